From an optimization exercise on the open Yosys and OpenROAD flow, aimed at small area, a short achievable clock period and few clock cycles; shortcuts taken in it are not production practice. RTL that was checked went through simulation tests only; none was proved equivalent to the original. Runs are listed by start time; runs that overlapped did not see each other's results, and the first one shown may already differ from the original design. Not every run is shown, and edits may drop behaviour that the tests do not exercise. The RTL of runs 7 to 12, 29, 32, 36 to 38 and 41 was laid out without a check of its function. Power figures rest on the tool's default switching activity, not on a simulated workload.

==> flow/design.v <==
module CLA4(A,B,Cin,Cout,P,G,S);
input [3:0]A,B;
input Cin;
output Cout, P,G;
output [3:0]S;
wire p0,p1,p2,p3;
wire g0,g1,g2,g3;
wire c1,c2,c3;
pfa bit0 (.A(A[0]),.B(B[0]),.Cin(Cin),.S(S[0]),.P(p0),.G(g0));
pfa bit1 (.A(A[1]),.B(B[1]),.Cin(c1),.S(S[1]),.P(p1),.G(g1));
pfa bit2 (.A(A[2]),.B(B[2]),.Cin(c2),.S(S[2]),.P(p2),.G(g2));
pfa bit3 (.A(A[3]),.B(B[3]),.Cin(c3),.S(S[3]),.P(p3),.G(g3));
assign P = p0&p1&p2&p3;
assign G = g3|(g2&p3)|(g1&p2&p3)|(g0&p1&p2&p3);
assign c1 = g0|(Cin&p0);
assign c2 = g1|(g0&p1)|(Cin&p0&p1);
assign c3 = g2|(g1&p2)|(g0&p1&p2)|(Cin&p0&p1&p2);
assign Cout = G |(Cin&P);
endmodule
module CLA16(A,B,Cin,Cout,S);
input [15:0]A,B;
input Cin;
output Cout;
output[15:0]S;
wire c30,c74,c118,c1512;
wire p30,p74,p118,p1512;
wire g30,g74,g118,g1512;
wire g70,p70,g158,p158;
wire p150,g150;
CLA4 A3_0 (.A(A[3:0]),.B(B[3:0]),.Cin(Cin),.Cout(),.P(p30),.G(g30),.S(S[3:0]));
CLA4 A7_4 (.A(A[7:4]),.B(B[7:4]),.Cin(c30),.Cout(),.P(p74),.G(g74),.S(S[7:4]));
CLA4 A11_8 (.A(A[11:8]),.B(B[11:8]),.Cin(c74),.Cout(),.P(p118),.G(g118),.S(S[11:8]));
CLA4 A15_12 (.A(A[15:12]),.B(B[15:12]),.Cin(c118),.Cout(),.P(p1512),.G(g1512),.S(S[15:12]));
assign g70 = g74|(p74&g30);
assign p70 = p30&p74;
assign g158 = g1512|(p1512&g118);
assign p158 = p118&p1512;
assign g150 = g158|(p158&g70);
assign p150 = p70&p158;
assign c30 = g30|(Cin&p30);
assign c74 = g70|(Cin&p70);
assign c118 = g118|(g74&p118)|(g30&p74&p118)|(Cin&p70&p118);
assign Cout = g1512|(g118&p1512)|(g74&p158)|(g30&p74&p158)|(Cin&p150);
endmodule
module pfa(A,B,Cin,S,P,G);
input A,B,Cin;
output S,P,G;
assign P = A^B;
assign S = P^Cin;
assign G = A&B;
endmodule
module dff (q, d, clk, rst);
    output         q;
    input          d;
    input          clk;
    input          rst;
    reg            state;
    assign q = state;
    always @(posedge clk) begin
      state <= rst? 0 : d;
    end
endmodule
module reg1(d,q,clk,rst,en);
input d, clk, rst,en;
output q;
wire d_in;
assign d_in = en? d:q;
dff d0 (.q(q),.d(d_in),.clk(clk),.rst(rst));
endmodule
module reg3(read,write,wr_en,rst,clk);
input [2:0]write;
input wr_en,rst,clk;
output [2:0] read;
wire [2:0]d_in;
assign d_in = (wr_en)? write:read;
dff d0 (.q(read[0]),.d(d_in[0]),.clk(clk),.rst(rst));
dff d1 (.q(read[1]),.d(d_in[1]),.clk(clk),.rst(rst));
dff d2 (.q(read[2]),.d(d_in[2]),.clk(clk),.rst(rst));
endmodule
module reg16(read,write,wr_en,rst,clk);
input [15:0]write;
input wr_en,rst,clk;
output [15:0] read;
wire [15:0]d_in;
assign d_in = (wr_en)? write:read;
dff d0 (.q(read[0]),.d(d_in[0]),.clk(clk),.rst(rst));
dff d1 (.q(read[1]),.d(d_in[1]),.clk(clk),.rst(rst));
dff d2 (.q(read[2]),.d(d_in[2]),.clk(clk),.rst(rst));
dff d3 (.q(read[3]),.d(d_in[3]),.clk(clk),.rst(rst));
dff d4 (.q(read[4]),.d(d_in[4]),.clk(clk),.rst(rst));
dff d5 (.q(read[5]),.d(d_in[5]),.clk(clk),.rst(rst));
dff d6 (.q(read[6]),.d(d_in[6]),.clk(clk),.rst(rst));
dff d7 (.q(read[7]),.d(d_in[7]),.clk(clk),.rst(rst));
dff d8 (.q(read[8]),.d(d_in[8]),.clk(clk),.rst(rst));
dff d9 (.q(read[9]),.d(d_in[9]),.clk(clk),.rst(rst));
dff d10 (.q(read[10]),.d(d_in[10]),.clk(clk),.rst(rst));
dff d11 (.q(read[11]),.d(d_in[11]),.clk(clk),.rst(rst));
dff d12 (.q(read[12]),.d(d_in[12]),.clk(clk),.rst(rst));
dff d13 (.q(read[13]),.d(d_in[13]),.clk(clk),.rst(rst));
dff d14 (.q(read[14]),.d(d_in[14]),.clk(clk),.rst(rst));
dff d15 (.q(read[15]),.d(d_in[15]),.clk(clk),.rst(rst));
endmodule
module reg16_init(read,write,wr_en,rst,clk);
input [15:0]write;
input wr_en,rst,clk;
output [15:0] read;
wire [15:0]d_in;
assign d_in = (rst)? 16'h0800:
              (wr_en)? write:
              read;
dff d0 (.q(read[0]),.d(d_in[0]),.clk(clk),.rst(1'b0));
dff d1 (.q(read[1]),.d(d_in[1]),.clk(clk),.rst(1'b0));
dff d2 (.q(read[2]),.d(d_in[2]),.clk(clk),.rst(1'b0));
dff d3 (.q(read[3]),.d(d_in[3]),.clk(clk),.rst(1'b0));
dff d4 (.q(read[4]),.d(d_in[4]),.clk(clk),.rst(1'b0));
dff d5 (.q(read[5]),.d(d_in[5]),.clk(clk),.rst(1'b0));
dff d6 (.q(read[6]),.d(d_in[6]),.clk(clk),.rst(1'b0));
dff d7 (.q(read[7]),.d(d_in[7]),.clk(clk),.rst(1'b0));
dff d8 (.q(read[8]),.d(d_in[8]),.clk(clk),.rst(1'b0));
dff d9 (.q(read[9]),.d(d_in[9]),.clk(clk),.rst(1'b0));
dff d10 (.q(read[10]),.d(d_in[10]),.clk(clk),.rst(1'b0));
dff d11 (.q(read[11]),.d(d_in[11]),.clk(clk),.rst(1'b0));
dff d12 (.q(read[12]),.d(d_in[12]),.clk(clk),.rst(1'b0));
dff d13 (.q(read[13]),.d(d_in[13]),.clk(clk),.rst(1'b0));
dff d14 (.q(read[14]),.d(d_in[14]),.clk(clk),.rst(1'b0));
dff d15 (.q(read[15]),.d(d_in[15]),.clk(clk),.rst(1'b0));
endmodule
module rf (
           read1data, read2data, err,
           clk, rst, read1regsel, read2regsel, writeregsel, writedata, write
           );
   input clk, rst;
   input [2:0] read1regsel;
   input [2:0] read2regsel;
   input [2:0] writeregsel;
   input [15:0] writedata;
   input        write;
   output [15:0] read1data;
   output [15:0] read2data;
   output        err;
   reg [7:0] writedecode;
   wire [15:0] readoutR0;
   wire [15:0] readoutR1;
   wire [15:0] readoutR2;
   wire [15:0] readoutR3;
   wire [15:0] readoutR4;
   wire [15:0] readoutR5;
   wire [15:0] readoutR6;
   wire [15:0] readoutR7;
   always @*
   begin
     case (writeregsel)
	   4'h0: writedecode = write?8'h01:8'h00;
	   4'h1: writedecode = write?8'h02:8'h00;
	   4'h2: writedecode = write?8'h04:8'h00;
	   4'h3: writedecode = write?8'h08:8'h00;
	   4'h4: writedecode = write?8'h10:8'h00;
	   4'h5: writedecode = write?8'h20:8'h00;
	   4'h6: writedecode = write?8'h40:8'h00;
	   4'h7: writedecode = write?8'h80:8'h00;
	   default: writedecode = 8'h00;
	 endcase
   end
   reg16 r0(.read(readoutR0),.write(writedata),.wr_en(writedecode[0]),.rst(rst),.clk(clk));
   reg16 r1(.read(readoutR1),.write(writedata),.wr_en(writedecode[1]),.rst(rst),.clk(clk));
   reg16 r2(.read(readoutR2),.write(writedata),.wr_en(writedecode[2]),.rst(rst),.clk(clk));
   reg16 r3(.read(readoutR3),.write(writedata),.wr_en(writedecode[3]),.rst(rst),.clk(clk));
   reg16 r4(.read(readoutR4),.write(writedata),.wr_en(writedecode[4]),.rst(rst),.clk(clk));
   reg16 r5(.read(readoutR5),.write(writedata),.wr_en(writedecode[5]),.rst(rst),.clk(clk));
   reg16 r6(.read(readoutR6),.write(writedata),.wr_en(writedecode[6]),.rst(rst),.clk(clk));
   reg16 r7(.read(readoutR7),.write(writedata),.wr_en(writedecode[7]),.rst(rst),.clk(clk));
   assign read1data = (read1regsel==0)? readoutR0:
                      (read1regsel==1)? readoutR1:
					  (read1regsel==2)? readoutR2:
					  (read1regsel==3)? readoutR3:
					  (read1regsel==4)? readoutR4:
					  (read1regsel==5)? readoutR5:
					  (read1regsel==6)? readoutR6:
					  (read1regsel==7)? readoutR7:16'h0000;
	assign read2data = (read2regsel==0)? readoutR0:
                      (read2regsel==1)? readoutR1:
					  (read2regsel==2)? readoutR2:
					  (read2regsel==3)? readoutR3:
					  (read2regsel==4)? readoutR4:
					  (read2regsel==5)? readoutR5:
					  (read2regsel==6)? readoutR6:
					  (read2regsel==7)? readoutR7:16'h0000;
endmodule
module rf_bypass (
           read1data, read2data, err,
           clk, rst, read1regsel, read2regsel, writeregsel, writedata, write
           );
   input clk, rst;
   input [2:0] read1regsel;
   input [2:0] read2regsel;
   input [2:0] writeregsel;
   input [15:0] writedata;
   input        write;
   output [15:0] read1data;
   output [15:0] read2data;
   output        err;
wire [15:0] read1tmp, read2tmp;
rf RFile (      
           .read1data(read1tmp), .read2data(read2tmp), .err(err),
           .clk(clk), .rst(rst), .read1regsel(read1regsel), .read2regsel(read2regsel),
            .writeregsel(writeregsel), .writedata(writedata), .write(write)
           );
           assign read1data = (read1regsel==writeregsel&&write)? writedata:
                               read1tmp;
           assign read2data = (read2regsel==writeregsel&&write)? writedata:
                               read2tmp;
endmodule
module shifter (In, Cnt, Op, Out);
   input [15:0] In;
   input [3:0]  Cnt;
   input [1:0]  Op;
   output [15:0] Out;
   reg [15:0] c;
   reg [15:0] d;
   reg [15:0] e;
   reg [15:0] inreg;
   reg [15:0] outreg;
   reg [1:0]  opreg;
   reg [3:0]  cntreg;
   always @ *
   begin
     inreg = In;
     opreg = Op;
     cntreg = Cnt;
    case (Op)
  	  2'b00	:	
		begin
	             	e = cntreg[0] ? {inreg[14:0],inreg[15]}	:	inreg;
             		d = cntreg[1] ? {e[13:0], e[15:14]}	: 	e;
             		c = cntreg[2] ? {d[11:0],d[15:12]} 	: 	d;
             		outreg = cntreg[3] ? {c[7:0], c[15:8]} : 	c;          
		end
	  2'b01	:
		begin
	             	e = cntreg[0] ? {inreg[14:0],1'b0}	:	inreg;
             		d = cntreg[1] ? {e[13:0], {2{1'b0}}}	: 	e;
             		c = cntreg[2] ? {d[11:0],{4{1'b0}}} 	: 	d;
             		outreg = cntreg[3] ? {c[7:0], {8{1'b0}}}: 	c;          
		end
  	  2'b10	:	
		begin
	             	e = cntreg[0] ? {inreg[0],inreg[15:1]}	:	inreg;
             		d = cntreg[1] ? {e[1:0], e[15:2]}	: 	e;
             		c = cntreg[2] ? {d[3:0],d[15:4]} 	: 	d;
             		outreg = cntreg[3] ? {c[7:0], c[15:8]} : 	c;          
		end
	  2'b11	:
		begin
	             	e = cntreg[0] ? {1'b0,inreg[15:1]}	:	inreg;
             		d = cntreg[1] ? {{2{1'b0}}, e[15:2]}	: 	e;
             		c = cntreg[2] ? {{4{1'b0}},d[15:4]} 	: 	d;
             		outreg = cntreg[3] ? {{8{1'b0}}, c[15:8]}: 	c;          
		end
	  default:	outreg = inreg;
      endcase
    end
    assign Out = outreg;
endmodule
module alu (A, B, Cin, Op, invA, invB, sign, Out, Ofl, Z,N,P, c_out);
        input [15:0] A;
        input [15:0] B;
        input Cin;
        input [2:0] Op;
        input invA;
        input invB;
        input sign;
        output reg [15:0] Out;
        output reg Ofl;
        output Z,N,P;
        output c_out;
  wire [15:0]notA,twosA ;
  wire [15:0]notB,twosB ;
  wire [15:0]shiftOut;
  wire [15:0]opA,opB;
  wire cout;
  wire [15:0] sumOut;
  wire or0,or1,or2,or3;
  assign notA = {~A[15],~A[14],~A[13],~A[12],~A[11],~A[10],~A[9],~A[8],~A[7],~A[6],~A[5],~A[4],~A[3],~A[2],~A[1],~A[0]};
  assign opA = (invA)?notA:A;
  assign notB = {~B[15],~B[14],~B[13],~B[12],~B[11],~B[10],~B[9],~B[8],~B[7],~B[6],~B[5],~B[4],~B[3],~B[2],~B[1],~B[0]};
  assign opB = (invB)?notB:B;
  shifter shift(.In(opA), .Cnt(opB[3:0]), .Op(Op[1:0]), .Out(shiftOut));
  CLA16 adder(.A(opA),.B(opB),.Cin(Cin),.Cout(cout),.S(sumOut));
  always @*
  begin
    Ofl = ((opA[15]&opB[15]&(~sumOut[15])))||((~opA[15])&(~opB[15])&(~opB[15])&sumOut[15]);
    case (Op[2])
      1'b0: Out = shiftOut;
      1'b1:begin
        case (Op[1:0])
          2'b00:
          begin
            Out = sumOut;
          end
          2'b01: Out = {opA[15]|opB[15],opA[14]|opB[14],opA[13]|opB[13],opA[12]|opB[12],opA[11]|opB[11],opA[10]|opB[10],opA[9]|opB[9],opA[8]|opB[8],opA[7]|opB[7],opA[6]|opB[6],opA[5]|opB[5],opA[4]|opB[4],opA[3]|opB[3],opA[2]|opB[2],opA[1]|opB[1],opA[0]|opB[0]};
          2'b10: Out = {opA[15]^opB[15],opA[14]^opB[14],opA[13]^opB[13],opA[12]^opB[12],opA[11]^opB[11],opA[10]^opB[10],opA[9]^opB[9],opA[8]^opB[8],opA[7]^opB[7],opA[6]^opB[6],opA[5]^opB[5],opA[4]^opB[4],opA[3]^opB[3],opA[2]^opB[2],opA[1]^opB[1],opA[0]^opB[0]};
          2'b11: Out = {opA[15]&opB[15],opA[14]&opB[14],opA[13]&opB[13],opA[12]&opB[12],opA[11]&opB[11],opA[10]&opB[10],opA[9]&opB[9],opA[8]&opB[8],opA[7]&opB[7],opA[6]&opB[6],opA[5]&opB[5],opA[4]&opB[4],opA[3]&opB[3],opA[2]&opB[2],opA[1]&opB[1],opA[0]&opB[0]};
        endcase
      end
      default:Out = shiftOut;
    endcase
  end
  assign or0 = Out[0]|Out[1]|Out[2]|Out[3];
  assign or1 = Out[4]|Out[5]|Out[6]|Out[7];
  assign or2 = Out[8]|Out[9]|Out[10]|Out[11];
  assign or3 = Out[12]|Out[13]|Out[14]|Out[15];
  assign Z = ~(or0|or1|or2|or3);
  assign N = Out[15];
  wire ovf_add;
  assign ovf_add = (opA[15] == opB[15]) & (sumOut[15] != opA[15]);
  assign P = ~(sumOut[15] ^ ovf_add) & ~Z;       
  assign c_out = cout; 
endmodule
module alu_control(
  alu_op,
  inv_a,
  inv_b,
  cin,
  shamt,
  flip_1,
  flip_2,
  shift,
  SLBI,
  opcode,
  func,
  immd
);
  output reg[2:0] alu_op;
  output reg inv_a;
  output reg inv_b;
  output reg cin;
  output reg [3:0] shamt;
  output reg flip_1;
  output reg flip_2; 
  output reg shift; 
  output reg SLBI;
  input [4:0] opcode;
  input [1:0] func;
  input [3:0] immd;
  always @ *
  begin
    inv_a = 1'b0;	
    alu_op = 3'b000;
    inv_b = 1'b0;
    cin = 1'b0; 
    shamt = 4'b0000;
    flip_1 = 1'b0;
    flip_2 = 1'b0;
    shift = 1'b0;
    SLBI = 1'b0;
    case(opcode)
			5'b01000 :  
			begin
				alu_op = 3'b100;
				inv_b = 0;
        cin = 0;
    		shamt = 4'b0000;
	    	flip_1 = 1'b0;
      	flip_2 = 1'b0;
		    shift = 1'b0;
		end      
	    5'b01001 :  
		  begin
				alu_op = 3'b100;
				inv_a = 1'b1;
        cin = 1'b1;
        shamt = 4'b0000;
	    	flip_1 = 1'b0;
      	flip_2 = 1'b0;
		    shift = 1'b0;
		end      
      5'b01010 :  
			begin
				alu_op = 3'b110; 
				inv_b = 1'b0;
				cin = 1'b0;		
        shamt = 4'b0000;
	    	flip_1 = 1'b0;
      	flip_2 = 1'b0;
		    shift = 1'b0;
		end
			5'b01011 :  
			begin
				alu_op = 3'b111;
				inv_b = 1'b1;
				cin = 1'b0;
        shamt = 4'b0000;
	    	flip_1 = 1'b0;
      	flip_2 = 1'b0;
		    shift = 1'b0;
		end
      5'b10100 :  
			begin
				alu_op = 3'b000;
				inv_b = 1'b0;
				cin = 1'b0;
				shamt = immd;
  	    flip_1 = 1'b0;
      	flip_2 = 1'b0;
 		    shift = 1'b1;
	   	end
      5'b10101 :  
			begin
				alu_op = 3'b001; 
				inv_b = 1'b0;
        cin = 1'b0;
				shamt = immd;
	    	flip_1 = 1'b0;
				flip_2 = 1'b0;
 		    shift = 1'b1;
			end
      5'b10110 :  
			begin
				alu_op = 3'b010; 
				inv_b = 1'b0;
        cin = 1'b0;
				shamt = immd;
	    	flip_1 = 1'b1;
      	flip_2 = 1'b1;
 		    shift = 1'b1;
			end
      5'b10111 :  
			begin
				alu_op = 3'b011; 
				inv_b = 1'b0;
        cin = 1'b0;
				shamt = immd;
	    	flip_1 = 1'b0;
      	flip_2 = 1'b0;
 		    shift = 1'b1;
			end
      5'b10000 :  
			begin
				alu_op = 3'b100; 
				inv_b = 1'b0;
        cin = 1'b0;
				shamt = 4'b0000;
	    	flip_1 = 1'b0;
      	flip_2 = 1'b0;
 		    shift = 1'b0;
			end
      5'b10001 :  
			begin
				alu_op = 3'b100; 
				inv_b = 1'b0;
        cin = 1'b0;
				shamt = 4'b0000;
	    	flip_1 = 1'b0;
      	flip_2 = 1'b0;
 		    shift = 1'b0;
			end
      5'b10011 :  
			begin
				alu_op = 3'b100; 
				inv_b = 1'b0;
        cin = 1'b0;
				shamt = 4'b0000;
	    	flip_1 = 1'b0;
      	flip_2 = 1'b0;
 		    shift = 1'b0;
			end
      5'b11001 :  
			begin
				alu_op = 3'b100; 
				inv_b = 1'b0;
        cin = 1'b0;
				shamt = 4'b0000;
	    	flip_1 = 1'b0;
      	flip_2 = 1'b0;
 		    shift = 1'b0;
			end
			5'b11011 :  
			begin
				case(func)
					2'b00 :  
						begin
							alu_op = 3'b100;
							inv_b = 1'b0;
							cin = 1'b0;
							shamt = 4'b0000;
							flip_1 = 1'b0;
							flip_2 = 1'b0;
 		    			shift = 1'b0;
						end
					2'b01 :  
						begin
							alu_op = 3'b100;
							inv_a = 1'b1;
							cin = 1'b1;
							shamt = 4'b0000;
							flip_1 = 1'b0;
							flip_2 = 1'b0;
 		    			shift = 1'b0;
						end
					2'b10 :  
						begin
							alu_op = 3'b110;
							inv_b = 1'b0;
							cin = 1'b0;
							shamt = 4'b0000;
							flip_1 = 1'b0;
							flip_2 = 1'b0;
 		    			shift = 1'b0;
						end
					2'b11 :  
						begin
							alu_op = 3'b111;
							inv_b = 1'b1;
							cin = 1'b0;
							shamt = 4'b0000;
							flip_1 = 1'b0;
							flip_2 = 1'b0;
 		    			shift = 1'b0;
						end
					endcase
			end
			5'b11010 :  
			begin
				case(func)
					2'b00 :  
						begin
							alu_op = 3'b000;
							inv_b = 1'b0;
							cin = 1'b0;
							shamt = immd;
							flip_1 = 1'b0;
							flip_2 = 1'b0;
 		    			shift = 1'b1;
						end
					2'b01 :  
						begin
							alu_op = 3'b001;
							inv_b = 1'b0;
							cin = 1'b0;
							shamt = immd;
							flip_1 = 1'b0;
							flip_2 = 1'b0;
 		    			shift = 1'b1;
						end
					2'b10 :  
						begin
							alu_op = 3'b010;
							inv_b = 1'b0;
							cin = 1'b0;
							shamt = immd;
							flip_1 = 1'b1;
							flip_2 = 1'b1;
 		    			shift = 1'b1;
						end
					2'b11 :  
						begin
							alu_op = 3'b011;
							inv_b = 1'b0;
							cin = 1'b0;
							shamt = immd;
							flip_1 = 1'b0;
							flip_2 = 1'b0;
 		    			shift = 1'b1;
						end
					endcase
			end
			5'b11100 :  
			begin
				alu_op = 3'b100;
				inv_a = 1;
        cin = 1;
    		shamt = 4'b0000;
	    	flip_1 = 1'b0;
      	flip_2 = 1'b0;
 		    shift = 1'b0;
			end      
	    5'b11101 :  
		  begin
				alu_op = 3'b100;
				inv_a = 1'b1;  
        cin = 1'b1;
        shamt = 4'b0000;
	    	flip_1 = 1'b0;
      	flip_2 = 1'b0;
 		    shift = 1'b0;
			end      
      5'b11110 :  
			begin
				alu_op = 3'b100; 
				inv_a = 1'b1;
				cin = 1'b1;		
        shamt = 4'b0000;
	    	flip_1 = 1'b0;
      	flip_2 = 1'b0;
 		    shift = 1'b0;
			end
			5'b11111 :  
			begin
				alu_op = 3'b100;
				inv_b = 1'b0;
				cin = 1'b0;
        shamt = 4'b0000;
	    	flip_1 = 1'b0;
      	flip_2 = 1'b0;
 		    shift = 1'b0;
			end
			5'b10010 :  
			begin
				alu_op = 3'b001;
				inv_b = 1'b0;
				cin = 1'b0;
        shamt = 4'b1000;
	    	flip_1 = 1'b0;
      	flip_2 = 1'b0;
 		    shift = 1'b1;
 		    SLBI = 1'b1;
			end
			default : 
			begin
		inv_a = 1'b0;
    		alu_op = 3'b000;
    		inv_b = 1'b0;
    		cin = 1'b0; 
    		shamt = 4'b0000;
    		flip_1 = 1'b0;
    		flip_2 = 1'b0;
 		    shift = 1'b0;
			end
    endcase
  end
endmodule
module decoder(inst,rt,rs,rd,imm,displacement);
  input[15:0] inst;
  output reg [2:0] rt,rs,rd;
  output reg [15:0] imm;
  output reg [15:0] displacement;
  always @* begin
      rt= 3'h0;
      rs= 3'h0;
      rd= 3'h0;
      imm = 16'h0000;
    displacement = 16'h0000;
    case (inst[15:13])
    3'b010: 
    begin
      rs = inst[10:8];
      rd = inst[7:5];
      rt = 3'h0;
      case (inst[12])
      1'b0:
        imm = {{11{inst[4]}},inst[4:0]};
      1'b1:
        imm = {{11{1'b0}},inst[4:0]};
      endcase
    end
    3'b101:
    begin
      rs = inst[10:8];
      rd = inst[7:5];
      rt = 3'h0;
      imm = {{11{inst[4]}},inst[4:0]};
    end
    3'b100:
    begin
      case (inst[12:11])
      2'b10:  
      begin
        rs = inst[10:8];
        imm = {{8{1'b0}},inst[7:0]};
        rd = 3'h0;
        rt = 3'h0;
      end
      default:
      begin
        rs = inst[10:8];
        rd = inst [7:5];
        rt = 3'h0;
       imm = {{11{inst[4]}},inst[4:0]};
      end
      endcase
    end
    3'b110:
    begin
      case (inst[12:11])
      2'b00:
      begin
        rs = inst[10:8];
        imm = {{8{inst[7]}},inst[7:0]};
        rd = 3'h0;
        rt = 3'h0;
      end
      2'b01:
      begin
        rs = inst[10:8];
        rd = inst[4:2];
        imm = 16'h0000;
        rt = 3'h0;
      end
      default:
      begin
        rd = inst[4:2];
        rs = inst[10:8];
        rt = inst[7:5];
        imm = 16'h0000;
      end
      endcase
    end
    3'b111:
    begin
      rd = inst[4:2];
      rs = inst[10:8];
      rt = inst[7:5];
      imm = 16'h0000;
    end
    3'b011:
    begin
      rs = inst[10:8];
      imm = {{8{inst[7]}},inst[7:0]};
      rd = 3'h0;
      rt = 3'h0;
    end
    3'b001:
    begin
      case (inst[12:11])
      2'b00:begin
        displacement = {{5{inst[11]}},inst[10:0]};
        imm = 16'h0000;
        rs = 3'h0;
        rd = 3'h0;
        rt = 3'h0;
      end
      2'b01:begin
        imm = {{8{inst[7]}},inst[7:0]};
        rs = inst[10:8];
        rd = 3'h0;
        rt = 3'h0;
        imm = 16'h0000;
      end
      2'b10:begin
        displacement = {{5{inst[11]}},inst[10:0]};
        imm = 16'h0000;
        rs = 3'h0;
        rd = 3'b111;
        rt = 3'h0;
      end
      2'b11:begin
        imm = {{8{inst[7]}},inst[7:0]};
        rs = inst[10:8];
        rd = 3'b111;
        rt = 3'h0;
        imm = 16'h0000;
      end
      endcase
    end
    endcase
  end
endmodule
module IF_control(
	Jump,
	Branch,
        jmp_r,
	opcode
);
	output reg Jump; 
        output reg jmp_r;
	output reg Branch;
	input [4:0] opcode;
	always @ *
	begin
		Jump = 1'b0;		 
		Branch = 1'b0;		 
                jmp_r = 1'b0;
		case(opcode)
			5'b00000 :  
			begin	
				Jump = 1'b0;
				Branch = 1'b0;
			end
			5'b00001 :  
			begin	
				Jump = 1'b0;
				Branch = 1'b0;
			end
			5'b01000 :  
			begin	
				Jump = 1'b0;
				Branch = 1'b0;
			end
			5'b01001 :  
			begin	
				Jump = 1'b0;
				Branch = 1'b0;
			end
			5'b01010 :  
			begin	
				Jump = 1'b0;
				Branch = 1'b0;
			end
			5'b01011 :  
			begin	
				Jump = 1'b0;
				Branch = 1'b0;
			end
			5'b10100 :  
			begin	
				Jump = 1'b0;
				Branch = 1'b0;
			end
			5'b10101 :  
			begin	
				Jump = 1'b0;
				Branch = 1'b0;
			end
			5'b10110 :  
			begin	
				Jump = 1'b0;
				Branch = 1'b0;
			end
			5'b10111 :  
			begin	
				Jump = 1'b0;
				Branch = 1'b0;
			end
			5'b10000 :  
			begin	
				Jump = 1'b0;
				Branch = 1'b0;
			end
			5'b10001 :  
			begin	
				Jump = 1'b0;
				Branch = 1'b0;
			end
			5'b10011 :  
			begin	
				Jump = 1'b0;
				Branch = 1'b0;
			end
			5'b11001 :  
			begin	
				Jump = 1'b0;
				Branch = 1'b0;
			end
			5'b11011 :  
			begin	
				Jump = 1'b0;
				Branch = 1'b0;
			end
			5'b11010 :  
			begin	
				Jump = 1'b0;
				Branch = 1'b0;
			end
			5'b11100 :  
			begin	
				Jump = 1'b0;
				Branch = 1'b0;
			end
			5'b11101 :  
			begin	
				Jump = 1'b0;
				Branch = 1'b0;
			end
			5'b11110 :  
			begin	
				Jump = 1'b0;
				Branch = 1'b0;
			end
			5'b11111 :  
			begin	
				Jump = 1'b0;
				Branch = 1'b0;
			end
			5'b01100 :  
			begin	
				Jump = 1'b0;
				Branch = 1'b1;
			end
			5'b01101 :  
			begin	
				Jump = 1'b0;
				Branch = 1'b1;
			end
			5'b01110 :  
			begin	
				Jump = 1'b0;
				Branch = 1'b1;
			end
			5'b01111 :  
			begin	
				Jump = 1'b0;
				Branch = 1'b1;
			end
			5'b11000 :  
			begin	
				Jump = 1'b0;
				Branch = 1'b0;
			end
			5'b10010 :  
			begin	
				Jump = 1'b0;
				Branch = 1'b0;
			end
			5'b00100 :  
			begin	
				Jump = 1'b1;
				Branch = 1'b0;
			end
			5'b00101 :  
			begin	
				Jump = 1'b1;
				Branch = 1'b0;
                                jmp_r = 1'b1;
			end
			5'b00110 :  
			begin	
				Jump = 1'b1;
				Branch = 1'b0;
			end
			5'b00111 :  
			begin	
				Jump = 1'b1;
				Branch = 1'b0;
                                jmp_r = 1'b1;
			end
			5'b00010 :  
			begin	
				Jump = 1'b0;
				Branch = 1'b0;
			end
			5'b00011 :  
			begin	
				Jump = 1'b0;
				Branch = 1'b0;
			end
			default:  
			begin	
				Jump = 1'b0;
				Branch = 1'b0;
                                jmp_r = 1'b0;
			end
		endcase
	end
endmodule
module ID_control(
	Rt_Rd,
	Halt,
        jmp_r,
	opcode
);
	output reg Rt_Rd;
        output reg Halt;
        output reg jmp_r;
	input [4:0] opcode;
	always @ *
	begin
	        Rt_Rd = 1'b0;		 
	        Halt = 1'b0;		 
                jmp_r = 1'b0;
		case(opcode)
			5'b00000 :  
			begin	
				Halt = 1'b1;
			end
			5'b10000 :  
			begin	
				Rt_Rd = 1'b1;
			end
			5'b10011 :  
			begin	
				Rt_Rd = 1'b1;
			end
			5'b00101 :  
			begin	
				jmp_r = 1'b1;
			end
			5'b00111 :  
			begin	
				jmp_r = 1'b1;
			end
			default:  
			begin	
				Halt = 1'b0;
				jmp_r = 1'b0;
			end
		endcase
	end
endmodule
module EX_control(
	ALUOp,
	ALUSrc,
        wr_r7,
        compareS_EX,
	opcode
);
	output reg[4:0] ALUOp;
	output reg ALUSrc;
        output reg wr_r7;
	output reg compareS_EX;
	input [4:0] opcode;
	always @ *
	begin
		ALUOp = 5'b00000;	 
		ALUSrc = 1'b0;		 
		wr_r7 = 1'b0;
		compareS_EX = 1'b1;
		case(opcode)
			5'b00000 :  
			begin
				ALUOp = 5'b00000;
				ALUSrc = 1'b0;
			end
			5'b00001 :  
			begin	
				ALUOp = 5'b00000;
				ALUSrc = 1'b0;
			end
			5'b01000 :  
			begin	
				ALUOp = 5'b01000;
				ALUSrc = 1'b0;
			end
			5'b01001 :  
			begin	
				ALUOp = 5'b01001;
				ALUSrc = 1'b0;
			end
			5'b01010 :  
			begin	
				ALUOp = 5'b01010;
				ALUSrc = 1'b0;
			end
			5'b01011 :  
			begin	
				ALUOp = 5'b01011;
				ALUSrc = 1'b0;
			end
			5'b10100 :  
			begin	
				ALUOp = 5'b10100;
				ALUSrc = 1'b0;
			end
			5'b10101 :  
			begin	
				ALUOp = 5'b10101;
				ALUSrc = 1'b0;
			end
			5'b10110 :  
			begin	
				ALUOp = 5'b10110;
				ALUSrc = 1'b0;
			end
			5'b10111 :  
			begin	
				ALUOp = 5'b10111;
				ALUSrc = 1'b0;
			end
			5'b10000 :  
			begin	
				ALUOp = 5'b10000;
				ALUSrc = 1'b0;
			end
			5'b10001 :  
			begin	
				ALUOp = 5'b10001;
				ALUSrc = 1'b0;
			end
			5'b10011 :  
			begin	
				ALUOp = 5'b10011;
				ALUSrc = 1'b0;
			end
			5'b11001 :  
			begin	
				ALUOp = 5'b11001;
				ALUSrc = 1'b0;	
			end
			5'b11011 :  
			begin	
				ALUOp = 5'b11011;
				ALUSrc = 1'b1;
			end
			5'b11010 :  
			begin	
				ALUOp = 5'b11010;
				ALUSrc = 1'b1;
			end
			5'b11100 :  
			begin	
				ALUOp = 5'b11100;
				ALUSrc = 1'b1;
			end
			5'b11101 :  
			begin	
				ALUOp = 5'b11101;
				ALUSrc = 1'b1;
			end
			5'b11110 :  
			begin	
				ALUOp = 5'b11110;
				ALUSrc = 1'b1;
			end
			5'b11111 :  
			begin	
				ALUOp = 5'b11111;
				ALUSrc = 1'b1;
				compareS_EX = 1'b1;
			end
			5'b01100 :  
			begin	
				ALUOp = 5'b01100;
				ALUSrc = 1'b0;
			end
			5'b01101 :  
			begin	
				ALUOp = 5'b01101;
				ALUSrc = 1'b0;
			end
			5'b01110 :  
			begin	
				ALUOp = 5'b01110;
				ALUSrc = 1'b0;
			end
			5'b01111 :  
			begin	
				ALUOp = 5'b01111;
				ALUSrc = 1'b0;
			end
			5'b11000 :  
			begin	
				ALUOp = 5'b11000;
				ALUSrc = 1'b0;
			end
			5'b10010 :  
			begin	
				ALUOp = 5'b10010;
				ALUSrc = 1'b0;
			end
			5'b00100 :  
			begin	
				ALUOp = 5'b00100;
				ALUSrc = 1'b0;
			end
			5'b00101 :  
			begin	
				ALUOp = 5'b00101;
				ALUSrc = 1'b0;
			end
			5'b00110 :  
			begin	
				ALUOp = 5'b00110;
				ALUSrc = 1'b0;
				wr_r7 = 1'b1;
			end
			5'b00111 :  
			begin	
				ALUOp = 5'b00111;
				ALUSrc = 1'b0;
				wr_r7 = 1'b1;
			end
			5'b00010 :  
			begin	
				ALUOp = 5'b00000;
				ALUSrc = 1'b0;
			end
			5'b00011 :  
			begin	
				ALUOp = 5'b00000;
				ALUSrc = 1'b0;
			end
			default:  
			begin	
				ALUOp = 5'b00000;
				ALUSrc = 1'b0;
				wr_r7 = 1'b0;
				compareS_EX = 1'b1;
			end
		endcase
	end
endmodule
module MEM_control(
	MemRead,
	MemWrite,
	opcode
);
	output reg MemRead;
	output reg MemWrite;
        input [4:0] opcode;
	always @ *
	begin
		MemRead = 1'b0;		 
		MemWrite = 1'b0;	 
		case(opcode)
			5'b00000 :  
			begin	
				MemRead = 1'b0;
				MemWrite = 1'b0;
			end
			5'b00001 :  
			begin	
				MemRead = 1'b0;
				MemWrite = 1'b0;
			end
			5'b01000 :  
			begin	
				MemRead = 1'b0;
				MemWrite = 1'b0;
			end
			5'b01001 :  
			begin	
				MemRead = 1'b0;
				MemWrite = 1'b0;
			end
			5'b01010 :  
			begin	
				MemRead = 1'b0;
				MemWrite = 1'b0;
			end
			5'b01011 :  
			begin	
				MemRead = 1'b0;
				MemWrite = 1'b0;
			end
			5'b10100 :  
			begin	
				MemRead = 1'b0;
				MemWrite = 1'b0;
			end
			5'b10101 :  
			begin	
				MemRead = 1'b0;
				MemWrite = 1'b0;
			end
			5'b10110 :  
			begin	
				MemRead = 1'b0;
				MemWrite = 1'b0;
			end
			5'b10111 :  
			begin	
				MemRead = 1'b0;
				MemWrite = 1'b0;
			end
			5'b10000 :  
			begin	
				MemRead = 1'b0;
				MemWrite = 1'b1;
			end
			5'b10001 :  
			begin	
				MemRead = 1'b1;
				MemWrite = 1'b0;
			end
			5'b10011 :  
			begin	
				MemRead = 1'b0;
				MemWrite = 1'b1;
			end
			5'b11001 :  
			begin	
				MemRead = 1'b0;
				MemWrite = 1'b0;
			end
			5'b11011 :  
			begin	
;
				MemRead = 1'b0;
				MemWrite = 1'b0;
			end
			5'b11010 :  
			begin	
				MemRead = 1'b0;
				MemWrite = 1'b0;
			end
			5'b11100 :  
			begin	
				MemRead = 1'b0;
				MemWrite = 1'b0;
			end
			5'b11101 :  
			begin	
				MemRead = 1'b0;
				MemWrite = 1'b0;
			end
			5'b11110 :  
			begin	
				MemRead = 1'b0;
				MemWrite = 1'b0;
			end
			5'b11111 :  
			begin	
				MemRead = 1'b0;
				MemWrite = 1'b0;
			end
			5'b01100 :  
			begin	
				MemRead = 1'b0;
				MemWrite = 1'b0;
			end
			5'b01101 :  
			begin	
				MemRead = 1'b0;
				MemWrite = 1'b0;
			end
			5'b01110 :  
			begin	
				MemRead = 1'b0;
				MemWrite = 1'b0;
			end
			5'b01111 :  
			begin	
				MemRead = 1'b0;
				MemWrite = 1'b0;
			end
			5'b11000 :  
			begin	
				MemRead = 1'b0;
				MemWrite = 1'b0;
			end
			5'b10010 :  
			begin	
				MemRead = 1'b0;
				MemWrite = 1'b0;
			end
			5'b00100 :  
			begin	
				MemRead = 1'b0;
				MemWrite = 1'b0;
			end
			5'b00101 :  
			begin	
				MemRead = 1'b0;
				MemWrite = 1'b0;
			end
			5'b00110 :  
			begin	
				MemRead = 1'b0;
				MemWrite = 1'b0;
			end
			5'b00111 :  
			begin	
				MemRead = 1'b0;
				MemWrite = 1'b0;
			end
			5'b00010 :  
			begin	
				MemRead = 1'b0;
				MemWrite = 1'b0;
			end
			5'b00011 :  
			begin	
				MemRead = 1'b0;
				MemWrite = 1'b0;
			end
			default:  
			begin	
				MemRead = 1'b0;
				MemWrite = 1'b0;
			end
		endcase
	end
endmodule
module WB_control(
	MemtoReg,
	RegWrite,
	ld_imm,
	compareS,
	btr,
	writeR7,
        RegDst,
	opcode
);
        output reg MemtoReg;
	output reg RegWrite;
	output reg ld_imm;
	output reg compareS;
	output reg btr;
        output reg writeR7;
        output reg RegDst;
	input [4:0] opcode;
	always @ *
	begin
		MemtoReg = 1'b0;	 
		RegWrite = 1'b0;	 
	        ld_imm = 1'b0;		 
		compareS = 1'b0;	 
		btr = 1'b0;		 
		writeR7 = 1'b0;		 
                RegDst = 1'b0;           
		case(opcode)
			5'b00000 :  
			begin	
				MemtoReg = 1'b0;
				RegWrite = 1'b0;
				RegDst = 1'b0;
			end
			5'b00001 :  
			begin	
				MemtoReg = 1'b0;
				RegWrite = 1'b0;
				RegDst = 1'b0;
			end
			5'b01000 :  
			begin	
				MemtoReg = 1'b0;
				RegWrite = 1'b1;
				RegDst = 1'b1;
			end
			5'b01001 :  
			begin	
				MemtoReg = 1'b0;
				RegWrite = 1'b1;
				RegDst = 1'b1;
			end
			5'b01010 :  
			begin	
				MemtoReg = 1'b0;
				RegWrite = 1'b1;
				RegDst = 1'b1;
			end
			5'b01011 :  
			begin	
				MemtoReg = 1'b0;
				RegWrite = 1'b1;
				RegDst = 1'b1;
			end
			5'b10100 :  
			begin	
				MemtoReg = 1'b0;
				RegWrite = 1'b1;
				RegDst = 1'b1;
			end
			5'b10101 :  
			begin	
				MemtoReg = 1'b0;
				RegWrite = 1'b1;
				RegDst = 1'b1;
			end
			5'b10110 :  
			begin	
				MemtoReg = 1'b0;
				RegWrite = 1'b1;
				RegDst = 1'b1;
			end
			5'b10111 :  
			begin	
				MemtoReg = 1'b0;
				RegWrite = 1'b1;
				RegDst = 1'b1;
			end
			5'b10000 :  
			begin	
				MemtoReg = 1'b0;
				RegWrite = 1'b0;
				RegDst = 1'b0;
			end
			5'b10001 :  
			begin	
				MemtoReg = 1'b1;
				RegWrite = 1'b1;
				RegDst = 1'b1;
			end
			5'b10011 :  
			begin	
				MemtoReg = 1'b0;
				RegWrite = 1'b1;
				RegDst = 1'b0;
			end
			5'b11001 :  
			begin	
				MemtoReg = 1'b0;
				RegWrite = 1'b1;
				btr = 1'b1;
				RegDst = 1'b1;	
			end
			5'b11011 :  
			begin	
				MemtoReg = 1'b0;
				RegWrite = 1'b1;
				RegDst = 1'b1;
			end
			5'b11010 :  
			begin	
				MemtoReg = 1'b0;
				RegWrite = 1'b1;
				RegDst = 1'b1;
			end
			5'b11100 :  
			begin	
				MemtoReg = 1'b0;
				RegWrite = 1'b1;
				compareS = 1'b1;
				RegDst = 1'b1;
			end
			5'b11101 :  
			begin	
				MemtoReg = 1'b0;
				RegWrite = 1'b1;
				compareS = 1'b1;
				RegDst = 1'b1;
			end
			5'b11110 :  
			begin	
				MemtoReg = 1'b0;
				RegWrite = 1'b1;
				compareS = 1'b1;
				RegDst = 1'b1;
			end
			5'b11111 :  
			begin	
				MemtoReg = 1'b0;
				RegWrite = 1'b1;
				compareS = 1'b1;
				RegDst = 1'b1;
			end
			5'b01100 :  
			begin	
				MemtoReg = 1'b0;
				RegWrite = 1'b0;
				RegDst = 1'b0;
			end
			5'b01101 :  
			begin	
				MemtoReg = 1'b0;
				RegWrite = 1'b0;
				RegDst = 1'b0;
			end
			5'b01110 :  
			begin	
				MemtoReg = 1'b0;
				RegWrite = 1'b0;
				RegDst = 1'b0;
			end
			5'b01111 :  
			begin	
				MemtoReg = 1'b0;
				RegWrite = 1'b0;
				RegDst = 1'b0;
			end
			5'b11000 :  
			begin	
				MemtoReg = 1'b0;
				RegWrite = 1'b1;
				ld_imm = 1'b1;
				RegDst = 1'b0;
			end
			5'b10010 :  
			begin	
				MemtoReg = 1'b0;
				RegWrite = 1'b1;
				RegDst = 1'b0;
			end
			5'b00100 :  
			begin	
				MemtoReg = 1'b0;
				RegWrite = 1'b0;
				RegDst = 1'b0;
			end
			5'b00101 :  
			begin	
				MemtoReg = 1'b0;
				RegWrite = 1'b0;
				RegDst = 1'b0;
			end
			5'b00110 :  
			begin	
				MemtoReg = 1'b0;
				RegWrite = 1'b1;
				writeR7 = 1'b1;
				RegDst = 1'b1;
			end
			5'b00111 :  
			begin	
				MemtoReg = 1'b0;
				RegWrite = 1'b1;
				writeR7 = 1'b1;
				RegDst = 1'b1;
			end
			5'b00010 :  
			begin	
				MemtoReg = 1'b0;
				RegWrite = 1'b0;
				RegDst = 1'b0;
			end
			5'b00011 :  
			begin	
				MemtoReg = 1'b0;
				RegWrite = 1'b0;
				RegDst = 1'b0;
			end
			default:  
			begin	
				MemtoReg = 1'b0;
				RegWrite = 1'b0;
				RegDst = 1'b0;
			end
		endcase
	end
endmodule
module reg_control(
    rs_v,
    rt_v,
    rd_v,
    r1_reg,
    r2_reg,
    r_wr,
	inst
);
    output reg rs_v;
    output reg rt_v;
    output reg rd_v;
    output reg [2:0] r1_reg;
    output reg [2:0] r2_reg;
    output reg [2:0] r_wr;
	input [15:0] inst;
	always @ *
	begin
        rs_v = 1'b0;
        rt_v = 1'b0;
        rd_v = 1'b0;
        r1_reg = 3'b000;
        r2_reg = 3'b000;
        r_wr = 3'b000;
		case(inst[15:11])
			5'b00000 :  
			begin	
                rs_v = 1'b0;
                rt_v = 1'b0;
                rd_v = 1'b0;
                r1_reg = 3'b000;
                r2_reg = 3'b000;
                r_wr = 3'b000;
			end
			5'b00001 :  
			begin
                rs_v = 1'b0;
                rt_v = 1'b0;
                rd_v = 1'b0;
                r1_reg = 3'b000;
                r2_reg = 3'b000;
                r_wr = 3'b000;
			end
			5'b01000 :  
			begin
                rs_v = 1'b1;
                rt_v = 1'b0;
                rd_v = 1'b1;
                r1_reg = inst[10:8];
                r2_reg = 3'b000;
                r_wr = inst[7:5];
			end
			5'b01001 :  
			begin
                rs_v = 1'b1;
                rt_v = 1'b0;
                rd_v = 1'b1;
                r1_reg = inst[10:8];
                r2_reg = 3'b000;
                r_wr = inst[7:5];
			end
			5'b01010 :  
			begin
                rs_v = 1'b1;
                rt_v = 1'b0;
                rd_v = 1'b1;
                r1_reg = inst[10:8];
                r2_reg = 3'b000;
                r_wr = inst[7:5];
			end
			5'b01011 :  
			begin
                rs_v = 1'b1;
                rt_v = 1'b0;
                rd_v = 1'b1;
                r1_reg = inst[10:8];
                r2_reg = 3'b000;
                r_wr = inst[7:5];
			end
			5'b10100 :  
			begin
                rs_v = 1'b1;
                rt_v = 1'b0;
                rd_v = 1'b1;
                r1_reg = inst[10:8];
                r2_reg = 3'b000;
                r_wr = inst[7:5];
			end
			5'b10101 :  
			begin
                rs_v = 1'b1;
                rt_v = 1'b0;
                rd_v = 1'b1;
                r1_reg = inst[10:8];
                r2_reg = 3'b000;
                r_wr = inst[7:5];
			end
			5'b10110 :  
			begin
                rs_v = 1'b1;
                rt_v = 1'b0;
                rd_v = 1'b1;
                r1_reg = inst[10:8];
                r2_reg = 3'b000;
                r_wr = inst[7:5];
			end
			5'b10111 :  
			begin
                rs_v = 1'b1;
                rt_v = 1'b0;
                rd_v = 1'b1;
                r1_reg = inst[10:8];
                r2_reg = 3'b000;
                r_wr = inst[7:5];
			end
			5'b10000 :  
			begin
                rs_v = 1'b1;
                rt_v = 1'b1;
                rd_v = 1'b0;
                r1_reg = inst[10:8];
                r2_reg = inst[7:5];
                r_wr = 3'b000;
			end
			5'b10001 :  
			begin
                rs_v = 1'b1;
                rt_v = 1'b0;
                rd_v = 1'b1;
                r1_reg = inst[10:8];
                r2_reg = 3'b000;
                r_wr = inst[7:5];
			end
			5'b10011 :  
			begin	
                rs_v = 1'b1;
                rt_v = 1'b1;
                rd_v = 1'b1;
                r1_reg = inst[10:8];
                r2_reg = inst[7:5];
                r_wr = inst[10:8];
			end
			5'b11001 :  
			begin	
                rs_v = 1'b1;
                rt_v = 1'b0;
                rd_v = 1'b1;
                r1_reg = inst[10:8];
                r2_reg = 3'b000;
                r_wr = inst[4:2];
			end
			5'b11011 :  
			begin	
                rs_v = 1'b1;
                rt_v = 1'b1;
                rd_v = 1'b1;
                r1_reg = inst[10:8];
                r2_reg = inst[7:5];
                r_wr = inst[4:2];
			end
			5'b11010 :  
			begin	
                rs_v = 1'b1;
                rt_v = 1'b1;
                rd_v = 1'b1;
                r1_reg = inst[10:8];
                r2_reg = inst[7:5];
                r_wr = inst[4:2];
			end
			5'b11100 :  
			begin	
                rs_v = 1'b1;
                rt_v = 1'b1;
                rd_v = 1'b1;
                r1_reg = inst[10:8];
                r2_reg = inst[7:5];
                r_wr = inst[4:2];
			end
			5'b11101 :  
			begin	
                rs_v = 1'b1;
                rt_v = 1'b1;
                rd_v = 1'b1;
                r1_reg = inst[10:8];
                r2_reg = inst[7:5];
                r_wr = inst[4:2];
			end
			5'b11110 :  
			begin	
                rs_v = 1'b1;
                rt_v = 1'b1;
                rd_v = 1'b1;
                r1_reg = inst[10:8];
                r2_reg = inst[7:5];
                r_wr = inst[4:2];
			end
			5'b11111 :  
			begin	
                rs_v = 1'b1;
                rt_v = 1'b1;
                rd_v = 1'b1;
                r1_reg = inst[10:8];
                r2_reg = inst[7:5];
                r_wr = inst[4:2];
			end
			5'b01100 :  
			begin	
                rs_v = 1'b1;
                rt_v = 1'b0;
                rd_v = 1'b0;
                r1_reg = inst[10:8];
                r2_reg = 3'b000;
                r_wr = 3'b000;
			end
			5'b01101 :  
			begin	
                rs_v = 1'b1;
                rt_v = 1'b0;
                rd_v = 1'b0;
                r1_reg = inst[10:8];
                r2_reg = 3'b000;
                r_wr = 3'b000;
			end
			5'b01110 :  
			begin	
                rs_v = 1'b1;
                rt_v = 1'b0;
                rd_v = 1'b0;
                r1_reg = inst[10:8];
                r2_reg = 3'b000;
                r_wr = 3'b000;
			end
			5'b01111 :  
			begin	
                rs_v = 1'b1;
                rt_v = 1'b0;
                rd_v = 1'b0;
                r1_reg = inst[10:8];
                r2_reg = 3'b000;
                r_wr = 3'b000;
			end
			5'b11000 :  
			begin	
                rs_v = 1'b0;
                rt_v = 1'b0;
                rd_v = 1'b1;
                r1_reg = 3'b000;
                r2_reg = 3'b000;
                r_wr = inst[10:8];
			end
			5'b10010 :  
			begin	
                rs_v = 1'b1;
                rt_v = 1'b0;
                rd_v = 1'b1;
                r1_reg = inst[10:8];
                r2_reg = 3'b000;
                r_wr = inst[10:8];
			end
			5'b00100 :  
			begin	
                rs_v = 1'b0;
                rt_v = 1'b0;
                rd_v = 1'b0;
                r1_reg = 3'b000;
                r2_reg = 3'b000;
                r_wr = 3'b000;
			end
			5'b00101 :  
			begin	
                rs_v = 1'b1;
                rt_v = 1'b0;
                rd_v = 1'b0;
                r1_reg = inst[10:8];
                r2_reg = 3'b000;
                r_wr = 3'b000;
			end
			5'b00110 :  
			begin	
                rs_v = 1'b0;
                rt_v = 1'b0;
                rd_v = 1'b1;
                r1_reg = 3'b000;
                r2_reg = 3'b000;
                r_wr = 3'b111;
			end
			5'b00111 :  
			begin	
                rs_v = 1'b1;
                rt_v = 1'b0;
                rd_v = 1'b1;
                r1_reg = inst[10:8];
                r2_reg = 3'b000;
                r_wr = 3'b111;
			end
			5'b00010 :  
			begin	
			end
			5'b00011 :  
			begin	
			end
			default:  
			begin	
                rs_v = 1'b0;
                rt_v = 1'b0;
                rd_v = 1'b0;
                r1_reg = 3'b000;
                r2_reg = 3'b000;
                r_wr = 3'b000;
			end
		endcase
	end
endmodule
module mf_data(rd,rs,regdst,memtoreg,slbi,compareS,btr_cntl,aluOut,mem_out,alu_out,imm,writereg,ofl,zero,N,P,cout,inst,ld_imm,regwritedata);
input [2:0] rd,rs;
input ofl,zero,N,P,ld_imm, cout;
input regdst,memtoreg,slbi,compareS,btr_cntl;
input [15:0] mem_out,alu_out,imm,inst,aluOut;
output [2:0]writereg;
output [15:0]regwritedata;
wire [15:0] regwrback, sResults, slbi_aluOut, btr_out;
assign writereg = (regdst)? rd:rs;
assign regwrback = (memtoreg)?mem_out:
                     (slbi)?slbi_aluOut:
                     (compareS)? sResults:
                     btr_cntl? btr_out:
                      aluOut;
assign sResults =  (zero&(inst[15:11]==5'b11100))? 16'h0001:
                   (P&(inst[15:11]==5'b11101))? 16'h0001:
                   ((P|zero)&(inst[15:11]==5'b11110))? 16'h0001:
                   (cout&(inst[15:11]==5'b11111))? 16'h0001:
                   16'h0000;
assign slbi_aluOut = {(aluOut[15]|imm[15]), (aluOut[14]|imm[14]),
                        (aluOut[13]|imm[13]), (aluOut[12]|imm[12]),
                        (aluOut[11]|imm[11]), (aluOut[10]|imm[10]),
                        (aluOut[9]|imm[9]), (aluOut[8]|imm[8]),
                        (aluOut[7]|imm[7]), (aluOut[6]|imm[6]),
                        (aluOut[5]|imm[5]), (aluOut[4]|imm[4]),
                        (aluOut[3]|imm[3]), (aluOut[2]|imm[2]),
                        (aluOut[1]|imm[1]), (aluOut[0]|imm[0])};
assign btr_out = {aluOut[0],aluOut[1],aluOut[2],aluOut[3],
                     aluOut[4],aluOut[5],aluOut[6],aluOut[7],
                    aluOut[8],aluOut[9],aluOut[10],aluOut[11],
                    aluOut[12],aluOut[13],aluOut[14],aluOut[15]};
assign regwritedata = (ld_imm)? imm:regwrback;
endmodule
module writeback(nxt_pc, wr_r7,rd,rs,regdst,memtoreg,slbi,compareS,btr_cntl,aluOut,mem_out,alu_out,imm,writereg,ofl,zero,N,P, cout,inst,ld_imm,regwritedata);
input[15:0] nxt_pc;
input wr_r7;
input [2:0] rd,rs;
input ofl,zero,N,P,ld_imm, cout;
input regdst,memtoreg,slbi,compareS,btr_cntl;
input [15:0] mem_out,alu_out,imm,inst,aluOut;
output [2:0]writereg;
output [15:0]regwritedata;
wire [15:0] regwrback, sResults, slbi_aluOut, btr_out;
assign writereg = (regdst)? rd:rs;
assign regwrback = (memtoreg)?mem_out:
                     (slbi)?slbi_aluOut:
                     (compareS)? sResults:
                     (btr_cntl) ? btr_out:
                     (wr_r7) ? nxt_pc:
                      aluOut;
assign sResults =  (zero&(inst[15:11]==5'b11100))? 16'h0001:
                   (P&(inst[15:11]==5'b11101))? 16'h0001:
                   ((P|zero)&(inst[15:11]==5'b11110))? 16'h0001:
                   (cout&(inst[15:11]==5'b11111))? 16'h0001:
                   16'h0000;
assign slbi_aluOut = {(aluOut[15]|imm[15]), (aluOut[14]|imm[14]),
  			(aluOut[13]|imm[13]), (aluOut[12]|imm[12]),
  			(aluOut[11]|imm[11]), (aluOut[10]|imm[10]),
  			(aluOut[9]|imm[9]), (aluOut[8]|imm[8]),
  			(aluOut[7]|imm[7]), (aluOut[6]|imm[6]),
  			(aluOut[5]|imm[5]), (aluOut[4]|imm[4]),
  			(aluOut[3]|imm[3]), (aluOut[2]|imm[2]),
  			(aluOut[1]|imm[1]), (aluOut[0]|imm[0])};
assign btr_out = {aluOut[0],aluOut[1],aluOut[2],aluOut[3],
                     aluOut[4],aluOut[5],aluOut[6],aluOut[7],
                    aluOut[8],aluOut[9],aluOut[10],aluOut[11],
                    aluOut[12],aluOut[13],aluOut[14],aluOut[15]};
assign regwritedata = (ld_imm)? imm:regwrback;
endmodule
module pc(ex_pc_inc_two, branch_if, pc_inc_two, jmp_r, en,clk,rst,jump,inst,addr,branch,rs,pc_nx,EX_inst,br_ctl);
input jmp_r;
input [15:0] ex_pc_inc_two;  
input branch_if;
input en, clk, rst, jump,branch;
input[15:0] inst,EX_inst;
input [15:0] rs;
output [15:0] addr;
output [15:0] pc_nx;
output br_ctl;
output [15:0] pc_inc_two;
wire Z,N,P;
wire [15:0] pc_wb, nxt_pc;
wire br_ctl;
wire [15:0] br_imm, br_out,br_pre;
wire [15:0] jmp_d, jmp_i, jmp_out;
wire [15:0] br_inc;
wire [15:0] prev_pc;
wire [15:0] inc;
wire [15:0] branch_addr;
reg16 branch_addr_reg(.read(branch_addr),.write(addr),.wr_en(branch_if),.rst(rst),.clk(clk));
reg16 pc_dff(.read(addr),.write(pc_wb),.wr_en(en),.rst(rst),.clk(clk));
CLA16 pc_incr(.A(addr),.B(16'h0002),.Cin(1'b0),.Cout(),.S(nxt_pc));
CLA16 br_inc_two(.A(branch_addr),.B(16'h0002),.Cin(1'b0),.Cout(),.S(br_inc));
CLA16 br_add(.A(ex_pc_inc_two),.B(br_imm),.Cin(1'b0),.Cout(),.S(br_pre));
  assign or0 = rs[0]|rs[1]|rs[2]|rs[3];
  assign or1 = rs[4]|rs[5]|rs[6]|rs[7];
  assign or2 = rs[8]|rs[9]|rs[10]|rs[11];
  assign or3 = rs[12]|rs[13]|rs[14]|rs[15];
  assign Z = ~(or0|or1|or2|or3);
  assign N = rs[15];
  assign P = ~(Z^N); 
assign br_ctl = ((EX_inst[15:11]==5'b01100)&Z) ?1'b1:
                ((EX_inst[15:11]==5'b01101)&(~Z))? 1'b1:
                ((EX_inst[15:11]==5'b01110)&N)? 1'b1:
                ((EX_inst[15:11]==5'b01111)&(Z|P))? 1'b1:
                1'b0;
assign br_imm = {{8{EX_inst[7]}}, EX_inst[7:0]};		 
CLA16 jmp_add_d(.A(nxt_pc),.B({{5{EX_inst[10]}},EX_inst[10:0]}),.Cin(1'b0),.Cout(),.S(jmp_d));
CLA16 jmp_add_i(.A(rs),.B({{8{EX_inst[7]}},EX_inst[7:0]}),.Cin(1'b0),.Cout(),.S(jmp_i));
assign jmp_out = (EX_inst[11])? jmp_i:jmp_d;
assign br_out = (br_ctl)? br_pre:nxt_pc;
assign pc_wb = (jump)? jmp_out : br_out;
assign pc_nx = pc_wb;
assign pc_inc_two = nxt_pc;
endmodule
module Harzard(ID_rs, ID_rt, EX_rd,MEM_rd,ID_rs_v, ID_rt_v, EX_rd_v,MEM_rd_v,EX_inst,fow_EXID_rs,fow_EXID_rt, fow_MEMID_rs,fow_MEMID_rt,stall,clk,rst);
input[2:0] ID_rs, ID_rt, EX_rd,MEM_rd;
input ID_rs_v, ID_rt_v, EX_rd_v,MEM_rd_v;
input [15:0] EX_inst;
input rst,clk;
output fow_EXID_rs,fow_EXID_rt, fow_MEMID_rs,fow_MEMID_rt; 
output  stall;
reg [1:0]stall_cnt;
wire [1:0]stall_cnt_q;
wire stall_LD;
assign fow_EXID_rs = (EX_rd_v&ID_rs_v&(EX_rd==ID_rs));
assign fow_EXID_rt = (EX_rd_v&ID_rt_v&(EX_rd==ID_rt));
assign fow_MEMID_rs = (MEM_rd_v&ID_rs_v&~(EX_rd_v&(EX_rd==MEM_rd))&(MEM_rd==ID_rs));
assign fow_MEMID_rt = (MEM_rd_v&ID_rt_v&~(EX_rd_v&(EX_rd==MEM_rd))&(MEM_rd==ID_rt));
dff st_cnt0(.q(stall_cnt_q[0]),.d(stall_cnt[0]),.clk(clk),.rst(rst));
dff st_cnt1(.q(stall_cnt_q[1]),.d(stall_cnt[1]),.clk(clk),.rst(rst));
assign stall = stall_LD;
assign stall_LD = ((EX_inst[15:11]==5'b10001)&EX_rd_v)&((ID_rs==EX_rd)|(ID_rt==EX_rd)); 
endmodule
module proc ( 
   imem_addr, dmem_addr, dmem_wdata, dmem_en, dmem_wr, halt,
   clk, rst, imem_rdata, dmem_rdata
   );
   input clk;
   input rst;
   output [15:0] imem_addr;
   input  [15:0] imem_rdata;
   output [15:0] dmem_addr;
   output [15:0] dmem_wdata;
   output        dmem_en;
   output        dmem_wr;
   input  [15:0] dmem_rdata;
   output        halt;
   wire err;
   wire pc_en;
   wire jump_IF;
   wire jump_ID, jump_EX, wr_jump_ID, wr_jump_IF;
   wire [15:0] instIF, instIF_normal, addr;
   wire [2:0] rs,rt,rd;
   wire [15:0] instID,immID,displacementID, read_instID;
   wire [15:0] read1dataID,read2dataID;
   wire [15:0] read1dataEX, read2dataEX, immEX,displacementEX, pc_nx;
   wire rt_rd;
   wire [2:0] writereg, writereg_m, read2sel;
   wire regdst;
   wire haltID, haltEX, haltMEM, haltWB;
   wire [15:0] immMEM, immWB;
   wire [15:0] opB;
   wire [4:0] aluop;
   wire [2:0] alu_op;
   wire slbi_EX, slbi_WB, slbi_MEM, invA,invB,cin,flip1,flip2; 
   wire [3:0]shamt;
   wire [15:0]aluOut,aluOutMEM,read2dataMEM,instEX_normal,instEX, instMEM, instWB;
   wire ofl,zero,N,P,c_out, c_outMEM, c_outWB,oflMEM,zeroMEM,NMEM,PMEM;
   wire [15:0]slbi_aluOut;
   wire memtoreg, regwrite,ld_imm,compareS,btr,writeR7;
   wire [15:0] aluOutWB;
   wire oflWB,zeroWB,PWB,NWB;
   wire [2:0] rdEX,rsEX ,rdMEM,rsMEM,rdWB,rsWB;
   wire[15:0] regwritedata, mem_out,mem_outWB;
   wire stall;
   wire br_ctl;
   wire [15:0] instStall;
   wire [15:0] wr_instIF, wr_instID, wr_read1dataID, wr_read2dataID;
   wire [2:0] wr_rs, wr_r_wr, wr_rd;
   wire wr_haltID;
   wire wr_branch_if;
   wire regdst_ex, memtoreg_ex, compareS_ex, btr_ex, ld_imm_ex, writeR7_ex;
   wire [15:0] regwritedata_m;
   wire regdst_m, memtoreg_m, compareS_m, btr_m, ld_imm_m, writeR7_m;
   wire [15:0] nx_pcID, nx_pcEX, nx_pcMEM, nx_pcWB; 
   wire [15:0] pc_inc_two, pc_inc_two_ID, pc_inc_two_EX, pc_inc_two_MEM, pc_inc_two_WB;
   wire jmp_r_IF;
   wire writeR7_EX;
   wire jmp_r_ID;
   wire jmp_r_EX;
   wire compareS_EX;
   wire branch_if;
   wire branch_id, branch_ex;
   wire id_rs_v,id_rt_v,id_rd_v;
   wire ex_rd_v,mem_rd_v;
   wire[15:0] forwarded_read1dataEX,forwarded_read2dataEX,read1dataWB,read2dataWB,read1dataMEM;
   wire fow_EXID_rs_ID,fow_EXID_rt_ID, fow_MEMID_rs_ID,fow_MEMID_rt_ID;
   wire fow_EXID_rs_EX,fow_EXID_rt_EX, fow_MEMID_rs_EX,fow_MEMID_rt_EX;
   wire[2:0] r1_reg,r2_reg,r_wr,ex_r_wr,mem_r_wr,wb_r_wr;
   wire  stall_q;
   wire[15:0] aluOEX;
   wire[15:0] forwarded_read2dataMEM;
   dff stal (.q(stall_q),.d(stall),.clk(clk),.rst(rst));
   assign instStall = 16'h0800;
   assign pc_en=( (stall&~rst) | ((jump_IF | jump_ID) & (~br_ctl)) )? 1'b0:1'b1;
   assign instIF = (jump_ID | jump_EX) ? instStall:instIF_normal;  
   IF_control ifcont (.Jump(jump_IF),.Branch(branch_if), .jmp_r(jmp_r_IF), .opcode(instIF[15:11]));
   pc prog_c (.ex_pc_inc_two(pc_inc_two_EX), .branch_if(branch_if),.pc_inc_two(pc_inc_two),.jmp_r(jmp_r),.en(pc_en),.clk(clk),.rst(rst),.jump(jump_EX),.inst(instIF),.addr(addr),.branch(branch_ex),.rs(forwarded_read1dataEX),.pc_nx(pc_nx),.EX_inst(instEX),.br_ctl(br_ctl));
   assign imem_addr = addr;
   assign instIF_normal = imem_rdata;
   assign wr_instIF = br_ctl? 16'h0800 :
                      haltMEM? 16'h0800 :
                      instIF;
  assign wr_jump_IF = br_ctl? 3'h0 :
                      haltMEM? 3'h0:
                      jump_IF;
  assign wr_branch_if = br_ctl? 3'h0 :
                        haltMEM? 3'h0:
                        branch_if;
   reg16_init IFID (.read(instID),.write(wr_instIF),.wr_en(~stall),.rst(rst),.clk(clk));
   reg16 nx_pcid(.read(nx_pcID),.write(pc_nx),.wr_en(~stall),.rst(rst),.clk(clk));
   reg16 pc_inc_twoid(.read(pc_inc_two_ID),.write(pc_inc_two),.wr_en(~stall),.rst(rst),.clk(clk));
   reg1 branchid(.q(branch_id),.d(wr_branch_if),.clk(clk),.rst(rst),.en(~stall));
   reg1 jumpid(.q(jump_ID),.d(wr_jump_IF),.clk(clk),.rst(rst),.en(~stall));
   ID_control idcont (.Rt_Rd(rt_rd),.Halt(haltID), .jmp_r(jmp_r_ID), .opcode(read_instID[15:11]));
   decoder inst_decode(.inst(read_instID),.rt(rt),.rs(rs),.rd(rd),.imm(immID),.displacement(displacementID));
   rf_bypass regfile (.read1data(read1dataID), .read2data(read2dataID), .err(err), .clk(clk), .rst(rst), .read1regsel(r1_reg), .read2regsel(r2_reg), .writeregsel(wb_r_wr), .writedata(regwritedata), .write(regwrite)); 
   reg_control regctl(
    .rs_v(id_rs_v),.rt_v(id_rt_v),.rd_v(id_rd_v),.r1_reg(r1_reg),.r2_reg(r2_reg),.
    r_wr(r_wr),.inst(read_instID));
   wire [2:0] hz_r1_reg, hz_r2_reg, hz_r_wr;
   wire hz_rs_v, hz_rt_v, hz_rd_v;
   reg_control hzctl(
    .rs_v(hz_rs_v),.rt_v(hz_rt_v),.rd_v(hz_rd_v),.r1_reg(hz_r1_reg),.r2_reg(hz_r2_reg),
    .r_wr(hz_r_wr),.inst(instID));
   assign read_instID = stall?16'h0800:
                           instID;
   assign wr_instID = (br_ctl|stall)? 16'h0800 :
                      haltMEM? 16'h0800 :
                      instID;
  assign wr_read1dataID = br_ctl? 16'h0000 :
                          haltMEM? 16'h0000 :
                          read1dataID;
  assign wr_read2dataID = br_ctl? 16'h0000 :
                          haltMEM? 16'h0000 :
                          read2dataID;
  assign wr_rs = br_ctl? 3'h0 :
                 haltMEM? 3'h0:
                 rs;
  assign wr_r_wr = (br_ctl|stall)? 3'h0 :
                 haltMEM? 3'h0:
                 r_wr;
  assign wr_rd = br_ctl? 3'h0 :
                 haltMEM? 3'h0:
                 rd;
  assign wr_jump_ID = (br_ctl|stall)? 3'h0 :
                 haltMEM? 3'h0:
                 jump_ID;
  assign wr_haltID = (br_ctl|stall)? 1'b0 :
                   haltMEM? 1'b0:
                   haltID;
   assign read2sel = (rt_rd)?rd:rt;
   reg3 rdex(.read(rdEX),.write(wr_rd),.wr_en(1'b1),.rst(rst),.clk(clk));
   reg3 rsex(.read(rsEX),.write(wr_rs),.wr_en(1'b1),.rst(rst),.clk(clk));
   reg3 rwrex(.read(ex_r_wr),.write(wr_r_wr),.wr_en(1'b1),.rst(rst),.clk(clk));
   reg16 instex (.read(instEX_normal),.write(wr_instID),.wr_en(1'b1),.rst(rst),.clk(clk));
   reg16 read1dataex(.read(read1dataEX),.write(wr_read1dataID),.wr_en(1'b1),.rst(rst),.clk(clk));
   reg16 read2dataex(.read(read2dataEX),.write(wr_read2dataID),.wr_en(1'b1),.rst(rst),.clk(clk));
   reg16 immex (.read(immEX),.write(immID),.wr_en(1'b1),.rst(rst),.clk(clk));
   reg16 disex (.read(displacementEX),.write(displacementID),.wr_en(1'b1),.rst(rst),.clk(clk));
   reg1 rdexv(.q(ex_rd_v),.d(id_rd_v & ~(br_ctl|haltMEM)),.clk(clk),.rst(rst),.en(1'b1));
   reg1 haltex(.q(haltEX),.d(wr_haltID),.clk(clk),.rst(rst),.en(1'b1));
   reg16 pc_inc_twoex(.read(pc_inc_two_EX),.write(pc_inc_two_ID),.wr_en(1'b1),.rst(rst),.clk(clk));
   reg1 ex_rs(.q(fow_EXID_rs_EX),.d(fow_EXID_rs_ID),.clk(clk),.rst(rst),.en(1'b1));
   reg1 mem_rs(.q(fow_MEMID_rs_EX),.d(fow_MEMID_rs_ID),.clk(clk),.rst(rst),.en(1'b1));
   reg1 ex_rt(.q(fow_EXID_rt_EX),.d(fow_EXID_rt_ID),.clk(clk),.rst(rst),.en(1'b1));
   reg1 mem_rt(.q(fow_MEMID_rt_EX),.d(fow_MEMID_rt_ID),.clk(clk),.rst(rst),.en(1'b1));
   reg1 jmp_rex(.q(jmp_r_EX),.d(jmp_r_ID),.clk(clk),.rst(rst),.en(1'b1));
   reg16 nx_pcex(.read(nx_pcEX),.write(nx_pcID),.wr_en(1'b1),.rst(rst),.clk(clk));
   reg16 aluO_ex(.read(aluOEX),.write(aluOut),.wr_en(1'b1),.rst(rst),.clk(clk));
   reg1 branchex(.q(branch_ex),.d(branch_id&~stall),.clk(clk),.rst(rst),.en(1'b1));
   reg1 jumpex(.q(jump_EX),.d(wr_jump_ID),.clk(clk),.rst(rst),.en(1'b1));
   assign instEX = instEX_normal;
   assign forwarded_read1dataEX = (fow_EXID_rs_EX)? regwritedata_m:
                                (fow_MEMID_rs_EX)?  regwritedata:
                                read1dataEX;
   assign forwarded_read2dataEX = (fow_EXID_rt_EX)? regwritedata_m:  
                                (fow_MEMID_rt_EX)?  regwritedata:   
                                read2dataEX;
   EX_control excont (.ALUOp(aluop),.ALUSrc(alusrc), .wr_r7(writeR7_EX), .compareS_EX(compareS_EX), .opcode(instEX[15:11]));
   alu ALU(.A(forwarded_read1dataEX), .B(opB), .Cin(cin), .Op(alu_op), .invA(invA), .invB(invB), .sign(1'b1), .Out(aluOut), .Ofl(ofl), .Z(zero),.N(N),.P(P),.c_out(c_out));
   alu_control a_c(
  .alu_op(alu_op), .inv_a(invA), .inv_b(invB), .cin(cin), .shamt(shamt),.flip_1(flip1),
  .flip_2(flip2), .shift(shift),.SLBI(slbi_EX), .opcode(instEX[15:11]), .func(instEX[1:0]),.immd(instEX[3:0]));
      assign opB = (alusrc)? forwarded_read2dataEX:
                (shift) ? {{12{1'b0}},shamt}:
                immEX; 
   reg3 rdmem(.read(rdMEM),.write(rdEX),.wr_en(1'b1),.rst(rst),.clk(clk));
   reg3 rsmem(.read(rsMEM),.write(rsEX),.wr_en(1'b1),.rst(rst),.clk(clk));
   reg3 rwrmem(.read(mem_r_wr),.write(ex_r_wr),.wr_en(1'b1),.rst(rst),.clk(clk));
   reg16 instM(.read(instMEM),.write(instEX),.wr_en(1'b1),.rst(rst),.clk(clk));
   reg16 aluOutM(.read(aluOutMEM),.write(aluOut),.wr_en(1'b1),.rst(rst),.clk(clk));
   reg16 read1dataM(.read(read1dataMEM),.write(forwarded_read1dataEX),.wr_en(1'b1),.rst(rst),.clk(clk));
   reg16 read2dataM(.read(read2dataMEM),.write(opB),.wr_en(1'b1),.rst(rst),.clk(clk));
   reg16 immM (.read(immMEM),.write(immEX),.wr_en(1'b1),.rst(rst),.clk(clk));
   reg16 reg_forwarded_read2dataMEM(.read(forwarded_read2dataMEM),.write(forwarded_read2dataEX),.wr_en(1'b1),.rst(rst),.clk(clk));
   reg16 pc_inc_twomem(.read(pc_inc_two_MEM),.write(pc_inc_two_EX),.wr_en(1'b1),.rst(rst),.clk(clk));
   reg1 oflM(.q(oflMEM),.d(ofl),.clk(clk),.rst(rst),.en(1'b1));
   reg1 c_outM(.q(c_outMEM),.d(c_out),.clk(clk),.rst(rst),.en(1'b1));
   reg1 zeroM(.q(zeroMEM),.d(zero),.clk(clk),.rst(rst),.en(1'b1));
   reg1 NM(.q(NMEM),.d(N),.clk(clk),.rst(rst),.en(1'b1));
   reg1 PM(.q(PMEM),.d(P),.clk(clk),.rst(rst),.en(1'b1));
   reg1 rdmemv(.q(mem_rd_v),.d(ex_rd_v),.clk(clk),.rst(rst),.en(1'b1));
   reg1 haltmem(.q(haltMEM),.d(haltEX),.clk(clk),.rst(rst),.en(1'b1));
   reg1 slbimem(.q(slbi_MEM),.d(slbi_EX),.clk(clk),.rst(rst),.en(1'b1));
   reg16 nx_pcmem(.read(nx_pcMEM),.write(nx_pcEX),.wr_en(1'b1),.rst(rst),.clk(clk));
   MEM_control memcont (.MemRead(memread),.MemWrite(memwrite),.opcode(instMEM[15:11]));
   WB_control mem_wbcntl(.MemtoReg(memtoreg_m),.RegWrite(regwrite_m),.ld_imm(ld_imm_m),.compareS(compareS_m),.btr(btr_m),.writeR7(writeR7_m),.opcode(instMEM[15:11]),.RegDst(regdst_m));
   assign dmem_addr = aluOutMEM;
   assign dmem_wdata = forwarded_read2dataMEM;
   assign dmem_en = memread|memwrite;
   assign dmem_wr = memwrite;
   assign mem_out = (dmem_en & ~dmem_wr) ? dmem_rdata : 16'h0000;
   mf_data mdata(.rd(rdMEM),.rs(rsMEM),.regdst(regdst_m),.memtoreg(memtoreg_m),.slbi(slbi_MEM),.compareS(compareS_m),.btr_cntl(btr_m),.aluOut(aluOutMEM),.mem_out(mem_out),.alu_out(aluOutMEM),.imm(immMEM),.writereg(writereg_m),.ofl(oflMEM),.zero(zeroMEM),.N(NMEM),.P(PMEM),.cout(c_outMEM),.inst(instMEM),.ld_imm(ld_imm_m),.regwritedata(regwritedata_m));
   reg3 rdwb(.read(rdWB),.write(rdMEM),.wr_en(1'b1),.rst(rst),.clk(clk));
   reg3 rswb(.read(rsWB),.write(rsMEM),.wr_en(1'b1),.rst(rst),.clk(clk));
   reg3 rwrwb(.read(wb_r_wr),.write(mem_r_wr),.wr_en(1'b1),.rst(rst),.clk(clk));
   reg16 instwb(.read(instWB),.write(instMEM),.wr_en(1'b1),.rst(rst),.clk(clk));
   reg16 aluOutwb(.read(aluOutWB),.write(aluOutMEM),.wr_en(1'b1),.rst(rst),.clk(clk));
   reg16 memoutwb(.read(mem_outWB),.write(mem_out),.wr_en(1'b1),.rst(rst),.clk(clk));
   reg16 immwb (.read(immWB),.write(immMEM),.wr_en(1'b1),.rst(rst),.clk(clk));
   reg16 read1datawb(.read(read1dataWB),.write(read1dataMEM),.wr_en(1'b1),.rst(rst),.clk(clk));
   reg16 read2datawb(.read(read2dataWB),.write(read2dataMEM),.wr_en(1'b1),.rst(rst),.clk(clk));
   reg16 pc_inc_twowb(.read(pc_inc_two_WB),.write(pc_inc_two_MEM),.wr_en(1'b1),.rst(rst),.clk(clk));
   reg1 oflwb(.q(oflWB),.d(oflMEM),.clk(clk),.rst(rst),.en(1'b1));
   reg1 zerowb(.q(zeroWB),.d(zeroMEM),.clk(clk),.rst(rst),.en(1'b1));
   reg1 Nwb(.q(NWB),.d(NMEM),.clk(clk),.rst(rst),.en(1'b1));
   reg1 Pwb(.q(PWB),.d(PMEM),.clk(clk),.rst(rst),.en(1'b1));
   reg1 c_out_WB(.q(c_outWB),.d(c_outMEM),.clk(clk),.rst(rst),.en(1'b1));
   reg1 haltwb(.q(haltWB),.d(haltMEM),.clk(clk),.rst(rst),.en(1'b1));
   reg1 slbiwb(.q(slbi_WB),.d(slbi_MEM),.clk(clk),.rst(rst),.en(1'b1));
   reg16 nx_pcwb(.read(nx_pcWB),.write(nx_pcMEM),.wr_en(1'b1),.rst(rst),.clk(clk));
   WB_control wbcntl(.MemtoReg(memtoreg),.RegWrite(regwrite),.ld_imm(ld_imm),.compareS(compareS),.btr(btr),.writeR7(writeR7),.opcode(instWB[15:11]),.RegDst(regdst));
    writeback wback (.nxt_pc(pc_inc_two_WB), .wr_r7(writeR7),.rd(rdWB),.rs(rsWB),.regdst(regdst),.memtoreg(memtoreg),.slbi(slbi_WB),.compareS(compareS),.btr_cntl(btr),.aluOut(aluOutWB),.mem_out(mem_outWB),.alu_out(aluOutWB),.imm(immWB),.writereg(writereg),.ofl(oflWB),.zero(zeroWB),.N(NWB),.P(PWB),.cout(c_outWB),.inst(instWB),.ld_imm(ld_imm),.regwritedata(regwritedata));
   Harzard HDU (.ID_rs(hz_r1_reg), .ID_rt(hz_r2_reg), .EX_rd(ex_r_wr),.MEM_rd(mem_r_wr),.ID_rs_v(id_rs_v), .ID_rt_v(id_rt_v), .EX_rd_v(ex_rd_v),.MEM_rd_v(mem_rd_v),.EX_inst(instEX),.fow_EXID_rs(fow_EXID_rs_ID),.fow_EXID_rt(fow_EXID_rt_ID),. fow_MEMID_rs(fow_MEMID_rs_ID),.fow_MEMID_rt(fow_MEMID_rt_ID),.stall(stall),.rst(rst),.clk(clk));
   assign halt = haltWB;
endmodule  
==> flow/run.sh <==
#!/bin/bash
# synth_recipe.tcl (not shown) runs the flow's synth.tcl, then flattens the netlist and writes it again
# the make line also repeats each setting of config.mk as NAME=value (left out here)
make -C /OpenROAD-flow-scripts/flow DESIGN_CONFIG=/design/flow/config.mk WORK_HOME=/design/flow/orfs CLKGATE_MAP_FILE= SYNTH_SCRIPT=/design/flow/synth_recipe.tcl finish
==> flow/config.mk <==
export PLATFORM = sky130hd
export DESIGN_NAME = proc
export DESIGN_NICKNAME = proc
export VERILOG_FILES = /design/flow/design.v
export SDC_FILE = /design/flow/constraint.sdc
export NUM_CORES = 4
export LEC_CHECK = 0
export CAP_MARGIN = 20
export CORE_MARGIN = 2
export CORE_UTILIZATION = 40
export SLEW_MARGIN = 20
==> flow/constraint.sdc <==
create_clock -name core_clock -period 9.0 [get_ports {clk}]
set_input_delay 1.8000 -clock core_clock [delete_from_list [all_inputs] [get_ports {clk}]]
set_output_delay 1.8000 -clock core_clock [all_outputs]
set_load 0.01 [all_outputs]
==> results of run 1 <==
-- per-stage QoR --
step / power [mW] / worst slack (ns) / util [%]
after global placement: 2.74 / 1.45 / 41.7
after floorplan: 2.47 / 2.19 / -
after detailed placement: 2.73 / 1.38 / 41.7
after CTS: 4.71 / 1.97 / 44.1
final: 4.71 / 1.87 / 44.1
after global routing: 4.85 / 1.47 / 44.1
-- cells in the mapped netlist (11+ instances only) --
master	number	share of area, %
buf_4	66	1.9
xnor2_1	56	1.8
mux2i_1	89	3.4
nor4_1	17	0.40
xor2_1	19	0.63
fa_1	15	1.1
nand3_1	56	1.1
ha_1	100	4.7
a22oi_1	47	1.3
buf_2	48	0.90
nor3_1	65	1.2
and3_1	39	0.92
buf_6	21	0.89
nand3b_1	24	0.68
a22o_1	33	1.1
o21ai_1	23	0.43
a211oi_1	108	3.1
o31ai_1	17	0.48
buf_1	14	0.20
inv_2	18	0.25
nand2_1	273	3.9
nand4_1	11	0.26
inv_1	86	1.2
clkbuf_1	153	2.2
o221ai_1	14	0.46
nor2b_1	128	3.0
dfxtp_1	412	31
or3_1	18	0.42
and2_1	11	0.26
nand2b_1	38	0.90
o211ai_1	42	1.2
o2111ai_1	12	0.40
o21ai_0	110	2.1
o21a_1	42	1.2
a31oi_1	38	0.90
a221oi_1	54	1.8
nor2_1	337	4.8
a21o_1	14	0.40
a32oi_1	11	0.36
nor3b_1	15	0.42
a221o_1	27	1.0
a21oi_1	243	4.6
o22ai_1	22	0.52
mux2_2	14	0.59
-- power breakdown --
part / total (mW) / internal (mW) / switching (mW)
logic: 0.765 / 0.276 / 0.488
clock network: 1.99 / 1.16 / 0.836
registers: 1.95 / 1.87 / 0.0806
total: 4.71 / 3.30 / 1.40
-- placed cells by master, fill, tap and decap left out, types with 16 or more instances in the layout --
master / count
a221oi_1: 54
o21a_1: 42
nor2_1: 334
a221o_1: 27
inv_1: 86
nand2b_1: 38
nand2_1: 273
o21ai_1: 22
clkdlybuf4s50_1: 83
o22ai_1: 21
buf_4: 60
inv_2: 18
mux2i_1: 89
a22o_1: 33
and3_1: 39
o21ai_0: 110
nand3b_1: 24
nand3_1: 55
a211oi_1: 108
a21oi_1: 243
xor2_1: 19
a31oi_1: 38
a22oi_1: 47
nor2b_1: 128
ha_1: 100
o31ai_1: 17
o211ai_1: 42
or3_1: 18
nor3_1: 59
clkbuf_16: 47
nor4_1: 16
dfxtp_1: 410
xnor2_1: 56
-- final cells by class --
class / count / area (µm²) / share of cell area (%)
sequential: 412 / 8250 / 28.4
timing repair buffer: 144 / 1300 / 4.47
inverter: 107 / 404 / 1.39
tap: 864 / 1080 / 3.73
clock buffer: 62 / 1280 / 4.42
clock inverter: 22 / 282 / 0.970
multi-input combinational: 2405 / 16400 / 56.6
-- worst paths after layout --
check,startpoint,end,cells past startpoint
worst max-delay path,dmem_rdata[1],PM.d0.state$_SDFF_PP0_,27
worst min-delay path,pc_inc_twomem.d0.state$_SDFF_PP0_,pc_inc_twowb.d0.state$_SDFF_PP0_,1
worst max register to register,wback.wr_r7$_SDFF_PP0_,PM.d0.state$_SDFF_PP0_,27
worst min register to register,pc_inc_twomem.d0.state$_SDFF_PP0_,pc_inc_twowb.d0.state$_SDFF_PP0_,1
-- per-layer routing --
| layer | up-vias | GRT usage, % | part of all wire [%] |
|---|---|---|---|
| met1 | 11800 | 39.8 | 43 |
| met4 | 0 | 12.2 | 4.6 |
| li1 | 11400 | - | - |
| met2 | 1314 | 43.7 | 43 |
| met5 | - | 0 | 0 |
| met3 | 256 | 5.16 | 9.1 |
-- cells by family (layout without fill, tap and decap cells) --
| family | after synthesis | in the layout | share of synthesized area (%) |
|---|---|---|---|
| compound gates | 980 | 980 | 26.4 |
| xor+xnor | 87 | 87 | 3.29 |
| fa+ha+maj | 115 | 115 | 5.84 |
| buf+inv | 410 | 335 | 7.60 |
| flops | 412 | 412 | 31.1 |
| mux | 119 | 119 | 4.95 |
| simple gates | 1104 | 1104 | 20.9 |
==> reports/results.tsv, run 1 <==
metric	value	unit
criticalPathCategory	input pin to flip-flop	
placed_area	27400	µm²
tritoncts	built	
arrival	7.59	ns
post_drt_wl_per_cell	25.0	µm
fin_skew	0.0310	ns
clock.fmax	140	MHz
instances_no_fill	4016	
overflow	0	
cp_num_buf_inv	1	
avgSynthCellArea	8.23	µm²
place.gp.congestion	0.978	
synthCells	3227	
rrSetupSlack	1.95	ns
io_buffers	84	
cts_buffer_depth	3	
die_area	68500	µm²
numCtsBuffers	47	
diodes	0	
min_period	7.13	ns
core-area	65700	µm²
tns	0	ns
ys_seq_elements	412	
synth_edf_count	0	
hp-class	flip-flop to flip-flop	
grt_pass1_wl	150000	µm
yosys_warnings	22	
drc	0	
power_density	162	nW/µm²
grt_max_degree	95	
report.final.slew_viol_count	0	
worst_slew_pin_slew	1.29	ns
drive_above_1_share	9.45	%
slew_headroom	11.5	%
maxCapViolCount	0	
drt_iter0_markers	3045	
ir_drop	0.000127	V
worst_path_max_delay_cell	clkdlybuf4s50_1	
drt_first_pass_iters	6	
cp-end-kind	flip-flop	
n_fill_cell	6571	
hpwl	70500	µm
grt_antenna_before_repair	0	
grt_pass1_vias	23400	
dieHeight	262	µm
rsz0062_at_grt	no	
post-route-period-util	79.3	%
stdcell_area	29000	µm²
status	finished clean	
clock_latency	0.61	ns
dp_cells	3932	
crit_path_max_incr_delay	0.56	ns
path_delay_family	compound AO/OA/AOI/OAI gates	
cts.clk_slew.worst_paths	0.06	ns
cp_max_fo	8	
cts_sinks	412	
cp.required	9.45	ns
rows	94	
start_util	40.4	%
holdWs	0.435	ns
track_usage	28.7	%
mappedNetlistArea	26600	µm²
ys_async_sr_fraction	0	%
vias	24800	
cts_setup_buffers	0	
htree_levels	2	
drtAntennaViolNets	0	
hold_violations	0	
synth_seq_area_share	31.1	%
crit_top_cell	o21a_1	
cts_hold_buf	0	
cp-start-kind	input pin	
ys.flop_type	dfxtp_1	
ys_types	126	
syn_nets	3376	
area_delta_synth_final	9.26	%
viasPerCell	6.17	
ctsResizeCount	0	
leakage	10.7	nW
drt-total-wl	100000	µm
ios	85	
cts_root_buffer	clkbuf_16	
die_x	262	µm
finalSetupViolCount	0	
nets	3266	
Testbench counts, summed over its fixed seeds: cycles 133,036.
==> run 2, diff against run 1 <==
==> flow/design.v (replaced) <==
module proc (
   imem_addr, dmem_addr, dmem_wdata, dmem_en, dmem_wr, halt,
   clk, rst, imem_rdata, dmem_rdata
   );
   input clk;
   input rst;
   output [15:0] imem_addr;
   input  [15:0] imem_rdata;
   output [15:0] dmem_addr;
   output [15:0] dmem_wdata;
   output        dmem_en;
   output        dmem_wr;
   input  [15:0] dmem_rdata;
   output        halt;
   reg  [15:0] ir;
   reg  [15:1] f;               
   reg  [15:0] r0, r1, r2, r3, r4, r5, r6, r7;
   wire [4:0]  op = ir[15:11];
   wire [2:0]  rs = ir[10:8];
   wire [2:0]  rt = ir[7:5];
   wire [2:0]  rd = ir[4:2];
   reg  [15:0] a, b;
   always @* begin
      case (rs)
        3'd0: a = r0; 3'd1: a = r1; 3'd2: a = r2; 3'd3: a = r3;
        3'd4: a = r4; 3'd5: a = r5; 3'd6: a = r6; default: a = r7;
      endcase
      case (rt)
        3'd0: b = r0; 3'd1: b = r1; 3'd2: b = r2; 3'd3: b = r3;
        3'd4: b = r4; 3'd5: b = r5; 3'd6: b = r6; default: b = r7;
      endcase
   end
   wire [15:0] s5  = {{11{ir[4]}}, ir[4:0]};
   wire [15:0] z5  = {11'd0, ir[4:0]};
   wire [15:0] s8  = {{8{ir[7]}}, ir[7:0]};
   wire        jr   = (op[4:2] == 3'b001) & op[0];        
   wire [15:0] agu  = a + (jr ? s8 : s5);
   wire        az   = ~|a;
   wire        bcond = (op[1:0] == 2'b00) ?  az :
                       (op[1:0] == 2'b01) ? ~az :
                       (op[1:0] == 2'b10) ?  a[15] : ~a[15];
   wire        isbr = (op[4:2] == 3'b011);
   wire        isj  = (op[4:2] == 3'b001) & ~op[0];       
   wire        taken = (isbr & bcond) | isj;
   wire [15:1] boff = isj ? {{5{ir[10]}}, ir[10:1]} : {{8{ir[7]}}, ir[7:1]};
   wire [15:1] btgt = f + boff;
   wire [15:1] nxt  = jr ? agu[15:1] : taken ? btgt : f;
   assign imem_addr = {nxt, 1'b0};
   always @(posedge clk) begin
      if (rst) begin
         f  <= 15'd0;
         ir <= {5'b00001, imem_rdata[10:0]};            
      end else begin
         f  <= nxt + 15'd1;
         ir <= imem_rdata;
      end
   end
   assign halt = (op == 5'b00000);
   wire        isst = (op == 5'b10000) | (op == 5'b10011);
   wire        isld = (op == 5'b10001);
   assign dmem_addr  = agu;
   assign dmem_wdata = b;
   assign dmem_en    = isst | isld;
   assign dmem_wr    = isst;
   wire        rfmt = (op[4:3] == 2'b11);
   wire        sub  = rfmt ? ((op[2:0] == 3'b011) ? ir[0] : (op[2:0] == 3'b101 || op[2:0] == 3'b110))
                           : 1'b1;                        
   wire [15:0] ax   = sub ? ~a : a;
   wire [15:0] by   = rfmt ? b : s5;
   wire [16:0] sum  = {1'b0, ax} + {1'b0, by} + {16'd0, sub};
   wire        eq   = (a == b);
   wire        sle  = (a[15] & ~b[15]) | (~(a[15] ^ b[15]) & sum[16]);
   wire        slt  = sle & ~eq;
   wire [15:0] lb   = rfmt ? b : z5;
   wire [15:0] lres = ((rfmt ? ir[0] : op[0]) ? (a & ~lb) : (a ^ lb));
   wire [1:0]  sht  = rfmt ? ir[1:0] : op[1:0];
   wire [3:0]  cnt  = rfmt ? b[3:0] : ir[3:0];
   wire [3:0]  k    = sht[1] ? (4'd0 - cnt) : cnt;
   wire [15:0] t1   = k[0] ? {a[14:0], a[15]}    : a;
   wire [15:0] t2   = k[1] ? {t1[13:0], t1[15:14]} : t1;
   wire [15:0] t3   = k[2] ? {t2[11:0], t2[15:12]} : t2;
   wire [15:0] rot  = k[3] ? {t3[7:0], t3[15:8]}   : t3;
   reg  [15:0] mask;
   integer i;
   always @* begin
      for (i = 0; i < 16; i = i + 1)
        mask[i] = ~sht[0] | (sht[1] ? (15 - i >= cnt) : (i >= cnt));
   end
   wire [15:0] shres = rot & mask;
   reg  [15:0] btr;
   always @* begin
      for (i = 0; i < 16; i = i + 1)
        btr[i] = a[15 - i];
   end
   reg  [15:0] wd;
   reg  [2:0]  wa;
   reg         we;
   always @* begin
      wd = agu; wa = rd; we = 1'b0;
      case (op)
        5'b01000: begin we = 1; wa = rt; wd = agu; end                
        5'b01001: begin we = 1; wa = rt; wd = sum[15:0]; end          
        5'b01010, 5'b01011: begin we = 1; wa = rt; wd = lres; end     
        5'b10100, 5'b10101, 5'b10110, 5'b10111:
                  begin we = 1; wa = rt; wd = shres; end              
        5'b10001: begin we = 1; wa = rt; wd = dmem_rdata; end         
        5'b10011: begin we = 1; wa = rs; wd = agu; end                
        5'b11001: begin we = 1; wa = rd; wd = btr; end                
        5'b11011: begin we = 1; wa = rd; wd = ir[1] ? lres : sum[15:0]; end
        5'b11010: begin we = 1; wa = rd; wd = shres; end
        5'b11100: begin we = 1; wa = rd; wd = {15'd0, eq}; end
        5'b11101: begin we = 1; wa = rd; wd = {15'd0, slt}; end
        5'b11110: begin we = 1; wa = rd; wd = {15'd0, sle}; end
        5'b11111: begin we = 1; wa = rd; wd = {15'd0, sum[16]}; end
        5'b11000: begin we = 1; wa = rs; wd = s8; end                 
        5'b10010: begin we = 1; wa = rs; wd = {a[7:0], ir[7:0]}; end  
        5'b00110, 5'b00111: begin we = 1; wa = 3'd7; wd = {f, 1'b0}; end  
        default: ;
      endcase
   end
   always @(posedge clk) begin
      if (we) begin
         case (wa)
           3'd0: r0 <= wd; 3'd1: r1 <= wd; 3'd2: r2 <= wd; 3'd3: r3 <= wd;
           3'd4: r4 <= wd; 3'd5: r5 <= wd; 3'd6: r6 <= wd; default: r7 <= wd;
         endcase
      end
   end
endmodule
==> run 2 against run 1 <==
Against the previous run:
- die area decreased by 51%
- clock power shrank 64%
- setup slack got worse by 0.66 ns
- highest routed layer unchanged
- non-clock buffer count fell by 19
- register-to-register slack improved by 0.35 ns
- critical path depth decreased by 11
==> reports/results.tsv, run 2 <==
metric	value	unit	change
cp-start-kind	flip-flop		was input pin
reg2reg_to	r0[12]$_DFFE_PP_		was PM.d0.state$_SDFF_PP0_
fin_skew	0.0144	ns	was 0.0310 ns
grt_pass1_wl	67800	µm	was 150,000 µm
synth_edf_count	128		was 0
synth.largest_area_cell	edfxtp_1		was dfxtp_1
synth_area_leaders	edfxtp_1, ha_1, mux2i_1		was dfxtp_1, nor2_1, ha_1
numCtsBuffers	17		was 47
fin_total_pwr	2.64	mW	was 4.71 mW
maxCapViolCount	0		unchanged
r2r-start	ir[7]$_DFF_P_		was wback.wr_r7$_SDFF_PP0_
leakage	5.55	nW	was 10.7 nW
hpwl	33900	µm	was 70,500 µm
pre_cts_ws	1.84	ns	was 1.38 ns
drc	0		unchanged
slew_headroom	25.9	%	was 11.5%
cts.clk_slew.worst_paths	0.07	ns	was 0.06 ns
tns	0	ns	unchanged
rsz0062_at_grt	no		unchanged
n_fill_cell	2945		was 6,571
synthTopCellsByCount	nor2_1, nand2_1, edfxtp_1		was dfxtp_1, nor2_1, nand2_1
min_period	7.79	ns	was 7.13 ns
grt_antenna_before_repair	0		unchanged
clock_latency	0.45	ns	was 0.61 ns
drtAntennaViolNets	0		unchanged
finalSetupViolCount	0		unchanged
ys_types	93		was 126
final_cell_mix	nor2_1, nand2_1, edfxtp_1, a21oi_1, clkdlybuf4s50_1		was dfxtp_1, nor2_1, nand2_1, a21oi_1, nor2b_1
cts_sinks	159		was 412
start_util	40.7	%	was 40.4%
drt_first_pass_iters	6		unchanged
hold_end	f[1]$_SDFF_PP0_		was pc_inc_twowb.d0.state$_SDFF_PP0_
synthCells	1394		was 3,227
cts_setup_buffers	0		unchanged
criticalPathCategory	flip-flop to output pin		was input pin to flip-flop
ctsResizeCount	0		unchanged
overflow	0		unchanged
fin_ws	1.21	ns	was 1.87 ns
synth_top_area_share	29.8	%	was 31.1%
instances_no_fill	1866		was 4,016
status	finished clean		unchanged
dieHeight	183	µm	was 262 µm
area_delta_synth_final	14.1	%	was 9.26%
hold_start	f[1]$_SDFF_PP0_		was pc_inc_twomem.d0.state$_SDFF_PP0_
yosys_warnings	1		was 22
die_x	183	µm	was 262 µm
syn_nets	1496		was 3,376
ys.flop_type	edfxtp_1		was dfxtp_1
rows	65		was 94
dp_cells	1832		was 3,932
ys_seq_elements	159		was 412
grt_pass1_vias	11100		was 23,400
avgSynthCellArea	9.24	µm²	was 8.23 µm²
grt_max_degree	44		was 95
drt_iter0_markers	1561		was 3,045
post-route-period-util	86.5	%	was 79.3%
tritoncts	built		unchanged
ios	85		unchanged
report.final.slew_viol_count	0		unchanged
synth_seq_area_share	34.7	%	was 31.1%
mappedNetlistArea	12900	µm²	was 26,600 µm²
drive_above_1_share	11.1	%	was 9.45%
final_common_cell	nor2_1		was dfxtp_1
ir_drop	0.000135	V	was 0.000127 V
holdPathStages	5		was 1
vias	11700		was 24,800
ys_async_sr_fraction	0	%	unchanged
hp-class	flip-flop to flip-flop		unchanged
rrSetupSlack	2.30	ns	was 1.95 ns
cts_buffer_depth	2		was 3
drt-total-wl	45600	µm	was 100,000 µm
clock.fmax	128	MHz	was 140 MHz
htree_levels	4		was 2
worst_slew_pin_slew	1.08	ns	was 1.29 ns
yosysMostFrequentCell	nor2_1		was dfxtp_1
arrival	5.99	ns	was 7.59 ns
cp-end-kind	output pin		was flip-flop
io_buffers	83		was 84
cp_max_fo	35		was 8
viasPerCell	6.25		was 6.17
cts_hold_buf	0		unchanged
power_density	180	nW/µm²	was 162 nW/µm²
die_area	33700	µm²	was 68,500 µm²
core-area	31600	µm²	was 65,700 µm²
track_usage	26.8	%	was 28.7%
hold_violations	0		unchanged
nets	1553		was 3,266
post_drt_wl_per_cell	24.4	µm	was 25.0 µm
rr_worst_depth	17		was 27
place.gp.congestion	0.982		was 0.978
cp.required	7.20	ns	was 9.45 ns
cts_root_buffer	clkbuf_16		unchanged
run 2: cell count changes after synthesis, sizes merged, moves of 106 or more:
cell / previous run / this run
nor2: 342 / 143
nand2: 274 / 130
buf: 150 / 32
dfxtp: 412 / 31
nor2b: 130 / 24
a21oi: 247 / 101
edfxtp: 0 / 128
run 2: worst max-delay path by stage:
stage | start | to | slack, ns | cells past startpoint
finish | ir[8]$_DFF_P_ | imem_addr[13] | 1.21 | 16
global route | ir[8]$_DFF_P_ | imem_addr[14] | 0.89 | 17
CTS | ir[8]$_DFF_P_ | imem_addr[13] | 1.33 | 16
detailed placement | ir[8]$_DFF_P_ | imem_addr[13] | 1.84 | 16
global placement | ir[8]$_DFF_P_ | imem_addr[13] | 1.99 | 16
floorplan | ir[9]$_DFF_P_ | imem_addr[13] | 3.29 | 18
run 2: cells by family after synthesis:
group / count (synthesis) / synth area share [%]
xor+xnor: 80 / 5.44
other cells: 1 / 0.0291
mux: 110 / 10.2
compound gates: 403 / 22.2
simple gates: 434 / 16.0
fa+ha+maj: 68 / 6.78
flops: 159 / 34.7
buf+inv: 139 / 4.78
run 2: per-stage QoR:
step | instance area [µm²] | util (%) | hold slack, ns
floorplan | 12900 | - | 0.739
global placement | 14100 | 44.6 | 0.774
detailed placement | 14100 | 44.6 | 0.784
CTS | 14700 | 46.4 | 0.800
global route | 14700 | 46.5 | 0.858
finish | 14700 | 46.5 | 0.793
run 2: layout make-up:
type                            count  area (µm²)  area share, %
Multi-Input combinational cell   1096        7810           53.1
Clock buffer                       18         429           2.92
Inverter                           52         195           1.33
Sequential cell                   159        4470           30.4
Timing Repair Buffer              125        1140           7.78
Clock inverter                     13         150           1.02
Antenna cell                        1        2.50         0.0170
Tap cell                          402         503           3.42
run 2: power breakdown:
group          internal [mW]  switching, mW  leakage, nW
clock                  0.391          0.322        0.278
combinational          0.384          0.611         3.85
sequential             0.887         0.0438         1.42
run 2: worst max-delay path: stages, from the launching register on:
cell and delay, ns:
dfxtp_2 0.86, and2_4 0.36, a221o_1 0.17, a21oi_1 0.05, nor2_1 0.68, ha_1 0.38, a21o_1 0.16, a21oi_1 0.21
o21ai_0 0.15, a2111o_1 0.47, nand2_1 0.13, o21ai_0 0.15, a31oi_1 0.33, xnor2_1 0.21, a221oi_1 0.55, inv_1 0.15
clkdlybuf4s50_1 0.51
run 2: metal layers:
metal	share of wire, %	vias up	global-route usage, %
li1	-	5365	-
met1	42	5613	35.6
met2	46	567	42.5
met3	8.1	115	4.56
met4	4.5	0	12.6
met5	0	-	0
Testbench counts for the RTL of run 2, summed over its fixed seeds: cycles 87,473.
==> run 3, diff against run 2 <==
--- a/flow/config.mk
+++ b/flow/config.mk
@@ -9,3 +9,4 @@
 export CORE_MARGIN = 2
 export CORE_UTILIZATION = 40
+export SETUP_SLACK_MARGIN = 4.0
 export SLEW_MARGIN = 20
==> run 3 against run 2 <==
Against the previous run:
- still clean on timing, DRC and antenna
- flip-flop and latch count unchanged
- first-iteration DRC count increased by 15%
- synthesized cell count is the same
- utilization is 6.9 points higher
- synthesized area is the same
- clock-buffer cell count rose by 1
- sequential power barely moved
- clock power increased by 0.6%
- sequential share of layout area shrank 3.8 points
- highest routed layer unchanged
==> reports/results.tsv, run 3 <==
metric	value	unit	change
drc	0		unchanged
cp_max_fo	5		was 35
fin_total_pwr	2.97	mW	was 2.64 mW
dp_cells	1840		was 1,832
place.gp.congestion	0.979		was 0.982
start_util	40.7	%	unchanged
overflow	0		unchanged
post-route-period-util	65.7	%	was 86.5%
numCtsBuffers	17		unchanged
min_period	5.91	ns	was 7.79 ns
drt-total-wl	52300	µm	was 45,600 µm
drive_above_1_share	28.1	%	was 11.1%
syn_nets	1496		unchanged
leakage	6.56	nW	was 5.55 nW
instances_no_fill	2002		was 1,866
tns	0	ns	unchanged
yosysMostFrequentCell	nor2_1		unchanged
cts_root_buffer	clkbuf_16		unchanged
cp-end-kind	output pin		unchanged
report.final.slew_viol_count	0		unchanged
synth_area_leaders	edfxtp_1, ha_1, mux2i_1		unchanged
drt_iter0_markers	1795		was 1,561
n_fill_cell	2720		was 2,945
io_buffers	83		unchanged
dieHeight	183	µm	unchanged
status	finished clean		unchanged
grt_antenna_before_repair	1		was 0
ys.flop_type	edfxtp_1		unchanged
clock.fmax	169	MHz	was 128 MHz
synth_seq_area_share	34.7	%	unchanged
criticalPathCategory	flip-flop to output pin		unchanged
worst_slew_pin_slew	0.994	ns	was 1.08 ns
area_delta_synth_final	31.0	%	was 14.1%
slew_headroom	33.5	%	was 25.9%
synthTopCellsByCount	nor2_1, nand2_1, edfxtp_1		unchanged
hp-class	flip-flop to flip-flop		unchanged
htree_levels	4		unchanged
vias	12900		was 11,700
cts_sinks	159		unchanged
hpwl	35900	µm	was 33,900 µm
cts_buffer_depth	2		unchanged
core-area	31600	µm²	unchanged
rsz0062_at_grt	yes		was no
final_common_cell	buf_4		was nor2_1
ys_types	93		unchanged
post_drt_wl_per_cell	26.1	µm	was 24.4 µm
ys_seq_elements	159		unchanged
yosys_warnings	1		unchanged
track_usage	31.0	%	was 26.8%
nets	1688		was 1,553
synth.largest_area_cell	edfxtp_1		unchanged
finalSetupViolCount	0		unchanged
cts.clk_slew.worst_paths	0.08	ns	was 0.07 ns
drt_first_pass_iters	8		was 6
cp-start-kind	flip-flop		unchanged
cp.required	7.20	ns	about the same
ios	85		unchanged
maxCapViolCount	0		unchanged
arrival	4.11	ns	was 5.99 ns
mappedNetlistArea	12900	µm²	unchanged
fin_ws	3.09	ns	was 1.21 ns
ir_drop	0.000153	V	was 0.000135 V
pre_cts_ws	2.17	ns	was 1.84 ns
hold_violations	0		unchanged
rows	65		unchanged
fin_skew	0.0188	ns	was 0.0144 ns
viasPerCell	6.44		was 6.25
final_cell_mix	buf_4, nor2_1, edfxtp_1, nand2_1, a21oi_1		was nor2_1, nand2_1, edfxtp_1, a21oi_1, clkdlybuf4s50_1
power_density	176	nW/µm²	was 180 nW/µm²
synth_top_area_share	29.8	%	unchanged
die_x	183	µm	unchanged
grt_max_degree	36		was 44
tritoncts	built		unchanged
drtAntennaViolNets	0		unchanged
synthCells	1394		unchanged
ys_async_sr_fraction	0	%	unchanged
clock_latency	0.46	ns	was 0.45 ns
avgSynthCellArea	9.24	µm²	unchanged
synth_edf_count	128		unchanged
die_area	33700	µm²	unchanged
grt_pass1_vias	12200		was 11,100
grt_pass1_wl	77900	µm	was 67,800 µm
==> run 3: area by class of cell <==
cell class	count	area, µm²	share of cell area (%)
diodes	1	2.50	0.0148
clock buffers	19	453	2.68
clock inverters	13	124	0.734
inverters	52	198	1.17
multi-input cells	1096	8710	51.6
flip-flops and latches	159	4490	26.6
well taps	402	503	2.98
repair buffers	260	2390	14.2
==> run 3: logic make-up after synthesis <==
family                   after synthesis  synth area share, %
AND/OR/NAND/NOR                      434                 16.0
adder cells (fa/ha/maj)               68                 6.78
multiplexers                         110                 10.2
other                                  1               0.0291
flip-flops                           159                 34.7
buffers and inverters                139                 4.78
XOR/XNOR                              80                 5.44
AO/OA/AOI/OAI                        403                 22.2
==> run 3: path summary, 6_finish.rpt <==
path                          from                to  slack [ns]  cells after the start
hold reg to reg   f[13]$_SDFF_PP0_  f[13]$_SDFF_PP0_        0.80                      4
hold / removal    f[13]$_SDFF_PP0_  f[13]$_SDFF_PP0_        0.80                      4
setup reg to reg    ir[10]$_DFF_P_  f[15]$_SDFF_PP0_        4.10                     24
setup / recovery    ir[10]$_DFF_P_     imem_addr[14]        3.09                     18
==> run 3: worst max-delay path, cell delays in order (launching register included) <==
cell      delay, ns
dfxtp_4        0.43
buf_12         0.14
buf_4          0.11
mux2_2         0.32
a221oi_1       0.28
a21oi_1        0.13
o22ai_4        0.20
inv_1          0.18
ha_1           0.48
a21oi_1        0.25
nand2_1        0.09
a31oi_2        0.23
buf_4          0.16
buf_6          0.09
o21ai_4        0.06
xor2_2         0.16
o21ai_2        0.17
inv_2          0.04
buf_2          0.13
==> run 3: repair_timing <==
item	4_1_cts	5_1_grt
resized for setup	228	74
setup endpoints to repair	168	110
cloned	2	2
setup buffers	106	19
pin swaps	56	35
hold buffers	0	0
==> run 3: power by group <==
group	total [mW]	internal, mW	switching, mW
clock network	0.716	0.378	0.338
logic	1.33	0.573	0.752
registers	0.929	0.885	0.0437
total	2.97	1.84	1.13
==> run 3: through the flow <==
step	hold WS, ns	area (µm²)	utilization, %
2_1_floorplan	0.728	13000	-
5_1_grt	0.844	16900	53.3
3_3_place_gp	0.775	14300	45.2
3_5_place_dp	0.777	14300	45.2
4_1_cts	0.789	16400	51.9
6_report	0.797	16900	53.3
==> run 3: metal layers <==
| metal | vias to the layer above | global-route usage, % | share of wire, % |
|---|---|---|---|
| li1 | 5637 | - | - |
| met1 | 6199 | 42.9 | 40 |
| met2 | 892 | 46.3 | 43 |
| met3 | 166 | 6.91 | 12 |
| met4 | 0 | 13.6 | 5.0 |
| met5 | - | 0 | 0 |
==> run 4, diff against run 3 <==
--- a/flow/config.mk
+++ b/flow/config.mk
@@ -6,4 +6,5 @@
 export NUM_CORES = 4
 export LEC_CHECK = 0
+export ABC_CLOCK_PERIOD_IN_PS = 4000
 export CAP_MARGIN = 20
 export CORE_MARGIN = 2
==> run 4 against run 3 <==
Against the previous run:
- clock-buffer cell count unchanged
- critical path type unchanged
- die area unchanged
- sequential share of layout area unchanged
- clock skew stayed put
- synthesized area did not move
- power unchanged
- combinational power about the same
- non-clock buffer count did not move
==> reports/results.tsv, run 4 <==
metric	value	unit	change
status	finished clean		unchanged
maxCapViolCount	0		unchanged
die_x	183	µm	unchanged
final_cell_mix	buf_4, nor2_1, edfxtp_1, nand2_1, a21oi_1		unchanged
cp-start-kind	flip-flop		unchanged
cts_buffer_depth	2		unchanged
io_buffers	83		unchanged
report.final.slew_viol_count	0		unchanged
synth_xor_xnor_area_share	5.44	%	unchanged
hold_start	f[13]$_SDFF_PP0_		unchanged
ir_drop	0.000153	V	unchanged
rrSetupSlack	4.10	ns	about the same
min_period	5.91	ns	unchanged
mappedNetlistArea	12900	µm²	unchanged
yosys_warnings	1		unchanged
drt_first_pass_iters	8		unchanged
place.gp.congestion	0.979		unchanged
numCtsBuffers	17		unchanged
drtAntennaViolNets	0		unchanged
yosysMostFrequentCell	nor2_1		unchanged
avgSynthCellArea	9.24	µm²	unchanged
synth_compound_area_share	22.2	%	unchanged
overflow	0		unchanged
clock.fmax	169	MHz	unchanged
holdPathStages	4		unchanged
synth_seq_area_share	34.7	%	unchanged
hold_violations	0		unchanged
synth_adder_area_share	6.78	%	unchanged
cts_hold_buf	0		unchanged
criticalPathCategory	flip-flop to output pin		unchanged
cts.clk_slew.worst_paths	0.08	ns	about the same
area_delta_synth_final	31.0	%	unchanged
synthMuxAreaShare	10.2	%	unchanged
cp.required	7.20	ns	about the same
viasPerCell	6.44		unchanged
core-area	31600	µm²	unchanged
dieHeight	183	µm	unchanged
rows	65		unchanged
post_drt_wl_per_cell	26.1	µm	unchanged
nets	1688		unchanged
synthTopCellsByCount	nor2_1, nand2_1, edfxtp_1		unchanged
worst_slew_pin_slew	0.994	ns	unchanged
synth.largest_area_cell	edfxtp_1		unchanged
track_usage	31.0	%	unchanged
hold_end	f[13]$_SDFF_PP0_		unchanged
finalSetupViolCount	0		unchanged
ys_async_sr_fraction	0	%	unchanged
cts_root_buffer	clkbuf_16		unchanged
leakage	6.56	nW	unchanged
slew_headroom	33.5	%	unchanged
grt_max_degree	36		unchanged
final_common_cell	buf_4		unchanged
reg2reg_to	f[15]$_SDFF_PP0_		unchanged
rr_worst_depth	24		unchanged
ys_seq_elements	159		unchanged
synth_area_leaders	edfxtp_1, ha_1, mux2i_1		unchanged
synth_top_family_by_area	compound AO/OA/AOI/OAI gates		unchanged
arrival	4.11	ns	about the same
tns	0	ns	unchanged
r2r-start	ir[10]$_DFF_P_		unchanged
synth-simple-area-share	16.0	%	unchanged
grt_antenna_before_repair	1		unchanged
rsz0062_at_grt	yes		unchanged
post-route-period-util	65.7	%	unchanged
crit_start	ir[10]$_DFF_P_		unchanged
fin_total_pwr	2.97	mW	unchanged
hp-class	flip-flop to flip-flop		unchanged
start_util	40.7	%	unchanged
power_density	176	nW/µm²	unchanged
syn_nets	1496		unchanged
fin_skew	0.0188	ns	unchanged
synth_edf_count	128		unchanged
vias	12900		unchanged
ys.flop_type	edfxtp_1		unchanged
tritoncts	built		unchanged
htree_levels	4		unchanged
hpwl	35900	µm	unchanged
cts_sinks	159		unchanged
drt_iter0_markers	1795		unchanged
grt_pass1_vias	12200		unchanged
cp_max_fo	5		unchanged
ys_types	93		unchanged
synth_top_area_share	29.8	%	unchanged
die_area	33700	µm²	unchanged
drt-total-wl	52300	µm	unchanged
drive_above_1_share	28.1	%	unchanged
cp-end-kind	output pin		unchanged
synthCells	1394		unchanged
grt_pass1_wl	77900	µm	unchanged
ios	85		unchanged
drc	0		unchanged
clock_latency	0.46	ns	about the same
run 4: worst max-delay path: stages, from the launching register on:
cell and delay [ns]:
dfxtp_4 0.43, buf_12 0.14, buf_4 0.11, mux2_2 0.32
a221oi_1 0.28, a21oi_1 0.13, o22ai_4 0.20, inv_1 0.18
ha_1 0.48, a21oi_1 0.25, nand2_1 0.09, a31oi_2 0.23
buf_4 0.16, buf_6 0.09, o21ai_4 0.06, xor2_2 0.16
o21ai_2 0.17, inv_2 0.04, buf_2 0.13
run 4: how the worst max path moves through the flow:
stage	to	slack, ns	cells past startpoint
2_1_floorplan	imem_addr[13]	3.83	17
3_3_place_gp	imem_addr[14]	2.27	18
3_5_place_dp	imem_addr[8]	2.17	19
4_1_cts	imem_addr[15]	3.10	18
5_1_grt	imem_addr[14]	2.92	21
6_report	imem_addr[14]	3.09	18
run 4: cell type report:
class	count	area, µm²
Sequential cell	159	4490
Antenna cell	1	2.50
Clock inverter	13	124
Timing Repair Buffer	260	2390
Tap cell	402	503
Fill cell	2720	14800
Clock buffer	19	453
Multi-Input combinational cell	1096	8710
Inverter	52	198
run 4: repair_timing:
action | CTS | global route
buffers inserted | 106 | 19
gates cloned | 2 | 2
resized for setup | 228 | 74
pin swaps | 56 | 35
setup endpoints to repair | 168 | 110
run 4: cell families after synthesis:
group           Yosys count
other cells               1
mux                     110
buf+inv                 139
simple gates            434
xor+xnor                 80
flops                   159
fa+ha+maj                68
compound gates          403
run 4: through the flow:
stage | hold slack, ns | area [µm²] | worst slack [ns] | instances | util [%]
2_1_floorplan | 0.728 | 13000 | 3.83 | 1394 | -
3_3_place_gp | 0.775 | 14300 | 2.27 | 1840 | 45.2
3_5_place_dp | 0.777 | 14300 | 2.17 | 1840 | 45.2
4_1_cts | 0.789 | 16400 | 3.10 | 1980 | 51.9
5_1_grt | 0.844 | 16900 | 2.92 | 2001 | 53.3
6_report | 0.797 | 16900 | 3.09 | 2002 | 53.3
run 4: power by group:
group	internal [mW]	switching [mW]
Combinational	0.573	0.752
Clock	0.378	0.338
Sequential	0.885	0.0437
Total	1.84	1.13
run 4: metal layers:
metal	part of all wire [%]	vias to the layer above	track usage, %
li1	-	5637	-
met2	43	892	46.3
met3	12	166	6.91
met4	5.0	0	13.6
met5	0	-	0
met1	40	6199	42.9
==> run 5, diff against run 4 <==
--- a/flow/config.mk
+++ b/flow/config.mk
@@ -6,8 +6,7 @@
 export NUM_CORES = 4
 export LEC_CHECK = 0
-export ABC_CLOCK_PERIOD_IN_PS = 4000
 export CAP_MARGIN = 20
 export CORE_MARGIN = 2
-export CORE_UTILIZATION = 40
-export SETUP_SLACK_MARGIN = 4.0
+export CORE_UTILIZATION = 60
+export SETUP_SLACK_MARGIN = 4.5
 export SLEW_MARGIN = 20
==> run 5 against run 4 <==
Against the previous run:
- sequential share of layout area is 0.96 points lower
- highest routed layer unchanged
- first-iteration DRC count is 26% higher
- synthesized area stayed put
- clock-buffer cell count is 2 lower
- largest cell class unchanged
- utilization is 30 points higher
==> reports/results.tsv, run 5 <==
metric	value	unit	change
avgSynthCellArea	9.24	µm²	unchanged
utilization	83.3	%	was 53.3%
viasPerCell	7.33		was 6.44
criticalPathCategory	flip-flop to output pin		unchanged
post-route-period-util	66.3	%	was 65.7%
syn_nets	1496		unchanged
arrival	4.17	ns	was 4.11 ns
p_int	1.89	mW	was 1.84 mW
start_util	61.3	%	was 40.7%
hp-class	flip-flop to flip-flop		unchanged
ios	85		unchanged
grt_pass1_vias	12500		was 12,200
stdcell_area	17500	µm²	was 16,900 µm²
post_drt_wl_per_cell	28.6	µm	was 26.1 µm
rr_worst_depth	24		unchanged
cp_num_buf_inv	4		was 7
fin_skew	0.0217	ns	was 0.0188 ns
clkPwrFrac	23.4	%	was 24.1%
drt_iter0_markers	2258		was 1,795
yosysMostFrequentCell	nor2_1		unchanged
cp_max_fo	6		was 5
cts_root_buffer	clkbuf_16		unchanged
final_cell_mix	buf_4, nor2_1, edfxtp_1, nand2_1, a21oi_1		unchanged
leakage	6.90	nW	was 6.56 nW
cts_buffer_depth	2		unchanged
n_fill_cell	1159		was 2,720
grt_pass1_wl	75400	µm	was 77,900 µm
r2r-start	ir[8]$_DFF_P_		was ir[10]$_DFF_P_
use_met2	66.7	%	was 46.3%
synth_top_area_share	29.8	%	unchanged
synth.largest_area_cell	edfxtp_1		unchanged
rows	53		was 65
die_area	22700	µm²	was 33,700 µm²
ir_drop	0.000144	V	was 0.000153 V
area_delta_synth_final	36.0	%	was 31.0%
maxCapViolCount	0		unchanged
numCtsBuffers	17		unchanged
slew_headroom	24.4	%	was 33.5%
crit_start	ir[8]$_DFF_P_		was ir[10]$_DFF_P_
drc	0		unchanged
cts.clk_slew.worst_paths	0.07	ns	was 0.08 ns
synth_edf_count	128		unchanged
diodes	0		was 1
final_common_cell	buf_4		unchanged
seq_area	4500	µm²	was 4490 µm²
holdWs	0.881	ns	was 0.797 ns
cp-start-kind	flip-flop		unchanged
tns	0	ns	unchanged
ys.flop_type	edfxtp_1		unchanged
grt.busiest_layer	met2		unchanged
crit_path_max_incr_delay	0.45	ns	was 0.48 ns
hold_violations	0		unchanged
mappedNetlistArea	12900	µm²	unchanged
overflow	0		unchanged
synth_area_leaders	edfxtp_1, ha_1, mux2i_1		unchanged
synthCells	1394		unchanged
nets	1729		was 1,688
yosys_warnings	1		unchanged
track_usage	45.0	%	was 31.0%
drt_first_pass_iters	17		was 8
hold_end	f[15]$_SDFF_PP0_		was f[13]$_SDFF_PP0_
grt_antenna_before_repair	0		was 1
synthTopCellsByCount	nor2_1, nand2_1, edfxtp_1		unchanged
rrSetupSlack	3.98	ns	was 4.10 ns
p_switching	1.22	mW	was 1.13 mW
ys_seq_elements	159		unchanged
tritoncts	built		unchanged
finalSetupViolCount	0		unchanged
dieHeight	151	µm	was 183 µm
ys_types	93		unchanged
status	finished clean		unchanged
core-area	21000	µm²	was 31,600 µm²
worst_path_max_delay_cell	dfxtp_4		was ha_1
worst_slew_pin_slew	1.12	ns	was 0.994 ns
reg2reg_to	f[13]$_SDFF_PP0_		was f[15]$_SDFF_PP0_
htree_levels	4		unchanged
drive_above_1_share	32.4	%	was 28.1%
report.final.slew_viol_count	0		unchanged
die_x	151	µm	was 183 µm
grt_max_degree	36		unchanged
hpwl	32900	µm	was 35,900 µm
crit_chain	buf_12 -> mux2i_1 -> o21ai_2 -> a21oi_2 -> nor2_4 -> ha_4 -> a21o_1 -> a21oi_2 -> o21ai_2 -> a2111o_1 -> nand2_4 -> o21ai_4 -> a31oi_4 -> buf_6 -> xnor2_4 -> a221oi_4 -> inv_2 -> buf_6		was buf_12 -> buf_4 -> mux2_2 -> a221oi_1 -> a21oi_1 -> o22ai_4 -> inv_1 -> ha_1 -> a21oi_1 -> nand2_1 -> a31oi_2 -> buf_4 -> buf_6 -> o21ai_4 -> xor2_2 -> o21ai_2 -> inv_2 -> buf_2
place.gp.congestion	1.03		was 0.979
met1_usage	59.5	%	was 42.9%
multi_input_area	9030	µm²	was 8710 µm²
io_buffers	83		unchanged
swShare	39.2	%	was 38.2%
clock_latency	0.44	ns	was 0.46 ns
min_period	5.97	ns	was 5.91 ns
drtAntennaViolNets	0		unchanged
holdPathStages	5		was 4
drt-total-wl	54800	µm	was 52,300 µm
rsz0062_at_grt	yes		unchanged
fin_total_pwr	3.12	mW	was 2.97 mW
met3_usage	12.1	%	was 6.91%
clock.fmax	168	MHz	was 169 MHz
power_frac_comb	46.9	%	was 44.6%
cts_sinks	159		unchanged
vias	14000		was 12,900
cp.required	7.20	ns	about the same
cp-end-kind	output pin		unchanged
placed_area	14100	µm²	was 14,300 µm²
hold_start	f[15]$_SDFF_PP0_		was f[13]$_SDFF_PP0_
path_delay_family	compound AO/OA/AOI/OAI gates		unchanged
ys_async_sr_fraction	0	%	unchanged
synth_seq_area_share	34.7	%	unchanged
power_density	178	nW/µm²	was 176 nW/µm²
power.sequential.fraction	29.7	%	was 31.3%
run 5: routing by layer:
layer	wire length, µm	part of all wire (%)	vias up
li1	-	-	5735
met1	18800	34	6544
met2	22900	42	1361
met3	8390	15	388
met4	4660	8.5	0
met5	0	0	-
run 5: how the worst max path moves through the flow:
stage / to / slack (ns) / cells past startpoint
after floorplan: imem_addr[13] / 3.83 / 17
after global placement: imem_addr[14] / 2.34 / 19
after detailed placement: imem_addr[14] / 2.22 / 19
after CTS: imem_addr[13] / 3.17 / 17
after global routing: imem_addr[13] / 2.95 / 18
final: imem_addr[13] / 3.03 / 18
run 5: logic make-up (layout without fill, tap and decap cells):
| family | after synthesis | after routing | synth area share, % |
|---|---|---|---|
| AOI/OAI and AO/OA | 403 | 403 | 22.2 |
| xor gates and xnor gates | 80 | 80 | 5.44 |
| adders and majority gates | 68 | 68 | 6.78 |
| buffers and inverters | 139 | 385 | 4.78 |
| DFF | 159 | 159 | 34.7 |
| muxes | 110 | 110 | 10.2 |
| other | 1 | 1 | 0.0291 |
| and+or+nand+nor | 434 | 434 | 16.0 |
run 5: timing repair:
action | in CTS | in global routing
resized for setup | 282 | 130
pin swaps | 67 | 57
hold buffers | 0 | 0
cloned | 2 | 2
endpoints found under the setup margin | 189 | 167
buffers inserted | 135 | 42
run 5: cell type report:
class | instances | area share (%)
clock buffer | 17 | 2.43
multi-input combinational | 1096 | 51.6
timing repair buffer | 301 | 16.2
inverter | 52 | 1.18
clock inverter | 15 | 0.950
sequential | 159 | 25.7
tap | 275 | 1.96
run 5: power groups by stage:
stage	combinational (mW)	sequential (mW)	clock, mW
finish	1.46	0.926	0.728
global route	1.50	0.927	0.760
CTS	1.23	0.921	0.724
detailed placement	0.982	0.951	0
global placement	0.971	0.950	0
floorplan	0.655	0.917	0
run 5: stage by stage:
step / setup slack (ns) / std cells
after floorplan: 3.83 / 1394
after global placement: 2.34 / 1702
after detailed placement: 2.22 / 1702
after CTS: 3.17 / 1871
after global routing: 2.95 / 1915
final: 3.03 / 1915
run 5: worst reg2reg max path, stage by stage (launching register included):
cell	delay (ns)
dfxtp_4	0.45
buf_12	0.16
mux2i_1	0.33
o21ai_2	0.15
a21oi_2	0.24
nor2_4	0.07
ha_4	0.22
a21o_1	0.20
a21oi_2	0.21
o21ai_2	0.09
a2111o_1	0.46
nand2_4	0.11
o21ai_4	0.07
buf_4	0.15
buf_6	0.12
xnor2_4	0.13
buf_6	0.14
o221ai_4	0.20
buf_6	0.13
nand4_1	0.12
or4_4	0.56
buf_6	0.13
buf_6	0.11
or2_2	0.27
a21oi_2	0.12
==> run 6, diff against run 5 <==
--- a/flow/config.mk
+++ b/flow/config.mk
@@ -8,5 +8,5 @@
 export CAP_MARGIN = 20
 export CORE_MARGIN = 2
-export CORE_UTILIZATION = 60
-export SETUP_SLACK_MARGIN = 4.5
+export CORE_UTILIZATION = 40
+export SETUP_SLACK_MARGIN = 5.0
 export SLEW_MARGIN = 20
==> run 6 against run 5 <==
Against the previous run:
- sequential power fell by 0.5%
- first-iteration DRC count is 15% lower
- clock skew down 0.0053 ns
- maximum frequency grew 0.93%
- critical endpoint is now imem_addr[15]
==> reports/results.tsv, run 6 <==
metric	value	unit	change
utilization	61.7	%	was 83.3%
final_common_cell	buf_4		unchanged
criticalPathCategory	flip-flop to output pin		unchanged
drc	0		unchanged
grt_pass1_wl	77000	µm	was 75,400 µm
core-area	31600	µm²	was 21,000 µm²
yosysMostFrequentCell	nor2_1		unchanged
cp_max_fo	6		unchanged
yosys_warnings	1		unchanged
clock_latency	0.45	ns	was 0.44 ns
drive_above_1_share	43.0	%	was 32.4%
synth_edf_count	128		unchanged
viasPerCell	6.33		was 7.33
power_density	170	nW/µm²	was 178 nW/µm²
syn_nets	1496		unchanged
mappedNetlistArea	12900	µm²	unchanged
nets	1821		was 1,729
cts_sinks	159		unchanged
maxCapViolCount	0		unchanged
slew_headroom	45.5	%	was 24.4%
tritoncts	built		unchanged
cts.clk_slew.worst_paths	0.08	ns	was 0.07 ns
die_x	183	µm	was 151 µm
drtAntennaViolNets	0		unchanged
rsz0062_at_grt	yes		unchanged
area_delta_synth_final	51.5	%	was 36.0%
post-route-period-util	65.7	%	was 66.3%
avgSynthCellArea	9.24	µm²	unchanged
ys_async_sr_fraction	0	%	unchanged
synth_seq_area_share	34.7	%	unchanged
drt_first_pass_iters	6		was 17
synthCells	1394		unchanged
post_drt_wl_per_cell	25.5	µm	was 28.6 µm
cp.required	7.20	ns	about the same
synth.largest_area_cell	edfxtp_1		unchanged
cts_buffer_depth	2		unchanged
grt_pass1_vias	12500		about the same
finalSetupViolCount	0		unchanged
vias	13500		was 14,000
synth_top_area_share	29.8	%	unchanged
track_usage	30.7	%	was 45.0%
cp-start-kind	flip-flop		unchanged
worst_slew_pin_slew	0.815	ns	was 1.12 ns
cp-end-kind	output pin		unchanged
rows	65		was 53
dieHeight	183	µm	was 151 µm
status	finished clean		unchanged
n_fill_cell	2466		was 1,159
start_util	40.7	%	was 61.3%
ir_drop	0.000151	V	was 0.000144 V
rr_worst_depth	21		was 24
min_period	5.91	ns	was 5.97 ns
hp-class	flip-flop to flip-flop		unchanged
grt_max_degree	36		unchanged
numCtsBuffers	17		unchanged
grt_antenna_before_repair	0		unchanged
final_cell_mix	buf_4, edfxtp_1, nor2_1, nand2_1, buf_6		was buf_4, nor2_1, edfxtp_1, nand2_1, a21oi_1
drt-total-wl	54500	µm	was 54,800 µm
die_area	33700	µm²	was 22,700 µm²
clock.fmax	169	MHz	was 168 MHz
drt_iter0_markers	1929		was 2,258
tns	0	ns	unchanged
htree_levels	4		unchanged
overflow	0		unchanged
ys_seq_elements	159		unchanged
place.gp.congestion	0.930		was 1.03
ys.flop_type	edfxtp_1		unchanged
ios	85		unchanged
synth_area_leaders	edfxtp_1, ha_1, mux2i_1		unchanged
arrival	4.11	ns	was 4.17 ns
cts_root_buffer	clkbuf_16		unchanged
holdPathStages	3		was 5
fin_skew	0.0164	ns	was 0.0217 ns
io_buffers	83		unchanged
report.final.slew_viol_count	0		unchanged
hpwl	34100	µm	was 32,900 µm
leakage	7.69	nW	was 6.90 nW
hold_violations	0		unchanged
ys_types	93		unchanged
synthTopCellsByCount	nor2_1, nand2_1, edfxtp_1		unchanged
-- run 6: kinds of logic (layout without fill, tap and decap cells) --
kind of cell             after synthesis  after routing  share of synthesized area [%]
AND/OR/NAND/NOR                      434            434                           16.0
other                                  1              2                         0.0291
buffers and inverters                139            477                           4.78
flip-flops                           159            159                           34.7
AO/OA/AOI/OAI                        403            403                           22.2
XOR/XNOR                              80             80                           5.44
multiplexers                         110            110                           10.2
adder cells (fa/ha/maj)               68             68                           6.78
-- run 6: final timing paths --
kind	from	end	slack [ns]
worst max-delay path	ir[9]$_DFF_P_	imem_addr[15]	3.09
worst min-delay path	f[7]$_SDFF_PP0_	f[7]$_SDFF_PP0_	0.81
worst max register to register	ir[9]$_DFF_P_	f[15]$_SDFF_PP0_	4.16
worst min register to register	f[7]$_SDFF_PP0_	f[7]$_SDFF_PP0_	0.81
-- run 6: final cells by class --
type / count / area (µm²) / area share, %
diodes: 1 / 2.50 / 0.0128
clock buffers: 18 / 439 / 2.25
clock inverters: 14 / 166 / 0.853
inverters: 52 / 213 / 1.09
multi-input cells: 1096 / 9870 / 50.6
flip-flops and latches: 159 / 4500 / 23.0
well taps: 402 / 503 / 2.58
repair buffers: 393 / 3830 / 19.6
-- run 6: timing repair --
item / in CTS / in global routing
hold buffers: 0 / 0
setup endpoints to repair: 193 / 183
buffers inserted: 196 / 72
resized for setup: 422 / 245
cloned: 4 / 0
endpoints found under the hold margin: 0 / 0
pin swaps: 101 / 95
-- run 6: report_power, final --
group          total [mW]  switching, mW  leakage (nW)  internal [mW]
Sequential          0.921         0.0374          1.42          0.884
Combinational        1.68          0.885          5.97          0.792
Clock               0.726          0.346         0.291          0.380
Total                3.33           1.27          7.69           2.06
-- run 6: layer usage --
layer	GRT usage, %	vias up	routed length, µm
li1	-	5910	-
met1	42.1	6524	21900
met2	47.8	885	24200
met3	5.78	186	5640
met4	12.5	0	2750
met5	0	-	0
-- run 6: critical path: stages, from the launching register on --
cell and delay, ns:
dfxtp_4 0.41, mux2_4 0.30, a221o_1 0.36, a21oi_2 0.19
nor2_4 0.07, ha_4 0.21, a21o_1 0.17, a21oi_2 0.18
o21ai_2 0.10, a2111o_1 0.42, nand2_4 0.13, o21ai_4 0.07
a31oi_4 0.20, mux2i_2 0.30, buf_4 0.16, buf_6 0.09
o21ai_2 0.05, o21ai_2 0.09, buf_2 0.15
-- run 6: through the flow --
stage | std cells | total power [mW] | setup WS [ns] | area, µm² | hold WS [ns]
floorplan | 1394 | 1.59 | 3.83 | 13300 | 0.727
global route | 2134 | 3.44 | 2.99 | 19500 | 0.878
detailed placement | 1829 | 1.96 | 2.18 | 14400 | 0.753
CTS | 2061 | 3.04 | 3.03 | 18000 | 0.808
global placement | 1829 | 1.96 | 2.29 | 14400 | 0.743
finish | 2135 | 3.33 | 3.09 | 19500 | 0.810
==> run 7, diff against run 6 <==
--- a/flow/design.v
+++ b/flow/design.v
@@ -20,9 +20,10 @@
    wire [2:0]  rt = ir[7:5];
    wire [2:0]  rd = ir[4:2];
-   reg  [15:0] a, b;
+   reg  [15:0] a, an, b;
+   wire [2:0]  nrs = imem_rdata[10:8];
    always @* begin
-      case (rs)
-        3'd0: a = r0; 3'd1: a = r1; 3'd2: a = r2; 3'd3: a = r3;
-        3'd4: a = r4; 3'd5: a = r5; 3'd6: a = r6; default: a = r7;
+      case (nrs)
+        3'd0: an = r0; 3'd1: an = r1; 3'd2: an = r2; 3'd3: an = r3;
+        3'd4: an = r4; 3'd5: an = r5; 3'd6: an = r6; default: an = r7;
       endcase
       case (rt)
@@ -119,4 +120,6 @@
       endcase
    end
+   always @(posedge clk)
+      a <= (we && wa == nrs) ? wd : an;
    always @(posedge clk) begin
       if (we) begin
--- a/flow/config.mk
+++ b/flow/config.mk
@@ -9,4 +9,4 @@
 export CORE_MARGIN = 2
 export CORE_UTILIZATION = 40
-export SETUP_SLACK_MARGIN = 5.0
+export SETUP_SLACK_MARGIN = 4.5
 export SLEW_MARGIN = 20
==> run 7 against run 6 <==
Against the previous run:
- still clean
- synthesized cell count is 17% higher
- setup slack better by 0.31 ns
- flip-flop and latch count grew 16
- critical path depth shrank 1
- design area decreased by 2.0%
- clock power grew 0.8%
- non-clock buffer count shrank 106
- die area is 12% higher
- synthesized area increased by 12%
- utilization decreased by 7.9 points
- register-to-register slack got worse by 0.46 ns
- power is 6.4% higher
- critical path type unchanged
==> reports/results.tsv, run 7 <==
metric	value	unit	change
status	finished clean		unchanged
nets	1924		was 1,821
post-route-period-util	62.2	%	was 65.7%
p_switching	1.43	mW	was 1.27 mW
drive_above_1_share	28.8	%	was 43.0%
grt_max_degree	58		was 36
slew_headroom	22.8	%	was 45.5%
clkPwrFrac	20.7	%	was 21.8%
yosys_warnings	1		unchanged
core-area	35600	µm²	was 31,600 µm²
criticalPathCategory	flip-flop to output pin		unchanged
min_period	5.60	ns	was 5.91 ns
synth_seq_area_share	33.2	%	was 34.7%
diodes	0		was 1
rr_worst_depth	37		was 21
cp-end-kind	output pin		unchanged
synthTopCellsByCount	nand2_1, nor2_1, edfxtp_1		was nor2_1, nand2_1, edfxtp_1
final_common_cell	nand2_1		was buf_4
drt_first_pass_iters	7		was 6
drc	0		unchanged
grt_pass1_vias	14000		was 12,500
fin_skew	0.0289	ns	was 0.0164 ns
ys_async_sr_fraction	0	%	unchanged
dieHeight	194	µm	was 183 µm
power_frac_comb	49.5	%	was 50.4%
worst_slew_pin_slew	1.15	ns	was 0.815 ns
multi_input_area	10200	µm²	was 9870 µm²
maxCapViolCount	0		unchanged
rrSetupSlack	3.70	ns	was 4.16 ns
ios	85		unchanged
finalSetupViolCount	0		unchanged
hpwl	41700	µm	was 34,100 µm
die_area	37600	µm²	was 33,700 µm²
die_x	194	µm	was 183 µm
io_buffers	83		unchanged
power_density	185	nW/µm²	was 170 nW/µm²
numCtsBuffers	17		unchanged
cp-start-kind	flip-flop		unchanged
htree_levels	4		unchanged
synth_edf_count	128		unchanged
reg2reg_to	f[14]$_SDFF_PP0_		was f[15]$_SDFF_PP0_
clock_latency	0.48	ns	was 0.45 ns
ys_seq_elements	175		was 159
hold_violations	0		unchanged
report.final.slew_viol_count	0		unchanged
overflow	0		unchanged
seq_area	4820	µm²	was 4500 µm²
track_usage	31.3	%	was 30.7%
cts_sinks	175		was 159
synth_top_area_share	26.6	%	was 29.8%
fin_ws	3.40	ns	was 3.09 ns
r2r-start	ir[15]$_SDFF_PP0_		was ir[9]$_DFF_P_
cts.clk_slew.worst_paths	0.09	ns	was 0.08 ns
ir_drop	0.000192	V	was 0.000151 V
cp.required	7.20	ns	about the same
area_delta_synth_final	32.6	%	was 51.5%
drtAntennaViolNets	0		unchanged
synth_area_leaders	edfxtp_1, dfxtp_1, ha_1		was edfxtp_1, ha_1, mux2i_1
ys_types	115		was 93
post_drt_wl_per_cell	27.2	µm	was 25.5 µm
endpoint	dmem_addr[15]		was imem_addr[15]
crit_start	ir[15]$_SDFF_PP0_		was ir[9]$_DFF_P_
final_cell_mix	nand2_1, buf_4, nor2_1, edfxtp_1		was buf_4, edfxtp_1, nor2_1, nand2_1, buf_6
cp_max_fo	3		was 6
arrival	3.80	ns	was 4.11 ns
start_util	40.6	%	was 40.7%
grt_pass1_wl	89500	µm	was 77,000 µm
cts_root_buffer	clkbuf_16		unchanged
tritoncts	built		unchanged
place.gp.congestion	0.978		was 0.930
pre_cts_ws	2.67	ns	was 2.18 ns
clock.fmax	179	MHz	was 169 MHz
avgSynthCellArea	8.87	µm²	was 9.24 µm²
tns	0	ns	unchanged
rows	69		was 65
drt_iter0_markers	1948		was 1,929
drt-total-wl	62400	µm	was 54,500 µm
rsz0062_at_grt	yes		unchanged
power.sequential.fraction	29.8	%	was 27.7%
yosysMostFrequentCell	nand2_1		was nor2_1
grt_antenna_before_repair	2		was 0
cts_buffer_depth	2		unchanged
synthCells	1627		was 1,394
leakage	7.26	nW	was 7.69 nW
swShare	40.3	%	was 38.2%
viasPerCell	6.64		was 6.33
hp-class	flip-flop to flip-flop		unchanged
ys.flop_type	edfxtp_1		unchanged
n_fill_cell	3194		was 2,466
syn_nets	1729		was 1,496
p_int	2.11	mW	was 2.06 mW
synth.largest_area_cell	edfxtp_1		unchanged
vias	15300		was 13,500
mappedNetlistArea	14400	µm²	was 12,900 µm²
-- run 7: changes by cell type in the layout (fill, tap and decap cells not counted), moves of 13 or more --
cell | previous run | this run
a22oi_1 | 19 | 45
o21ai_0 | 36 | 75
a221oi_1 | 11 | 24
a21o_1 | 13 | 34
nor3_1 | 13 | 26
buf_4 | 192 | 148
nand3_1 | 16 | 51
dfxtp_1 | 21 | 36
nand2_1 | 116 | 150
o22ai_1 | 4 | 28
buf_6 | 97 | 46
a31oi_1 | 9 | 22
o211ai_1 | 19 | 47
-- run 7: cell type report --
cell class / count / share of cell area [%]
Inverter: 45 / 1.01
Tap cell: 461 / 3.02
Clock buffer: 17 / 2.22
Sequential cell: 175 / 25.2
Clock inverter: 15 / 0.759
Timing Repair Buffer: 287 / 14.5
Multi-Input combinational cell: 1296 / 53.3
-- run 7: power by group through the flow --
stage	clock network [mW]	logic, mW	registers [mW]
global placement	0	1.25	1.07
floorplan	0	0.822	1.03
global route	0.773	1.84	1.06
finish	0.732	1.75	1.05
detailed placement	0	1.26	1.07
CTS	0.740	1.51	1.05
-- run 7: cell families (layout without fill, tap and decap cells) --
family          after synthesis  count (layout)  synth area share, %
compound gates              581             582                 29.0
xor+xnor                     71              71                 4.49
fa+ha+maj                    68              68                 6.05
buf+inv                     158             364                 5.06
flops                       175             175                 33.2
mux                          73              73                 5.76
other cells                   1               1               0.0260
simple gates                500             501                 16.4
-- run 7: timing repair --
item | CTS | global route
pin swaps | 62 | 71
gates resized for setup | 263 | 147
hold buffers | 0 | 0
buffers inserted | 113 | 47
cloned | 6 | 3
endpoints found under the setup margin | 193 | 181
-- run 7: routing by layer --
layer  track usage (%)  routed length [µm]  up-vias
li1                  -                   -     6649
met1              42.3               25100     7377
met2              48.5               27600     1007
met3              5.77                6410      216
met4              15.0                3280        2
met5                 0                  17        -
-- run 7: worst min-delay path by stage --
stage / startpoint / end / slack [ns] / cells past startpoint
3_3_place_gp: r7[6]$_DFFE_PP_ / a[6]$_DFF_P_ / 0.60 / 2
3_5_place_dp: r7[6]$_DFFE_PP_ / a[6]$_DFF_P_ / 0.60 / 2
4_1_cts: r7[6]$_DFFE_PP_ / a[6]$_DFF_P_ / 0.62 / 2
5_1_grt: r7[6]$_DFFE_PP_ / a[6]$_DFF_P_ / 0.66 / 2
2_1_floorplan: r7[6]$_DFFE_PP_ / a[6]$_DFF_P_ / 0.55 / 2
6_report: r7[6]$_DFFE_PP_ / a[6]$_DFF_P_ / 0.63 / 2
-- run 7: through the flow --
step | instances | area [µm²] | hold WS, ns | total power, mW | utilization, %
2_1_floorplan | 1627 | 14600 | 0.551 | 1.85 | -
3_5_place_dp | 2095 | 15700 | 0.602 | 2.33 | 44.1
3_3_place_gp | 2094 | 15700 | 0.602 | 2.32 | 44.1
5_1_grt | 2296 | 19100 | 0.660 | 3.67 | 53.8
4_1_cts | 2246 | 18000 | 0.621 | 3.30 | 50.7
6_report | 2296 | 19100 | 0.627 | 3.54 | 53.8
-- run 7: critical path, stage by stage, from the launching register on --
cell and delay (ns):
dfxtp_4 0.35, buf_12 0.12, nor3b_4 0.25, nand2_4 0.12, nand2_4 0.08, a21boi_4 0.23, inv_4 0.09, buf_12 0.14
ha_4 0.22, and3_4 0.18, o311a_1 0.12, a221o_1 0.42, a21oi_2 0.20, a21oi_2 0.08, xor2_1 0.26, buf_4 0.19
xnor2_4 0.13, buf_2 0.16
==> run 8, diff against run 7 <==
--- a/flow/design.v
+++ b/flow/design.v
@@ -37,11 +37,6 @@
    wire        jr   = (op[4:2] == 3'b001) & op[0];        
    wire [15:0] agu  = a + (jr ? s8 : s5);
-   wire        az   = ~|a;
-   wire        bcond = (op[1:0] == 2'b00) ?  az :
-                       (op[1:0] == 2'b01) ? ~az :
-                       (op[1:0] == 2'b10) ?  a[15] : ~a[15];
-   wire        isbr = (op[4:2] == 3'b011);
+   reg         taken;
    wire        isj  = (op[4:2] == 3'b001) & ~op[0];       
-   wire        taken = (isbr & bcond) | isj;
    wire [15:1] boff = isj ? {{5{ir[10]}}, ir[10:1]} : {{8{ir[7]}}, ir[7:1]};
    wire [15:1] btgt = f + boff;
@@ -120,6 +115,15 @@
       endcase
    end
-   always @(posedge clk)
-      a <= (we && wa == nrs) ? wd : an;
+   wire [15:0] av   = (we && wa == nrs) ? wd : an;
+   wire [4:0]  nop_ = imem_rdata[15:11];
+   wire        naz  = ~|av;
+   wire        nbc  = (nop_[1:0] == 2'b00) ?  naz :
+                      (nop_[1:0] == 2'b01) ? ~naz :
+                      (nop_[1:0] == 2'b10) ?  av[15] : ~av[15];
+   wire        ntk  = ((nop_[4:2] == 3'b011) & nbc) | ((nop_[4:2] == 3'b001) & ~nop_[0]);
+   always @(posedge clk) begin
+      a     <= av;
+      taken <= ~rst & ntk;
+   end
    always @(posedge clk) begin
       if (we) begin
==> run 8 against run 7 <==
Against the previous run:
- maximum frequency increased by 4.2%
- critical path depth decreased by 3
- clock-buffer cell count unchanged
- global-route usage increased by 1.6 points
- utilization increased by 1.3 points
- synthesized cell count increased by 0.80%
- highest routed layer unchanged
==> reports/results.tsv, run 8 <==
metric	value	unit	change
post_drt_wl_per_cell	28.7	µm	was 27.2 µm
htree_levels	4		unchanged
vias	15700		was 15,300
diodes	0		unchanged
placed_area	16000	µm²	was 15,700 µm²
core-area	35700	µm²	was 35,600 µm²
clock_latency	0.45	ns	was 0.48 ns
grt_pass1_wl	93800	µm	was 89,500 µm
ir_drop	0.000173	V	was 0.000192 V
place.gp.congestion	1.00		was 0.978
grt_pass1_vias	14400		was 14,000
multi_input_area	10700	µm²	was 10,200 µm²
drt_iter0_markers	2152		was 1,948
cts.clk_slew.worst_paths	0.08	ns	was 0.09 ns
arrival	3.57	ns	was 3.80 ns
n_fill_cell	3129		was 3,194
mappedNetlistArea	14600	µm²	was 14,400 µm²
cp_max_fo	3		unchanged
ys_seq_elements	176		was 175
cp-end-kind	output pin		unchanged
instances_no_fill	2319		was 2,296
seq_area	4840	µm²	was 4820 µm²
drt_first_pass_iters	6		was 7
synth.largest_area_cell	edfxtp_1		unchanged
criticalPathCategory	flip-flop to output pin		unchanged
maxCapViolCount	0		unchanged
drive_above_1_share	30.2	%	was 28.8%
cts_sinks	176		was 175
viasPerCell	6.78		was 6.64
area_delta_synth_final	35.0	%	was 32.6%
rsz0062_at_grt	yes		unchanged
io_buffers	83		unchanged
synth_edf_count	128		unchanged
drc	0		unchanged
yosys_warnings	1		unchanged
dp_cells	2111		was 2,095
utilization	55.0	%	was 53.8%
hold_violations	0		unchanged
rr_worst_depth	24		was 37
pre_cts_ws	2.62	ns	was 2.67 ns
nets	1947		was 1,924
holdPathStages	2		unchanged
clock.fmax	186	MHz	was 179 MHz
fin_ws	3.63	ns	was 3.40 ns
status	finished clean		unchanged
die_area	38000	µm²	was 37,600 µm²
grt_antenna_before_repair	1		was 2
syn_nets	1742		was 1,729
final_cell_mix	nand2_1, buf_4, edfxtp_1, nor2_1, o21ai_0		was nand2_1, buf_4, nor2_1, edfxtp_1
synth_seq_area_share	33.0	%	was 33.2%
dieHeight	195	µm	was 194 µm
report.final.slew_viol_count	0		unchanged
die_x	195	µm	was 194 µm
min_period	5.37	ns	was 5.60 ns
synthTopCellsByCount	nand2_1, nor2_1, edfxtp_1		unchanged
cts_hold_buf	0		unchanged
leakage	7.45	nW	was 7.26 nW
fin_skew	0.0157	ns	was 0.0289 ns
slew_headroom	12.8	%	was 22.8%
synthCells	1640		was 1,627
yosysMostFrequentCell	nand2_1		unchanged
ys.flop_type	edfxtp_1		unchanged
hp-class	flip-flop to flip-flop		unchanged
ys_types	96		was 115
track_usage	33.0	%	was 31.3%
worst_slew_pin_slew	1.27	ns	was 1.15 ns
synth_top_area_share	26.4	%	was 26.6%
cp.required	7.20	ns	about the same
stdcell_area	19700	µm²	was 19,100 µm²
cts_buffer_depth	2		unchanged
post-route-period-util	59.7	%	was 62.2%
drt-total-wl	66500	µm	was 62,400 µm
cp-start-kind	flip-flop		unchanged
tns	0	ns	unchanged
ys_async_sr_fraction	0	%	unchanged
drtAntennaViolNets	0		unchanged
holdWs	0.667	ns	was 0.627 ns
power_density	188	nW/µm²	was 185 nW/µm²
hpwl	43100	µm	was 41,700 µm
synth_area_leaders	edfxtp_1, dfxtp_1, ha_1		unchanged
fin_total_pwr	3.69	mW	was 3.54 mW
ios	85		unchanged
start_util	40.8	%	was 40.6%
cts_root_buffer	clkbuf_16		unchanged
rows	69		unchanged
finalSetupViolCount	0		unchanged
avgSynthCellArea	8.89	µm²	was 8.87 µm²
grt_max_degree	52		was 58
overflow	0		unchanged
tritoncts	built		unchanged
numCtsBuffers	17		unchanged
-- run 8: cell types whose count changed after synthesis, moves of 15 or more --
cell	change
o221ai_1	+19
a21oi_1	-16
mux2i_1	+16
o22ai_1	-16
nand2b_1	+15
nor2_1	-17
a2111oi_0	+20
o211ai_1	-29
-- run 8: cell type report --
cell class	instances	area share [%]
clock inverters	15	0.986
clock buffers	17	2.16
repair buffers	298	14.1
flip-flops and latches	176	24.6
inverters	44	0.897
multi-input cells	1308	54.3
well taps	461	2.93
-- run 8: path summary, 6_finish.rpt --
kind	from	endpoint	slack [ns]
setup / recovery	ir[0]$_DFF_P_	imem_addr[10]	3.63
hold / removal	r7[8]$_DFFE_PP_	a[8]$_DFF_P_	0.67
setup reg to reg	ir[5]$_DFF_P_	taken$_DFF_P_	4.04
hold reg to reg	r7[8]$_DFFE_PP_	a[8]$_DFF_P_	0.67
-- run 8: routing by layer --
metal,routed length (µm),track usage [%],up-vias
met2,28800,50.4,1098
li1,-,-,6770
met3,7450,7.95,261
met5,13,0,-
met4,4240,16.9,2
met1,26000,43.5,7592
-- run 8: worst max-delay path, stage by stage (launching register included) --
cell,delay [ns]
dfxtp_1,0.32
buf_6,0.13
ha_4,0.16
fa_2,0.36
a21o_1,0.22
a211o_4,0.36
a2111oi_4,0.44
o311ai_4,0.16
buf_4,0.17
xor2_2,0.16
buf_4,0.17
nand2_4,0.06
o21ai_1,0.09
o21a_2,0.21
buf_6,0.12
-- run 8: timing repair --
item                       in CTS  in global routing
setup endpoints to repair     195                171
gates cloned                    7                  3
buffers inserted              106                 59
pin swaps                      69                 59
resized for setup             278                154
-- run 8: power breakdown --
group	internal, mW	total (mW)	switching (mW)
combinational	0.797	1.85	1.05
sequential	0.978	1.06	0.0774
clock	0.383	0.786	0.402
-- run 8: cell families (layout without fill, tap and decap cells) --
family                   count (synthesis)  in the layout  synth area share [%]
AO/OA/AOI/OAI                          548            550                  27.6
other                                    1              1                0.0257
multiplexers                            93             93                  7.23
flip-flops                             176            176                  33.0
buffers and inverters                  159            374                  4.66
XOR/XNOR                                73             73                  4.39
adder cells (fa/ha/maj)                 68             68                  5.99
AND/OR/NAND/NOR                        522            523                  17.2
==> run 9, diff against run 8 <==
--- a/flow/design.v
+++ b/flow/design.v
@@ -35,6 +35,7 @@
    wire [15:0] z5  = {11'd0, ir[4:0]};
    wire [15:0] s8  = {{8{ir[7]}}, ir[7:0]};
+   reg  [7:5]  ix;
    wire        jr   = (op[4:2] == 3'b001) & op[0];        
-   wire [15:0] agu  = a + (jr ? s8 : s5);
+   wire [15:0] agu  = a + {{8{ix[7]}}, ix, ir[4:0]};
    reg         taken;
    wire        isj  = (op[4:2] == 3'b001) & ~op[0];       
@@ -125,4 +126,5 @@
       a     <= av;
       taken <= ~rst & ntk;
+      ix    <= ((nop_[4:2] == 3'b001) & nop_[0]) ? imem_rdata[7:5] : {3{imem_rdata[4]}};
    end
    always @(posedge clk) begin
--- a/flow/config.mk
+++ b/flow/config.mk
@@ -9,4 +9,4 @@
 export CORE_MARGIN = 2
 export CORE_UTILIZATION = 40
-export SETUP_SLACK_MARGIN = 4.5
+export SETUP_SLACK_MARGIN = 3.5
 export SLEW_MARGIN = 20
==> run 9 against run 8 <==
Against the previous run:
- still clean on timing, DRC and antenna
- utilization fell by 7.7 points
- synthesized cell count fell by 1.4%
- clock power fell by 2.7%
- setup slack improved by 0.010 ns
- critical path depth fell by 3
- largest power group unchanged
==> reports/results.tsv, run 9 <==
metric	value	unit	change
ios	85		unchanged
leakage	6.28	nW	was 7.45 nW
grt_max_degree	54		was 52
diodes	0		unchanged
drtAntennaViolNets	0		unchanged
drt-total-wl	57100	µm	was 66,500 µm
fin_skew	0.0162	ns	was 0.0157 ns
final_cell_mix	nand2_1, edfxtp_1, nor2_1, o21ai_0, a21oi_1		was nand2_1, buf_4, edfxtp_1, nor2_1, o21ai_0
start_util	40.4	%	was 40.8%
hold_violations	0		unchanged
drt_first_pass_iters	6		unchanged
worst_slew_pin_slew	1.11	ns	was 1.27 ns
drive_above_1_share	14.3	%	was 30.2%
track_usage	30.3	%	was 33.0%
crit_top_cell	o21ai_0		
rows	69		unchanged
hp-class	flip-flop to flip-flop		unchanged
cp-start-kind	flip-flop		unchanged
fin_ws	3.64	ns	was 3.63 ns
die_x	193	µm	was 195 µm
clock.fmax	186	MHz	about the same
worst_path_max_delay_cell	clkdlybuf4s50_1		was a2111oi_4
synthTopCellsByCount	nand2_1, edfxtp_1, nor2_1		was nand2_1, nor2_1, edfxtp_1
synth.largest_area_cell	edfxtp_1		unchanged
rsz0062_at_grt	yes		unchanged
cts.clk_slew.worst_paths	0.07	ns	was 0.08 ns
cts_hold_buf	0		unchanged
holdWs	0.613	ns	was 0.667 ns
ys_async_sr_fraction	0	%	unchanged
cp_num_buf_inv	2		was 4
path_delay_family	compound AO/OA/AOI/OAI gates		unchanged
grt_antenna_before_repair	1		unchanged
synth_top_area_share	26.9	%	was 26.4%
vias	13900		was 15,700
place.gp.congestion	0.972		was 1.00
drt_iter0_markers	1571		was 2,152
status	finished clean		unchanged
die_area	37300	µm²	was 38,000 µm²
nets	1771		was 1,947
overflow	0		unchanged
ys_types	97		was 96
grt_pass1_vias	13000		was 14,400
mappedNetlistArea	14300	µm²	was 14,600 µm²
placed_area	15500	µm²	was 16,000 µm²
numCtsBuffers	17		unchanged
core-area	35400	µm²	was 35,700 µm²
pre_cts_ws	1.86	ns	was 2.62 ns
cp-end-kind	output pin		unchanged
cts_root_buffer	clkbuf_16		unchanged
finalSetupViolCount	0		unchanged
crit_path_max_incr_delay	0.57	ns	was 0.44 ns
crit_chain	ha_1 -> fa_2 -> a211oi_2 -> o21ai_0 -> a31oi_1 -> buf_4 -> o21ai_0 -> xor2_2 -> a21oi_1 -> nand2_1 -> clkdlybuf4s50_1		was buf_6 -> ha_4 -> fa_2 -> a21o_1 -> a211o_4 -> a2111oi_4 -> o311ai_4 -> buf_4 -> xor2_2 -> buf_4 -> nand2_4 -> o21ai_1 -> o21a_2 -> buf_6
synthCells	1617		was 1,640
cp_max_fo	6		was 3
synth_seq_area_share	34.0	%	was 33.0%
syn_nets	1719		was 1,742
synth_edf_count	128		unchanged
instances_no_fill	2143		was 2,319
io_buffers	83		unchanged
post-route-period-util	59.6	%	was 59.7%
drc	0		unchanged
tns	0	ns	unchanged
ir_drop	0.000162	V	was 0.000173 V
avgSynthCellArea	8.84	µm²	was 8.89 µm²
maxCapViolCount	0		unchanged
arrival	3.56	ns	was 3.57 ns
ys.flop_type	edfxtp_1		unchanged
cts_sinks	179		was 176
tritoncts	built		unchanged
htree_levels	4		unchanged
hpwl	41700	µm	was 43,100 µm
dieHeight	193	µm	was 195 µm
dp_cells	2083		was 2,111
final_common_cell	nand2_1		
clock_latency	0.46	ns	was 0.45 ns
power_density	188	nW/µm²	about the same
yosys_warnings	1		unchanged
grt_pass1_wl	82900	µm	was 93,800 µm
yosysMostFrequentCell	nand2_1		unchanged
min_period	5.36	ns	was 5.37 ns
criticalPathCategory	flip-flop to output pin		unchanged
report.final.slew_viol_count	0		unchanged
cp.required	7.20	ns	about the same
viasPerCell	6.50		was 6.78
area_delta_synth_final	17.3	%	was 35.0%
ys_seq_elements	179		was 176
stdcell_area	16800	µm²	was 19,700 µm²
slew_headroom	24.7	%	was 12.8%
cts_buffer_depth	2		unchanged
post_drt_wl_per_cell	26.7	µm	was 28.7 µm
synth_area_leaders	edfxtp_1, dfxtp_1, ha_1		unchanged
[run 9: cell types whose count changed in the layout (fill, tap and decap cells not counted), moves of 11 or more]
cell	change
o21ai_0	+25
and3_1	+24
a41o_1	-12
buf_6	-48
a21o_1	-11
a22oi_1	+14
a21oi_1	+41
clkdlybuf4s50_1	+23
nor2_4	-13
nand4_1	+15
a2111oi_0	-15
o221ai_1	-16
nor2_1	+12
buf_4	-104
[run 9: layer usage]
metal / GRT usage [%] / up-vias / wire length, µm
met5: 0 / - / 13
met4: 13.9 / 2 / 3130
met3: 4.83 / 176 / 4690
met2: 49.1 / 761 / 26000
li1: - / 6214 / -
met1: 39.9 / 6786 / 23300
[run 9: logic make-up (layout without fill, tap and decap cells)]
logic type                 count (synthesis)  in the layout  share of synthesized area [%]
AOI/OAI and AO/OA                        506            506                           23.9
other                                      1              1                         0.0262
adders and majority gates                 68             68                           6.11
DFF                                      179            179                           34.0
buffers and inverters                    167            231                           4.97
muxes                                    101            101                           8.46
and+or+nand+nor                          527            528                           18.3
xor gates and xnor gates                  68             68                           4.17
[run 9: final cells by class]
class,instances,area [µm²]
timing repair buffer,150,1400
multi-input combinational,1272,9100
inverter,49,184
clock inverter,14,170
clock buffer,18,429
sequential,179,4900
tap,461,577
fill,3375,18600
[run 9: report_power, final]
group	switching [mW]	internal, mW
sequential	0.0630	0.998
clock	0.348	0.418
combinational	0.823	0.495
[run 9: what timing repair did]
action,CTS,global route
setup endpoints to repair,154,19
pin swaps,11,12
setup buffers,11,15
gates cloned,0,2
resized for setup,79,37
[run 9: through the flow]
stage | power [mW] | util [%]
4_1_cts | 3.09 | 46.5
3_5_place_dp | 2.29 | 43.7
6_report | 3.15 | 47.4
2_1_floorplan | 1.80 | -
3_3_place_gp | 2.28 | 43.7
5_1_grt | 3.27 | 47.4
[run 9: path summary, 6_finish.rpt]
kind	start	end	depth (start not counted)	slack, ns
max	ir[0]$_DFF_P_	imem_addr[10]	11	3.64
min	r7[4]$_DFFE_PP_	a[4]$_DFF_P_	2	0.61
max reg2reg	ir[15]$_SDFF_PP0_	taken$_DFF_P_	20	3.65
min reg2reg	r7[4]$_DFFE_PP_	a[4]$_DFF_P_	2	0.61
[run 9: worst min-delay path: cells and delay by family (launching register included)]
family             cells  cell delay, ns
and+or+nand+nor        1            0.09
AOI/OAI and AO/OA      1            0.16
DFF                    1            0.34
==> run 10, diff against run 9 <==
--- a/flow/config.mk
+++ b/flow/config.mk
@@ -9,4 +9,4 @@
 export CORE_MARGIN = 2
 export CORE_UTILIZATION = 40
-export SETUP_SLACK_MARGIN = 3.5
+export SETUP_SLACK_MARGIN = 4.0
 export SLEW_MARGIN = 20
==> run 10 against run 9 <==
Against the previous run:
- synthesized area unchanged
- via count grew 1.6%
- routed wire length is 1.6% higher
- non-clock buffer count rose by 36
- clock skew barely moved
- sequential power about the same
- critical path depth grew 5
- setup slack better by 0.093 ns
- power rose by 3.7%
- first-iteration DRC count rose by 9.5%
- largest cell class unchanged
- register-to-register slack gained 0.08 ns
- maximum frequency rose by 1.8%
- highest routed layer is now met4
==> reports/results.tsv, run 10 <==
metric	value	unit	change
status	finished clean		unchanged
cts.clk_slew.worst_paths	0.08	ns	was 0.07 ns
fin_total_pwr	3.26	mW	was 3.15 mW
cts_sinks	179		unchanged
drt_first_pass_iters	8		was 6
drive_above_1_share	18.6	%	was 14.3%
drc	0		unchanged
dieHeight	193	µm	unchanged
cp-start-kind	flip-flop		unchanged
place.gp.congestion	0.994		was 0.972
drt_iter0_markers	1720		was 1,571
cts_hold_buf	0		unchanged
synthMuxAreaShare	8.46	%	unchanged
grt_pass1_vias	13400		was 13,000
start_util	40.4	%	unchanged
area_delta_synth_final	21.3	%	was 17.3%
avgSynthCellArea	8.84	µm²	unchanged
grt_pass1_wl	84500	µm	was 82,900 µm
mappedNetlistArea	14300	µm²	unchanged
cp_max_fo	2		was 6
ys_types	97		unchanged
die_x	193	µm	unchanged
overflow	0		unchanged
worst_slew_pin_slew	1.06	ns	was 1.11 ns
final_common_cell	nand2_1		unchanged
synth.largest_area_cell	edfxtp_1		unchanged
crit_chain	buf_6 -> ha_4 -> fa_2 -> a21o_1 -> a21oi_2 -> o21bai_1 -> a21oi_2 -> o21bai_2 -> a211oi_2 -> o21a_1 -> o31ai_2 -> xnor2_1 -> a21oi_1 -> nor3b_4 -> nor2_1 -> buf_2		was ha_1 -> fa_2 -> a211oi_2 -> o21ai_0 -> a31oi_1 -> buf_4 -> o21ai_0 -> xor2_2 -> a21oi_1 -> nand2_1 -> clkdlybuf4s50_1
synth_edf_count	128		unchanged
synth_adder_area_share	6.11	%	unchanged
cts_root_buffer	clkbuf_16		unchanged
htree_levels	4		unchanged
arrival	3.47	ns	was 3.56 ns
synth_xor_xnor_area_share	4.17	%	unchanged
cts_buffer_depth	2		unchanged
rows	69		unchanged
p_switching	1.28	mW	was 1.23 mW
core-area	35400	µm²	unchanged
die_area	37300	µm²	unchanged
diodes	0		unchanged
ios	85		unchanged
viasPerCell	6.50		about the same
maxCapViolCount	0		unchanged
fin_skew	0.0159	ns	was 0.0162 ns
yosys_warnings	1		unchanged
yosysMostFrequentCell	nand2_1		unchanged
hold_violations	0		unchanged
hpwl	41700	µm	about the same
ys_async_sr_fraction	0	%	unchanged
tns	0	ns	unchanged
finalSetupViolCount	0		unchanged
synth_seq_area_share	34.0	%	unchanged
power.sequential.fraction	32.7	%	was 33.7%
drtAntennaViolNets	0		unchanged
cp-end-kind	output pin		unchanged
post_drt_wl_per_cell	26.6	µm	was 26.7 µm
slew_headroom	29.4	%	was 24.7%
clock.fmax	190	MHz	was 186 MHz
clock_latency	0.46	ns	about the same
vias	14200		was 13,900
power_density	188	nW/µm²	about the same
power_frac_comb	43.2	%	was 41.9%
crit_path_max_incr_delay	0.36	ns	was 0.57 ns
track_usage	30.8	%	was 30.3%
nets	1807		was 1,771
n_fill_cell	3320		was 3,375
synthTopCellsByCount	nand2_1, edfxtp_1, nor2_1		unchanged
hp-class	flip-flop to flip-flop		unchanged
grt_antenna_before_repair	0		was 1
post-route-period-util	58.6	%	was 59.6%
criticalPathCategory	flip-flop to output pin		unchanged
grt_max_degree	53		was 54
rsz0062_at_grt	yes		unchanged
synth_top_family_by_area	compound AO/OA/AOI/OAI gates		unchanged
cp.required	7.20	ns	about the same
placed_area	15500	µm²	about the same
drt-total-wl	58000	µm	was 57,100 µm
syn_nets	1719		unchanged
report.final.slew_viol_count	0		unchanged
synth-simple-area-share	18.3	%	unchanged
crit_top_cell	a21oi_2		was o21ai_0
synthCells	1617		unchanged
p_int	1.99	mW	was 1.91 mW
numCtsBuffers	17		unchanged
synth_top_area_share	26.9	%	unchanged
ys_seq_elements	179		unchanged
min_period	5.27	ns	was 5.36 ns
tritoncts	built		unchanged
ys.flop_type	edfxtp_1		unchanged
holdWs	0.620	ns	was 0.613 ns
leakage	6.59	nW	was 6.28 nW
final_cell_mix	nand2_1, edfxtp_1, nor2_1, o21ai_0, a21oi_1		unchanged
clkPwrFrac	24.0	%	was 24.3%
synth_compound_area_share	23.9	%	unchanged
synth_area_leaders	edfxtp_1, dfxtp_1, ha_1		unchanged
worst_path_max_delay_cell	fa_2		was clkdlybuf4s50_1
io_buffers	83		unchanged
ir_drop	0.000215	V	was 0.000162 V
swShare	39.1	%	was 39.2%
stdcell_area	17300	µm²	was 16,800 µm²
==> run 10: through the flow <==
step	worst slack, ns	utilization [%]	cells
floorplan	4.02	-	1617
global placement	2.07	43.8	2085
detailed placement	1.92	43.8	2085
CTS	3.72	47.9	2157
global route	3.60	49.0	2179
finish	3.73	49.0	2179
==> run 10: layer usage <==
metal / vias up / part of all wire (%) / global-route usage (%)
li1: 6290 / - / -
met1: 6874 / 39 / 38.8
met2: 818 / 46 / 50.5
met3: 185 / 9.1 / 5.94
met4: 0 / 5.4 / 15.6
met5: - / 0 / 0
==> run 10: final cells by class <==
class	instances	area (µm²)	share of cell area, %
Sequential cell	179	4910	28.3
Tap cell	461	577	3.33
Inverter	49	188	1.08
Multi-Input combinational cell	1272	9340	53.9
Clock buffer	24	547	3.15
Clock inverter	8	75.1	0.433
Timing Repair Buffer	186	1700	9.80
==> run 10: power by group through the flow <==
stage	combinational [mW]	clock, mW	sequential (mW)
after floorplan	0.758	0	1.04
after global placement	1.19	0	1.09
after detailed placement	1.20	0	1.09
after CTS	1.31	0.793	1.06
after global routing	1.49	0.823	1.07
final	1.41	0.784	1.07
==> run 10: cells by family after synthesis <==
family | Yosys count
other cells | 1
xor+xnor | 68
simple gates | 527
buf+inv | 167
mux | 101
compound gates | 506
flops | 179
fa+ha+maj | 68
==> run 10: worst max-delay path, delay by kind of cell (launching register included) <==
kind | cells | cell delay, ns
xor gates and xnor gates | 1 | 0.21
buffers and inverters | 2 | 0.26
DFF | 1 | 0.32
and+or+nand+nor | 2 | 0.29
AOI/OAI and AO/OA | 9 | 1.41
adders and majority gates | 2 | 0.52
==> run 10: final timing paths <==
kind | startpoint | endpoint | slack [ns] | cells past startpoint
worst max-delay path | ir[1]$_DFF_P_ | imem_addr[15] | 3.73 | 16
worst min-delay path | r7[4]$_DFFE_PP_ | a[4]$_DFF_P_ | 0.62 | 2
worst max register to register | ir[5]$_DFF_P_ | taken$_DFF_P_ | 3.73 | 19
worst min register to register | r7[4]$_DFFE_PP_ | a[4]$_DFF_P_ | 0.62 | 2
==> run 10: what timing repair did <==
action / CTS / global route
setup endpoints to repair: 176 / 46
buffers inserted: 38 / 22
pin swaps: 42 / 38
resized for setup: 161 / 54
gates cloned: 2 / 0
==> run 11, diff against run 10 <==
--- a/flow/design.v
+++ b/flow/design.v
@@ -20,5 +20,6 @@
    wire [2:0]  rt = ir[7:5];
    wire [2:0]  rd = ir[4:2];
-   reg  [15:0] a, an, b;
+   reg  [15:0] a, an, b, bn;
+   wire [2:0]  nrt = imem_rdata[7:5];
    wire [2:0]  nrs = imem_rdata[10:8];
    always @* begin
@@ -27,7 +28,7 @@
         3'd4: an = r4; 3'd5: an = r5; 3'd6: an = r6; default: an = r7;
       endcase
-      case (rt)
-        3'd0: b = r0; 3'd1: b = r1; 3'd2: b = r2; 3'd3: b = r3;
-        3'd4: b = r4; 3'd5: b = r5; 3'd6: b = r6; default: b = r7;
+      case (nrt)
+        3'd0: bn = r0; 3'd1: bn = r1; 3'd2: bn = r2; 3'd3: bn = r3;
+        3'd4: bn = r4; 3'd5: bn = r5; 3'd6: bn = r6; default: bn = r7;
       endcase
    end
@@ -125,4 +126,5 @@
    always @(posedge clk) begin
       a     <= av;
+      b     <= (we && wa == nrt) ? wd : bn;
       taken <= ~rst & ntk;
       ix    <= ((nop_[4:2] == 3'b001) & nop_[0]) ? imem_rdata[7:5] : {3{imem_rdata[4]}};
--- a/flow/config.mk
+++ b/flow/config.mk
@@ -9,4 +9,4 @@
 export CORE_MARGIN = 2
 export CORE_UTILIZATION = 40
-export SETUP_SLACK_MARGIN = 4.0
+export SETUP_SLACK_MARGIN = 3.5
 export SLEW_MARGIN = 20
==> run 11 against run 10 <==
Against the previous run:
- critical path depth is 6 lower
- clock-buffer cell count is 6 lower
- clock skew is 0.017 ns higher
- register-to-register slack worse by 0.08 ns
- non-clock buffer count is 44 lower
- largest cell class unchanged
- largest power group unchanged
==> reports/results.tsv, run 11 <==
metric	value	unit	change
cts_buffer_depth	2		unchanged
final_cell_mix	nand2_1, edfxtp_1, nor2_1, o21ai_0, a21oi_1		unchanged
pre_cts_ws	2.89	ns	was 1.92 ns
hp-class	flip-flop to flip-flop		unchanged
cp-end-kind	flip-flop		was output pin
cp_max_fo	39		was 2
n_fill_cell	3482		was 3,320
synth_top_area_share	25.9	%	was 26.9%
core-area	36600	µm²	was 35,400 µm²
multi_input_area	9320	µm²	was 9340 µm²
post_drt_wl_per_cell	26.1	µm	was 26.6 µm
hold_start	r7[12]$_DFFE_PP_		was r7[4]$_DFFE_PP_
crit_chain	clkdlybuf4s50_1 -> buf_4 -> nand3_1 -> o221ai_1 -> nand4_1 -> nor4_1 -> o221ai_1 -> a2111oi_2 -> mux2_1 -> o311ai_1		was buf_6 -> ha_4 -> fa_2 -> a21o_1 -> a21oi_2 -> o21bai_1 -> a21oi_2 -> o21bai_2 -> a211oi_2 -> o21a_1 -> o31ai_2 -> xnor2_1 -> a21oi_1 -> nor3b_4 -> nor2_1 -> buf_2
synthCells	1614		was 1,617
place.gp.congestion	1.02		was 0.994
post-route-period-util	60.0	%	was 58.6%
overflow	0		unchanged
tritoncts	built		unchanged
ys_async_sr_fraction	0	%	unchanged
grt_pass1_vias	13200		was 13,400
stdcell_area	17200	µm²	was 17,300 µm²
cp.required	9.36	ns	was 7.20 ns
ios	85		unchanged
final_common_cell	nand2_1		unchanged
ys_types	104		was 97
leakage	6.27	nW	was 6.59 nW
yosysMostFrequentCell	nand2_1		unchanged
diodes	0		unchanged
crit_path_max_incr_delay	0.79	ns	was 0.36 ns
die_x	197	µm	was 193 µm
syn_nets	1716		was 1,719
track_usage	28.8	%	was 30.8%
yosys_warnings	1		unchanged
finalSetupViolCount	0		unchanged
synthTopCellsByCount	nand2_1, edfxtp_1, nor2_1		unchanged
fin_ws	3.60	ns	was 3.73 ns
drt_iter0_markers	1365		was 1,720
holdWs	0.594	ns	was 0.620 ns
synth_area_leaders	edfxtp_1, dfxtp_1, ha_1		unchanged
criticalPathCategory	input pin to flip-flop		was flip-flop to output pin
hpwl	40600	µm	was 41,700 µm
crit_top_cell	o221ai_1		was a21oi_2
area_delta_synth_final	15.6	%	was 21.3%
wl_met3	5060	µm	was 5280 µm
rsz0062_at_grt	yes		unchanged
dieHeight	197	µm	was 193 µm
htree_levels	4		unchanged
highest_layer	met4		unchanged
io_buffers	83		unchanged
r2r-start	ir[14]$_SDFF_PP0_		was ir[5]$_DFF_P_
grt_antenna_before_repair	0		unchanged
drive_above_1_share	14.0	%	was 18.6%
rows	70		was 69
mappedNetlistArea	14800	µm²	was 14,300 µm²
slew_headroom	28.3	%	was 29.4%
worst_slew_pin_slew	1.07	ns	was 1.06 ns
die_area	38700	µm²	was 37,300 µm²
synth_edf_count	128		unchanged
power_density	190	nW/µm²	was 188 nW/µm²
drtAntennaViolNets	0		unchanged
min_period	5.40	ns	was 5.27 ns
viasPerCell	6.48		was 6.50
synth.largest_area_cell	edfxtp_1		unchanged
ys_seq_elements	195		was 179
clock_latency	0.48	ns	was 0.46 ns
nets	1771		was 1,807
hold_violations	0		unchanged
numCtsBuffers	17		unchanged
cts.clk_slew.worst_paths	0.08	ns	about the same
cts_root_buffer	clkbuf_16		unchanged
fin_skew	0.0330	ns	was 0.0159 ns
dr_wl_met2	25900	µm	was 26,800 µm
avgSynthCellArea	9.20	µm²	was 8.84 µm²
ys.flop_type	edfxtp_1		unchanged
tns	0	ns	unchanged
drt-total-wl	56100	µm	was 58,000 µm
clock.fmax	185	MHz	was 190 MHz
crit_start	imem_rdata[10]		was ir[1]$_DFF_P_
grt_max_degree	55		was 53
vias	13900		was 14,200
cts_sinks	195		was 179
drt_first_pass_iters	5		was 8
worst_path_max_delay_cell	nand3_1		was fa_2
drc	0		unchanged
start_util	40.6	%	was 40.4%
synth_seq_area_share	34.9	%	was 34.0%
ir_drop	0.000165	V	was 0.000215 V
seq_area	5200	µm²	was 4910 µm²
cts_hold_buf	0		unchanged
status	finished clean		unchanged
grt_pass1_wl	83200	µm	was 84,500 µm
wl_met1	22800	µm	about the same
arrival	5.76	ns	was 3.47 ns
dp_cells	2100		was 2,085
report.final.slew_viol_count	0		unchanged
placed_area	16100	µm²	was 15,500 µm²
cp-start-kind	input pin		was flip-flop
maxCapViolCount	0		unchanged
instances_no_fill	2150		was 2,179
-- run 11: cell types whose count changed in the layout (fill, tap and decap cells not counted), sizes merged, moves of 12 or more --
cell | before | now
buf | 110 | 62
mux2i | 66 | 34
a211oi | 15 | 42
and3 | 40 | 19
mux4 | 13 | 32
dfxtp | 51 | 67
nand4 | 25 | 12
xor2 | 25 | 37
-- run 11: per-layer routing --
metal	up-vias	GRT usage, %
met5	-	0
met4	0	12.3
met3	130	6.26
met2	705	46.2
met1	6806	37.5
li1	6300	-
-- run 11: area by class of cell --
type	count	area share (%)
Clock buffer	18	2.56
Clock inverter	14	0.926
Inverter	44	0.962
Multi-Input combinational cell	1269	54.3
Sequential cell	195	30.3
Tap cell	468	3.41
Timing Repair Buffer	142	7.54
-- run 11: kinds of logic (layout without fill, tap and decap cells) --
kind of cell	after synthesis	after routing	share of synthesized area [%]
buffers and inverters	150	218	4.51
and+or+nand+nor	494	494	16.4
xor gates and xnor gates	72	72	4.25
adders and majority gates	68	68	5.88
DFF	195	195	34.9
other	1	1	0.0253
muxes	89	89	8.91
AOI/OAI and AO/OA	545	545	25.1
-- run 11: metrics by stage --
| stage | utilization (%) | power, mW |
|---|---|---|
| floorplan | - | 1.88 |
| global placement | 43.9 | 2.38 |
| detailed placement | 43.9 | 2.39 |
| CTS | 46.3 | 3.21 |
| global route | 46.9 | 3.40 |
| finish | 46.9 | 3.26 |
-- run 11: timing repair --
| action | in CTS | in global routing |
|---|---|---|
| resized for setup | 48 | 26 |
| setup endpoints to repair | 14 | 10 |
| buffers inserted | 7 | 10 |
| cloned | 0 | 1 |
| pin swaps | 8 | 14 |
| endpoints found under the hold margin | 0 | 0 |
-- run 11: final timing paths --
path,endpoint,slack [ns],cells past startpoint
worst max-delay path,taken$_DFF_P_,3.60,10
worst min-delay path,b[12]$_DFF_P_,0.59,2
worst min register to register,b[12]$_DFF_P_,0.59,2
worst max register to register,taken$_DFF_P_,3.65,16
-- run 11: critical path: cells and delay by family --
family	cells	cell delay, ns
compound gates	4	1.43
buf+inv	2	0.88
simple gates	3	1.25
mux	1	0.37
-- run 11: power breakdown --
group	internal, mW	switching (mW)	total [mW]
logic	0.511	0.785	1.30
registers	1.08	0.109	1.18
clock network	0.403	0.375	0.778
total	1.99	1.27	3.26
==> run 12, diff against run 11 <==
--- a/flow/config.mk
+++ b/flow/config.mk
@@ -9,4 +9,4 @@
 export CORE_MARGIN = 2
 export CORE_UTILIZATION = 40
-export SETUP_SLACK_MARGIN = 3.5
+export SETUP_SLACK_MARGIN = 3.0
 export SLEW_MARGIN = 20
==> run 12 against run 11 <==
Against the previous run:
- still clean on timing, DRC and antenna
- die area did not move
- setup slack got worse by 0.40 ns
- clock-buffer cell count did not move
- routed wire length fell by 0.97%
- cell count fell by 0.79%
- design area fell by 2.1%
- non-clock buffer count fell by 17
- critical path type is now flip-flop to output pin
==> reports/results.tsv, run 12 <==
metric	value	unit	change
drt-total-wl	55600	µm	was 56,100 µm
n_fill_cell	3524		was 3,482
cp-start-kind	flip-flop		was input pin
leakage	6.09	nW	was 6.27 nW
fin_skew	0.0384	ns	was 0.0330 ns
power.sequential.fraction	36.9	%	was 36.4%
cp_max_fo	8		was 39
vias	13800		was 13,900
synth_edf_count	128		unchanged
hold_start	r7[12]$_DFFE_PP_		unchanged
mappedNetlistArea	14800	µm²	unchanged
min_period	5.80	ns	was 5.40 ns
worst_slew_pin_slew	1.09	ns	was 1.07 ns
synthTopCellsByCount	nand2_1, edfxtp_1, nor2_1		unchanged
synth_top_area_share	25.9	%	unchanged
cp_num_buf_inv	1		was 2
dieHeight	197	µm	unchanged
criticalPathCategory	flip-flop to output pin		was input pin to flip-flop
cts_sinks	195		unchanged
grt_pass1_wl	82600	µm	was 83,200 µm
hpwl	40600	µm	unchanged
rows	70		unchanged
crit_path_max_incr_delay	0.63	ns	was 0.79 ns
slew_headroom	26.9	%	was 28.3%
ys_types	104		unchanged
area_delta_synth_final	13.2	%	was 15.6%
crit_chain	ha_1 -> a21o_1 -> and4_1 -> o31ai_2 -> a311oi_1 -> nor2_1 -> xnor2_2 -> nor2_1 -> a21oi_1 -> clkdlybuf4s50_1		was clkdlybuf4s50_1 -> buf_4 -> nand3_1 -> o221ai_1 -> nand4_1 -> nor4_1 -> o221ai_1 -> a2111oi_2 -> mux2_1 -> o311ai_1
rr_worst_depth	16		unchanged
drt_first_pass_iters	5		unchanged
cp-end-kind	output pin		was flip-flop
place.gp.congestion	1.02		unchanged
rsz0062_at_grt	yes		unchanged
power_frac_comb	38.7	%	was 39.8%
reg2reg_to	taken$_DFF_P_		unchanged
track_usage	28.6	%	was 28.8%
die_x	197	µm	unchanged
tns	0	ns	unchanged
start_util	40.6	%	unchanged
ir_drop	0.000165	V	about the same
instances_no_fill	2133		was 2,150
yosys_warnings	1		unchanged
ys_async_sr_fraction	0	%	unchanged
path_delay_family	compound AO/OA/AOI/OAI gates		unchanged
status	finished clean		unchanged
rrSetupSlack	3.40	ns	was 3.65 ns
cts_hold_buf	0		unchanged
maxCapViolCount	0		unchanged
crit_start	ir[0]$_DFF_P_		was imem_rdata[10]
swShare	38.9	%	about the same
p_int	1.96	mW	was 1.99 mW
cp.required	7.20	ns	was 9.36 ns
tritoncts	built		unchanged
cts_setup_buffers	0		was 7
fin_total_pwr	3.20	mW	was 3.26 mW
synth_seq_area_share	34.9	%	unchanged
io_buffers	83		unchanged
clock.fmax	172	MHz	was 185 MHz
r2r-start	ir[14]$_SDFF_PP0_		unchanged
diodes	0		unchanged
core-area	36600	µm²	unchanged
drc	0		unchanged
synth.largest_area_cell	edfxtp_1		unchanged
crit_top_cell	nor2_1		was o221ai_1
clock_latency	0.48	ns	about the same
power_density	191	nW/µm²	was 190 nW/µm²
drive_above_1_share	11.7	%	was 14.0%
syn_nets	1716		unchanged
cts_buffer_depth	2		unchanged
post-route-period-util	64.4	%	was 60.0%
grt_pass1_vias	13100		was 13,200
ys_seq_elements	195		unchanged
worst_path_max_delay_cell	clkdlybuf4s50_1		was nand3_1
hold_violations	0		unchanged
ys.flop_type	edfxtp_1		unchanged
final_cell_mix	nand2_1, edfxtp_1, nor2_1, o21ai_0, a21oi_1		unchanged
ios	85		unchanged
post_drt_wl_per_cell	26.0	µm	was 26.1 µm
cts_root_buffer	clkbuf_16		unchanged
holdPathStages	2		unchanged
p_switching	1.25	mW	was 1.27 mW
clkPwrFrac	24.3	%	was 23.9%
synthCells	1614		unchanged
dp_cells	2100		unchanged
drt_iter0_markers	1351		was 1,365
hp-class	flip-flop to flip-flop		unchanged
drtAntennaViolNets	0		unchanged
finalSetupViolCount	0		unchanged
die_area	38700	µm²	unchanged
yosysMostFrequentCell	nand2_1		unchanged
grt_max_degree	55		unchanged
hold_end	b[12]$_DFF_P_		unchanged
avgSynthCellArea	9.20	µm²	unchanged
htree_levels	4		unchanged
final_common_cell	nand2_1		unchanged
grt_antenna_before_repair	0		unchanged
arrival	4.00	ns	was 5.76 ns
report.final.slew_viol_count	0		unchanged
numCtsBuffers	17		unchanged
nets	1754		was 1,771
cts.clk_slew.worst_paths	0.08	ns	about the same
overflow	0		unchanged
synth_area_leaders	edfxtp_1, dfxtp_1, ha_1		unchanged
utilization	45.9	%	was 46.9%
viasPerCell	6.48		about the same
run 12: cell count changes in the layout (fill, tap and decap cells not counted), sizes merged:
cell / change
clkdlybuf4s50: +5
buf: -16
clkbuf: -1
dlygate4sd2: -1
clkdlybuf4s15: -1
dlymetal6s2s: -3
run 12: routing by layer:
metal	vias to the layer above	track usage (%)	routed length, µm
met3	113	5.41	4650
li1	6270	-	-
met5	-	0	0
met4	0	12.1	2290
met2	705	46.0	25500
met1	6742	37.8	23100
run 12: cell families after synthesis:
family | Yosys count | share of synthesized area [%]
compound gates | 545 | 25.1
xor+xnor | 72 | 4.25
fa+ha+maj | 68 | 5.88
buf+inv | 150 | 4.51
flops | 195 | 34.9
mux | 89 | 8.91
other cells | 1 | 0.0253
simple gates | 494 | 16.4
run 12: repair_timing:
action / 4_1_cts / 5_1_grt
setup endpoints to repair: 5 / 7
gates cloned: 0 / 0
gates resized for setup: 9 / 20
pin swaps: 2 / 2
run 12: area by class of cell:
| cell class | instances | area (µm²) | area share, % |
|---|---|---|---|
| clock buffers | 18 | 439 | 2.61 |
| clock inverters | 14 | 159 | 0.946 |
| inverters | 44 | 165 | 0.983 |
| multi-input cells | 1269 | 9130 | 54.4 |
| flip-flops and latches | 195 | 5190 | 30.9 |
| well taps | 468 | 586 | 3.48 |
| repair buffers | 125 | 1130 | 6.71 |
run 12: worst max-delay path by stage:
stage,to,slack (ns),cells after the start
final,imem_addr[11],3.20,10
after global routing,imem_addr[13],2.99,14
after CTS,imem_addr[15],3.00,15
after detailed placement,imem_addr[15],2.89,13
after global placement,imem_addr[15],2.98,13
after floorplan,imem_addr[15],3.92,15
run 12: tightest hold or removal path: stages, from the launching register on:
cell and delay [ns]:
edfxtp_1 0.35, o22ai_1 0.09, o21ai_0 0.13
run 12: through the flow:
stage / area, µm² / setup slack (ns) / hold slack [ns]
after floorplan: 14800 / 3.92 / 0.534
after global placement: 16100 / 2.98 / 0.586
after detailed placement: 16100 / 2.89 / 0.586
after CTS: 16700 / 3.00 / 0.595
after global routing: 16800 / 2.99 / 0.648
final: 16800 / 3.20 / 0.595
run 12: power by group through the flow:
stage,Clock [mW],Combinational (mW),Sequential [mW]
after floorplan,0,0.735,1.15
after global placement,0,1.18,1.20
after detailed placement,0,1.19,1.20
after CTS,0.794,1.20,1.18
after global routing,0.827,1.33,1.18
final,0.780,1.24,1.18
==> run 13, diff against run 12 <==
==> flow/design.v (replaced) <==
module proc (
   imem_addr, dmem_addr, dmem_wdata, dmem_en, dmem_wr, halt,
   clk, rst, imem_rdata, dmem_rdata
   );
   input clk;
   input rst;
   output [15:0] imem_addr;
   input  [15:0] imem_rdata;
   output [15:0] dmem_addr;
   output [15:0] dmem_wdata;
   output        dmem_en;
   output        dmem_wr;
   input  [15:0] dmem_rdata;
   output        halt;
   function [16:0] add16;
      input [15:0] x, y;
      input        cin;
      reg   [15:0] g, p, gg, pp;
      integer      l, m, n;
      begin
         g  = x & y;
         p  = x ^ y;
         gg = g;
         pp = p;
         gg[0] = g[0] | (p[0] & cin);
         for (l = 1; l < 16; l = l * 2)
            for (m = 0; m < 16; m = m + 1)
               if (m & l) begin
                  n = (m & ~(2 * l - 1)) + l - 1;
                  gg[m] = gg[m] | (pp[m] & gg[n]);
                  pp[m] = pp[m] & pp[n];
               end
         add16 = {gg[15], p ^ {gg[14:0], cin}};
      end
   endfunction
   wire [15:0] ni  = imem_rdata;
   wire [4:0]  nop = ni[15:11];
   wire [2:0]  nrs = ni[10:8];
   wire [2:0]  nrt = ni[7:5];
   wire n_rfmt  = (nop[4:3] == 2'b11) & (nop[2:1] != 2'b00);    
   wire n_addi  = (nop == 5'b01000);
   wire n_subi  = (nop == 5'b01001);
   wire n_logi  = (nop[4:1] == 4'b0101);                       
   wire n_shi   = (nop[4:2] == 3'b101);                        
   wire n_st    = (nop == 5'b10000);
   wire n_ld    = (nop == 5'b10001);
   wire n_slbi  = (nop == 5'b10010);
   wire n_stu   = (nop == 5'b10011);
   wire n_btr   = (nop == 5'b11001);
   wire n_lbi   = (nop == 5'b11000);
   wire n_arith = (nop == 5'b11011);                           
   wire n_shr   = (nop == 5'b11010);                           
   wire n_cmp   = (nop[4:2] == 3'b111);                        
   wire n_br    = (nop[4:2] == 3'b011);
   wire n_j     = (nop[4:2] == 3'b001) & ~nop[0];              
   wire n_jr    = (nop[4:2] == 3'b001) &  nop[0];              
   wire n_link  = (nop[4:1] == 4'b0011);                       
   wire       n_we = n_addi | n_subi | n_logi | n_shi | n_ld | n_slbi | n_stu |
                     n_btr | n_lbi | n_arith | n_shr | n_cmp | n_link;
   wire [2:0] n_wa = n_link ? 3'd7 :
                     (n_lbi | n_slbi | n_stu) ? nrs :
                     (n_btr | n_arith | n_shr | n_cmp) ? ni[4:2] : nrt;
   reg  [15:0] r0, r1, r2, r3, r4, r5, r6, r7;
   reg  [15:0] an, bn;
   always @* begin
      case (nrs)
        3'd0: an = r0; 3'd1: an = r1; 3'd2: an = r2; 3'd3: an = r3;
        3'd4: an = r4; 3'd5: an = r5; 3'd6: an = r6; default: an = r7;
      endcase
      case (nrt)
        3'd0: bn = r0; 3'd1: bn = r1; 3'd2: bn = r2; 3'd3: bn = r3;
        3'd4: bn = r4; 3'd5: bn = r5; 3'd6: bn = r6; default: bn = r7;
      endcase
   end
   reg  [15:1] f;            
   reg  [15:0] agu;          
   reg  [15:1] bt;           
   reg  [15:0] a, b;         
   reg         we;
   reg  [2:0]  wa;
   reg         x_jr, taken;
   reg         x_en, x_wr, x_halt;
   reg         x_sub, x_andn;
   reg  [1:0]  x_sht, x_cmpt;
   reg         s_agu, s_add, s_log, s_sh, s_btr, s_cmp, s_imm, s_slbi, s_ld, s_link;
   assign dmem_addr  = agu;
   assign dmem_wdata = b;
   assign dmem_en    = x_en;
   assign dmem_wr    = x_wr;
   assign halt       = x_halt;
   wire [15:1] nxt   = x_jr ? agu[15:1] : taken ? bt : f;
   assign imem_addr  = {nxt, 1'b0};
   wire [15:0] ax   = x_sub ? ~a : a;
   wire [16:0] sum  = add16(ax, b, x_sub);
   wire        eq   = (a == b);
   wire        sle  = (a[15] & ~b[15]) | (~(a[15] ^ b[15]) & sum[16]);
   wire        cmpb = (x_cmpt == 2'd0) ? eq :
                      (x_cmpt == 2'd1) ? (sle & ~eq) :
                      (x_cmpt == 2'd2) ? sle : sum[16];
   wire [15:0] lres = x_andn ? (a & ~b) : (a ^ b);
   wire [3:0]  k    = b[3:0];
   wire [15:0] t1   = k[0] ? {a[14:0], a[15]}      : a;
   wire [15:0] t2   = k[1] ? {t1[13:0], t1[15:14]} : t1;
   wire [15:0] t3   = k[2] ? {t2[11:0], t2[15:12]} : t2;
   wire [15:0] rot  = k[3] ? {t3[7:0], t3[15:8]}   : t3;
   reg  [15:0] mask, btr;
   integer i;
   always @* begin
      for (i = 0; i < 16; i = i + 1) begin
         mask[i] = ~x_sht[0] | (x_sht[1] ? (i < k || k == 4'd0) : (i >= k));
         btr[i]  = a[15 - i];
      end
   end
   wire [15:0] shres = rot & mask;
   wire [15:0] wd = ({16{s_agu}}  & agu) |
                    ({16{s_add}}  & sum[15:0]) |
                    ({16{s_log}}  & lres) |
                    ({16{s_sh}}   & shres) |
                    ({16{s_btr}}  & btr) |
                    ({16{s_cmp}}  & {15'd0, cmpb}) |
                    ({16{s_imm}}  & {s_slbi ? a[7:0] : b[15:8], b[7:0]}) |
                    ({16{s_ld}}   & dmem_rdata) |
                    ({16{s_link}} & {f, 1'b0});
   always @(posedge clk) begin
      if (we) begin
         case (wa)
           3'd0: r0 <= wd; 3'd1: r1 <= wd; 3'd2: r2 <= wd; 3'd3: r3 <= wd;
           3'd4: r4 <= wd; 3'd5: r5 <= wd; 3'd6: r6 <= wd; default: r7 <= wd;
         endcase
      end
   end
   wire [15:0] n_s5 = {{11{ni[4]}}, ni[4:0]};
   wire [15:0] n_z5 = {11'd0, ni[4:0]};
   wire [15:0] n_s8 = {{8{ni[7]}}, ni[7:0]};
   wire [15:0] fa   = (we && wa == nrs) ? wd : an;
   wire [15:0] fb   = (we && wa == nrt) ? wd : bn;
   wire [3:0]  n_cnt = n_shi ? ni[3:0] : fb[3:0];
   wire        n_rgt = n_shi ? nop[1] : ni[1];
   wire [3:0]  n_k   = n_rgt ? 4'd0 - n_cnt : n_cnt;
   wire        n_az  = ~|fa;
   wire        n_tk  = n_j | (n_br & ((nop[1:0] == 2'b00) ?  n_az :
                                      (nop[1:0] == 2'b01) ? ~n_az :
                                      (nop[1:0] == 2'b10) ?  fa[15] : ~fa[15]));
   always @(posedge clk) begin
      a <= fa;
      b <= n_subi           ? n_s5 :
           (n_shi | n_shr)  ? {12'd0, n_k} :
           n_logi           ? n_z5 :
           (n_lbi | n_slbi) ? n_s8 : fb;
      agu <= add16(fa, n_jr ? n_s8 : n_s5, 1'b0);
      bt  <= nxt + (n_j ? {{5{ni[10]}}, ni[10:1]} : {{8{ni[7]}}, ni[7:1]}) + 15'd1;
      f        <= rst ? 15'd0 : nxt + 15'd1;
      we     <= ~rst & n_we;
      wa     <= n_wa;
      x_jr   <= ~rst & n_jr;
      taken  <= ~rst & n_tk;
      x_en   <= ~rst & (n_st | n_ld | n_stu);
      x_wr   <= ~rst & (n_st | n_stu);
      x_halt <= ~rst & (nop == 5'b00000);
      x_sub  <= n_subi | (n_arith & (ni[1:0] == 2'b01)) | (n_cmp & (nop[1:0] == 2'b01 || nop[1:0] == 2'b10));
      x_andn <= n_rfmt ? ni[0] : nop[0];
      x_sht  <= n_rfmt ? ni[1:0] : nop[1:0];
      x_cmpt <= nop[1:0];
      s_agu  <= n_addi | n_stu;
      s_add  <= n_subi | (n_arith & ~ni[1]);
      s_log  <= n_logi | (n_arith & ni[1]);
      s_sh   <= n_shi | n_shr;
      s_btr  <= n_btr;
      s_cmp  <= n_cmp;
      s_imm  <= n_lbi | n_slbi;
      s_slbi <= n_slbi;
      s_ld   <= n_ld;
      s_link <= n_link;
   end
endmodule
--- a/flow/config.mk
+++ b/flow/config.mk
@@ -9,4 +9,4 @@
 export CORE_MARGIN = 2
 export CORE_UTILIZATION = 40
-export SETUP_SLACK_MARGIN = 3.0
+export SETUP_SLACK_MARGIN = 4.5
 export SLEW_MARGIN = 20
==> run 13 against run 12 <==
Against the previous run:
- clock-buffer cell count up 10
- critical path depth rose by 11
- synthesized area down 1.9%
- register-to-register slack improved by 0.96 ns
- still clean
- largest cell class unchanged
==> reports/results.tsv, run 13 <==
metric	value	unit	change
clock_latency	0.57	ns	was 0.48 ns
synthCells	1477		was 1,614
synth_top_area_share	26.4	%	was 25.9%
final_cell_mix	nand2_1, edfxtp_1, o21ai_0, nor2_1, dfxtp_1		was nand2_1, edfxtp_1, nor2_1, o21ai_0, a21oi_1
criticalPathCategory	input pin to flip-flop		was flip-flop to output pin
cp.required	9.47	ns	was 7.20 ns
nets	1675		was 1,754
post_drt_wl_per_cell	25.3	µm	was 26.0 µm
holdWs	0.781	ns	was 0.595 ns
cp_max_fo	12		was 8
hold_violations	0		unchanged
ir_drop	0.000149	V	was 0.000165 V
area_delta_synth_final	22.2	%	was 13.2%
yosys_warnings	1		unchanged
cts_buffer_depth	3		was 2
final_common_cell	nand2_1		unchanged
cp_num_buf_inv	5		was 1
status	finished clean		unchanged
fin_total_pwr	3.59	mW	was 3.20 mW
cts_sinks	230		was 195
ios	85		unchanged
dp_cells	1949		was 2,100
min_period	4.67	ns	was 5.80 ns
report.final.slew_viol_count	0		unchanged
worst_path_max_delay_cell	fa_2		was clkdlybuf4s50_1
ys_types	82		was 104
crit_path_max_incr_delay	0.35	ns	was 0.63 ns
hp-class	flip-flop to flip-flop		unchanged
synth_area_leaders	edfxtp_1, dfxtp_1, ha_1		unchanged
vias	12700		was 13,800
viasPerCell	6.19		was 6.48
grt_pass1_vias	12300		was 13,100
rrSetupSlack	4.36	ns	was 3.40 ns
die_area	38000	µm²	was 38,700 µm²
drt_iter0_markers	1322		was 1,351
path_delay_family	compound AO/OA/AOI/OAI gates		unchanged
avgSynthCellArea	9.86	µm²	was 9.20 µm²
syn_nets	1584		was 1,716
tritoncts	built		unchanged
finalSetupViolCount	0		unchanged
power_density	202	nW/µm²	was 191 nW/µm²
cp-end-kind	flip-flop		was output pin
core-area	35700	µm²	was 36,600 µm²
grt_pass1_wl	76700	µm	was 82,600 µm
start_util	40.7	%	was 40.6%
ys_seq_elements	230		was 195
drc	0		unchanged
cp-start-kind	input pin		was flip-flop
diodes	0		unchanged
crit_top_cell	o21ai_1		was nor2_1
synth_seq_area_share	40.4	%	was 34.9%
track_usage	26.5	%	was 28.6%
grt_max_degree	53		was 55
tns	0	ns	unchanged
clock.fmax	214	MHz	was 172 MHz
crit_chain	buf_2 -> buf_12 -> clkinvlp_4 -> nor3_1 -> o31a_1 -> o21ai_1 -> nor2_2 -> a31oi_4 -> ha_2 -> inv_2 -> fa_2 -> nor2b_2 -> o21a_1 -> o21ai_2 -> a21oi_2 -> o2111ai_2 -> a311oi_2 -> o21ai_1 -> nand2b_1 -> buf_4 -> xor2_1		was ha_1 -> a21o_1 -> and4_1 -> o31ai_2 -> a311oi_1 -> nor2_1 -> xnor2_2 -> nor2_1 -> a21oi_1 -> clkdlybuf4s50_1
ys.flop_type	edfxtp_1		unchanged
cts.clk_slew.worst_paths	0.06	ns	was 0.08 ns
drtAntennaViolNets	0		unchanged
yosysMostFrequentCell	nand2_1		unchanged
maxCapViolCount	0		unchanged
overflow	0		unchanged
die_x	195	µm	was 197 µm
drt-total-wl	51900	µm	was 55,600 µm
synth_edf_count	128		unchanged
slew_headroom	28.1	%	was 26.9%
mappedNetlistArea	14600	µm²	was 14,800 µm²
post-route-period-util	51.8	%	was 64.4%
cts_hold_buf	0		unchanged
rows	69		was 70
place.gp.congestion	0.990		was 1.02
synth.largest_area_cell	edfxtp_1		unchanged
dieHeight	195	µm	was 197 µm
grt_antenna_before_repair	0		unchanged
drt_first_pass_iters	5		unchanged
worst_slew_pin_slew	1.07	ns	was 1.09 ns
rsz0062_at_grt	yes		unchanged
fin_skew	0.0377	ns	was 0.0384 ns
arrival	5.14	ns	was 4.00 ns
ys_async_sr_fraction	0	%	unchanged
synthTopCellsByCount	nand2_1, edfxtp_1, o21ai_0		was nand2_1, edfxtp_1, nor2_1
drive_above_1_share	18.7	%	was 11.7%
leakage	6.70	nW	was 6.09 nW
htree_levels	1		was 4
numCtsBuffers	26		was 17
cts_root_buffer	clkbuf_16		unchanged
utilization	49.8	%	was 45.9%
io_buffers	83		unchanged
hpwl	35400	µm	was 40,600 µm
instances_no_fill	2048		was 2,133
==> run 13: timing repair <==
action                     4_1_cts  5_1_grt
buffers inserted                34       11
setup endpoints to repair       35       26
hold endpoints to repair         0        0
pin swaps                       32       30
gates resized for setup        117       57
cloned                           4        3
==> run 13: worst register-to-register path: stages, from the launching register on <==
cell and delay, ns:
dfxtp_2 0.38, buf_12 0.18, ha_2 0.38, o211ai_1 0.27, o211a_4 0.36, nor4_4 0.33
o21ai_2 0.15, o2bb2ai_4 0.18, a31oi_4 0.23, ha_2 0.20, inv_2 0.04, fa_2 0.35
nor2b_2 0.13, o21a_1 0.17, o21ai_2 0.08, a21oi_2 0.21, o2111ai_2 0.18, a311oi_2 0.30
o21ai_1 0.11, nand2b_1 0.10, buf_4 0.11, xor2_1 0.15
==> run 13: per-stage QoR <==
step                      area, µm²  worst slack, ns
after floorplan               14700             3.93
final                         17800             4.33
after CTS                     17400             4.32
after detailed placement      15800             2.30
after global placement        15800             2.45
after global routing          17800             4.20
==> run 13: cell families after synthesis <==
group	Yosys count	synth area share, %
simple gates	415	13.8
compound gates	410	18.6
flops	230	40.4
buf+inv	169	4.76
mux	115	11.8
fa+ha+maj	73	6.74
xor+xnor	64	3.85
other cells	1	0.0257
==> run 13: path summary, 6_finish.rpt <==
path                   start                to  cells after the start
max            imem_rdata[9]   agu[14]$_DFF_P_                     21
min          agu[15]$_DFF_P_  f[15]$_SDFF_PP0_                      3
max reg2reg     b[3]$_DFF_P_   agu[14]$_DFF_P_                     21
min reg2reg  agu[15]$_DFF_P_  f[15]$_SDFF_PP0_                      3
==> run 13: metal layers <==
metal	track usage (%)	share of wire [%]
met5	0	0
met4	10.4	4.0
met3	5.54	8.9
met2	43.2	46
met1	34.5	41
==> run 13: report_power, final <==
| group | internal [mW] | switching [mW] |
|---|---|---|
| clock network | 0.595 | 0.453 |
| registers | 1.24 | 0.128 |
| logic | 0.524 | 0.643 |
==> run 13: area by class of cell <==
class | count | area, µm²
Inverter | 69 | 287
Clock buffer | 28 | 658
Clock inverter | 19 | 191
Sequential cell | 230 | 5920
Fill cell | 3237 | 18000
Multi-Input combinational cell | 1078 | 8500
Tap cell | 461 | 577
Timing Repair Buffer | 163 | 1660
Testbench counts for the RTL of run 13, summed over its fixed seeds: cycles 87,473.
==> run 14, diff against run 13 <==
--- a/flow/config.mk
+++ b/flow/config.mk
@@ -9,4 +9,4 @@
 export CORE_MARGIN = 2
 export CORE_UTILIZATION = 40
-export SETUP_SLACK_MARGIN = 4.5
+export SETUP_SLACK_MARGIN = 4.0
 export SLEW_MARGIN = 20
==> run 14 against run 13 <==
Against the previous run:
- flip-flop and latch count unchanged
- clock power about the same
- synthesized area unchanged
- cell count down 1.6%
- utilization down 2.2 points
- sequential share of layout area up 1.4 points
- clock skew down 0.018 ns
- synthesized cell count unchanged
- combinational power down 9%
==> reports/results.tsv, run 14 <==
metric	value	unit	change
status	finished clean		unchanged
clock_latency	0.55	ns	was 0.57 ns
core-area	35700	µm²	unchanged
arrival	5.31	ns	was 5.14 ns
area_delta_synth_final	16.9	%	was 22.2%
drt-total-wl	49700	µm	was 51,900 µm
io_buffers	83		unchanged
synth_top_area_share	26.4	%	unchanged
tns	0	ns	unchanged
clock.fmax	204	MHz	was 214 MHz
track_usage	25.7	%	was 26.5%
synthTopCellsByCount	nand2_1, edfxtp_1, o21ai_0		unchanged
cts_root_buffer	clkbuf_16		unchanged
start_util	40.7	%	unchanged
report.final.slew_viol_count	0		unchanged
cp-end-kind	flip-flop		unchanged
htree_levels	1		unchanged
dr_wl_met2	23100	µm	was 24,100 µm
drive_above_1_share	13.6	%	was 18.7%
grt_pass1_vias	11900		was 12,300
ir_drop	0.000173	V	was 0.000149 V
hold_violations	0		unchanged
fin_skew	0.0202	ns	was 0.0377 ns
synth_area_leaders	edfxtp_1, dfxtp_1, ha_1		unchanged
ios	85		unchanged
finalSetupViolCount	0		unchanged
grt_antenna_before_repair	1		was 0
overflow	0		unchanged
vias	12500		was 12,700
nets	1642		was 1,675
post-route-period-util	54.4	%	was 51.8%
final_cell_mix	nand2_1, edfxtp_1, o21ai_0, nor2_1, dfxtp_1		unchanged
numCtsBuffers	26		unchanged
mappedNetlistArea	14600	µm²	unchanged
power_density	205	nW/µm²	was 202 nW/µm²
ys_async_sr_fraction	0	%	unchanged
cts_sinks	230		unchanged
drt_first_pass_iters	6		was 5
post_drt_wl_per_cell	24.6	µm	was 25.3 µm
synth.largest_area_cell	edfxtp_1		unchanged
cp.required	9.42	ns	was 9.47 ns
ys_seq_elements	230		unchanged
synth_edf_count	128		unchanged
syn_nets	1584		unchanged
highest_layer	met4		unchanged
min_period	4.89	ns	was 4.67 ns
criticalPathCategory	input pin to flip-flop		unchanged
rsz0062_at_grt	yes		unchanged
wl_met3	3890	µm	was 4610 µm
die_area	38000	µm²	unchanged
yosys_warnings	1		unchanged
synthCells	1477		unchanged
diodes	0		unchanged
worst_slew_pin_slew	1.06	ns	was 1.07 ns
ys_types	82		unchanged
cp-start-kind	input pin		unchanged
ys.flop_type	edfxtp_1		unchanged
viasPerCell	6.21		was 6.19
yosysMostFrequentCell	nand2_1		unchanged
grt_max_degree	50		was 53
placed_area	15700	µm²	was 15,800 µm²
hpwl	35700	µm	was 35,400 µm
grt_pass1_wl	74700	µm	was 76,700 µm
rows	69		unchanged
slew_headroom	29.2	%	was 28.1%
cts.clk_slew.worst_paths	0.06	ns	about the same
place.gp.congestion	0.971		was 0.990
tritoncts	built		unchanged
cts_buffer_depth	3		unchanged
die_x	195	µm	unchanged
stdcell_area	17000	µm²	was 17,800 µm²
leakage	6.40	nW	was 6.70 nW
cp_max_fo	3		was 12
drc	0		unchanged
synth_seq_area_share	40.4	%	unchanged
maxCapViolCount	0		unchanged
avgSynthCellArea	9.86	µm²	unchanged
final_common_cell	nand2_1		unchanged
drt_iter0_markers	1396		was 1,322
wl_met1	20900	µm	was 21,000 µm
cts_hold_buf	0		unchanged
hp-class	flip-flop to flip-flop		unchanged
dieHeight	195	µm	unchanged
drtAntennaViolNets	0		unchanged
-- run 14: cell counts after synthesis --
No cell type changed its count.
-- run 14: final cells by class --
cell class | count | area, µm²
clock buffers | 31 | 711
clock inverters | 17 | 148
fillers | 3375 | 18700
inverters | 69 | 272
multi-input cells | 1078 | 8160
flip-flops and latches | 230 | 5900
well taps | 461 | 577
repair buffers | 130 | 1250
-- run 14: worst max-delay path: stages --
cell and delay [ns]:
clkdlybuf4s50_1 0.44, a22o_1 0.21, a221oi_1 0.71, and4_1 0.31, a32oi_1 0.17, a211o_1 0.31
or4b_4 0.51, nor4b_2 0.25, nand4bb_1 0.23, o41ai_1 0.30, nor3_1 0.08
-- run 14: logic make-up (layout without fill, tap and decap cells) --
group	after synthesis	in the layout	share of synthesized area (%)
flip-flops	230	230	40.4
AO/OA/AOI/OAI	410	410	18.6
other	1	1	0.0257
AND/OR/NAND/NOR	415	415	13.8
XOR/XNOR	64	64	3.85
multiplexers	115	115	11.8
buffers and inverters	169	247	4.76
adder cells (fa/ha/maj)	73	73	6.74
-- run 14: report_power, final --
| group | switching [mW] | internal, mW | total, mW | leakage, nW |
|---|---|---|---|---|
| sequential | 0.123 | 1.24 | 1.37 | 2.03 |
| clock | 0.442 | 0.620 | 1.06 | 0.412 |
| combinational | 0.605 | 0.461 | 1.07 | 3.96 |
| total | 1.17 | 2.32 | 3.49 | 6.40 |
-- run 14: timing repair --
action / CTS / global route
gates cloned: 1 / 0
setup buffers: 4 / 15
resized for setup: 25 / 48
pin swaps: 4 / 8
setup endpoints to repair: 14 / 9
-- run 14: worst paths after layout --
kind | start | end | slack (ns) | cells after the start
hold reg to reg | agu[15]$_DFF_P_ | f[15]$_SDFF_PP0_ | 0.76 | 3
setup / recovery | dmem_rdata[9] | taken$_DFF_P_ | 4.11 | 11
setup reg to reg | b[0]$_DFF_P_ | agu[15]$_DFF_P_ | 4.17 | 20
hold / removal | agu[15]$_DFF_P_ | f[15]$_SDFF_PP0_ | 0.76 | 3
-- run 14: per-layer routing --
layer	GRT usage (%)	vias up
met5	0	-
met4	9.22	0
met3	3.73	110
met2	42.3	602
met1	34.5	6119
li1	-	5690
-- run 14: through the flow --
stage | utilization, % | total power, mW | instances | setup slack [ns] | hold slack, ns
2_1_floorplan | - | 1.99 | 1477 | 3.95 | 0.542
3_3_place_gp | 44.1 | 2.37 | 1948 | 2.66 | 0.757
3_5_place_dp | 44.1 | 2.38 | 1948 | 2.56 | 0.762
4_1_cts | 46.8 | 3.46 | 2001 | 3.94 | 0.769
5_1_grt | 47.6 | 3.64 | 2016 | 3.97 | 0.807
6_report | 47.6 | 3.49 | 2016 | 4.11 | 0.763
==> run 15, diff against run 14 <==
--- a/flow/design.v
+++ b/flow/design.v
@@ -13,12 +13,10 @@
    input  [15:0] dmem_rdata;
    output        halt;
-   function [16:0] add16;
-      input [15:0] x, y;
+   function [16:0] pfx16;
+      input [15:0] p, g;
       input        cin;
-      reg   [15:0] g, p, gg, pp;
+      reg   [15:0] gg, pp;
       integer      l, m, n;
       begin
-         g  = x & y;
-         p  = x ^ y;
          gg = g;
          pp = p;
@@ -31,5 +29,5 @@
                   pp[m] = pp[m] & pp[n];
                end
-         add16 = {gg[15], p ^ {gg[14:0], cin}};
+         pfx16 = {gg[15], p ^ {gg[14:0], cin}};
       end
    endfunction
@@ -75,9 +73,8 @@
    reg  [15:1] f;            
    reg  [15:0] agu;          
-   reg  [15:1] bt;           
+   reg         redir;        
    reg  [15:0] a, b;         
    reg         we;
    reg  [2:0]  wa;
-   reg         x_jr, taken;
    reg         x_en, x_wr, x_halt;
    reg         x_sub, x_andn;
@@ -89,8 +86,8 @@
    assign dmem_wr    = x_wr;
    assign halt       = x_halt;
-   wire [15:1] nxt   = x_jr ? agu[15:1] : taken ? bt : f;
+   wire [15:1] nxt   = redir ? agu[15:1] : f;
    assign imem_addr  = {nxt, 1'b0};
    wire [15:0] ax   = x_sub ? ~a : a;
-   wire [16:0] sum  = add16(ax, b, x_sub);
+   wire [16:0] sum  = pfx16(ax ^ b, ax & b, x_sub);
    wire        eq   = (a == b);
    wire        sle  = (a[15] & ~b[15]) | (~(a[15] ^ b[15]) & sum[16]);
@@ -135,4 +132,9 @@
    wire [15:0] fa   = (we && wa == nrs) ? wd : an;
    wire [15:0] fb   = (we && wa == nrt) ? wd : bn;
+   wire        n_pcrel = n_j | n_br;
+   wire [15:0] n_x  = n_pcrel ? {nxt, 1'b1} : fa;
+   wire [15:0] n_y  = n_j  ? {{5{ni[10]}}, ni[10:1], 1'b1} :
+                      n_br ? {{8{ni[7]}}, ni[7:1], 1'b1} :
+                      n_jr ? n_s8 : n_s5;
    wire [3:0]  n_cnt = n_shi ? ni[3:0] : fb[3:0];
    wire        n_rgt = n_shi ? nop[1] : ni[1];
@@ -148,11 +150,9 @@
            n_logi           ? n_z5 :
            (n_lbi | n_slbi) ? n_s8 : fb;
-      agu <= add16(fa, n_jr ? n_s8 : n_s5, 1'b0);
-      bt  <= nxt + (n_j ? {{5{ni[10]}}, ni[10:1]} : {{8{ni[7]}}, ni[7:1]}) + 15'd1;
+      agu <= pfx16(n_x ^ n_y, n_x & n_y, 1'b0);
       f        <= rst ? 15'd0 : nxt + 15'd1;
       we     <= ~rst & n_we;
       wa     <= n_wa;
-      x_jr   <= ~rst & n_jr;
-      taken  <= ~rst & n_tk;
+      redir  <= ~rst & (n_jr | n_tk);
       x_en   <= ~rst & (n_st | n_ld | n_stu);
       x_wr   <= ~rst & (n_st | n_stu);
--- a/flow/config.mk
+++ b/flow/config.mk
@@ -9,4 +9,7 @@
 export CORE_MARGIN = 2
 export CORE_UTILIZATION = 40
-export SETUP_SLACK_MARGIN = 4.0
+export CTS_BUF_LIST = sky130_fd_sc_hd__clkbuf_16
+export CTS_CLUSTER_DIAMETER = 150
+export CTS_CLUSTER_SIZE = 30
+export SETUP_SLACK_MARGIN = 4.5
 export SLEW_MARGIN = 20
==> run 15 against run 14 <==
Against the previous run:
- design area fell by 4.5%
- routed wire length rose by 1.1%
- utilization rose by 0.63 points
- global-route usage rose by 1.6 points
- power fell by 12%
- flip-flop and latch count fell by 16
- still clean
- critical path depth rose by 5
- first-iteration DRC count rose by 24%
- non-clock buffer count rose by 31
- synthesized cell count fell by 5.3%
- maximum frequency fell by 0.55%
==> reports/results.tsv, run 15 <==
metric	value	unit	change
status	finished clean		unchanged
final_common_cell	edfxtp_1		was nand2_1
cts.clk_slew.worst_paths	0.12	ns	was 0.06 ns
drive_above_1_share	17.0	%	was 13.6%
overflow	0		unchanged
final_cell_mix	edfxtp_1, nor2_1, nand2_1, o21ai_0, clkdlybuf4s50_1		was nand2_1, edfxtp_1, o21ai_0, nor2_1, dfxtp_1
viasPerCell	6.32		was 6.21
ir_drop	0.000121	V	was 0.000173 V
yosys_warnings	1		unchanged
core-area	33700	µm²	was 35,700 µm²
ys.flop_type	edfxtp_1		unchanged
ys_types	86		was 82
arrival	5.35	ns	was 5.31 ns
clock_latency	0.49	ns	was 0.55 ns
criticalPathCategory	input pin to flip-flop		unchanged
slew_headroom	31.4	%	was 29.2%
numCtsBuffers	11		was 26
synthTopCellsByCount	edfxtp_1, nor2_1, nand2_1		was nand2_1, edfxtp_1, o21ai_0
synth_seq_area_share	40.5	%	was 40.4%
cts_hold_buf	0		unchanged
post-route-period-util	54.7	%	was 54.4%
drc	0		unchanged
dieHeight	189	µm	was 195 µm
leakage	6.23	nW	was 6.40 nW
io_buffers	83		unchanged
drt_first_pass_iters	6		unchanged
stdcell_area	16300	µm²	was 17,000 µm²
min_period	4.92	ns	was 4.89 ns
area_delta_synth_final	18.4	%	was 16.9%
die_x	189	µm	was 195 µm
place.gp.congestion	0.929		was 0.971
tritoncts	built		unchanged
hpwl	35400	µm	was 35,700 µm
maxCapViolCount	0		unchanged
tns	0	ns	unchanged
diodes	0		unchanged
drtAntennaViolNets	0		unchanged
report.final.slew_viol_count	0		unchanged
vias	12200		was 12,500
grt_max_degree	50		unchanged
power_density	190	nW/µm²	was 205 nW/µm²
ys_async_sr_fraction	0	%	unchanged
synth_top_area_share	28.0	%	was 26.4%
synth_area_leaders	edfxtp_1, dfxtp_1, ha_1		unchanged
cp_max_fo	10		was 3
drt_iter0_markers	1730		was 1,396
hp-class	flip-flop to flip-flop		unchanged
drt-total-wl	50200	µm	was 49,700 µm
track_usage	27.3	%	was 25.7%
synth_edf_count	128		unchanged
worst_slew_pin_slew	1.03	ns	was 1.06 ns
n_fill_cell	3091		was 3,375
grt_pass1_vias	11700		was 11,900
syn_nets	1490		was 1,584
fin_ws	4.08	ns	was 4.11 ns
ios	85		unchanged
rsz0062_at_grt	yes		unchanged
clock.fmax	203	MHz	was 204 MHz
nets	1570		was 1,642
post_drt_wl_per_cell	26.0	µm	was 24.6 µm
rows	67		was 69
htree_levels	1		unchanged
cp-start-kind	input pin		unchanged
grt_pass1_wl	74000	µm	was 74,700 µm
die_area	35800	µm²	was 38,000 µm²
cts_sinks	214		was 230
mappedNetlistArea	13700	µm²	was 14,600 µm²
cts_buffer_depth	3		unchanged
cts_root_buffer	clkbuf_16		unchanged
pre_cts_ws	2.47	ns	was 2.56 ns
ys_seq_elements	214		was 230
cp-end-kind	flip-flop		unchanged
hold_violations	0		unchanged
cp.required	9.43	ns	was 9.42 ns
placed_area	15000	µm²	was 15,700 µm²
synthCells	1398		was 1,477
grt_antenna_before_repair	0		was 1
finalSetupViolCount	0		unchanged
synth.largest_area_cell	edfxtp_1		unchanged
fin_skew	0.0423	ns	was 0.0202 ns
avgSynthCellArea	9.82	µm²	was 9.86 µm²
yosysMostFrequentCell	edfxtp_1		was nand2_1
start_util	40.8	%	was 40.7%
run 15: logic make-up (layout without fill, tap and decap cells):
logic type	Yosys count	after routing	share of synthesized area, %
and+or+nand+nor	395	395	13.6
AOI/OAI and AO/OA	394	394	19.5
DFF	214	214	40.5
buffers and inverters	160	243	4.73
muxes	124	124	12.6
adders and majority gates	58	58	5.72
xor gates and xnor gates	52	52	3.32
other	1	1	0.0273
run 15: per-layer routing:
metal	up-vias	wire [µm]	track usage, %
met4	0	1630	8.20
met1	6028	21300	38.6
met2	648	22600	42.6
li1	5411	-	-
met5	-	0	0
met3	95	4690	4.67
run 15: path summary, 6_finish.rpt:
| kind | from | to | slack [ns] | depth (start not counted) |
|---|---|---|---|---|
| worst max register to register | b[0]$_DFF_P_ | agu[15]$_DFF_P_ | 4.11 | 22 |
| worst min-delay path | f[1]$_SDFF_PP0_ | f[1]$_SDFF_PP0_ | 0.67 | 2 |
| worst max-delay path | dmem_rdata[13] | agu[15]$_DFF_P_ | 4.08 | 16 |
| worst min register to register | f[1]$_SDFF_PP0_ | f[1]$_SDFF_PP0_ | 0.67 | 2 |
run 15: metrics by stage:
| step | std cells | hold WS, ns | power [mW] | util [%] |
|---|---|---|---|---|
| 6_report | 1929 | 0.675 | 3.09 | 48.3 |
| 5_1_grt | 1929 | 0.724 | 3.21 | 48.3 |
| 4_1_cts | 1915 | 0.674 | 3.03 | 47.6 |
| 3_5_place_dp | 1866 | 0.659 | 2.36 | 44.6 |
| 3_3_place_gp | 1866 | 0.646 | 2.34 | 44.6 |
| 2_1_floorplan | 1398 | 0.574 | 1.92 | - |
run 15: area by class of cell:
cell class                      count  area, µm²  share of cell area (%)
Multi-Input combinational cell   1024       7890                    48.5
Sequential cell                   214       5600                    34.4
Timing Repair Buffer              161       1630                    10.0
Tap cell                          448        561                    3.45
Clock buffer                       11        275                    1.69
Inverter                           66        259                    1.59
Clock inverter                      5       45.0                   0.277
run 15: report_power, final:
part           internal [mW]  total [mW]  switching (mW)
registers               1.16        1.30           0.137
logic                  0.555        1.22           0.669
clock network          0.232       0.563           0.331
run 15: worst max-delay path, cell delays in order:
cell and delay (ns):
clkdlybuf4s50_1 0.40, a22oi_1 0.22, nand3_1 0.10, a221o_1 0.35, a311oi_1 0.39, o311ai_1 0.24, buf_4 0.23, o21a_1 0.30
nor2_1 0.14, a21oi_1 0.06, ha_1 0.35, and2_1 0.18, o21ai_1 0.21, o31ai_4 0.12, nor2_1 0.14, xnor2_1 0.12
run 15: timing repair:
item	4_1_cts	5_1_grt
cloned	4	1
pin swaps	35	19
gates resized for setup	100	24
hold endpoints to repair	0	0
setup buffers	29	13
setup endpoints to repair	24	22
Testbench counts for the RTL of run 15, summed over its fixed seeds: cycles 87,473.
==> run 16, diff against run 15 <==
--- a/flow/config.mk
+++ b/flow/config.mk
@@ -9,7 +9,4 @@
 export CORE_MARGIN = 2
 export CORE_UTILIZATION = 40
-export CTS_BUF_LIST = sky130_fd_sc_hd__clkbuf_16
-export CTS_CLUSTER_DIAMETER = 150
-export CTS_CLUSTER_SIZE = 30
 export SETUP_SLACK_MARGIN = 4.5
 export SLEW_MARGIN = 20
==> run 16 against run 15 <==
Against the previous run:
- largest power group unchanged
- highest routed layer unchanged
- still clean on timing, DRC and antenna
- critical path depth is the same
- via count grew 2.0%
- largest cell class unchanged
- cell count grew 2.1%
- critical endpoint unchanged
==> reports/results.tsv, run 16 <==
metric	value	unit	change
rr_worst_depth	23		was 22
fin_total_pwr	3.58	mW	was 3.09 mW
tns	0	ns	unchanged
rrSetupSlack	4.24	ns	was 4.11 ns
ys_types	86		unchanged
slew_headroom	40.3	%	was 31.4%
ys_async_sr_fraction	0	%	unchanged
cp_max_fo	10		unchanged
rsz0062_at_grt	yes		unchanged
nets	1595		was 1,570
n_fill_cell	3013		was 3,091
cts_root_buffer	clkbuf_16		unchanged
drtAntennaViolNets	0		unchanged
hpwl	35400	µm	unchanged
p_switching	1.23	mW	was 1.14 mW
drt_iter0_markers	1712		was 1,730
finalSetupViolCount	0		unchanged
clock.fmax	208	MHz	was 203 MHz
cts_sinks	214		unchanged
worst_slew_pin_slew	0.894	ns	was 1.03 ns
htree_levels	1		unchanged
drive_above_1_share	19.5	%	was 17.0%
synth_top_area_share	28.0	%	unchanged
viasPerCell	6.31		was 6.32
grt_pass1_vias	11800		was 11,700
start_util	40.8	%	unchanged
maxCapViolCount	0		unchanged
holdPathStages	2		unchanged
mappedNetlistArea	13700	µm²	unchanged
numCtsBuffers	24		was 11
die_x	189	µm	unchanged
dieHeight	189	µm	unchanged
min_period	4.82	ns	was 4.92 ns
yosysMostFrequentCell	edfxtp_1		unchanged
crit_chain	clkdlybuf4s50_1 -> a22oi_1 -> nand3_1 -> a221o_1 -> a311oi_2 -> o311ai_1 -> buf_4 -> o21a_1 -> nor2_1 -> a21oi_1 -> ha_1 -> and2_1 -> o21ai_1 -> o31ai_4 -> nor2_1 -> xnor2_1		was clkdlybuf4s50_1 -> a22oi_1 -> nand3_1 -> a221o_1 -> a311oi_1 -> o311ai_1 -> buf_4 -> o21a_1 -> nor2_1 -> a21oi_1 -> ha_1 -> and2_1 -> o21ai_1 -> o31ai_4 -> nor2_1 -> xnor2_1
synthTopCellsByCount	edfxtp_1, nor2_1, nand2_1		unchanged
grt_antenna_before_repair	0		unchanged
synth.largest_area_cell	edfxtp_1		unchanged
hp-class	flip-flop to flip-flop		unchanged
status	finished clean		unchanged
hold_end	f[1]$_SDFF_PP0_		unchanged
r2r-start	x_sub$_DFF_P_		was b[0]$_DFF_P_
grt_pass1_wl	74800	µm	was 74,000 µm
drt_first_pass_iters	6		unchanged
p_int	2.36	mW	was 1.95 mW
synthCells	1398		unchanged
tritoncts	built		unchanged
synth_edf_count	128		unchanged
power_frac_comb	35.4	%	was 39.6%
cp.required	9.39	ns	was 9.43 ns
track_usage	27.5	%	was 27.3%
die_area	35800	µm²	unchanged
ys.flop_type	edfxtp_1		unchanged
overflow	0		unchanged
power_density	211	nW/µm²	was 190 nW/µm²
criticalPathCategory	input pin to flip-flop		unchanged
synth_seq_area_share	40.5	%	unchanged
post-route-period-util	53.5	%	was 54.7%
clock_latency	0.54	ns	was 0.49 ns
crit_path_max_incr_delay	0.41	ns	was 0.40 ns
post_drt_wl_per_cell	25.9	µm	was 26.0 µm
drc	0		unchanged
vias	12400		was 12,200
cts_hold_buf	0		unchanged
swShare	34.3	%	was 36.8%
report.final.slew_viol_count	0		unchanged
crit_top_cell	nor2_1		unchanged
clkPwrFrac	28.2	%	was 18.2%
arrival	5.21	ns	was 5.35 ns
synth_area_leaders	edfxtp_1, dfxtp_1, ha_1		unchanged
power.sequential.fraction	36.4	%	was 42.1%
drt-total-wl	51000	µm	was 50,200 µm
grt_max_degree	50		unchanged
path_delay_family	compound AO/OA/AOI/OAI gates		unchanged
cp-end-kind	flip-flop		unchanged
yosys_warnings	1		unchanged
cts_buffer_depth	3		unchanged
fin_skew	0.0395	ns	was 0.0423 ns
place.gp.congestion	0.929		unchanged
final_cell_mix	edfxtp_1, nor2_1, nand2_1, o21ai_0, clkdlybuf4s50_1		unchanged
cp_num_buf_inv	2		unchanged
cp-start-kind	input pin		unchanged
reg2reg_to	agu[15]$_DFF_P_		unchanged
final_common_cell	edfxtp_1		unchanged
hold_violations	0		unchanged
holdWs	0.671	ns	was 0.675 ns
avgSynthCellArea	9.82	µm²	unchanged
core-area	33700	µm²	unchanged
hold_start	f[1]$_SDFF_PP0_		unchanged
ys_seq_elements	214		unchanged
ir_drop	0.000120	V	was 0.000121 V
io_buffers	83		unchanged
worst_path_max_delay_cell	clkdlybuf4s50_1		unchanged
syn_nets	1490		unchanged
leakage	6.57	nW	was 6.23 nW
ios	85		unchanged
cts.clk_slew.worst_paths	0.06	ns	was 0.12 ns
diodes	0		unchanged
rows	67		unchanged
utilization	50.3	%	was 48.3%
area_delta_synth_final	23.5	%	was 18.4%
run 16: tightest hold or removal path: cells and delay by family, from the launching register on:
family	cells	cell delay (ns)
flops	1	0.33
mux	1	0.24
simple gates	1	0.05
run 16: logic make-up after synthesis:
kind of cell               after synthesis  synth area share [%]
other                                    1                0.0273
xor gates and xnor gates                52                  3.32
and+or+nand+nor                        395                  13.6
muxes                                  124                  12.6
adders and majority gates               58                  5.72
DFF                                    214                  40.5
AOI/OAI and AO/OA                      394                  19.5
buffers and inverters                  160                  4.73
run 16: worst max-delay path by stage:
stage / slack (ns) / cells past startpoint / end / start
6_report: 4.18 / 16 / agu[15]$_DFF_P_ / dmem_rdata[13]
5_1_grt: 4.06 / 16 / agu[15]$_DFF_P_ / dmem_rdata[13]
4_1_cts: 4.18 / 23 / agu[15]$_DFF_P_ / x_sub$_DFF_P_
3_5_place_dp: 2.47 / 16 / agu[13]$_DFF_P_ / imem_rdata[10]
3_3_place_gp: 2.67 / 16 / agu[13]$_DFF_P_ / imem_rdata[10]
2_1_floorplan: 3.93 / 19 / agu[13]$_DFF_P_ / imem_rdata[9]
run 16: stage by stage:
step	setup WS, ns	instances	area [µm²]
CTS	4.18	1947	16600
detailed placement	2.47	1866	15000
global placement	2.67	1866	15000
finish	4.18	1969	17000
global route	4.06	1969	17000
floorplan	3.93	1398	13900
run 16: layer usage:
metal	track usage, %	up-vias	wire, µm
met5	0	-	0
li1	-	5478	-
met1	39.1	6181	21200
met3	4.80	93	5360
met2	43.0	668	22900
met4	7.81	0	1490
run 16: cell type report:
| type | instances | area [µm²] | area share [%] |
|---|---|---|---|
| multi-input combinational | 1024 | 7960 | 46.9 |
| sequential | 214 | 5590 | 33.0 |
| clock inverter | 14 | 183 | 1.08 |
| tap | 448 | 561 | 3.30 |
| timing repair buffer | 173 | 1790 | 10.6 |
| clock buffer | 30 | 623 | 3.67 |
| inverter | 66 | 255 | 1.50 |
run 16: repair_timing:
action | in CTS | in global routing
endpoints found under the hold margin | 0 | 0
pin swaps | 36 | 40
endpoints found under the setup margin | 24 | 22
gates cloned | 4 | 2
buffers inserted | 33 | 20
resized for setup | 101 | 48
run 16: power groups by stage:
| stage | clock, mW | sequential (mW) | combinational (mW) |
|---|---|---|---|
| 6_report | 1.01 | 1.30 | 1.27 |
| 3_5_place_dp | 0 | 1.31 | 1.05 |
| 3_3_place_gp | 0 | 1.31 | 1.03 |
| 2_1_floorplan | 0 | 1.26 | 0.660 |
| 4_1_cts | 1.02 | 1.29 | 1.17 |
| 5_1_grt | 1.06 | 1.31 | 1.35 |
==> run 17, diff against run 16 <==
--- a/flow/config.mk
+++ b/flow/config.mk
@@ -6,4 +6,5 @@
 export NUM_CORES = 4
 export LEC_CHECK = 0
+export ABC_AREA = 1
 export CAP_MARGIN = 20
 export CORE_MARGIN = 2
==> run 17 against run 16 <==
Against the previous run:
- clock power about the same
- non-clock buffer count decreased by 23
- critical path depth increased by 4
- combinational power decreased by 13%
- maximum frequency increased by 7.7%
- synthesized area decreased by 0.35%
- worst hold slack got worse by 0.017 ns
- synthesized cell count increased by 29%
- global-route usage increased by 1.5 points
- register-to-register slack improved by 0.32 ns
- power decreased by 4.8%
- sequential power about the same
- critical path type unchanged
- largest cell class unchanged
==> reports/results.tsv, run 17 <==
metric	value	unit	change
mappedNetlistArea	13700	µm²	about the same
worst_slew_pin_slew	1.10	ns	was 0.894 ns
drc	0		unchanged
drt_iter0_markers	1498		was 1,712
dieHeight	189	µm	about the same
yosysMostFrequentCell	nand2_1		was edfxtp_1
htree_levels	1		unchanged
arrival	4.94	ns	was 5.21 ns
post-route-period-util	49.7	%	was 53.5%
min_period	4.47	ns	was 4.82 ns
holdPathStages	4		was 2
r2r-start	b[0]$_DFF_P_		was x_sub$_DFF_P_
finalSetupViolCount	0		unchanged
die_area	35700	µm²	was 35,800 µm²
place.gp.congestion	0.961		was 0.929
core-area	33600	µm²	was 33,700 µm²
die_x	189	µm	about the same
synth_top_area_share	28.1	%	was 28.0%
grt_pass1_wl	78400	µm	was 74,800 µm
rr_worst_depth	29		was 23
grt_max_degree	36		was 50
cp.required	9.47	ns	was 9.39 ns
cp-start-kind	input pin		unchanged
rows	67		unchanged
power_density	207	nW/µm²	was 211 nW/µm²
rsz0062_at_grt	yes		unchanged
ir_drop	0.000163	V	was 0.000120 V
grt_pass1_vias	12400		was 11,800
clock.fmax	224	MHz	was 208 MHz
drive_above_1_share	12.3	%	was 19.5%
tns	0	ns	unchanged
utilization	49.0	%	was 50.3%
cp-end-kind	flip-flop		unchanged
overflow	0		unchanged
post_drt_wl_per_cell	22.4	µm	was 25.9 µm
numCtsBuffers	24		unchanged
nets	2000		was 1,595
ys_types	62		was 86
drt-total-wl	53100	µm	was 51,000 µm
report.final.slew_viol_count	0		unchanged
synth_area_leaders	edfxtp_1, dfxtp_1, nand2_1		was edfxtp_1, dfxtp_1, ha_1
ys_async_sr_fraction	0	%	unchanged
viasPerCell	5.67		was 6.31
status	finished clean		unchanged
synthCells	1797		was 1,398
reg2reg_to	agu[14]$_DFF_P_		was agu[15]$_DFF_P_
cp_max_fo	4		was 10
criticalPathCategory	input pin to flip-flop		unchanged
clock_latency	0.56	ns	was 0.54 ns
cts.clk_slew.worst_paths	0.07	ns	was 0.06 ns
syn_nets	1889		was 1,490
multi_input_area	7070	µm²	was 7960 µm²
area_delta_synth_final	20.4	%	was 23.5%
synth_edf_count	128		unchanged
maxCapViolCount	0		unchanged
synth.largest_area_cell	edfxtp_1		unchanged
final_cell_mix	nand2_1, inv_1, nand3_1, edfxtp_1, o21ai_0		was edfxtp_1, nor2_1, nand2_1, o21ai_0, clkdlybuf4s50_1
rrSetupSlack	4.56	ns	was 4.24 ns
hold_violations	0		unchanged
drtAntennaViolNets	0		unchanged
hpwl	39500	µm	was 35,400 µm
slew_headroom	26.2	%	was 40.3%
grt_antenna_before_repair	1		was 0
hp-class	flip-flop to flip-flop		unchanged
hold_end	a[2]$_DFF_P_		was f[1]$_SDFF_PP0_
diodes	0		unchanged
cts_sinks	214		unchanged
ys.flop_type	edfxtp_1		unchanged
vias	13400		was 12,400
cts_root_buffer	clkbuf_16		unchanged
final_common_cell	nand2_1		was edfxtp_1
yosys_warnings	1		unchanged
drt_first_pass_iters	7		was 6
tritoncts	built		unchanged
hold_start	r7[2]$_DFFE_PP_		was f[1]$_SDFF_PP0_
n_fill_cell	3350		was 3,013
fin_skew	0.0367	ns	was 0.0395 ns
start_util	40.7	%	was 40.8%
ios	85		unchanged
leakage	7.19	nW	was 6.57 nW
cts_buffer_depth	3		unchanged
ys_seq_elements	214		unchanged
synthTopCellsByCount	nand2_1, inv_1, nand3_1		was edfxtp_1, nor2_1, nand2_1
io_buffers	83		unchanged
synth_seq_area_share	40.7	%	was 40.5%
avgSynthCellArea	7.62	µm²	was 9.82 µm²
seq_area	5590	µm²	about the same
track_usage	29.0	%	was 27.5%
-- run 17: where the power goes --
group          internal (mW)  total [mW]  switching [mW]
registers               1.16        1.27           0.114
logic                  0.412        1.10           0.686
clock network          0.615        1.04           0.425
total                   2.19        3.41            1.23
-- run 17: logic make-up (layout without fill, tap and decap cells) --
logic type | count (synthesis) | after routing | synth area share, %
adder cells (fa/ha/maj) | 58 | 58 | 5.74
flip-flops | 214 | 214 | 40.7
buffers and inverters | 324 | 452 | 10.0
XOR/XNOR | 29 | 29 | 1.86
multiplexers | 1 | 1 | 0.0731
AO/OA/AOI/OAI | 390 | 390 | 16.5
other | 1 | 1 | 0.0274
AND/OR/NAND/NOR | 780 | 780 | 25.1
-- run 17: how the worst max path moves through the flow --
stage                        start               to  slack, ns  cells after the start
detailed placement  imem_rdata[10]  agu[14]$_DFF_P_       2.94                     23
global route          b[0]$_DFF_P_  agu[14]$_DFF_P_       4.33                     29
global placement    imem_rdata[10]  agu[14]$_DFF_P_       3.02                     25
floorplan           imem_rdata[10]  agu[14]$_DFF_P_       4.34                     26
CTS                 imem_rdata[14]  agu[14]$_DFF_P_       4.43                     23
finish               dmem_rdata[3]  agu[14]$_DFF_P_       4.53                     20
-- run 17: worst max-delay path, stage by stage --
cell	delay (ns)
clkdlybuf4s50_1	0.40
nand2_1	0.08
nand4_1	0.11
nor3_2	0.32
nand3_1	0.14
nand2_1	0.18
o21ai_1	0.09
ha_1	0.33
nand2_1	0.11
nor2_2	0.04
a211oi_2	0.23
o21ai_2	0.12
nand2_1	0.09
nand2_2	0.07
a21oi_4	0.23
o21bai_4	0.11
a21oi_2	0.15
inv_1	0.06
a21oi_2	0.14
xor2_1	0.13
-- run 17: routing by layer --
metal	global-route usage [%]	share of wire, %	vias to the layer above
li1	-	-	6322
met1	39.0	43	6386
met2	49.1	47	623
met3	3.37	6.9	114
met4	8.53	3.4	2
met5	0	0.017	-
-- run 17: what timing repair did --
item / in CTS / in global routing
setup endpoints to repair: 20 / 11
cloned: 0 / 1
gates resized for setup: 66 / 73
setup buffers: 17 / 31
pin swaps: 8 / 34
hold buffers: 0 / 0
-- run 17: per-stage QoR --
stage	total power [mW]	area, µm²	worst slack [ns]	std cells	hold WS [ns]
3_5_place_dp	2.29	14900	2.94	2281	0.592
3_3_place_gp	2.28	14900	3.02	2281	0.571
6_report	3.41	16500	4.53	2373	0.655
2_1_floorplan	1.88	13700	4.34	1797	0.525
5_1_grt	3.57	16500	4.33	2373	0.701
4_1_cts	3.35	16000	4.43	2341	0.628
-- run 17: area by class of cell --
cell class | instances | share of cell area (%)
timing repair buffer | 150 | 8.32
sequential | 214 | 33.9
tap | 448 | 3.40
clock buffer | 30 | 4.03
inverter | 259 | 6.33
multi-input combinational | 1259 | 42.9
clock inverter | 13 | 1.11
==> run 18, diff against run 17 <==
--- a/flow/config.mk
+++ b/flow/config.mk
@@ -10,4 +10,4 @@
 export CORE_MARGIN = 2
 export CORE_UTILIZATION = 40
-export SETUP_SLACK_MARGIN = 4.5
+export SETUP_SLACK_MARGIN = 5.0
 export SLEW_MARGIN = 20
==> run 18 against run 17 <==
Against the previous run:
- via count grew 1.5%
- flip-flop and latch count stayed put
- synthesized area is the same
- power down 1.4%
- largest cell class unchanged
- largest power group unchanged
- highest routed layer is now met4
==> reports/results.tsv, run 18 <==
metric	value	unit	change
place.gp.congestion	0.974		was 0.961
clock.fmax	233	MHz	was 224 MHz
vias	13600		was 13,400
ios	85		unchanged
yosysMostFrequentCell	nand2_1		unchanged
crit_start	b[0]$_DFF_P_		was dmem_rdata[3]
numCtsBuffers	24		unchanged
cp_max_fo	3		was 4
grt_pass1_vias	12700		was 12,400
fin_skew	0.0316	ns	was 0.0367 ns
synth_seq_area_share	40.7	%	unchanged
synth_top_area_share	28.1	%	unchanged
report.final.slew_viol_count	0		unchanged
synth_edf_count	128		unchanged
drive_above_1_share	14.6	%	was 12.3%
cp.depth	30		was 20
power_density	202	nW/µm²	was 207 nW/µm²
diodes	0		unchanged
placed_area	14900	µm²	about the same
htree_levels	1		unchanged
endpoint	agu[11]$_DFF_P_		was agu[14]$_DFF_P_
min_period	4.29	ns	was 4.47 ns
drtAntennaViolNets	0		unchanged
rrSetupSlack	4.71	ns	was 4.56 ns
final_common_cell	nand2_1		unchanged
post_drt_wl_per_cell	22.1	µm	was 22.4 µm
nets	2019		was 2,000
post-route-period-util	47.7	%	was 49.7%
ys.flop_type	edfxtp_1		unchanged
clock_latency	0.56	ns	about the same
r2r-start	b[0]$_DFF_P_		unchanged
dieHeight	189	µm	unchanged
cp_num_buf_inv	7		was 2
synth_area_leaders	edfxtp_1, dfxtp_1, nand2_1		unchanged
cts_sinks	214		unchanged
cts.clk_slew.worst_paths	0.06	ns	was 0.07 ns
io_buffers	83		unchanged
crit_path_max_incr_delay	0.40	ns	about the same
start_util	40.7	%	unchanged
hold_violations	0		unchanged
hpwl	39000	µm	was 39,500 µm
viasPerCell	5.71		was 5.67
status	finished clean		unchanged
drt-total-wl	52800	µm	was 53,100 µm
rsz0062_at_grt	yes		unchanged
slew_headroom	45.3	%	was 26.2%
arrival	4.75	ns	was 4.94 ns
synthTopCellsByCount	nand2_1, inv_1, nand3_1		unchanged
cts_root_buffer	clkbuf_16		unchanged
area_delta_synth_final	21.7	%	was 20.4%
grt_max_degree	36		unchanged
overflow	0		unchanged
crit_top_cell	nand2_1		unchanged
grt_pass1_wl	79000	µm	was 78,400 µm
syn_nets	1889		unchanged
cts_buffer_depth	3		unchanged
synthCells	1797		unchanged
ys_seq_elements	214		unchanged
hp-class	flip-flop to flip-flop		unchanged
track_usage	29.1	%	was 29.0%
rows	67		unchanged
drt_iter0_markers	1722		was 1,498
drt_first_pass_iters	6		was 7
worst_slew_pin_slew	0.820	ns	was 1.10 ns
stdcell_area	16700	µm²	was 16,500 µm²
maxCapViolCount	0		unchanged
worst_path_max_delay_cell	fa_2		was clkdlybuf4s50_1
ys_async_sr_fraction	0	%	unchanged
ir_drop	0.000156	V	was 0.000163 V
grt_antenna_before_repair	0		was 1
ys_types	62		unchanged
final_cell_mix	nand2_1, inv_1, nand3_1, edfxtp_1, nor2_1		was nand2_1, inv_1, nand3_1, edfxtp_1, o21ai_0
finalSetupViolCount	0		unchanged
yosys_warnings	1		unchanged
criticalPathCategory	flip-flop to flip-flop		was input pin to flip-flop
rr_worst_depth	30		was 29
die_x	189	µm	unchanged
seq_area	5590	µm²	about the same
mappedNetlistArea	13700	µm²	unchanged
drc	0		unchanged
cp-end-kind	flip-flop		unchanged
tns	0	ns	unchanged
multi_input_area	7180	µm²	was 7070 µm²
cp-start-kind	flip-flop		was input pin
die_area	35700	µm²	unchanged
tritoncts	built		unchanged
path_delay_family	adder cells		was simple AND/OR/NAND/NOR gates
avgSynthCellArea	7.62	µm²	unchanged
synth.largest_area_cell	edfxtp_1		unchanged
reg2reg_to	agu[11]$_DFF_P_		was agu[14]$_DFF_P_
n_fill_cell	3295		was 3,350
core-area	33600	µm²	unchanged
cp.required	9.46	ns	was 9.47 ns
hold_start	f[14]$_SDFF_PP0_		was r7[2]$_DFFE_PP_
leakage	7.25	nW	was 7.19 nW
-- run 18: cell counts after synthesis --
Identical to the previous run, type by type.
-- run 18: logic make-up after synthesis --
| logic type | Yosys count | synth area share, % |
|---|---|---|
| compound gates | 390 | 16.5 |
| xor+xnor | 29 | 1.86 |
| fa+ha+maj | 58 | 5.74 |
| buf+inv | 324 | 10.0 |
| flops | 214 | 40.7 |
| mux | 1 | 0.0731 |
| other cells | 1 | 0.0274 |
| simple gates | 780 | 25.1 |
-- run 18: area by class of cell --
type	count	share of cell area, %
multi-input combinational	1259	43.1
inverter	259	6.23
timing repair buffer	169	9.34
clock inverter	11	0.571
sequential	214	33.5
clock buffer	31	3.88
tap	448	3.36
-- run 18: repair_timing --
item | in CTS | in global routing
endpoints found under the setup margin | 47 | 32
pin swaps | 58 | 36
cloned | 1 | 0
resized for setup | 153 | 44
hold buffers | 0 | 0
setup buffers | 51 | 17
-- run 18: worst min-delay path by stage --
| stage | end | cells past startpoint |
|---|---|---|
| detailed placement | f[10]$_SDFF_PP0_ | 2 |
| global route | f[4]$_SDFF_PP0_ | 2 |
| finish | f[14]$_SDFF_PP0_ | 2 |
| CTS | a[2]$_DFF_P_ | 4 |
| global placement | f[10]$_SDFF_PP0_ | 2 |
| floorplan | a[9]$_DFF_P_ | 2 |
-- run 18: stage by stage --
| stage | std cells | util (%) | worst slack, ns | total power [mW] | hold WS (ns) |
|---|---|---|---|---|---|
| final | 2391 | 49.6 | 4.71 | 3.37 | 0.638 |
| after global routing | 2391 | 49.6 | 4.47 | 3.53 | 0.697 |
| after CTS | 2374 | 48.9 | 4.70 | 3.31 | 0.662 |
| after detailed placement | 2280 | 44.2 | 2.93 | 2.29 | 0.590 |
| after global placement | 2280 | 44.2 | 3.07 | 2.28 | 0.570 |
| after floorplan | 1797 | - | 4.38 | 1.89 | 0.525 |
-- run 18: where the power goes --
group / internal (mW) / switching, mW / leakage (nW)
logic: 0.458 / 0.714 / 5.00
clock network: 0.512 / 0.411 / 0.356
registers: 1.16 / 0.110 / 1.90
total: 2.13 / 1.24 / 7.25
-- run 18: layer usage --
metal  up-vias  track usage, %  part of all wire, %
met4         0            10.1                  3.8
met2       692            48.3                   47
met1      6460            38.8                   42
met5         -               0                    0
li1       6361               -                    -
met3       131            3.97                  7.5
-- run 18: worst min-delay path, delay by kind of cell (launching register included) --
family	cells	cell delay, ns
DFF	1	0.33
AOI/OAI and AO/OA	2	0.27
==> run 19, diff against run 18 <==
--- a/flow/design.v
+++ b/flow/design.v
@@ -72,6 +72,8 @@
    end
    reg  [15:1] f;            
-   reg  [15:0] agu;          
-   reg         redir;        
+   reg  [7:0]  agl;          
+   reg         x_inc, x_dec;     
+   reg  [15:1] bt;           
+   reg         nx_f, nx_bt, nx_agu;  
    reg  [15:0] a, b;         
    reg         we;
@@ -81,4 +83,6 @@
    reg  [1:0]  x_sht, x_cmpt;
    reg         s_agu, s_add, s_log, s_sh, s_btr, s_cmp, s_imm, s_slbi, s_ld, s_link;
+   wire [15:8] agh   = x_inc ? a[15:8] + 8'd1 : x_dec ? a[15:8] - 8'd1 : a[15:8];
+   wire [15:0] agu   = {agh, agl};
    assign dmem_addr  = agu;
    assign dmem_wdata = b;
@@ -86,5 +90,5 @@
    assign dmem_wr    = x_wr;
    assign halt       = x_halt;
-   wire [15:1] nxt   = redir ? agu[15:1] : f;
+   wire [15:1] nxt   = ({15{nx_f}} & f) | ({15{nx_bt}} & bt) | ({15{nx_agu}} & agu[15:1]);
    assign imem_addr  = {nxt, 1'b0};
    wire [15:0] ax   = x_sub ? ~a : a;
@@ -132,9 +136,7 @@
    wire [15:0] fa   = (we && wa == nrs) ? wd : an;
    wire [15:0] fb   = (we && wa == nrt) ? wd : bn;
-   wire        n_pcrel = n_j | n_br;
-   wire [15:0] n_x  = n_pcrel ? {nxt, 1'b1} : fa;
-   wire [15:0] n_y  = n_j  ? {{5{ni[10]}}, ni[10:1], 1'b1} :
-                      n_br ? {{8{ni[7]}}, ni[7:1], 1'b1} :
-                      n_jr ? n_s8 : n_s5;
+   wire [7:0]  n_imm = n_jr ? ni[7:0] : {{3{ni[4]}}, ni[4:0]};
+   wire [8:0]  n_agl = {1'b0, fa[7:0]} + {1'b0, n_imm};
+   wire [15:1] n_off = n_j ? {{5{ni[10]}}, ni[10:1]} : {{8{ni[7]}}, ni[7:1]};
    wire [3:0]  n_cnt = n_shi ? ni[3:0] : fb[3:0];
    wire        n_rgt = n_shi ? nop[1] : ni[1];
@@ -150,9 +152,14 @@
            n_logi           ? n_z5 :
            (n_lbi | n_slbi) ? n_s8 : fb;
-      agu <= pfx16(n_x ^ n_y, n_x & n_y, 1'b0);
+      agl   <= n_agl[7:0];
+      x_inc <= n_agl[8] & ~n_imm[7];
+      x_dec <= ~n_agl[8] & n_imm[7];
+      bt    <= nxt + n_off + 15'd1;
       f        <= rst ? 15'd0 : nxt + 15'd1;
       we     <= ~rst & n_we;
       wa     <= n_wa;
-      redir  <= ~rst & (n_jr | n_tk);
+      nx_f   <= rst | ~(n_jr | n_tk);
+      nx_bt  <= ~rst & n_tk;
+      nx_agu <= ~rst & n_jr;
       x_en   <= ~rst & (n_st | n_ld | n_stu);
       x_wr   <= ~rst & (n_st | n_stu);
==> run 19 against run 18 <==
Against the previous run:
- cell count grew 5.5%
- via count is 4.6% higher
- first-iteration DRC count is 15% lower
- critical endpoint is now imem_addr[10]
- clock skew fell by 0.0021 ns
- worst hold slack gained 0.0065 ns
- largest cell class unchanged
- critical path type is now flip-flop to output pin
- still clean on timing, DRC and antenna
- non-clock buffer count fell by 9
- die area is 5.3% higher
==> reports/results.tsv, run 19 <==
metric	value	unit	change
status	finished clean		unchanged
hold_violations	0		unchanged
reg2reg_to	x_inc$_DFF_P_		was agu[11]$_DFF_P_
wl_met3	3930	µm	was 3970 µm
drt_iter0_markers	1458		was 1,722
drt-total-wl	55600	µm	was 52,800 µm
io_buffers	83		unchanged
grt_antenna_before_repair	0		unchanged
n_fill_cell	3549		was 3,295
clock.fmax	252	MHz	was 233 MHz
fin_ws	5.04	ns	was 4.71 ns
synth.largest_area_cell	edfxtp_1		unchanged
rr_worst_depth	23		was 30
pre_cts_ws	3.38	ns	was 2.93 ns
post_drt_wl_per_cell	22.0	µm	was 22.1 µm
cp_max_fo	5		was 3
vias	14300		was 13,600
cp-start-kind	flip-flop		unchanged
ys_async_sr_fraction	0	%	unchanged
path_delay_family	buffers and inverters		was adder cells
numCtsBuffers	25		was 24
nets	2142		was 2,019
criticalPathCategory	flip-flop to output pin		was flip-flop to flip-flop
ys.flop_type	edfxtp_1		unchanged
hpwl	41000	µm	was 39,000 µm
crit_path_max_incr_delay	0.41	ns	was 0.40 ns
final_common_cell	nand2_1		unchanged
avgSynthCellArea	7.51	µm²	was 7.62 µm²
tns	0	ns	unchanged
drtAntennaViolNets	0		unchanged
area_delta_synth_final	21.5	%	was 21.7%
r2r-start	b[0]$_DFF_P_		unchanged
drt_first_pass_iters	7		was 6
slew_headroom	39.1	%	was 45.3%
cts_sinks	225		was 214
syn_nets	2022		was 1,889
tritoncts	built		unchanged
cts_root_buffer	clkbuf_16		unchanged
cp_num_buf_inv	5		was 7
seq_area	5840	µm²	was 5590 µm²
clock_latency	0.55	ns	was 0.56 ns
instances_no_fill	2522		was 2,391
synth_area_leaders	edfxtp_1, dfxtp_1, nand2_1		unchanged
multi_input_area	7740	µm²	was 7180 µm²
min_period	3.96	ns	was 4.29 ns
post-route-period-util	44.0	%	was 47.7%
hold_start	r7[13]$_DFFE_PP_		was f[14]$_SDFF_PP0_
synthCells	1922		was 1,797
crit_chain	inv_4 -> ha_4 -> nand2_2 -> o21ai_2 -> xor2_1 -> buf_4 -> nand2_1 -> inv_1 -> a221oi_2 -> inv_1 -> buf_2		
worst_path_max_delay_cell	dfxtp_4		was fa_2
ir_drop	0.000143	V	was 0.000156 V
synth_seq_area_share	40.1	%	was 40.7%
grt_pass1_wl	82200	µm	was 79,000 µm
arrival	2.16	ns	was 4.75 ns
hp-class	flip-flop to flip-flop		unchanged
leakage	7.75	nW	was 7.25 nW
grt_max_degree	43		was 36
synth_edf_count	128		unchanged
final_cell_mix	nand2_1, inv_1, nand3_1, edfxtp_1, nor2_1		unchanged
mappedNetlistArea	14400	µm²	was 13,700 µm²
cp.required	7.20	ns	was 9.46 ns
rrSetupSlack	5.13	ns	was 4.71 ns
synth_top_area_share	26.6	%	was 28.1%
overflow	0		unchanged
stdcell_area	17500	µm²	was 16,700 µm²
ios	85		unchanged
grt_pass1_vias	13300		was 12,700
finalSetupViolCount	0		unchanged
crit_top_cell	inv_1		was nand2_1
holdPathStages	2		unchanged
die_x	194	µm	was 189 µm
place.gp.congestion	0.989		was 0.974
core-area	35600	µm²	was 33,600 µm²
dp_cells	2415		was 2,280
dieHeight	194	µm	was 189 µm
placed_area	15600	µm²	was 14,900 µm²
worst_slew_pin_slew	0.890	ns	was 0.820 ns
highest_layer	met4		unchanged
report.final.slew_viol_count	0		unchanged
drive_above_1_share	14.8	%	was 14.6%
htree_levels	1		unchanged
drc	0		unchanged
ys_types	57		was 62
power_density	203	nW/µm²	was 202 nW/µm²
wl_met1	23400	µm	was 22,200 µm
synthTopCellsByCount	nand2_1, inv_1, nand3_1		unchanged
track_usage	28.4	%	was 29.1%
hold_end	a[13]$_DFF_P_		was f[14]$_SDFF_PP0_
rsz0062_at_grt	yes		unchanged
yosysMostFrequentCell	nand2_1		unchanged
rows	69		was 67
maxCapViolCount	0		unchanged
cts_hold_buf	0		unchanged
die_area	37600	µm²	was 35,700 µm²
dr_wl_met2	26400	µm	was 24,700 µm
ys_seq_elements	225		was 214
start_util	40.6	%	was 40.7%
diodes	0		unchanged
yosys_warnings	1		unchanged
viasPerCell	5.66		was 5.71
cts_buffer_depth	3		unchanged
cts.clk_slew.worst_paths	0.06	ns	about the same
utilization	49.3	%	was 49.6%
cp-end-kind	output pin		was flip-flop
fin_skew	0.0295	ns	was 0.0316 ns
-- run 19: cell types whose count changed after synthesis, moves of 6 or more --
cell       change
xor2_1        +11
ha_1          +10
o21ai_1       -18
nand2_1       +58
a22o_1        +10
dfxtp_1       +11
buf_2          +6
nand3_1        +7
inv_1         +24
nor2_1        +12
o21ai_0       -12
a2111oi_0      +6
-- run 19: where the power goes --
part / switching (mW) / internal (mW)
clock network: 0.433 / 0.676
logic: 0.703 / 0.413
registers: 0.117 / 1.21
total: 1.25 / 2.30
-- run 19: area by class of cell --
type | count | area share (%)
Multi-Input combinational cell | 1353 | 44.1
Sequential cell | 225 | 33.3
Timing Repair Buffer | 160 | 7.91
Inverter | 277 | 6.28
Clock buffer | 31 | 3.81
Tap cell | 461 | 3.29
Clock inverter | 15 | 1.29
-- run 19: cells by family after synthesis --
group                    Yosys count  share of synthesized area [%]
adder cells (fa/ha/maj)           66                           6.04
flip-flops                       225                           40.1
AND/OR/NAND/NOR                  866                           26.0
other                              1                         0.0260
buffers and inverters            344                           9.80
XOR/XNOR                          39                           2.37
AO/OA/AOI/OAI                    381                           15.7
-- run 19: worst max path at each step --
| stage | start | end | slack, ns | depth (start not counted) |
|---|---|---|---|---|
| after floorplan | imem_rdata[8] | x_dec$_DFF_P_ | 4.99 | 19 |
| after global placement | imem_rdata[10] | x_inc$_DFF_P_ | 3.35 | 20 |
| after detailed placement | imem_rdata[10] | x_dec$_DFF_P_ | 3.38 | 20 |
| after CTS | a[8]$_DFF_P_ | imem_addr[10] | 4.98 | 11 |
| after global routing | imem_rdata[9] | agl[7]$_DFF_P_ | 4.90 | 21 |
| final | a[8]$_DFF_P_ | imem_addr[10] | 5.04 | 11 |
-- run 19: what timing repair did --
item | in CTS | in global routing
pin swaps | 7 | 36
resized for setup | 146 | 107
setup endpoints to repair | 48 | 34
gates cloned | 0 | 1
buffers inserted | 18 | 42
-- run 19: worst register-to-register path: stages, from the launching register on --
cell      delay, ns
dfxtp_4        0.35
buf_12         0.14
inv_8          0.06
nand2_2        0.07
o21a_1         0.14
fa_2           0.36
nand2_2        0.10
nand2_4        0.07
and2_4         0.15
fa_2           0.51
a22o_1         0.25
nor4_2         0.30
nand2_2        0.13
nand2_2        0.11
nand2_4        0.07
ha_4           0.28
a21oi_2        0.13
inv_1          0.06
a21oi_2        0.15
nor2_1         0.06
nor2_1         0.10
o21bai_1       0.09
nand2_1        0.06
inv_1          0.04
-- run 19: metrics by stage --
step / hold slack (ns) / total power [mW]
floorplan: 0.515 / 1.95
global placement: 0.599 / 2.33
detailed placement: 0.610 / 2.34
CTS: 0.636 / 3.49
global route: 0.684 / 3.72
finish: 0.645 / 3.55
-- run 19: metal layers --
layer / up-vias / GRT usage, %
met5: - / 0
met4: 0 / 9.43
met3: 114 / 3.46
met2: 668 / 48.0
met1: 6755 / 38.0
li1: 6728 / -
Testbench counts for the RTL of run 19, summed over its fixed seeds: cycles 87,473.
==> run 20, diff against run 19 <==
--- a/flow/config.mk
+++ b/flow/config.mk
@@ -7,7 +7,7 @@
 export LEC_CHECK = 0
 export ABC_AREA = 1
-export CAP_MARGIN = 20
+export CAP_MARGIN = 0
 export CORE_MARGIN = 2
 export CORE_UTILIZATION = 40
 export SETUP_SLACK_MARGIN = 5.0
-export SLEW_MARGIN = 20
+export SLEW_MARGIN = 0
==> run 20 against run 19 <==
Against the previous run:
- still clean
- flip-flop and latch count did not move
- design area did not move
- non-clock buffer count did not move
- die area did not move
- maximum frequency did not move
- synthesized cell count did not move
- utilization did not move
- power did not move
- cell count did not move
- clock-buffer cell count did not move
==> reports/results.tsv, run 20 <==
metric	value	unit	change
start_util	40.6	%	unchanged
grt_max_degree	43		unchanged
yosys_warnings	1		unchanged
grt_pass1_wl	82200	µm	unchanged
criticalPathCategory	flip-flop to output pin		unchanged
drc	0		unchanged
area_delta_synth_final	21.5	%	unchanged
leakage	7.75	nW	unchanged
cp_max_fo	5		unchanged
ys_types	57		unchanged
status	finished clean		unchanged
synthCells	1922		unchanged
die_area	37600	µm²	unchanged
numCtsBuffers	25		unchanged
min_period	3.96	ns	unchanged
io_buffers	83		unchanged
crit_chain	inv_4 -> ha_4 -> nand2_2 -> o21ai_2 -> xor2_1 -> buf_4 -> nand2_1 -> inv_1 -> a221oi_2 -> inv_1 -> buf_2		unchanged
rsz0062_at_grt	yes		unchanged
drt-total-wl	55600	µm	unchanged
hold_violations	0		unchanged
post-route-period-util	44.0	%	unchanged
ios	85		unchanged
fin_ws	5.04	ns	unchanged
synth_area_leaders	edfxtp_1, dfxtp_1, nand2_1		unchanged
grt_pass1_vias	13300		unchanged
final_cell_mix	nand2_1, inv_1, nand3_1, edfxtp_1, nor2_1		unchanged
path_delay_family	buffers and inverters		unchanged
ys_async_sr_fraction	0	%	unchanged
clock_latency	0.55	ns	about the same
synth.largest_area_cell	edfxtp_1		unchanged
crit_path_max_incr_delay	0.41	ns	about the same
synthTopCellsByCount	nand2_1, inv_1, nand3_1		unchanged
cp-start-kind	flip-flop		unchanged
yosysMostFrequentCell	nand2_1		unchanged
synth_seq_area_share	40.1	%	unchanged
worst_path_max_delay_cell	dfxtp_4		unchanged
slew_headroom	39.1	%	unchanged
rows	69		unchanged
drive_above_1_share	14.8	%	unchanged
nets	2142		unchanged
cp-end-kind	output pin		unchanged
dieHeight	194	µm	unchanged
fin_skew	0.0295	ns	unchanged
cts.clk_slew.worst_paths	0.06	ns	about the same
syn_nets	2022		unchanged
avgSynthCellArea	7.51	µm²	unchanged
synth_edf_count	128		unchanged
diodes	0		unchanged
viasPerCell	5.66		unchanged
track_usage	28.4	%	unchanged
place.gp.congestion	0.989		unchanged
cp_num_buf_inv	5		unchanged
utilization	49.3	%	unchanged
worst_slew_pin_slew	0.890	ns	unchanged
drt_first_pass_iters	7		unchanged
power_density	203	nW/µm²	unchanged
drtAntennaViolNets	0		unchanged
report.final.slew_viol_count	0		unchanged
cp.required	7.20	ns	about the same
cts_root_buffer	clkbuf_16		unchanged
crit_top_cell	inv_1		unchanged
finalSetupViolCount	0		unchanged
arrival	2.16	ns	about the same
maxCapViolCount	0		unchanged
ys_seq_elements	225		unchanged
mappedNetlistArea	14400	µm²	unchanged
hp-class	flip-flop to flip-flop		unchanged
die_x	194	µm	unchanged
tritoncts	built		unchanged
cts_buffer_depth	3		unchanged
cts_hold_buf	0		unchanged
vias	14300		unchanged
ir_drop	0.000143	V	unchanged
rrSetupSlack	5.13	ns	about the same
grt_antenna_before_repair	0		unchanged
tns	0	ns	unchanged
drt_iter0_markers	1458		unchanged
hpwl	41000	µm	unchanged
cts_sinks	225		unchanged
overflow	0		unchanged
ys.flop_type	edfxtp_1		unchanged
final_common_cell	nand2_1		unchanged
core-area	35600	µm²	unchanged
htree_levels	1		unchanged
post_drt_wl_per_cell	22.0	µm	unchanged
synth_top_area_share	26.6	%	unchanged
clock.fmax	252	MHz	unchanged
pre_cts_ws	3.38	ns	unchanged
-- run 20: cell counts in the layout (fill, tap and decap cells not counted) --
No cell type changed its count.
-- run 20: worst reg2reg max path, delay by kind of cell, from the launching register on --
family | cells | cell delay (ns)
flops | 1 | 0.35
simple gates | 11 | 1.22
compound gates | 5 | 0.76
buf+inv | 4 | 0.30
fa+ha+maj | 3 | 1.15
-- run 20: worst paths after layout --
| check | startpoint | endpoint | cells after the start |
|---|---|---|---|
| worst min register to register | r7[13]$_DFFE_PP_ | a[13]$_DFF_P_ | 2 |
| worst max register to register | b[0]$_DFF_P_ | x_inc$_DFF_P_ | 23 |
| worst min-delay path | r7[13]$_DFFE_PP_ | a[13]$_DFF_P_ | 2 |
| worst max-delay path | a[8]$_DFF_P_ | imem_addr[10] | 11 |
-- run 20: cells by family after synthesis --
kind of cell / synth area share, %
compound gates: 15.7
xor+xnor: 2.37
fa+ha+maj: 6.04
buf+inv: 9.80
flops: 40.1
other cells: 0.0260
simple gates: 26.0
-- run 20: final cells by class --
class | instances | area (µm²)
flip-flops and latches | 225 | 5840
well taps | 461 | 577
clock buffers | 31 | 668
multi-input cells | 1353 | 7740
clock inverters | 15 | 226
inverters | 277 | 1100
repair buffers | 160 | 1390
fillers | 3549 | 18000
-- run 20: per-stage QoR --
step | area [µm²] | power (mW) | hold WS [ns] | std cells
floorplan | 14500 | 1.95 | 0.515 | 1922
global placement | 15600 | 2.33 | 0.599 | 2415
detailed placement | 15600 | 2.34 | 0.610 | 2415
CTS | 16900 | 3.49 | 0.636 | 2479
global route | 17500 | 3.72 | 0.684 | 2522
finish | 17500 | 3.55 | 0.645 | 2522
-- run 20: layer usage --
| metal | part of all wire, % | routed length (µm) | vias to the layer above | global-route usage, % |
|---|---|---|---|---|
| li1 | - | - | 6728 | - |
| met1 | 42 | 23400 | 6755 | 38.0 |
| met2 | 47 | 26400 | 668 | 48.0 |
| met3 | 7.1 | 3930 | 114 | 3.46 |
| met4 | 3.4 | 1880 | 0 | 9.43 |
| met5 | 0 | 0 | - | 0 |
-- run 20: timing repair --
item | in CTS | in global routing
setup buffers | 18 | 42
cloned | 0 | 1
setup endpoints to repair | 48 | 34
pin swaps | 7 | 36
resized for setup | 146 | 107
-- run 20: power by group --
group          switching, mW  total (mW)  leakage, nW  internal, mW
clock network          0.433        1.11        0.432         0.676
registers              0.117        1.33         1.99          1.21
logic                  0.703        1.12         5.33         0.413
==> run 21, diff against run 20 <==
==> flow/flow/run.sh (new file) <==
#!/bin/bash
# Standard layout, unchanged; logs kept in the work folder.
bash standard.sh > standard.log 2>&1
==> flow/standard.sh (new file) <==
#!/bin/bash
# synth_recipe.tcl (not shown) runs the flow's synth.tcl, then flattens the netlist and writes it again
# the make line also repeats each setting of config.mk as NAME=value (left out here)
make -C /OpenROAD-flow-scripts/flow DESIGN_CONFIG=/design/flow/config.mk WORK_HOME=/design/flow/orfs CLKGATE_MAP_FILE= SYNTH_SCRIPT=/design/flow/synth_recipe.tcl "${@:-finish}"
--- a/flow/config.mk
+++ b/flow/config.mk
@@ -7,7 +7,10 @@
 export LEC_CHECK = 0
 export ABC_AREA = 1
-export CAP_MARGIN = 0
+export CAP_MARGIN = 20
 export CORE_MARGIN = 2
 export CORE_UTILIZATION = 40
+export CTS_BUF_LIST = sky130_fd_sc_hd__clkbuf_16
+export CTS_CLUSTER_DIAMETER = 100
+export CTS_CLUSTER_SIZE = 20
 export SETUP_SLACK_MARGIN = 5.0
-export SLEW_MARGIN = 0
+export SLEW_MARGIN = 20
removed: flow/run.sh
==> run 21 against run 20 <==
Against the previous run:
- via count fell by 1.8%
- cell count fell by 1.5%
- sequential power barely moved
- synthesized area did not move
- clock-buffer cell count fell by 16
- power fell by 12%
- flip-flop and latch count did not move
- die area did not move
- largest power group unchanged
- highest routed layer unchanged
==> reports/results.tsv, run 21 <==
metric	value	unit	change
drtAntennaViolNets	0		unchanged
maxCapViolCount	0		unchanged
cts_buffer_depth	3		unchanged
hpwl	41000	µm	unchanged
worst_slew_pin_slew	0.968	ns	was 0.890 ns
synth_top_area_share	26.6	%	unchanged
ys_types	57		unchanged
track_usage	28.4	%	about the same
synth_seq_area_share	40.1	%	unchanged
hp-class	flip-flop to flip-flop		unchanged
min_period	3.97	ns	was 3.96 ns
arrival	2.17	ns	was 2.16 ns
synth.largest_area_cell	edfxtp_1		unchanged
criticalPathCategory	flip-flop to output pin		unchanged
pre_cts_ws	3.38	ns	unchanged
htree_levels	1		unchanged
final_common_cell	nand2_1		unchanged
die_area	37600	µm²	unchanged
ir_drop	0.000194	V	was 0.000143 V
leakage	7.50	nW	was 7.75 nW
grt_max_degree	43		unchanged
clock_latency	0.52	ns	was 0.55 ns
io_buffers	83		unchanged
core-area	35600	µm²	unchanged
drt_first_pass_iters	8		was 7
cts_root_buffer	clkbuf_16		unchanged
clock.fmax	252	MHz	about the same
status	finished clean		unchanged
vias	14000		was 14,300
utilization	47.7	%	was 49.3%
nets	2114		was 2,142
drive_above_1_share	13.0	%	was 14.8%
synth_area_leaders	edfxtp_1, dfxtp_1, nand2_1		unchanged
dieHeight	194	µm	unchanged
tritoncts	built		unchanged
ys_seq_elements	225		unchanged
post-route-period-util	44.1	%	was 44.0%
cts_hold_buf	0		unchanged
hold_violations	0		unchanged
cp_max_fo	12		was 5
synthTopCellsByCount	nand2_1, inv_1, nand3_1		unchanged
power_density	184	nW/µm²	was 203 nW/µm²
cp-start-kind	flip-flop		unchanged
rows	69		unchanged
grt_pass1_wl	81900	µm	was 82,200 µm
ios	85		unchanged
final_cell_mix	nand2_1, inv_1, nand3_1, edfxtp_1, nor2_1		unchanged
yosys_warnings	1		unchanged
ys_async_sr_fraction	0	%	unchanged
cp-end-kind	output pin		unchanged
cp.required	7.20	ns	about the same
cts_sinks	225		unchanged
start_util	40.6	%	unchanged
drc	0		unchanged
synthCells	1922		unchanged
fin_skew	0.0368	ns	was 0.0295 ns
diodes	0		unchanged
drt-total-wl	55400	µm	was 55,600 µm
grt_pass1_vias	13100		was 13,300
syn_nets	2022		unchanged
numCtsBuffers	15		was 25
cts.clk_slew.worst_paths	0.10	ns	was 0.06 ns
slew_headroom	33.8	%	was 39.1%
grt_antenna_before_repair	0		unchanged
ys.flop_type	edfxtp_1		unchanged
area_delta_synth_final	17.5	%	was 21.5%
drt_iter0_markers	1451		was 1,458
finalSetupViolCount	0		unchanged
yosysMostFrequentCell	nand2_1		unchanged
post_drt_wl_per_cell	22.3	µm	was 22.0 µm
avgSynthCellArea	7.51	µm²	unchanged
report.final.slew_viol_count	0		unchanged
overflow	0		unchanged
viasPerCell	5.64		was 5.66
place.gp.congestion	0.989		unchanged
tns	0	ns	unchanged
synth_edf_count	128		unchanged
die_x	194	µm	unchanged
rsz0062_at_grt	yes		unchanged
fin_ws	5.03	ns	was 5.04 ns
mappedNetlistArea	14400	µm²	unchanged
run 21: cell counts after synthesis:
No cell type changed its count.
run 21: kinds of logic after synthesis:
logic type	share of synthesized area, %
AOI/OAI and AO/OA	15.7
adders and majority gates	6.04
xor gates and xnor gates	2.37
DFF	40.1
and+or+nand+nor	26.0
buffers and inverters	9.80
other	0.0260
run 21: layer usage:
| layer | global-route usage, % | wire [µm] | up-vias |
|---|---|---|---|
| met2 | 48.3 | 26300 | 633 |
| li1 | - | - | 6653 |
| met1 | 37.9 | 23300 | 6592 |
| met3 | 2.99 | 3760 | 131 |
| met4 | 9.23 | 2040 | 0 |
| met5 | 0 | 0 | - |
run 21: layout make-up:
type,count,area (µm²)
Clock buffer,15,375
Clock inverter,11,53.8
Fill cell,3577,18600
Inverter,277,1100
Multi-Input combinational cell,1353,7720
Sequential cell,225,5830
Tap cell,461,577
Timing Repair Buffer,142,1290
run 21: worst max-delay path: stages, from the launching register on:
cell	delay (ns)
dfxtp_2	0.51
inv_1	0.23
o211ai_4	0.33
clkdlybuf4s50_1	0.60
run 21: metrics by stage:
| stage | hold slack (ns) | power (mW) | area [µm²] | cells |
|---|---|---|---|---|
| detailed placement | 0.610 | 2.34 | 15600 | 2415 |
| global placement | 0.599 | 2.33 | 15600 | 2415 |
| finish | 0.629 | 3.11 | 17000 | 2484 |
| global route | 0.658 | 3.27 | 17000 | 2484 |
| floorplan | 0.515 | 1.95 | 14500 | 1922 |
| CTS | 0.606 | 3.05 | 16500 | 2461 |
run 21: repair_timing:
| action | CTS | global route |
|---|---|---|
| setup buffers | 20 | 22 |
| pin swaps | 9 | 34 |
| resized for setup | 148 | 96 |
| gates cloned | 0 | 1 |
| endpoints found under the setup margin | 48 | 34 |
run 21: power by group:
group	internal (mW)	switching [mW]
Combinational	0.410	0.703
Sequential	1.21	0.116
Clock	0.309	0.367
run 21: path summary, 6_finish.rpt:
kind                         start       endpoint  slack [ns]  cells after the start
setup / recovery      nx_f$_DFF_P_   imem_addr[3]        5.03                      3
hold / removal    r7[13]$_DFFE_PP_  a[13]$_DFF_P_        0.63                      2
setup reg to reg      b[0]$_DFF_P_   nx_f$_DFF_P_        5.10                     23
hold reg to reg   r7[13]$_DFFE_PP_  a[13]$_DFF_P_        0.63                      2
==> run 22, diff against run 21 <==
==> flow/flow/run.sh (replaced) <==
#!/bin/bash
bash standard.sh SETUP_SLACK_MARGIN=5.5 finish > standard.log 2>&1
==> run 22 against run 21 <==
Against the previous run:
- cell count increased by 3.9%
- clock skew decreased by 0.0046 ns
- utilization increased by 4.3 points
- flip-flop and latch count unchanged
- sequential share of layout area decreased by 2.7 points
- synthesized area unchanged
- design area increased by 9.0%
- combinational power increased by 15%
- power increased by 5.1%
- non-clock buffer count increased by 97
- setup slack improved by 0.13 ns
- clock-buffer cell count unchanged
- critical path type unchanged
==> reports/results.tsv, run 22 <==
metric	value	unit	change
ys.flop_type	edfxtp_1		unchanged
min_period	3.84	ns	was 3.97 ns
grt_antenna_before_repair	0		unchanged
vias	14700		was 14,000
cp-end-kind	output pin		unchanged
cts.clk_slew.worst_paths	0.09	ns	was 0.10 ns
grt_max_degree	43		unchanged
cp.required	7.20	ns	about the same
instances_no_fill	2581		was 2,484
finalSetupViolCount	0		unchanged
arrival	2.04	ns	was 2.17 ns
hold_violations	0		unchanged
hp-class	flip-flop to flip-flop		unchanged
power_density	177	nW/µm²	was 184 nW/µm²
start_util	40.6	%	unchanged
fin_total_pwr	3.27	mW	was 3.11 mW
dp_cells	2414		was 2,415
grt_pass1_vias	14000		was 13,100
holdWs	0.590	ns	was 0.629 ns
criticalPathCategory	flip-flop to output pin		unchanged
pre_cts_ws	3.39	ns	was 3.38 ns
die_x	194	µm	unchanged
crit_path_max_incr_delay	0.43	ns	was 0.60 ns
stdcell_area	18500	µm²	was 17,000 µm²
synthCells	1922		unchanged
path_delay_family	flip-flops		was buffers and inverters
drc	0		unchanged
drive_above_1_share	22.2	%	was 13.0%
leakage	8.20	nW	was 7.50 nW
grt_pass1_wl	85800	µm	was 81,900 µm
dieHeight	194	µm	unchanged
ys_types	57		unchanged
hpwl	41000	µm	about the same
die_area	37600	µm²	unchanged
yosysMostFrequentCell	nand2_1		unchanged
final_cell_mix	nand2_1, inv_1, nand3_1, buf_4, edfxtp_1		was nand2_1, inv_1, nand3_1, edfxtp_1, nor2_1
rows	69		unchanged
drtAntennaViolNets	0		unchanged
synth_edf_count	128		unchanged
syn_nets	2022		unchanged
avgSynthCellArea	7.51	µm²	unchanged
nets	2213		was 2,114
cp-start-kind	flip-flop		unchanged
cp_num_buf_inv	4		was 2
utilization	52.0	%	was 47.7%
htree_levels	1		unchanged
synth_area_leaders	edfxtp_1, dfxtp_1, nand2_1		unchanged
placed_area	15700	µm²	was 15,600 µm²
drt_iter0_markers	1510		was 1,451
synthTopCellsByCount	nand2_1, inv_1, nand3_1		unchanged
crit_chain	inv_4 -> ha_4 -> nand2_4 -> o21ai_4 -> xor2_2 -> nand2_1 -> inv_1 -> a221oi_2 -> inv_1 -> buf_2		was inv_1 -> o211ai_4 -> clkdlybuf4s50_1
ys_async_sr_fraction	0	%	unchanged
area_delta_synth_final	28.1	%	was 17.5%
cp_max_fo	5		was 12
mappedNetlistArea	14400	µm²	unchanged
report.final.slew_viol_count	0		unchanged
cts_buffer_depth	3		unchanged
ys_seq_elements	225		unchanged
place.gp.congestion	0.980		was 0.989
cts_root_buffer	clkbuf_16		unchanged
final_common_cell	nand2_1		unchanged
ios	85		unchanged
slew_headroom	30.0	%	was 33.8%
crit_top_cell	inv_1		
overflow	0		unchanged
clock.fmax	261	MHz	was 252 MHz
rsz0062_at_grt	yes		unchanged
clock_latency	0.51	ns	was 0.52 ns
synth_seq_area_share	40.1	%	unchanged
cts_hold_buf	0		unchanged
tritoncts	built		unchanged
status	finished clean		unchanged
post_drt_wl_per_cell	22.5	µm	was 22.3 µm
track_usage	29.7	%	was 28.4%
synth_top_area_share	26.6	%	unchanged
core-area	35600	µm²	unchanged
drt_first_pass_iters	7		was 8
worst_slew_pin_slew	1.02	ns	was 0.968 ns
fin_skew	0.0322	ns	was 0.0368 ns
cts_sinks	225		unchanged
ir_drop	0.000151	V	was 0.000194 V
yosys_warnings	1		unchanged
drt-total-wl	58200	µm	was 55,400 µm
synth.largest_area_cell	edfxtp_1		unchanged
tns	0	ns	unchanged
maxCapViolCount	0		unchanged
fin_ws	5.16	ns	was 5.03 ns
worst_path_max_delay_cell	dfxtp_4		was clkdlybuf4s50_1
viasPerCell	5.69		was 5.64
diodes	0		unchanged
numCtsBuffers	15		unchanged
io_buffers	83		unchanged
post-route-period-util	42.6	%	was 44.1%
## run 22: area by class of cell
cell class,count,area [µm²]
clock buffer,15,375
clock inverter,9,51.3
fill,3432,17100
inverter,277,1150
multi-input combinational,1354,8250
sequential,225,5850
tap,461,577
timing repair buffer,239,2200
timing repair inverter,1,8.76
## run 22: path summary, 6_finish.rpt
path | depth (start not counted) | start | slack (ns) | endpoint
setup / recovery | 10 | a[8]$_DFF_P_ | 5.16 | imem_addr[10]
hold / removal | 3 | bt[1]$_DFF_P_ | 0.59 | f[1]$_SDFF_PP0_
setup reg to reg | 24 | b[0]$_DFF_P_ | 5.29 | agl[7]$_DFF_P_
hold reg to reg | 3 | bt[1]$_DFF_P_ | 0.59 | f[1]$_SDFF_PP0_
## run 22: kinds of logic after synthesis
logic type	count (synthesis)	synth area share, %
AO/OA/AOI/OAI	381	15.7
XOR/XNOR	39	2.37
adder cells (fa/ha/maj)	66	6.04
buffers and inverters	344	9.80
flip-flops	225	40.1
other	1	0.0260
AND/OR/NAND/NOR	866	26.0
## run 22: tightest hold or removal path: stages, from the launching register on
cell	delay, ns
dfxtp_1	0.32
nand2_1	0.06
nand3_2	0.13
nor2_1	0.05
## run 22: routing by layer
| layer | track usage (%) | share of wire [%] | up-vias |
|---|---|---|---|
| li1 | - | - | 6874 |
| met1 | 37.4 | 40 | 6979 |
| met2 | 50.8 | 47 | 664 |
| met3 | 4.11 | 7.3 | 170 |
| met4 | 13.6 | 5.2 | 0 |
| met5 | 0 | 0 | - |
## run 22: where the power goes
group	switching [mW]	total [mW]	internal [mW]
clock network	0.362	0.671	0.309
registers	0.116	1.33	1.21
logic	0.761	1.28	0.515
## run 22: repair_timing
| item | 4_1_cts | 5_1_grt |
|---|---|---|
| gates cloned | 3 | 1 |
| buffers inserted | 102 | 37 |
| pin swaps | 89 | 66 |
| endpoints found under the setup margin | 124 | 49 |
| resized for setup | 380 | 101 |
==> run 23, diff against run 22 <==
==> flow/run.sh (new file) <==
#!/bin/bash
# synth_recipe.tcl (not shown) runs the flow's synth.tcl, then flattens the netlist and writes it again
# the make line also repeats each setting of config.mk as NAME=value (left out here)
make -C /OpenROAD-flow-scripts/flow DESIGN_CONFIG=/design/flow/config.mk WORK_HOME=/design/flow/orfs CLKGATE_MAP_FILE= SYNTH_SCRIPT=/design/flow/synth_recipe.tcl finish
--- a/flow/config.mk
+++ b/flow/config.mk
@@ -11,6 +11,6 @@
 export CORE_UTILIZATION = 40
 export CTS_BUF_LIST = sky130_fd_sc_hd__clkbuf_16
-export CTS_CLUSTER_DIAMETER = 100
-export CTS_CLUSTER_SIZE = 20
-export SETUP_SLACK_MARGIN = 5.0
+export CTS_CLUSTER_DIAMETER = 120
+export CTS_CLUSTER_SIZE = 24
+export SETUP_SLACK_MARGIN = 4.8
 export SLEW_MARGIN = 20
removed: flow/flow/run.sh
removed: flow/standard.sh
==> run 23 against run 22 <==
Against the previous run:
- combinational power decreased by 16%
- via count fell by 4.6%
- clock power down about 10%
- largest power group unchanged
- die area unchanged
- non-clock buffer count down 117
- worst hold slack improved by 0.090 ns
- cell count fell by 4.8%
- power is 8.1% lower
- sequential share of layout area is 3.5 points higher
- maximum frequency fell by 7.2%
- largest cell class unchanged
==> reports/results.tsv, run 23 <==
metric	value	unit	change
status	finished clean		unchanged
die_area	37600	µm²	unchanged
ys_types	57		unchanged
tritoncts	built		unchanged
slew_headroom	47.2	%	was 30.0%
rows	69		unchanged
maxCapViolCount	0		unchanged
clock.fmax	242	MHz	was 261 MHz
synth_top_area_share	26.6	%	unchanged
drt_first_pass_iters	8		was 7
synthCells	1922		unchanged
cts_root_buffer	clkbuf_16		unchanged
nets	2092		was 2,213
syn_nets	2022		unchanged
drtAntennaViolNets	0		unchanged
worst_slew_pin_slew	0.790	ns	was 1.02 ns
fin_skew	0.0403	ns	was 0.0322 ns
die_x	194	µm	unchanged
numCtsBuffers	13		was 15
synthTopCellsByCount	nand2_1, inv_1, nand3_1		unchanged
dieHeight	194	µm	unchanged
cp.required	9.35	ns	was 7.20 ns
holdWs	0.680	ns	was 0.590 ns
cp-end-kind	flip-flop		was output pin
synth.largest_area_cell	edfxtp_1		unchanged
clock_latency	0.50	ns	was 0.51 ns
final_common_cell	nand2_1		unchanged
io_buffers	83		unchanged
vias	14000		was 14,700
htree_levels	1		unchanged
leakage	7.35	nW	was 8.20 nW
instances_no_fill	2457		was 2,581
drt-total-wl	55100	µm	was 58,200 µm
hold_violations	0		unchanged
ys_seq_elements	225		unchanged
cp_max_fo	9		was 5
place.gp.congestion	1.01		was 0.980
cts_buffer_depth	3		unchanged
synth_adder_area_share	6.04	%	unchanged
avgSynthCellArea	7.51	µm²	unchanged
cp-start-kind	input pin		was flip-flop
criticalPathCategory	input pin to flip-flop		was flip-flop to output pin
finalSetupViolCount	0		unchanged
final_cell_mix	nand2_1, inv_1, nand3_1, edfxtp_1, nor2_1		was nand2_1, inv_1, nand3_1, buf_4, edfxtp_1
ys.flop_type	edfxtp_1		unchanged
cts_sinks	225		unchanged
area_delta_synth_final	14.7	%	was 28.1%
cts.clk_slew.worst_paths	0.09	ns	about the same
synthMuxAreaShare	0	%	unchanged
crit_top_cell	nand2_1		was inv_1
mappedNetlistArea	14400	µm²	unchanged
clkPwrFrac	20.1	%	was 20.5%
ys_async_sr_fraction	0	%	unchanged
yosysMostFrequentCell	nand2_1		unchanged
worst_path_max_delay_cell	clkdlybuf4s50_1		was dfxtp_4
power.sequential.fraction	44.0	%	was 40.5%
swShare	37.9	%	was 37.8%
start_util	40.6	%	unchanged
p_switching	1.14	mW	was 1.24 mW
crit_path_max_incr_delay	0.40	ns	was 0.43 ns
grt_antenna_before_repair	2		was 0
ios	85		unchanged
hpwl	41500	µm	was 41,000 µm
grt_pass1_wl	82100	µm	was 85,800 µm
synth_edf_count	128		unchanged
hp-class	flip-flop to flip-flop		unchanged
tns	0	ns	unchanged
post-route-period-util	45.9	%	was 42.6%
rsz0062_at_grt	yes		unchanged
p_int	1.87	mW	was 2.04 mW
core-area	35600	µm²	unchanged
grt_pass1_vias	13500		was 14,000
drt_iter0_markers	1584		was 1,510
overflow	0		unchanged
ir_drop	0.000149	V	was 0.000151 V
synth_top_family_by_area	simple AND/OR/NAND/NOR gates		unchanged
drc	0		unchanged
track_usage	28.4	%	was 29.7%
crit_chain	clkdlybuf4s50_1 -> nand2_1 -> nand3_1 -> a211oi_1 -> nand2_1 -> nor2_2 -> nand2_1 -> nand2_1 -> nand3_1 -> nor2_1 -> nand3_2 -> a21oi_2 -> nand2_1 -> nand3_1 -> nand2_1		was inv_4 -> ha_4 -> nand2_4 -> o21ai_4 -> xor2_2 -> nand2_1 -> inv_1 -> a221oi_2 -> inv_1 -> buf_2
synth_compound_area_share	15.7	%	unchanged
synth_seq_area_share	40.1	%	unchanged
drive_above_1_share	9.63	%	was 22.2%
synth-simple-area-share	26.0	%	unchanged
grt_max_degree	43		unchanged
min_period	4.13	ns	was 3.84 ns
dp_cells	2415		was 2,414
report.final.slew_viol_count	0		unchanged
arrival	4.49	ns	was 2.04 ns
synth_area_leaders	edfxtp_1, dfxtp_1, nand2_1		unchanged
power_frac_comb	35.9	%	was 39.0%
post_drt_wl_per_cell	22.4	µm	was 22.5 µm
viasPerCell	5.70		was 5.69
power_density	182	nW/µm²	was 177 nW/µm²
yosys_warnings	1		unchanged
n_fill_cell	3630		was 3,432
synth_xor_xnor_area_share	2.37	%	unchanged
## run 23: repair_timing
item | CTS | global route
buffers inserted | 12 | 11
setup endpoints to repair | 45 | 24
pin swaps | 4 | 16
resized for setup | 104 | 71
cloned | 0 | 0
hold endpoints to repair | 0 | 0
hold buffers | 0 | 0
## run 23: final cells by class
cell class	instances	area, µm²	share of cell area, %
Tap cell	461	577	3.49
Antenna cell	2	5.00	0.0303
Clock inverter	4	31.3	0.189
Clock buffer	13	325	1.97
Timing Repair Buffer	122	1120	6.80
Inverter	277	1090	6.56
Multi-Input combinational cell	1353	7580	45.8
Sequential cell	225	5810	35.1
## run 23: critical path, delay by kind of cell
| kind | cells | cell delay, ns |
|---|---|---|
| AOI/OAI and AO/OA | 2 | 0.51 |
| and+or+nand+nor | 12 | 1.77 |
| buffers and inverters | 1 | 0.40 |
## run 23: cell families after synthesis
kind of cell,Yosys count
AO/OA/AOI/OAI,381
XOR/XNOR,39
buffers and inverters,344
other,1
adder cells (fa/ha/maj),66
AND/OR/NAND/NOR,866
flip-flops,225
## run 23: per-stage QoR
step	setup slack [ns]	utilization, %	total power [mW]	cell area [µm²]
floorplan	4.78	-	1.94	14400
global placement	3.45	43.8	2.32	15600
detailed placement	3.38	43.8	2.34	15600
CTS	4.80	45.7	2.97	16200
global route	4.67	46.5	3.17	16500
finish	4.87	46.5	3.01	16500
## run 23: path summary, 6_finish.rpt
path / from / endpoint / slack (ns) / cells past startpoint
max: dmem_rdata[13] / nx_f$_DFF_P_ / 4.87 / 15
min: bt[1]$_DFF_P_ / f[1]$_SDFF_PP0_ / 0.68 / 3
max reg2reg: b[0]$_DFF_P_ / x_inc$_DFF_P_ / 4.89 / 23
min reg2reg: bt[1]$_DFF_P_ / f[1]$_SDFF_PP0_ / 0.68 / 3
## run 23: per-layer routing
metal	vias to the layer above	wire length, µm	part of all wire (%)	track usage [%]
li1	6609	-	-	-
met1	6627	22600	41	36.2
met2	644	26100	47	48.1
met3	127	4020	7.3	4.37
met4	0	2460	4.5	11.8
met5	-	0	0	0
## run 23: power by group through the flow
stage | Clock (mW) | Combinational (mW) | Sequential, mW
3_3_place_gp | 0 | 0.977 | 1.35
6_report | 0.604 | 1.08 | 1.32
3_5_place_dp | 0 | 0.991 | 1.35
4_1_cts | 0.619 | 1.03 | 1.32
5_1_grt | 0.651 | 1.19 | 1.33
2_1_floorplan | 0 | 0.655 | 1.29
==> run 24, diff against run 23 <==
--- a/flow/config.mk
+++ b/flow/config.mk
@@ -11,6 +11,6 @@
 export CORE_UTILIZATION = 40
 export CTS_BUF_LIST = sky130_fd_sc_hd__clkbuf_16
-export CTS_CLUSTER_DIAMETER = 120
-export CTS_CLUSTER_SIZE = 24
-export SETUP_SLACK_MARGIN = 4.8
+export CTS_CLUSTER_DIAMETER = 100
+export CTS_CLUSTER_SIZE = 20
+export SETUP_SLACK_MARGIN = 4.5
 export SLEW_MARGIN = 20
==> run 24 against run 23 <==
Against the previous run:
- still clean
- combinational power fell by 5%
- design area fell by 1.1%
- sequential share of layout area rose by 0.32 points
- utilization fell by 0.52 points
- cell count fell by 0.16%
- flip-flop and latch count did not move
- synthesized area did not move
- maximum frequency fell by 6.5%
- clock skew rose by 0.0034 ns
- global-route usage fell by 0.42 points
- critical path depth fell by 6
- critical endpoint is now imem_addr[15]
- largest cell class unchanged
==> reports/results.tsv, run 24 <==
metric	value	unit	change
io_buffers	83		unchanged
synth_seq_area_share	40.1	%	unchanged
worst_path_max_delay_cell	dfxtp_1		was clkdlybuf4s50_1
yosys_warnings	1		unchanged
cts_root_buffer	clkbuf_16		unchanged
synthTopCellsByCount	nand2_1, inv_1, nand3_1		unchanged
synth_compound_area_share	15.7	%	unchanged
synth_area_leaders	edfxtp_1, dfxtp_1, nand2_1		unchanged
synthMuxAreaShare	0	%	unchanged
pre_cts_ws	3.25	ns	was 3.38 ns
synthCells	1922		unchanged
drc	0		unchanged
arrival	2.62	ns	was 4.49 ns
core-area	35600	µm²	unchanged
final_cell_mix	nand2_1, inv_1, nand3_1, edfxtp_1, nor2_1		unchanged
rsz0062_at_grt	yes		unchanged
clock.fmax	226	MHz	was 242 MHz
instances_no_fill	2453		was 2,457
mappedNetlistArea	14400	µm²	unchanged
cp-end-kind	output pin		was flip-flop
ys_async_sr_fraction	0	%	unchanged
synth.largest_area_cell	edfxtp_1		unchanged
synth_edf_count	128		unchanged
htree_levels	1		unchanged
placed_area	15600	µm²	about the same
stdcell_area	16400	µm²	was 16,500 µm²
finalSetupViolCount	0		unchanged
drt_iter0_markers	1607		was 1,584
clock_latency	0.52	ns	was 0.50 ns
crit_top_cell	nand2_1		unchanged
synth_adder_area_share	6.04	%	unchanged
area_delta_synth_final	13.4	%	was 14.7%
cts.clk_slew.worst_paths	0.08	ns	was 0.09 ns
cts_buffer_depth	3		unchanged
slew_headroom	43.2	%	was 47.2%
min_period	4.42	ns	was 4.13 ns
dieHeight	194	µm	unchanged
grt_max_degree	43		unchanged
die_area	37600	µm²	unchanged
grt_pass1_vias	13200		was 13,500
overflow	0		unchanged
tritoncts	built		unchanged
holdWs	0.657	ns	was 0.680 ns
place.gp.congestion	1.01		about the same
numCtsBuffers	15		was 13
worst_slew_pin_slew	0.830	ns	was 0.790 ns
tns	0	ns	unchanged
synth_xor_xnor_area_share	2.37	%	unchanged
maxCapViolCount	0		unchanged
status	finished clean		unchanged
report.final.slew_viol_count	0		unchanged
rows	69		unchanged
fin_skew	0.0438	ns	was 0.0403 ns
ys.flop_type	edfxtp_1		unchanged
ir_drop	0.000166	V	was 0.000149 V
synth_top_family_by_area	simple AND/OR/NAND/NOR gates		unchanged
vias	13900		was 14,000
leakage	7.30	nW	was 7.35 nW
fin_total_pwr	3.05	mW	was 3.01 mW
syn_nets	2022		unchanged
post-route-period-util	49.1	%	was 45.9%
power_density	186	nW/µm²	was 182 nW/µm²
ios	85		unchanged
drtAntennaViolNets	0		unchanged
ys_types	57		unchanged
hpwl	41000	µm	was 41,500 µm
avgSynthCellArea	7.51	µm²	unchanged
ys_seq_elements	225		unchanged
crit_chain	inv_1 -> nand3_1 -> nand2_1 -> nand3_1 -> nand2_1 -> inv_1 -> nand2_1 -> nand2_1 -> clkdlybuf4s50_1		was clkdlybuf4s50_1 -> nand2_1 -> nand3_1 -> a211oi_1 -> nand2_1 -> nor2_2 -> nand2_1 -> nand2_1 -> nand3_1 -> nor2_1 -> nand3_2 -> a21oi_2 -> nand2_1 -> nand3_1 -> nand2_1
hold_violations	0		unchanged
track_usage	28.0	%	was 28.4%
final_common_cell	nand2_1		unchanged
nets	2086		was 2,092
die_x	194	µm	unchanged
synth_top_area_share	26.6	%	unchanged
post_drt_wl_per_cell	22.0	µm	was 22.4 µm
drt_first_pass_iters	8		unchanged
hp-class	flip-flop to flip-flop		unchanged
start_util	40.6	%	unchanged
synth-simple-area-share	26.0	%	unchanged
cts_sinks	225		unchanged
drive_above_1_share	7.43	%	was 9.63%
drt-total-wl	53900	µm	was 55,100 µm
yosysMostFrequentCell	nand2_1		unchanged
viasPerCell	5.68		was 5.70
utilization	46.0	%	was 46.5%
cp_max_fo	8		was 9
criticalPathCategory	flip-flop to output pin		was input pin to flip-flop
diodes	0		was 2
dp_cells	2417		was 2,415
fin_ws	4.58	ns	was 4.87 ns
cp-start-kind	flip-flop		was input pin
cp.required	7.20	ns	was 9.35 ns
grt_pass1_wl	81200	µm	was 82,100 µm
grt_antenna_before_repair	0		was 2
crit_path_max_incr_delay	0.71	ns	was 0.40 ns
-- run 24: cell counts after synthesis --
No cell type changed its count.
-- run 24: layer usage --
metal	track usage [%]	vias up	wire, µm
li1	-	6592	-
met1	37.4	6511	23000
met2	46.9	695	25000
met3	3.60	128	3930
met4	9.51	0	1980
met5	0	-	0
-- run 24: path summary, 6_finish.rpt --
kind                                       start       endpoint  slack (ns)  cells past startpoint
worst max-delay path               a[13]$_DFF_P_  imem_addr[15]        4.58                      9
worst min-delay path            r7[11]$_DFFE_PP_  a[11]$_DFF_P_        0.66                      4
worst max register to register      b[0]$_DFF_P_   nx_f$_DFF_P_        4.74                     23
worst min register to register  r7[11]$_DFFE_PP_  a[11]$_DFF_P_        0.66                      4
-- run 24: logic make-up (layout without fill, tap and decap cells) --
kind of cell,count (synthesis),after routing
flops,225,225
buf+inv,344,414
fa+ha+maj,66,66
compound gates,381,381
simple gates,866,866
xor+xnor,39,39
other cells,1,1
-- run 24: where the power goes --
part           internal, mW  switching (mW)
Combinational         0.369           0.666
Sequential             1.21           0.115
Clock                 0.336           0.357
Total                  1.91            1.14
-- run 24: final cells by class --
cell class,instances,area [µm²]
fill,3627,19200
inverter,277,1080
clock inverter,8,68.8
clock buffer,15,375
timing repair buffer,114,1050
multi-input combinational,1353,7400
sequential,225,5800
tap,461,577
-- run 24: worst max-delay path, delay by kind of cell, from the launching register on --
kind                   cells  cell delay (ns)
buffers and inverters      3             0.85
AND/OR/NAND/NOR            6             0.59
flip-flops                 1             0.71
-- run 24: repair_timing --
action                     4_1_cts  5_1_grt
buffers inserted                 4        9
setup endpoints to repair       28       19
hold buffers                     0        0
gates resized for setup         45       58
pin swaps                        2        3
==> run 25, diff against run 24 <==
--- a/flow/config.mk
+++ b/flow/config.mk
@@ -9,8 +9,8 @@
 export CAP_MARGIN = 20
 export CORE_MARGIN = 2
-export CORE_UTILIZATION = 40
+export CORE_UTILIZATION = 50
 export CTS_BUF_LIST = sky130_fd_sc_hd__clkbuf_16
 export CTS_CLUSTER_DIAMETER = 100
 export CTS_CLUSTER_SIZE = 20
-export SETUP_SLACK_MARGIN = 4.5
+export SETUP_SLACK_MARGIN = 5.0
 export SLEW_MARGIN = 20
==> run 25 against run 24 <==
Against the previous run:
- maximum frequency up 11%
- critical path type unchanged
- worst hold slack got worse by 0.032 ns
- still clean on timing, DRC and antenna
- critical endpoint is now imem_addr[10]
- highest routed layer unchanged
- power increased by 1.3%
- clock skew down 0.024 ns
==> reports/results.tsv, run 25 <==
metric	value	unit	change
post_drt_wl_per_cell	21.8	µm	was 22.0 µm
cp-end-kind	output pin		unchanged
avgSynthCellArea	7.51	µm²	unchanged
synth_top_area_share	26.6	%	unchanged
arrival	2.18	ns	was 2.62 ns
die_area	30200	µm²	was 37,600 µm²
leakage	7.67	nW	was 7.30 nW
ys_async_sr_fraction	0	%	unchanged
cp_max_fo	5		was 8
overflow	0		unchanged
grt_antenna_before_repair	0		unchanged
grt_max_degree	43		unchanged
post-route-period-util	44.2	%	was 49.1%
drc	0		unchanged
clock.fmax	251	MHz	was 226 MHz
hold_end	a[13]$_DFF_P_		was a[11]$_DFF_P_
yosys_warnings	1		unchanged
rsz0062_at_grt	yes		unchanged
drt_first_pass_iters	6		was 8
grt_pass1_wl	79100	µm	was 81,200 µm
ys.flop_type	edfxtp_1		unchanged
htree_levels	1		unchanged
die_x	174	µm	was 194 µm
io_buffers	83		unchanged
cp.required	7.20	ns	about the same
core-area	28500	µm²	was 35,600 µm²
holdPathStages	2		was 4
report.final.slew_viol_count	0		unchanged
cts.clk_slew.worst_paths	0.09	ns	was 0.08 ns
viasPerCell	5.89		was 5.68
tritoncts	built		unchanged
maxCapViolCount	0		unchanged
cp-start-kind	flip-flop		unchanged
cts_buffer_depth	3		unchanged
rows	62		was 69
placed_area	15500	µm²	was 15,600 µm²
dp_cells	2337		was 2,417
syn_nets	2022		unchanged
fin_skew	0.0193	ns	was 0.0438 ns
rrSetupSlack	5.04	ns	was 4.74 ns
rr_worst_depth	28		was 23
finalSetupViolCount	0		unchanged
tns	0	ns	unchanged
synth_edf_count	128		unchanged
drt-total-wl	53200	µm	was 53,900 µm
final_common_cell	nand2_1		unchanged
r2r-start	a[8]$_DFF_P_		was b[0]$_DFF_P_
place.gp.congestion	0.985		was 1.01
numCtsBuffers	15		unchanged
drtAntennaViolNets	0		unchanged
status	finished clean		unchanged
hold_start	r7[13]$_DFFE_PP_		was r7[11]$_DFFE_PP_
synth_seq_area_share	40.1	%	unchanged
grt_pass1_vias	13200		about the same
utilization	59.7	%	was 46.0%
diodes	0		unchanged
hold_violations	0		unchanged
nets	2145		was 2,086
synth_area_leaders	edfxtp_1, dfxtp_1, nand2_1		unchanged
ys_seq_elements	225		unchanged
final_cell_mix	nand2_1, inv_1, nand3_1, edfxtp_1, nor2_1		unchanged
area_delta_synth_final	18.1	%	was 13.4%
cts_sinks	225		unchanged
synthCells	1922		unchanged
drive_above_1_share	13.7	%	was 7.43%
vias	14300		was 13,900
drt_iter0_markers	1584		was 1,607
ios	85		unchanged
hpwl	39400	µm	was 41,000 µm
track_usage	34.0	%	was 28.0%
clock_latency	0.49	ns	was 0.52 ns
synth.largest_area_cell	edfxtp_1		unchanged
mappedNetlistArea	14400	µm²	unchanged
power_density	181	nW/µm²	was 186 nW/µm²
stdcell_area	17000	µm²	was 16,400 µm²
worst_slew_pin_slew	0.821	ns	was 0.830 ns
ys_types	57		unchanged
min_period	3.98	ns	was 4.42 ns
dieHeight	174	µm	was 194 µm
ir_drop	0.000197	V	was 0.000166 V
yosysMostFrequentCell	nand2_1		unchanged
slew_headroom	44.8	%	was 43.2%
reg2reg_to	bt[15]$_DFF_P_		was nx_f$_DFF_P_
instances_no_fill	2435		was 2,453
synthTopCellsByCount	nand2_1, inv_1, nand3_1		unchanged
fin_total_pwr	3.09	mW	was 3.05 mW
criticalPathCategory	flip-flop to output pin		unchanged
cts_root_buffer	clkbuf_16		unchanged
hp-class	flip-flop to flip-flop		unchanged
start_util	50.5	%	was 40.6%
==> run 25: layout make-up <==
| cell class | count | area (µm²) |
|---|---|---|
| tap | 384 | 480 |
| multi-input combinational | 1353 | 7690 |
| clock inverter | 8 | 40.0 |
| inverter | 277 | 1090 |
| fill | 2679 | 11500 |
| timing repair buffer | 172 | 1530 |
| clock buffer | 15 | 375 |
| timing repair inverter | 1 | 5.00 |
| sequential | 225 | 5830 |
==> run 25: power by group <==
part	switching [mW]	internal, mW	leakage, nW	total, mW
Sequential	0.109	1.21	1.99	1.32
Combinational	0.696	0.421	5.45	1.12
Clock	0.349	0.306	0.226	0.655
Total	1.15	1.94	7.67	3.09
==> run 25: worst max path at each step <==
stage                   startpoint            end  cells after the start
global route         dmem_rdata[3]  x_inc$_DFF_P_                     19
finish                a[8]$_DFF_P_  imem_addr[10]                     11
floorplan            imem_rdata[8]  x_dec$_DFF_P_                     19
global placement    imem_rdata[10]  x_inc$_DFF_P_                     20
detailed placement  imem_rdata[10]  x_inc$_DFF_P_                     20
CTS                   b[0]$_DFF_P_  x_inc$_DFF_P_                     23
==> run 25: layer usage <==
layer / wire length [µm] / part of all wire (%) / vias up / track usage (%)
met5: 0 / 0 / - / 0
met2: 24700 / 46 / 776 / 57.1
met1: 21000 / 40 / 6678 / 43.4
met4: 2890 / 5.4 / 0 / 15.4
li1: - / - / 6718 / -
met3: 4560 / 8.6 / 159 / 5.24
==> run 25: through the flow <==
stage,setup WS (ns),hold slack [ns]
after floorplan,4.99,0.515
after global placement,3.55,0.601
after detailed placement,3.50,0.608
after CTS,4.99,0.630
after global routing,4.87,0.665
final,5.02,0.625
==> run 25: worst max-delay path: stages (launching register included) <==
cell      delay (ns)
dfxtp_4         0.41
inv_2           0.06
ha_1            0.21
nand2_2         0.09
o21ai_2         0.07
xor2_2          0.16
buf_12          0.14
nand2_1         0.07
inv_2           0.05
a221oi_4        0.20
inv_2           0.08
buf_6           0.13
==> run 25: what timing repair did <==
item / CTS / global route
buffers inserted: 29 / 44
setup endpoints to repair: 46 / 36
resized for setup: 149 / 84
pin swaps: 7 / 38
hold buffers: 0 / 0
cloned: 0 / 2
==> run 25: cell families after synthesis <==
kind of cell,share of synthesized area (%)
flops,40.1
buf+inv,9.80
other cells,0.0260
simple gates,26.0
compound gates,15.7
xor+xnor,2.37
fa+ha+maj,6.04
==> run 26, diff against run 25 <==
--- a/flow/config.mk
+++ b/flow/config.mk
@@ -9,8 +9,9 @@
 export CAP_MARGIN = 20
 export CORE_MARGIN = 2
-export CORE_UTILIZATION = 50
+export CORE_UTILIZATION = 40
 export CTS_BUF_LIST = sky130_fd_sc_hd__clkbuf_16
 export CTS_CLUSTER_DIAMETER = 100
 export CTS_CLUSTER_SIZE = 20
+export GPL_TIMING_DRIVEN = 0
 export SETUP_SLACK_MARGIN = 5.0
 export SLEW_MARGIN = 20
==> run 26 against run 25 <==
Against the previous run:
- combinational power grew 7%
- synthesized cell count did not move
- die area rose by 24%
- power up 3.0%
- still clean
- highest routed layer is now met5
- critical path depth unchanged
- maximum frequency is 0.18% lower
==> reports/results.tsv, run 26 <==
metric	value	unit	change
clkPwrFrac	21.2	%	about the same
fin_ws	5.01	ns	was 5.02 ns
drc	0		unchanged
grt_pass1_vias	13600		was 13,200
met1_usage	39.2	%	was 43.4%
hpwl	42800	µm	was 39,400 µm
synth_area_leaders	edfxtp_1, dfxtp_1, nand2_1		unchanged
die_x	194	µm	was 174 µm
cts_sinks	225		unchanged
pre_cts_ws	3.81	ns	was 3.50 ns
rrSetupSlack	5.05	ns	was 5.04 ns
start_util	40.6	%	was 50.5%
placed_area	15900	µm²	was 15,500 µm²
clock_latency	0.52	ns	was 0.49 ns
ys_types	57		unchanged
min_period	3.99	ns	was 3.98 ns
worst_slew_pin_slew	0.841	ns	was 0.821 ns
yosys_warnings	1		unchanged
drt-total-wl	57500	µm	was 53,200 µm
dieHeight	194	µm	was 174 µm
drive_above_1_share	16.3	%	was 13.7%
grt_pass1_wl	83800	µm	was 79,100 µm
holdPathStages	2		unchanged
drt_first_pass_iters	6		unchanged
overflow	0		unchanged
post_drt_wl_per_cell	22.5	µm	was 21.8 µm
arrival	2.19	ns	was 2.18 ns
rsz0062_at_grt	yes		unchanged
tns	0	ns	unchanged
core-area	35600	µm²	was 28,500 µm²
status	finished clean		unchanged
criticalPathCategory	flip-flop to output pin		unchanged
ys_seq_elements	225		unchanged
final_common_cell	nand2_1		unchanged
drt_iter0_markers	1417		was 1,584
synth_top_area_share	26.6	%	unchanged
slew_headroom	42.5	%	was 44.8%
drtAntennaViolNets	0		unchanged
fin_skew	0.0477	ns	was 0.0193 ns
post-route-period-util	44.3	%	was 44.2%
p_int	1.97	mW	was 1.94 mW
clock.fmax	251	MHz	about the same
cts_buffer_depth	3		unchanged
p_switching	1.21	mW	was 1.15 mW
report.final.slew_viol_count	0		unchanged
n_fill_cell	3569		was 2,679
track_usage	29.3	%	was 34.0%
die_area	37600	µm²	was 30,200 µm²
instances_no_fill	2555		was 2,435
swShare	38.2	%	was 37.3%
hold_violations	0		unchanged
grt_antenna_before_repair	1		was 0
power_frac_comb	37.6	%	was 36.2%
synth_seq_area_share	40.1	%	unchanged
synthCells	1922		unchanged
cp-end-kind	output pin		unchanged
power.sequential.fraction	41.2	%	was 42.6%
stdcell_area	17600	µm²	was 17,000 µm²
place.gp.congestion	0.952		was 0.985
htree_levels	1		unchanged
synth.largest_area_cell	edfxtp_1		unchanged
maxCapViolCount	0		unchanged
vias	14400		was 14,300
rr_worst_depth	21		was 28
hp-class	flip-flop to flip-flop		unchanged
viasPerCell	5.64		was 5.89
leakage	7.84	nW	was 7.67 nW
finalSetupViolCount	0		unchanged
synthTopCellsByCount	nand2_1, inv_1, nand3_1		unchanged
cp_max_fo	2		was 5
cp.required	7.20	ns	about the same
final_cell_mix	nand2_1, inv_1, nand3_1, edfxtp_1, nor2_1		unchanged
ir_drop	0.000175	V	was 0.000197 V
grt.busiest_layer	met2		unchanged
diodes	0		unchanged
ios	85		unchanged
yosysMostFrequentCell	nand2_1		unchanged
cp-start-kind	flip-flop		unchanged
io_buffers	80		was 83
use_met2	48.6	%	was 57.1%
power_density	181	nW/µm²	about the same
tritoncts	built		unchanged
cts_hold_buf	0		unchanged
grt_max_degree	22		was 43
cts_root_buffer	clkbuf_16		unchanged
synth_edf_count	128		unchanged
ys_async_sr_fraction	0	%	unchanged
syn_nets	2022		unchanged
avgSynthCellArea	7.51	µm²	unchanged
met3_usage	2.90	%	was 5.24%
cts.clk_slew.worst_paths	0.10	ns	was 0.09 ns
nets	2187		was 2,145
dp_cells	2468		was 2,337
ys.flop_type	edfxtp_1		unchanged
numCtsBuffers	15		unchanged
rows	69		was 62
mappedNetlistArea	14400	µm²	unchanged
fin_total_pwr	3.18	mW	was 3.09 mW
area_delta_synth_final	21.9	%	was 18.1%
run 26: cell counts after synthesis:
No cell type changed its count.
run 26: area by class of cell:
class	instances	area, µm²	share of cell area (%)
plain buffers	67	529	3.01
clock buffers	15	375	2.13
clock inverters	9	52.6	0.299
inverters	277	1100	6.25
multi-input cells	1353	7840	44.6
flip-flops and latches	225	5800	33.0
well taps	461	577	3.28
repair buffers	148	1320	7.48
run 26: logic make-up after synthesis:
kind of cell	synth area share, %
compound gates	15.7
xor+xnor	2.37
fa+ha+maj	6.04
buf+inv	9.80
flops	40.1
other cells	0.0260
simple gates	26.0
run 26: power by group through the flow:
stage	registers [mW]	clock network, mW	logic, mW
6_report	1.31	0.674	1.20
3_3_place_gp	1.33	0	1.02
5_1_grt	1.32	0.717	1.30
3_5_place_dp	1.33	0	1.04
4_1_cts	1.31	0.682	1.10
2_1_floorplan	1.29	0	0.660
run 26: metal layers:
| layer | up-vias | wire length, µm |
|---|---|---|
| met5 | - | 13 |
| li1 | 6810 | - |
| met2 | 653 | 26700 |
| met4 | 2 | 2670 |
| met1 | 6786 | 24300 |
| met3 | 150 | 3800 |
run 26: what timing repair did:
item                       4_1_cts  5_1_grt
buffers inserted                31       31
cloned                           0        1
resized for setup              169      113
pin swaps                       18       58
setup endpoints to repair       50       32
run 26: worst max-delay path: stages, from the launching register on:
cell and delay, ns:
dfxtp_4 0.37, buf_4 0.15, ha_2 0.19, nand2_2 0.08
o21ai_4 0.06, xor2_2 0.14, buf_4 0.15, nand2_2 0.05
inv_2 0.03, a221oi_2 0.19, inv_1 0.12, buf_2 0.16
run 26: worst paths after layout:
check / to / startpoint
worst max-delay path: imem_addr[10] / a[9]$_DFF_P_
worst max register to register: agl[7]$_DFF_P_ / x_sub$_DFF_P_
worst min-delay path: a[13]$_DFF_P_ / r7[13]$_DFFE_PP_
worst min register to register: a[13]$_DFF_P_ / r7[13]$_DFFE_PP_
run 26: stage by stage:
step	utilization [%]	hold WS, ns
4_1_cts	47.9	0.614
6_report	49.4	0.619
3_5_place_dp	44.8	0.596
5_1_grt	49.4	0.659
3_3_place_gp	44.6	0.592
2_1_floorplan	-	0.515
==> run 27, diff against run 26 <==
--- a/flow/config.mk
+++ b/flow/config.mk
@@ -13,5 +13,5 @@
 export CTS_CLUSTER_DIAMETER = 100
 export CTS_CLUSTER_SIZE = 20
-export GPL_TIMING_DRIVEN = 0
+export PLACE_DENSITY = 0.5
 export SETUP_SLACK_MARGIN = 5.0
 export SLEW_MARGIN = 20
==> run 27 against run 26 <==
Against the previous run:
- design area is 1.5% lower
- clock-buffer cell count up 1
- synthesized cell count unchanged
- largest power group unchanged
- highest routed layer is now met4
==> reports/results.tsv, run 27 <==
metric	value	unit	change
status	finished clean		unchanged
crit_chain	inv_1 -> o211ai_2 -> clkdlybuf4s50_1		was buf_4 -> ha_2 -> nand2_2 -> o21ai_4 -> xor2_2 -> buf_4 -> nand2_2 -> inv_2 -> a221oi_2 -> inv_1 -> buf_2
drive_above_1_share	14.9	%	was 16.3%
drt-total-wl	57700	µm	was 57,500 µm
worst_slew_pin_slew	0.809	ns	was 0.841 ns
holdPathStages	3		was 2
n_fill_cell	3553		was 3,569
min_period	3.95	ns	was 3.99 ns
syn_nets	2022		unchanged
synth_compound_area_share	15.7	%	unchanged
io_buffers	83		was 80
tns	0	ns	unchanged
avgSynthCellArea	7.51	µm²	unchanged
ys.flop_type	edfxtp_1		unchanged
yosysMostFrequentCell	nand2_1		unchanged
drt_first_pass_iters	7		was 6
seq_area	5820	µm²	was 5800 µm²
fin_skew	0.0144	ns	was 0.0477 ns
synth_xor_xnor_area_share	2.37	%	unchanged
synthMuxAreaShare	0	%	unchanged
grt_pass1_vias	13300		was 13,600
drc	0		unchanged
grt_pass1_wl	84200	µm	was 83,800 µm
synth_adder_area_share	6.04	%	unchanged
report.final.slew_viol_count	0		unchanged
synthCells	1922		unchanged
cp.depth	3		was 11
cp_num_buf_inv	2		was 5
area_delta_synth_final	20.0	%	was 21.9%
track_usage	29.6	%	was 29.3%
drt_iter0_markers	1254		was 1,417
overflow	0		unchanged
rsz0062_at_grt	yes		unchanged
yosys_warnings	1		unchanged
drtAntennaViolNets	0		unchanged
clock_latency	0.50	ns	was 0.52 ns
synth_top_family_by_area	simple AND/OR/NAND/NOR gates		unchanged
hold_violations	0		unchanged
maxCapViolCount	0		unchanged
place.gp.congestion	0.935		was 0.952
reg2reg_to	bt[15]$_DFF_P_		was agl[7]$_DFF_P_
mappedNetlistArea	14400	µm²	unchanged
grt_max_degree	43		was 22
dieHeight	194	µm	unchanged
power_density	182	nW/µm²	was 181 nW/µm²
viasPerCell	5.59		was 5.64
worst_path_max_delay_cell	clkdlybuf4s50_1		was dfxtp_4
hp-class	flip-flop to flip-flop		unchanged
die_x	194	µm	unchanged
tritoncts	built		unchanged
hpwl	43200	µm	was 42,800 µm
post-route-period-util	43.9	%	was 44.3%
numCtsBuffers	15		unchanged
endpoint	imem_addr[3]		was imem_addr[10]
synth_top_area_share	26.6	%	unchanged
synthTopCellsByCount	nand2_1, inv_1, nand3_1		unchanged
crit_start	nx_f$_DFF_P_		was a[9]$_DFF_P_
cts_hold_buf	0		unchanged
ys_types	57		unchanged
multi_input_area	7790	µm²	was 7840 µm²
finalSetupViolCount	0		unchanged
path_delay_family	buffers and inverters		unchanged
synth.largest_area_cell	edfxtp_1		unchanged
nets	2151		was 2,187
clock.fmax	253	MHz	was 251 MHz
cts.clk_slew.worst_paths	0.09	ns	was 0.10 ns
arrival	2.15	ns	was 2.19 ns
grt_antenna_before_repair	0		was 1
cp.required	7.20	ns	about the same
final_cell_mix	nand2_1, inv_1, nand3_1, edfxtp_1, nor2_1		unchanged
core-area	35600	µm²	unchanged
synth_area_leaders	edfxtp_1, dfxtp_1, nand2_1		unchanged
synth-simple-area-share	26.0	%	unchanged
die_area	37600	µm²	unchanged
cts_sinks	225		unchanged
leakage	7.72	nW	was 7.84 nW
cp-start-kind	flip-flop		unchanged
diodes	0		unchanged
fin_ws	5.05	ns	was 5.01 ns
start_util	40.6	%	unchanged
synth_seq_area_share	40.1	%	unchanged
ys_seq_elements	225		unchanged
criticalPathCategory	flip-flop to output pin		unchanged
final_common_cell	nand2_1		unchanged
ios	85		unchanged
post_drt_wl_per_cell	22.9	µm	was 22.5 µm
crit_path_max_incr_delay	0.60	ns	was 0.37 ns
cts_buffer_depth	3		unchanged
cp_max_fo	12		was 2
cp-end-kind	output pin		unchanged
slew_headroom	46.0	%	was 42.5%
rows	69		unchanged
ys_async_sr_fraction	0	%	unchanged
htree_levels	1		unchanged
ir_drop	0.000179	V	was 0.000175 V
vias	14100		was 14,400
pre_cts_ws	3.38	ns	was 3.81 ns
synth_edf_count	128		unchanged
r2r-start	a[9]$_DFF_P_		was x_sub$_DFF_P_
cts_root_buffer	clkbuf_16		unchanged
rr_worst_depth	29		was 21
rrSetupSlack	5.06	ns	was 5.05 ns
-- run 27: worst min-delay path by stage --
stage	from	endpoint	slack (ns)
after CTS	bt[1]$_DFF_P_	f[1]$_SDFF_PP0_	0.66
after floorplan	r7[13]$_DFFE_PP_	a[13]$_DFF_P_	0.52
after global placement	r7[13]$_DFFE_PP_	a[13]$_DFF_P_	0.64
after detailed placement	bt[1]$_DFF_P_	f[1]$_SDFF_PP0_	0.64
after global routing	bt[1]$_DFF_P_	f[1]$_SDFF_PP0_	0.69
final	bt[1]$_DFF_P_	f[1]$_SDFF_PP0_	0.65
-- run 27: worst register-to-register path, delay by kind of cell, from the launching register on --
family / cells / cell delay (ns)
buffers and inverters: 16 / 1.69
AO/OA/AOI/OAI: 5 / 0.75
adder cells (fa/ha/maj): 2 / 0.43
flip-flops: 1 / 0.42
AND/OR/NAND/NOR: 4 / 0.29
XOR/XNOR: 2 / 0.27
-- run 27: layer usage --
metal / GRT usage, % / wire length, µm / vias up
met5: 0 / 0 / -
met4: 12.5 / 2670 / 0
met3: 3.93 / 3660 / 115
met2: 50.4 / 27500 / 569
met1: 37.7 / 23900 / 6645
li1: - / - / 6746
-- run 27: cell type report --
| cell class | instances | area share, % |
|---|---|---|
| Multi-Input combinational cell | 1353 | 45.0 |
| Sequential cell | 225 | 33.6 |
| Timing Repair Buffer | 178 | 9.04 |
| Inverter | 277 | 6.45 |
| Tap cell | 461 | 3.33 |
| Clock buffer | 16 | 2.31 |
| Clock inverter | 8 | 0.210 |
| Timing Repair inverter | 1 | 0.0434 |
-- run 27: power breakdown --
group,leakage [nW],switching (mW),internal [mW]
Sequential,1.99,0.114,1.21
Clock,0.233,0.360,0.323
Combinational,5.50,0.709,0.429
Total,7.72,1.18,1.96
-- run 27: cells by family after synthesis --
| kind of cell | count (synthesis) |
|---|---|
| AND/OR/NAND/NOR | 866 |
| AO/OA/AOI/OAI | 381 |
| buffers and inverters | 344 |
| flip-flops | 225 |
| adder cells (fa/ha/maj) | 66 |
| XOR/XNOR | 39 |
| other | 1 |
-- run 27: per-stage QoR --
step	hold WS [ns]	area, µm²	total power, mW	instances	utilization (%)
2_1_floorplan	0.515	14500	1.95	1922	-
3_3_place_gp	0.638	15600	2.34	2417	44.0
3_5_place_dp	0.639	15600	2.34	2417	44.0
4_1_cts	0.656	16600	3.06	2478	46.8
5_1_grt	0.692	17300	3.32	2519	48.7
6_report	0.650	17300	3.14	2519	48.7
-- run 27: timing repair --
item,in CTS,in global routing
setup endpoints to repair,59,31
pin swaps,7,32
gates resized for setup,153,126
setup buffers,36,40
gates cloned,1,1
==> run 28, diff against run 27 <==
--- a/flow/config.mk
+++ b/flow/config.mk
@@ -13,5 +13,5 @@
 export CTS_CLUSTER_DIAMETER = 100
 export CTS_CLUSTER_SIZE = 20
-export PLACE_DENSITY = 0.5
+export PLACE_DENSITY = 0.75
 export SETUP_SLACK_MARGIN = 5.0
 export SLEW_MARGIN = 20
==> run 28 against run 27 <==
Against the previous run:
- clock skew is 0.018 ns higher
- power is 1.1% lower
- setup slack got worse by 0.050 ns
==> reports/results.tsv, run 28 <==
metric	value	unit	change
status	finished clean		unchanged
clkPwrFrac	21.5	%	was 21.7%
diodes	0		unchanged
clock_latency	0.51	ns	was 0.50 ns
synthTopCellsByCount	nand2_1, inv_1, nand3_1		unchanged
start_util	40.6	%	unchanged
placed_area	15600	µm²	about the same
overflow	0		unchanged
power.sequential.fraction	42.6	%	was 42.1%
swShare	37.9	%	was 37.6%
drt_iter0_markers	1677		was 1,254
ys_async_sr_fraction	0	%	unchanged
ys_seq_elements	225		unchanged
hpwl	40700	µm	was 43,200 µm
cts.clk_slew.worst_paths	0.09	ns	about the same
synth_seq_area_share	40.1	%	unchanged
arrival	2.20	ns	was 2.15 ns
cp-start-kind	flip-flop		unchanged
final_common_cell	nand2_1		unchanged
slew_headroom	33.2	%	was 46.0%
synth_area_leaders	edfxtp_1, dfxtp_1, nand2_1		unchanged
rsz0062_at_grt	yes		unchanged
cts_buffer_depth	3		unchanged
grt_max_degree	43		unchanged
nets	2124		was 2,151
ys_types	57		unchanged
yosys_warnings	1		unchanged
stdcell_area	17000	µm²	was 17,300 µm²
cp_max_fo	5		was 12
yosysMostFrequentCell	nand2_1		unchanged
crit_chain	buf_6 -> ha_4 -> nand2_2 -> o21ai_2 -> xor2_2 -> buf_4 -> nand2_2 -> inv_2 -> a221oi_2 -> inv_1 -> buf_2		was inv_1 -> o211ai_2 -> clkdlybuf4s50_1
tns	0	ns	unchanged
drtAntennaViolNets	0		unchanged
fin_total_pwr	3.11	mW	was 3.14 mW
worst_path_max_delay_cell	dfxtp_4		was clkdlybuf4s50_1
grt_pass1_wl	81800	µm	was 84,200 µm
mappedNetlistArea	14400	µm²	unchanged
io_buffers	83		unchanged
tritoncts	built		unchanged
place.gp.congestion	1.03		was 0.935
clock.fmax	250	MHz	was 253 MHz
hp-class	flip-flop to flip-flop		unchanged
fin_skew	0.0322	ns	was 0.0144 ns
power_frac_comb	35.9	%	was 36.2%
core-area	35600	µm²	unchanged
cts_hold_buf	0		unchanged
ys.flop_type	edfxtp_1		unchanged
synth_edf_count	128		unchanged
cp-end-kind	output pin		unchanged
finalSetupViolCount	0		unchanged
p_int	1.93	mW	was 1.96 mW
grt_pass1_vias	13300		about the same
htree_levels	1		unchanged
rows	69		unchanged
min_period	4.00	ns	was 3.95 ns
p_switching	1.18	mW	about the same
post_drt_wl_per_cell	22.2	µm	was 22.9 µm
die_area	37600	µm²	unchanged
hold_violations	0		unchanged
synthCells	1922		unchanged
worst_slew_pin_slew	0.976	ns	was 0.809 ns
cts_root_buffer	clkbuf_16		unchanged
final_cell_mix	nand2_1, inv_1, nand3_1, edfxtp_1, nor2_1		unchanged
report.final.slew_viol_count	0		unchanged
numCtsBuffers	15		unchanged
avgSynthCellArea	7.51	µm²	unchanged
cts_sinks	225		unchanged
dieHeight	194	µm	unchanged
ios	85		unchanged
area_delta_synth_final	18.1	%	was 20.0%
criticalPathCategory	flip-flop to output pin		unchanged
drc	0		unchanged
ir_drop	0.000132	V	was 0.000179 V
syn_nets	2022		unchanged
drt-total-wl	55300	µm	was 57,700 µm
drive_above_1_share	13.7	%	was 14.9%
synth_top_area_share	26.6	%	unchanged
synth.largest_area_cell	edfxtp_1		unchanged
track_usage	28.3	%	was 29.6%
use_met2	47.0	%	was 50.4%
maxCapViolCount	0		unchanged
crit_top_cell	nand2_2		
cp.required	7.20	ns	about the same
vias	14300		was 14,100
met3_usage	4.17	%	was 3.93%
leakage	7.53	nW	was 7.72 nW
viasPerCell	5.72		was 5.59
grt.busiest_layer	met2		unchanged
crit_path_max_incr_delay	0.39	ns	was 0.60 ns
met1_usage	36.5	%	was 37.7%
post-route-period-util	44.5	%	was 43.9%
holdWs	0.682	ns	was 0.650 ns
grt_antenna_before_repair	1		was 0
drt_first_pass_iters	9		was 7
die_x	194	µm	unchanged
power_density	183	nW/µm²	was 182 nW/µm²
## run 28: cell types whose count changed in the layout (fill, tap and decap cells not counted), moves of 3 or more
| cell | delta |
|---|---|
| clkdlybuf4s50_1 | +3 |
| inv_8 | +3 |
| a21oi_4 | -3 |
| nand3_1 | -3 |
| buf_6 | -4 |
| inv_1 | +3 |
| dlygate4sd2_1 | +3 |
| clkinvlp_4 | -3 |
| buf_4 | -23 |
| dlymetal6s2s_1 | -5 |
| nand2_2 | +4 |
| inv_2 | +3 |
## run 28: per-layer routing
| metal | part of all wire [%] | vias up |
|---|---|---|
| met4 | 4.5 | 2 |
| met3 | 8.4 | 161 |
| met2 | 47 | 741 |
| met1 | 40 | 6661 |
| li1 | - | 6690 |
| met5 | 0.020 | - |
## run 28: cell type report
class                   instances  area [µm²]
fillers                      3505       18500
multi-input cells            1353        7760
flip-flops and latches        225        5830
repair buffers                152        1350
inverters                     277        1090
well taps                     461         577
clock buffers                  15         375
clock inverters                10        55.1
## run 28: through the flow
step	std cells	setup WS [ns]	utilization (%)
after floorplan	1922	4.99	-
after global placement	2413	3.49	43.9
after detailed placement	2413	3.34	43.9
after CTS	2462	4.92	46.5
after global routing	2493	4.86	47.9
final	2493	5.00	47.9
## run 28: what timing repair did
action	CTS	global route
setup buffers	24	31
pin swaps	7	42
endpoints found under the setup margin	60	33
gates resized for setup	156	104
## run 28: critical path, delay by kind of cell, from the launching register on
kind / cells / cell delay [ns]
AO/OA/AOI/OAI: 2 / 0.29
flip-flops: 1 / 0.39
AND/OR/NAND/NOR: 2 / 0.12
XOR/XNOR: 1 / 0.16
adder cells (fa/ha/maj): 1 / 0.15
buffers and inverters: 5 / 0.60
## run 28: power by group through the flow
stage / registers (mW) / logic (mW) / clock network (mW)
final: 1.33 / 1.12 / 0.669
after floorplan: 1.29 / 0.660 / 0
after detailed placement: 1.35 / 0.990 / 0
after CTS: 1.32 / 1.05 / 0.678
after global placement: 1.35 / 0.973 / 0
after global routing: 1.33 / 1.22 / 0.711
## run 28: cell families after synthesis
family / share of synthesized area, %
flip-flops: 40.1
XOR/XNOR: 2.37
other: 0.0260
AND/OR/NAND/NOR: 26.0
AO/OA/AOI/OAI: 15.7
adder cells (fa/ha/maj): 6.04
buffers and inverters: 9.80
## run 28: worst paths after layout
path,start,endpoint,slack [ns],depth (start not counted)
setup / recovery,a[8]$_DFF_P_,imem_addr[10],5.00,11
hold / removal,r7[8]$_DFFE_PP_,a[8]$_DFF_P_,0.68,4
setup reg to reg,b[0]$_DFF_P_,x_inc$_DFF_P_,5.12,23
hold reg to reg,r7[8]$_DFFE_PP_,a[8]$_DFF_P_,0.68,4
==> run 29, diff against run 28 <==
--- a/flow/design.v
+++ b/flow/design.v
@@ -93,5 +93,6 @@
    assign imem_addr  = {nxt, 1'b0};
    wire [15:0] ax   = x_sub ? ~a : a;
-   wire [16:0] sum  = pfx16(ax ^ b, ax & b, x_sub);
+   wire [15:0] p    = ax ^ b;
+   wire [16:0] sum  = pfx16(p, ax & b, x_sub);
    wire        eq   = (a == b);
    wire        sle  = (a[15] & ~b[15]) | (~(a[15] ^ b[15]) & sum[16]);
@@ -99,5 +100,5 @@
                       (x_cmpt == 2'd1) ? (sle & ~eq) :
                       (x_cmpt == 2'd2) ? sle : sum[16];
-   wire [15:0] lres = x_andn ? (a & ~b) : (a ^ b);
+   wire [15:0] lres = p & (a | {16{~x_andn}});     
    wire [3:0]  k    = b[3:0];
    wire [15:0] t1   = k[0] ? {a[14:0], a[15]}      : a;
--- a/flow/config.mk
+++ b/flow/config.mk
@@ -13,5 +13,4 @@
 export CTS_CLUSTER_DIAMETER = 100
 export CTS_CLUSTER_SIZE = 20
-export PLACE_DENSITY = 0.75
 export SETUP_SLACK_MARGIN = 5.0
 export SLEW_MARGIN = 20
==> run 29 against run 28 <==
Against the previous run:
- non-clock buffer count grew 33
- critical path type is now input pin to flip-flop
- clock skew grew 0.0031 ns
- still clean on timing, DRC and antenna
- sequential share of layout area shrank 0.25 points
- clock-buffer cell count is the same
- synthesized cell count shrank 1.2%
- combinational power is essentially flat
- synthesized area shrank 1.8%
- first-iteration DRC count shrank 18%
- cell count is essentially flat
- die area shrank 1.7%
- design area grew 0.79%
- via count shrank 0.83%
==> reports/results.tsv, run 29 <==
metric	value	unit	change
hold_violations	0		unchanged
dieHeight	192	µm	was 194 µm
die_x	192	µm	was 194 µm
cts_hold_buf	0		unchanged
tritoncts	built		unchanged
use_met2	50.5	%	was 47.0%
drive_above_1_share	16.0	%	was 13.7%
die_area	37000	µm²	was 37,600 µm²
grt_pass1_wl	81100	µm	was 81,800 µm
grt.busiest_layer	met2		unchanged
synth_edf_count	128		unchanged
grt_antenna_before_repair	0		was 1
synth_top_area_share	27.1	%	was 26.6%
min_period	3.98	ns	was 4.00 ns
cts_root_buffer	clkbuf_16		unchanged
seq_area	5830	µm²	about the same
avgSynthCellArea	7.46	µm²	was 7.51 µm²
synth.largest_area_cell	edfxtp_1		unchanged
rsz0062_at_grt	yes		unchanged
start_util	40.8	%	was 40.6%
htree_levels	1		unchanged
cp.required	9.38	ns	was 7.20 ns
ys_types	58		was 57
arrival	4.36	ns	was 2.20 ns
hp-class	flip-flop to flip-flop		unchanged
synthCells	1899		was 1,922
drt_iter0_markers	1382		was 1,677
mappedNetlistArea	14200	µm²	was 14,400 µm²
ir_drop	0.000143	V	was 0.000132 V
grt_max_degree	29		was 43
ys.flop_type	edfxtp_1		unchanged
drt_first_pass_iters	6		was 9
rows	68		was 69
n_fill_cell	3436		was 3,505
cts_buffer_depth	3		unchanged
maxCapViolCount	0		unchanged
synthTopCellsByCount	nand2_1, inv_1, nand3_1		unchanged
grt_pass1_vias	13100		was 13,300
fin_skew	0.0353	ns	was 0.0322 ns
numCtsBuffers	15		unchanged
cp-start-kind	input pin		was flip-flop
vias	14100		was 14,300
hpwl	40200	µm	was 40,700 µm
rrSetupSlack	5.17	ns	was 5.12 ns
place.gp.congestion	0.954		was 1.03
yosys_warnings	1		unchanged
report.final.slew_viol_count	0		unchanged
drc	0		unchanged
viasPerCell	5.67		was 5.72
drtAntennaViolNets	0		unchanged
finalSetupViolCount	0		unchanged
cp-end-kind	flip-flop		was output pin
stdcell_area	17200	µm²	was 17,000 µm²
criticalPathCategory	input pin to flip-flop		was flip-flop to output pin
ys_async_sr_fraction	0	%	unchanged
post_drt_wl_per_cell	22.3	µm	was 22.2 µm
final_common_cell	nand2_1		unchanged
cp_max_fo	4		was 5
core-area	34700	µm²	was 35,600 µm²
nets	2119		was 2,124
overflow	0		unchanged
worst_slew_pin_slew	0.846	ns	was 0.976 ns
post-route-period-util	44.2	%	was 44.5%
io_buffers	83		unchanged
met1_usage	37.5	%	was 36.5%
status	finished clean		unchanged
met3_usage	3.89	%	was 4.17%
yosysMostFrequentCell	nand2_1		unchanged
placed_area	15400	µm²	was 15,600 µm²
power_density	181	nW/µm²	was 183 nW/µm²
clock.fmax	251	MHz	was 250 MHz
cts.clk_slew.worst_paths	0.08	ns	was 0.09 ns
ios	85		unchanged
syn_nets	1985		was 2,022
drt-total-wl	55500	µm	was 55,300 µm
cts_sinks	225		unchanged
ys_seq_elements	225		unchanged
area_delta_synth_final	21.2	%	was 18.1%
leakage	7.57	nW	was 7.53 nW
clock_latency	0.51	ns	about the same
slew_headroom	43.0	%	was 33.2%
synth_area_leaders	edfxtp_1, dfxtp_1, nand2_1		unchanged
synth_seq_area_share	40.8	%	was 40.1%
final_cell_mix	nand2_1, inv_1, nand3_1, nor2_1, edfxtp_1		was nand2_1, inv_1, nand3_1, edfxtp_1, nor2_1
tns	0	ns	unchanged
multi_input_area	7660	µm²	was 7760 µm²
utilization	49.5	%	was 47.9%
track_usage	29.4	%	was 28.3%
diodes	0		unchanged
## run 29: changes by cell type in the layout (fill, tap and decap cells not counted), moves of 7 or more
cell     previous run  this run
ha_1               53        41
buf_4              65        91
nand3_1           174       181
inv_1             247       215
inv_2              21        28
nor2_1            120       132
a21oi_1           109        83
nand2_2            36        29
o21ai_1            10        17
nand2_1           430       457
o22ai_1            45        32
## run 29: repair_timing
action                                  4_1_cts  5_1_grt
endpoints found under the setup margin       66       48
resized for setup                           144      129
cloned                                        2        0
pin swaps                                    22       54
buffers inserted                             31       56
## run 29: cells by family after synthesis
group           Yosys count  synth area share, %
other cells               1               0.0265
buf+inv                 325                 9.54
simple gates            896                 26.8
fa+ha+maj                52                 4.91
xor+xnor                 44                 2.72
compound gates          356                 15.1
flops                   225                 40.8
## run 29: final timing paths
kind                          from             end  depth (start not counted)
setup / recovery     dmem_rdata[2]  agl[7]$_DFF_P_                         17
hold / removal    r7[13]$_DFFE_PP_   a[13]$_DFF_P_                          4
setup reg to reg     x_sub$_DFF_P_   x_inc$_DFF_P_                         27
hold reg to reg   r7[13]$_DFFE_PP_   a[13]$_DFF_P_                          4
## run 29: area by class of cell
class	instances	share of cell area, %
inverters	255	5.97
flip-flops and latches	225	33.9
multi-input cells	1349	44.6
repair inverters	2	0.0583
repair buffers	185	9.63
clock buffers	15	2.19
well taps	455	3.32
clock inverters	9	0.284
## run 29: per-stage QoR
| step | hold WS, ns | worst slack, ns | instances | power, mW |
|---|---|---|---|---|
| 2_1_floorplan | 0.544 | 4.81 | 1899 | 1.94 |
| 4_1_cts | 0.671 | 4.92 | 2439 | 3.03 |
| 6_report | 0.685 | 5.02 | 2495 | 3.10 |
| 3_5_place_dp | 0.631 | 3.31 | 2382 | 2.31 |
| 3_3_place_gp | 0.635 | 3.39 | 2382 | 2.30 |
| 5_1_grt | 0.728 | 4.85 | 2495 | 3.26 |
## run 29: critical path: stages
cell             delay, ns
clkdlybuf4s50_1       0.43
nand2_1               0.10
nand4_1               0.13
a311oi_2              0.38
nand3_1               0.14
nand2_2               0.10
inv_2                 0.05
ha_4                  0.23
a21oi_1               0.14
nand2_1               0.09
a21oi_2               0.13
inv_1                 0.07
a21oi_2               0.17
nor2_1                0.06
o21ai_1               0.12
nand2_1               0.07
xor2_1                0.14
## run 29: routing by layer
| metal | share of wire, % | wire (µm) |
|---|---|---|
| met3 | 7.6 | 4210 |
| met4 | 4.2 | 2360 |
| met5 | 0 | 0 |
| met2 | 48 | 26700 |
| met1 | 40 | 22300 |
## run 29: power by group
group	switching [mW]	total, mW	leakage [nW]	internal (mW)
logic	0.704	1.12	5.35	0.412
clock network	0.356	0.665	0.230	0.309
registers	0.113	1.32	1.99	1.21
total	1.17	3.10	7.57	1.93
==> run 30, diff against run 29 <==
--- a/flow/design.v
+++ b/flow/design.v
@@ -93,6 +93,5 @@
    assign imem_addr  = {nxt, 1'b0};
    wire [15:0] ax   = x_sub ? ~a : a;
-   wire [15:0] p    = ax ^ b;
-   wire [16:0] sum  = pfx16(p, ax & b, x_sub);
+   wire [16:0] sum  = pfx16(ax ^ b, ax & b, x_sub);
    wire        eq   = (a == b);
    wire        sle  = (a[15] & ~b[15]) | (~(a[15] ^ b[15]) & sum[16]);
@@ -100,5 +99,5 @@
                       (x_cmpt == 2'd1) ? (sle & ~eq) :
                       (x_cmpt == 2'd2) ? sle : sum[16];
-   wire [15:0] lres = p & (a | {16{~x_andn}});     
+   wire [15:0] lres = x_andn ? (a & ~b) : (a ^ b);
    wire [3:0]  k    = b[3:0];
    wire [15:0] t1   = k[0] ? {a[14:0], a[15]}      : a;
==> run 30 against run 29 <==
Against the previous run:
- synthesized area up 1.8%
- worst hold slack got worse by 0.056 ns
- first-iteration DRC count increased by 5.0%
- non-clock buffer count down 43
- critical endpoint is now imem_addr[3]
- largest cell class unchanged
==> reports/results.tsv, run 30 <==
metric	value	unit	change
post-route-period-util	44.1	%	was 44.2%
tritoncts	built		unchanged
overflow	0		unchanged
synth_top_area_share	26.6	%	was 27.1%
maxCapViolCount	0		unchanged
ir_drop	0.000194	V	was 0.000143 V
diodes	0		unchanged
final_cell_mix	nand2_1, inv_1, nand3_1, edfxtp_1, nor2_1		was nand2_1, inv_1, nand3_1, nor2_1, edfxtp_1
synth_top_family_by_area	simple AND/OR/NAND/NOR gates		unchanged
place.gp.congestion	0.989		was 0.954
die_area	37600	µm²	was 37,000 µm²
p_int	1.93	mW	about the same
synth-simple-area-share	26.0	%	was 26.8%
post_drt_wl_per_cell	22.3	µm	about the same
synth_xor_xnor_area_share	2.37	%	was 2.72%
holdPathStages	2		was 4
power_frac_comb	35.7	%	was 35.9%
fin_skew	0.0368	ns	was 0.0353 ns
power.sequential.fraction	42.6	%	about the same
crit_path_max_incr_delay	0.60	ns	was 0.43 ns
report.final.slew_viol_count	0		unchanged
drt_first_pass_iters	8		was 6
leakage	7.50	nW	was 7.57 nW
vias	14000		was 14,100
ys_seq_elements	225		unchanged
mappedNetlistArea	14400	µm²	was 14,200 µm²
worst_slew_pin_slew	0.968	ns	was 0.846 ns
cts_buffer_depth	3		unchanged
cp.required	7.20	ns	was 9.38 ns
cts.clk_slew.worst_paths	0.10	ns	was 0.08 ns
cp_max_fo	12		was 4
ys_async_sr_fraction	0	%	unchanged
final_common_cell	nand2_1		unchanged
ys.flop_type	edfxtp_1		unchanged
hold_start	r7[13]$_DFFE_PP_		unchanged
hold_end	a[13]$_DFF_P_		unchanged
criticalPathCategory	flip-flop to output pin		was input pin to flip-flop
ios	85		unchanged
status	finished clean		unchanged
start_util	40.6	%	was 40.8%
multi_input_area	7720	µm²	was 7660 µm²
clock_latency	0.52	ns	was 0.51 ns
crit_chain	inv_1 -> o211ai_4 -> clkdlybuf4s50_1		was clkdlybuf4s50_1 -> nand2_1 -> nand4_1 -> a311oi_2 -> nand3_1 -> nand2_2 -> inv_2 -> ha_4 -> a21oi_1 -> nand2_1 -> a21oi_2 -> inv_1 -> a21oi_2 -> nor2_1 -> o21ai_1 -> nand2_1 -> xor2_1
finalSetupViolCount	0		unchanged
rr_worst_depth	23		was 27
hpwl	41000	µm	was 40,200 µm
yosysMostFrequentCell	nand2_1		unchanged
clkPwrFrac	21.7	%	was 21.4%
synth_adder_area_share	6.04	%	was 4.91%
io_buffers	83		unchanged
synthMuxAreaShare	0	%	unchanged
grt_pass1_wl	81900	µm	was 81,100 µm
area_delta_synth_final	17.5	%	was 21.2%
ys_types	57		was 58
holdWs	0.629	ns	was 0.685 ns
synth_edf_count	128		unchanged
reg2reg_to	nx_f$_DFF_P_		was x_inc$_DFF_P_
n_fill_cell	3577		was 3,436
rrSetupSlack	5.10	ns	was 5.17 ns
syn_nets	2022		was 1,985
dieHeight	194	µm	was 192 µm
slew_headroom	33.8	%	was 43.0%
arrival	2.17	ns	was 4.36 ns
drt_iter0_markers	1451		was 1,382
die_x	194	µm	was 192 µm
dp_cells	2415		was 2,382
clock.fmax	252	MHz	was 251 MHz
cp-start-kind	flip-flop		was input pin
grt_antenna_before_repair	0		unchanged
hp-class	flip-flop to flip-flop		unchanged
track_usage	28.4	%	was 29.4%
instances_no_fill	2484		was 2,495
htree_levels	1		unchanged
nets	2114		was 2,119
p_switching	1.19	mW	was 1.17 mW
seq_area	5830	µm²	about the same
numCtsBuffers	15		unchanged
synth_compound_area_share	15.7	%	was 15.1%
drc	0		unchanged
drt-total-wl	55400	µm	was 55,500 µm
rows	69		was 68
drive_above_1_share	13.0	%	was 16.0%
yosys_warnings	1		unchanged
synth.largest_area_cell	edfxtp_1		unchanged
grt_pass1_vias	13100		about the same
synth_seq_area_share	40.1	%	was 40.8%
min_period	3.97	ns	was 3.98 ns
cts_sinks	225		unchanged
grt_max_degree	43		was 29
cp-end-kind	output pin		was flip-flop
swShare	38.1	%	was 37.8%
rsz0062_at_grt	yes		unchanged
worst_path_max_delay_cell	clkdlybuf4s50_1		unchanged
synthTopCellsByCount	nand2_1, inv_1, nand3_1		unchanged
tns	0	ns	unchanged
hold_violations	0		unchanged
synthCells	1922		was 1,899
cts_root_buffer	clkbuf_16		unchanged
drtAntennaViolNets	0		unchanged
viasPerCell	5.64		was 5.67
core-area	35600	µm²	was 34,700 µm²
r2r-start	b[0]$_DFF_P_		was x_sub$_DFF_P_
synth_area_leaders	edfxtp_1, dfxtp_1, nand2_1		unchanged
avgSynthCellArea	7.51	µm²	was 7.46 µm²
fin_total_pwr	3.11	mW	was 3.10 mW
power_density	184	nW/µm²	was 181 nW/µm²
==> run 30: cell types whose count changed in the layout (fill, tap and decap cells not counted), sizes merged, moves of 5 or more <==
cell         before  now
buf             108   64
a21oi            98  123
inv             254  277
nand2           496  476
ha               46   60
o22ai            35   45
nand3           197  189
nor2            146  138
a2111oi           0    6
dlygate4sd2       5   11
a221oi           16   11
nand3b            6   11
o21a              2    7
==> run 30: through the flow <==
stage / setup WS (ns) / utilization, % / cell area, µm²
after global routing: 4.83 / 47.7 / 17000
after global placement: 3.35 / 43.9 / 15600
after floorplan: 4.99 / - / 14500
final: 5.03 / 47.7 / 17000
after CTS: 5.01 / 46.4 / 16500
after detailed placement: 3.38 / 43.9 / 15600
==> run 30: cell type report <==
class | count | share of cell area (%)
multi-input cells | 1353 | 45.6
flip-flops and latches | 225 | 34.4
repair buffers | 142 | 7.64
inverters | 277 | 6.47
well taps | 461 | 3.40
clock buffers | 15 | 2.21
clock inverters | 11 | 0.317
==> run 30: worst max path at each step <==
| stage | startpoint | end |
|---|---|---|
| after floorplan | imem_rdata[8] | x_dec$_DFF_P_ |
| after global placement | imem_rdata[10] | x_inc$_DFF_P_ |
| after detailed placement | imem_rdata[10] | x_dec$_DFF_P_ |
| after CTS | a[8]$_DFF_P_ | imem_addr[14] |
| after global routing | dmem_rdata[1] | agl[7]$_DFF_P_ |
| final | nx_f$_DFF_P_ | imem_addr[3] |
==> run 30: power groups by stage <==
stage                     Combinational (mW)  Clock (mW)  Sequential, mW
after floorplan                        0.660           0            1.29
after global routing                    1.22       0.719            1.33
after CTS                               1.04       0.688            1.32
after detailed placement               0.995           0            1.35
after global placement                 0.980           0            1.35
final                                   1.11       0.677            1.33
==> run 30: cell families (layout without fill, tap and decap cells) <==
| logic type | Yosys count | count (layout) |
|---|---|---|
| buffers and inverters | 344 | 445 |
| other | 1 | 1 |
| AO/OA/AOI/OAI | 381 | 381 |
| adder cells (fa/ha/maj) | 66 | 66 |
| flip-flops | 225 | 225 |
| AND/OR/NAND/NOR | 866 | 866 |
| XOR/XNOR | 39 | 39 |
==> run 30: metal layers <==
| metal | part of all wire [%] | GRT usage [%] | vias up | wire [µm] |
|---|---|---|---|---|
| li1 | - | - | 6653 | - |
| met4 | 3.7 | 9.23 | 0 | 2040 |
| met1 | 42 | 37.9 | 6592 | 23300 |
| met2 | 47 | 48.3 | 633 | 26300 |
| met3 | 6.8 | 2.99 | 131 | 3760 |
| met5 | 0 | 0 | - | 0 |
==> run 30: worst max-delay path: cells and delay by family (launching register included) <==
family	cells	cell delay (ns)
buffers and inverters	2	0.83
AOI/OAI and AO/OA	1	0.33
DFF	1	0.51
==> run 30: timing repair <==
action	CTS	global route
cloned	0	1
setup buffers	20	22
pin swaps	9	34
gates resized for setup	148	96
hold buffers	0	0
endpoints found under the setup margin	48	34
Testbench counts for the RTL of run 30, summed over its fixed seeds: cycles 87,473.
==> run 31, diff against run 30 <==
--- a/flow/design.v
+++ b/flow/design.v
@@ -93,11 +93,12 @@
    assign imem_addr  = {nxt, 1'b0};
    wire [15:0] ax   = x_sub ? ~a : a;
-   wire [16:0] sum  = pfx16(ax ^ b, ax & b, x_sub);
-   wire        eq   = (a == b);
+   wire [15:0] p    = ax ^ b;
+   wire [16:0] sum  = pfx16(p, ax & b, x_sub);
+   wire        eq   = x_sub ? &p : ~|p;           
    wire        sle  = (a[15] & ~b[15]) | (~(a[15] ^ b[15]) & sum[16]);
    wire        cmpb = (x_cmpt == 2'd0) ? eq :
                       (x_cmpt == 2'd1) ? (sle & ~eq) :
                       (x_cmpt == 2'd2) ? sle : sum[16];
-   wire [15:0] lres = x_andn ? (a & ~b) : (a ^ b);
+   wire [15:0] lres = p & (a | {16{~x_andn}});     
    wire [3:0]  k    = b[3:0];
    wire [15:0] t1   = k[0] ? {a[14:0], a[15]}      : a;
==> run 31 against run 30 <==
Against the previous run:
- critical endpoint is now dmem_addr[11]
- register-to-register slack better by 0.02 ns
- die area is 2.1% lower
- power is 2.4% higher
- synthesized cell count fell by 3.9%
- critical path type unchanged
- non-clock buffer count is 16 higher
- flip-flop and latch count did not move
- clock-buffer cell count grew 1
- global-route usage increased by 0.72 points
- still clean on timing, DRC and antenna
- first-iteration DRC count up 1.8%
==> reports/results.tsv, run 31 <==
metric	value	unit	change
rows	68		was 69
viasPerCell	5.73		was 5.64
slew_headroom	21.7	%	was 33.8%
avgSynthCellArea	7.65	µm²	was 7.51 µm²
cp_max_fo	5		was 12
synth.largest_area_cell	edfxtp_1		unchanged
cp.depth	6		was 3
ys_async_sr_fraction	0	%	unchanged
tritoncts	built		unchanged
final_cell_mix	nand2_1, inv_1, nand3_1, edfxtp_1, nor2_1		unchanged
maxCapViolCount	0		unchanged
crit_start	a[8]$_DFF_P_		was nx_f$_DFF_P_
diodes	0		unchanged
nets	2033		was 2,114
placed_area	15300	µm²	was 15,600 µm²
ir_drop	0.000191	V	was 0.000194 V
io_buffers	83		unchanged
ys_seq_elements	225		unchanged
synth_top_area_share	27.2	%	was 26.6%
vias	13800		was 14,000
arrival	2.13	ns	was 2.17 ns
area_delta_synth_final	19.5	%	was 17.5%
final_common_cell	nand2_1		unchanged
fin_total_pwr	3.19	mW	was 3.11 mW
rsz0062_at_grt	yes		unchanged
drive_above_1_share	14.4	%	was 13.0%
hold_violations	0		unchanged
wl_met3	3960	µm	was 3760 µm
worst_slew_pin_slew	1.17	ns	was 0.968 ns
numCtsBuffers	16		was 15
dr_wl_met2	25400	µm	was 26,300 µm
die_x	192	µm	was 194 µm
reg2reg_to	x_inc$_DFF_P_		was nx_f$_DFF_P_
clock_latency	0.54	ns	was 0.52 ns
crit_top_cell	nor2_2		
fin_skew	0.0584	ns	was 0.0368 ns
track_usage	29.1	%	was 28.4%
ys_types	59		was 57
yosys_warnings	1		unchanged
post-route-period-util	43.7	%	was 44.1%
rrSetupSlack	5.12	ns	was 5.10 ns
hp-class	flip-flop to flip-flop		unchanged
stdcell_area	16900	µm²	was 17,000 µm²
multi_input_area	7570	µm²	was 7720 µm²
cts_buffer_depth	3		unchanged
grt_max_degree	30		was 43
cp.required	7.20	ns	about the same
synthCells	1847		was 1,922
grt_antenna_before_repair	1		was 0
grt_pass1_wl	80200	µm	was 81,900 µm
min_period	3.93	ns	was 3.97 ns
leakage	7.29	nW	was 7.50 nW
cp-end-kind	output pin		unchanged
ios	85		unchanged
drt_first_pass_iters	6		was 8
endpoint	dmem_addr[11]		was imem_addr[3]
cts_sinks	225		unchanged
clock.fmax	254	MHz	was 252 MHz
dp_cells	2327		was 2,415
core-area	34600	µm²	was 35,600 µm²
highest_layer	met4		unchanged
fin_ws	5.07	ns	was 5.03 ns
yosysMostFrequentCell	nand2_1		unchanged
report.final.slew_viol_count	0		unchanged
die_area	36800	µm²	was 37,600 µm²
hpwl	40200	µm	was 41,000 µm
grt_pass1_vias	13000		was 13,100
pre_cts_ws	3.46	ns	was 3.38 ns
wl_met1	22200	µm	was 23,300 µm
syn_nets	1933		was 2,022
cp_num_buf_inv	2		unchanged
synth_edf_count	128		unchanged
worst_path_max_delay_cell	clkdlybuf4s50_1		unchanged
place.gp.congestion	0.963		was 0.989
cts_root_buffer	clkbuf_16		unchanged
holdWs	0.605	ns	was 0.629 ns
seq_area	5830	µm²	about the same
synth_area_leaders	edfxtp_1, dfxtp_1, nand2_1		unchanged
post_drt_wl_per_cell	22.7	µm	was 22.3 µm
instances_no_fill	2412		was 2,484
cts.clk_slew.worst_paths	0.09	ns	was 0.10 ns
finalSetupViolCount	0		unchanged
start_util	40.8	%	was 40.6%
crit_chain	nand3_1 -> nor2_2 -> nor2_2 -> xor2_2 -> buf_4 -> clkdlybuf4s50_1		was inv_1 -> o211ai_4 -> clkdlybuf4s50_1
r2r-start	b[0]$_DFF_P_		unchanged
drc	0		unchanged
ys.flop_type	edfxtp_1		unchanged
rr_worst_depth	30		was 23
synth_seq_area_share	41.0	%	was 40.1%
overflow	0		unchanged
status	finished clean		unchanged
synthTopCellsByCount	nand2_1, inv_1, nand3_1		unchanged
n_fill_cell	3424		was 3,577
power_density	189	nW/µm²	was 184 nW/µm²
dieHeight	192	µm	was 194 µm
tns	0	ns	unchanged
drt-total-wl	54700	µm	was 55,400 µm
mappedNetlistArea	14100	µm²	was 14,400 µm²
criticalPathCategory	flip-flop to output pin		unchanged
drt_iter0_markers	1477		was 1,451
utilization	48.7	%	was 47.7%
path_delay_family	buffers and inverters		unchanged
cp-start-kind	flip-flop		unchanged
drtAntennaViolNets	0		unchanged
htree_levels	1		unchanged
crit_path_max_incr_delay	0.52	ns	was 0.60 ns
## run 31: changes by cell type in the layout (fill, tap and decap cells not counted), moves of 8 or more
cell | before | now
inv_1 | 249 | 210
nand2_1 | 432 | 422
buf_4 | 55 | 67
ha_1 | 55 | 37
a21oi_1 | 110 | 102
o22ai_1 | 45 | 32
## run 31: worst min-delay path by stage
| stage | from | end | slack, ns | cells past startpoint |
|---|---|---|---|---|
| floorplan | r7[12]$_DFFE_PP_ | a[12]$_DFF_P_ | 0.51 | 2 |
| global placement | r7[8]$_DFFE_PP_ | a[8]$_DFF_P_ | 0.56 | 2 |
| detailed placement | r7[12]$_DFFE_PP_ | a[12]$_DFF_P_ | 0.56 | 2 |
| CTS | r7[12]$_DFFE_PP_ | a[12]$_DFF_P_ | 0.59 | 2 |
| global route | r7[12]$_DFFE_PP_ | a[12]$_DFF_P_ | 0.62 | 2 |
| finish | r7[12]$_DFFE_PP_ | a[12]$_DFF_P_ | 0.61 | 2 |
## run 31: layout make-up
type                       instances  share of cell area [%]
clock buffer                      16                    2.37
multi-input combinational       1313                    44.9
inverter                         233                    5.56
timing repair buffer             158                    8.64
tap                              455                    3.37
sequential                       225                    34.5
clock inverter                    12                   0.652
## run 31: repair_timing
item | CTS | global route
gates resized for setup | 136 | 115
gates cloned | 0 | 2
endpoints found under the hold margin | 0 | 0
endpoints found under the setup margin | 60 | 29
hold buffers | 0 | 0
setup buffers | 22 | 33
pin swaps | 18 | 46
## run 31: worst register-to-register path: cells and delay by family (launching register included)
kind	cells	cell delay, ns
buffers and inverters	3	0.26
flip-flops	1	0.36
AO/OA/AOI/OAI	4	0.60
AND/OR/NAND/NOR	20	1.54
adder cells (fa/ha/maj)	3	0.95
## run 31: cells by family after synthesis
kind of cell	share of synthesized area, %
and+or+nand+nor	26.1
AOI/OAI and AO/OA	16.1
buffers and inverters	9.29
DFF	41.0
adders and majority gates	4.92
xor gates and xnor gates	2.60
other	0.0265
## run 31: layer usage
layer  track usage, %  vias up
li1                 -     6466
met1             38.0     6559
met2             47.9      632
met3             3.67      163
met4             13.6        0
met5                0        -
## run 31: where the power goes
| part | total (mW) | switching, mW | internal (mW) | leakage, nW |
|---|---|---|---|---|
| clock network | 0.751 | 0.387 | 0.363 | 0.266 |
| logic | 1.12 | 0.705 | 0.414 | 5.03 |
| registers | 1.32 | 0.112 | 1.21 | 2.00 |
| total | 3.19 | 1.20 | 1.99 | 7.29 |
Testbench counts for the RTL of run 31, summed over its fixed seeds: cycles 87,473.
==> run 32, diff against run 31 <==
--- a/flow/design.v
+++ b/flow/design.v
@@ -92,9 +92,8 @@
    wire [15:1] nxt   = ({15{nx_f}} & f) | ({15{nx_bt}} & bt) | ({15{nx_agu}} & agu[15:1]);
    assign imem_addr  = {nxt, 1'b0};
-   wire [15:0] ax   = x_sub ? ~a : a;
-   wire [15:0] p    = ax ^ b;
-   wire [16:0] sum  = pfx16(p, ax & b, x_sub);
+   wire [15:0] p    = a ^ b;
+   wire [16:0] sum  = pfx16(p, a & b, x_sub);
    wire        eq   = x_sub ? &p : ~|p;           
-   wire        sle  = (a[15] & ~b[15]) | (~(a[15] ^ b[15]) & sum[16]);
+   wire        sle  = (~a[15] & ~b[15]) | ((a[15] ^ b[15]) & sum[16]);
    wire        cmpb = (x_cmpt == 2'd0) ? eq :
                       (x_cmpt == 2'd1) ? (sle & ~eq) :
@@ -140,4 +139,5 @@
    wire [8:0]  n_agl = {1'b0, fa[7:0]} + {1'b0, n_imm};
    wire [15:1] n_off = n_j ? {{5{ni[10]}}, ni[10:1]} : {{8{ni[7]}}, ni[7:1]};
+   wire        n_sub = n_subi | (n_arith & (ni[1:0] == 2'b01)) | (n_cmp & (nop[1:0] == 2'b01 || nop[1:0] == 2'b10));
    wire [3:0]  n_cnt = n_shi ? ni[3:0] : fb[3:0];
    wire        n_rgt = n_shi ? nop[1] : ni[1];
@@ -148,5 +148,5 @@
                                       (nop[1:0] == 2'b10) ?  fa[15] : ~fa[15]));
    always @(posedge clk) begin
-      a <= fa;
+      a <= n_sub ? ~fa : fa;
       b <= n_subi           ? n_s5 :
            (n_shi | n_shr)  ? {12'd0, n_k} :
@@ -166,5 +166,5 @@
       x_wr   <= ~rst & (n_st | n_stu);
       x_halt <= ~rst & (nop == 5'b00000);
-      x_sub  <= n_subi | (n_arith & (ni[1:0] == 2'b01)) | (n_cmp & (nop[1:0] == 2'b01 || nop[1:0] == 2'b10));
+      x_sub  <= n_sub;
       x_andn <= n_rfmt ? ni[0] : nop[0];
       x_sht  <= n_rfmt ? ni[1:0] : nop[1:0];
==> run 32 against run 31 <==
Against the previous run:
- still clean on timing, DRC and antenna
- synthesized cell count is 0.32% higher
- register-to-register slack better by 0.06 ns
- power is 0.26% higher
- routed wire length is 0.79% higher
- clock power is 11% lower
- non-clock buffer count is 33 higher
- sequential power hardly changed
- maximum frequency is 1.2% lower
- sequential share of layout area is 0.85 points lower
- die area is 0.57% lower
- largest power group unchanged
==> reports/results.tsv, run 32 <==
metric	value	unit	change
path_delay_family	simple AND/OR/NAND/NOR gates		was buffers and inverters
tns	0	ns	unchanged
ir_drop	0.000154	V	was 0.000191 V
worst_path_max_delay_cell	dfxtp_4		was clkdlybuf4s50_1
die_x	191	µm	was 192 µm
start_util	40.7	%	was 40.8%
hpwl	39400	µm	was 40,200 µm
yosysMostFrequentCell	nand2_1		unchanged
drt-total-wl	55100	µm	was 54,700 µm
synth_seq_area_share	41.2	%	was 41.0%
arrival	2.18	ns	was 2.13 ns
grt_pass1_vias	13000		about the same
ys_async_sr_fraction	0	%	unchanged
fin_skew	0.0412	ns	was 0.0584 ns
clock_latency	0.51	ns	was 0.54 ns
min_period	3.98	ns	was 3.93 ns
drt_first_pass_iters	6		unchanged
synthTopCellsByCount	nand2_1, inv_1, nand3_1		unchanged
power_density	185	nW/µm²	was 189 nW/µm²
diodes	0		unchanged
nets	2088		was 2,033
area_delta_synth_final	23.3	%	was 19.5%
cts_root_buffer	clkbuf_16		unchanged
drc	0		unchanged
synth_top_area_share	27.4	%	was 27.2%
syn_nets	1941		was 1,933
multi_input_area	7670	µm²	was 7570 µm²
synth.largest_area_cell	edfxtp_1		unchanged
ys.flop_type	edfxtp_1		unchanged
synth_edf_count	128		unchanged
viasPerCell	5.79		was 5.73
placed_area	15300	µm²	about the same
mappedNetlistArea	14000	µm²	was 14,100 µm²
maxCapViolCount	0		unchanged
rsz0062_at_grt	yes		unchanged
hp-class	flip-flop to flip-flop		unchanged
ys_types	53		was 59
synth_area_leaders	edfxtp_1, dfxtp_1, nand2_1		unchanged
cts_buffer_depth	3		unchanged
report.final.slew_viol_count	0		unchanged
cts.clk_slew.worst_paths	0.10	ns	was 0.09 ns
vias	14300		was 13,800
utilization	50.1	%	was 48.7%
synthCells	1853		was 1,847
crit_top_cell	nand2_1		was nor2_2
cp_num_buf_inv	3		was 2
ys_seq_elements	225		unchanged
n_fill_cell	3392		was 3,424
overflow	0		unchanged
clock.fmax	251	MHz	was 254 MHz
io_buffers	83		unchanged
crit_chain	buf_4 -> nor2_1 -> nand4_1 -> buf_4 -> nand2_1 -> nand2_1 -> and2_4 -> nand2_1 -> o221ai_4 -> buf_2		was nand3_1 -> nor2_2 -> nor2_2 -> xor2_2 -> buf_4 -> clkdlybuf4s50_1
drt_iter0_markers	1614		was 1,477
rows	68		unchanged
worst_slew_pin_slew	1.00	ns	was 1.17 ns
avgSynthCellArea	7.58	µm²	was 7.65 µm²
ios	85		unchanged
cp_max_fo	5		unchanged
post_drt_wl_per_cell	22.4	µm	was 22.7 µm
core-area	34500	µm²	was 34,600 µm²
final_cell_mix	nand2_1, inv_1, nand3_1, edfxtp_1, nor2_1		unchanged
leakage	7.61	nW	was 7.29 nW
finalSetupViolCount	0		unchanged
seq_area	5840	µm²	was 5830 µm²
cp-end-kind	output pin		unchanged
place.gp.congestion	0.954		was 0.963
stdcell_area	17300	µm²	was 16,900 µm²
numCtsBuffers	15		was 16
drive_above_1_share	16.6	%	was 14.4%
yosys_warnings	1		unchanged
cts_hold_buf	0		unchanged
grt_pass1_wl	79700	µm	was 80,200 µm
crit_path_max_incr_delay	0.39	ns	was 0.52 ns
cp-start-kind	flip-flop		unchanged
drtAntennaViolNets	0		unchanged
final_common_cell	nand2_1		unchanged
cp.required	7.20	ns	about the same
cts_sinks	225		unchanged
status	finished clean		unchanged
grt_max_degree	31		was 30
criticalPathCategory	flip-flop to output pin		unchanged
dieHeight	191	µm	was 192 µm
track_usage	28.9	%	was 29.1%
post-route-period-util	44.3	%	was 43.7%
die_area	36600	µm²	was 36,800 µm²
hold_violations	0		unchanged
tritoncts	built		unchanged
grt_antenna_before_repair	0		was 1
htree_levels	1		unchanged
slew_headroom	33.0	%	was 21.7%
run 32: tightest hold or removal path, delay by kind of cell, from the launching register on:
| kind | cells | cell delay [ns] |
|---|---|---|
| and+or+nand+nor | 2 | 0.22 |
| DFF | 1 | 0.34 |
| AOI/OAI and AO/OA | 1 | 0.07 |
run 32: through the flow:
stage | total power [mW] | hold WS (ns) | setup WS [ns] | cells
after floorplan | 1.96 | 0.541 | 4.81 | 1853
after global placement | 2.34 | 0.577 | 3.44 | 2340
after detailed placement | 2.35 | 0.581 | 3.38 | 2340
after CTS | 3.09 | 0.666 | 4.83 | 2403
after global routing | 3.35 | 0.687 | 4.90 | 2463
final | 3.20 | 0.670 | 5.02 | 2463
run 32: area by class of cell:
| cell class | count | share of cell area, % |
|---|---|---|
| Clock buffer | 15 | 2.17 |
| Timing Repair Buffer | 191 | 10.3 |
| Inverter | 255 | 5.87 |
| Tap cell | 455 | 3.29 |
| Clock inverter | 10 | 0.311 |
| Multi-Input combinational cell | 1309 | 44.3 |
| Sequential cell | 225 | 33.7 |
| Timing Repair inverter | 3 | 0.101 |
run 32: logic make-up after synthesis:
kind of cell / share of synthesized area, %
compound gates: 15.8
simple gates: 25.9
fa+ha+maj: 5.18
other cells: 0.0267
flops: 41.2
xor+xnor: 2.49
buf+inv: 9.40
run 32: routing by layer:
layer	vias up	global-route usage (%)	wire, µm
met5	-	0	0
met4	0	13.0	3010
met3	154	2.59	4150
met2	740	47.9	25600
met1	6742	38.4	22400
li1	6622	-	-
run 32: what timing repair did:
| item | in CTS | in global routing |
|---|---|---|
| setup buffers | 34 | 56 |
| gates resized for setup | 156 | 139 |
| endpoints found under the setup margin | 76 | 57 |
| gates cloned | 4 | 4 |
| pin swaps | 22 | 41 |
run 32: path summary, 6_finish.rpt:
check | from | end | slack (ns) | depth (start not counted)
max | a[9]$_DFF_P_ | imem_addr[13] | 5.02 | 10
min | f[9]$_SDFF_PP0_ | f[9]$_SDFF_PP0_ | 0.67 | 3
max reg2reg | a[9]$_DFF_P_ | x_inc$_DFF_P_ | 5.18 | 26
min reg2reg | f[9]$_SDFF_PP0_ | f[9]$_SDFF_PP0_ | 0.67 | 3
run 32: power breakdown:
part           internal [mW]  switching [mW]
clock network          0.310           0.360
registers               1.22           0.122
logic                  0.448           0.739
==> run 33, diff against run 32 <==
--- a/flow/design.v
+++ b/flow/design.v
@@ -92,8 +92,9 @@
    wire [15:1] nxt   = ({15{nx_f}} & f) | ({15{nx_bt}} & bt) | ({15{nx_agu}} & agu[15:1]);
    assign imem_addr  = {nxt, 1'b0};
-   wire [15:0] p    = a ^ b;
-   wire [16:0] sum  = pfx16(p, a & b, x_sub);
+   wire [15:0] ax   = x_sub ? ~a : a;
+   wire [15:0] p    = ax ^ b;
+   wire [16:0] sum  = pfx16(p, ax & b, x_sub);
    wire        eq   = x_sub ? &p : ~|p;           
-   wire        sle  = (~a[15] & ~b[15]) | ((a[15] ^ b[15]) & sum[16]);
+   wire        sle  = (a[15] & ~b[15]) | (~(a[15] ^ b[15]) & sum[16]);
    wire        cmpb = (x_cmpt == 2'd0) ? eq :
                       (x_cmpt == 2'd1) ? (sle & ~eq) :
@@ -139,5 +140,4 @@
    wire [8:0]  n_agl = {1'b0, fa[7:0]} + {1'b0, n_imm};
    wire [15:1] n_off = n_j ? {{5{ni[10]}}, ni[10:1]} : {{8{ni[7]}}, ni[7:1]};
-   wire        n_sub = n_subi | (n_arith & (ni[1:0] == 2'b01)) | (n_cmp & (nop[1:0] == 2'b01 || nop[1:0] == 2'b10));
    wire [3:0]  n_cnt = n_shi ? ni[3:0] : fb[3:0];
    wire        n_rgt = n_shi ? nop[1] : ni[1];
@@ -148,5 +148,5 @@
                                       (nop[1:0] == 2'b10) ?  fa[15] : ~fa[15]));
    always @(posedge clk) begin
-      a <= n_sub ? ~fa : fa;
+      a <= fa;
       b <= n_subi           ? n_s5 :
            (n_shi | n_shr)  ? {12'd0, n_k} :
@@ -166,5 +166,5 @@
       x_wr   <= ~rst & (n_st | n_stu);
       x_halt <= ~rst & (nop == 5'b00000);
-      x_sub  <= n_sub;
+      x_sub  <= n_subi | (n_arith & (ni[1:0] == 2'b01)) | (n_cmp & (nop[1:0] == 2'b01 || nop[1:0] == 2'b10));
       x_andn <= n_rfmt ? ni[0] : nop[0];
       x_sht  <= n_rfmt ? ni[1:0] : nop[1:0];
--- a/flow/config.mk
+++ b/flow/config.mk
@@ -11,6 +11,6 @@
 export CORE_UTILIZATION = 40
 export CTS_BUF_LIST = sky130_fd_sc_hd__clkbuf_16
-export CTS_CLUSTER_DIAMETER = 100
-export CTS_CLUSTER_SIZE = 20
+export CTS_CLUSTER_DIAMETER = 80
+export CTS_CLUSTER_SIZE = 16
 export SETUP_SLACK_MARGIN = 5.0
 export SLEW_MARGIN = 20
==> run 33 against run 32 <==
Against the previous run:
- die area is 0.57% higher
- clock power is 17% higher
- critical path type is now input pin to flip-flop
- combinational power is 6% lower
- critical path depth is 1 lower
- routed wire length is 0.16% lower
- sequential share of layout area is 0.73 points higher
- synthesized cell count is 0.32% lower
- still clean
- via count is 3.1% lower
- cell count is 1.7% lower
- worst hold slack worse by 0.045 ns
- clock skew is 0.0060 ns higher
==> reports/results.tsv, run 33 <==
metric	value	unit	change
arrival	4.37	ns	was 2.18 ns
die_area	36800	µm²	was 36,600 µm²
grt_max_degree	30		was 31
core-area	34600	µm²	was 34,500 µm²
crit_start	imem_rdata[12]		was a[9]$_DFF_P_
r2r-start	b[0]$_DFF_P_		was a[9]$_DFF_P_
cp-start-kind	input pin		was flip-flop
tritoncts	built		unchanged
cts_buffer_depth	3		unchanged
drt_first_pass_iters	6		unchanged
numCtsBuffers	19		was 15
fin_total_pwr	3.22	mW	was 3.20 mW
synthCells	1847		was 1,853
synth_top_area_share	27.2	%	was 27.4%
htree_levels	1		unchanged
final_common_cell	nand2_1		unchanged
maxCapViolCount	0		unchanged
synth.largest_area_cell	edfxtp_1		unchanged
hpwl	40200	µm	was 39,400 µm
cts_root_buffer	clkbuf_16		unchanged
finalSetupViolCount	0		unchanged
placed_area	15300	µm²	about the same
reg2reg_to	nx_f$_DFF_P_		was x_inc$_DFF_P_
track_usage	29.2	%	was 28.9%
status	finished clean		unchanged
drtAntennaViolNets	0		unchanged
yosys_warnings	1		unchanged
hold_violations	0		unchanged
min_period	4.01	ns	was 3.98 ns
grt_antenna_before_repair	1		was 0
nets	2041		was 2,088
viasPerCell	5.71		was 5.79
drt-total-wl	55000	µm	was 55,100 µm
ys_async_sr_fraction	0	%	unchanged
ys_seq_elements	225		unchanged
avgSynthCellArea	7.65	µm²	was 7.58 µm²
syn_nets	1933		was 1,941
synthTopCellsByCount	nand2_1, inv_1, nand3_1		unchanged
grt_pass1_vias	13100		was 13,000
io_buffers	83		unchanged
dieHeight	192	µm	was 191 µm
clock_latency	0.53	ns	was 0.51 ns
drive_above_1_share	14.5	%	was 16.6%
post-route-period-util	44.6	%	was 44.3%
synth_edf_count	128		unchanged
place.gp.congestion	0.963		was 0.954
cp.required	9.36	ns	was 7.20 ns
synth_seq_area_share	41.0	%	was 41.2%
clock.fmax	249	MHz	was 251 MHz
criticalPathCategory	input pin to flip-flop		was flip-flop to output pin
post_drt_wl_per_cell	22.7	µm	was 22.4 µm
rrSetupSlack	5.09	ns	was 5.18 ns
area_delta_synth_final	19.9	%	was 23.3%
leakage	7.37	nW	was 7.61 nW
ios	85		unchanged
ir_drop	0.000188	V	was 0.000154 V
power_density	190	nW/µm²	was 185 nW/µm²
cp_max_fo	13		was 5
synth_area_leaders	edfxtp_1, dfxtp_1, nand2_1		unchanged
endpoint	b[5]$_DFF_P_		was imem_addr[13]
drt_iter0_markers	1304		was 1,614
vias	13800		was 14,300
report.final.slew_viol_count	0		unchanged
diodes	0		unchanged
utilization	48.9	%	was 50.1%
worst_slew_pin_slew	1.21	ns	was 1.00 ns
grt_pass1_wl	80300	µm	was 79,700 µm
stdcell_area	16900	µm²	was 17,300 µm²
cts_sinks	225		unchanged
fin_skew	0.0472	ns	was 0.0412 ns
start_util	40.8	%	was 40.7%
ys.flop_type	edfxtp_1		unchanged
final_cell_mix	nand2_1, inv_1, nand3_1, edfxtp_1, nor2_1		unchanged
hp-class	flip-flop to flip-flop		unchanged
ys_types	59		was 53
yosysMostFrequentCell	nand2_1		unchanged
die_x	192	µm	was 191 µm
rr_worst_depth	25		was 26
cts.clk_slew.worst_paths	0.07	ns	was 0.10 ns
slew_headroom	19.1	%	was 33.0%
rows	68		unchanged
cts_hold_buf	0		unchanged
drc	0		unchanged
tns	0	ns	unchanged
overflow	0		unchanged
mappedNetlistArea	14100	µm²	was 14,000 µm²
rsz0062_at_grt	yes		unchanged
cp-end-kind	flip-flop		was output pin
[run 33: changes by cell type after synthesis, moves of 13 or more]
cell | previous run | this run
nand3_1 | 215 | 184
nor2_1 | 114 | 132
o22ai_1 | 66 | 32
nand2_1 | 424 | 445
inv_1 | 236 | 214
xor2_1 | 25 | 38
[run 33: logic make-up (layout without fill, tap and decap cells)]
logic type / count (synthesis) / after routing / share of synthesized area [%]
buffers and inverters: 309 / 428 / 9.29
flip-flops: 225 / 225 / 41.0
AO/OA/AOI/OAI: 373 / 373 / 16.1
AND/OR/NAND/NOR: 845 / 845 / 26.1
XOR/XNOR: 42 / 42 / 2.60
other: 1 / 1 / 0.0265
adder cells (fa/ha/maj): 52 / 52 / 4.92
[run 33: how the worst min path moves through the flow]
stage / from / to / slack (ns) / cells past startpoint
finish: r7[8]$_DFFE_PP_ / a[8]$_DFF_P_ / 0.62 / 2
detailed placement: r7[12]$_DFFE_PP_ / a[12]$_DFF_P_ / 0.56 / 2
CTS: r7[8]$_DFFE_PP_ / a[8]$_DFF_P_ / 0.61 / 2
global route: s_cmp$_DFF_P_ / a[0]$_DFF_P_ / 0.65 / 4
floorplan: r7[12]$_DFFE_PP_ / a[12]$_DFF_P_ / 0.51 / 2
global placement: r7[8]$_DFFE_PP_ / a[8]$_DFF_P_ / 0.56 / 2
[run 33: critical path, cell delays in order]
cell             delay, ns
clkdlybuf4s50_1       0.64
ha_1                  0.21
inv_1                 0.08
nor2_1                0.27
inv_1                 0.07
nand2_1               0.34
clkinvlp_4            0.38
o21ai_0               0.42
o21ai_0               0.15
[run 33: timing repair]
| item | CTS | global route |
|---|---|---|
| gates resized for setup | 136 | 107 |
| buffers inserted | 25 | 34 |
| pin swaps | 16 | 45 |
| endpoints found under the setup margin | 60 | 30 |
| gates cloned | 0 | 3 |
[run 33: through the flow]
step                      cells  worst slack (ns)  hold slack, ns
after floorplan            1847              4.91           0.510
after global placement     2327              3.49           0.561
after detailed placement   2327              3.46           0.561
after CTS                  2384              4.94           0.615
after global routing       2421              4.91           0.649
final                      2421              4.99           0.625
[run 33: final cells by class]
class | count | area (µm²)
inverters | 233 | 952
flip-flops and latches | 225 | 5830
well taps | 455 | 569
multi-input cells | 1313 | 7550
repair buffers | 162 | 1480
fillers | 3421 | 17700
clock buffers | 19 | 475
repair inverters | 1 | 5.00
clock inverters | 13 | 77.6
[run 33: power by group]
part | internal (mW) | switching (mW)
clock | 0.390 | 0.395
combinational | 0.412 | 0.706
sequential | 1.21 | 0.111
[run 33: metal layers]
metal  GRT usage (%)  wire length, µm
met5               0                0
met2            48.3            25800
met4            13.1             2850
met1            38.2            22100
met3            3.62             4240
Testbench counts for the RTL of run 33, summed over its fixed seeds: cycles 87,473.
==> run 34, diff against run 33 <==
--- a/flow/config.mk
+++ b/flow/config.mk
@@ -11,6 +11,6 @@
 export CORE_UTILIZATION = 40
 export CTS_BUF_LIST = sky130_fd_sc_hd__clkbuf_16
-export CTS_CLUSTER_DIAMETER = 80
-export CTS_CLUSTER_SIZE = 16
+export CTS_CLUSTER_DIAMETER = 120
+export CTS_CLUSTER_SIZE = 25
 export SETUP_SLACK_MARGIN = 5.0
 export SLEW_MARGIN = 20
==> run 34 against run 33 <==
Against the previous run:
- clock-buffer cell count fell by 6
- critical path type unchanged
- non-clock buffer count fell by 4
- critical path depth is 2 higher
- clock power shrank about 20%
- register-to-register slack improved by 0.04 ns
- maximum frequency grew 2.7%
- power decreased by 5.1%
- largest cell class unchanged
- combinational power about the same
- utilization fell by 0.61 points
==> reports/results.tsv, run 34 <==
metric	value	unit	change
status	finished clean		unchanged
cts_hold_buf	0		unchanged
synth_edf_count	128		unchanged
track_usage	28.9	%	was 29.2%
hp-class	flip-flop to flip-flop		unchanged
htree_levels	1		unchanged
place.gp.congestion	0.963		unchanged
power_density	183	nW/µm²	was 190 nW/µm²
rows	68		unchanged
cp_max_fo	9		was 13
tritoncts	built		unchanged
drc	0		unchanged
utilization	48.3	%	was 48.9%
grt_antenna_before_repair	1		unchanged
ys_types	59		unchanged
yosys_warnings	1		unchanged
rrSetupSlack	5.13	ns	was 5.09 ns
viasPerCell	5.70		was 5.71
drt_iter0_markers	1272		was 1,304
ys_async_sr_fraction	0	%	unchanged
avgSynthCellArea	7.65	µm²	unchanged
synth.largest_area_cell	edfxtp_1		unchanged
cts_sinks	225		unchanged
area_delta_synth_final	18.4	%	was 19.9%
post_drt_wl_per_cell	22.6	µm	was 22.7 µm
worst_slew_pin_slew	1.15	ns	was 1.21 ns
cts.clk_slew.worst_paths	0.11	ns	was 0.07 ns
core-area	34600	µm²	unchanged
die_area	36800	µm²	unchanged
placed_area	15300	µm²	unchanged
hold_violations	0		unchanged
fin_skew	0.0465	ns	was 0.0472 ns
vias	13700		was 13,800
cp-start-kind	input pin		unchanged
numCtsBuffers	13		was 19
arrival	4.33	ns	was 4.37 ns
synth_seq_area_share	41.0	%	unchanged
ir_drop	0.000147	V	was 0.000188 V
r2r-start	b[0]$_DFF_P_		unchanged
slew_headroom	23.0	%	was 19.1%
final_common_cell	nand2_1		unchanged
n_fill_cell	3443		was 3,421
dp_cells	2327		unchanged
criticalPathCategory	input pin to flip-flop		unchanged
rr_worst_depth	25		unchanged
drt-total-wl	54300	µm	was 55,000 µm
mappedNetlistArea	14100	µm²	unchanged
grt_pass1_wl	79600	µm	was 80,300 µm
synthTopCellsByCount	nand2_1, inv_1, nand3_1		unchanged
tns	0	ns	unchanged
clock_latency	0.51	ns	was 0.53 ns
reg2reg_to	nx_f$_DFF_P_		unchanged
seq_area	5840	µm²	was 5830 µm²
start_util	40.8	%	unchanged
cp.required	9.42	ns	was 9.36 ns
crit_chain	clkdlybuf4s50_1 -> ha_1 -> inv_1 -> nor2_1 -> nor2_2 -> inv_1 -> nor2_1 -> nand2_1 -> a21oi_4 -> o21ai_0 -> nand2_1		was clkdlybuf4s50_1 -> ha_1 -> inv_1 -> nor2_1 -> inv_1 -> nand2_1 -> clkinvlp_4 -> o21ai_0 -> o21ai_0
post-route-period-util	43.4	%	was 44.6%
ys_seq_elements	225		unchanged
overflow	0		unchanged
clock.fmax	256	MHz	was 249 MHz
multi_input_area	7550	µm²	about the same
synth_area_leaders	edfxtp_1, dfxtp_1, nand2_1		unchanged
maxCapViolCount	0		unchanged
nets	2030		was 2,041
yosysMostFrequentCell	nand2_1		unchanged
cp-end-kind	flip-flop		unchanged
final_cell_mix	nand2_1, inv_1, nand3_1, edfxtp_1, nor2_1		unchanged
endpoint	b[11]$_DFF_P_		was b[5]$_DFF_P_
cts_buffer_depth	3		unchanged
syn_nets	1933		unchanged
crit_start	imem_rdata[12]		unchanged
cts_root_buffer	clkbuf_16		unchanged
stdcell_area	16700	µm²	was 16,900 µm²
drtAntennaViolNets	0		unchanged
grt_pass1_vias	13000		was 13,100
ys.flop_type	edfxtp_1		unchanged
drt_first_pass_iters	6		unchanged
hpwl	40200	µm	unchanged
die_x	192	µm	unchanged
instances_no_fill	2404		was 2,421
worst_path_max_delay_cell	clkdlybuf4s50_1		unchanged
diodes	0		unchanged
dieHeight	192	µm	unchanged
finalSetupViolCount	0		unchanged
io_buffers	83		unchanged
grt_max_degree	30		unchanged
synth_top_area_share	27.2	%	unchanged
report.final.slew_viol_count	0		unchanged
drive_above_1_share	14.1	%	was 14.5%
min_period	3.91	ns	was 4.01 ns
crit_path_max_incr_delay	0.57	ns	was 0.64 ns
synthCells	1847		unchanged
ios	85		unchanged
leakage	7.26	nW	was 7.37 nW
rsz0062_at_grt	yes		unchanged
==> run 34: cell counts after synthesis <==
No cell type changed its count.
==> run 34: logic make-up after synthesis <==
family	share of synthesized area, %
compound gates	16.1
fa+ha+maj	4.92
flops	41.0
xor+xnor	2.60
simple gates	26.1
buf+inv	9.29
other cells	0.0265
==> run 34: worst min path at each step <==
stage,from,endpoint,slack (ns),depth (start not counted)
after floorplan,r7[12]$_DFFE_PP_,a[12]$_DFF_P_,0.51,2
after global placement,r7[8]$_DFFE_PP_,a[8]$_DFF_P_,0.56,2
after detailed placement,r7[12]$_DFFE_PP_,a[12]$_DFF_P_,0.56,2
after CTS,r7[8]$_DFFE_PP_,a[8]$_DFF_P_,0.59,2
after global routing,r7[12]$_DFFE_PP_,a[12]$_DFF_P_,0.63,2
final,r7[8]$_DFFE_PP_,a[8]$_DFF_P_,0.61,2
==> run 34: layer usage <==
metal	part of all wire, %	global-route usage [%]
met1	41	37.6
met2	47	47.7
met3	6.7	3.54
met4	5.4	13.9
met5	0	0
==> run 34: area by class of cell <==
type	instances	share of cell area (%)
multi-input cells	1313	45.1
well taps	455	3.40
clock buffers	13	1.94
clock inverters	7	0.284
inverters	233	5.60
repair buffers	158	8.73
flip-flops and latches	225	34.9
==> run 34: through the flow <==
step | hold slack (ns) | setup slack, ns | power [mW]
floorplan | 0.510 | 4.91 | 1.94
global placement | 0.561 | 3.49 | 2.31
detailed placement | 0.561 | 3.46 | 2.32
CTS | 0.587 | 4.80 | 2.99
global route | 0.626 | 4.94 | 3.22
finish | 0.608 | 5.09 | 3.06
==> run 34: report_power, final <==
part           switching, mW  internal (mW)  leakage [nW]
registers              0.113           1.21          2.00
logic                  0.698          0.410          5.07
clock network          0.356          0.273         0.199
total                   1.17           1.89          7.26
==> run 34: worst max-delay path, delay by kind of cell <==
| family | cells | cell delay [ns] |
|---|---|---|
| buffers and inverters | 3 | 0.89 |
| AOI/OAI and AO/OA | 2 | 0.47 |
| adders and majority gates | 1 | 0.27 |
| and+or+nand+nor | 5 | 0.90 |
==> run 34: timing repair <==
action                                  in CTS  in global routing
pin swaps                                   14                 34
endpoints found under the hold margin        0                  0
buffers inserted                            20                 35
gates resized for setup                    129                117
gates cloned                                 0                  2
endpoints found under the setup margin      60                 35
==> run 35, diff against run 34 <==
--- a/flow/config.mk
+++ b/flow/config.mk
@@ -9,5 +9,5 @@
 export CAP_MARGIN = 20
 export CORE_MARGIN = 2
-export CORE_UTILIZATION = 40
+export CORE_UTILIZATION = 45
 export CTS_BUF_LIST = sky130_fd_sc_hd__clkbuf_16
 export CTS_CLUSTER_DIAMETER = 120
==> run 35 against run 34 <==
Against the previous run:
- synthesized area unchanged
- design area down 0.61%
- synthesized cell count unchanged
- sequential share of layout area up 0.19 points
- die area down 11%
- critical path type unchanged
- routed wire length down 0.44%
- clock-buffer cell count down 1
- first-iteration DRC count up 32%
==> reports/results.tsv, run 35 <==
metric	value	unit	change
final_common_cell	nand2_1		unchanged
start_util	45.9	%	was 40.8%
hpwl	39500	µm	was 40,200 µm
rows	64		was 68
met3_usage	2.78	%	was 3.54%
fin_skew	0.0258	ns	was 0.0465 ns
viasPerCell	5.94		was 5.70
slew_headroom	40.9	%	was 23.0%
ios	85		unchanged
hold_violations	0		unchanged
grt_pass1_wl	81000	µm	was 79,600 µm
ys_async_sr_fraction	0	%	unchanged
multi_input_area	7620	µm²	was 7550 µm²
finalSetupViolCount	0		unchanged
power_density	181	nW/µm²	was 183 nW/µm²
ir_drop	0.000104	V	was 0.000147 V
swShare	38.2	%	about the same
leakage	7.19	nW	was 7.26 nW
drt_first_pass_iters	7		was 6
synthMuxAreaShare	0	%	unchanged
seq_area	5830	µm²	was 5840 µm²
power_frac_comb	36.7	%	was 36.2%
mappedNetlistArea	14100	µm²	unchanged
drc	0		unchanged
numCtsBuffers	12		was 13
synth_xor_xnor_area_share	2.60	%	unchanged
cts.clk_slew.worst_paths	0.11	ns	about the same
cp.required	9.40	ns	was 9.42 ns
clkPwrFrac	19.4	%	was 20.6%
ys.flop_type	edfxtp_1		unchanged
synth_seq_area_share	41.0	%	unchanged
arrival	4.39	ns	was 4.33 ns
place.gp.congestion	0.957		was 0.963
synth_compound_area_share	16.1	%	unchanged
status	finished clean		unchanged
ys_types	59		unchanged
grt_max_degree	30		unchanged
grt.busiest_layer	met2		unchanged
syn_nets	1933		unchanged
report.final.slew_viol_count	0		unchanged
tritoncts	built		unchanged
post-route-period-util	44.3	%	was 43.4%
track_usage	32.4	%	was 28.9%
yosys_warnings	1		unchanged
avgSynthCellArea	7.65	µm²	unchanged
drive_above_1_share	14.3	%	was 14.1%
overflow	0		unchanged
synthCells	1847		unchanged
cts_root_buffer	clkbuf_16		unchanged
synth.largest_area_cell	edfxtp_1		unchanged
criticalPathCategory	input pin to flip-flop		unchanged
cp_max_fo	16		was 9
cts_buffer_depth	3		unchanged
synthTopCellsByCount	nand2_1, inv_1, nand3_1		unchanged
core-area	30700	µm²	was 34,600 µm²
io_buffers	83		unchanged
drtAntennaViolNets	0		unchanged
dp_cells	2264		was 2,327
hp-class	flip-flop to flip-flop		unchanged
instances_no_fill	2342		was 2,404
n_fill_cell	3013		was 3,443
grt_antenna_before_repair	1		unchanged
die_area	32800	µm²	was 36,800 µm²
htree_levels	1		unchanged
worst_slew_pin_slew	0.885	ns	was 1.15 ns
p_switching	1.15	mW	was 1.17 mW
met1_usage	48.7	%	was 37.6%
min_period	3.99	ns	was 3.91 ns
nets	2028		was 2,030
power.sequential.fraction	43.9	%	was 43.2%
synth-simple-area-share	26.1	%	unchanged
diodes	0		unchanged
cp-start-kind	input pin		unchanged
maxCapViolCount	0		unchanged
die_x	181	µm	was 192 µm
synth_adder_area_share	4.92	%	unchanged
dieHeight	181	µm	was 192 µm
synth_top_area_share	27.2	%	unchanged
clock_latency	0.50	ns	was 0.51 ns
cp-end-kind	flip-flop		unchanged
synth_area_leaders	edfxtp_1, dfxtp_1, nand2_1		unchanged
clock.fmax	251	MHz	was 256 MHz
p_int	1.86	mW	was 1.89 mW
yosysMostFrequentCell	nand2_1		unchanged
drt-total-wl	54000	µm	was 54,300 µm
use_met2	49.8	%	was 47.7%
synth_edf_count	128		unchanged
post_drt_wl_per_cell	23.1	µm	was 22.6 µm
tns	0	ns	unchanged
final_cell_mix	nand2_1, inv_1, nand3_1, edfxtp_1, nor2_1		unchanged
cts_hold_buf	0		unchanged
cts_sinks	225		unchanged
rsz0062_at_grt	yes		unchanged
ys_seq_elements	225		unchanged
synth_top_family_by_area	simple AND/OR/NAND/NOR gates		unchanged
area_delta_synth_final	17.7	%	was 18.4%
grt_pass1_vias	12900		was 13,000
vias	13900		was 13,700
drt_iter0_markers	1685		was 1,272
[run 35: cell count changes in the layout (fill, tap and decap cells not counted), sizes merged, moves of 2 or more]
cell | before | now
clkinvlp | 6 | 4
dlymetal6s2s | 8 | 5
dlygate4sd2 | 5 | 9
clkbuf | 20 | 18
[run 35: area by class of cell]
type	count	area share [%]
multi-input combinational	1313	45.8
sequential	225	35.1
timing repair buffer	157	8.47
inverter	233	5.64
tap	396	2.98
clock buffer	12	1.81
clock inverter	6	0.211
[run 35: layer usage]
layer | wire [µm] | share of wire [%]
met3 | 4490 | 8.3
met5 | 0 | 0
met1 | 24300 | 45
met2 | 23800 | 44
met4 | 1420 | 2.6
[run 35: kinds of logic (layout without fill, tap and decap cells)]
family / after synthesis / in the layout
AND/OR/NAND/NOR: 845 / 845
AO/OA/AOI/OAI: 373 / 373
buffers and inverters: 309 / 408
flip-flops: 225 / 225
adder cells (fa/ha/maj): 52 / 52
XOR/XNOR: 42 / 42
other: 1 / 1
[run 35: through the flow]
step / total power, mW / instance area [µm²] / setup slack [ns] / hold WS (ns) / utilization, %
2_1_floorplan: 1.94 / 14200 / 4.91 / 0.510 / -
3_3_place_gp: 2.30 / 15200 / 3.34 / 0.565 / 49.4
3_5_place_dp: 2.31 / 15200 / 3.24 / 0.568 / 49.4
4_1_cts: 2.95 / 16200 / 4.95 / 0.591 / 52.7
5_1_grt: 3.17 / 16600 / 4.84 / 0.610 / 54.1
6_report: 3.01 / 16600 / 5.01 / 0.589 / 54.1
[run 35: power groups by stage]
stage	combinational (mW)	clock [mW]	sequential, mW
detailed placement	0.963	0	1.35
floorplan	0.651	0	1.29
CTS	1.04	0.595	1.32
finish	1.10	0.585	1.32
global route	1.21	0.630	1.33
global placement	0.955	0	1.35
[run 35: what timing repair did]
action                                  4_1_cts  5_1_grt
setup buffers                                38       21
gates cloned                                  1        0
pin swaps                                    18       36
resized for setup                           163      101
endpoints found under the setup margin       72       24
[run 35: worst paths after layout]
kind	start	to	slack (ns)	cells after the start
max	imem_rdata[10]	x_inc$_DFF_P_	5.01	21
min	r7[12]$_DFFE_PP_	a[12]$_DFF_P_	0.59	2
max reg2reg	x_sub$_DFF_P_	nx_f$_DFF_P_	5.04	23
min reg2reg	r7[12]$_DFFE_PP_	a[12]$_DFF_P_	0.59	2
[run 35: critical path, cell delays in order]
cell and delay, ns:
buf_12 0.14, inv_4 0.08, nand2_4 0.13, inv_6 0.09, nand2_1 0.07, o21ai_1 0.06
a21oi_1 0.13, o2111ai_1 0.16, o211ai_1 0.19, nand2_2 0.13, ha_4 0.18, fa_2 0.37
nand3_2 0.07, nand2_2 0.06, a21oi_2 0.12, nor2_1 0.05, nor2_1 0.15, o21ai_1 0.10
a21o_1 0.19, nand2_1 0.06, inv_1 0.04
==> run 36, diff against run 35 <==
--- a/flow/design.v
+++ b/flow/design.v
@@ -92,9 +92,8 @@
    wire [15:1] nxt   = ({15{nx_f}} & f) | ({15{nx_bt}} & bt) | ({15{nx_agu}} & agu[15:1]);
    assign imem_addr  = {nxt, 1'b0};
-   wire [15:0] ax   = x_sub ? ~a : a;
-   wire [15:0] p    = ax ^ b;
-   wire [16:0] sum  = pfx16(p, ax & b, x_sub);
+   wire [15:0] p    = a ^ b;
+   wire [16:0] sum  = pfx16(p, a & b, x_sub);
    wire        eq   = x_sub ? &p : ~|p;           
-   wire        sle  = (a[15] & ~b[15]) | (~(a[15] ^ b[15]) & sum[16]);
+   wire        sle  = (~a[15] & ~b[15]) | ((a[15] ^ b[15]) & sum[16]);
    wire        cmpb = (x_cmpt == 2'd0) ? eq :
                       (x_cmpt == 2'd1) ? (sle & ~eq) :
@@ -140,4 +139,5 @@
    wire [8:0]  n_agl = {1'b0, fa[7:0]} + {1'b0, n_imm};
    wire [15:1] n_off = n_j ? {{5{ni[10]}}, ni[10:1]} : {{8{ni[7]}}, ni[7:1]};
+   wire        n_sub = n_subi | (n_arith & (ni[1:0] == 2'b01)) | (n_cmp & (nop[1:0] == 2'b01 || nop[1:0] == 2'b10));
    wire [3:0]  n_cnt = n_shi ? ni[3:0] : fb[3:0];
    wire        n_rgt = n_shi ? nop[1] : ni[1];
@@ -148,5 +148,5 @@
                                       (nop[1:0] == 2'b10) ?  fa[15] : ~fa[15]));
    always @(posedge clk) begin
-      a <= fa;
+      a <= n_sub ? ~fa : fa;
       b <= n_subi           ? n_s5 :
            (n_shi | n_shr)  ? {12'd0, n_k} :
@@ -166,5 +166,5 @@
       x_wr   <= ~rst & (n_st | n_stu);
       x_halt <= ~rst & (nop == 5'b00000);
-      x_sub  <= n_subi | (n_arith & (ni[1:0] == 2'b01)) | (n_cmp & (nop[1:0] == 2'b01 || nop[1:0] == 2'b10));
+      x_sub  <= n_sub;
       x_andn <= n_rfmt ? ni[0] : nop[0];
       x_sht  <= n_rfmt ? ni[1:0] : nop[1:0];
--- a/flow/config.mk
+++ b/flow/config.mk
@@ -9,5 +9,5 @@
 export CAP_MARGIN = 20
 export CORE_MARGIN = 2
-export CORE_UTILIZATION = 45
+export CORE_UTILIZATION = 40
 export CTS_BUF_LIST = sky130_fd_sc_hd__clkbuf_16
 export CTS_CLUSTER_DIAMETER = 120
==> run 36 against run 35 <==
Against the previous run:
- critical path depth fell by 9
- combinational power rose by 5%
- worst hold slack improved by 0.0042 ns
- synthesized cell count rose by 0.32%
- routed wire length up 1.1%
- non-clock buffer count is 25 higher
- via count increased by 1.4%
- clock-buffer cell count grew 1
==> reports/results.tsv, run 36 <==
metric	value	unit	change
start_util	40.7	%	was 45.9%
rr_worst_depth	26		was 23
drive_above_1_share	14.9	%	was 14.3%
drt-total-wl	54600	µm	was 54,000 µm
clock_latency	0.49	ns	was 0.50 ns
cp-start-kind	flip-flop		was input pin
drtAntennaViolNets	0		unchanged
die_area	36600	µm²	was 32,800 µm²
synth.largest_area_cell	edfxtp_1		unchanged
drc	0		unchanged
ios	85		unchanged
final_common_cell	nand2_1		unchanged
clock.fmax	248	MHz	was 251 MHz
grt_pass1_wl	79600	µm	was 81,000 µm
cts_sinks	225		unchanged
io_buffers	83		unchanged
drt_first_pass_iters	6		was 7
cp-end-kind	output pin		was flip-flop
diodes	0		unchanged
yosysMostFrequentCell	nand2_1		unchanged
grt_pass1_vias	13000		was 12,900
min_period	4.03	ns	was 3.99 ns
stdcell_area	17000	µm²	was 16,600 µm²
p_switching	1.18	mW	was 1.15 mW
crit_chain	buf_4 -> ha_1 -> nand2_2 -> nor2_1 -> nand3_1 -> nand3_1 -> nand2_2 -> nand2_1 -> inv_1 -> a221oi_2 -> inv_1 -> clkbuf_2		was buf_12 -> inv_4 -> nand2_4 -> inv_6 -> nand2_1 -> o21ai_1 -> a21oi_1 -> o2111ai_1 -> o211ai_1 -> nand2_2 -> ha_4 -> fa_2 -> nand3_2 -> nand2_2 -> a21oi_2 -> nor2_1 -> nor2_1 -> o21ai_1 -> a21o_1 -> nand2_1 -> inv_1
synth_area_leaders	edfxtp_1, dfxtp_1, nand2_1		unchanged
swShare	38.2	%	about the same
area_delta_synth_final	20.7	%	was 17.7%
ys_types	53		was 59
place.gp.congestion	0.954		was 0.957
leakage	7.47	nW	was 7.19 nW
power.sequential.fraction	43.3	%	was 43.9%
synth_seq_area_share	41.2	%	was 41.0%
ys_seq_elements	225		unchanged
status	finished clean		unchanged
pre_cts_ws	3.38	ns	was 3.24 ns
cp.required	7.20	ns	was 9.40 ns
cts.clk_slew.worst_paths	0.10	ns	was 0.11 ns
nets	2075		was 2,028
mappedNetlistArea	14000	µm²	was 14,100 µm²
ir_drop	0.000193	V	was 0.000104 V
tns	0	ns	unchanged
synth_edf_count	128		unchanged
power_density	183	nW/µm²	was 181 nW/µm²
dieHeight	191	µm	was 181 µm
rrSetupSlack	5.16	ns	was 5.04 ns
power_frac_comb	37.5	%	was 36.7%
report.final.slew_viol_count	0		unchanged
placed_area	15300	µm²	was 15,200 µm²
cts_root_buffer	clkbuf_16		unchanged
core-area	34500	µm²	was 30,700 µm²
overflow	0		unchanged
hpwl	39400	µm	was 39,500 µm
slew_headroom	34.0	%	was 40.9%
r2r-start	a[0]$_DFF_P_		was x_sub$_DFF_P_
synthTopCellsByCount	nand2_1, inv_1, nand3_1		unchanged
avgSynthCellArea	7.58	µm²	was 7.65 µm²
drt_iter0_markers	1624		was 1,685
p_int	1.91	mW	was 1.86 mW
hold_violations	0		unchanged
endpoint	imem_addr[14]		was x_inc$_DFF_P_
die_x	191	µm	was 181 µm
worst_path_max_delay_cell	dfxtp_4		was fa_2
fin_ws	4.97	ns	was 5.01 ns
criticalPathCategory	flip-flop to output pin		was input pin to flip-flop
maxCapViolCount	0		unchanged
fin_skew	0.0156	ns	was 0.0258 ns
viasPerCell	5.76		was 5.94
ys_async_sr_fraction	0	%	unchanged
instances_no_fill	2447		was 2,342
yosys_warnings	1		unchanged
synth_top_area_share	27.4	%	was 27.2%
syn_nets	1941		was 1,933
arrival	2.23	ns	was 4.39 ns
track_usage	29.0	%	was 32.4%
clkPwrFrac	19.2	%	was 19.4%
rsz0062_at_grt	yes		unchanged
cp_max_fo	5		was 16
tritoncts	built		unchanged
crit_path_max_incr_delay	0.39	ns	was 0.37 ns
post-route-period-util	44.8	%	was 44.3%
grt_antenna_before_repair	0		was 1
finalSetupViolCount	0		unchanged
hp-class	flip-flop to flip-flop		unchanged
grt_max_degree	31		was 30
post_drt_wl_per_cell	22.3	µm	was 23.1 µm
reg2reg_to	nx_f$_DFF_P_		unchanged
worst_slew_pin_slew	0.987	ns	was 0.885 ns
rows	68		was 64
vias	14100		was 13,900
ys.flop_type	edfxtp_1		unchanged
htree_levels	1		unchanged
synthCells	1853		was 1,847
numCtsBuffers	12		unchanged
final_cell_mix	nand2_1, inv_1, nand3_1, edfxtp_1, nor2_1		unchanged
crit_start	a[8]$_DFF_P_		was imem_rdata[10]
cts_buffer_depth	3		unchanged
dp_cells	2340		was 2,264
==> run 36: cell types whose count changed in the layout (fill, tap and decap cells not counted), moves of 16 or more <==
| cell | change |
|---|---|
| nor2_1 | -16 |
| nand2_1 | -20 |
| inv_1 | +24 |
| o22ai_1 | +33 |
| nand3_1 | +28 |
| buf_4 | +23 |
==> run 36: cells by family after synthesis <==
group                    Yosys count  synth area share [%]
XOR/XNOR                          40                  2.49
flip-flops                       225                  41.2
adder cells (fa/ha/maj)           54                  5.18
buffers and inverters            321                  9.40
other                              1                0.0267
AO/OA/AOI/OAI                    376                  15.8
AND/OR/NAND/NOR                  836                  25.9
==> run 36: metrics by stage <==
stage / hold WS, ns / power (mW) / util [%]
after floorplan: 0.541 / 1.96 / -
after global placement: 0.577 / 2.34 / 44.3
after detailed placement: 0.581 / 2.35 / 44.3
after CTS: 0.590 / 3.02 / 47.3
after global routing: 0.663 / 3.25 / 49.1
final: 0.593 / 3.10 / 49.1
==> run 36: layout make-up <==
class | count | area, µm²
timing repair inverter | 3 | 17.5
timing repair buffer | 182 | 1630
clock buffer | 13 | 325
tap | 455 | 569
sequential | 225 | 5830
fill | 3450 | 17600
clock inverter | 6 | 22.5
multi-input combinational | 1308 | 7540
inverter | 255 | 1010
==> run 36: worst min path at each step <==
stage | startpoint | end | slack (ns) | cells past startpoint
2_1_floorplan | bt[14]$_DFF_P_ | f[14]$_SDFF_PP0_ | 0.54 | 3
4_1_cts | bt[14]$_DFF_P_ | f[14]$_SDFF_PP0_ | 0.59 | 3
5_1_grt | bt[14]$_DFF_P_ | f[14]$_SDFF_PP0_ | 0.66 | 3
6_report | bt[14]$_DFF_P_ | f[14]$_SDFF_PP0_ | 0.59 | 3
3_3_place_gp | bt[14]$_DFF_P_ | f[14]$_SDFF_PP0_ | 0.58 | 3
3_5_place_dp | bt[14]$_DFF_P_ | f[14]$_SDFF_PP0_ | 0.58 | 3
==> run 36: metal layers <==
| layer | global-route usage (%) | wire length, µm | up-vias |
|---|---|---|---|
| met5 | 0 | 0 | - |
| met4 | 12.6 | 2940 | 0 |
| met3 | 2.92 | 4180 | 160 |
| met2 | 48.2 | 25300 | 722 |
| met1 | 38.2 | 22200 | 6651 |
| li1 | - | - | 6571 |
==> run 36: repair_timing <==
action / CTS / global route
hold buffers: 0 / 0
hold endpoints to repair: 0 / 0
buffers inserted: 38 / 44
pin swaps: 10 / 22
endpoints found under the setup margin: 76 / 54
gates resized for setup: 154 / 95
cloned: 4 / 2
==> run 36: worst max-delay path: cells and delay by family (launching register included) <==
family | cells | cell delay (ns)
AO/OA/AOI/OAI | 1 | 0.19
adder cells (fa/ha/maj) | 1 | 0.19
buffers and inverters | 4 | 0.46
flip-flops | 1 | 0.39
AND/OR/NAND/NOR | 6 | 0.50
==> run 36: power groups by stage <==
stage | Sequential [mW] | Clock (mW) | Combinational (mW)
after floorplan | 1.30 | 0 | 0.659
after global placement | 1.36 | 0 | 0.988
after detailed placement | 1.36 | 0 | 0.993
after CTS | 1.34 | 0.610 | 1.08
after global routing | 1.35 | 0.644 | 1.26
final | 1.34 | 0.594 | 1.16
==> run 37, diff against run 36 <==
--- a/flow/design.v
+++ b/flow/design.v
@@ -92,8 +92,9 @@
    wire [15:1] nxt   = ({15{nx_f}} & f) | ({15{nx_bt}} & bt) | ({15{nx_agu}} & agu[15:1]);
    assign imem_addr  = {nxt, 1'b0};
-   wire [15:0] p    = a ^ b;
-   wire [16:0] sum  = pfx16(p, a & b, x_sub);
-   wire        eq   = x_sub ? &p : ~|p;           
-   wire        sle  = (~a[15] & ~b[15]) | ((a[15] ^ b[15]) & sum[16]);
+   wire [15:0] ax   = x_sub ? ~a : a;
+   wire [15:0] p    = ax ^ b;
+   wire [16:0] sum  = pfx16(p, ax & b, x_sub);
+   wire        eq   = (a == b);
+   wire        sle  = (a[15] & ~b[15]) | (~(a[15] ^ b[15]) & sum[16]);
    wire        cmpb = (x_cmpt == 2'd0) ? eq :
                       (x_cmpt == 2'd1) ? (sle & ~eq) :
@@ -139,5 +140,4 @@
    wire [8:0]  n_agl = {1'b0, fa[7:0]} + {1'b0, n_imm};
    wire [15:1] n_off = n_j ? {{5{ni[10]}}, ni[10:1]} : {{8{ni[7]}}, ni[7:1]};
-   wire        n_sub = n_subi | (n_arith & (ni[1:0] == 2'b01)) | (n_cmp & (nop[1:0] == 2'b01 || nop[1:0] == 2'b10));
    wire [3:0]  n_cnt = n_shi ? ni[3:0] : fb[3:0];
    wire        n_rgt = n_shi ? nop[1] : ni[1];
@@ -148,5 +148,5 @@
                                       (nop[1:0] == 2'b10) ?  fa[15] : ~fa[15]));
    always @(posedge clk) begin
-      a <= n_sub ? ~fa : fa;
+      a <= fa;
       b <= n_subi           ? n_s5 :
            (n_shi | n_shr)  ? {12'd0, n_k} :
@@ -166,5 +166,5 @@
       x_wr   <= ~rst & (n_st | n_stu);
       x_halt <= ~rst & (nop == 5'b00000);
-      x_sub  <= n_sub;
+      x_sub  <= n_subi | (n_arith & (ni[1:0] == 2'b01)) | (n_cmp & (nop[1:0] == 2'b01 || nop[1:0] == 2'b10));
       x_andn <= n_rfmt ? ni[0] : nop[0];
       x_sht  <= n_rfmt ? ni[1:0] : nop[1:0];
==> run 37 against run 36 <==
Against the previous run:
- power is 2.8% lower
- synthesized cell count increased by 2.5%
- sequential power about the same
- non-clock buffer count is 10 lower
- maximum frequency shrank 0.58%
- flip-flop and latch count unchanged
- clock-buffer cell count shrank 1
- critical endpoint is now agl[7]$_DFF_P_
- highest routed layer unchanged
==> reports/results.tsv, run 37 <==
metric	value	unit	change
status	finished clean		unchanged
leakage	7.47	nW	about the same
swShare	38.0	%	was 38.2%
power.sequential.fraction	43.9	%	was 43.3%
fin_skew	0.0460	ns	was 0.0156 ns
diodes	0		unchanged
synth-simple-area-share	26.8	%	was 25.9%
cts_sinks	225		unchanged
stdcell_area	17000	µm²	unchanged
nets	2103		was 2,075
ys.flop_type	edfxtp_1		unchanged
arrival	4.42	ns	was 2.23 ns
ys_types	58		was 53
worst_path_max_delay_cell	clkdlybuf4s50_1		was dfxtp_4
final_cell_mix	nand2_1, inv_1, nand3_1, nor2_1, edfxtp_1		was nand2_1, inv_1, nand3_1, edfxtp_1, nor2_1
instances_no_fill	2476		was 2,447
synth_adder_area_share	4.91	%	was 5.18%
crit_path_max_incr_delay	0.44	ns	was 0.39 ns
drt_first_pass_iters	7		was 6
drt-total-wl	55100	µm	was 54,600 µm
clkPwrFrac	19.2	%	about the same
mappedNetlistArea	14200	µm²	was 14,000 µm²
start_util	40.8	%	was 40.7%
synth_area_leaders	edfxtp_1, dfxtp_1, nand2_1		unchanged
placed_area	15400	µm²	was 15,300 µm²
crit_top_cell	nand2_1		
drc	0		unchanged
grt_antenna_before_repair	0		unchanged
drt_iter0_markers	1307		was 1,624
vias	13900		was 14,100
synth_top_family_by_area	simple AND/OR/NAND/NOR gates		unchanged
synth_compound_area_share	15.1	%	was 15.8%
report.final.slew_viol_count	0		unchanged
die_area	37000	µm²	was 36,600 µm²
cp-end-kind	flip-flop		was output pin
hp-class	flip-flop to flip-flop		unchanged
yosys_warnings	1		unchanged
overflow	0		unchanged
core-area	34700	µm²	was 34,500 µm²
cts.clk_slew.worst_paths	0.10	ns	about the same
power_frac_comb	36.8	%	was 37.5%
place.gp.congestion	0.954		about the same
clock_latency	0.51	ns	was 0.49 ns
dieHeight	192	µm	was 191 µm
min_period	4.05	ns	was 4.03 ns
rsz0062_at_grt	yes		unchanged
p_switching	1.14	mW	was 1.18 mW
p_int	1.86	mW	was 1.91 mW
tritoncts	built		unchanged
slew_headroom	43.5	%	was 34.0%
worst_slew_pin_slew	0.847	ns	was 0.987 ns
finalSetupViolCount	0		unchanged
maxCapViolCount	0		unchanged
post_drt_wl_per_cell	22.2	µm	was 22.3 µm
die_x	192	µm	was 191 µm
synth_xor_xnor_area_share	2.72	%	was 2.49%
holdWs	0.679	ns	was 0.593 ns
synthTopCellsByCount	nand2_1, inv_1, nand3_1		unchanged
synthCells	1899		was 1,853
final_common_cell	nand2_1		unchanged
ios	85		unchanged
syn_nets	1985		was 1,941
criticalPathCategory	input pin to flip-flop		was flip-flop to output pin
htree_levels	1		unchanged
synth_edf_count	128		unchanged
io_buffers	83		unchanged
ys_async_sr_fraction	0	%	unchanged
clock.fmax	247	MHz	was 248 MHz
yosysMostFrequentCell	nand2_1		unchanged
tns	0	ns	unchanged
drive_above_1_share	14.7	%	was 14.9%
numCtsBuffers	12		unchanged
cts_hold_buf	0		unchanged
cp.required	9.37	ns	was 7.20 ns
post-route-period-util	45.0	%	was 44.8%
grt_pass1_vias	13000		about the same
synth.largest_area_cell	edfxtp_1		unchanged
rows	68		unchanged
cts_root_buffer	clkbuf_16		unchanged
synth_seq_area_share	40.8	%	was 41.2%
power_density	178	nW/µm²	was 183 nW/µm²
hold_violations	0		unchanged
cts_buffer_depth	3		unchanged
viasPerCell	5.63		was 5.76
area_delta_synth_final	19.6	%	was 20.7%
grt_pass1_wl	80600	µm	was 79,600 µm
ir_drop	0.000180	V	was 0.000193 V
ys_seq_elements	225		unchanged
drtAntennaViolNets	0		unchanged
dp_cells	2382		was 2,340
cp-start-kind	input pin		was flip-flop
hpwl	40200	µm	was 39,400 µm
crit_chain	clkdlybuf4s50_1 -> nand2_1 -> nand4_1 -> a311oi_2 -> nand3_1 -> nand2_1 -> inv_1 -> ha_4 -> a21oi_1 -> nand2_1 -> a21oi_1 -> inv_1 -> a21oi_2 -> nor2_1 -> o21ai_0 -> nand2_1 -> xor2_1		was buf_4 -> ha_1 -> nand2_2 -> nor2_1 -> nand3_1 -> nand3_1 -> nand2_2 -> nand2_1 -> inv_1 -> a221oi_2 -> inv_1 -> clkbuf_2
cp_max_fo	4		was 5
track_usage	29.2	%	was 29.0%
avgSynthCellArea	7.46	µm²	was 7.58 µm²
synthMuxAreaShare	0	%	unchanged
synth_top_area_share	27.1	%	was 27.4%
grt_max_degree	29		was 31
-- run 37: timing repair --
action,CTS,global route
setup endpoints to repair,66,45
cloned,2,1
buffers inserted,31,42
resized for setup,144,109
pin swaps,21,39
-- run 37: power by group through the flow --
stage | logic [mW] | registers, mW | clock network, mW
3_5_place_dp | 0.966 | 1.35 | 0
3_3_place_gp | 0.955 | 1.35 | 0
6_report | 1.11 | 1.32 | 0.579
2_1_floorplan | 0.648 | 1.29 | 0
4_1_cts | 1.03 | 1.32 | 0.595
5_1_grt | 1.21 | 1.33 | 0.624
-- run 37: final timing paths --
path | slack [ns] | depth (start not counted) | from | end
worst max register to register | 5.01 | 21 | x_sub$_DFF_P_ | agl[7]$_DFF_P_
worst min-delay path | 0.68 | 4 | bt[14]$_DFF_P_ | f[14]$_SDFF_PP0_
worst max-delay path | 4.95 | 17 | dmem_rdata[2] | agl[7]$_DFF_P_
worst min register to register | 0.68 | 4 | bt[14]$_DFF_P_ | f[14]$_SDFF_PP0_
-- run 37: critical path: cells and delay by family --
family / cells / cell delay, ns
fa+ha+maj: 1 / 0.24
compound gates: 5 / 0.96
simple gates: 7 / 0.68
xor+xnor: 1 / 0.14
buf+inv: 3 / 0.58
-- run 37: per-layer routing --
metal / share of wire [%] / track usage (%)
met4: 4.2 / 10.5
met2: 48 / 50.6
met1: 40 / 37.2
met5: 0 / 0
met3: 7.4 / 3.75
-- run 37: layout make-up --
class                           instances  area (µm²)
Clock buffer                           12         300
Clock inverter                          6        35.0
Fill cell                            3441       17800
Inverter                              255        1020
Multi-Input combinational cell       1349        7610
Sequential cell                       225        5830
Tap cell                              455         569
Timing Repair Buffer                  172        1570
Timing Repair inverter                  2        10.0
-- run 37: through the flow --
stage	worst slack (ns)	power [mW]	utilization [%]
after floorplan	4.81	1.94	-
after global placement	3.39	2.30	44.3
after detailed placement	3.31	2.31	44.3
after CTS	4.92	2.95	47.1
after global routing	4.80	3.16	48.8
final	4.95	3.01	48.8
-- run 37: kinds of logic (layout without fill, tap and decap cells) --
| family | Yosys count | count (layout) |
|---|---|---|
| buffers and inverters | 325 | 447 |
| XOR/XNOR | 44 | 44 |
| AO/OA/AOI/OAI | 356 | 356 |
| adder cells (fa/ha/maj) | 52 | 52 |
| flip-flops | 225 | 225 |
| other | 1 | 1 |
| AND/OR/NAND/NOR | 896 | 896 |
==> run 38, diff against run 37 <==
--- a/flow/design.v
+++ b/flow/design.v
@@ -71,9 +71,8 @@
       endcase
    end
-   reg  [15:1] f;            
+   reg  [15:1] t;            
    reg  [7:0]  agl;          
    reg         x_inc, x_dec;     
-   reg  [15:1] bt;           
-   reg         nx_f, nx_bt, nx_agu;  
+   reg         nx_agu;       
    reg  [15:0] a, b;         
    reg         we;
@@ -82,5 +81,5 @@
    reg         x_sub, x_andn;
    reg  [1:0]  x_sht, x_cmpt;
-   reg         s_agu, s_add, s_log, s_sh, s_btr, s_cmp, s_imm, s_slbi, s_ld, s_link;
+   reg         s_agu, s_add, s_log, s_sh, s_btr, s_cmp, s_imm, s_slbi, s_ld;
    wire [15:8] agh   = x_inc ? a[15:8] + 8'd1 : x_dec ? a[15:8] - 8'd1 : a[15:8];
    wire [15:0] agu   = {agh, agl};
@@ -90,10 +89,10 @@
    assign dmem_wr    = x_wr;
    assign halt       = x_halt;
-   wire [15:1] nxt   = ({15{nx_f}} & f) | ({15{nx_bt}} & bt) | ({15{nx_agu}} & agu[15:1]);
+   wire [15:1] nxt   = nx_agu ? agu[15:1] : t;
    assign imem_addr  = {nxt, 1'b0};
    wire [15:0] ax   = x_sub ? ~a : a;
    wire [15:0] p    = ax ^ b;
    wire [16:0] sum  = pfx16(p, ax & b, x_sub);
-   wire        eq   = (a == b);
+   wire        eq   = x_sub ? &p : ~|p;           
    wire        sle  = (a[15] & ~b[15]) | (~(a[15] ^ b[15]) & sum[16]);
    wire        cmpb = (x_cmpt == 2'd0) ? eq :
@@ -122,6 +121,5 @@
                     ({16{s_cmp}}  & {15'd0, cmpb}) |
                     ({16{s_imm}}  & {s_slbi ? a[7:0] : b[15:8], b[7:0]}) |
-                    ({16{s_ld}}   & dmem_rdata) |
-                    ({16{s_link}} & {f, 1'b0});
+                    ({16{s_ld}}   & dmem_rdata);
    always @(posedge clk) begin
       if (we) begin
@@ -140,4 +138,6 @@
    wire [8:0]  n_agl = {1'b0, fa[7:0]} + {1'b0, n_imm};
    wire [15:1] n_off = n_j ? {{5{ni[10]}}, ni[10:1]} : {{8{ni[7]}}, ni[7:1]};
+   wire [15:1] n_seq = nxt + 15'd1;
+   wire [15:1] n_tgt = nxt + n_off + 15'd1;
    wire [3:0]  n_cnt = n_shi ? ni[3:0] : fb[3:0];
    wire        n_rgt = n_shi ? nop[1] : ni[1];
@@ -152,14 +152,12 @@
            (n_shi | n_shr)  ? {12'd0, n_k} :
            n_logi           ? n_z5 :
-           (n_lbi | n_slbi) ? n_s8 : fb;
+           (n_lbi | n_slbi) ? n_s8 :
+           n_link           ? {n_seq, 1'b0} : fb;     
       agl   <= n_agl[7:0];
       x_inc <= n_agl[8] & ~n_imm[7];
       x_dec <= ~n_agl[8] & n_imm[7];
-      bt    <= nxt + n_off + 15'd1;
-      f        <= rst ? 15'd0 : nxt + 15'd1;
+      t     <= rst ? 15'd0 : n_tk ? n_tgt : n_seq;
       we     <= ~rst & n_we;
       wa     <= n_wa;
-      nx_f   <= rst | ~(n_jr | n_tk);
-      nx_bt  <= ~rst & n_tk;
       nx_agu <= ~rst & n_jr;
       x_en   <= ~rst & (n_st | n_ld | n_stu);
@@ -176,8 +174,7 @@
       s_btr  <= n_btr;
       s_cmp  <= n_cmp;
-      s_imm  <= n_lbi | n_slbi;
+      s_imm  <= n_lbi | n_slbi | n_link;
       s_slbi <= n_slbi;
       s_ld   <= n_ld;
-      s_link <= n_link;
    end
 endmodule
==> run 38 against run 37 <==
Against the previous run:
- register-to-register slack got worse by 0.03 ns
- clock skew rose by 0.013 ns
- power is 0.14% lower
- combinational power up 9.9%
- sequential power down 9%
- via count rose by 2.1%
- die area fell by 2.6%
- critical endpoint is now t[7]$_SDFF_PP0_
==> reports/results.tsv, run 38 <==
metric	value	unit	change
tritoncts	built		unchanged
avgSynthCellArea	7.34	µm²	was 7.46 µm²
cp.required	9.36	ns	was 9.37 ns
start_util	40.2	%	was 40.8%
numCtsBuffers	12		unchanged
utilization	50.1	%	was 48.8%
track_usage	30.3	%	was 29.2%
drt_iter0_markers	1556		was 1,307
power_density	175	nW/µm²	was 178 nW/µm²
cts_buffer_depth	3		unchanged
ys_seq_elements	207		was 225
grt_max_degree	30		was 29
synthTopCellsByCount	nand2_1, inv_1, nand3_1		unchanged
min_period	4.05	ns	about the same
cts.clk_slew.worst_paths	0.10	ns	about the same
n_fill_cell	3353		was 3,441
tns	0	ns	unchanged
grt_antenna_before_repair	0		unchanged
ys_async_sr_fraction	0	%	unchanged
holdPathStages	2		was 4
hold_start	r7[15]$_DFFE_PP_		was bt[14]$_DFF_P_
die_x	190	µm	was 192 µm
rsz0062_at_grt	yes		unchanged
yosys_warnings	1		unchanged
synth_area_leaders	edfxtp_1, dfxtp_1, nand2_1		unchanged
instances_no_fill	2489		was 2,476
seq_area	5460	µm²	was 5830 µm²
rows	68		unchanged
drc	0		unchanged
grt_pass1_vias	13300		was 13,000
slew_headroom	40.3	%	was 43.5%
finalSetupViolCount	0		unchanged
drive_above_1_share	17.6	%	was 14.7%
ir_drop	0.000194	V	was 0.000180 V
nets	2115		was 2,103
hold_violations	0		unchanged
drtAntennaViolNets	0		unchanged
io_buffers	83		unchanged
drt_first_pass_iters	7		unchanged
maxCapViolCount	0		unchanged
multi_input_area	7940	µm²	was 7610 µm²
status	finished clean		unchanged
reg2reg_to	t[7]$_SDFF_PP0_		was agl[7]$_DFF_P_
area_delta_synth_final	24.5	%	was 19.6%
place.gp.congestion	0.933		was 0.954
ys.flop_type	edfxtp_1		unchanged
yosysMostFrequentCell	nand2_1		unchanged
hp-class	flip-flop to flip-flop		unchanged
leakage	7.57	nW	was 7.47 nW
clock.fmax	247	MHz	about the same
synth_seq_area_share	39.3	%	was 40.8%
ios	85		unchanged
worst_slew_pin_slew	0.872	ns	was 0.847 ns
post-route-period-util	45.0	%	about the same
synthCells	1880		was 1,899
core-area	34300	µm²	was 34,700 µm²
mappedNetlistArea	13800	µm²	was 14,200 µm²
stdcell_area	17200	µm²	was 17,000 µm²
synth.largest_area_cell	edfxtp_1		unchanged
vias	14200		was 13,900
hpwl	40300	µm	was 40,200 µm
fin_skew	0.0589	ns	was 0.0460 ns
cts_root_buffer	clkbuf_16		unchanged
diodes	0		unchanged
viasPerCell	5.72		was 5.63
arrival	4.42	ns	about the same
htree_levels	1		unchanged
grt_pass1_wl	81900	µm	was 80,600 µm
hold_end	a[15]$_DFF_P_		was f[14]$_SDFF_PP0_
cts_sinks	207		was 225
criticalPathCategory	input pin to flip-flop		unchanged
r2r-start	x_sub$_DFF_P_		unchanged
final_common_cell	nand2_1		unchanged
drt-total-wl	56700	µm	was 55,100 µm
synth_top_area_share	27.9	%	was 27.1%
post_drt_wl_per_cell	22.8	µm	was 22.2 µm
dp_cells	2358		was 2,382
clock_latency	0.52	ns	was 0.51 ns
cp-end-kind	flip-flop		unchanged
cp-start-kind	input pin		unchanged
ys_types	56		was 58
final_cell_mix	nand2_1, inv_1, nand3_1, nor2_1, edfxtp_1		unchanged
cp_max_fo	11		was 4
rrSetupSlack	4.98	ns	was 5.01 ns
placed_area	15000	µm²	was 15,400 µm²
syn_nets	1966		was 1,985
rr_worst_depth	25		was 21
overflow	0		unchanged
report.final.slew_viol_count	0		unchanged
dieHeight	190	µm	was 192 µm
synth_edf_count	128		unchanged
die_area	36000	µm²	was 37,000 µm²
-- run 38: how the worst max path moves through the flow --
| stage | from | endpoint | slack (ns) |
|---|---|---|---|
| floorplan | imem_rdata[9] | x_inc$_DFF_P_ | 4.89 |
| global placement | imem_rdata[7] | b[1]$_DFF_P_ | 3.01 |
| detailed placement | imem_rdata[7] | b[1]$_DFF_P_ | 2.92 |
| CTS | a[8]$_DFF_P_ | imem_addr[10] | 4.81 |
| global route | x_sub$_DFF_P_ | t[7]$_SDFF_PP0_ | 4.86 |
| finish | dmem_rdata[12] | t[7]$_SDFF_PP0_ | 4.95 |
-- run 38: per-layer routing --
| metal | vias to the layer above | global-route usage (%) | wire (µm) |
|---|---|---|---|
| met5 | - | 0 | 0 |
| met2 | 692 | 50.0 | 26300 |
| met1 | 6734 | 39.3 | 22900 |
| met4 | 0 | 12.8 | 2830 |
| li1 | 6671 | - | - |
| met3 | 144 | 5.05 | 4760 |
-- run 38: cells by family after synthesis --
family,Yosys count,synth area share (%)
buffers and inverters,334,9.61
XOR/XNOR,51,3.24
adder cells (fa/ha/maj),52,5.04
other,1,0.0272
flip-flops,207,39.3
AND/OR/NAND/NOR,842,26.0
AO/OA/AOI/OAI,393,16.8
-- run 38: final cells by class --
class | count | area share (%)
Clock inverter | 7 | 0.299
Inverter | 259 | 6.08
Clock buffer | 12 | 1.75
Timing Repair inverter | 4 | 0.153
Sequential cell | 207 | 31.8
Multi-Input combinational cell | 1342 | 46.2
Timing Repair Buffer | 203 | 10.4
Tap cell | 455 | 3.31
-- run 38: critical path, cell delays in order --
cell	delay, ns
clkdlybuf4s50_1	0.41
nand2_1	0.09
o211ai_1	0.11
nor2_1	0.09
o21ai_0	0.19
nand3b_1	0.37
a21boi_1	0.27
nand3_2	0.15
nor2_1	0.14
nand2_2	0.10
a21oi_4	0.22
buf_6	0.16
nand2_8	0.09
a21oi_1	0.17
nor2_1	0.06
-- run 38: per-stage QoR --
stage | total power [mW] | hold WS, ns | setup WS, ns
2_1_floorplan | 1.84 | 0.538 | 4.89
3_3_place_gp | 2.23 | 0.598 | 3.01
3_5_place_dp | 2.23 | 0.605 | 2.92
4_1_cts | 2.93 | 0.628 | 4.81
5_1_grt | 3.15 | 0.678 | 4.86
6_report | 3.01 | 0.628 | 4.95
-- run 38: power by group --
| group | switching, mW | leakage (nW) | internal [mW] |
|---|---|---|---|
| Clock | 0.331 | 0.187 | 0.253 |
| Combinational | 0.774 | 5.55 | 0.447 |
| Sequential | 0.0924 | 1.84 | 1.11 |
-- run 38: repair_timing --
action / in CTS / in global routing
pin swaps: 31 / 31
buffers inserted: 67 / 38
gates resized for setup: 243 / 120
hold buffers: 0 / 0
cloned: 4 / 3
setup endpoints to repair: 73 / 49
==> run 39, diff against run 38 <==
==> flow/design.v: back to that of run 31 <==
--- a/flow/config.mk
+++ b/flow/config.mk
@@ -13,4 +13,5 @@
 export CTS_CLUSTER_DIAMETER = 120
 export CTS_CLUSTER_SIZE = 25
+export MAX_ROUTING_LAYER = met4
 export SETUP_SLACK_MARGIN = 5.0
 export SLEW_MARGIN = 20
==> run 39 against run 38 <==
Against the previous run:
- power rose by 0.68%
- critical path depth grew 4
- setup slack better by 0.057 ns
- global-route usage decreased by 0.66 points
- utilization down 2.4 points
- sequential share of layout area rose by 3.5 points
- still clean on timing, DRC and antenna
- critical endpoint is now x_inc$_DFF_P_
- synthesized area increased by 2.4%
- largest cell class unchanged
==> reports/results.tsv, run 39 <==
metric	value	unit	change
final_cell_mix	nand2_1, inv_1, nand3_1, edfxtp_1, nor2_1		was nand2_1, inv_1, nand3_1, nor2_1, edfxtp_1
fin_ws	5.01	ns	was 4.95 ns
report.final.slew_viol_count	0		unchanged
utilization	47.7	%	was 50.1%
synth_area_leaders	edfxtp_1, dfxtp_1, nand2_1		unchanged
drc	0		unchanged
criticalPathCategory	input pin to flip-flop		unchanged
diodes	0		unchanged
cp-end-kind	flip-flop		unchanged
die_x	192	µm	was 190 µm
area_delta_synth_final	16.9	%	was 24.5%
drt-total-wl	54300	µm	was 56,700 µm
synthCells	1847		was 1,880
seq_area	5830	µm²	was 5460 µm²
synth_edf_count	128		unchanged
cp_max_fo	16		was 11
tritoncts	built		unchanged
cp.required	9.40	ns	was 9.36 ns
cts.clk_slew.worst_paths	0.11	ns	was 0.10 ns
met1_usage	38.0	%	was 39.3%
core-area	34600	µm²	was 34,300 µm²
cp-start-kind	input pin		unchanged
grt_antenna_before_repair	0		unchanged
synth_top_area_share	27.2	%	was 27.9%
cts_buffer_depth	3		unchanged
worst_slew_pin_slew	0.902	ns	was 0.872 ns
crit_chain	buf_8 -> inv_4 -> nand3_4 -> o21ai_1 -> a21oi_1 -> o2111ai_2 -> o211ai_1 -> nand2_2 -> ha_4 -> fa_2 -> nand3_2 -> nand2_2 -> a21oi_2 -> nor2_1 -> nor2_1 -> o21ai_1 -> a21o_1 -> nand2_1 -> inv_1		was clkdlybuf4s50_1 -> nand2_1 -> o211ai_1 -> nor2_1 -> o21ai_0 -> nand3b_1 -> a21boi_1 -> nand3_2 -> nor2_1 -> nand2_2 -> a21oi_4 -> buf_6 -> nand2_8 -> a21oi_1 -> nor2_1
yosys_warnings	1		unchanged
worst_path_max_delay_cell	fa_2		was clkdlybuf4s50_1
overflow	0		unchanged
drt_iter0_markers	1318		was 1,556
htree_levels	1		unchanged
ys_seq_elements	225		was 207
final_common_cell	nand2_1		unchanged
viasPerCell	5.72		about the same
mappedNetlistArea	14100	µm²	was 13,800 µm²
ys_async_sr_fraction	0	%	unchanged
clock_latency	0.51	ns	was 0.52 ns
start_util	40.8	%	was 40.2%
arrival	4.39	ns	was 4.42 ns
io_buffers	83		unchanged
drtAntennaViolNets	0		unchanged
fin_total_pwr	3.03	mW	was 3.01 mW
yosysMostFrequentCell	nand2_1		unchanged
die_area	36800	µm²	was 36,000 µm²
slew_headroom	39.8	%	was 40.3%
nets	2025		was 2,115
drive_above_1_share	13.7	%	was 17.6%
crit_path_max_incr_delay	0.37	ns	was 0.41 ns
min_period	4.00	ns	was 4.05 ns
syn_nets	1933		was 1,966
hpwl	40600	µm	was 40,300 µm
vias	13700		was 14,200
grt_pass1_vias	12700		was 13,300
clock.fmax	250	MHz	was 247 MHz
power_density	183	nW/µm²	was 175 nW/µm²
rsz0062_at_grt	yes		unchanged
ys_types	59		was 56
cts_sinks	225		was 207
fin_skew	0.0380	ns	was 0.0589 ns
maxCapViolCount	0		unchanged
ir_drop	0.000191	V	was 0.000194 V
drt_first_pass_iters	6		was 7
avgSynthCellArea	7.65	µm²	was 7.34 µm²
cp_num_buf_inv	3		was 2
track_usage	29.6	%	was 30.3%
cts_root_buffer	clkbuf_16		unchanged
dp_cells	2324		was 2,358
ios	85		unchanged
post-route-period-util	44.4	%	was 45.0%
grt_max_degree	30		unchanged
dieHeight	192	µm	was 190 µm
path_delay_family	compound AO/OA/AOI/OAI gates		was simple AND/OR/NAND/NOR gates
numCtsBuffers	13		was 12
instances_no_fill	2400		was 2,489
grt.busiest_layer	met2		unchanged
synth.largest_area_cell	edfxtp_1		unchanged
n_fill_cell	3497		was 3,353
place.gp.congestion	0.977		was 0.933
tns	0	ns	unchanged
synth_seq_area_share	41.0	%	was 39.3%
finalSetupViolCount	0		unchanged
synthTopCellsByCount	nand2_1, inv_1, nand3_1		unchanged
post_drt_wl_per_cell	22.6	µm	was 22.8 µm
ys.flop_type	edfxtp_1		unchanged
hold_violations	0		unchanged
status	finished clean		unchanged
rows	68		unchanged
leakage	7.16	nW	was 7.57 nW
met3_usage	2.92	%	was 5.05%
use_met2	47.7	%	was 50.0%
hp-class	flip-flop to flip-flop		unchanged
multi_input_area	7470	µm²	was 7940 µm²
grt_pass1_wl	79100	µm	was 81,900 µm
pre_cts_ws	3.49	ns	was 2.92 ns
-- run 39: cell count changes after synthesis, sizes merged, moves of 9 or more --
cell,before,now
nor2,161,140
buf,39,48
o22ai,54,32
nand2,420,458
a221oi,5,18
inv,258,231
or2,11,2
dfxtp,79,97
a22o,2,13
nand3,205,192
o21ai,138,126
-- run 39: stage by stage --
stage               instance area, µm²  hold slack, ns
floorplan                        14200           0.510
global placement                 15300           0.548
detailed placement               15300           0.546
CTS                              16100           0.588
global route                     16500           0.650
finish                           16500           0.597
-- run 39: repair_timing --
action | 4_1_cts | 5_1_grt
cloned | 0 | 2
setup endpoints to repair | 59 | 27
buffers inserted | 20 | 33
resized for setup | 147 | 82
hold buffers | 0 | 0
pin swaps | 14 | 36
-- run 39: path summary, 6_finish.rpt --
path | cells past startpoint | startpoint | slack [ns] | to
max | 19 | imem_rdata[10] | 5.01 | x_inc$_DFF_P_
min | 2 | r7[8]$_DFFE_PP_ | 0.60 | a[8]$_DFF_P_
max reg2reg | 22 | b[0]$_DFF_P_ | 5.11 | agl[7]$_DFF_P_
min reg2reg | 2 | r7[8]$_DFFE_PP_ | 0.60 | a[8]$_DFF_P_
-- run 39: where the power goes --
| group | total, mW | leakage, nW | internal, mW | switching (mW) |
|---|---|---|---|---|
| Combinational | 1.08 | 4.96 | 0.394 | 0.682 |
| Sequential | 1.32 | 1.99 | 1.21 | 0.112 |
| Clock | 0.631 | 0.205 | 0.275 | 0.356 |
-- run 39: worst reg2reg max path, stage by stage (launching register included) --
cell	delay (ns)
dfxtp_2	0.34
buf_12	0.17
inv_8	0.09
nand2_2	0.08
o21a_1	0.16
fa_2	0.34
buf_4	0.14
fa_1	0.46
a22o_1	0.25
nor3_4	0.25
nand3_1	0.12
nand2_2	0.10
inv_2	0.05
ha_4	0.23
a21oi_2	0.15
nand2_2	0.08
a21oi_2	0.16
inv_2	0.06
a21oi_2	0.17
nor2_1	0.06
o21ai_1	0.11
nand2_1	0.07
xor2_1	0.14
-- run 39: final cells by class --
cell class | count | share of cell area [%]
Multi-Input combinational cell | 1313 | 45.2
Sequential cell | 225 | 35.3
Timing Repair Buffer | 153 | 8.13
Inverter | 233 | 5.61
Tap cell | 455 | 3.45
Clock buffer | 13 | 1.97
Clock inverter | 8 | 0.333
-- run 39: cell families (layout without fill, tap and decap cells) --
family	after synthesis	count (layout)	share of synthesized area, %
AND/OR/NAND/NOR	845	845	26.1
AO/OA/AOI/OAI	373	373	16.1
buffers and inverters	309	407	9.29
flip-flops	225	225	41.0
adder cells (fa/ha/maj)	52	52	4.92
XOR/XNOR	42	42	2.60
other	1	1	0.0265
-- run 39: metal layers --
layer  routed length (µm)  up-vias
met5                    0        -
met4                 2580        0
met3                 3730      120
met2                25700      605
met1                22300     6540
li1                     -     6451
Testbench counts for the RTL of run 39, summed over its fixed seeds: cycles 87,473.
==> run 40, diff against run 39 <==
--- a/flow/config.mk
+++ b/flow/config.mk
@@ -13,5 +13,5 @@
 export CTS_CLUSTER_DIAMETER = 120
 export CTS_CLUSTER_SIZE = 25
-export MAX_ROUTING_LAYER = met4
+export GPL_ROUTABILITY_DRIVEN = 0
 export SETUP_SLACK_MARGIN = 5.0
 export SLEW_MARGIN = 20
==> run 40 against run 39 <==
Against the previous run:
- still clean on timing, DRC and antenna
- sequential power about the same
- clock skew up 0.010 ns
- register-to-register slack worse by 0.02 ns
- cell count up 0.54%
- sequential share of layout area fell by 0.51 points
- flip-flop and latch count is the same
- combinational power barely moved
- maximum frequency rose by 0.80%
==> reports/results.tsv, run 40 <==
metric	value	unit	change
status	finished clean		unchanged
power.sequential.fraction	43.5	%	was 43.6%
ir_drop	0.000149	V	was 0.000191 V
die_area	36800	µm²	unchanged
syn_nets	1933		unchanged
avgSynthCellArea	7.65	µm²	unchanged
power_density	181	nW/µm²	was 183 nW/µm²
final_cell_mix	nand2_1, inv_1, nand3_1, edfxtp_1, nor2_1		unchanged
ys_types	59		unchanged
cp_max_fo	5		was 16
hp-class	flip-flop to flip-flop		unchanged
synth_xor_xnor_area_share	2.60	%	unchanged
power_frac_comb	35.8	%	was 35.5%
grt_pass1_wl	75400	µm	was 79,100 µm
grt_pass1_vias	12800		was 12,700
ys.flop_type	edfxtp_1		unchanged
synth-simple-area-share	26.1	%	unchanged
synth_top_area_share	27.2	%	unchanged
synthMuxAreaShare	0	%	unchanged
ios	85		unchanged
drive_above_1_share	14.2	%	was 13.7%
swShare	37.8	%	was 38.0%
synth_area_leaders	edfxtp_1, dfxtp_1, nand2_1		unchanged
clock_latency	0.51	ns	about the same
post-route-period-util	44.0	%	was 44.4%
drc	0		unchanged
synth.largest_area_cell	edfxtp_1		unchanged
drt_iter0_markers	1861		was 1,318
diodes	0		unchanged
tns	0	ns	unchanged
core-area	34600	µm²	unchanged
arrival	2.16	ns	was 4.39 ns
maxCapViolCount	0		unchanged
mappedNetlistArea	14100	µm²	unchanged
min_period	3.96	ns	was 4.00 ns
drt-total-wl	51500	µm	was 54,300 µm
rows	68		unchanged
fin_skew	0.0482	ns	was 0.0380 ns
post_drt_wl_per_cell	21.4	µm	was 22.6 µm
track_usage	27.0	%	was 29.6%
seq_area	5820	µm²	was 5830 µm²
finalSetupViolCount	0		unchanged
synth_adder_area_share	4.92	%	unchanged
cts_hold_buf	0		unchanged
synth_edf_count	128		unchanged
synth_seq_area_share	41.0	%	unchanged
grt_max_degree	30		unchanged
grt_antenna_before_repair	1		was 0
tritoncts	built		unchanged
rsz0062_at_grt	yes		unchanged
cts_buffer_depth	3		unchanged
hold_violations	0		unchanged
yosysMostFrequentCell	nand2_1		unchanged
worst_slew_pin_slew	0.813	ns	was 0.902 ns
dieHeight	192	µm	unchanged
synth_top_family_by_area	simple AND/OR/NAND/NOR gates		unchanged
criticalPathCategory	flip-flop to output pin		was input pin to flip-flop
fin_total_pwr	3.03	mW	about the same
rr_worst_depth	22		unchanged
rrSetupSlack	5.09	ns	was 5.11 ns
ys_async_sr_fraction	0	%	unchanged
overflow	0		unchanged
ys_seq_elements	225		unchanged
cp-start-kind	flip-flop		was input pin
hold_start	r7[8]$_DFFE_PP_		unchanged
synthTopCellsByCount	nand2_1, inv_1, nand3_1		unchanged
holdWs	0.579	ns	was 0.597 ns
cts_root_buffer	clkbuf_16		unchanged
reg2reg_to	nx_f$_DFF_P_		was agl[7]$_DFF_P_
drtAntennaViolNets	0		unchanged
p_switching	1.15	mW	about the same
final_common_cell	nand2_1		unchanged
area_delta_synth_final	18.6	%	was 16.9%
numCtsBuffers	13		unchanged
cts.clk_slew.worst_paths	0.10	ns	was 0.11 ns
yosys_warnings	1		unchanged
nets	2037		was 2,025
vias	14000		was 13,700
p_int	1.89	mW	was 1.88 mW
cts_sinks	225		unchanged
start_util	40.8	%	unchanged
r2r-start	a[1]$_DFF_P_		was b[0]$_DFF_P_
cp.required	7.20	ns	was 9.40 ns
drt_first_pass_iters	7		was 6
synthCells	1847		unchanged
leakage	7.26	nW	was 7.16 nW
clkPwrFrac	20.7	%	was 20.8%
htree_levels	1		unchanged
die_x	192	µm	unchanged
hpwl	37800	µm	was 40,600 µm
slew_headroom	45.7	%	was 39.8%
synth_compound_area_share	16.1	%	unchanged
hold_end	a[8]$_DFF_P_		unchanged
cp-end-kind	output pin		was flip-flop
io_buffers	83		unchanged
clock.fmax	252	MHz	was 250 MHz
viasPerCell	5.79		was 5.72
holdPathStages	2		unchanged
report.final.slew_viol_count	0		unchanged
n_fill_cell	3357		was 3,497
multi_input_area	7540	µm²	was 7470 µm²
==> run 40: repair_timing <==
action,CTS,global route
gates resized for setup,132,110
pin swaps,15,43
endpoints found under the setup margin,59,30
cloned,0,2
buffers inserted,22,43
==> run 40: power by group through the flow <==
| stage | clock, mW | sequential (mW) | combinational [mW] |
|---|---|---|---|
| floorplan | 0 | 1.29 | 0.651 |
| global placement | 0 | 1.34 | 0.944 |
| detailed placement | 0 | 1.34 | 0.955 |
| CTS | 0.638 | 1.31 | 1.00 |
| global route | 0.671 | 1.32 | 1.19 |
| finish | 0.629 | 1.32 | 1.08 |
==> run 40: how the worst max path moves through the flow <==
| stage | cells after the start | slack, ns | startpoint | endpoint |
|---|---|---|---|---|
| final | 7 | 5.04 | a[9]$_DFF_P_ | dmem_addr[11] |
| after global routing | 22 | 4.89 | b[0]$_DFF_P_ | agl[7]$_DFF_P_ |
| after CTS | 10 | 4.84 | x_inc$_DFF_P_ | imem_addr[11] |
| after detailed placement | 21 | 3.38 | imem_rdata[9] | x_inc$_DFF_P_ |
| after global placement | 21 | 3.52 | imem_rdata[9] | x_inc$_DFF_P_ |
| after floorplan | 22 | 4.91 | imem_rdata[8] | x_inc$_DFF_P_ |
==> run 40: per-stage QoR <==
stage / instances / util, % / setup slack, ns / area, µm²
floorplan: 1847 / - / 4.91 / 14200
global placement: 2324 / 44.1 / 3.52 / 15300
detailed placement: 2324 / 44.1 / 3.38 / 15300
CTS: 2368 / 46.4 / 4.84 / 16100
global route: 2413 / 48.4 / 4.89 / 16700
finish: 2413 / 48.4 / 5.04 / 16700
==> run 40: per-layer routing <==
layer | share of wire, % | up-vias | GRT usage [%]
met5 | 0 | - | 0
met4 | 4.2 | 0 | 10.3
met3 | 8.9 | 151 | 3.22
met2 | 46 | 785 | 44.1
met1 | 41 | 6563 | 36.6
li1 | - | 6471 | -
==> run 40: cells by family (layout without fill, tap and decap cells) <==
kind of cell / count (synthesis) / in the layout
AND/OR/NAND/NOR: 845 / 845
XOR/XNOR: 42 / 42
other: 1 / 1
AO/OA/AOI/OAI: 373 / 373
flip-flops: 225 / 225
adder cells (fa/ha/maj): 52 / 52
buffers and inverters: 309 / 420
==> run 40: worst max-delay path, stage by stage, from the launching register on <==
cell and delay [ns]:
dfxtp_4 0.39, nand3_1 0.11, nor2_2 0.06, buf_4 0.13, nor2_2 0.15, xor2_2 0.17
buf_4 0.14, clkdlybuf4s50_1 0.52
==> run 40: cell type report <==
cell class	instances	area share, %
clock buffers	13	1.94
inverters	233	5.59
multi-input cells	1313	45.0
flip-flops and latches	225	34.8
well taps	455	3.40
clock inverters	9	0.381
repair buffers	165	8.89
==> run 41, diff against run 40 <==
--- a/flow/design.v
+++ b/flow/design.v
@@ -80,6 +80,9 @@
    reg  [2:0]  wa;
    reg         x_en, x_wr, x_halt;
-   reg         x_sub, x_andn;
-   reg  [1:0]  x_sht, x_cmpt;
+   reg         x_sub;
+   reg  [1:0]  x_fn;         
+   wire        x_andn = x_fn[0];
+   wire [1:0]  x_sht  = x_fn;
+   wire [1:0]  x_cmpt = x_fn;
    reg         s_agu, s_add, s_log, s_sh, s_btr, s_cmp, s_imm, s_slbi, s_ld, s_link;
    wire [15:8] agh   = x_inc ? a[15:8] + 8'd1 : x_dec ? a[15:8] - 8'd1 : a[15:8];
@@ -167,7 +170,5 @@
       x_halt <= ~rst & (nop == 5'b00000);
       x_sub  <= n_subi | (n_arith & (ni[1:0] == 2'b01)) | (n_cmp & (nop[1:0] == 2'b01 || nop[1:0] == 2'b10));
-      x_andn <= n_rfmt ? ni[0] : nop[0];
-      x_sht  <= n_rfmt ? ni[1:0] : nop[1:0];
-      x_cmpt <= nop[1:0];
+      x_fn   <= (n_rfmt & ~n_cmp) ? ni[1:0] : nop[1:0];
       s_agu  <= n_addi | n_stu;
       s_add  <= n_subi | (n_arith & ~ni[1]);
--- a/flow/config.mk
+++ b/flow/config.mk
@@ -13,5 +13,4 @@
 export CTS_CLUSTER_DIAMETER = 120
 export CTS_CLUSTER_SIZE = 25
-export GPL_ROUTABILITY_DRIVEN = 0
 export SETUP_SLACK_MARGIN = 5.0
 export SLEW_MARGIN = 20
==> run 41 against run 40 <==
Against the previous run:
- critical path type unchanged
- critical path depth decreased by 1
- via count decreased by 0.89%
- sequential power about the same
- routed wire length increased by 6.0%
- sequential share of layout area decreased by 0.47 points
- global-route usage increased by 2.1 points
- worst hold slack improved by 0.038 ns
- clock power decreased by 4.9%
- setup slack improved by 0.024 ns
- still clean on timing, DRC and antenna
==> reports/results.tsv, run 41 <==
metric	value	unit	change
status	finished clean		unchanged
hp-class	flip-flop to flip-flop		unchanged
mappedNetlistArea	14000	µm²	was 14,100 µm²
power_density	182	nW/µm²	was 181 nW/µm²
maxCapViolCount	0		unchanged
holdWs	0.618	ns	was 0.579 ns
place.gp.congestion	0.964		
tritoncts	built		unchanged
synthMuxAreaShare	0	%	unchanged
ys_seq_elements	223		was 225
area_delta_synth_final	20.7	%	was 18.6%
die_area	36400	µm²	was 36,800 µm²
synth-simple-area-share	26.7	%	was 26.1%
drtAntennaViolNets	0		unchanged
cts_sinks	223		was 225
cts_hold_buf	0		unchanged
finalSetupViolCount	0		unchanged
overflow	0		unchanged
cp-end-kind	output pin		unchanged
clock_latency	0.50	ns	was 0.51 ns
ys.flop_type	edfxtp_1		unchanged
dieHeight	191	µm	was 192 µm
cp.required	7.20	ns	about the same
vias	13800		was 14,000
synthTopCellsByCount	nand2_1, inv_1, nand3_1		unchanged
slew_headroom	48.8	%	was 45.7%
drt_first_pass_iters	5		was 7
io_buffers	83		unchanged
cts_buffer_depth	3		unchanged
track_usage	29.1	%	was 27.0%
clock.fmax	254	MHz	was 252 MHz
drt_iter0_markers	1324		was 1,861
ys_types	56		was 59
yosysMostFrequentCell	nand2_1		unchanged
ir_drop	0.000205	V	was 0.000149 V
report.final.slew_viol_count	0		unchanged
viasPerCell	5.67		was 5.79
synth_edf_count	128		unchanged
grt_antenna_before_repair	0		was 1
grt_max_degree	27		was 30
start_util	40.5	%	was 40.8%
htree_levels	1		unchanged
grt_pass1_vias	13000		was 12,800
avgSynthCellArea	7.46	µm²	was 7.65 µm²
synth_adder_area_share	4.98	%	was 4.92%
yosys_warnings	1		unchanged
cts_root_buffer	clkbuf_16		unchanged
die_x	191	µm	was 192 µm
fin_skew	0.0301	ns	was 0.0482 ns
arrival	2.14	ns	was 2.16 ns
syn_nets	1958		was 1,933
synth_compound_area_share	15.0	%	was 16.1%
drive_above_1_share	14.1	%	was 14.2%
hold_violations	0		unchanged
drc	0		unchanged
synth.largest_area_cell	edfxtp_1		unchanged
nets	2067		was 2,037
criticalPathCategory	flip-flop to output pin		unchanged
ios	85		unchanged
worst_slew_pin_slew	0.768	ns	was 0.813 ns
min_period	3.94	ns	was 3.96 ns
cp-start-kind	flip-flop		unchanged
final_common_cell	nand2_1		unchanged
rows	68		unchanged
synth_seq_area_share	41.1	%	was 41.0%
synth_top_family_by_area	simple AND/OR/NAND/NOR gates		unchanged
hpwl	40000	µm	was 37,800 µm
core-area	34500	µm²	was 34,600 µm²
ys_async_sr_fraction	0	%	unchanged
leakage	7.40	nW	was 7.26 nW
post_drt_wl_per_cell	22.4	µm	was 21.4 µm
grt_pass1_wl	79500	µm	was 75,400 µm
cp_max_fo	5		unchanged
post-route-period-util	43.8	%	was 44.0%
synth_area_leaders	edfxtp_1, dfxtp_1, nand2_1		unchanged
final_cell_mix	nand2_1, inv_1, nand3_1, edfxtp_1, nor2_1		unchanged
numCtsBuffers	12		was 13
tns	0	ns	unchanged
diodes	0		unchanged
rsz0062_at_grt	yes		unchanged
drt-total-wl	54600	µm	was 51,500 µm
cts.clk_slew.worst_paths	0.11	ns	was 0.10 ns
synthCells	1872		was 1,847
synth_xor_xnor_area_share	2.63	%	was 2.60%
synth_top_area_share	27.5	%	was 27.2%
run 41: cell count changes in the layout (fill, tap and decap cells not counted), sizes merged, moves of 4 or more:
cell | previous run | this run
a221oi | 18 | 13
nand2 | 458 | 468
o221ai | 9 | 5
nor3 | 13 | 19
o211ai | 19 | 12
nand3 | 192 | 199
a2111oi | 1 | 5
o21ai | 126 | 110
a21oi | 112 | 105
inv | 232 | 259
o22ai | 32 | 49
run 41: worst paths after layout:
kind	from	to	slack (ns)	cells past startpoint
max	a[8]$_DFF_P_	imem_addr[8]	5.06	6
min	r7[14]$_DFFE_PP_	a[14]$_DFF_P_	0.62	2
max reg2reg	a[5]$_DFF_P_	nx_f$_DFF_P_	5.08	22
min reg2reg	r7[14]$_DFFE_PP_	a[14]$_DFF_P_	0.62	2
run 41: metrics by stage:
stage | cells | util (%) | total power, mW | worst slack [ns] | instance area [µm²]
floorplan | 1872 | - | 1.93 | 4.67 | 14000
global placement | 2362 | 44.2 | 2.32 | 3.03 | 15200
detailed placement | 2362 | 44.2 | 2.33 | 3.02 | 15200
CTS | 2413 | 46.9 | 2.97 | 4.95 | 16200
global route | 2442 | 48.9 | 3.22 | 4.88 | 16900
finish | 2442 | 48.9 | 3.07 | 5.06 | 16900
run 41: layout make-up:
cell class / count / area (µm²)
well taps: 455 / 569
clock inverters: 7 / 26.3
fillers: 3470 / 17600
repair buffers: 165 / 1510
inverters: 258 / 1030
flip-flops and latches: 223 / 5780
multi-input cells: 1321 / 7610
clock buffers: 13 / 325
run 41: critical path: stages, from the launching register on:
cell	delay [ns]
dfxtp_4	0.40
buf_4	0.14
xor2_1	0.17
inv_1	0.13
nand2_1	0.09
nand2_2	0.13
clkdlybuf4s50_1	0.57
run 41: repair_timing:
action / CTS / global route
setup buffers: 31 / 28
pin swaps: 19 / 42
setup endpoints to repair: 54 / 29
cloned: 0 / 1
resized for setup: 143 / 142
run 41: logic make-up after synthesis:
group / count (synthesis)
AOI/OAI and AO/OA: 350
DFF: 223
and+or+nand+nor: 876
xor gates and xnor gates: 42
other: 1
adders and majority gates: 52
buffers and inverters: 328
run 41: layer usage:
metal / vias to the layer above / wire length [µm] / share of wire (%) / track usage [%]
met5: - / 0 / 0 / 0
met4: 0 / 2420 / 4.4 / 11.4
met3: 143 / 4310 / 7.9 / 4.49
met2: 629 / 25700 / 47 / 49.6
met1: 6548 / 22200 / 41 / 37.0
li1: 6526 / - / - / -
run 41: report_power, final:
part | switching, mW | internal, mW
sequential | 0.117 | 1.20
combinational | 0.720 | 0.426
clock | 0.334 | 0.264
total | 1.17 | 1.89

-- afterwards: timing with drivers on the ports --
The results above use ideal ports. As a check the final layouts listed here were re-extracted and re-timed, cells and wires unchanged.
Step 1 sets driving cells, clkbuf_16 on the clock port and buf_2 on the other inputs (assumed; they add their load-dependent delay and slew).
Step 2 moves the port delays by t, midway between the first and last clock arrival at a register: inputs arrive t later, outputs are due t later. That takes back most of the time a late clock gives input paths.
Three values: no drivers, after step 1, after step 2; two values: the first two.
| run | t (ns) | slack for setup (ns) | hold slack, ns | cell pins on the clock port's net |
|---|---|---|---|---|
| run 1 | 0.661 | 1.867 / 1.907 / 1.247 | 0.435 / 0.435 / 0.435 | 1 |
| run 2 | 0.491 | 1.211 / 1.161 / 1.653 | 0.793 / 0.793 / 0.793 | 1 |
| run 3 | 0.497 | 3.086 / 3.035 / 3.533 | 0.797 / 0.797 / 0.797 | 1 |
| run 4 | 0.497 | 3.086 / 3.035 / 3.533 | 0.797 / 0.797 / 0.797 | 1 |
| run 5 | 0.480 | 3.034 / 2.986 / 3.466 | 0.881 / 0.881 / 0.881 | 1 |
| run 6 | 0.496 | 3.090 / 3.038 / 3.534 | 0.810 / 0.810 / 0.810 | 1 |
| run 7 | 0.510 | 3.400 / 3.351 / 3.705 | 0.627 / 0.627 / 0.627 | 1 |
| run 8 | 0.498 | 3.626 / 3.574 / 3.798 | 0.667 / 0.667 / 0.667 | 1 |
| run 9 | 0.500 | 3.636 / 3.585 / 3.460 | 0.613 / 0.613 / 0.613 | 1 |
| run 10 | 0.507 | 3.729 / 3.674 / 3.642 | 0.620 / 0.620 / 0.620 | 1 |
| run 11 | 0.510 | 3.602 / 3.609 / 3.120 | 0.594 / 0.594 / 0.594 | 1 |
| run 12 | 0.513 | 3.201 / 3.150 / 3.149 | 0.595 / 0.595 / 0.595 | 1 |
| run 13 | 0.609 | 4.334 / 4.273 / 3.664 | 0.781 / 0.781 / 0.781 | 1 |
| run 14 | 0.587 | 4.105 / 4.104 / 3.543 | 0.763 / 0.763 / 0.763 | 1 |
| run 15 | 0.524 | 4.078 / 4.082 / 3.558 | 0.675 / 0.675 / 0.675 | 1 |
| run 16 | 0.567 | 4.182 / 4.179 / 3.612 | 0.671 / 0.671 / 0.671 | 1 |
| run 17 | 0.596 | 4.528 / 4.555 / 3.961 | 0.655 / 0.655 / 0.655 | 1 |
| run 18 | 0.593 | 4.707 / 4.707 / 4.154 | 0.638 / 0.638 / 0.638 | 1 |
| run 19 | 0.590 | 5.037 / 4.982 / 4.568 | 0.645 / 0.645 / 0.645 | 1 |
| run 20 | 0.590 | 5.037 / 4.982 / 4.568 | 0.645 / 0.645 / 0.645 | 1 |
| run 21 | 0.554 | 5.035 / 4.982 / 4.533 | 0.629 / 0.629 / 0.629 | 1 |
| run 22 | 0.544 | 5.164 / 5.114 / 4.640 | 0.590 / 0.590 / 0.590 | 1 |
| run 23 | 0.536 | 4.866 / 4.817 / 4.359 | 0.680 / 0.680 / 0.680 | 1 |
| run 24 | 0.554 | 4.577 / 4.519 / 4.123 | 0.657 / 0.657 / 0.657 | 1 |
| run 25 | 0.534 | 5.019 / 4.967 / 4.546 | 0.625 / 0.625 / 0.625 | 1 |
| run 26 | 0.546 | 5.011 / 4.958 / 4.487 | 0.619 / 0.619 / 0.619 | 1 |
| run 27 | 0.547 | 5.048 / 4.995 / 4.574 | 0.650 / 0.650 / 0.650 | 1 |
| run 28 | 0.538 | 4.998 / 4.949 / 4.556 | 0.682 / 0.682 / 0.682 | 1 |
| run 29 | 0.539 | 5.020 / 4.974 / 4.490 | 0.685 / 0.685 / 0.685 | 1 |
| run 30 | 0.554 | 5.035 / 4.982 / 4.533 | 0.629 / 0.629 / 0.629 | 1 |
| run 31 | 0.559 | 5.067 / 5.014 / 4.525 | 0.605 / 0.605 / 0.605 | 1 |
| run 32 | 0.538 | 5.017 / 4.969 / 4.450 | 0.670 / 0.670 / 0.670 | 1 |
| run 33 | 0.562 | 4.988 / 5.008 / 4.446 | 0.625 / 0.625 / 0.625 | 1 |
| run 34 | 0.534 | 5.092 / 5.062 / 4.581 | 0.608 / 0.608 / 0.608 | 1 |
| run 35 | 0.542 | 5.013 / 4.999 / 4.456 | 0.589 / 0.589 / 0.589 | 1 |
| run 36 | 0.534 | 4.971 / 4.919 / 4.532 | 0.593 / 0.593 / 0.593 | 1 |
| run 37 | 0.537 | 4.947 / 4.971 / 4.434 | 0.679 / 0.679 / 0.679 | 1 |
| run 38 | 0.540 | 4.948 / 4.971 / 4.431 | 0.628 / 0.628 / 0.628 | 1 |
| run 39 | 0.540 | 5.005 / 4.999 / 4.459 | 0.597 / 0.597 / 0.597 | 1 |
| run 40 | 0.534 | 5.037 / 4.987 / 4.537 | 0.579 / 0.579 / 0.579 | 1 |
| run 41 | 0.535 | 5.061 / 5.011 / 4.529 | 0.618 / 0.618 / 0.618 | 1 |
After both steps setup and hold are still met in every run listed. The setup slack of run 13, which loses most, moves by -0.061 ns with the drivers and by -0.670 ns with both steps.
